From an optimization exercise on the open Yosys and OpenROAD flow, aimed at small area and a short achievable clock period; shortcuts taken in it are not production practice.
At most, simulation tests tie the RTL to the original design; equivalence was not proved.
Order is by start time. A run may have started before the one above it ended, and the first run may already hold edits.
Some runs may be left out. An edit can pass the tests and still lose a function that they never use.
No functional check of the RTL was part of runs 2 to 8, 11 to 21, 23, 25, 26 and 34 to 36.
Power is estimated from default activity; no workload was simulated.

==> design/flow/design.v <==
module fp_abs #(
    parameter WIDTH = 24
)(
    input  wire [WIDTH - 1:0] a,
    output wire [WIDTH - 1:0] result
);
    assign result = {1'b0, a[WIDTH - 2:0]};
endmodule
module fp_neg #(
    parameter WIDTH = 24
)(
    input  wire [WIDTH - 1:0] a,
    output wire [WIDTH - 1:0] result
);
    assign result = {~a[WIDTH - 1], a[WIDTH - 2:0]};
endmodule
module fp_sign #(
    parameter WIDTH = 24
)(
    input  wire logic [WIDTH - 1:0] a,
    output logic [WIDTH - 1:0] result
);
    logic result_sign;
    assign result_sign = a[23];
    always_comb begin
        if (result_sign == 1'b0) begin
            result = 24'h3f8000; 
        end else begin
            result = 24'hbf8000;
        end
    end
endmodule
module fp_misc #(
    parameter WIDTH = 24
)(
    input logic clk,
    input logic [WIDTH - 1:0] a,
    input logic [3:0] opcode,
    output logic [WIDTH - 1:0] result
);
    wire [WIDTH - 1:0] result_neg;  
    wire [WIDTH - 1:0] result_abs;  
    wire [WIDTH - 1:0] result_sign;  
    wire [WIDTH - 1:0] intermmediate_result;
    reg [WIDTH - 1:0] intermmediate_result_reg;
    fp_neg #(.WIDTH(WIDTH)) fp_neg_inst (
        .a(a),
        .result(result_neg)
    );
    fp_abs #(.WIDTH(WIDTH)) fp_abs_inst (
        .a(a),
        .result(result_abs)
    );
    fp_sign #(.WIDTH(WIDTH)) fp_sign_inst (
        .a(a),
        .result(result_sign)
    );
    assign intermmediate_result = (opcode == 4'b0110) ? result_neg :
                    (opcode == 4'b0101) ? result_abs :
                    result_sign;
    always_ff @(posedge clk) begin
        intermmediate_result_reg <= intermmediate_result;
        result <= intermmediate_result_reg;
    end
endmodule
module fp_floor #(
    parameter WIDTH = 24
)(
    input wire [WIDTH-1:0] a,
    output logic [WIDTH-1:0] result
);
    wire sign = a[23];
    wire [7:0] exponent = a[22:15];
    wire [14:0] fraction = a[14:0];
    wire [14:0] mask;
    wire [14:0] inverted_mask;
    wire [14:0] rounded_fraction;
    wire has_fraction;
    assign mask = {
        exponent>8'd127, exponent>8'd128, exponent>8'd129,
        exponent>8'd130, exponent>8'd131, exponent>8'd132, exponent>8'd133,
        exponent>8'd134, exponent>8'd135, exponent>8'd136, exponent>8'd137,
        exponent>8'd138, exponent>8'd139, exponent>8'd140, exponent>8'd141
    };
    assign inverted_mask = ~mask;
    assign rounded_fraction = fraction & mask;
    assign has_fraction = |(fraction & inverted_mask);
    always_comb begin
        if (exponent < 8'd127) begin
            result = sign ? 24'h800000 : 24'h000000;  
        end else if (!sign) begin
            result = {a[23:15], rounded_fraction};
        end else begin
            if (has_fraction) begin
                if (rounded_fraction == 15'b0) begin
                    result = {1'b1, exponent + 8'd1, 15'b0};
                end else begin
                    result = {1'b1, exponent, rounded_fraction} + 24'd1;
                end
            end else begin
                result = a;
            end
        end
    end
endmodule
module fp_ceil #(
    parameter WIDTH = 24
)(
    input wire [WIDTH-1:0] a,
    output logic [WIDTH-1:0] result
);
    wire sign;
    wire [7:0] exponent;
    wire [14:0] fraction;
    wire is_integer;
    wire [7:0] shift_amount;
    wire [14:0] fraction_mask;
    wire has_fraction;
    wire [14:0] increment;
    logic [14:0] new_fraction;
    logic [7:0] new_exponent;
    logic new_sign;
    assign sign = a[23];
    assign exponent = a[22:15];
    assign fraction = a[14:0];
    assign is_integer = (exponent >= 8'd150) || (fraction == 15'b0);
    assign shift_amount = 8'd150 - exponent;
    assign fraction_mask = (15'h7fff >> shift_amount);
    assign has_fraction = (fraction & fraction_mask) != 15'b0;
    assign increment = 15'h4000 >> (8'd14 - shift_amount);
    always_comb begin
        if (is_integer) begin
            {new_sign, new_exponent, new_fraction} = a;
        end else if (!sign && has_fraction) begin
            {new_sign, new_exponent, new_fraction} = {1'b0, exponent, fraction} + {9'b0, increment};
        end else if (sign && has_fraction) begin
            new_sign = 1'b1;
            new_exponent = exponent;
            new_fraction = fraction & ~fraction_mask;
        end else begin
            {new_sign, new_exponent, new_fraction} = a;
        end
    end
    assign result = {new_sign, new_exponent, new_fraction};
endmodule
module fp_std_0 #(
    parameter WIDTH = 24
)(
    input  logic clk_i,
    input  wire [WIDTH - 1:0] a_i,
    input  wire [WIDTH - 1:0] b_i,
    input  wire [3:0]  op_i,
    output logic [WIDTH - 1:0] result_o,
    output logic [16:0] add_result_mantissa_o,
    output logic [15:0] sub_result_mantissa_o,
    output logic max_sign_o,
    output logic min_sign_o,
    output logic [WIDTH - 1:0] max_result_o,
    output logic [WIDTH - 1:0] min_result_o,
    output logic [7:0] max_exponent_o
);
    logic [WIDTH - 1:0] max_result;
    logic [WIDTH - 1:0] min_result;
    logic sign1;
    logic sign2;
    logic [7:0] exp1;
    logic [7:0] exp2;
    logic mantissa_top_bit_1;
    logic mantissa_top_bit_2;
    logic [15:0] mant1;
    logic [15:0] mant2;
    wire a_is_bigger;
    wire [15:0] max_mantissa;
    wire [7:0] max_exponent;
    wire [15:0] min_mantissa;
    wire [7:0] min_exponent;
    wire [7:0] exp_diff;
    wire [15:0] shift_mantissa;
    wire [16:0] add_result_mantissa;
    wire [15:0] sub_result_mantissa;
    wire max_sign;
    wire min_sign;
    assign sign1 = a_i[23];
    assign sign2 = (op_i[2] == 1) ? ~b_i[23] : b_i[23];
    assign exp1 = a_i[22:15];
    assign exp2 = b_i[22:15];
    assign mantissa_top_bit_1 = (exp1 == 0) ? 1'b0 : 1'b1;
    assign mantissa_top_bit_2 = (exp2 == 0) ? 1'b0 : 1'b1;
    assign mant1 = {mantissa_top_bit_1, a_i[14:0]};  
    assign mant2 = {mantissa_top_bit_2, b_i[14:0]}; 
    assign a_is_bigger = (exp1 > exp2) || ((exp1 == exp2) && (mant1 > mant2));
    assign max_mantissa = a_is_bigger ? mant1 : mant2;
    assign max_exponent = a_is_bigger ? exp1 : exp2;
    assign min_mantissa = a_is_bigger ? mant2 : mant1;
    assign min_exponent = a_is_bigger ? exp2 : exp1;
    assign exp_diff = max_exponent - min_exponent;
    assign shift_mantissa = min_mantissa >> exp_diff[3:0];
    assign add_result_mantissa = max_mantissa + shift_mantissa;
    assign sub_result_mantissa = max_mantissa - shift_mantissa;
    assign max_sign = a_is_bigger ? sign1 : sign2;
    assign min_sign = a_is_bigger ? sign2 : sign1;
    always_comb begin
        max_result = 24'b0;
        min_result = 24'b0;
        if (!sign1 && !sign2) begin
            max_result = a_is_bigger ? a_i : b_i;
            min_result = a_is_bigger ? b_i : a_i;
        end else if (!sign1 && sign2) begin
            max_result = a_i;
            min_result = b_i;
        end else if (sign1 && !sign2) begin
            max_result = b_i;
            min_result = a_i;
        end else if (sign1 && sign2) begin
            max_result = a_is_bigger ? b_i : a_i;
            min_result = a_is_bigger ? a_i : b_i;
        end
    end
    assign result_o = '0;
    always_ff @(posedge clk_i) begin
        max_result_o <= max_result;
        min_result_o <= min_result;
        add_result_mantissa_o <= add_result_mantissa;
        sub_result_mantissa_o <= sub_result_mantissa;
        max_sign_o <= max_sign;
        min_sign_o <= min_sign;
        max_exponent_o <= max_exponent;
    end
endmodule
module fp_std_1 #(
    parameter WIDTH = 24
)(
    input logic clk_i,
    input wire [3:0] op_i,
    input logic [WIDTH - 1:0] result_i,
    input logic [16:0] add_result_mantissa_i,
    input logic [15:0] sub_result_mantissa_i,
    input logic max_sign_i,
    input logic min_sign_i,
    input logic [WIDTH - 1:0] max_result_i,
    input logic [WIDTH - 1:0] min_result_i,
    input logic [7:0] max_exponent_i,
    output logic [WIDTH - 1:0] result_o
);
    logic [WIDTH - 1:0] add_sub_result;
    logic [7:0] new_exp_diff;
    wire [4:0] new_exp_diff_w;
    wire [7:0] add_result_exponent;
    wire [15:0] new_sub_result_mantissa;
    wire [7:0] sub_result_exponent;
    assign new_exp_diff_w = new_exp_diff[3:0] + 1;
    assign add_result_exponent = add_result_mantissa_i[16] ? max_exponent_i + 1 : max_exponent_i;
    assign new_sub_result_mantissa = sub_result_mantissa_i << new_exp_diff_w;
    assign sub_result_exponent = max_exponent_i - new_exp_diff;
    always_comb begin
        casez (sub_result_mantissa_i)
            16'b1???????????????: new_exp_diff = 0;
            16'b01??????????????: new_exp_diff = 1;
            16'b001?????????????: new_exp_diff = 2;
            16'b0001????????????: new_exp_diff = 3;
            16'b00001???????????: new_exp_diff = 4;
            16'b000001??????????: new_exp_diff = 5;
            16'b0000001?????????: new_exp_diff = 6;
            16'b00000001????????: new_exp_diff = 7;
            16'b000000001???????: new_exp_diff = 8;
            16'b0000000001??????: new_exp_diff = 9;
            16'b00000000001?????: new_exp_diff = 10;
            16'b000000000001????: new_exp_diff = 11;
            16'b0000000000001???: new_exp_diff = 12;
            16'b00000000000001??: new_exp_diff = 13;
            16'b000000000000001?: new_exp_diff = 14;
            16'b0000000000000001: new_exp_diff = 15;
            default: new_exp_diff = max_exponent_i;
        endcase
    end
    logic [WIDTH - 1:0] result_reg;
    always_ff @(posedge clk_i) begin
        case (op_i[1:0])
            2'b00: result_reg <= max_sign_i == min_sign_i ? {max_sign_i, add_result_exponent, add_result_mantissa_i[16] ? add_result_mantissa_i[15:1] : add_result_mantissa_i[14:0]} : {max_sign_i, sub_result_exponent, new_sub_result_mantissa[15:1]};
            2'b01: result_reg <= max_result_i;
            2'b10: result_reg <= min_result_i;
            default: result_reg <= 24'b0;
        endcase
    end
    assign result_o = result_reg;
endmodule
module fp_addpipe #(
    parameter WIDTH = 24
)(
    input logic clk,
    input logic [WIDTH - 1:0] a,
    input logic [WIDTH - 1:0] b,
    input logic [3:0] opcode,
    output logic [WIDTH - 1:0] result
);
    wire [WIDTH - 1:0] std_result_stage1;
    wire [WIDTH - 1:0] std_result_stage2;
    wire [WIDTH - 1:0] floor_result;
    wire [WIDTH - 1:0] ceil_result;
    reg [WIDTH - 1:0] a_reg, b_reg;
    reg [3:0] opcode_reg;
    reg [3:0] opcode_reg2;
    reg [WIDTH - 1:0] std_result_stage1_reg;
    reg [WIDTH - 1:0] floor_result_reg, ceil_result_reg;
    logic [WIDTH - 1:0] result_o;
    logic [16:0] add_result_mantissa_o;
    logic [15:0] sub_result_mantissa_o;
    logic max_sign_o;
    logic min_sign_o;
    logic [WIDTH - 1:0] max_result_o;
    logic [WIDTH - 1:0] min_result_o;
    logic [7:0] max_exponent_o;
    fp_std_0 #(.WIDTH(WIDTH)) fp_std_0_inst (
        .clk_i(clk),
        .a_i(a),
        .b_i(b),
        .op_i(opcode),
        .result_o(std_result_stage1),
        .add_result_mantissa_o(add_result_mantissa_o),
        .sub_result_mantissa_o(sub_result_mantissa_o),
        .max_sign_o(max_sign_o),
        .min_sign_o(min_sign_o),
        .max_result_o(max_result_o),
        .min_result_o(min_result_o),
        .max_exponent_o(max_exponent_o)
    );
    fp_std_1 #(.WIDTH(WIDTH)) fp_std_1_inst (
        .clk_i(clk),
        .op_i(opcode_reg),
        .result_i(std_result_stage1),
        .add_result_mantissa_i(add_result_mantissa_o),
        .sub_result_mantissa_i(sub_result_mantissa_o),
        .max_sign_i(max_sign_o),
        .min_sign_i(min_sign_o),
        .max_result_i(max_result_o),
        .min_result_i(min_result_o),
        .max_exponent_i(max_exponent_o),
        .result_o(std_result_stage2)
    );
    fp_floor #(.WIDTH(WIDTH)) fp_floor_inst (
        .a(a_reg),
        .result(floor_result)
    );
    fp_ceil #(.WIDTH(WIDTH)) fp_ceil_inst (
        .a(a_reg),
        .result(ceil_result)
    );
    always_ff @(posedge clk) begin
        a_reg <= a;
        b_reg <= b;
        opcode_reg <= opcode;
        opcode_reg2 <= opcode_reg;
        std_result_stage1_reg <= std_result_stage1;
        floor_result_reg <= floor_result;
        ceil_result_reg <= ceil_result;
        case (opcode_reg2)
            4'b0000, 4'b0100, 4'b0001, 4'b0010: result <= std_result_stage2;  
            4'b1000: result <= floor_result_reg;
            4'b1001: result <= ceil_result_reg;
            default: result <= '0;  
        endcase
    end
endmodule
module fp_mul_0 #(
    parameter WIDTH = 24
)(
    input logic clk,
    input  wire [WIDTH - 1:0] a,
    input  wire [WIDTH - 1:0] b,
    output logic [16:0] product_o,
    output logic zero_flag_o,
    output logic sign_xor_o,
    output logic [8:0] sum_exp_o
);
    logic sign1;
    logic sign2;
    logic [7:0] exp1;
    logic [7:0] exp2;
    logic mantissa_top_bit_1;
    logic mantissa_top_bit_2;
    logic [15:0] mant1;
    logic [15:0] mant2;
    logic [31:0] product;
    assign sign1 = a[23];
    assign sign2 = b[23];
    assign exp1 = a[22:15];
    assign exp2 = b[22:15];
    assign mantissa_top_bit_1 = (exp1 == 0) ? 1'b0 : 1'b1;
    assign mantissa_top_bit_2 = (exp2 == 0) ? 1'b0 : 1'b1;
    assign mant1 = {mantissa_top_bit_1, a[14:0]};  
    assign mant2 = {mantissa_top_bit_2, b[14:0]}; 
    assign product = mant1 * mant2;  
    always_ff @(posedge clk) begin
        if (mant1[15] == 0 || mant2[15] == 0) begin
            zero_flag_o <= 1;
        end
        else if (exp1 + exp2 < 128) begin
            zero_flag_o <= 1;
        end else begin
            zero_flag_o <= 0;
        end
        product_o <= product[31:15];  
        sign_xor_o <= sign1 ^ sign2;
        sum_exp_o <= exp1 + exp2;
    end
endmodule
module fp_mul_1 #(
    parameter WIDTH = 24
)(
    input  logic            clk,
    input  wire [16:0]      product_i,
    input  wire             zero_flag_i,
    input  logic            sign_xor_i,
    input  wire [8:0]       sum_exp_i,
    output logic [WIDTH - 1:0] result_o
);
    logic sign_o;
    logic [8:0] exp_o;
    logic [14:0] mant_o;
    always_ff @(posedge clk) begin
        if (!zero_flag_i) begin
            if (product_i[16] == 1) begin
                exp_o <= sum_exp_i - 126;
                mant_o <= product_i[15:1];  
            end
            else begin
                exp_o <= sum_exp_i - 127;
                mant_o <= product_i[14:0];  
            end
            sign_o <= sign_xor_i;
        end else begin
            sign_o <= 0;
            exp_o <= 0;
            mant_o <= 0;
        end
    end
    assign result_o = exp_o > 254 ? 24'h7f8000 : {sign_o, exp_o[7:0], mant_o};
endmodule
module fp_mul #(
    parameter WIDTH = 24
)(
    input logic clk, 
    input wire [WIDTH - 1:0] a,
    input wire [WIDTH - 1:0] b,
    output wire [23:0] result
);
    logic [16:0] product_o;
    logic zero_flag_o;
    logic sign_xor_o;
    logic [8:0] sum_exp_o;
    fp_mul_0 fp_mul_0_inst (
        .clk(clk),
        .a(a),
        .b(b),
        .product_o(product_o),
        .zero_flag_o(zero_flag_o),
        .sign_xor_o(sign_xor_o),
        .sum_exp_o(sum_exp_o)
    );
    fp_mul_1 fp_mul_1_inst (
        .clk(clk),
        .product_i(product_o),
        .zero_flag_i(zero_flag_o),
        .sign_xor_i(sign_xor_o),
        .sum_exp_i(sum_exp_o),
        .result_o(result)
    );
endmodule
module fpu #(
    parameter WIDTH = 24
)(
    input   logic clk,
    input   wire logic [WIDTH - 1:0] a,
    input   wire logic [WIDTH - 1:0] b,
    input   wire logic [3:0]         opcode,
    output  logic [WIDTH - 1:0] result
);
    logic [WIDTH - 1:0] result_std;
    logic [WIDTH - 1:0] result_mul;
    logic [WIDTH - 1:0] result_misc;
    fp_addpipe fp_addpipe_inst (
        .clk(clk),
        .a(a),
        .b(b),
        .opcode(opcode),
        .result(result_std)
    );
    fp_mul fp_mul_inst (
        .clk(clk),
        .a(a),
        .b(b),
        .result(result_mul)
    );
    fp_misc fp_misc_inst (
        .clk(clk),
        .a(a),
        .opcode(opcode),
        .result(result_misc)
    );
    logic [3:0] opcode_d1, opcode_d2, opcode_d3;
    logic [WIDTH - 1:0] result_mul_d;
    logic [WIDTH - 1:0] result_misc_d;
    always_ff @(posedge clk) begin
        opcode_d1 <= opcode;
        opcode_d2 <= opcode_d1;
        opcode_d3 <= opcode_d2;
        result_mul_d <= result_mul;
        result_misc_d <= result_misc;
    end
    always_comb begin
        case(opcode_d3)
            4'b0000, 4'b0100, 4'b0001, 4'b0010, 4'b1000, 4'b1001: result = result_std;
            4'b0011: result = result_mul_d;
            default: result = result_misc_d;
        endcase
    end
endmodule
==> design/flow/run.sh <==
#!/bin/bash
# synth_recipe.tcl (not shown) runs the flow's synth.tcl, then flattens the netlist and writes it again
# the make line also repeats each setting of config.mk as NAME=value (left out here)
make -C /OpenROAD-flow-scripts/flow DESIGN_CONFIG=/design/flow/config.mk WORK_HOME=/design/flow/orfs CLKGATE_MAP_FILE= SYNTH_SCRIPT=/design/flow/synth_recipe.tcl finish
==> design/flow/config.mk <==
export PLATFORM = sky130hd
export DESIGN_NAME = fpu
export DESIGN_NICKNAME = fpu
export VERILOG_FILES = /design/flow/design.v
export SDC_FILE = /design/flow/constraint.sdc
export NUM_CORES = 4
export LEC_CHECK = 0
export CAP_MARGIN = 20
export CORE_MARGIN = 2
export CORE_UTILIZATION = 40
export SLEW_MARGIN = 20
==> design/flow/constraint.sdc <==
create_clock -name core_clock -period 8.5 [get_ports {clk}]
set_input_delay 1.7000 -clock core_clock [delete_from_list [all_inputs] [get_ports {clk}]]
set_output_delay 1.7000 -clock core_clock [all_outputs]
set_load 0.01 [all_outputs]
==> results of run 1 <==
## path summary, 6_finish.rpt
path,from,endpoint,slack [ps],cells after the start
setup / recovery,b[21],register,390,33
hold / removal,fp_misc_inst.intermmediate_result_reg[16]$_DFF_P_,fp_misc_inst.result[16]$_DFF_P_,310,0
setup reg to reg,fp_addpipe_inst.a_reg[15]$_DFF_P_,fp_addpipe_inst.ceil_result_reg[14]$_DFF_P_,1500,19
hold reg to reg,fp_misc_inst.intermmediate_result_reg[16]$_DFF_P_,fp_misc_inst.result[16]$_DFF_P_,310,0
## report_power, final
group	leakage [nW]	internal (mW)	switching (mW)
clock network	0.607	0.948	0.713
logic	10.5	3.00	3.15
registers	3.10	2.17	0.281
## cell families (layout without fill, tap and decap cells)
family	Yosys count	in the layout	synth area share, %
and+or+nand+nor	877	877	16.1
AOI/OAI and AO/OA	539	539	13.6
buffers and inverters	525	738	7.66
adders and majority gates	409	409	25.1
DFF	371	371	28.2
muxes	143	143	5.97
xor gates and xnor gates	100	100	3.33
## cell usage after synthesis (13+ instances only)
cell type	number
a31oi_1	13
nand2b_1	24
o21bai_1	17
a21oi_1	121
and2_1	127
nor3_1	35
nor2b_1	31
buf_2	18
fa_1	198
a211oi_1	17
o22ai_1	30
mux2_2	40
nor2_1	197
dfxtp_1	371
a21o_1	20
or3_1	17
nand2_1	320
xor2_1	34
o21ai_0	128
inv_1	363
a22oi_1	31
mux2i_1	85
o31ai_1	14
nand4_1	18
nand3_1	29
a222oi_1	25
clkbuf_1	128
or2_2	13
ha_1	210
xnor2_1	66
## layout make-up
cell class	count	area, µm²
Clock buffer	47	1000
Clock inverter	21	250
Sequential cell	371	7430
Multi-Input combinational cell	2068	17000
Fill cell	6368	34700
Inverter	368	1380
Tap cell	864	1080
Timing Repair Buffer	302	2560
## repair_timing
| item | CTS | global route |
|---|---|---|
| gates resized for setup | 0 | 8 |
| setup buffers | 0 | 0 |
| endpoints found under the setup margin | 0 | 13 |
## per-stage QoR
stage               instances  hold WS, ps  TNS [ps]
global route             4041          311         0
floorplan                2964          310         0
global placement         3973          311     -1710
CTS                      4041          315         0
finish                   4041          312         0
detailed placement       3973          312     -3770
## cell usage in the layout (no fill, tap or decap), types with 17 or more instances in the layout
cell               n
or3_1             17
a22oi_1           31
clkdlybuf4s50_1   76
a21o_1            20
a211oi_1          17
nand2_1          320
nor3_1            34
xnor2_1           65
o21bai_1          17
buf_4            218
o21ai_0          128
clkbuf_16         38
mux2i_1           85
nor2_1           197
nand3_1           29
inv_1            363
a222oi_1          25
xor2_1            33
and2_1           127
dfxtp_1          370
fa_1             198
nand4_1           18
nor2b_1           31
ha_1             210
a21oi_1          119
mux2_2            40
nand2b_1          23
o22ai_1           30
## metal layers
metal / vias to the layer above / GRT usage, %
li1: 10200 / -
met1: 10700 / 33.7
met2: 728 / 41.1
met3: 124 / 3.30
met4: 0 / 8.25
met5: - / 0
## worst max-delay path, delay by kind of cell
| kind | cells | cell delay (ps) |
|---|---|---|
| adders and majority gates | 4 | 1020 |
| AOI/OAI and AO/OA | 13 | 2750 |
| muxes | 1 | 530 |
| and+or+nand+nor | 7 | 1220 |
| buffers and inverters | 8 | 1330 |
==> flow_metrics.py, run 1 <==
metrics = {
    "timing": {
        "relSlewSlack_pct": 24.9,
        "finalWorstSetupSlack_ps": 388,
        "period_needed_ps": 8110,
        "fin_skew_ps": 20.9,
        "clock.fmax_ghz": 0.123,
        "fin_crit_sh_pct": 95.4,
        "slew_viol_final": 0,
        "setup_viol": 0,
        "worstMarginPinSlew_ps": 1120,
        "rsz0062_at_grt": "no",
        "hold_viol": 0,
    },
    "die": {
        "ios": 77,
        "core_um2": 65400,
        "num_rows": 94,
        "die_area_um2": 67900,
        "initial_core_util_pct": 40.2,
        "die_h_um": 260,
        "die_w_um": 260,
    },
    "route": {
        "wirelength_um": 83900,
        "met1_length_um": 36800,
        "postRouteAntennaNets": 0,
        "viasPerCell": 5.39,
        "dr.pass1.iters": 6,
        "vias": 21800,
        "highest_layer": "met4",
        "wl_met3_um": 5110,
        "dr_wl_met2_um": 39500,
        "route.detailed.drc": 0,
        "wl_per_cell_um": 20.8,
        "first_iter_violations": 1642,
    },
    "clock_tree": {
        "cts_buffers": 38,
        "clockBufferDepth": 3,
        "hold_buffers": 0,
        "cts_root_buf": "clkbuf_16",
        "clock_sinks": 371,
        "clk_pin_slew_worst_paths_ps": 60,
        "h-tree-depth": 2,
        "cts_tree": "built",
        "clk_latency_ps": 560,
    },
    "cells_and_area": {
        "area_growth_pct": 16.6,
        "finish.instance_area_um2": 30700,
        "nets": 3610,
        "final_layout_size_suffix_gt1_share_pct": 12.7,
        "n_antenna_cell": 0,
        "fin_util_pct": 46.9,
    },
    "synthesis": {
        "yosys.area.top_type": "dfxtp_1",
        "synth_cells": 2964,
        "synth_seq_cells": 371,
        "avgSynthCellArea_um2": 8.88,
        "syn_area_um2": 26300,
        "seq_area_frac_synth_pct": 28.2,
        "ys_types": 99,
        "synth-main-ff-cell": "dfxtp_1",
        "synth_edf_count": 0,
        "yosysTopAreaCellShare_pct": 28.2,
        "yosysWarningCount": 10,
        "synth_area_leaders": "dfxtp_1 28%, fa_1 15%, ha_1 10%",
        "synthArstFlopShare_pct": 0,
    },
    "place": {
        "port_buffers": 76,
        "globalplace.congestion": 0.936,
        "pre_cts_ws_ps": -474,
        "dpl_cell_area_um2": 29400,
        "dp_hpwl_um": 66000,
    },
    "grt": {
        "antenna_found_initial": 0,
        "grt_max_degree": 72,
        "grt_overflow_total": 0,
        "grt_first_pass_wirelength_um": 130000,
        "grt_use_total_pct": 24.9,
        "grt_pass1_vias": 22000,
    },
    "critical_path": {
        "critical_path_class": "input pin to register",
        "cp_max_fo": 7,
        "crit_required_ps": 8950,
        "cpPeakStageDelay_ps": 530,
        "cpMostUsedCell": "buf_4",
        "worstSetupEndpointType": "register",
        "startpoint_type": "input pin",
        "critical-path-slowest-cell": "mux4_2",
        "arrival_ps": 8560,
    },
    "pwr": {
        "power_mw": 10.3,
        "vdd_drop_max_mv": 0.442,
        "power.density_nw_per_um2": 334,
        "power.leakage_nw": 14.2,
    },
    "hold_path": {
        "min_path_type": "register to register",
    },
    "flow_run": {
        "cap_violations": 0,
    },
    "outcome": {
        "outcome": "finished clean",
    },
}
==> run 2: changes to the inputs <==
==> design/flow/design.v (replaced) <==
module fp_floor #(
    parameter WIDTH = 24
)(
    input wire [WIDTH-1:0] a,
    output logic [WIDTH-1:0] result
);
    wire sign = a[23];
    wire [7:0] exponent = a[22:15];
    wire [14:0] fraction = a[14:0];
    wire [14:0] mask;
    wire [14:0] inverted_mask;
    wire [14:0] rounded_fraction;
    wire has_fraction;
    assign mask = {
        exponent>8'd127, exponent>8'd128, exponent>8'd129,
        exponent>8'd130, exponent>8'd131, exponent>8'd132, exponent>8'd133,
        exponent>8'd134, exponent>8'd135, exponent>8'd136, exponent>8'd137,
        exponent>8'd138, exponent>8'd139, exponent>8'd140, exponent>8'd141
    };
    assign inverted_mask = ~mask;
    assign rounded_fraction = fraction & mask;
    assign has_fraction = |(fraction & inverted_mask);
    always_comb begin
        if (exponent < 8'd127) begin
            result = sign ? 24'h800000 : 24'h000000;  
        end else if (!sign) begin
            result = {a[23:15], rounded_fraction};
        end else begin
            if (has_fraction) begin
                if (rounded_fraction == 15'b0) begin
                    result = {1'b1, exponent + 8'd1, 15'b0};
                end else begin
                    result = {1'b1, exponent, rounded_fraction} + 24'd1;
                end
            end else begin
                result = a;
            end
        end
    end
endmodule
module fp_ceil #(
    parameter WIDTH = 24
)(
    input wire [WIDTH-1:0] a,
    output logic [WIDTH-1:0] result
);
    wire sign;
    wire [7:0] exponent;
    wire [14:0] fraction;
    wire is_integer;
    wire [7:0] shift_amount;
    wire [14:0] fraction_mask;
    wire has_fraction;
    wire [14:0] increment;
    logic [14:0] new_fraction;
    logic [7:0] new_exponent;
    logic new_sign;
    assign sign = a[23];
    assign exponent = a[22:15];
    assign fraction = a[14:0];
    assign is_integer = (exponent >= 8'd150) || (fraction == 15'b0);
    assign shift_amount = 8'd150 - exponent;
    assign fraction_mask = (15'h7fff >> shift_amount);
    assign has_fraction = (fraction & fraction_mask) != 15'b0;
    assign increment = 15'h4000 >> (8'd14 - shift_amount);
    always_comb begin
        if (is_integer) begin
            {new_sign, new_exponent, new_fraction} = a;
        end else if (!sign && has_fraction) begin
            {new_sign, new_exponent, new_fraction} = {1'b0, exponent, fraction} + {9'b0, increment};
        end else if (sign && has_fraction) begin
            new_sign = 1'b1;
            new_exponent = exponent;
            new_fraction = fraction & ~fraction_mask;
        end else begin
            {new_sign, new_exponent, new_fraction} = a;
        end
    end
    assign result = {new_sign, new_exponent, new_fraction};
endmodule
module fp_mul_tree (
    input  wire [14:0] fa,
    input  wire [14:0] fb,
    output wire [31:0] r0,
    output wire [31:0] r1
);
    wire pp [0:14][0:14];
    genvar i, j;
    generate for (i = 0; i < 15; i = i + 1) begin : g_i
        for (j = 0; j < 15; j = j + 1) begin : g_j
            assign pp[i][j] = fa[i] & fb[j];
        end
    end endgenerate
    wire s1;
    wire c2;
    wire s3;
    wire c4;
    wire s5;
    wire c6;
    wire s7;
    wire c8;
    wire s9;
    wire c10;
    wire s11;
    wire c12;
    wire s13;
    wire c14;
    wire s15;
    wire c16;
    wire s17;
    wire c18;
    wire s19;
    wire c20;
    wire s21;
    wire c22;
    wire s23;
    wire c24;
    wire s25;
    wire c26;
    wire s27;
    wire c28;
    wire s29;
    wire c30;
    wire s31;
    wire c32;
    wire s33;
    wire c34;
    wire s35;
    wire c36;
    wire s37;
    wire c38;
    wire s39;
    wire c40;
    wire s41;
    wire c42;
    wire s43;
    wire c44;
    wire s45;
    wire c46;
    wire s47;
    wire c48;
    wire s49;
    wire c50;
    wire s51;
    wire c52;
    wire s53;
    wire c54;
    wire s55;
    wire c56;
    wire s57;
    wire c58;
    wire s59;
    wire c60;
    wire s61;
    wire c62;
    wire s63;
    wire c64;
    wire s65;
    wire c66;
    wire s67;
    wire c68;
    wire s69;
    wire c70;
    wire s71;
    wire c72;
    wire s73;
    wire c74;
    wire s75;
    wire c76;
    wire s77;
    wire c78;
    wire s79;
    wire c80;
    wire s81;
    wire c82;
    wire s83;
    wire c84;
    wire s85;
    wire c86;
    wire s87;
    wire c88;
    wire s89;
    wire c90;
    wire s91;
    wire c92;
    wire s93;
    wire c94;
    wire s95;
    wire c96;
    wire s97;
    wire c98;
    wire s99;
    wire c100;
    wire s101;
    wire c102;
    wire s103;
    wire c104;
    wire s105;
    wire c106;
    wire s107;
    wire c108;
    wire s109;
    wire c110;
    wire s111;
    wire c112;
    wire s113;
    wire c114;
    wire s115;
    wire c116;
    wire s117;
    wire c118;
    wire s119;
    wire c120;
    wire s121;
    wire c122;
    wire s123;
    wire c124;
    wire s125;
    wire c126;
    wire s127;
    wire c128;
    wire s129;
    wire c130;
    wire s131;
    wire c132;
    wire s133;
    wire c134;
    wire s135;
    wire c136;
    wire s137;
    wire c138;
    wire s139;
    wire c140;
    wire s141;
    wire c142;
    wire s143;
    wire c144;
    wire s145;
    wire c146;
    wire s147;
    wire c148;
    wire s149;
    wire c150;
    wire s151;
    wire c152;
    wire s153;
    wire c154;
    wire s155;
    wire c156;
    wire s157;
    wire c158;
    wire s159;
    wire c160;
    wire s161;
    wire c162;
    wire s163;
    wire c164;
    wire s165;
    wire c166;
    wire s167;
    wire c168;
    wire s169;
    wire c170;
    wire s171;
    wire c172;
    wire s173;
    wire c174;
    wire s175;
    wire c176;
    wire s177;
    wire c178;
    wire s179;
    wire c180;
    wire s181;
    wire c182;
    wire s183;
    wire c184;
    wire s185;
    wire c186;
    wire s187;
    wire c188;
    wire s189;
    wire c190;
    wire s191;
    wire c192;
    wire s193;
    wire c194;
    wire s195;
    wire c196;
    wire s197;
    wire c198;
    wire s199;
    wire c200;
    wire s201;
    wire c202;
    wire s203;
    wire c204;
    wire s205;
    wire c206;
    wire s207;
    wire c208;
    wire s209;
    wire c210;
    wire s211;
    wire c212;
    wire s213;
    wire c214;
    wire s215;
    wire c216;
    wire s217;
    wire c218;
    wire s219;
    wire c220;
    wire s221;
    wire c222;
    wire s223;
    wire c224;
    wire s225;
    wire c226;
    wire s227;
    wire c228;
    wire s229;
    wire c230;
    wire s231;
    wire c232;
    wire s233;
    wire c234;
    wire s235;
    wire c236;
    wire s237;
    wire c238;
    wire s239;
    wire c240;
    wire s241;
    wire c242;
    wire s243;
    wire c244;
    wire s245;
    wire c246;
    wire s247;
    wire c248;
    wire s249;
    wire c250;
    wire s251;
    wire c252;
    wire s253;
    wire c254;
    wire s255;
    wire c256;
    wire s257;
    wire c258;
    wire s259;
    wire c260;
    wire s261;
    wire c262;
    wire s263;
    wire c264;
    wire s265;
    wire c266;
    wire s267;
    wire c268;
    wire s269;
    wire c270;
    wire s271;
    wire c272;
    wire s273;
    wire c274;
    wire s275;
    wire c276;
    wire s277;
    wire c278;
    wire s279;
    wire c280;
    wire s281;
    wire c282;
    wire s283;
    wire c284;
    wire s285;
    wire c286;
    wire s287;
    wire c288;
    wire s289;
    wire c290;
    wire s291;
    wire c292;
    wire s293;
    wire c294;
    wire s295;
    wire c296;
    wire s297;
    wire c298;
    wire s299;
    wire c300;
    wire s301;
    wire c302;
    wire s303;
    wire c304;
    wire s305;
    wire c306;
    wire s307;
    wire c308;
    wire s309;
    wire c310;
    wire s311;
    wire c312;
    wire s313;
    wire c314;
    wire s315;
    wire c316;
    wire s317;
    wire c318;
    wire s319;
    wire c320;
    wire s321;
    wire c322;
    wire s323;
    wire c324;
    wire s325;
    wire c326;
    wire s327;
    wire c328;
    wire s329;
    wire c330;
    wire s331;
    wire c332;
    wire s333;
    wire c334;
    wire s335;
    wire c336;
    wire s337;
    wire c338;
    wire s339;
    wire c340;
    wire s341;
    wire c342;
    wire s343;
    wire c344;
    wire s345;
    wire c346;
    wire s347;
    wire c348;
    wire s349;
    wire c350;
    wire s351;
    wire c352;
    wire s353;
    wire c354;
    wire s355;
    wire c356;
    wire s357;
    wire c358;
    wire s359;
    wire c360;
    wire s361;
    wire c362;
    wire s363;
    wire c364;
    wire s365;
    wire c366;
    wire s367;
    wire c368;
    wire s369;
    wire c370;
    wire s371;
    wire c372;
    wire s373;
    wire c374;
    wire s375;
    wire c376;
    wire s377;
    wire c378;
    wire s379;
    wire c380;
    wire s381;
    wire c382;
    wire s383;
    wire c384;
    wire s385;
    wire c386;
    wire s387;
    wire c388;
    wire s389;
    wire c390;
    wire s391;
    wire c392;
    wire s393;
    wire c394;
    wire s395;
    wire c396;
    wire s397;
    wire c398;
    wire s399;
    wire c400;
    wire s401;
    wire c402;
    wire s403;
    wire c404;
    wire s405;
    wire c406;
    wire s407;
    wire c408;
    wire s409;
    wire c410;
    wire s411;
    wire c412;
    wire s413;
    wire c414;
    wire s415;
    wire c416;
    wire s417;
    wire c418;
    wire s419;
    wire c420;
    assign s1 = pp[0][13] ^ pp[1][12];
    assign c2 = pp[0][13] & pp[1][12];
    assign s3 = pp[0][14] ^ pp[1][13] ^ pp[2][12];
    assign c4 = (pp[0][14] & pp[1][13]) | (pp[0][14] & pp[2][12]) | (pp[1][13] & pp[2][12]);
    assign s5 = pp[3][11] ^ pp[4][10];
    assign c6 = pp[3][11] & pp[4][10];
    assign s7 = pp[1][14] ^ pp[2][13] ^ pp[3][12];
    assign c8 = (pp[1][14] & pp[2][13]) | (pp[1][14] & pp[3][12]) | (pp[2][13] & pp[3][12]);
    assign s9 = pp[4][11] ^ pp[5][10] ^ pp[6][9];
    assign c10 = (pp[4][11] & pp[5][10]) | (pp[4][11] & pp[6][9]) | (pp[5][10] & pp[6][9]);
    assign s11 = pp[7][8] ^ pp[8][7];
    assign c12 = pp[7][8] & pp[8][7];
    assign s13 = pp[2][14] ^ pp[3][13] ^ pp[4][12];
    assign c14 = (pp[2][14] & pp[3][13]) | (pp[2][14] & pp[4][12]) | (pp[3][13] & pp[4][12]);
    assign s15 = pp[5][11] ^ pp[6][10] ^ pp[7][9];
    assign c16 = (pp[5][11] & pp[6][10]) | (pp[5][11] & pp[7][9]) | (pp[6][10] & pp[7][9]);
    assign s17 = pp[8][8] ^ pp[9][7];
    assign c18 = pp[8][8] & pp[9][7];
    assign s19 = pp[3][14] ^ pp[4][13] ^ pp[5][12];
    assign c20 = (pp[3][14] & pp[4][13]) | (pp[3][14] & pp[5][12]) | (pp[4][13] & pp[5][12]);
    assign s21 = pp[6][11] ^ pp[7][10] ^ pp[8][9];
    assign c22 = (pp[6][11] & pp[7][10]) | (pp[6][11] & pp[8][9]) | (pp[7][10] & pp[8][9]);
    assign s23 = pp[4][14] ^ pp[5][13] ^ pp[6][12];
    assign c24 = (pp[4][14] & pp[5][13]) | (pp[4][14] & pp[6][12]) | (pp[5][13] & pp[6][12]);
    assign s25 = pp[0][9] ^ pp[1][8];
    assign c26 = pp[0][9] & pp[1][8];
    assign s27 = pp[0][10] ^ pp[1][9] ^ pp[2][8];
    assign c28 = (pp[0][10] & pp[1][9]) | (pp[0][10] & pp[2][8]) | (pp[1][9] & pp[2][8]);
    assign s29 = pp[3][7] ^ pp[4][6];
    assign c30 = pp[3][7] & pp[4][6];
    assign s31 = pp[0][11] ^ pp[1][10] ^ pp[2][9];
    assign c32 = (pp[0][11] & pp[1][10]) | (pp[0][11] & pp[2][9]) | (pp[1][10] & pp[2][9]);
    assign s33 = pp[3][8] ^ pp[4][7] ^ pp[5][6];
    assign c34 = (pp[3][8] & pp[4][7]) | (pp[3][8] & pp[5][6]) | (pp[4][7] & pp[5][6]);
    assign s35 = pp[6][5] ^ pp[7][4];
    assign c36 = pp[6][5] & pp[7][4];
    assign s37 = pp[0][12] ^ pp[1][11] ^ pp[2][10];
    assign c38 = (pp[0][12] & pp[1][11]) | (pp[0][12] & pp[2][10]) | (pp[1][11] & pp[2][10]);
    assign s39 = pp[3][9] ^ pp[4][8] ^ pp[5][7];
    assign c40 = (pp[3][9] & pp[4][8]) | (pp[3][9] & pp[5][7]) | (pp[4][8] & pp[5][7]);
    assign s41 = pp[6][6] ^ pp[7][5] ^ pp[8][4];
    assign c42 = (pp[6][6] & pp[7][5]) | (pp[6][6] & pp[8][4]) | (pp[7][5] & pp[8][4]);
    assign s43 = pp[9][3] ^ pp[10][2];
    assign c44 = pp[9][3] & pp[10][2];
    assign s45 = pp[2][11] ^ pp[3][10] ^ pp[4][9];
    assign c46 = (pp[2][11] & pp[3][10]) | (pp[2][11] & pp[4][9]) | (pp[3][10] & pp[4][9]);
    assign s47 = pp[5][8] ^ pp[6][7] ^ pp[7][6];
    assign c48 = (pp[5][8] & pp[6][7]) | (pp[5][8] & pp[7][6]) | (pp[6][7] & pp[7][6]);
    assign s49 = pp[8][5] ^ pp[9][4] ^ pp[10][3];
    assign c50 = (pp[8][5] & pp[9][4]) | (pp[8][5] & pp[10][3]) | (pp[9][4] & pp[10][3]);
    assign s51 = pp[11][2] ^ pp[12][1] ^ pp[13][0];
    assign c52 = (pp[11][2] & pp[12][1]) | (pp[11][2] & pp[13][0]) | (pp[12][1] & pp[13][0]);
    assign s53 = pp[5][9] ^ pp[6][8] ^ pp[7][7];
    assign c54 = (pp[5][9] & pp[6][8]) | (pp[5][9] & pp[7][7]) | (pp[6][8] & pp[7][7]);
    assign s55 = pp[8][6] ^ pp[9][5] ^ pp[10][4];
    assign c56 = (pp[8][6] & pp[9][5]) | (pp[8][6] & pp[10][4]) | (pp[9][5] & pp[10][4]);
    assign s57 = pp[11][3] ^ pp[12][2] ^ pp[13][1];
    assign c58 = (pp[11][3] & pp[12][2]) | (pp[11][3] & pp[13][1]) | (pp[12][2] & pp[13][1]);
    assign s59 = pp[14][0] ^ c2 ^ s3;
    assign c60 = (pp[14][0] & c2) | (pp[14][0] & s3) | (c2 & s3);
    assign s61 = pp[9][6] ^ pp[10][5] ^ pp[11][4];
    assign c62 = (pp[9][6] & pp[10][5]) | (pp[9][6] & pp[11][4]) | (pp[10][5] & pp[11][4]);
    assign s63 = pp[12][3] ^ pp[13][2] ^ pp[14][1];
    assign c64 = (pp[12][3] & pp[13][2]) | (pp[12][3] & pp[14][1]) | (pp[13][2] & pp[14][1]);
    assign s65 = fa[0] ^ fb[0] ^ c4;
    assign c66 = (fa[0] & fb[0]) | (fa[0] & c4) | (fb[0] & c4);
    assign s67 = c6 ^ s7 ^ s9;
    assign c68 = (c6 & s7) | (c6 & s9) | (s7 & s9);
    assign s69 = pp[10][6] ^ pp[11][5] ^ pp[12][4];
    assign c70 = (pp[10][6] & pp[11][5]) | (pp[10][6] & pp[12][4]) | (pp[11][5] & pp[12][4]);
    assign s71 = pp[13][3] ^ pp[14][2] ^ fa[1];
    assign c72 = (pp[13][3] & pp[14][2]) | (pp[13][3] & fa[1]) | (pp[14][2] & fa[1]);
    assign s73 = fb[1] ^ c8 ^ c10;
    assign c74 = (fb[1] & c8) | (fb[1] & c10) | (c8 & c10);
    assign s75 = c12 ^ s13 ^ s15;
    assign c76 = (c12 & s13) | (c12 & s15) | (s13 & s15);
    assign s77 = pp[9][8] ^ pp[10][7] ^ pp[11][6];
    assign c78 = (pp[9][8] & pp[10][7]) | (pp[9][8] & pp[11][6]) | (pp[10][7] & pp[11][6]);
    assign s79 = pp[12][5] ^ pp[13][4] ^ pp[14][3];
    assign c80 = (pp[12][5] & pp[13][4]) | (pp[12][5] & pp[14][3]) | (pp[13][4] & pp[14][3]);
    assign s81 = fa[2] ^ fb[2] ^ c14;
    assign c82 = (fa[2] & fb[2]) | (fa[2] & c14) | (fb[2] & c14);
    assign s83 = c16 ^ c18 ^ s19;
    assign c84 = (c16 & c18) | (c16 & s19) | (c18 & s19);
    assign s85 = pp[7][11] ^ pp[8][10] ^ pp[9][9];
    assign c86 = (pp[7][11] & pp[8][10]) | (pp[7][11] & pp[9][9]) | (pp[8][10] & pp[9][9]);
    assign s87 = pp[10][8] ^ pp[11][7] ^ pp[12][6];
    assign c88 = (pp[10][8] & pp[11][7]) | (pp[10][8] & pp[12][6]) | (pp[11][7] & pp[12][6]);
    assign s89 = pp[13][5] ^ pp[14][4] ^ fa[3];
    assign c90 = (pp[13][5] & pp[14][4]) | (pp[13][5] & fa[3]) | (pp[14][4] & fa[3]);
    assign s91 = fb[3] ^ c20 ^ c22;
    assign c92 = (fb[3] & c20) | (fb[3] & c22) | (c20 & c22);
    assign s93 = pp[5][14] ^ pp[6][13] ^ pp[7][12];
    assign c94 = (pp[5][14] & pp[6][13]) | (pp[5][14] & pp[7][12]) | (pp[6][13] & pp[7][12]);
    assign s95 = pp[8][11] ^ pp[9][10] ^ pp[10][9];
    assign c96 = (pp[8][11] & pp[9][10]) | (pp[8][11] & pp[10][9]) | (pp[9][10] & pp[10][9]);
    assign s97 = pp[11][8] ^ pp[12][7] ^ pp[13][6];
    assign c98 = (pp[11][8] & pp[12][7]) | (pp[11][8] & pp[13][6]) | (pp[12][7] & pp[13][6]);
    assign s99 = pp[14][5] ^ fa[4] ^ fb[4];
    assign c100 = (pp[14][5] & fa[4]) | (pp[14][5] & fb[4]) | (fa[4] & fb[4]);
    assign s101 = pp[6][14] ^ pp[7][13] ^ pp[8][12];
    assign c102 = (pp[6][14] & pp[7][13]) | (pp[6][14] & pp[8][12]) | (pp[7][13] & pp[8][12]);
    assign s103 = pp[9][11] ^ pp[10][10] ^ pp[11][9];
    assign c104 = (pp[9][11] & pp[10][10]) | (pp[9][11] & pp[11][9]) | (pp[10][10] & pp[11][9]);
    assign s105 = pp[12][8] ^ pp[13][7] ^ pp[14][6];
    assign c106 = (pp[12][8] & pp[13][7]) | (pp[12][8] & pp[14][6]) | (pp[13][7] & pp[14][6]);
    assign s107 = pp[7][14] ^ pp[8][13] ^ pp[9][12];
    assign c108 = (pp[7][14] & pp[8][13]) | (pp[7][14] & pp[9][12]) | (pp[8][13] & pp[9][12]);
    assign s109 = pp[10][11] ^ pp[11][10] ^ pp[12][9];
    assign c110 = (pp[10][11] & pp[11][10]) | (pp[10][11] & pp[12][9]) | (pp[11][10] & pp[12][9]);
    assign s111 = pp[8][14] ^ pp[9][13] ^ pp[10][12];
    assign c112 = (pp[8][14] & pp[9][13]) | (pp[8][14] & pp[10][12]) | (pp[9][13] & pp[10][12]);
    assign s113 = pp[0][6] ^ pp[1][5];
    assign c114 = pp[0][6] & pp[1][5];
    assign s115 = pp[0][7] ^ pp[1][6] ^ pp[2][5];
    assign c116 = (pp[0][7] & pp[1][6]) | (pp[0][7] & pp[2][5]) | (pp[1][6] & pp[2][5]);
    assign s117 = pp[3][4] ^ pp[4][3];
    assign c118 = pp[3][4] & pp[4][3];
    assign s119 = pp[0][8] ^ pp[1][7] ^ pp[2][6];
    assign c120 = (pp[0][8] & pp[1][7]) | (pp[0][8] & pp[2][6]) | (pp[1][7] & pp[2][6]);
    assign s121 = pp[3][5] ^ pp[4][4] ^ pp[5][3];
    assign c122 = (pp[3][5] & pp[4][4]) | (pp[3][5] & pp[5][3]) | (pp[4][4] & pp[5][3]);
    assign s123 = pp[6][2] ^ pp[7][1];
    assign c124 = pp[6][2] & pp[7][1];
    assign s125 = pp[2][7] ^ pp[3][6] ^ pp[4][5];
    assign c126 = (pp[2][7] & pp[3][6]) | (pp[2][7] & pp[4][5]) | (pp[3][6] & pp[4][5]);
    assign s127 = pp[5][4] ^ pp[6][3] ^ pp[7][2];
    assign c128 = (pp[5][4] & pp[6][3]) | (pp[5][4] & pp[7][2]) | (pp[6][3] & pp[7][2]);
    assign s129 = pp[8][1] ^ pp[9][0] ^ s25;
    assign c130 = (pp[8][1] & pp[9][0]) | (pp[8][1] & s25) | (pp[9][0] & s25);
    assign s131 = pp[5][5] ^ pp[6][4] ^ pp[7][3];
    assign c132 = (pp[5][5] & pp[6][4]) | (pp[5][5] & pp[7][3]) | (pp[6][4] & pp[7][3]);
    assign s133 = pp[8][2] ^ pp[9][1] ^ pp[10][0];
    assign c134 = (pp[8][2] & pp[9][1]) | (pp[8][2] & pp[10][0]) | (pp[9][1] & pp[10][0]);
    assign s135 = c26 ^ s27 ^ s29;
    assign c136 = (c26 & s27) | (c26 & s29) | (s27 & s29);
    assign s137 = pp[8][3] ^ pp[9][2] ^ pp[10][1];
    assign c138 = (pp[8][3] & pp[9][2]) | (pp[8][3] & pp[10][1]) | (pp[9][2] & pp[10][1]);
    assign s139 = pp[11][0] ^ c28 ^ c30;
    assign c140 = (pp[11][0] & c28) | (pp[11][0] & c30) | (c28 & c30);
    assign s141 = s31 ^ s33 ^ s35;
    assign c142 = (s31 & s33) | (s31 & s35) | (s33 & s35);
    assign s143 = pp[11][1] ^ pp[12][0] ^ c32;
    assign c144 = (pp[11][1] & pp[12][0]) | (pp[11][1] & c32) | (pp[12][0] & c32);
    assign s145 = c34 ^ c36 ^ s37;
    assign c146 = (c34 & c36) | (c34 & s37) | (c36 & s37);
    assign s147 = s39 ^ s41 ^ s43;
    assign c148 = (s39 & s41) | (s39 & s43) | (s41 & s43);
    assign s149 = s1 ^ c38 ^ c40;
    assign c150 = (s1 & c38) | (s1 & c40) | (c38 & c40);
    assign s151 = c42 ^ c44 ^ s45;
    assign c152 = (c42 & c44) | (c42 & s45) | (c44 & s45);
    assign s153 = s47 ^ s49 ^ s51;
    assign c154 = (s47 & s49) | (s47 & s51) | (s49 & s51);
    assign s155 = s5 ^ c46 ^ c48;
    assign c156 = (s5 & c46) | (s5 & c48) | (c46 & c48);
    assign s157 = c50 ^ c52 ^ s53;
    assign c158 = (c50 & c52) | (c50 & s53) | (c52 & s53);
    assign s159 = s55 ^ s57 ^ s59;
    assign c160 = (s55 & s57) | (s55 & s59) | (s57 & s59);
    assign s161 = s11 ^ c54 ^ c56;
    assign c162 = (s11 & c54) | (s11 & c56) | (c54 & c56);
    assign s163 = c58 ^ c60 ^ s61;
    assign c164 = (c58 & c60) | (c58 & s61) | (c60 & s61);
    assign s165 = s63 ^ s65 ^ s67;
    assign c166 = (s63 & s65) | (s63 & s67) | (s65 & s67);
    assign s167 = s17 ^ c62 ^ c64;
    assign c168 = (s17 & c62) | (s17 & c64) | (c62 & c64);
    assign s169 = c66 ^ c68 ^ s69;
    assign c170 = (c66 & c68) | (c66 & s69) | (c68 & s69);
    assign s171 = s71 ^ s73 ^ s75;
    assign c172 = (s71 & s73) | (s71 & s75) | (s73 & s75);
    assign s173 = s21 ^ c70 ^ c72;
    assign c174 = (s21 & c70) | (s21 & c72) | (c70 & c72);
    assign s175 = c74 ^ c76 ^ s77;
    assign c176 = (c74 & c76) | (c74 & s77) | (c76 & s77);
    assign s177 = s79 ^ s81 ^ s83;
    assign c178 = (s79 & s81) | (s79 & s83) | (s81 & s83);
    assign s179 = s23 ^ c78 ^ c80;
    assign c180 = (s23 & c78) | (s23 & c80) | (c78 & c80);
    assign s181 = c82 ^ c84 ^ s85;
    assign c182 = (c82 & c84) | (c82 & s85) | (c84 & s85);
    assign s183 = s87 ^ s89 ^ s91;
    assign c184 = (s87 & s89) | (s87 & s91) | (s89 & s91);
    assign s185 = c24 ^ c86 ^ c88;
    assign c186 = (c24 & c86) | (c24 & c88) | (c86 & c88);
    assign s187 = c90 ^ c92 ^ s93;
    assign c188 = (c90 & c92) | (c90 & s93) | (c92 & s93);
    assign s189 = s95 ^ s97 ^ s99;
    assign c190 = (s95 & s97) | (s95 & s99) | (s97 & s99);
    assign s191 = fa[5] ^ fb[5] ^ c94;
    assign c192 = (fa[5] & fb[5]) | (fa[5] & c94) | (fb[5] & c94);
    assign s193 = c96 ^ c98 ^ c100;
    assign c194 = (c96 & c98) | (c96 & c100) | (c98 & c100);
    assign s195 = s101 ^ s103 ^ s105;
    assign c196 = (s101 & s103) | (s101 & s105) | (s103 & s105);
    assign s197 = pp[13][8] ^ pp[14][7] ^ fa[6];
    assign c198 = (pp[13][8] & pp[14][7]) | (pp[13][8] & fa[6]) | (pp[14][7] & fa[6]);
    assign s199 = fb[6] ^ c102 ^ c104;
    assign c200 = (fb[6] & c102) | (fb[6] & c104) | (c102 & c104);
    assign s201 = c106 ^ s107 ^ s109;
    assign c202 = (c106 & s107) | (c106 & s109) | (s107 & s109);
    assign s203 = pp[11][11] ^ pp[12][10] ^ pp[13][9];
    assign c204 = (pp[11][11] & pp[12][10]) | (pp[11][11] & pp[13][9]) | (pp[12][10] & pp[13][9]);
    assign s205 = pp[14][8] ^ fa[7] ^ fb[7];
    assign c206 = (pp[14][8] & fa[7]) | (pp[14][8] & fb[7]) | (fa[7] & fb[7]);
    assign s207 = c108 ^ c110 ^ s111;
    assign c208 = (c108 & c110) | (c108 & s111) | (c110 & s111);
    assign s209 = pp[9][14] ^ pp[10][13] ^ pp[11][12];
    assign c210 = (pp[9][14] & pp[10][13]) | (pp[9][14] & pp[11][12]) | (pp[10][13] & pp[11][12]);
    assign s211 = pp[12][11] ^ pp[13][10] ^ pp[14][9];
    assign c212 = (pp[12][11] & pp[13][10]) | (pp[12][11] & pp[14][9]) | (pp[13][10] & pp[14][9]);
    assign s213 = fa[8] ^ fb[8] ^ c112;
    assign c214 = (fa[8] & fb[8]) | (fa[8] & c112) | (fb[8] & c112);
    assign s215 = pp[10][14] ^ pp[11][13] ^ pp[12][12];
    assign c216 = (pp[10][14] & pp[11][13]) | (pp[10][14] & pp[12][12]) | (pp[11][13] & pp[12][12]);
    assign s217 = pp[13][11] ^ pp[14][10] ^ fa[9];
    assign c218 = (pp[13][11] & pp[14][10]) | (pp[13][11] & fa[9]) | (pp[14][10] & fa[9]);
    assign s219 = pp[11][14] ^ pp[12][13] ^ pp[13][12];
    assign c220 = (pp[11][14] & pp[12][13]) | (pp[11][14] & pp[13][12]) | (pp[12][13] & pp[13][12]);
    assign s221 = pp[0][4] ^ pp[1][3];
    assign c222 = pp[0][4] & pp[1][3];
    assign s223 = pp[0][5] ^ pp[1][4] ^ pp[2][3];
    assign c224 = (pp[0][5] & pp[1][4]) | (pp[0][5] & pp[2][3]) | (pp[1][4] & pp[2][3]);
    assign s225 = pp[3][2] ^ pp[4][1];
    assign c226 = pp[3][2] & pp[4][1];
    assign s227 = pp[2][4] ^ pp[3][3] ^ pp[4][2];
    assign c228 = (pp[2][4] & pp[3][3]) | (pp[2][4] & pp[4][2]) | (pp[3][3] & pp[4][2]);
    assign s229 = pp[5][1] ^ pp[6][0] ^ s113;
    assign c230 = (pp[5][1] & pp[6][0]) | (pp[5][1] & s113) | (pp[6][0] & s113);
    assign s231 = pp[5][2] ^ pp[6][1] ^ pp[7][0];
    assign c232 = (pp[5][2] & pp[6][1]) | (pp[5][2] & pp[7][0]) | (pp[6][1] & pp[7][0]);
    assign s233 = c114 ^ s115 ^ s117;
    assign c234 = (c114 & s115) | (c114 & s117) | (s115 & s117);
    assign s235 = pp[8][0] ^ c116 ^ c118;
    assign c236 = (pp[8][0] & c116) | (pp[8][0] & c118) | (c116 & c118);
    assign s237 = s119 ^ s121 ^ s123;
    assign c238 = (s119 & s121) | (s119 & s123) | (s121 & s123);
    assign s239 = c120 ^ c122 ^ c124;
    assign c240 = (c120 & c122) | (c120 & c124) | (c122 & c124);
    assign s241 = s125 ^ s127 ^ s129;
    assign c242 = (s125 & s127) | (s125 & s129) | (s127 & s129);
    assign s243 = c126 ^ c128 ^ c130;
    assign c244 = (c126 & c128) | (c126 & c130) | (c128 & c130);
    assign s245 = s131 ^ s133 ^ s135;
    assign c246 = (s131 & s133) | (s131 & s135) | (s133 & s135);
    assign s247 = c132 ^ c134 ^ c136;
    assign c248 = (c132 & c134) | (c132 & c136) | (c134 & c136);
    assign s249 = s137 ^ s139 ^ s141;
    assign c250 = (s137 & s139) | (s137 & s141) | (s139 & s141);
    assign s251 = c138 ^ c140 ^ c142;
    assign c252 = (c138 & c140) | (c138 & c142) | (c140 & c142);
    assign s253 = s143 ^ s145 ^ s147;
    assign c254 = (s143 & s145) | (s143 & s147) | (s145 & s147);
    assign s255 = c144 ^ c146 ^ c148;
    assign c256 = (c144 & c146) | (c144 & c148) | (c146 & c148);
    assign s257 = s149 ^ s151 ^ s153;
    assign c258 = (s149 & s151) | (s149 & s153) | (s151 & s153);
    assign s259 = c150 ^ c152 ^ c154;
    assign c260 = (c150 & c152) | (c150 & c154) | (c152 & c154);
    assign s261 = s155 ^ s157 ^ s159;
    assign c262 = (s155 & s157) | (s155 & s159) | (s157 & s159);
    assign s263 = c156 ^ c158 ^ c160;
    assign c264 = (c156 & c158) | (c156 & c160) | (c158 & c160);
    assign s265 = s161 ^ s163 ^ s165;
    assign c266 = (s161 & s163) | (s161 & s165) | (s163 & s165);
    assign s267 = c162 ^ c164 ^ c166;
    assign c268 = (c162 & c164) | (c162 & c166) | (c164 & c166);
    assign s269 = s167 ^ s169 ^ s171;
    assign c270 = (s167 & s169) | (s167 & s171) | (s169 & s171);
    assign s271 = c168 ^ c170 ^ c172;
    assign c272 = (c168 & c170) | (c168 & c172) | (c170 & c172);
    assign s273 = s173 ^ s175 ^ s177;
    assign c274 = (s173 & s175) | (s173 & s177) | (s175 & s177);
    assign s275 = c174 ^ c176 ^ c178;
    assign c276 = (c174 & c176) | (c174 & c178) | (c176 & c178);
    assign s277 = s179 ^ s181 ^ s183;
    assign c278 = (s179 & s181) | (s179 & s183) | (s181 & s183);
    assign s279 = c180 ^ c182 ^ c184;
    assign c280 = (c180 & c182) | (c180 & c184) | (c182 & c184);
    assign s281 = s185 ^ s187 ^ s189;
    assign c282 = (s185 & s187) | (s185 & s189) | (s187 & s189);
    assign s283 = c186 ^ c188 ^ c190;
    assign c284 = (c186 & c188) | (c186 & c190) | (c188 & c190);
    assign s285 = s191 ^ s193 ^ s195;
    assign c286 = (s191 & s193) | (s191 & s195) | (s193 & s195);
    assign s287 = c192 ^ c194 ^ c196;
    assign c288 = (c192 & c194) | (c192 & c196) | (c194 & c196);
    assign s289 = s197 ^ s199 ^ s201;
    assign c290 = (s197 & s199) | (s197 & s201) | (s199 & s201);
    assign s291 = c198 ^ c200 ^ c202;
    assign c292 = (c198 & c200) | (c198 & c202) | (c200 & c202);
    assign s293 = s203 ^ s205 ^ s207;
    assign c294 = (s203 & s205) | (s203 & s207) | (s205 & s207);
    assign s295 = c204 ^ c206 ^ c208;
    assign c296 = (c204 & c206) | (c204 & c208) | (c206 & c208);
    assign s297 = s209 ^ s211 ^ s213;
    assign c298 = (s209 & s211) | (s209 & s213) | (s211 & s213);
    assign s299 = fb[9] ^ c210 ^ c212;
    assign c300 = (fb[9] & c210) | (fb[9] & c212) | (c210 & c212);
    assign s301 = c214 ^ s215 ^ s217;
    assign c302 = (c214 & s215) | (c214 & s217) | (s215 & s217);
    assign s303 = pp[14][11] ^ fa[10] ^ fb[10];
    assign c304 = (pp[14][11] & fa[10]) | (pp[14][11] & fb[10]) | (fa[10] & fb[10]);
    assign s305 = c216 ^ c218 ^ s219;
    assign c306 = (c216 & c218) | (c216 & s219) | (c218 & s219);
    assign s307 = pp[12][14] ^ pp[13][13] ^ pp[14][12];
    assign c308 = (pp[12][14] & pp[13][13]) | (pp[12][14] & pp[14][12]) | (pp[13][13] & pp[14][12]);
    assign s309 = fa[11] ^ fb[11] ^ c220;
    assign c310 = (fa[11] & fb[11]) | (fa[11] & c220) | (fb[11] & c220);
    assign s311 = pp[13][14] ^ pp[14][13] ^ fa[12];
    assign c312 = (pp[13][14] & pp[14][13]) | (pp[13][14] & fa[12]) | (pp[14][13] & fa[12]);
    assign s313 = pp[0][3] ^ pp[1][2];
    assign c314 = pp[0][3] & pp[1][2];
    assign s315 = pp[2][2] ^ pp[3][1] ^ pp[4][0];
    assign c316 = (pp[2][2] & pp[3][1]) | (pp[2][2] & pp[4][0]) | (pp[3][1] & pp[4][0]);
    assign s317 = pp[5][0] ^ c222 ^ s223;
    assign c318 = (pp[5][0] & c222) | (pp[5][0] & s223) | (c222 & s223);
    assign s319 = c224 ^ c226 ^ s227;
    assign c320 = (c224 & c226) | (c224 & s227) | (c226 & s227);
    assign s321 = c228 ^ c230 ^ s231;
    assign c322 = (c228 & c230) | (c228 & s231) | (c230 & s231);
    assign s323 = c232 ^ c234 ^ s235;
    assign c324 = (c232 & c234) | (c232 & s235) | (c234 & s235);
    assign s325 = c236 ^ c238 ^ s239;
    assign c326 = (c236 & c238) | (c236 & s239) | (c238 & s239);
    assign s327 = c240 ^ c242 ^ s243;
    assign c328 = (c240 & c242) | (c240 & s243) | (c242 & s243);
    assign s329 = c244 ^ c246 ^ s247;
    assign c330 = (c244 & c246) | (c244 & s247) | (c246 & s247);
    assign s331 = c248 ^ c250 ^ s251;
    assign c332 = (c248 & c250) | (c248 & s251) | (c250 & s251);
    assign s333 = c252 ^ c254 ^ s255;
    assign c334 = (c252 & c254) | (c252 & s255) | (c254 & s255);
    assign s335 = c256 ^ c258 ^ s259;
    assign c336 = (c256 & c258) | (c256 & s259) | (c258 & s259);
    assign s337 = c260 ^ c262 ^ s263;
    assign c338 = (c260 & c262) | (c260 & s263) | (c262 & s263);
    assign s339 = c264 ^ c266 ^ s267;
    assign c340 = (c264 & c266) | (c264 & s267) | (c266 & s267);
    assign s341 = c268 ^ c270 ^ s271;
    assign c342 = (c268 & c270) | (c268 & s271) | (c270 & s271);
    assign s343 = c272 ^ c274 ^ s275;
    assign c344 = (c272 & c274) | (c272 & s275) | (c274 & s275);
    assign s345 = c276 ^ c278 ^ s279;
    assign c346 = (c276 & c278) | (c276 & s279) | (c278 & s279);
    assign s347 = c280 ^ c282 ^ s283;
    assign c348 = (c280 & c282) | (c280 & s283) | (c282 & s283);
    assign s349 = c284 ^ c286 ^ s287;
    assign c350 = (c284 & c286) | (c284 & s287) | (c286 & s287);
    assign s351 = c288 ^ c290 ^ s291;
    assign c352 = (c288 & c290) | (c288 & s291) | (c290 & s291);
    assign s353 = c292 ^ c294 ^ s295;
    assign c354 = (c292 & c294) | (c292 & s295) | (c294 & s295);
    assign s355 = c296 ^ c298 ^ s299;
    assign c356 = (c296 & c298) | (c296 & s299) | (c298 & s299);
    assign s357 = c300 ^ c302 ^ s303;
    assign c358 = (c300 & c302) | (c300 & s303) | (c302 & s303);
    assign s359 = c304 ^ c306 ^ s307;
    assign c360 = (c304 & c306) | (c304 & s307) | (c306 & s307);
    assign s361 = fb[12] ^ c308 ^ c310;
    assign c362 = (fb[12] & c308) | (fb[12] & c310) | (c308 & c310);
    assign s363 = pp[14][14] ^ fa[13] ^ fb[13];
    assign c364 = (pp[14][14] & fa[13]) | (pp[14][14] & fb[13]) | (fa[13] & fb[13]);
    assign s365 = pp[0][2] ^ pp[1][1];
    assign c366 = pp[0][2] & pp[1][1];
    assign s367 = pp[2][1] ^ pp[3][0] ^ s313;
    assign c368 = (pp[2][1] & pp[3][0]) | (pp[2][1] & s313) | (pp[3][0] & s313);
    assign s369 = s221 ^ c314 ^ s315;
    assign c370 = (s221 & c314) | (s221 & s315) | (c314 & s315);
    assign s371 = s225 ^ c316 ^ s317;
    assign c372 = (s225 & c316) | (s225 & s317) | (c316 & s317);
    assign s373 = s229 ^ c318 ^ s319;
    assign c374 = (s229 & c318) | (s229 & s319) | (c318 & s319);
    assign s375 = s233 ^ c320 ^ s321;
    assign c376 = (s233 & c320) | (s233 & s321) | (c320 & s321);
    assign s377 = s237 ^ c322 ^ s323;
    assign c378 = (s237 & c322) | (s237 & s323) | (c322 & s323);
    assign s379 = s241 ^ c324 ^ s325;
    assign c380 = (s241 & c324) | (s241 & s325) | (c324 & s325);
    assign s381 = s245 ^ c326 ^ s327;
    assign c382 = (s245 & c326) | (s245 & s327) | (c326 & s327);
    assign s383 = s249 ^ c328 ^ s329;
    assign c384 = (s249 & c328) | (s249 & s329) | (c328 & s329);
    assign s385 = s253 ^ c330 ^ s331;
    assign c386 = (s253 & c330) | (s253 & s331) | (c330 & s331);
    assign s387 = s257 ^ c332 ^ s333;
    assign c388 = (s257 & c332) | (s257 & s333) | (c332 & s333);
    assign s389 = s261 ^ c334 ^ s335;
    assign c390 = (s261 & c334) | (s261 & s335) | (c334 & s335);
    assign s391 = s265 ^ c336 ^ s337;
    assign c392 = (s265 & c336) | (s265 & s337) | (c336 & s337);
    assign s393 = s269 ^ c338 ^ s339;
    assign c394 = (s269 & c338) | (s269 & s339) | (c338 & s339);
    assign s395 = s273 ^ c340 ^ s341;
    assign c396 = (s273 & c340) | (s273 & s341) | (c340 & s341);
    assign s397 = s277 ^ c342 ^ s343;
    assign c398 = (s277 & c342) | (s277 & s343) | (c342 & s343);
    assign s399 = s281 ^ c344 ^ s345;
    assign c400 = (s281 & c344) | (s281 & s345) | (c344 & s345);
    assign s401 = s285 ^ c346 ^ s347;
    assign c402 = (s285 & c346) | (s285 & s347) | (c346 & s347);
    assign s403 = s289 ^ c348 ^ s349;
    assign c404 = (s289 & c348) | (s289 & s349) | (c348 & s349);
    assign s405 = s293 ^ c350 ^ s351;
    assign c406 = (s293 & c350) | (s293 & s351) | (c350 & s351);
    assign s407 = s297 ^ c352 ^ s353;
    assign c408 = (s297 & c352) | (s297 & s353) | (c352 & s353);
    assign s409 = s301 ^ c354 ^ s355;
    assign c410 = (s301 & c354) | (s301 & s355) | (c354 & s355);
    assign s411 = s305 ^ c356 ^ s357;
    assign c412 = (s305 & c356) | (s305 & s357) | (c356 & s357);
    assign s413 = s309 ^ c358 ^ s359;
    assign c414 = (s309 & c358) | (s309 & s359) | (c358 & s359);
    assign s415 = s311 ^ c360 ^ s361;
    assign c416 = (s311 & c360) | (s311 & s361) | (c360 & s361);
    assign s417 = c312 ^ c362 ^ s363;
    assign c418 = (c312 & c362) | (c312 & s363) | (c362 & s363);
    assign s419 = fa[14] ^ fb[14] ^ c364;
    assign c420 = (fa[14] & fb[14]) | (fa[14] & c364) | (fb[14] & c364);
    assign r0[0] = pp[0][0];
    assign r1[0] = 1'b0;
    assign r0[1] = pp[0][1];
    assign r1[1] = pp[1][0];
    assign r0[2] = pp[2][0];
    assign r1[2] = s365;
    assign r0[3] = c366;
    assign r1[3] = s367;
    assign r0[4] = c368;
    assign r1[4] = s369;
    assign r0[5] = c370;
    assign r1[5] = s371;
    assign r0[6] = c372;
    assign r1[6] = s373;
    assign r0[7] = c374;
    assign r1[7] = s375;
    assign r0[8] = c376;
    assign r1[8] = s377;
    assign r0[9] = c378;
    assign r1[9] = s379;
    assign r0[10] = c380;
    assign r1[10] = s381;
    assign r0[11] = c382;
    assign r1[11] = s383;
    assign r0[12] = c384;
    assign r1[12] = s385;
    assign r0[13] = c386;
    assign r1[13] = s387;
    assign r0[14] = c388;
    assign r1[14] = s389;
    assign r0[15] = c390;
    assign r1[15] = s391;
    assign r0[16] = c392;
    assign r1[16] = s393;
    assign r0[17] = c394;
    assign r1[17] = s395;
    assign r0[18] = c396;
    assign r1[18] = s397;
    assign r0[19] = c398;
    assign r1[19] = s399;
    assign r0[20] = c400;
    assign r1[20] = s401;
    assign r0[21] = c402;
    assign r1[21] = s403;
    assign r0[22] = c404;
    assign r1[22] = s405;
    assign r0[23] = c406;
    assign r1[23] = s407;
    assign r0[24] = c408;
    assign r1[24] = s409;
    assign r0[25] = c410;
    assign r1[25] = s411;
    assign r0[26] = c412;
    assign r1[26] = s413;
    assign r0[27] = c414;
    assign r1[27] = s415;
    assign r0[28] = c416;
    assign r1[28] = s417;
    assign r0[29] = c418;
    assign r1[29] = s419;
    assign r0[30] = c420;
    assign r1[30] = 1'b1;
    assign r0[31] = 1'b0;
    assign r1[31] = 1'b0;
endmodule
module fpu #(
    parameter WIDTH = 24
)(
    input   logic clk,
    input   wire logic [WIDTH - 1:0] a,
    input   wire logic [WIDTH - 1:0] b,
    input   wire logic [3:0]         opcode,
    output  logic [WIDTH - 1:0] result
);
    logic [23:0] a1, b1;
    logic [3:0]  op1;
    always_ff @(posedge clk) begin
        a1  <= a;
        b1  <= b;
        op1 <= opcode;
    end
    wire is_as   = (op1 == 4'b0000) || (op1 == 4'b0100);
    wire is_max  = (op1 == 4'b0001);
    wire is_min  = (op1 == 4'b0010);
    wire is_fl   = (op1 == 4'b1000);
    wire is_ce   = (op1 == 4'b1001);
    wire is_mul  = (op1 == 4'b0011);
    wire is_abs  = (op1 == 4'b0101);
    wire is_neg  = (op1 == 4'b0110);
    wire [7:0]  ea = a1[22:15];
    wire [7:0]  eb = b1[22:15];
    wire [15:0] ma = {ea != 8'd0, a1[14:0]};
    wire [15:0] mb = {eb != 8'd0, b1[14:0]};
    wire        sa    = a1[23];
    wire        sb    = b1[23] ^ op1[2];
    wire        abig  = a1[22:0] > b1[22:0];
    wire [15:0] maxm  = abig ? ma : mb;
    wire [15:0] minm  = abig ? mb : ma;
    wire [7:0]  maxe  = abig ? ea : eb;
    wire [3:0]  dab   = ea[3:0] - eb[3:0];
    wire [3:0]  shamt = abig ? dab : 4'd0 - dab;
    wire [15:0] shm   = minm >> shamt;
    wire        effsub = sa ^ sb;
    wire        ssign = abig ? sa : sb;
    wire [16:0] m17   = effsub ? {1'b0, maxm - shm} : {1'b0, maxm} + {1'b0, shm};
    wire a_gt = (a1[23] == b1[23]) ? (abig ^ a1[23]) : b1[23];
    wire [23:0] mm = (a_gt ^ is_min) ? a1 : b1;
    wire [23:0] fl_r, ce_r;
    fp_floor u_floor (.a(a1), .result(fl_r));
    fp_ceil  u_ceil  (.a(a1), .result(ce_r));
    wire [23:0] pass_r =
        (is_max | is_min) ? mm :
        is_fl  ? fl_r :
        is_ce  ? ce_r :
        is_abs ? {1'b0, a1[22:0]} :
        is_neg ? {~a1[23], a1[22:0]} :
        (a1[23] ? 24'hbf8000 : 24'h3f8000);
    wire [31:0] r0, r1;
    fp_mul_tree u_tree (.fa(a1[14:0]), .fb(b1[14:0]), .r0(r0), .r1(r1));
    wire [15:0] lo   = {1'b0, r0[14:0]} + {1'b0, r1[14:0]};
    wire        pcin = lo[15];
    wire [8:0]  sum9 = {1'b0, ea} + {1'b0, eb};
    wire [8:0]  e9   = sum9 - 9'd127;
    wire        mzero = (ea == 8'd0) || (eb == 8'd0) || (sum9 < 9'd128);
    wire        movf  = sum9 >= 9'd382;
    wire        meq   = sum9 == 9'd381;
    wire        msign = a1[23] ^ b1[23];
    logic        k_mul, k_as, k_sub;
    logic [43:0] d2;
    always_ff @(posedge clk) begin
        k_mul <= is_mul;
        k_as  <= is_as;
        k_sub <= effsub;
        if (is_mul)
            d2 <= {meq, movf, mzero, msign, e9[7:0], pcin, r1[29:15], r0[30:15]};
        else if (is_as)
            d2 <= {18'd0, ssign, maxe, m17};
        else
            d2 <= {20'd0, pass_r};
    end
    wire [16:0] m  = d2[16:0];
    wire [7:0]  me = d2[24:17];
    wire        ms = d2[25];
    logic [3:0] lz;
    always_comb begin
        lz = 4'd15;
        for (int i = 0; i < 16; i++)
            if (m[i]) lz = 4'(15 - i);
    end
    wire [15:0] nsh = m[15:0] << lz;
    wire [23:0] add_r = m[16] ? {ms, me + 8'd1, m[15:1]} : {ms, me, m[14:0]};
    wire [23:0] sub_r = (m[15:0] == 16'd0) ? {ms, 23'd0} : {ms, me - {4'd0, lz}, nsh[14:0]};
    wire [16:0] p    = {1'b0, d2[15:0]} + {2'b01, d2[30:16]} + {16'd0, d2[31]};
    wire [7:0]  pe   = d2[39:32] + {7'd0, p[16]};
    wire [14:0] pm   = p[16] ? p[15:1] : p[14:0];
    wire        povf = d2[42] | (d2[43] & p[16]);
    wire [23:0] mul_r = d2[41] ? 24'd0 : povf ? 24'h7f8000 : {d2[40], pe, pm};
    always_ff @(posedge clk) begin
        if (k_mul)
            result <= mul_r;
        else if (k_as)
            result <= k_sub ? sub_r : add_r;
        else
            result <= d2[23:0];
    end
endmodule
==> run 2 against run 1 <==
  * Count of clock-buffer cells in the layout down 29
  * Still clean on timing, DRC and antenna
  * Core utilization down 2.6 points
  * Synthesized cell count down 16%
  * First-iteration DRC count rose by 26%
  * Non-clock buffer count shrank 170
  * Final area decreased by 30%
  * Critical path type is now register to register
==> flow_metrics.py, run 2 <==
metrics = {
    "outcome": {
        "outcome": "finished clean",
    },
    "cells_and_area": {
        "multi_input_area_um2": 15400,
        "largest_reg_flops": 44,
        "nets": 2887,
        "final-seq-area_um2": 2460,
        "fill_cells": 4906,
        "final_layout_size_suffix_gt1_share_pct": 5.86,
        "layout_commonest_cell": "inv_1",
        "largest_register": "d2",
        "most-common-layout-cells": "297 x inv_1, 255 x nor2_1, 206 x nand2_1",
        "area_growth_pct": 10.0,
    },
    "clock_tree": {
        "hold_buffers": 0,
        "ctsResizeCount": 0,
        "cts_tree": "built",
        "clk_latency_ps": 480,
        "cts_root_buf": "clkbuf_16",
        "clk_pin_slew_worst_paths_ps": 60,
        "cts_setup_buffers": 0,
        "clockBufferDepth": 2,
        "clock_sinks": 123,
        "cts_buffers": 17,
        "h-tree-depth": 4,
    },
    "synthesis": {
        "yosysTopAreaCellShare_pct": 20.7,
        "yosys.area.top_type": "fa_1",
        "yosysWarningCount": 4,
        "synth_top_cells_by_count": "297 x inv_1, 255 x nor2_1, 206 x nand2_1, 203 x fa_1, 151 x ha_1",
        "synth_seq_cells": 123,
        "seq_area_frac_synth_pct": 12.6,
        "synth_edf_count": 0,
        "synth_cells": 2478,
        "synth-main-ff-cell": "dfxtp_1",
        "synthArstFlopShare_pct": 0,
        "post-synth-top-count-cell": "inv_1",
        "avgSynthCellArea_um2": 7.92,
        "ys_types": 93,
        "syn_area_um2": 19600,
        "synth_area_leaders": "fa_1 21%, dfxtp_1 13%, ha_1 9.6%",
    },
    "route": {
        "vias": 19000,
        "wl_per_cell_um": 25.0,
        "route.detailed.drc": 0,
        "postRouteAntennaNets": 0,
        "wirelength_um": 77900,
        "dr.pass1.iters": 6,
        "first_iter_violations": 2073,
        "viasPerCell": 6.10,
    },
    "grt": {
        "antenna_found_initial": 2,
        "grt_use_total_pct": 31.0,
        "grt_overflow_total": 0,
        "grt_first_pass_wirelength_um": 117000,
        "grt_max_degree": 41,
        "grt_pass1_vias": 18600,
    },
    "critical_path": {
        "crit_required_ps": 8830,
        "critical_path_class": "register to register",
        "worstSetupEndpointType": "register",
        "cp_max_fo": 19,
        "startpoint_type": "register",
        "arrival_ps": 7660,
    },
    "timing": {
        "slew_viol_final": 0,
        "hold_viol": 0,
        "clock.fmax_ghz": 0.136,
        "setup_viol": 0,
        "fin_skew_ps": 17.9,
        "worstMarginPinSlew_ps": 1010,
        "period_needed_ps": 7330,
        "fin_crit_sh_pct": 86.2,
        "whs_ps": 548,
        "relSlewSlack_pct": 32.7,
        "rsz0062_at_grt": "no",
        "fin_setup_tns_ps": 0,
    },
    "pwr": {
        "power_mw": 4.66,
        "seq_power_share_pct": 17.1,
        "swShare_pct": 50.1,
        "power.leakage_nw": 9.51,
        "combPwrFrac_pct": 66.4,
        "p_clk_share_pct": 16.5,
        "power.density_nw_per_um2": 216,
        "intPower_mw": 2.32,
        "vdd_drop_max_mv": 0.146,
        "switchingPower_mw": 2.33,
    },
    "flow_run": {
        "cap_violations": 0,
    },
    "place": {
        "port_buffers": 76,
        "dp_hpwl_um": 59200,
        "globalplace.congestion": 1.00,
    },
    "die": {
        "die_h_um": 225,
        "die_area_um2": 50800,
        "initial_core_util_pct": 40.3,
        "ios": 77,
        "num_rows": 81,
        "core_um2": 48600,
        "die_w_um": 225,
    },
    "hold_path": {
        "min_path_type": "register to register",
    },
}
run 2: cell count changes after synthesis, moves of 16 or more:
cell	change
mux2i_1	-33
inv_1	-66
nor2_1	+58
clkbuf_1	-22
a21oi_1	+21
and2_1	-47
nand2_1	-114
dfxtp_1	-248
o221ai_1	+16
nand3_1	+23
a222oi_1	-19
mux2_2	-26
a22oi_1	-17
ha_1	-59
run 2: logic make-up after synthesis:
group	count (synthesis)	synth area share, %
AND/OR/NAND/NOR	783	19.0
AO/OA/AOI/OAI	593	20.1
buffers and inverters	464	9.19
adder cells (fa/ha/maj)	354	30.4
flip-flops	123	12.6
multiplexers	81	5.18
XOR/XNOR	80	3.61
run 2: final timing paths:
check                          from            endpoint  slack (ps)  cells past startpoint
setup / recovery     b1[13]$_DFF_P_      d2[13]$_DFF_P_        1170                     21
hold / removal    d2[40]$_SDFF_PN0_  result[23]$_DFF_P_         550                      2
setup reg to reg     b1[13]$_DFF_P_      d2[13]$_DFF_P_        1170                     21
hold reg to reg   d2[40]$_SDFF_PN0_  result[23]$_DFF_P_         550                      2
run 2: per-stage QoR:
step           util, %  worst slack (ps)  cells  instance area (µm²)
2_1_floorplan        -              2780   2478                19600
3_3_place_gp      43.1              1460   3082                21000
3_5_place_dp      43.1              1340   3082                21000
4_1_cts           44.3              1290   3114                21600
5_1_grt           44.3               837   3115                21600
6_report          44.4              1170   3117                21600
run 2: power groups by stage:
stage / sequential, mW / combinational (mW) / clock, mW
final: 0.798 / 3.09 / 0.768
after global routing: 0.807 / 3.37 / 0.805
after CTS: 0.794 / 3.02 / 0.781
after detailed placement: 0.807 / 2.99 / 0
after global placement: 0.807 / 2.97 / 0
after floorplan: 0.746 / 1.96 / 0
run 2: layout make-up:
type	instances	share of cell area, %
antenna	2	0.0232
sequential	123	11.4
inverter	315	5.48
multi-input combinational	1891	71.2
timing repair buffer	132	5.49
tap	622	3.61
clock buffer	18	2.04
clock inverter	14	0.742
run 2: worst max-delay path, cell delays in order (launching register included):
cell and delay [ps]:
dfxtp_1 740, clkinv_1 520, ha_1 460, nand4_1 120
nor4_1 380, o21ai_0 170, o32ai_2 310, or2_2 490
mux2i_4 720, mux2i_1 360, mux2i_1 130, mux2_2 320
ha_1 290, or2_2 310, a221oi_1 370, o41ai_1 160
o41a_1 380, a21oi_1 280, a211oi_1 120, a211oi_1 280
xnor2_1 180, a32oi_1 80
run 2: metal layers:
| layer | vias to the layer above | wire length (µm) | track usage, % |
|---|---|---|---|
| met3 | 188 | 8170 | 7.73 |
| li1 | 8481 | - | - |
| met5 | - | 0 | 0.978 |
| met4 | 0 | 3190 | 11.9 |
| met2 | 1047 | 33300 | 46.4 |
| met1 | 9285 | 33200 | 42.8 |
--- run 3: outline of the changes from run 2 ---
design/flow/design.v: 1099 -> 897 lines; modules unchanged: 3
  fp_mul_tree: edited, 918 -> 708 lines, shown in part
  fp_fa: new, 4 lines
  fp_ha: new, 4 lines
==> module fp_mul_tree as of run 3, first 116 of 708 lines <==
module fp_mul_tree (
    input  wire [14:0] fa,
    input  wire [14:0] fb,
    output wire [31:0] r0,
    output wire [31:0] r1
);
    wire pp [0:14][0:14];
    genvar i, j;
    generate for (i = 0; i < 15; i = i + 1) begin : g_i
        for (j = 0; j < 15; j = j + 1) begin : g_j
            assign pp[i][j] = fa[i] & fb[j];
        end
    end endgenerate
    wire s1;
    wire c2;
    wire s3;
    wire c4;
    wire s5;
    wire c6;
    wire s7;
    wire c8;
    wire s9;
    wire c10;
    wire s11;
    wire c12;
    wire s13;
    wire c14;
    wire s15;
    wire c16;
    wire s17;
    wire c18;
    wire s19;
    wire c20;
    wire s21;
    wire c22;
    wire s23;
    wire c24;
    wire s25;
    wire c26;
    wire s27;
    wire c28;
    wire s29;
    wire c30;
    wire s31;
    wire c32;
    wire s33;
    wire c34;
    wire s35;
    wire c36;
    wire s37;
    wire c38;
    wire s39;
    wire c40;
    wire s41;
    wire c42;
    wire s43;
    wire c44;
    wire s45;
    wire c46;
    wire s47;
    wire c48;
    wire s49;
    wire c50;
    wire s51;
    wire c52;
    wire s53;
    wire c54;
    wire s55;
    wire c56;
    wire s57;
    wire c58;
    wire s59;
    wire c60;
    wire s61;
    wire c62;
    wire s63;
    wire c64;
    wire s65;
    wire c66;
    wire s67;
    wire c68;
    wire s69;
    wire c70;
    wire s71;
    wire c72;
    wire s73;
    wire c74;
    wire s75;
    wire c76;
    wire s77;
    wire c78;
    wire s79;
    wire c80;
    wire s81;
    wire c82;
    wire s83;
    wire c84;
    wire s85;
    wire c86;
    wire s87;
    wire c88;
    wire s89;
    wire c90;
    wire s91;
    wire c92;
    wire s93;
    wire c94;
    wire s95;
    wire c96;
    wire s97;
    wire c98;
    wire s99;
    wire c100;
    wire s101;
    wire c102;
    wire s103;
==> module fp_fa as of run 3 <==
module fp_fa (input wire a, input wire b, input wire c, output wire s, output wire co);
    assign s  = a ^ b ^ c;
    assign co = (a & b) | (a & c) | (b & c);
endmodule
==> module fp_ha as of run 3 <==
module fp_ha (input wire a, input wire b, output wire s, output wire co);
    assign s  = a ^ b;
    assign co = a & b;
endmodule
--- a/design/flow/config.mk
+++ b/design/flow/config.mk
@@ -8,4 +8,5 @@
 export CAP_MARGIN = 20
 export CORE_MARGIN = 2
 export CORE_UTILIZATION = 40
+export SETUP_SLACK_MARGIN = 5
 export SLEW_MARGIN = 20
==> run 3 against run 2 <==
  * Still clean
  * Final area is 16% higher
  * Combinational power is 31% higher
  * Worst hold slack worse by 83 ps
  * Count of clock-buffer cells in the layout stayed put
  * First-iteration DRC count is 14% higher
  * Critical endpoint is now d2[14]$_DFF_P_
  * Highest routed layer is now met5
==> flow_metrics.py, run 3 <==
metrics = {
    "outcome": {
        "outcome": "finished clean",
    },
    "clock_tree": {
        "clk_latency_ps": 500,
        "cts_tree": "built",
        "clk_pin_slew_worst_paths_ps": 70,
        "hold_buffers": 0,
        "cts_root_buf": "clkbuf_16",
        "h-tree-depth": 4,
        "clock_sinks": 123,
        "clockBufferDepth": 2,
        "cts_buffers": 17,
    },
    "cells_and_area": {
        "final_layout_size_suffix_gt1_share_pct": 23.5,
        "n_antenna_cell": 0,
        "nets": 3020,
        "fill_cells": 4593,
        "most-common-layout-cells": "261 x inv_1, 246 x nor2_1, 178 x nand2_1",
        "area_growth_pct": 26.6,
        "largest_reg_flops": 44,
        "layout_commonest_cell": "inv_1",
        "largest_register": "d2",
    },
    "die": {
        "core_um2": 48800,
        "die_area_um2": 51100,
        "die_w_um": 226,
        "ios": 77,
        "num_rows": 81,
        "die_h_um": 226,
        "initial_core_util_pct": 40.4,
    },
    "grt": {
        "antenna_found_initial": 2,
        "grt_first_pass_wirelength_um": 122000,
        "grt_max_degree": 46,
        "grt_use_total_pct": 31.9,
        "grt_pass1_vias": 19700,
        "grt_overflow_total": 0,
    },
    "synthesis": {
        "seq_area_frac_synth_pct": 12.5,
        "synthArstFlopShare_pct": 0,
        "synth_edf_count": 0,
        "ys_types": 104,
        "syn_area_um2": 19700,
        "synth-main-ff-cell": "dfxtp_1",
        "synth_area_leaders": "fa_1 21%, dfxtp_1 12%, ha_1 9.6%",
        "yosys.area.top_type": "fa_1",
        "yosysWarningCount": 4,
        "synth_cells": 2463,
        "yosysTopAreaCellShare_pct": 20.6,
        "synth_top_cells_by_count": "297 x inv_1, 274 x nor2_1, 203 x fa_1, 185 x nand2_1, 151 x ha_1",
        "synth_seq_cells": 123,
        "avgSynthCellArea_um2": 8.01,
        "post-synth-top-count-cell": "inv_1",
    },
    "critical_path": {
        "cpMostUsedCell": "buf_4",
        "arrival_ps": 6210,
        "worstSetupEndpointType": "register",
        "cpPeakStageDelay_ps": 430,
        "cp_max_fo": 4,
        "startpoint_type": "register",
        "worst-path-buf-inv": 8,
        "crit_required_ps": 8910,
        "cp_top_family": "compound AO/OA/AOI/OAI gates",
        "critical-path-slowest-cell": "a221oi_4",
        "critical_path_class": "register to register",
    },
    "route": {
        "wl_met3_um": 7890,
        "route.detailed.drc": 0,
        "dr.pass1.iters": 6,
        "first_iter_violations": 2372,
        "postRouteAntennaNets": 0,
        "dr_wl_met2_um": 35100,
        "wirelength_um": 81600,
        "wl_per_cell_um": 24.8,
        "vias": 20100,
        "viasPerCell": 6.10,
        "met1_length_um": 33500,
        "highest_layer": "met5",
    },
    "timing": {
        "fin_setup_tns_ps": 0,
        "whs_ps": 466,
        "period_needed_ps": 5800,
        "relSlewSlack_pct": 21.5,
        "fin_skew_ps": 26.5,
        "clock.fmax_ghz": 0.172,
        "worstMarginPinSlew_ps": 1170,
        "fin_crit_sh_pct": 68.3,
        "hold_viol": 0,
        "slew_viol_final": 0,
        "rsz0062_at_grt": "yes",
        "setup_viol": 0,
    },
    "pwr": {
        "power.density_nw_per_um2": 224,
        "power_mw": 5.61,
        "vdd_drop_max_mv": 0.196,
        "power.leakage_nw": 10.7,
    },
    "flow_run": {
        "cap_violations": 0,
    },
    "place": {
        "dp_hpwl_um": 57700,
        "port_buffers": 76,
        "globalplace.congestion": 1.01,
    },
    "hold_path": {
        "min_path_type": "register to register",
    },
}
[run 3: cell types whose count changed after synthesis, sizes merged, moves of 8 or more]
cell and change:
a21oi -32, and2 -23, nand2 -20, nor2 +18, a31oi +15, o21ai -15, o22ai +15, a211oi +8
nand4 -8, nor2b +8
[run 3: cell type report]
cell class                      count  area (µm²)  area share [%]
Multi-Input combinational cell   1878       16800            67.4
Timing Repair Buffer              278        2820            11.3
Sequential cell                   123        2570            10.3
Inverter                          315        1310            5.26
Tap cell                          664         831            3.33
Clock buffer                       18         450            1.80
Clock inverter                     14         145           0.581
[run 3: logic make-up after synthesis]
family	share of synthesized area, %
multiplexers	5.29
AND/OR/NAND/NOR	18.4
adder cells (fa/ha/maj)	30.2
AO/OA/AOI/OAI	21.0
XOR/XNOR	3.55
flip-flops	12.5
buffers and inverters	9.12
[run 3: through the flow]
step	worst slack (ps)	cell area, µm²	utilization, %	instances
CTS	2760	24000	49.0	3238
floorplan	3330	20400	-	2463
global placement	1890	21400	43.9	3092
global route	2550	25000	51.1	3290
detailed placement	1670	21400	43.9	3092
finish	2700	25000	51.1	3290
[run 3: report_power, final]
group	internal, mW	switching, mW
registers	0.659	0.127
clock network	0.430	0.345
logic	1.75	2.30
[run 3: repair_timing]
| action | 4_1_cts | 5_1_grt |
|---|---|---|
| hold endpoints to repair | 0 | 0 |
| cloned | 6 | 1 |
| endpoints found under the setup margin | 53 | 37 |
| resized for setup | 232 | 155 |
| pin swaps | 73 | 93 |
| buffers inserted | 108 | 51 |
[run 3: worst paths after layout]
check,start,endpoint,slack [ps],cells after the start
min,d2[40]$_SDFF_PN0_,result[23]$_DFF_P_,470,2
max reg2reg,b1[16]$_DFF_P_,d2[14]$_DFF_P_,2700,29
max,b1[16]$_DFF_P_,d2[14]$_DFF_P_,2700,29
min reg2reg,d2[40]$_SDFF_PN0_,result[23]$_DFF_P_,470,2
[run 3: worst min-delay path: stages, from the launching register on]
cell     delay, ps
dfxtp_1        300
inv_1           40
o22ai_1         70
[run 3: per-layer routing]
metal | up-vias | global-route usage (%)
met5 | - | 0
met4 | 4 | 16.9
met3 | 280 | 7.92
met2 | 1087 | 47.7
met1 | 9903 | 42.6
li1 | 8807 | -
==> run 4: changes to the inputs <==
--- a/design/flow/config.mk
+++ b/design/flow/config.mk
@@ -5,6 +5,7 @@
 export SDC_FILE = /design/flow/constraint.sdc
 export NUM_CORES = 4
 export LEC_CHECK = 0
+export ABC_CLOCK_PERIOD_IN_PS = 3000
 export CAP_MARGIN = 20
 export CORE_MARGIN = 2
 export CORE_UTILIZATION = 40
==> run 4 against run 3 <==
  * Routed wire length unchanged
  * Highest routed layer unchanged
  * Clock power barely moved
  * Final area unchanged
  * Via count stayed put
  * Critical path depth did not move
  * Critical endpoint unchanged
==> flow_metrics.py, run 4 <==
metrics = {
    "cells_and_area": {
        "n_antenna_cell": 0,
        "final-seq-area_um2": 2570,
        "layout_commonest_cell": "inv_1",
        "most-common-layout-cells": "261 x inv_1, 246 x nor2_1, 178 x nand2_1",
        "final_layout_size_suffix_gt1_share_pct": 23.5,
        "fill_cells": 4593,
        "area_growth_pct": 26.6,
        "multi_input_area_um2": 16800,
        "largest_register": "d2",
        "fin_util_pct": 51.1,
        "largest_reg_flops": 44,
        "nets": 3020,
    },
    "critical_path": {
        "critical-path-slowest-cell": "a221oi_4",
        "cp_top_family": "compound AO/OA/AOI/OAI gates",
        "critical_path_class": "register to register",
        "cpPeakStageDelay_ps": 430,
        "cpMostUsedCell": "buf_4",
        "worst-path-buf-inv": 8,
        "cp_max_fo": 4,
        "worstSetupEndpointType": "register",
        "arrival_ps": 6210,
        "startpoint_type": "register",
        "crit_required_ps": 8910,
    },
    "pwr": {
        "seq_power_share_pct": 14.0,
        "vdd_drop_max_mv": 0.196,
        "power.density_nw_per_um2": 224,
        "swShare_pct": 49.4,
        "combPwrFrac_pct": 72.2,
        "switchingPower_mw": 2.77,
        "power.leakage_nw": 10.7,
        "intPower_mw": 2.84,
        "p_clk_share_pct": 13.8,
    },
    "timing": {
        "clock.fmax_ghz": 0.172,
        "setup_viol": 0,
        "fin_skew_ps": 26.5,
        "hold_viol": 0,
        "slew_viol_final": 0,
        "rsz0062_at_grt": "yes",
        "fin_setup_tns_ps": 0,
        "worstMarginPinSlew_ps": 1170,
        "period_needed_ps": 5800,
        "fin_crit_sh_pct": 68.3,
        "relSlewSlack_pct": 21.5,
    },
    "synthesis": {
        "syn_area_um2": 19700,
        "synth_seq_cells": 123,
        "yosys.area.top_type": "fa_1",
        "synthArstFlopShare_pct": 0,
        "seq_area_frac_synth_pct": 12.5,
        "synth_edf_count": 0,
        "avgSynthCellArea_um2": 8.01,
        "synth_top_cells_by_count": "297 x inv_1, 274 x nor2_1, 203 x fa_1, 185 x nand2_1, 151 x ha_1",
        "ys_types": 104,
        "synth-main-ff-cell": "dfxtp_1",
        "yosysWarningCount": 4,
        "synth_cells": 2463,
        "yosysTopAreaCellShare_pct": 20.6,
        "post-synth-top-count-cell": "inv_1",
        "synth_area_leaders": "fa_1 21%, dfxtp_1 12%, ha_1 9.6%",
    },
    "route": {
        "viasPerCell": 6.10,
        "wirelength_um": 81600,
        "route.detailed.drc": 0,
        "dr.pass1.iters": 6,
        "vias": 20100,
        "postRouteAntennaNets": 0,
        "wl_per_cell_um": 24.8,
        "first_iter_violations": 2372,
    },
    "clock_tree": {
        "clock_sinks": 123,
        "h-tree-depth": 4,
        "cts_buffers": 17,
        "cts_tree": "built",
        "clk_latency_ps": 500,
        "clk_pin_slew_worst_paths_ps": 70,
        "cts_root_buf": "clkbuf_16",
        "clockBufferDepth": 2,
    },
    "die": {
        "num_rows": 81,
        "die_w_um": 226,
        "ios": 77,
        "initial_core_util_pct": 40.4,
        "die_h_um": 226,
        "die_area_um2": 51100,
        "core_um2": 48800,
    },
    "grt": {
        "grt_use_total_pct": 31.9,
        "antenna_found_initial": 2,
        "grt_overflow_total": 0,
        "grt_first_pass_wirelength_um": 122000,
        "grt_pass1_vias": 19700,
        "grt_max_degree": 46,
    },
    "outcome": {
        "outcome": "finished clean",
    },
    "place": {
        "dp_hpwl_um": 57700,
        "globalplace.congestion": 1.01,
        "port_buffers": 76,
    },
    "hold_path": {
        "min_path_type": "register to register",
    },
    "flow_run": {
        "cap_violations": 0,
    },
}
run 4: cell counts in the layout (fill, tap and decap cells not counted):
Identical to the previous run, type by type.
run 4: area by class of cell:
class / instances / share of cell area (%)
inverter: 315 / 5.26
timing repair buffer: 278 / 11.3
tap: 664 / 3.33
multi-input combinational: 1878 / 67.4
clock buffer: 18 / 1.80
clock inverter: 14 / 0.581
sequential: 123 / 10.3
run 4: kinds of logic (layout without fill, tap and decap cells):
group                      Yosys count  count (layout)  synth area share [%]
AOI/OAI and AO/OA                  601             601                  21.0
xor gates and xnor gates            79              79                  3.55
adders and majority gates          354             354                  30.2
buffers and inverters              464             625                  9.12
DFF                                123             123                  12.5
muxes                               81              82                  5.29
and+or+nand+nor                    761             762                  18.4
run 4: layer usage:
layer,GRT usage (%),up-vias,share of wire (%)
li1,-,8807,-
met1,42.6,9903,41
met2,47.7,1087,43
met3,7.92,280,9.7
met4,16.9,4,6.2
met5,0,-,0.032
run 4: repair_timing:
action / in CTS / in global routing
pin swaps: 73 / 93
gates cloned: 6 / 1
gates resized for setup: 232 / 155
setup buffers: 108 / 51
hold buffers: 0 / 0
setup endpoints to repair: 53 / 37
endpoints found under the hold margin: 0 / 0
run 4: worst min-delay path, delay by kind of cell (launching register included):
family                 cells  cell delay [ps]
flip-flops                 1              300
AO/OA/AOI/OAI              1               70
buffers and inverters      1               40
run 4: worst paths after layout:
path,startpoint,endpoint,slack (ps),depth (start not counted)
hold / removal,d2[40]$_SDFF_PN0_,result[23]$_DFF_P_,470,2
setup reg to reg,b1[16]$_DFF_P_,d2[14]$_DFF_P_,2700,29
hold reg to reg,d2[40]$_SDFF_PN0_,result[23]$_DFF_P_,470,2
setup / recovery,b1[16]$_DFF_P_,d2[14]$_DFF_P_,2700,29
run 4: per-stage QoR:
| step | worst slack [ps] | instance area, µm² | hold slack, ps | std cells | power (mW) |
|---|---|---|---|---|---|
| global placement | 1890 | 21400 | 455 | 3092 | 3.99 |
| CTS | 2760 | 24000 | 474 | 3238 | 5.17 |
| floorplan | 3330 | 20400 | 437 | 2463 | 2.86 |
| global route | 2550 | 25000 | 499 | 3290 | 5.93 |
| finish | 2700 | 25000 | 466 | 3290 | 5.61 |
| detailed placement | 1670 | 21400 | 463 | 3092 | 4.01 |
run 4: power groups by stage:
stage / sequential [mW] / combinational (mW) / clock [mW]
after global placement: 0.812 / 3.18 / 0
after global routing: 0.794 / 4.32 / 0.815
after floorplan: 0.751 / 2.11 / 0
after CTS: 0.782 / 3.60 / 0.789
after detailed placement: 0.815 / 3.19 / 0
final: 0.786 / 4.05 / 0.775
==> run 5: changes to the inputs <==
--- a/design/flow/design.v
+++ b/design/flow/design.v
@@ -1,82 +1,92 @@
-module fp_floor #(
-    parameter WIDTH = 24
-)(
-    input wire [WIDTH-1:0] a,
-    output logic [WIDTH-1:0] result
+module fp_round (
+    input  wire [23:0] a,
+    output wire [23:0] fl,
+    output wire [23:0] ce
 );
-    wire sign = a[23];
-    wire [7:0] exponent = a[22:15];
-    wire [14:0] fraction = a[14:0];
-    wire [14:0] mask;
-    wire [14:0] inverted_mask;
-    wire [14:0] rounded_fraction;
-    wire has_fraction;
-    assign mask = {
-        exponent>8'd127, exponent>8'd128, exponent>8'd129,
-        exponent>8'd130, exponent>8'd131, exponent>8'd132, exponent>8'd133,
-        exponent>8'd134, exponent>8'd135, exponent>8'd136, exponent>8'd137,
-        exponent>8'd138, exponent>8'd139, exponent>8'd140, exponent>8'd141
-    };
-    assign inverted_mask = ~mask;
-    assign rounded_fraction = fraction & mask;
-    assign has_fraction = |(fraction & inverted_mask);
-    always_comb begin
-        if (exponent < 8'd127) begin
-            result = sign ? 24'h800000 : 24'h000000;  
-        end else if (!sign) begin
-            result = {a[23:15], rounded_fraction};
-        end else begin
-            if (has_fraction) begin
-                if (rounded_fraction == 15'b0) begin
-                    result = {1'b1, exponent + 8'd1, 15'b0};
-                end else begin
-                    result = {1'b1, exponent, rounded_fraction} + 24'd1;
-                end
-            end else begin
-                result = a;
-            end
-        end
-    end
+    wire        s = a[23];
+    wire [7:0]  e = a[22:15];
+    wire [14:0] f = a[14:0];
+    wire [22:0] th;
+    genvar k;
+    generate for (k = 0; k < 23; k = k + 1) begin : g_th
+        assign th[k] = e >= 8'(128 + k);
+    end endgenerate
+    wire [14:0] fmask;
+    generate for (k = 0; k < 15; k = k + 1) begin : g_fm
+        assign fmask[k] = th[14 - k];
+    end endgenerate
+    wire [14:0] rf   = f & fmask;
+    wire        fhf  = |(f & ~fmask);
+    wire        frz  = ~|rf;
+    wire        lt1  = ~th[0] & (e != 8'd127);
+    wire        fup  = s & fhf;
+    assign fl = {s,
+                 lt1 ? 8'd0 : (fup & frz) ? e + 8'd1 : e,
+                 rf[14:1], rf[0] | (fup & ~frz)};
+    wire [14:0] cm;    
+    wire [14:0] hm;    
+    generate for (k = 0; k < 15; k = k + 1) begin : g_cm
+        assign cm[k] = th[8 + k];
+        assign hm[k] = th[22 - k];
+    end endgenerate
+    wire        inr  = ~th[22];                
+    wire        chf  = inr & |(f & cm);
+    wire [14:0] x    = f | ~hm;
+    wire [15:0] pa;                             
+    assign pa[0] = 1'b1;
+    generate for (k = 0; k < 15; k = k + 1) begin : g_pa
+        assign pa[k + 1] = pa[k] & x[k];
+    end endgenerate
+    wire [14:0] q    = hm & pa[14:0];
+    wire [14:0] fi   = f ^ q;
+    wire [7:0]  ei   = e + {7'd0, pa[15]};
+    assign ce = ~chf ? a :
+                s    ? {1'b1, e, f & ~cm} :
+                       {1'b0, ei, fi};
 endmodule
-module fp_ceil #(
-    parameter WIDTH = 24
-)(
-    input wire [WIDTH-1:0] a,
-    output logic [WIDTH-1:0] result
+module fp_align (
+    input  wire [23:0] a,
+    input  wire [23:0] b,
+    input  wire        bneg,    
+    input  wire        abig,    
+    output wire [16:0] m,       
+    output wire [7:0]  maxe,
+    output wire        sign,
+    output wire        effsub
+);
+    wire [7:0]  ea = a[22:15];
+    wire [7:0]  eb = b[22:15];
+    wire [15:0] ma = {ea != 8'd0, a[14:0]};
+    wire [15:0] mb = {eb != 8'd0, b[14:0]};
+    wire        sa = a[23];
+    wire        sb = b[23] ^ bneg;
+    wire [15:0] maxm  = abig ? ma : mb;
+    wire [15:0] minm  = abig ? mb : ma;
+    assign      maxe  = abig ? ea : eb;
+    wire [3:0]  dab   = ea[3:0] - eb[3:0];
+    wire [3:0]  shamt = abig ? dab : 4'd0 - dab;
+    wire [15:0] shm   = minm >> shamt;
+    assign effsub = sa ^ sb;
+    assign sign   = abig ? sa : sb;
+    assign m = {1'b0, maxm} + {1'b0, effsub ? ~shm : shm} + {16'd0, effsub};
+endmodule
+module fp_norm (
+    input  wire [16:0] m,
+    input  wire [7:0]  e,
+    input  wire        s,
+    input  wire        sub,
+    output wire [23:0] r
 );
-    wire sign;
-    wire [7:0] exponent;
-    wire [14:0] fraction;
-    wire is_integer;
-    wire [7:0] shift_amount;
-    wire [14:0] fraction_mask;
-    wire has_fraction;
-    wire [14:0] increment;
-    logic [14:0] new_fraction;
-    logic [7:0] new_exponent;
-    logic new_sign;
-    assign sign = a[23];
-    assign exponent = a[22:15];
-    assign fraction = a[14:0];
-    assign is_integer = (exponent >= 8'd150) || (fraction == 15'b0);
-    assign shift_amount = 8'd150 - exponent;
-    assign fraction_mask = (15'h7fff >> shift_amount);
-    assign has_fraction = (fraction & fraction_mask) != 15'b0;
-    assign increment = 15'h4000 >> (8'd14 - shift_amount);
+    logic [3:0] lz;
     always_comb begin
-        if (is_integer) begin
-            {new_sign, new_exponent, new_fraction} = a;
-        end else if (!sign && has_fraction) begin
-            {new_sign, new_exponent, new_fraction} = {1'b0, exponent, fraction} + {9'b0, increment};
-        end else if (sign && has_fraction) begin
-            new_sign = 1'b1;
-            new_exponent = exponent;
-            new_fraction = fraction & ~fraction_mask;
-        end else begin
-            {new_sign, new_exponent, new_fraction} = a;
-        end
+        lz = 4'd15;
+        for (int i = 0; i < 16; i++)
+            if (m[i]) lz = 4'(15 - i);
     end
-    assign result = {new_sign, new_exponent, new_fraction};
+    wire [15:0] nsh   = m[15:0] << lz;
+    wire [23:0] add_r = m[16] ? {s, e + 8'd1, m[15:1]} : {s, e, m[14:0]};
+    wire [23:0] sub_r = (m[15:0] == 16'd0) ? {s, 23'd0} : {s, e - {4'd0, lz}, nsh[14:0]};
+    assign r = sub ? sub_r : add_r;
 endmodule
 module fp_mul_tree (
     input  wire [14:0] fa,
@@ -794,6 +804,22 @@
     assign s  = a ^ b;
     assign co = a & b;
 endmodule
+module fp_mul_fin (
+    input  wire [15:0] r0,      
+    input  wire [14:0] r1,      
+    input  wire        cin,     
+    input  wire [7:0]  e,       
+    input  wire        s,
+    input  wire        zero,
+    input  wire        ovf,     
+    input  wire        eq,      
+    output wire [23:0] r
+);
+    wire [16:0] p  = {1'b0, r0} + {2'b01, r1} + {16'd0, cin};
+    wire [7:0]  pe = e + {7'd0, p[16]};
+    wire [14:0] pm = p[16] ? p[15:1] : p[14:0];
+    assign r = zero ? 24'd0 : (ovf | (eq & p[16])) ? 24'h7f8000 : {s, pe, pm};
+endmodule
 module fpu #(
     parameter WIDTH = 24
 )(
@@ -805,10 +831,12 @@
 );
     logic [23:0] a1, b1;
     logic [3:0]  op1;
+    logic        abig1;
     always_ff @(posedge clk) begin
-        a1  <= a;
-        b1  <= b;
-        op1 <= opcode;
+        a1    <= a;
+        b1    <= b;
+        op1   <= opcode;
+        abig1 <= a[22:0] > b[22:0];
     end
     wire is_as   = (op1 == 4'b0000) || (op1 == 4'b0100);
     wire is_max  = (op1 == 4'b0001);
@@ -818,27 +846,17 @@
     wire is_mul  = (op1 == 4'b0011);
     wire is_abs  = (op1 == 4'b0101);
     wire is_neg  = (op1 == 4'b0110);
-    wire [7:0]  ea = a1[22:15];
-    wire [7:0]  eb = b1[22:15];
-    wire [15:0] ma = {ea != 8'd0, a1[14:0]};
-    wire [15:0] mb = {eb != 8'd0, b1[14:0]};
-    wire        sa    = a1[23];
-    wire        sb    = b1[23] ^ op1[2];
-    wire        abig  = a1[22:0] > b1[22:0];
-    wire [15:0] maxm  = abig ? ma : mb;
-    wire [15:0] minm  = abig ? mb : ma;
-    wire [7:0]  maxe  = abig ? ea : eb;
-    wire [3:0]  dab   = ea[3:0] - eb[3:0];
-    wire [3:0]  shamt = abig ? dab : 4'd0 - dab;
-    wire [15:0] shm   = minm >> shamt;
-    wire        effsub = sa ^ sb;
-    wire        ssign = abig ? sa : sb;
-    wire [16:0] m17   = effsub ? {1'b0, maxm - shm} : {1'b0, maxm} + {1'b0, shm};
-    wire a_gt = (a1[23] == b1[23]) ? (abig ^ a1[23]) : b1[23];
+    wire [7:0] ea = a1[22:15];
+    wire [7:0] eb = b1[22:15];
+    wire [16:0] m17;
+    wire [7:0]  maxe;
+    wire        ssign, effsub;
+    fp_align u_align (.a(a1), .b(b1), .bneg(op1[2]), .abig(abig1),
+                      .m(m17), .maxe(maxe), .sign(ssign), .effsub(effsub));
+    wire a_gt = (a1[23] == b1[23]) ? (abig1 ^ a1[23]) : b1[23];
     wire [23:0] mm = (a_gt ^ is_min) ? a1 : b1;
     wire [23:0] fl_r, ce_r;
-    fp_floor u_floor (.a(a1), .result(fl_r));
-    fp_ceil  u_ceil  (.a(a1), .result(ce_r));
+    fp_round u_round (.a(a1), .fl(fl_r), .ce(ce_r));
     wire [23:0] pass_r =
         (is_max | is_min) ? mm :
         is_fl  ? fl_r :
@@ -848,10 +866,9 @@
         (a1[23] ? 24'hbf8000 : 24'h3f8000);
     wire [31:0] r0, r1;
     fp_mul_tree u_tree (.fa(a1[14:0]), .fb(b1[14:0]), .r0(r0), .r1(r1));
-    wire [15:0] lo   = {1'b0, r0[14:0]} + {1'b0, r1[14:0]};
-    wire        pcin = lo[15];
-    wire [8:0]  sum9 = {1'b0, ea} + {1'b0, eb};
-    wire [8:0]  e9   = sum9 - 9'd127;
+    wire [15:0] lo    = {1'b0, r0[14:0]} + {1'b0, r1[14:0]};
+    wire [8:0]  sum9  = {1'b0, ea} + {1'b0, eb};
+    wire [8:0]  e9    = sum9 - 9'd127;
     wire        mzero = (ea == 8'd0) || (eb == 8'd0) || (sum9 < 9'd128);
     wire        movf  = sum9 >= 9'd382;
     wire        meq   = sum9 == 9'd381;
@@ -863,34 +880,21 @@
         k_as  <= is_as;
         k_sub <= effsub;
         if (is_mul)
-            d2 <= {meq, movf, mzero, msign, e9[7:0], pcin, r1[29:15], r0[30:15]};
+            d2 <= {meq, movf, mzero, msign, e9[7:0], lo[15], r1[29:15], r0[30:15]};
         else if (is_as)
             d2 <= {18'd0, ssign, maxe, m17};
         else
             d2 <= {20'd0, pass_r};
     end
-    wire [16:0] m  = d2[16:0];
-    wire [7:0]  me = d2[24:17];
-    wire        ms = d2[25];
-    logic [3:0] lz;
-    always_comb begin
-        lz = 4'd15;
-        for (int i = 0; i < 16; i++)
-            if (m[i]) lz = 4'(15 - i);
-    end
-    wire [15:0] nsh = m[15:0] << lz;
-    wire [23:0] add_r = m[16] ? {ms, me + 8'd1, m[15:1]} : {ms, me, m[14:0]};
-    wire [23:0] sub_r = (m[15:0] == 16'd0) ? {ms, 23'd0} : {ms, me - {4'd0, lz}, nsh[14:0]};
-    wire [16:0] p    = {1'b0, d2[15:0]} + {2'b01, d2[30:16]} + {16'd0, d2[31]};
-    wire [7:0]  pe   = d2[39:32] + {7'd0, p[16]};
-    wire [14:0] pm   = p[16] ? p[15:1] : p[14:0];
-    wire        povf = d2[42] | (d2[43] & p[16]);
-    wire [23:0] mul_r = d2[41] ? 24'd0 : povf ? 24'h7f8000 : {d2[40], pe, pm};
+    wire [23:0] as_r, mul_r;
+    fp_norm u_norm (.m(d2[16:0]), .e(d2[24:17]), .s(d2[25]), .sub(k_sub), .r(as_r));
+    fp_mul_fin u_mfin (.r0(d2[15:0]), .r1(d2[30:16]), .cin(d2[31]), .e(d2[39:32]),
+                       .s(d2[40]), .zero(d2[41]), .ovf(d2[42]), .eq(d2[43]), .r(mul_r));
     always_ff @(posedge clk) begin
         if (k_mul)
             result <= mul_r;
         else if (k_as)
-            result <= k_sub ? sub_r : add_r;
+            result <= as_r;
         else
             result <= d2[23:0];
     end
--- a/design/flow/config.mk
+++ b/design/flow/config.mk
@@ -5,7 +5,6 @@
 export SDC_FILE = /design/flow/constraint.sdc
 export NUM_CORES = 4
 export LEC_CHECK = 0
-export ABC_CLOCK_PERIOD_IN_PS = 3000
 export CAP_MARGIN = 20
 export CORE_MARGIN = 2
 export CORE_UTILIZATION = 40
==> run 5 against run 4 <==
  * Synthesized cell count fell by 11%
  * Maximum frequency up 20%
  * Worst setup slack better by 970 ps
  * Sequential share of layout area is 1.2 points higher
  * Clock skew decreased by 11 ps
  * Non-clock buffer count is 42 lower
  * First-iteration DRC count fell by 22%
==> flow_metrics.py, run 5 <==
metrics = {
    "cells_and_area": {
        "layout_commonest_cell": "inv_1",
        "nets": 2668,
        "final_layout_size_suffix_gt1_share_pct": 20.7,
        "most-common-layout-cells": "251 x inv_1, 163 x nand2_1, 162 x nor2_1",
        "final_cells": 2906,
        "largest_register": "d2",
        "n_antenna_cell": 0,
        "fill_cells": 4174,
        "area_growth_pct": 24.2,
        "fin_util_pct": 50.2,
        "largest_reg_flops": 44,
    },
    "clock_tree": {
        "hold_buffers": 0,
        "cts_tree": "built",
        "h-tree-depth": 4,
        "clk_pin_slew_worst_paths_ps": 60,
        "clock_sinks": 124,
        "clockBufferDepth": 2,
        "cts_root_buf": "clkbuf_16",
        "clk_latency_ps": 460,
        "cts_buffers": 17,
    },
    "die": {
        "die_w_um": 215,
        "ios": 77,
        "core_um2": 44100,
        "initial_core_util_pct": 40.4,
        "die_area_um2": 46300,
        "die_h_um": 215,
        "num_rows": 77,
    },
    "synthesis": {
        "yosys.area.top_type": "fa_1",
        "yosysWarningCount": 3,
        "seq_area_frac_synth_pct": 13.9,
        "synth-main-ff-cell": "dfxtp_1",
        "yosysTopAreaCellShare_pct": 22.6,
        "syn_area_um2": 17800,
        "synthXorXnorAreaFrac_pct": 3.67,
        "yosys.area_share.simple_pct": 19.1,
        "avgSynthCellArea_um2": 8.18,
        "synth_area_leaders": "fa_1 23%, dfxtp_1 14%, ha_1 7.9%",
        "synth_compound_area_share_pct": 17.9,
        "synth_mux_area_share_pct": 5.79,
        "synthArstFlopShare_pct": 0,
        "synth_seq_cells": 124,
        "synth-adder-area-share_pct": 30.5,
        "synth_cells": 2182,
        "synth_top_cells_by_count": "280 x inv_1, 201 x fa_1, 180 x nor2_1, 169 x nand2_1, 151 x and2_1",
        "synth_top_family_by_area": "adder cells",
        "post-synth-top-count-cell": "inv_1",
        "ys_types": 90,
        "synth_edf_count": 0,
    },
    "place": {
        "dp_hpwl_um": 47200,
        "port_buffers": 76,
        "globalplace.congestion": 0.998,
        "dp.cells": 2758,
    },
    "timing": {
        "fin_skew_ps": 15.9,
        "fin_setup_tns_ps": 0,
        "clock.fmax_ghz": 0.207,
        "period_needed_ps": 4830,
        "slew_viol_final": 0,
        "setup_viol": 0,
        "rsz0062_at_grt": "yes",
        "fin_crit_sh_pct": 56.9,
        "worstMarginPinSlew_ps": 996,
        "relSlewSlack_pct": 33.6,
        "hold_viol": 0,
    },
    "grt": {
        "grt_use_total_pct": 29.7,
        "grt_max_degree": 39,
        "grt_overflow_total": 0,
        "grt_pass1_vias": 17100,
        "grt_first_pass_wirelength_um": 104000,
        "antenna_found_initial": 1,
    },
    "critical_path": {
        "arrival_ps": 5160,
        "cp_max_fo": 5,
        "worstSetupEndpointType": "register",
        "crit_required_ps": 8830,
        "critical_path_class": "register to register",
        "startpoint_type": "register",
    },
    "route": {
        "dr.pass1.iters": 6,
        "wirelength_um": 69200,
        "first_iter_violations": 1852,
        "wl_per_cell_um": 23.8,
        "postRouteAntennaNets": 0,
        "viasPerCell": 5.91,
        "vias": 17200,
        "route.detailed.drc": 0,
    },
    "pwr": {
        "vdd_drop_max_mv": 0.144,
        "power.density_nw_per_um2": 231,
        "power.leakage_nw": 9.67,
    },
    "hold_path": {
        "min_path_type": "register to register",
    },
    "outcome": {
        "outcome": "finished clean",
    },
    "flow_run": {
        "cap_violations": 0,
    },
}
## run 5: cell types whose count changed after synthesis, sizes merged, moves of 9 or more
cell / change
and3: -9
nand3: -16
ha: -38
nand2: -17
inv: -19
o211ai: -11
a221oi: -10
and2: +94
o21ai: -20
a211oi: -17
buf: -18
nor2: -94
a31oi: -13
## run 5: metrics by stage
stage / hold slack (ps) / setup WS (ps) / area, µm² / power [mW]
final: 500 / 3670 / 22200 / 5.12
after global placement: 499 / 3110 / 19300 / 3.66
after global routing: 523 / 3460 / 22200 / 5.48
after CTS: 517 / 3810 / 21600 / 4.85
after floorplan: 437 / 3850 / 18100 / 2.72
after detailed placement: 503 / 3010 / 19300 / 3.68
## run 5: report_power, final
group          switching (mW)  internal (mW)  leakage, nW  total [mW]
Sequential              0.157          0.672         1.04       0.829
Combinational            1.94           1.59         8.34        3.53
Clock                   0.313          0.446        0.287       0.759
Total                    2.41           2.71         9.67        5.12
## run 5: worst max-delay path, stage by stage, from the launching register on
cell and delay [ps]:
dfxtp_4 350, clkinv_4 50, ha_4 110, inv_2 40, fa_2 550, inv_2 60
ha_4 250, nor2b_4 140, a21oi_4 210, mux4_2 330, mux2i_2 190, nand2_1 80
o21ai_1 80, nand2_1 100, o21ai_2 70, xnor2_1 90, ha_1 370, buf_4 130
buf_4 100, nand2_2 60, a311o_1 350, nor3_4 230, o31ai_4 150, buf_6 160
xnor2_1 140, a22oi_1 220, nand2_1 90
## run 5: path summary, 6_finish.rpt
check                                        from                  to  slack [ps]  cells after the start
worst max-delay path               a1[15]$_DFF_P_       d2[7]$_DFF_P_        3670                     26
worst min-delay path            d2[40]$_SDFF_PN0_  result[23]$_DFF_P_         500                      2
worst max register to register     a1[15]$_DFF_P_       d2[7]$_DFF_P_        3670                     26
worst min register to register  d2[40]$_SDFF_PN0_  result[23]$_DFF_P_         500                      2
## run 5: final cells by class
cell class	instances	area [µm²]	area share, %
clock buffers	19	443	2.00
clock inverters	13	156	0.706
inverters	289	1160	5.22
multi-input cells	1633	14600	66.1
flip-flops and latches	124	2560	11.6
well taps	592	741	3.34
repair buffers	236	2460	11.1
## run 5: layer usage
layer | vias up | GRT usage [%] | share of wire (%)
li1 | 7610 | - | -
met1 | 8425 | 39.5 | 41
met2 | 927 | 45.9 | 44
met3 | 200 | 5.72 | 8.9
met4 | 0 | 15.1 | 5.8
met5 | - | 0 | 0
## run 5: timing repair
item / CTS / global route
gates resized for setup: 234 / 99
buffers inserted: 85 / 25
endpoints found under the setup margin: 52 / 51
gates cloned: 5 / 1
pin swaps: 91 / 79
## run 5: kinds of logic (layout without fill, tap and decap cells)
| family | count (synthesis) | count (layout) |
|---|---|---|
| simple gates | 684 | 684 |
| fa+ha+maj | 314 | 314 |
| flops | 124 | 124 |
| mux | 87 | 87 |
| xor+xnor | 73 | 73 |
| compound gates | 475 | 475 |
| buf+inv | 425 | 557 |
==> run 6: changes to the inputs <==
--- a/design/flow/config.mk
+++ b/design/flow/config.mk
@@ -10,3 +10,5 @@
 export CORE_UTILIZATION = 40
 export SETUP_SLACK_MARGIN = 5
 export SLEW_MARGIN = 20
+export SYNTH_HIERARCHICAL = 1
+export SYNTH_MINIMUM_KEEP_SIZE = 0
==> run 6 against run 5 <==
  * Still clean
  * Worst setup slack got worse by 240 ps
  * Synthesized cell count fell by 1.8%
  * Area after synthesis rose by 6.5%
  * Final area fell by 0.55%
  * Total power rose by 7.2%
  * Combinational power rose by 8.8%
  * Clock skew fell by 0.76 ps
  * Die area rose by 6.3%
  * Highest routed layer unchanged
==> flow_metrics.py, run 6 <==
metrics = {
    "timing": {
        "relSlewSlack_pct": 24.4,
        "slew_viol_final": 0,
        "clock.fmax_ghz": 0.197,
        "worstMarginPinSlew_ps": 1130,
        "setup_viol": 0,
        "fin_crit_sh_pct": 59.7,
        "fin_setup_tns_ps": 0,
        "period_needed_ps": 5070,
        "hold_viol": 0,
        "rsz0062_at_grt": "yes",
        "fin_skew_ps": 15.1,
    },
    "pwr": {
        "p_clk_share_pct": 14.3,
        "power.leakage_nw": 9.06,
        "power_mw": 5.49,
        "seq_power_share_pct": 15.7,
        "intPower_mw": 2.92,
        "combPwrFrac_pct": 70.0,
        "switchingPower_mw": 2.57,
        "power.density_nw_per_um2": 249,
        "swShare_pct": 46.8,
        "vdd_drop_max_mv": 0.124,
    },
    "clock_tree": {
        "clk_pin_slew_worst_paths_ps": 60,
        "cts_buffers": 17,
        "clockBufferDepth": 2,
        "clk_latency_ps": 470,
        "clock_sinks": 124,
        "hold_buffers": 0,
        "cts_tree": "built",
        "h-tree-depth": 4,
        "cts_root_buf": "clkbuf_16",
    },
    "synthesis": {
        "syn_area_um2": 19000,
        "yosysWarningCount": 9,
        "avgSynthCellArea_um2": 8.87,
        "synth_cells": 2142,
    },
    "cells_and_area": {
        "most-common-layout-cells": "145 x fa_1, 143 x nand2_1, 128 x and2_2",
        "finish.instance_area_um2": 22000,
        "final_layout_size_suffix_gt1_share_pct": 26.3,
        "fin_util_pct": 47.1,
        "largest_register": "d2",
        "largest_reg_flops": 44,
        "layout_commonest_cell": "fa_1",
        "nets": 2541,
        "area_growth_pct": 16.0,
        "n_antenna_cell": 0,
    },
    "critical_path": {
        "startpoint_type": "register",
        "worstSetupEndpointType": "register",
        "crit_required_ps": 8850,
        "arrival_ps": 5420,
        "cp_max_fo": 3,
        "critical_path_class": "register to register",
    },
    "grt": {
        "antenna_found_initial": 1,
        "grt_max_degree": 49,
        "grt_pass1_vias": 16900,
        "grt_overflow_total": 0,
        "grt_first_pass_wirelength_um": 100000,
        "grt_use_total_pct": 26.6,
    },
    "route": {
        "wl_per_cell_um": 23.7,
        "dr.pass1.iters": 8,
        "viasPerCell": 6.03,
        "route.detailed.drc": 0,
        "postRouteAntennaNets": 0,
        "first_iter_violations": 1710,
        "vias": 16900,
        "wirelength_um": 66200,
    },
    "place": {
        "port_buffers": 76,
        "globalplace.congestion": 0.974,
        "dp_hpwl_um": 44100,
        "dpl_cell_area_um2": 19700,
    },
    "hold_path": {
        "min_path_type": "register to register",
    },
    "die": {
        "die_h_um": 222,
        "ios": 77,
        "core_um2": 46800,
        "die_area_um2": 49200,
        "num_rows": 79,
        "initial_core_util_pct": 40.6,
        "die_w_um": 222,
    },
    "outcome": {
        "outcome": "finished clean",
    },
    "flow_run": {
        "cap_violations": 0,
    },
}
==> run 6: area by class of cell <==
class	count	area, µm²
timing repair buffer	206	2090
fill	4395	24700
inverter	88	344
tap	607	759
sequential	124	2600
multi-input combinational	1740	15600
clock buffer	18	450
clock inverter	14	173
==> run 6: worst paths after layout <==
path | startpoint | to | slack [ps] | cells past startpoint
worst max-delay path | a1[15]$_DFF_P_ | d2[14]$_DFF_P_ | 3430 | 24
worst min-delay path | d2[40]$_SDFF_PN0_ | result[23]$_DFF_P_ | 580 | 3
worst max register to register | a1[15]$_DFF_P_ | d2[14]$_DFF_P_ | 3430 | 24
worst min register to register | d2[40]$_SDFF_PN0_ | result[23]$_DFF_P_ | 580 | 3
==> run 6: power by group through the flow <==
stage,Sequential (mW),Combinational (mW),Clock (mW)
floorplan,0.790,2.64,0
global placement,0.889,3.13,0
detailed placement,0.891,3.16,0
CTS,0.862,3.54,0.799
global route,0.875,4.12,0.826
finish,0.863,3.84,0.786
==> run 6: stage by stage <==
| stage | setup slack [ps] | hold slack [ps] | instances |
|---|---|---|---|
| CTS | 3480 | 579 | 2773 |
| global placement | 2620 | 571 | 2661 |
| floorplan | 3350 | 503 | 2142 |
| finish | 3430 | 577 | 2797 |
| detailed placement | 2570 | 566 | 2661 |
| global route | 3200 | 610 | 2797 |
==> run 6: repair_timing <==
item                                    CTS  global route
endpoints found under the setup margin   35            31
gates resized for setup                 123            86
gates cloned                              3             0
pin swaps                                56            40
buffers inserted                         77            24
==> run 6: critical path: stages, from the launching register on <==
cell and delay [ps]:
dfxtp_4 350, inv_4 50, ha_4 110, inv_2 40, fa_2 540, inv_2 60
ha_4 220, mux2_4 310, mux2i_2 180, mux2i_1 250, mux2_4 330, or2_4 230
fa_2 350, a21o_1 200, a21oi_2 150, o21bai_1 90, a21oi_2 210, o21bai_2 120
a2111oi_4 330, nor2_2 120, o21ai_1 130, a2bb2oi_1 80, a22oi_1 160, nand2_1 60
a221o_1 260
==> run 6: per-layer routing <==
layer	global-route usage, %	wire, µm	up-vias
met4	15.6	3990	0
met1	34.1	27000	8240
met2	41.2	29500	899
met5	0	0	-
met3	6.12	5770	175
li1	-	-	7548
==> run 7: changes to the inputs <==
--- a/design/flow/design.v
+++ b/design/flow/design.v
@@ -1,93 +1,3 @@
-module fp_round (
-    input  wire [23:0] a,
-    output wire [23:0] fl,
-    output wire [23:0] ce
-);
-    wire        s = a[23];
-    wire [7:0]  e = a[22:15];
-    wire [14:0] f = a[14:0];
-    wire [22:0] th;
-    genvar k;
-    generate for (k = 0; k < 23; k = k + 1) begin : g_th
-        assign th[k] = e >= 8'(128 + k);
-    end endgenerate
-    wire [14:0] fmask;
-    generate for (k = 0; k < 15; k = k + 1) begin : g_fm
-        assign fmask[k] = th[14 - k];
-    end endgenerate
-    wire [14:0] rf   = f & fmask;
-    wire        fhf  = |(f & ~fmask);
-    wire        frz  = ~|rf;
-    wire        lt1  = ~th[0] & (e != 8'd127);
-    wire        fup  = s & fhf;
-    assign fl = {s,
-                 lt1 ? 8'd0 : (fup & frz) ? e + 8'd1 : e,
-                 rf[14:1], rf[0] | (fup & ~frz)};
-    wire [14:0] cm;    
-    wire [14:0] hm;    
-    generate for (k = 0; k < 15; k = k + 1) begin : g_cm
-        assign cm[k] = th[8 + k];
-        assign hm[k] = th[22 - k];
-    end endgenerate
-    wire        inr  = ~th[22];                
-    wire        chf  = inr & |(f & cm);
-    wire [14:0] x    = f | ~hm;
-    wire [15:0] pa;                             
-    assign pa[0] = 1'b1;
-    generate for (k = 0; k < 15; k = k + 1) begin : g_pa
-        assign pa[k + 1] = pa[k] & x[k];
-    end endgenerate
-    wire [14:0] q    = hm & pa[14:0];
-    wire [14:0] fi   = f ^ q;
-    wire [7:0]  ei   = e + {7'd0, pa[15]};
-    assign ce = ~chf ? a :
-                s    ? {1'b1, e, f & ~cm} :
-                       {1'b0, ei, fi};
-endmodule
-module fp_align (
-    input  wire [23:0] a,
-    input  wire [23:0] b,
-    input  wire        bneg,    
-    input  wire        abig,    
-    output wire [16:0] m,       
-    output wire [7:0]  maxe,
-    output wire        sign,
-    output wire        effsub
-);
-    wire [7:0]  ea = a[22:15];
-    wire [7:0]  eb = b[22:15];
-    wire [15:0] ma = {ea != 8'd0, a[14:0]};
-    wire [15:0] mb = {eb != 8'd0, b[14:0]};
-    wire        sa = a[23];
-    wire        sb = b[23] ^ bneg;
-    wire [15:0] maxm  = abig ? ma : mb;
-    wire [15:0] minm  = abig ? mb : ma;
-    assign      maxe  = abig ? ea : eb;
-    wire [3:0]  dab   = ea[3:0] - eb[3:0];
-    wire [3:0]  shamt = abig ? dab : 4'd0 - dab;
-    wire [15:0] shm   = minm >> shamt;
-    assign effsub = sa ^ sb;
-    assign sign   = abig ? sa : sb;
-    assign m = {1'b0, maxm} + {1'b0, effsub ? ~shm : shm} + {16'd0, effsub};
-endmodule
-module fp_norm (
-    input  wire [16:0] m,
-    input  wire [7:0]  e,
-    input  wire        s,
-    input  wire        sub,
-    output wire [23:0] r
-);
-    logic [3:0] lz;
-    always_comb begin
-        lz = 4'd15;
-        for (int i = 0; i < 16; i++)
-            if (m[i]) lz = 4'(15 - i);
-    end
-    wire [15:0] nsh   = m[15:0] << lz;
-    wire [23:0] add_r = m[16] ? {s, e + 8'd1, m[15:1]} : {s, e, m[14:0]};
-    wire [23:0] sub_r = (m[15:0] == 16'd0) ? {s, 23'd0} : {s, e - {4'd0, lz}, nsh[14:0]};
-    assign r = sub ? sub_r : add_r;
-endmodule
 module fp_mul_tree (
     input  wire [14:0] fa,
     input  wire [14:0] fb,
@@ -602,20 +512,20 @@
     fp_fa u_s157 (.a(c50), .b(c52), .c(s53), .s(s157), .co(c158));
     fp_fa u_s159 (.a(s55), .b(s57), .c(s59), .s(s159), .co(c160));
     fp_fa u_s161 (.a(s11), .b(c54), .c(c56), .s(s161), .co(c162));
-    fp_fa u_s163 (.a(c58), .b(c60), .c(s61), .s(s163), .co(c164));
-    fp_fa u_s165 (.a(s63), .b(s65), .c(s67), .s(s165), .co(c166));
+    fp_fa u_s163 (.a(c58), .b(s61), .c(s63), .s(s163), .co(c164));
+    fp_fa u_s165 (.a(c60), .b(s65), .c(s67), .s(s165), .co(c166));
     fp_fa u_s167 (.a(s17), .b(c62), .c(c64), .s(s167), .co(c168));
-    fp_fa u_s169 (.a(c66), .b(c68), .c(s69), .s(s169), .co(c170));
-    fp_fa u_s171 (.a(s71), .b(s73), .c(s75), .s(s171), .co(c172));
+    fp_fa u_s169 (.a(s69), .b(s71), .c(c66), .s(s169), .co(c170));
+    fp_fa u_s171 (.a(c68), .b(s73), .c(s75), .s(s171), .co(c172));
     fp_fa u_s173 (.a(s21), .b(c70), .c(c72), .s(s173), .co(c174));
-    fp_fa u_s175 (.a(c74), .b(c76), .c(s77), .s(s175), .co(c176));
-    fp_fa u_s177 (.a(s79), .b(s81), .c(s83), .s(s177), .co(c178));
+    fp_fa u_s175 (.a(s77), .b(s79), .c(c74), .s(s175), .co(c176));
+    fp_fa u_s177 (.a(c76), .b(s81), .c(s83), .s(s177), .co(c178));
     fp_fa u_s179 (.a(s23), .b(c78), .c(c80), .s(s179), .co(c180));
-    fp_fa u_s181 (.a(c82), .b(c84), .c(s85), .s(s181), .co(c182));
-    fp_fa u_s183 (.a(s87), .b(s89), .c(s91), .s(s183), .co(c184));
+    fp_fa u_s181 (.a(s85), .b(s87), .c(s89), .s(s181), .co(c182));
+    fp_fa u_s183 (.a(c82), .b(c84), .c(s91), .s(s183), .co(c184));
     fp_fa u_s185 (.a(c24), .b(c86), .c(c88), .s(s185), .co(c186));
-    fp_fa u_s187 (.a(c90), .b(c92), .c(s93), .s(s187), .co(c188));
-    fp_fa u_s189 (.a(s95), .b(s97), .c(s99), .s(s189), .co(c190));
+    fp_fa u_s187 (.a(c90), .b(s93), .c(s95), .s(s187), .co(c188));
+    fp_fa u_s189 (.a(s97), .b(s99), .c(c92), .s(s189), .co(c190));
     fp_fa u_s191 (.a(fa[5]), .b(fb[5]), .c(c94), .s(s191), .co(c192));
     fp_fa u_s193 (.a(c96), .b(c98), .c(c100), .s(s193), .co(c194));
     fp_fa u_s195 (.a(s101), .b(s103), .c(s105), .s(s195), .co(c196));
@@ -642,36 +552,36 @@
     fp_fa u_s237 (.a(s119), .b(s121), .c(s123), .s(s237), .co(c238));
     fp_fa u_s239 (.a(c120), .b(c122), .c(c124), .s(s239), .co(c240));
     fp_fa u_s241 (.a(s125), .b(s127), .c(s129), .s(s241), .co(c242));
-    fp_fa u_s243 (.a(c126), .b(c128), .c(c130), .s(s243), .co(c244));
-    fp_fa u_s245 (.a(s131), .b(s133), .c(s135), .s(s245), .co(c246));
-    fp_fa u_s247 (.a(c132), .b(c134), .c(c136), .s(s247), .co(c248));
-    fp_fa u_s249 (.a(s137), .b(s139), .c(s141), .s(s249), .co(c250));
+    fp_fa u_s243 (.a(c126), .b(c128), .c(s131), .s(s243), .co(c244));
+    fp_fa u_s245 (.a(s133), .b(c130), .c(s135), .s(s245), .co(c246));
+    fp_fa u_s247 (.a(c132), .b(c134), .c(s137), .s(s247), .co(c248));
+    fp_fa u_s249 (.a(c136), .b(s139), .c(s141), .s(s249), .co(c250));
     fp_fa u_s251 (.a(c138), .b(c140), .c(c142), .s(s251), .co(c252));
     fp_fa u_s253 (.a(s143), .b(s145), .c(s147), .s(s253), .co(c254));
     fp_fa u_s255 (.a(c144), .b(c146), .c(c148), .s(s255), .co(c256));
     fp_fa u_s257 (.a(s149), .b(s151), .c(s153), .s(s257), .co(c258));
     fp_fa u_s259 (.a(c150), .b(c152), .c(c154), .s(s259), .co(c260));
     fp_fa u_s261 (.a(s155), .b(s157), .c(s159), .s(s261), .co(c262));
-    fp_fa u_s263 (.a(c156), .b(c158), .c(c160), .s(s263), .co(c264));
-    fp_fa u_s265 (.a(s161), .b(s163), .c(s165), .s(s265), .co(c266));
-    fp_fa u_s267 (.a(c162), .b(c164), .c(c166), .s(s267), .co(c268));
-    fp_fa u_s269 (.a(s167), .b(s169), .c(s171), .s(s269), .co(c270));
-    fp_fa u_s271 (.a(c168), .b(c170), .c(c172), .s(s271), .co(c272));
-    fp_fa u_s273 (.a(s173), .b(s175), .c(s177), .s(s273), .co(c274));
-    fp_fa u_s275 (.a(c174), .b(c176), .c(c178), .s(s275), .co(c276));
-    fp_fa u_s277 (.a(s179), .b(s181), .c(s183), .s(s277), .co(c278));
-    fp_fa u_s279 (.a(c180), .b(c182), .c(c184), .s(s279), .co(c280));
-    fp_fa u_s281 (.a(s185), .b(s187), .c(s189), .s(s281), .co(c282));
-    fp_fa u_s283 (.a(c186), .b(c188), .c(c190), .s(s283), .co(c284));
-    fp_fa u_s285 (.a(s191), .b(s193), .c(s195), .s(s285), .co(c286));
-    fp_fa u_s287 (.a(c192), .b(c194), .c(c196), .s(s287), .co(c288));
-    fp_fa u_s289 (.a(s197), .b(s199), .c(s201), .s(s289), .co(c290));
-    fp_fa u_s291 (.a(c198), .b(c200), .c(c202), .s(s291), .co(c292));
-    fp_fa u_s293 (.a(s203), .b(s205), .c(s207), .s(s293), .co(c294));
-    fp_fa u_s295 (.a(c204), .b(c206), .c(c208), .s(s295), .co(c296));
-    fp_fa u_s297 (.a(s209), .b(s211), .c(s213), .s(s297), .co(c298));
+    fp_fa u_s263 (.a(c156), .b(c158), .c(s161), .s(s263), .co(c264));
+    fp_fa u_s265 (.a(s163), .b(c160), .c(s165), .s(s265), .co(c266));
+    fp_fa u_s267 (.a(c162), .b(c164), .c(s167), .s(s267), .co(c268));
+    fp_fa u_s269 (.a(c166), .b(s169), .c(s171), .s(s269), .co(c270));
+    fp_fa u_s271 (.a(c168), .b(s173), .c(c170), .s(s271), .co(c272));
+    fp_fa u_s273 (.a(c172), .b(s175), .c(s177), .s(s273), .co(c274));
+    fp_fa u_s275 (.a(c174), .b(s179), .c(s181), .s(s275), .co(c276));
+    fp_fa u_s277 (.a(c176), .b(c178), .c(s183), .s(s277), .co(c278));
+    fp_fa u_s279 (.a(c180), .b(c182), .c(s185), .s(s279), .co(c280));
+    fp_fa u_s281 (.a(s187), .b(c184), .c(s189), .s(s281), .co(c282));
+    fp_fa u_s283 (.a(c186), .b(c188), .c(s191), .s(s283), .co(c284));
+    fp_fa u_s285 (.a(s193), .b(s195), .c(c190), .s(s285), .co(c286));
+    fp_fa u_s287 (.a(s197), .b(c192), .c(c194), .s(s287), .co(c288));
+    fp_fa u_s289 (.a(c196), .b(s199), .c(s201), .s(s289), .co(c290));
+    fp_fa u_s291 (.a(c198), .b(s203), .c(s205), .s(s291), .co(c292));
+    fp_fa u_s293 (.a(c200), .b(c202), .c(s207), .s(s293), .co(c294));
+    fp_fa u_s295 (.a(c204), .b(c206), .c(s209), .s(s295), .co(c296));
+    fp_fa u_s297 (.a(s211), .b(c208), .c(s213), .s(s297), .co(c298));
     fp_fa u_s299 (.a(fb[9]), .b(c210), .c(c212), .s(s299), .co(c300));
-    fp_fa u_s301 (.a(c214), .b(s215), .c(s217), .s(s301), .co(c302));
+    fp_fa u_s301 (.a(s215), .b(s217), .c(c214), .s(s301), .co(c302));
     fp_fa u_s303 (.a(pp[14][11]), .b(fa[10]), .c(fb[10]), .s(s303), .co(c304));
     fp_fa u_s305 (.a(c216), .b(c218), .c(s219), .s(s305), .co(c306));
     fp_fa u_s307 (.a(pp[12][14]), .b(pp[13][13]), .c(pp[14][12]), .s(s307), .co(c308));
@@ -681,27 +591,27 @@
     fp_fa u_s315 (.a(pp[2][2]), .b(pp[3][1]), .c(pp[4][0]), .s(s315), .co(c316));
     fp_fa u_s317 (.a(pp[5][0]), .b(c222), .c(s223), .s(s317), .co(c318));
     fp_fa u_s319 (.a(c224), .b(c226), .c(s227), .s(s319), .co(c320));
-    fp_fa u_s321 (.a(c228), .b(c230), .c(s231), .s(s321), .co(c322));
+    fp_fa u_s321 (.a(c228), .b(s231), .c(c230), .s(s321), .co(c322));
     fp_fa u_s323 (.a(c232), .b(c234), .c(s235), .s(s323), .co(c324));
     fp_fa u_s325 (.a(c236), .b(c238), .c(s239), .s(s325), .co(c326));
-    fp_fa u_s327 (.a(c240), .b(c242), .c(s243), .s(s327), .co(c328));
-    fp_fa u_s329 (.a(c244), .b(c246), .c(s247), .s(s329), .co(c330));
+    fp_fa u_s327 (.a(c240), .b(s243), .c(c242), .s(s327), .co(c328));
+    fp_fa u_s329 (.a(c244), .b(s247), .c(c246), .s(s329), .co(c330));
     fp_fa u_s331 (.a(c248), .b(c250), .c(s251), .s(s331), .co(c332));
     fp_fa u_s333 (.a(c252), .b(c254), .c(s255), .s(s333), .co(c334));
     fp_fa u_s335 (.a(c256), .b(c258), .c(s259), .s(s335), .co(c336));
-    fp_fa u_s337 (.a(c260), .b(c262), .c(s263), .s(s337), .co(c338));
-    fp_fa u_s339 (.a(c264), .b(c266), .c(s267), .s(s339), .co(c340));
+    fp_fa u_s337 (.a(c260), .b(s263), .c(c262), .s(s337), .co(c338));
+    fp_fa u_s339 (.a(c264), .b(s267), .c(c266), .s(s339), .co(c340));
     fp_fa u_s341 (.a(c268), .b(c270), .c(s271), .s(s341), .co(c342));
-    fp_fa u_s343 (.a(c272), .b(c274), .c(s275), .s(s343), .co(c344));
-    fp_fa u_s345 (.a(c276), .b(c278), .c(s279), .s(s345), .co(c346));
-    fp_fa u_s347 (.a(c280), .b(c282), .c(s283), .s(s347), .co(c348));
-    fp_fa u_s349 (.a(c284), .b(c286), .c(s287), .s(s349), .co(c350));
-    fp_fa u_s351 (.a(c288), .b(c290), .c(s291), .s(s351), .co(c352));
-    fp_fa u_s353 (.a(c292), .b(c294), .c(s295), .s(s353), .co(c354));
-    fp_fa u_s355 (.a(c296), .b(c298), .c(s299), .s(s355), .co(c356));
-    fp_fa u_s357 (.a(c300), .b(c302), .c(s303), .s(s357), .co(c358));
-    fp_fa u_s359 (.a(c304), .b(c306), .c(s307), .s(s359), .co(c360));
-    fp_fa u_s361 (.a(fb[12]), .b(c308), .c(c310), .s(s361), .co(c362));
+    fp_fa u_s343 (.a(s275), .b(c272), .c(c274), .s(s343), .co(c344));
+    fp_fa u_s345 (.a(c276), .b(s279), .c(c278), .s(s345), .co(c346));
+    fp_fa u_s347 (.a(c280), .b(s283), .c(c282), .s(s347), .co(c348));
+    fp_fa u_s349 (.a(c284), .b(s287), .c(s289), .s(s349), .co(c350));
+    fp_fa u_s351 (.a(s291), .b(c288), .c(c290), .s(s351), .co(c352));
+    fp_fa u_s353 (.a(c292), .b(s295), .c(c294), .s(s353), .co(c354));
+    fp_fa u_s355 (.a(c296), .b(s299), .c(c298), .s(s355), .co(c356));
+    fp_fa u_s357 (.a(s303), .b(c300), .c(s305), .s(s357), .co(c358));
+    fp_fa u_s359 (.a(c304), .b(s307), .c(c306), .s(s359), .co(c360));
+    fp_fa u_s361 (.a(fb[12]), .b(c308), .c(s311), .s(s361), .co(c362));
     fp_fa u_s363 (.a(pp[14][14]), .b(fa[13]), .c(fb[13]), .s(s363), .co(c364));
     fp_ha u_s365 (.a(pp[0][2]), .b(pp[1][1]), .s(s365), .co(c366));
     fp_fa u_s367 (.a(pp[2][1]), .b(pp[3][0]), .c(s313), .s(s367), .co(c368));
@@ -722,14 +632,14 @@
     fp_fa u_s397 (.a(s277), .b(c342), .c(s343), .s(s397), .co(c398));
     fp_fa u_s399 (.a(s281), .b(c344), .c(s345), .s(s399), .co(c400));
     fp_fa u_s401 (.a(s285), .b(c346), .c(s347), .s(s401), .co(c402));
-    fp_fa u_s403 (.a(s289), .b(c348), .c(s349), .s(s403), .co(c404));
+    fp_fa u_s403 (.a(c286), .b(s349), .c(c348), .s(s403), .co(c404));
     fp_fa u_s405 (.a(s293), .b(c350), .c(s351), .s(s405), .co(c406));
     fp_fa u_s407 (.a(s297), .b(c352), .c(s353), .s(s407), .co(c408));
     fp_fa u_s409 (.a(s301), .b(c354), .c(s355), .s(s409), .co(c410));
-    fp_fa u_s411 (.a(s305), .b(c356), .c(s357), .s(s411), .co(c412));
+    fp_fa u_s411 (.a(c302), .b(s357), .c(c356), .s(s411), .co(c412));
     fp_fa u_s413 (.a(s309), .b(c358), .c(s359), .s(s413), .co(c414));
-    fp_fa u_s415 (.a(s311), .b(c360), .c(s361), .s(s415), .co(c416));
-    fp_fa u_s417 (.a(c312), .b(c362), .c(s363), .s(s417), .co(c418));
+    fp_fa u_s415 (.a(c310), .b(s361), .c(c360), .s(s415), .co(c416));
+    fp_fa u_s417 (.a(c312), .b(s363), .c(c362), .s(s417), .co(c418));
     fp_fa u_s419 (.a(fa[14]), .b(fb[14]), .c(c364), .s(s419), .co(c420));
     assign r0[0] = pp[0][0];
     assign r1[0] = 1'b0;
@@ -792,7 +702,7 @@
     assign r0[29] = c418;
     assign r1[29] = s419;
     assign r0[30] = c420;
-    assign r1[30] = 1'b1;
+    assign r1[30] = 1'b0;
     assign r0[31] = 1'b0;
     assign r1[31] = 1'b0;
 endmodule
@@ -804,22 +714,6 @@
     assign s  = a ^ b;
     assign co = a & b;
 endmodule
-module fp_mul_fin (
-    input  wire [15:0] r0,      
-    input  wire [14:0] r1,      
-    input  wire        cin,     
-    input  wire [7:0]  e,       
-    input  wire        s,
-    input  wire        zero,
-    input  wire        ovf,     
-    input  wire        eq,      
-    output wire [23:0] r
-);
-    wire [16:0] p  = {1'b0, r0} + {2'b01, r1} + {16'd0, cin};
-    wire [7:0]  pe = e + {7'd0, p[16]};
-    wire [14:0] pm = p[16] ? p[15:1] : p[14:0];
-    assign r = zero ? 24'd0 : (ovf | (eq & p[16])) ? 24'h7f8000 : {s, pe, pm};
-endmodule
 module fpu #(
     parameter WIDTH = 24
 )(
@@ -829,14 +723,42 @@
     input   wire logic [3:0]         opcode,
     output  logic [WIDTH - 1:0] result
 );
+    function automatic [17:0] add17(input [16:0] x, input [16:0] y, input ci);
+        logic [17:0] g, p, gn, pn, p0;
+        g[0] = ci;
+        p[0] = 1'b0;
+        for (int i = 0; i < 17; i++) begin
+            g[i + 1] = x[i] & y[i];
+            p[i + 1] = x[i] ^ y[i];
+        end
+        p0 = p;
+        for (int l = 0; l < 5; l++) begin
+            gn = g;
+            pn = p;
+            for (int i = 0; i < 18; i++)
+                if (((i >> l) & 1) == 1) begin
+                    gn[i] = g[i] | (p[i] & g[((i >> l) << l) - 1]);
+                    pn[i] = p[i] & p[((i >> l) << l) - 1];
+                end
+            g = gn;
+            p = pn;
+        end
+        for (int i = 0; i < 17; i++)
+            add17[i] = p0[i + 1] ^ g[i];
+        add17[17] = g[17];
+    endfunction
+    wire       abig  = a[22:0] > b[22:0];
+    wire [3:0] dab   = a[18:15] - b[18:15];
     logic [23:0] a1, b1;
     logic [3:0]  op1;
     logic        abig1;
+    logic [3:0]  sh1;      
     always_ff @(posedge clk) begin
         a1    <= a;
         b1    <= b;
         op1   <= opcode;
-        abig1 <= a[22:0] > b[22:0];
+        abig1 <= abig;
+        sh1   <= abig ? dab : 4'd0 - dab;
     end
     wire is_as   = (op1 == 4'b0000) || (op1 == 4'b0100);
     wire is_max  = (op1 == 4'b0001);
@@ -846,33 +768,70 @@
     wire is_mul  = (op1 == 4'b0011);
     wire is_abs  = (op1 == 4'b0101);
     wire is_neg  = (op1 == 4'b0110);
-    wire [7:0] ea = a1[22:15];
-    wire [7:0] eb = b1[22:15];
-    wire [16:0] m17;
-    wire [7:0]  maxe;
-    wire        ssign, effsub;
-    fp_align u_align (.a(a1), .b(b1), .bneg(op1[2]), .abig(abig1),
-                      .m(m17), .maxe(maxe), .sign(ssign), .effsub(effsub));
-    wire a_gt = (a1[23] == b1[23]) ? (abig1 ^ a1[23]) : b1[23];
-    wire [23:0] mm = (a_gt ^ is_min) ? a1 : b1;
-    wire [23:0] fl_r, ce_r;
-    fp_round u_round (.a(a1), .fl(fl_r), .ce(ce_r));
+    wire        sa = a1[23];
+    wire [7:0]  ea = a1[22:15];
+    wire [14:0] fa = a1[14:0];
+    wire        sb = b1[23];
+    wire [7:0]  eb = b1[22:15];
+    wire [14:0] fb = b1[14:0];
+    wire [15:0] ma     = {ea != 8'd0, fa};
+    wire [15:0] mb     = {eb != 8'd0, fb};
+    wire        sbx    = sb ^ op1[2];
+    wire [15:0] maxm   = abig1 ? ma : mb;
+    wire [15:0] minm   = abig1 ? mb : ma;
+    wire [7:0]  maxe   = abig1 ? ea : eb;
+    wire [15:0] shm    = minm >> sh1;
+    wire        effsub = sa ^ sbx;
+    wire        ssign  = abig1 ? sa : sbx;
+    wire [17:0] sum    = add17({1'b0, maxm}, {1'b0, effsub ? ~shm : shm}, effsub);
+    wire        a_gt = (sa == sb) ? (abig1 ^ sa) : sb;
+    wire [23:0] mm   = (a_gt ^ is_min) ? a1 : b1;
+    wire [22:0] th;
+    genvar k;
+    generate for (k = 0; k < 23; k = k + 1) begin : g_th
+        assign th[k] = ea >= 8'(128 + k);
+    end endgenerate
+    wire [14:0] fmask;     
+    wire [14:0] cm;        
+    wire [14:0] hm;        
+    generate for (k = 0; k < 15; k = k + 1) begin : g_masks
+        assign fmask[k] = th[14 - k];
+        assign cm[k]    = th[8 + k];
+        assign hm[k]    = th[22 - k];
+    end endgenerate
+    wire [14:0] rf   = fa & fmask;
+    wire        fhf  = |(fa & ~fmask);
+    wire        frz  = ~|rf;
+    wire        lt1  = ~th[0] & (ea != 8'd127);
+    wire        fup  = sa & fhf;
+    wire [23:0] fl_r = {sa, lt1 ? 8'd0 : (fup & frz) ? ea + 8'd1 : ea,
+                        rf[14:1], rf[0] | (fup & ~frz)};
+    wire        chf  = ~th[22] & |(fa & cm);
+    wire [14:0] cx   = fa | ~hm;
+    wire [15:0] cpa;                       
+    assign cpa[0] = 1'b1;
+    generate for (k = 0; k < 15; k = k + 1) begin : g_cpa
+        assign cpa[k + 1] = cpa[k] & cx[k];
+    end endgenerate
+    wire [23:0] ce_r = ~chf ? a1 :
+                       sa   ? {1'b1, ea, fa & ~cm} :
+                              {1'b0, ea + {7'd0, cpa[15]}, fa ^ (hm & cpa[14:0])};
     wire [23:0] pass_r =
         (is_max | is_min) ? mm :
         is_fl  ? fl_r :
         is_ce  ? ce_r :
         is_abs ? {1'b0, a1[22:0]} :
-        is_neg ? {~a1[23], a1[22:0]} :
-        (a1[23] ? 24'hbf8000 : 24'h3f8000);
+        is_neg ? {~sa, a1[22:0]} :
+        (sa ? 24'hbf8000 : 24'h3f8000);
     wire [31:0] r0, r1;
-    fp_mul_tree u_tree (.fa(a1[14:0]), .fb(b1[14:0]), .r0(r0), .r1(r1));
-    wire [15:0] lo    = {1'b0, r0[14:0]} + {1'b0, r1[14:0]};
+    fp_mul_tree u_tree (.fa(fa), .fb(fb), .r0(r0), .r1(r1));
+    wire [17:0] lo    = add17({2'b0, r0[14:0]}, {2'b0, r1[14:0]}, 1'b0);
     wire [8:0]  sum9  = {1'b0, ea} + {1'b0, eb};
     wire [8:0]  e9    = sum9 - 9'd127;
     wire        mzero = (ea == 8'd0) || (eb == 8'd0) || (sum9 < 9'd128);
     wire        movf  = sum9 >= 9'd382;
     wire        meq   = sum9 == 9'd381;
-    wire        msign = a1[23] ^ b1[23];
+    wire        msign = sa ^ sb;
     logic        k_mul, k_as, k_sub;
     logic [43:0] d2;
     always_ff @(posedge clk) begin
@@ -882,19 +841,32 @@
         if (is_mul)
             d2 <= {meq, movf, mzero, msign, e9[7:0], lo[15], r1[29:15], r0[30:15]};
         else if (is_as)
-            d2 <= {18'd0, ssign, maxe, m17};
+            d2 <= {18'd0, ssign, maxe, sum[16:0]};
         else
             d2 <= {20'd0, pass_r};
     end
-    wire [23:0] as_r, mul_r;
-    fp_norm u_norm (.m(d2[16:0]), .e(d2[24:17]), .s(d2[25]), .sub(k_sub), .r(as_r));
-    fp_mul_fin u_mfin (.r0(d2[15:0]), .r1(d2[30:16]), .cin(d2[31]), .e(d2[39:32]),
-                       .s(d2[40]), .zero(d2[41]), .ovf(d2[42]), .eq(d2[43]), .r(mul_r));
+    wire [16:0] m  = d2[16:0];
+    wire [7:0]  me = d2[24:17];
+    wire        ms = d2[25];
+    logic [3:0] lz;
+    always_comb begin
+        lz = 4'd15;
+        for (int i = 0; i < 16; i++)
+            if (m[i]) lz = 4'(15 - i);
+    end
+    wire [15:0] nsh   = m[15:0] << lz;
+    wire [23:0] add_r = m[16] ? {ms, me + 8'd1, m[15:1]} : {ms, me, m[14:0]};
+    wire [23:0] sub_r = (m[15:0] == 16'd0) ? {ms, 23'd0} : {ms, me - {4'd0, lz}, nsh[14:0]};
+    wire [17:0] p     = add17({1'b0, d2[15:0]}, {2'b01, d2[30:16]}, d2[31]);
+    wire [7:0]  pe    = d2[39:32] + {7'd0, p[16]};
+    wire [14:0] pm    = p[16] ? p[15:1] : p[14:0];
+    wire        povf  = d2[42] | (d2[43] & p[16]);
+    wire [23:0] mul_r = d2[41] ? 24'd0 : povf ? 24'h7f8000 : {d2[40], pe, pm};
     always_ff @(posedge clk) begin
         if (k_mul)
             result <= mul_r;
         else if (k_as)
-            result <= as_r;
+            result <= k_sub ? sub_r : add_r;
         else
             result <= d2[23:0];
     end
--- a/design/flow/config.mk
+++ b/design/flow/config.mk
@@ -10,5 +10,3 @@
 export CORE_UTILIZATION = 40
 export SETUP_SLACK_MARGIN = 5
 export SLEW_MARGIN = 20
-export SYNTH_HIERARCHICAL = 1
-export SYNTH_MINIMUM_KEEP_SIZE = 0
==> run 7 against run 6 <==
  * Still clean on timing, DRC and antenna
  * Global-route usage is 3.7 points higher
  * Clock skew is 0.82 ps higher
  * Sequential power is 4.1% higher
==> flow_metrics.py, run 7 <==
metrics = {
    "outcome": {
        "outcome": "finished clean",
    },
    "cells_and_area": {
        "fin_util_pct": 52.1,
        "finish.instance_area_um2": 22900,
        "largest_register": "d2",
        "final_layout_size_suffix_gt1_share_pct": 25.7,
        "layout_commonest_cell": "inv_1",
        "area_growth_pct": 29.2,
        "most-common-layout-cells": "227 x inv_1, 161 x fa_1, 154 x nand2_1",
        "largest_reg_flops": 44,
        "nets": 2656,
        "final_cells": 2894,
    },
    "grt": {
        "grt_pass1_vias": 17700,
        "grt_overflow_total": 0,
        "antenna_found_initial": 3,
        "grt_use_total_pct": 30.3,
        "grt_first_pass_wirelength_um": 107000,
        "grt_max_degree": 54,
    },
    "flow_run": {
        "cap_violations": 0,
    },
    "die": {
        "die_area_um2": 46000,
        "num_rows": 77,
        "die_h_um": 214,
        "ios": 77,
        "initial_core_util_pct": 40.3,
        "core_um2": 43900,
        "die_w_um": 214,
    },
    "synthesis": {
        "synth_edf_count": 0,
        "synth_top_cells_by_count": "262 x inv_1, 206 x fa_1, 166 x nor2_1, 159 x nand2_1, 129 x clkbuf_1",
        "synth-adder-area-share_pct": 31.1,
        "synth_compound_area_share_pct": 17.5,
        "synthXorXnorAreaFrac_pct": 3.39,
        "seq_area_frac_synth_pct": 14.5,
        "yosysTopAreaCellShare_pct": 23.3,
        "synth_top_family_by_area": "adder cells",
        "synth_cells": 2133,
        "synthArstFlopShare_pct": 0,
        "synth-main-ff-cell": "dfxtp_1",
        "avgSynthCellArea_um2": 8.31,
        "yosysWarningCount": 2,
        "yosys.area_share.simple_pct": 17.5,
        "ys_types": 83,
        "synth_mux_area_share_pct": 7.08,
        "syn_area_um2": 17700,
        "synth_seq_cells": 128,
        "synth_area_leaders": "fa_1 23%, dfxtp_1 14%, ha_1 7.8%",
        "post-synth-top-count-cell": "inv_1",
        "yosys.area.top_type": "fa_1",
    },
    "critical_path": {
        "arrival_ps": 4820,
        "cp_max_fo": 4,
        "rr_endpoint": "d2[15]$_DFF_P_",
        "r2r_start": "a1[20]$_DFF_P_",
        "critical_path_class": "register to register",
        "worstSetupEndpointType": "register",
        "rr_worst_depth": 23,
        "startpoint_type": "register",
        "crit_required_ps": 8800,
        "rrSetupSlack_ps": 3970,
    },
    "clock_tree": {
        "clk_latency_ps": 440,
        "clock_sinks": 128,
        "clk_pin_slew_worst_paths_ps": 70,
        "cts_tree": "built",
        "cts_buffers": 17,
        "hold_buffers": 0,
        "h-tree-depth": 4,
        "cts_root_buf": "clkbuf_16",
        "clockBufferDepth": 2,
    },
    "place": {
        "dp.cells": 2694,
        "port_buffers": 76,
        "dp_hpwl_um": 46700,
        "pre_cts_ws_ps": 3380,
        "dpl_cell_area_um2": 19200,
        "globalplace.congestion": 0.995,
    },
    "route": {
        "wirelength_um": 70400,
        "route.detailed.drc": 0,
        "vias": 17300,
        "first_iter_violations": 1712,
        "wl_per_cell_um": 24.3,
        "dr.pass1.iters": 8,
        "postRouteAntennaNets": 0,
        "viasPerCell": 5.97,
    },
    "timing": {
        "setup_viol": 0,
        "rsz0062_at_grt": "yes",
        "fin_setup_tns_ps": 0,
        "fin_crit_sh_pct": 53.3,
        "worstMarginPinSlew_ps": 988,
        "relSlewSlack_pct": 34.1,
        "period_needed_ps": 4530,
        "fin_skew_ps": 15.9,
        "whs_ps": 507,
        "finalWorstSetupSlack_ps": 3970,
        "hold_viol": 0,
        "clock.fmax_ghz": 0.221,
        "slew_viol_final": 0,
    },
    "hold_path": {
        "min_path_type": "register to register",
        "whs_path_depth": 2,
        "min_to": "result[23]$_DFF_P_",
        "min_from": "d2[40]$_SDFF_PN0_",
    },
    "pwr": {
        "vdd_drop_max_mv": 0.192,
        "power_mw": 5.12,
        "power.density_nw_per_um2": 224,
        "power.leakage_nw": 9.84,
    },
}
run 7: cells by family (layout without fill, tap and decap cells):
| kind of cell | count (synthesis) | after routing |
|---|---|---|
| xor+xnor | 67 | 67 |
| fa+ha+maj | 317 | 317 |
| other cells | 0 | 2 |
| mux | 98 | 98 |
| buf+inv | 422 | 589 |
| flops | 128 | 128 |
| compound gates | 469 | 469 |
| simple gates | 632 | 632 |
run 7: metal layers:
layer  GRT usage, %  share of wire, %  vias to the layer above
met5              0                 0                        -
met2           49.2                46                      970
li1               -                 -                     7558
met1           39.0                40                     8494
met3           6.13               8.9                      247
met4           14.0               5.6                        0
run 7: timing repair:
action | CTS | global route
resized for setup | 322 | 129
hold endpoints to repair | 0 | 0
pin swaps | 99 | 87
setup endpoints to repair | 54 | 54
gates cloned | 7 | 2
buffers inserted | 125 | 32
run 7: how the worst max path moves through the flow:
stage / cells after the start / from / end
finish: 23 / a1[20]$_DFF_P_ / d2[15]$_DFF_P_
CTS: 23 / a1[18]$_DFF_P_ / d2[15]$_DFF_P_
global placement: 13 / a1[4]$_DFF_P_ / d2[2]$_DFF_P_
detailed placement: 13 / a1[4]$_DFF_P_ / d2[2]$_DFF_P_
global route: 20 / a1[20]$_DFF_P_ / d2[15]$_DFF_P_
floorplan: 21 / a1[21]$_DFF_P_ / d2[15]$_DFF_P_
run 7: cell type report:
cell class,count,area (µm²)
fill,4064,21000
multi-input combinational,1583,14700
timing repair buffer,282,3000
sequential,128,2700
inverter,275,1180
tap,592,741
clock buffer,17,425
clock inverter,15,148
antenna,2,5.00
run 7: where the power goes:
group / switching, mW / internal, mW
registers: 0.190 / 0.708
logic: 1.89 / 1.60
clock network: 0.318 / 0.411
total: 2.40 / 2.72
run 7: critical path, stage by stage, from the launching register on:
cell      delay [ps]
dfxtp_4          350
or4_4            570
o41ai_4          220
buf_4            190
nor2_2            40
mux2i_1          200
nand2_1          100
o21ai_2          100
mux2i_1          110
xnor2_1          250
ha_2             230
a21o_1           110
a21o_1           120
a21oi_2           60
o211ai_1         250
a21o_1           180
a21oi_2           70
a311oi_2         340
a21oi_2          100
nor2b_1          120
nor2_1            60
fa_1             470
o22a_1           120
nand2_1           50
==> run 8: changes to the inputs <==
--- a/design/flow/config.mk
+++ b/design/flow/config.mk
@@ -10,3 +10,5 @@
 export CORE_UTILIZATION = 40
 export SETUP_SLACK_MARGIN = 5
 export SLEW_MARGIN = 20
+export SYNTH_HIERARCHICAL = 1
+export SYNTH_MINIMUM_KEEP_SIZE = 0
==> run 8 against run 7 <==
  * Combinational power rose by 1%
  * Worst setup slack improved by 49 ps
  * Final cell count fell by 9.1%
  * Worst hold slack got worse by 13 ps
  * Global-route usage fell by 2.2 points
  * Count of clock-buffer cells in the layout did not move
  * Non-clock buffer count fell by 53
  * Clock power rose by 4.7%
  * Critical path depth fell by 2
  * Sequential share of layout area rose by 0.50 points
  * Area after synthesis rose by 1.9%
  * Critical endpoint unchanged
==> flow_metrics.py, run 8 <==
metrics = {
    "outcome": {
        "outcome": "finished clean",
    },
    "timing": {
        "finalWorstSetupSlack_ps": 4020,
        "rsz0062_at_grt": "yes",
        "relSlewSlack_pct": 37.8,
        "slew_viol_final": 0,
        "clock.fmax_ghz": 0.223,
        "worstMarginPinSlew_ps": 932,
        "hold_viol": 0,
        "whs_ps": 494,
        "fin_crit_sh_pct": 52.7,
        "fin_skew_ps": 26.3,
        "setup_viol": 0,
        "period_needed_ps": 4480,
        "fin_setup_tns_ps": 0,
    },
    "synthesis": {
        "yosysWarningCount": 8,
        "avgSynthCellArea_um2": 9.20,
        "syn_area_um2": 18000,
        "synth_cells": 1962,
    },
    "route": {
        "wirelength_um": 65900,
        "dr.pass1.iters": 7,
        "wl_per_cell_um": 25.0,
        "first_iter_violations": 1824,
        "postRouteAntennaNets": 0,
        "vias": 16000,
        "route.detailed.drc": 0,
        "viasPerCell": 6.08,
    },
    "cells_and_area": {
        "fin_util_pct": 49.3,
        "layout_commonest_cell": "fa_1",
        "nets": 2389,
        "final_layout_size_suffix_gt1_share_pct": 29.2,
        "fill_cells": 4081,
        "multi_input_area_um2": 15100,
        "largest_reg_flops": 44,
        "area_growth_pct": 21.4,
        "finish.instance_area_um2": 21900,
        "final_cells": 2630,
        "final-seq-area_um2": 2690,
        "largest_register": "d2",
        "most-common-layout-cells": "152 x fa_1, 127 x and2_2, 113 x nor2_1",
    },
    "clock_tree": {
        "clockBufferDepth": 2,
        "clock_sinks": 128,
        "hold_buffers": 0,
        "cts_buffers": 17,
        "h-tree-depth": 4,
        "cts_root_buf": "clkbuf_16",
        "cts_tree": "built",
        "clk_pin_slew_worst_paths_ps": 70,
        "clk_latency_ps": 490,
    },
    "critical_path": {
        "r2r_start": "b1[15]$_DFF_P_",
        "rr_worst_depth": 21,
        "crit_required_ps": 8910,
        "worstSetupEndpointType": "register",
        "startpoint_type": "register",
        "arrival_ps": 4890,
        "rr_endpoint": "d2[15]$_DFF_P_",
        "rrSetupSlack_ps": 4020,
        "critical_path_class": "register to register",
        "cp_max_fo": 4,
    },
    "grt": {
        "grt_first_pass_wirelength_um": 99300,
        "grt_use_total_pct": 28.1,
        "grt_max_degree": 35,
        "grt_overflow_total": 0,
        "grt_pass1_vias": 16300,
        "antenna_found_initial": 3,
    },
    "flow_run": {
        "cap_violations": 0,
    },
    "hold_path": {
        "min_from": "d2[40]$_SDFF_PN0_",
        "min_to": "result[23]$_DFF_P_",
        "whs_path_depth": 2,
        "min_path_type": "register to register",
    },
    "place": {
        "dp.cells": 2473,
        "port_buffers": 76,
        "dpl_cell_area_um2": 18900,
        "globalplace.congestion": 0.938,
        "dp_hpwl_um": 43200,
        "pre_cts_ws_ps": 3280,
    },
    "pwr": {
        "vdd_drop_max_mv": 0.164,
        "power.leakage_nw": 8.94,
        "power_mw": 5.18,
        "power.density_nw_per_um2": 236,
    },
    "die": {
        "core_um2": 44400,
        "initial_core_util_pct": 40.6,
        "die_h_um": 216,
        "num_rows": 77,
        "die_area_um2": 46800,
        "ios": 77,
        "die_w_um": 216,
    },
}
[run 8: cell count changes in the layout (fill, tap and decap cells not counted), sizes merged, moves of 9 or more]
cell    change
or3        -11
a21oi       -9
inv       -183
a21o       +15
o21ai      -20
nor2       -49
clkinv     -12
and2      +115
o211ai     -12
nand2      -59
buf        -49
nand3      +10
[run 8: report_power, final]
| group | internal [mW] | leakage, nW | switching [mW] | total, mW |
|---|---|---|---|---|
| combinational | 1.67 | 7.57 | 1.86 | 3.53 |
| sequential | 0.700 | 1.08 | 0.183 | 0.883 |
| clock | 0.416 | 0.290 | 0.346 | 0.762 |
[run 8: routing by layer]
metal	wire [µm]	track usage, %	up-vias
met5	0	0	-
met4	3510	13.4	0
met3	5080	5.18	187
met2	29400	44.1	808
met1	27900	37.5	7996
li1	-	-	7003
[run 8: cell type report]
class                   count  area share [%]
clock buffers              17            1.94
multi-input cells        1570            68.7
inverters                  78            1.42
diodes                      1          0.0114
well taps                 592            3.38
clock inverters            15           0.771
repair buffers            229            11.5
flip-flops and latches    128            12.3
[run 8: critical path: stages, from the launching register on]
cell and delay [ps]:
dfxtp_1 480, nor4_2 70, buf_4 160, nand3_2 110, nand2_2 90, or3_4 340, mux2_4 270, mux2i_1 180
xnor2_1 180, ha_1 290, a21o_1 230, a2111oi_4 370, o41ai_2 150, a21oi_1 170, o21ai_2 90, a41o_1 200
o21a_1 180, nor2_2 90, fa_1 410, nand2_1 70, o21ai_1 90, a211oi_2 170
[run 8: timing repair]
item                                    CTS  global route
pin swaps                               108            45
endpoints found under the setup margin   55            54
resized for setup                       239            74
cloned                                    5             1
hold endpoints to repair                  0             0
buffers inserted                         92            26
[run 8: worst max path at each step]
stage	start	endpoint	slack, ps	depth (start not counted)
2_1_floorplan	sh1[0]$_DFF_P_	d2[15]$_DFF_P_	4150	23
3_3_place_gp	abig1$_DFF_P_	d2[15]$_DFF_P_	3370	21
3_5_place_dp	abig1$_DFF_P_	d2[15]$_DFF_P_	3280	21
4_1_cts	a1[16]$_DFF_P_	d2[15]$_DFF_P_	3990	21
5_1_grt	b1[17]$_DFF_P_	d2[15]$_DFF_P_	3760	21
6_report	b1[15]$_DFF_P_	d2[15]$_DFF_P_	4020	21
==> run 9: changes to the inputs <==
--- a/design/flow/design.v
+++ b/design/flow/design.v
@@ -714,6 +714,292 @@
     assign s  = a ^ b;
     assign co = a & b;
 endmodule
+module fp_add17 (
+    input  wire [16:0] x,
+    input  wire [16:0] y,
+    input  wire ci,
+    output wire [16:0] s,
+    output wire co
+);
+    wire [17:0] g0, p0;
+    assign g0[0] = ci;
+    assign p0[0] = 1'b0;
+    assign g0[17:1] = x & y;
+    assign p0[17:1] = x ^ y;
+    wire g1_1;
+    fp_gc u_0_1 (.gh(g0[1]), .ph(p0[1]), .gl(g0[0]), .g(g1_1));
+    wire g1_3, p1_3;
+    fp_pgc u_0_3 (.gh(g0[3]), .ph(p0[3]), .gl(g0[2]), .pl(p0[2]), .g(g1_3), .p(p1_3));
+    wire g1_5, p1_5;
+    fp_pgc u_0_5 (.gh(g0[5]), .ph(p0[5]), .gl(g0[4]), .pl(p0[4]), .g(g1_5), .p(p1_5));
+    wire g1_7, p1_7;
+    fp_pgc u_0_7 (.gh(g0[7]), .ph(p0[7]), .gl(g0[6]), .pl(p0[6]), .g(g1_7), .p(p1_7));
+    wire g1_9, p1_9;
+    fp_pgc u_0_9 (.gh(g0[9]), .ph(p0[9]), .gl(g0[8]), .pl(p0[8]), .g(g1_9), .p(p1_9));
+    wire g1_11, p1_11;
+    fp_pgc u_0_11 (.gh(g0[11]), .ph(p0[11]), .gl(g0[10]), .pl(p0[10]), .g(g1_11), .p(p1_11));
+    wire g1_13, p1_13;
+    fp_pgc u_0_13 (.gh(g0[13]), .ph(p0[13]), .gl(g0[12]), .pl(p0[12]), .g(g1_13), .p(p1_13));
+    wire g1_15, p1_15;
+    fp_pgc u_0_15 (.gh(g0[15]), .ph(p0[15]), .gl(g0[14]), .pl(p0[14]), .g(g1_15), .p(p1_15));
+    wire g1_17, p1_17;
+    fp_pgc u_0_17 (.gh(g0[17]), .ph(p0[17]), .gl(g0[16]), .pl(p0[16]), .g(g1_17), .p(p1_17));
+    wire g2_2;
+    fp_gc u_1_2 (.gh(g0[2]), .ph(p0[2]), .gl(g1_1), .g(g2_2));
+    wire g2_3;
+    fp_gc u_1_3 (.gh(g1_3), .ph(p1_3), .gl(g1_1), .g(g2_3));
+    wire g2_6, p2_6;
+    fp_pgc u_1_6 (.gh(g0[6]), .ph(p0[6]), .gl(g1_5), .pl(p1_5), .g(g2_6), .p(p2_6));
+    wire g2_7, p2_7;
+    fp_pgc u_1_7 (.gh(g1_7), .ph(p1_7), .gl(g1_5), .pl(p1_5), .g(g2_7), .p(p2_7));
+    wire g2_10, p2_10;
+    fp_pgc u_1_10 (.gh(g0[10]), .ph(p0[10]), .gl(g1_9), .pl(p1_9), .g(g2_10), .p(p2_10));
+    wire g2_11, p2_11;
+    fp_pgc u_1_11 (.gh(g1_11), .ph(p1_11), .gl(g1_9), .pl(p1_9), .g(g2_11), .p(p2_11));
+    wire g2_14, p2_14;
+    fp_pgc u_1_14 (.gh(g0[14]), .ph(p0[14]), .gl(g1_13), .pl(p1_13), .g(g2_14), .p(p2_14));
+    wire g2_15, p2_15;
+    fp_pgc u_1_15 (.gh(g1_15), .ph(p1_15), .gl(g1_13), .pl(p1_13), .g(g2_15), .p(p2_15));
+    wire g3_4;
+    fp_gc u_2_4 (.gh(g0[4]), .ph(p0[4]), .gl(g2_3), .g(g3_4));
+    wire g3_5;
+    fp_gc u_2_5 (.gh(g1_5), .ph(p1_5), .gl(g2_3), .g(g3_5));
+    wire g3_6;
+    fp_gc u_2_6 (.gh(g2_6), .ph(p2_6), .gl(g2_3), .g(g3_6));
+    wire g3_7;
+    fp_gc u_2_7 (.gh(g2_7), .ph(p2_7), .gl(g2_3), .g(g3_7));
+    wire g3_12, p3_12;
+    fp_pgc u_2_12 (.gh(g0[12]), .ph(p0[12]), .gl(g2_11), .pl(p2_11), .g(g3_12), .p(p3_12));
+    wire g3_13, p3_13;
+    fp_pgc u_2_13 (.gh(g1_13), .ph(p1_13), .gl(g2_11), .pl(p2_11), .g(g3_13), .p(p3_13));
+    wire g3_14, p3_14;
+    fp_pgc u_2_14 (.gh(g2_14), .ph(p2_14), .gl(g2_11), .pl(p2_11), .g(g3_14), .p(p3_14));
+    wire g3_15, p3_15;
+    fp_pgc u_2_15 (.gh(g2_15), .ph(p2_15), .gl(g2_11), .pl(p2_11), .g(g3_15), .p(p3_15));
+    wire g4_8;
+    fp_gc u_3_8 (.gh(g0[8]), .ph(p0[8]), .gl(g3_7), .g(g4_8));
+    wire g4_9;
+    fp_gc u_3_9 (.gh(g1_9), .ph(p1_9), .gl(g3_7), .g(g4_9));
+    wire g4_10;
+    fp_gc u_3_10 (.gh(g2_10), .ph(p2_10), .gl(g3_7), .g(g4_10));
+    wire g4_11;
+    fp_gc u_3_11 (.gh(g2_11), .ph(p2_11), .gl(g3_7), .g(g4_11));
+    wire g4_12;
+    fp_gc u_3_12 (.gh(g3_12), .ph(p3_12), .gl(g3_7), .g(g4_12));
+    wire g4_13;
+    fp_gc u_3_13 (.gh(g3_13), .ph(p3_13), .gl(g3_7), .g(g4_13));
+    wire g4_14;
+    fp_gc u_3_14 (.gh(g3_14), .ph(p3_14), .gl(g3_7), .g(g4_14));
+    wire g4_15;
+    fp_gc u_3_15 (.gh(g3_15), .ph(p3_15), .gl(g3_7), .g(g4_15));
+    wire g5_16;
+    fp_gc u_4_16 (.gh(g0[16]), .ph(p0[16]), .gl(g4_15), .g(g5_16));
+    wire g5_17;
+    fp_gc u_4_17 (.gh(g1_17), .ph(p1_17), .gl(g4_15), .g(g5_17));
+    assign s[0] = p0[1] ^ g0[0];
+    assign s[1] = p0[2] ^ g1_1;
+    assign s[2] = p0[3] ^ g2_2;
+    assign s[3] = p0[4] ^ g2_3;
+    assign s[4] = p0[5] ^ g3_4;
+    assign s[5] = p0[6] ^ g3_5;
+    assign s[6] = p0[7] ^ g3_6;
+    assign s[7] = p0[8] ^ g3_7;
+    assign s[8] = p0[9] ^ g4_8;
+    assign s[9] = p0[10] ^ g4_9;
+    assign s[10] = p0[11] ^ g4_10;
+    assign s[11] = p0[12] ^ g4_11;
+    assign s[12] = p0[13] ^ g4_12;
+    assign s[13] = p0[14] ^ g4_13;
+    assign s[14] = p0[15] ^ g4_14;
+    assign s[15] = p0[16] ^ g4_15;
+    assign s[16] = p0[17] ^ g5_16;
+    assign co = g5_17;
+endmodule
+module fp_add22 (
+    input  wire [21:0] x,
+    input  wire [21:0] y,
+    input  wire ci,
+    output wire [21:0] s,
+    output wire co
+);
+    wire [22:0] g0, p0;
+    assign g0[0] = ci;
+    assign p0[0] = 1'b0;
+    assign g0[22:1] = x & y;
+    assign p0[22:1] = x ^ y;
+    wire g1_1;
+    fp_gc u_0_1 (.gh(g0[1]), .ph(p0[1]), .gl(g0[0]), .g(g1_1));
+    wire g1_3, p1_3;
+    fp_pgc u_0_3 (.gh(g0[3]), .ph(p0[3]), .gl(g0[2]), .pl(p0[2]), .g(g1_3), .p(p1_3));
+    wire g1_5, p1_5;
+    fp_pgc u_0_5 (.gh(g0[5]), .ph(p0[5]), .gl(g0[4]), .pl(p0[4]), .g(g1_5), .p(p1_5));
+    wire g1_7, p1_7;
+    fp_pgc u_0_7 (.gh(g0[7]), .ph(p0[7]), .gl(g0[6]), .pl(p0[6]), .g(g1_7), .p(p1_7));
+    wire g1_9, p1_9;
+    fp_pgc u_0_9 (.gh(g0[9]), .ph(p0[9]), .gl(g0[8]), .pl(p0[8]), .g(g1_9), .p(p1_9));
+    wire g1_11, p1_11;
+    fp_pgc u_0_11 (.gh(g0[11]), .ph(p0[11]), .gl(g0[10]), .pl(p0[10]), .g(g1_11), .p(p1_11));
+    wire g1_13, p1_13;
+    fp_pgc u_0_13 (.gh(g0[13]), .ph(p0[13]), .gl(g0[12]), .pl(p0[12]), .g(g1_13), .p(p1_13));
+    wire g1_15, p1_15;
+    fp_pgc u_0_15 (.gh(g0[15]), .ph(p0[15]), .gl(g0[14]), .pl(p0[14]), .g(g1_15), .p(p1_15));
+    wire g1_17, p1_17;
+    fp_pgc u_0_17 (.gh(g0[17]), .ph(p0[17]), .gl(g0[16]), .pl(p0[16]), .g(g1_17), .p(p1_17));
+    wire g1_19, p1_19;
+    fp_pgc u_0_19 (.gh(g0[19]), .ph(p0[19]), .gl(g0[18]), .pl(p0[18]), .g(g1_19), .p(p1_19));
+    wire g1_21, p1_21;
+    fp_pgc u_0_21 (.gh(g0[21]), .ph(p0[21]), .gl(g0[20]), .pl(p0[20]), .g(g1_21), .p(p1_21));
+    wire g2_2;
+    fp_gc u_1_2 (.gh(g0[2]), .ph(p0[2]), .gl(g1_1), .g(g2_2));
+    wire g2_3;
+    fp_gc u_1_3 (.gh(g1_3), .ph(p1_3), .gl(g1_1), .g(g2_3));
+    wire g2_6, p2_6;
+    fp_pgc u_1_6 (.gh(g0[6]), .ph(p0[6]), .gl(g1_5), .pl(p1_5), .g(g2_6), .p(p2_6));
+    wire g2_7, p2_7;
+    fp_pgc u_1_7 (.gh(g1_7), .ph(p1_7), .gl(g1_5), .pl(p1_5), .g(g2_7), .p(p2_7));
+    wire g2_10, p2_10;
+    fp_pgc u_1_10 (.gh(g0[10]), .ph(p0[10]), .gl(g1_9), .pl(p1_9), .g(g2_10), .p(p2_10));
+    wire g2_11, p2_11;
+    fp_pgc u_1_11 (.gh(g1_11), .ph(p1_11), .gl(g1_9), .pl(p1_9), .g(g2_11), .p(p2_11));
+    wire g2_14, p2_14;
+    fp_pgc u_1_14 (.gh(g0[14]), .ph(p0[14]), .gl(g1_13), .pl(p1_13), .g(g2_14), .p(p2_14));
+    wire g2_15, p2_15;
+    fp_pgc u_1_15 (.gh(g1_15), .ph(p1_15), .gl(g1_13), .pl(p1_13), .g(g2_15), .p(p2_15));
+    wire g2_18, p2_18;
+    fp_pgc u_1_18 (.gh(g0[18]), .ph(p0[18]), .gl(g1_17), .pl(p1_17), .g(g2_18), .p(p2_18));
+    wire g2_19, p2_19;
+    fp_pgc u_1_19 (.gh(g1_19), .ph(p1_19), .gl(g1_17), .pl(p1_17), .g(g2_19), .p(p2_19));
+    wire g2_22, p2_22;
+    fp_pgc u_1_22 (.gh(g0[22]), .ph(p0[22]), .gl(g1_21), .pl(p1_21), .g(g2_22), .p(p2_22));
+    wire g3_4;
+    fp_gc u_2_4 (.gh(g0[4]), .ph(p0[4]), .gl(g2_3), .g(g3_4));
+    wire g3_5;
+    fp_gc u_2_5 (.gh(g1_5), .ph(p1_5), .gl(g2_3), .g(g3_5));
+    wire g3_6;
+    fp_gc u_2_6 (.gh(g2_6), .ph(p2_6), .gl(g2_3), .g(g3_6));
+    wire g3_7;
+    fp_gc u_2_7 (.gh(g2_7), .ph(p2_7), .gl(g2_3), .g(g3_7));
+    wire g3_12, p3_12;
+    fp_pgc u_2_12 (.gh(g0[12]), .ph(p0[12]), .gl(g2_11), .pl(p2_11), .g(g3_12), .p(p3_12));
+    wire g3_13, p3_13;
+    fp_pgc u_2_13 (.gh(g1_13), .ph(p1_13), .gl(g2_11), .pl(p2_11), .g(g3_13), .p(p3_13));
+    wire g3_14, p3_14;
+    fp_pgc u_2_14 (.gh(g2_14), .ph(p2_14), .gl(g2_11), .pl(p2_11), .g(g3_14), .p(p3_14));
+    wire g3_15, p3_15;
+    fp_pgc u_2_15 (.gh(g2_15), .ph(p2_15), .gl(g2_11), .pl(p2_11), .g(g3_15), .p(p3_15));
+    wire g3_20, p3_20;
+    fp_pgc u_2_20 (.gh(g0[20]), .ph(p0[20]), .gl(g2_19), .pl(p2_19), .g(g3_20), .p(p3_20));
+    wire g3_21, p3_21;
+    fp_pgc u_2_21 (.gh(g1_21), .ph(p1_21), .gl(g2_19), .pl(p2_19), .g(g3_21), .p(p3_21));
+    wire g3_22, p3_22;
+    fp_pgc u_2_22 (.gh(g2_22), .ph(p2_22), .gl(g2_19), .pl(p2_19), .g(g3_22), .p(p3_22));
+    wire g4_8;
+    fp_gc u_3_8 (.gh(g0[8]), .ph(p0[8]), .gl(g3_7), .g(g4_8));
+    wire g4_9;
+    fp_gc u_3_9 (.gh(g1_9), .ph(p1_9), .gl(g3_7), .g(g4_9));
+    wire g4_10;
+    fp_gc u_3_10 (.gh(g2_10), .ph(p2_10), .gl(g3_7), .g(g4_10));
+    wire g4_11;
+    fp_gc u_3_11 (.gh(g2_11), .ph(p2_11), .gl(g3_7), .g(g4_11));
+    wire g4_12;
+    fp_gc u_3_12 (.gh(g3_12), .ph(p3_12), .gl(g3_7), .g(g4_12));
+    wire g4_13;
+    fp_gc u_3_13 (.gh(g3_13), .ph(p3_13), .gl(g3_7), .g(g4_13));
+    wire g4_14;
+    fp_gc u_3_14 (.gh(g3_14), .ph(p3_14), .gl(g3_7), .g(g4_14));
+    wire g4_15;
+    fp_gc u_3_15 (.gh(g3_15), .ph(p3_15), .gl(g3_7), .g(g4_15));
+    wire g5_16;
+    fp_gc u_4_16 (.gh(g0[16]), .ph(p0[16]), .gl(g4_15), .g(g5_16));
+    wire g5_17;
+    fp_gc u_4_17 (.gh(g1_17), .ph(p1_17), .gl(g4_15), .g(g5_17));
+    wire g5_18;
+    fp_gc u_4_18 (.gh(g2_18), .ph(p2_18), .gl(g4_15), .g(g5_18));
+    wire g5_19;
+    fp_gc u_4_19 (.gh(g2_19), .ph(p2_19), .gl(g4_15), .g(g5_19));
+    wire g5_20;
+    fp_gc u_4_20 (.gh(g3_20), .ph(p3_20), .gl(g4_15), .g(g5_20));
+    wire g5_21;
+    fp_gc u_4_21 (.gh(g3_21), .ph(p3_21), .gl(g4_15), .g(g5_21));
+    wire g5_22;
+    fp_gc u_4_22 (.gh(g3_22), .ph(p3_22), .gl(g4_15), .g(g5_22));
+    assign s[0] = p0[1] ^ g0[0];
+    assign s[1] = p0[2] ^ g1_1;
+    assign s[2] = p0[3] ^ g2_2;
+    assign s[3] = p0[4] ^ g2_3;
+    assign s[4] = p0[5] ^ g3_4;
+    assign s[5] = p0[6] ^ g3_5;
+    assign s[6] = p0[7] ^ g3_6;
+    assign s[7] = p0[8] ^ g3_7;
+    assign s[8] = p0[9] ^ g4_8;
+    assign s[9] = p0[10] ^ g4_9;
+    assign s[10] = p0[11] ^ g4_10;
+    assign s[11] = p0[12] ^ g4_11;
+    assign s[12] = p0[13] ^ g4_12;
+    assign s[13] = p0[14] ^ g4_13;
+    assign s[14] = p0[15] ^ g4_14;
+    assign s[15] = p0[16] ^ g4_15;
+    assign s[16] = p0[17] ^ g5_16;
+    assign s[17] = p0[18] ^ g5_17;
+    assign s[18] = p0[19] ^ g5_18;
+    assign s[19] = p0[20] ^ g5_19;
+    assign s[20] = p0[21] ^ g5_20;
+    assign s[21] = p0[22] ^ g5_21;
+    assign co = g5_22;
+endmodule
+module fp_cy10 (
+    input  wire [9:0] x,
+    input  wire [9:0] y,
+    output wire co
+);
+    wire [10:0] g0, p0;
+    assign g0[0] = 1'b0;
+    assign p0[0] = 1'b0;
+    assign g0[10:1] = x & y;
+    assign p0[10:1] = x ^ y;
+    wire g1_1;
+    fp_gc u_0_1 (.gh(g0[1]), .ph(p0[1]), .gl(g0[0]), .g(g1_1));
+    wire g1_3, p1_3;
+    fp_pgc u_0_3 (.gh(g0[3]), .ph(p0[3]), .gl(g0[2]), .pl(p0[2]), .g(g1_3), .p(p1_3));
+    wire g1_5, p1_5;
+    fp_pgc u_0_5 (.gh(g0[5]), .ph(p0[5]), .gl(g0[4]), .pl(p0[4]), .g(g1_5), .p(p1_5));
+    wire g1_7, p1_7;
+    fp_pgc u_0_7 (.gh(g0[7]), .ph(p0[7]), .gl(g0[6]), .pl(p0[6]), .g(g1_7), .p(p1_7));
+    wire g1_9, p1_9;
+    fp_pgc u_0_9 (.gh(g0[9]), .ph(p0[9]), .gl(g0[8]), .pl(p0[8]), .g(g1_9), .p(p1_9));
+    wire g2_2;
+    fp_gc u_1_2 (.gh(g0[2]), .ph(p0[2]), .gl(g1_1), .g(g2_2));
+    wire g2_3;
+    fp_gc u_1_3 (.gh(g1_3), .ph(p1_3), .gl(g1_1), .g(g2_3));
+    wire g2_6, p2_6;
+    fp_pgc u_1_6 (.gh(g0[6]), .ph(p0[6]), .gl(g1_5), .pl(p1_5), .g(g2_6), .p(p2_6));
+    wire g2_7, p2_7;
+    fp_pgc u_1_7 (.gh(g1_7), .ph(p1_7), .gl(g1_5), .pl(p1_5), .g(g2_7), .p(p2_7));
+    wire g2_10, p2_10;
+    fp_pgc u_1_10 (.gh(g0[10]), .ph(p0[10]), .gl(g1_9), .pl(p1_9), .g(g2_10), .p(p2_10));
+    wire g3_4;
+    fp_gc u_2_4 (.gh(g0[4]), .ph(p0[4]), .gl(g2_3), .g(g3_4));
+    wire g3_5;
+    fp_gc u_2_5 (.gh(g1_5), .ph(p1_5), .gl(g2_3), .g(g3_5));
+    wire g3_6;
+    fp_gc u_2_6 (.gh(g2_6), .ph(p2_6), .gl(g2_3), .g(g3_6));
+    wire g3_7;
+    fp_gc u_2_7 (.gh(g2_7), .ph(p2_7), .gl(g2_3), .g(g3_7));
+    wire g4_8;
+    fp_gc u_3_8 (.gh(g0[8]), .ph(p0[8]), .gl(g3_7), .g(g4_8));
+    wire g4_9;
+    fp_gc u_3_9 (.gh(g1_9), .ph(p1_9), .gl(g3_7), .g(g4_9));
+    wire g4_10;
+    fp_gc u_3_10 (.gh(g2_10), .ph(p2_10), .gl(g3_7), .g(g4_10));
+    assign co = g4_10;
+endmodule
+module fp_gc (input wire gh, input wire ph, input wire gl, output wire g);
+    assign g = gh | (ph & gl);
+endmodule
+module fp_pgc (input wire gh, input wire ph, input wire gl, input wire pl, output wire g, output wire p);
+    assign g = gh | (ph & gl);
+    assign p = ph & pl;
+endmodule
 module fpu #(
     parameter WIDTH = 24
 )(
@@ -723,42 +1009,21 @@
     input   wire logic [3:0]         opcode,
     output  logic [WIDTH - 1:0] result
 );
-    function automatic [17:0] add17(input [16:0] x, input [16:0] y, input ci);
-        logic [17:0] g, p, gn, pn, p0;
-        g[0] = ci;
-        p[0] = 1'b0;
-        for (int i = 0; i < 17; i++) begin
-            g[i + 1] = x[i] & y[i];
-            p[i + 1] = x[i] ^ y[i];
-        end
-        p0 = p;
-        for (int l = 0; l < 5; l++) begin
-            gn = g;
-            pn = p;
-            for (int i = 0; i < 18; i++)
-                if (((i >> l) & 1) == 1) begin
-                    gn[i] = g[i] | (p[i] & g[((i >> l) << l) - 1]);
-                    pn[i] = p[i] & p[((i >> l) << l) - 1];
-                end
-            g = gn;
-            p = pn;
-        end
-        for (int i = 0; i < 17; i++)
-            add17[i] = p0[i + 1] ^ g[i];
-        add17[17] = g[17];
-    endfunction
     wire       abig  = a[22:0] > b[22:0];
     wire [3:0] dab   = a[18:15] - b[18:15];
     logic [23:0] a1, b1;
     logic [3:0]  op1;
     logic        abig1;
     logic [3:0]  sh1;      
+    logic        ha1, hb1;  
     always_ff @(posedge clk) begin
         a1    <= a;
         b1    <= b;
         op1   <= opcode;
         abig1 <= abig;
         sh1   <= abig ? dab : 4'd0 - dab;
+        ha1   <= a[22:15] != 8'd0;
+        hb1   <= b[22:15] != 8'd0;
     end
     wire is_as   = (op1 == 4'b0000) || (op1 == 4'b0100);
     wire is_max  = (op1 == 4'b0001);
@@ -774,8 +1039,8 @@
     wire        sb = b1[23];
     wire [7:0]  eb = b1[22:15];
     wire [14:0] fb = b1[14:0];
-    wire [15:0] ma     = {ea != 8'd0, fa};
-    wire [15:0] mb     = {eb != 8'd0, fb};
+    wire [15:0] ma     = {ha1, fa};
+    wire [15:0] mb     = {hb1, fb};
     wire        sbx    = sb ^ op1[2];
     wire [15:0] maxm   = abig1 ? ma : mb;
     wire [15:0] minm   = abig1 ? mb : ma;
@@ -783,7 +1048,10 @@
     wire [15:0] shm    = minm >> sh1;
     wire        effsub = sa ^ sbx;
     wire        ssign  = abig1 ? sa : sbx;
-    wire [17:0] sum    = add17({1'b0, maxm}, {1'b0, effsub ? ~shm : shm}, effsub);
+    wire [16:0] sum;
+    wire        sum_co;
+    fp_add17 u_add (.x({1'b0, maxm}), .y({1'b0, effsub ? ~shm : shm}), .ci(effsub),
+                    .s(sum), .co(sum_co));
     wire        a_gt = (sa == sb) ? (abig1 ^ sa) : sb;
     wire [23:0] mm   = (a_gt ^ is_min) ? a1 : b1;
     wire [22:0] th;
@@ -825,25 +1093,26 @@
         (sa ? 24'hbf8000 : 24'h3f8000);
     wire [31:0] r0, r1;
     fp_mul_tree u_tree (.fa(fa), .fb(fb), .r0(r0), .r1(r1));
-    wire [17:0] lo    = add17({2'b0, r0[14:0]}, {2'b0, r1[14:0]}, 1'b0);
+    wire        lo_co;     
+    fp_cy10 u_lo (.x(r0[9:0]), .y(r1[9:0]), .co(lo_co));
     wire [8:0]  sum9  = {1'b0, ea} + {1'b0, eb};
     wire [8:0]  e9    = sum9 - 9'd127;
-    wire        mzero = (ea == 8'd0) || (eb == 8'd0) || (sum9 < 9'd128);
+    wire        mzero = ~ha1 || ~hb1 || (sum9 < 9'd128);
     wire        movf  = sum9 >= 9'd382;
     wire        meq   = sum9 == 9'd381;
     wire        msign = sa ^ sb;
     logic        k_mul, k_as, k_sub;
-    logic [43:0] d2;
+    logic [53:0] d2;
     always_ff @(posedge clk) begin
         k_mul <= is_mul;
         k_as  <= is_as;
         k_sub <= effsub;
         if (is_mul)
-            d2 <= {meq, movf, mzero, msign, e9[7:0], lo[15], r1[29:15], r0[30:15]};
+            d2 <= {meq, movf, mzero, msign, e9[7:0], lo_co, r1[29:10], r0[30:10]};
         else if (is_as)
-            d2 <= {18'd0, ssign, maxe, sum[16:0]};
+            d2 <= {28'd0, ssign, maxe, sum};
         else
-            d2 <= {20'd0, pass_r};
+            d2 <= {30'd0, pass_r};
     end
     wire [16:0] m  = d2[16:0];
     wire [7:0]  me = d2[24:17];
@@ -857,11 +1126,17 @@
     wire [15:0] nsh   = m[15:0] << lz;
     wire [23:0] add_r = m[16] ? {ms, me + 8'd1, m[15:1]} : {ms, me, m[14:0]};
     wire [23:0] sub_r = (m[15:0] == 16'd0) ? {ms, 23'd0} : {ms, me - {4'd0, lz}, nsh[14:0]};
-    wire [17:0] p     = add17({1'b0, d2[15:0]}, {2'b01, d2[30:16]}, d2[31]);
-    wire [7:0]  pe    = d2[39:32] + {7'd0, p[16]};
+    wire [21:0] ps;                        
+    wire        ps_co;
+    fp_add22 u_cpa (.x({1'b0, d2[20:0]}), .y({2'b01, d2[40:21]}), .ci(d2[41]),
+                    .s(ps), .co(ps_co));
+    wire [16:0] p     = ps[21:5];          
+    wire [7:0]  pe0   = d2[49:42];
+    wire [7:0]  pe1   = d2[49:42] + 8'd1;
+    wire [7:0]  pe    = p[16] ? pe1 : pe0;
     wire [14:0] pm    = p[16] ? p[15:1] : p[14:0];
-    wire        povf  = d2[42] | (d2[43] & p[16]);
-    wire [23:0] mul_r = d2[41] ? 24'd0 : povf ? 24'h7f8000 : {d2[40], pe, pm};
+    wire        povf  = d2[52] | (d2[53] & p[16]);
+    wire [23:0] mul_r = d2[51] ? 24'd0 : povf ? 24'h7f8000 : {d2[50], pe, pm};
     always_ff @(posedge clk) begin
         if (k_mul)
             result <= mul_r;
--- a/design/flow/config.mk
+++ b/design/flow/config.mk
@@ -8,7 +8,7 @@
 export CAP_MARGIN = 20
 export CORE_MARGIN = 2
 export CORE_UTILIZATION = 40
-export SETUP_SLACK_MARGIN = 5
+export SETUP_SLACK_MARGIN = 4
 export SLEW_MARGIN = 20
 export SYNTH_HIERARCHICAL = 1
 export SYNTH_MINIMUM_KEEP_SIZE = 0
==> run 9 against run 8 <==
  * Area after synthesis increased by 5.6%
  * Still clean
  * Worst setup slack better by 17 ps
  * Final cell count rose by 0.53%
  * Total power fell by 15%
  * Via count fell by 0.83%
  * Register-to-register slack gained 20 ps
  * Clock skew is 7.1 ps lower
  * Routed wire length shrank 4.6%
  * Count of clock-buffer cells in the layout unchanged
  * Maximum frequency rose by 0.39%
  * First-iteration DRC count decreased by 19%
  * Non-clock buffer count fell by 113
  * Largest cell class unchanged
==> flow_metrics.py, run 9 <==
metrics = {
    "clock_tree": {
        "clockBufferDepth": 2,
        "hold_buffers": 0,
        "h-tree-depth": 4,
        "cts_tree": "built",
        "cts_buffers": 17,
        "clock_sinks": 140,
        "clk_latency_ps": 490,
        "clk_pin_slew_worst_paths_ps": 80,
        "cts_root_buf": "clkbuf_16",
    },
    "cells_and_area": {
        "final_layout_size_suffix_gt1_share_pct": 14.5,
        "area_growth_pct": 7.41,
        "n_antenna_cell": 0,
        "fill_cells": 4595,
        "largest_reg_flops": 54,
        "nets": 2386,
        "final_cells": 2644,
        "layout_commonest_cell": "fa_1",
        "largest_register": "d2",
        "most-common-layout-cells": "196 x fa_1, 162 x and2_1, 134 x and2_2",
    },
    "critical_path": {
        "critical-path-slowest-cell": "a222oi_1",
        "arrival_ps": 4800,
        "rr_worst_depth": 10,
        "critical_path_class": "register to register",
        "cpPeakStageDelay_ps": 660,
        "startpoint_type": "register",
        "cpMostUsedCell": "fa_1",
        "crit_chain": "buf_6 -> and2_2 -> fa_1 -> fa_1 -> fa_1 -> fa_1 -> fa_1 -> fa_2 -> a222oi_1 -> o211ai_1",
        "worstSetupEndpointType": "register",
        "cp_max_fo": 28,
        "crit_required_ps": 8840,
    },
    "route": {
        "first_iter_violations": 1481,
        "wl_per_cell_um": 23.8,
        "dr.pass1.iters": 6,
        "vias": 15900,
        "postRouteAntennaNets": 0,
        "route.detailed.drc": 0,
        "wirelength_um": 62800,
        "viasPerCell": 6.00,
    },
    "grt": {
        "grt_first_pass_wirelength_um": 97900,
        "grt_max_degree": 45,
        "grt_use_total_pct": 25.8,
        "grt_pass1_vias": 16300,
        "grt_overflow_total": 0,
        "antenna_found_initial": 1,
    },
    "pwr": {
        "vdd_drop_max_mv": 0.132,
        "power_mw": 4.39,
        "power.leakage_nw": 9.02,
        "power.density_nw_per_um2": 214,
    },
    "timing": {
        "hold_viol": 0,
        "relSlewSlack_pct": 22.8,
        "fin_crit_sh_pct": 52.5,
        "slew_viol_final": 0,
        "finalWorstSetupSlack_ps": 4040,
        "fin_setup_tns_ps": 0,
        "fin_skew_ps": 19.2,
        "setup_viol": 0,
        "period_needed_ps": 4460,
        "clock.fmax_ghz": 0.224,
        "rsz0062_at_grt": "yes",
        "worstMarginPinSlew_ps": 1150,
    },
    "place": {
        "dp.cells": 2610,
        "dp_hpwl_um": 45800,
        "pre_cts_ws_ps": 3670,
        "port_buffers": 76,
        "globalplace.congestion": 0.970,
    },
    "die": {
        "core_um2": 46800,
        "die_area_um2": 49400,
        "die_h_um": 222,
        "initial_core_util_pct": 40.7,
        "ios": 77,
        "num_rows": 79,
        "die_w_um": 222,
    },
    "synthesis": {
        "avgSynthCellArea_um2": 9.13,
        "synth_cells": 2087,
        "syn_area_um2": 19000,
        "yosysWarningCount": 8,
    },
    "outcome": {
        "outcome": "finished clean",
    },
    "hold_path": {
        "min_path_type": "register to register",
        "whs_path_depth": 2,
    },
    "flow_run": {
        "cap_violations": 0,
    },
}
## run 9: metal layers
layer  up-vias  routed length [µm]  track usage, %
li1       7133                   -               -
met4         0                2110            9.20
met3       124                4520            4.77
met5         -                   0               0
met2       692               29000            41.6
met1      7912               27200            34.7
## run 9: final cells by class
cell class | instances | area [µm²] | share of cell area [%]
Clock inverter | 15 | 175 | 0.856
Multi-Input combinational cell | 1686 | 14900 | 72.8
Clock buffer | 17 | 425 | 2.08
Inverter | 63 | 236 | 1.16
Sequential cell | 140 | 2830 | 13.8
Tap cell | 607 | 759 | 3.71
Timing Repair Buffer | 116 | 1150 | 5.61
## run 9: repair_timing
item | in CTS | in global routing
endpoints found under the setup margin | 10 | 8
resized for setup | 15 | 24
cloned | 0 | 1
buffers inserted | 0 | 1
pin swaps | 1 | 3
## run 9: stage by stage
stage	hold slack (ps)	utilization (%)	instance area [µm²]
after floorplan	437	-	19100
after global placement	533	42.2	19700
after detailed placement	523	42.2	19700
after CTS	529	43.5	20400
after global routing	539	43.8	20500
final	529	43.8	20500
## run 9: final timing paths
check | endpoint | slack (ps) | start
max | d2[10]$_DFF_P_ | 4040 | a1[5]$_DFF_P_
min | result[23]$_DFF_P_ | 530 | d2[50]$_SDFF_PN0_
max reg2reg | d2[10]$_DFF_P_ | 4040 | a1[5]$_DFF_P_
min reg2reg | result[23]$_DFF_P_ | 530 | d2[50]$_SDFF_PN0_
## run 9: worst max-delay path: cells and delay by family, from the launching register on
family                     cells  cell delay, ps
DFF                            1             310
buffers and inverters          1             190
AOI/OAI and AO/OA              2             820
adders and majority gates      6            2750
and+or+nand+nor                1             240
## run 9: where the power goes
part	internal [mW]	switching (mW)	leakage, nW
Combinational	1.20	1.47	7.55
Sequential	0.753	0.186	1.17
Clock	0.419	0.357	0.294
Total	2.38	2.01	9.02
==> run 10: changes to the inputs <==
--- a/design/flow/config.mk
+++ b/design/flow/config.mk
@@ -8,7 +8,7 @@
 export CAP_MARGIN = 20
 export CORE_MARGIN = 2
 export CORE_UTILIZATION = 40
-export SETUP_SLACK_MARGIN = 4
+export SETUP_SLACK_MARGIN = 5
 export SLEW_MARGIN = 20
 export SYNTH_HIERARCHICAL = 1
 export SYNTH_MINIMUM_KEEP_SIZE = 0
==> run 10 against run 9 <==
  * Still clean
  * Via count increased by 6.3%
  * Count of clock-buffer cells in the layout increased by 1
  * Core utilization rose by 4.4 points
  * Total power grew 7.6%
  * First-iteration DRC count grew 18%
  * Clock power about the same
  * Routed wire length up 10%
  * Final cell count increased by 4.8%
  * Combinational power increased by 13%
  * Critical path depth stayed put
  * Final area grew 10%
  * Global-route usage rose by 2.3 points
  * Critical path type unchanged
  * Largest cell class unchanged
==> flow_metrics.py, run 10 <==
metrics = {
    "outcome": {
        "outcome": "finished clean",
    },
    "flow_run": {
        "cap_violations": 0,
    },
    "timing": {
        "hold_viol": 0,
        "period_needed_ps": 3950,
        "fin_setup_tns_ps": 0,
        "slew_viol_final": 0,
        "setup_viol": 0,
        "relSlewSlack_pct": 33.3,
        "fin_crit_sh_pct": 46.4,
        "clock.fmax_ghz": 0.253,
        "rsz0062_at_grt": "yes",
        "worstMarginPinSlew_ps": 1000,
        "fin_skew_ps": 21.8,
    },
    "synthesis": {
        "avgSynthCellArea_um2": 9.13,
        "synth_cells": 2087,
        "syn_area_um2": 19000,
        "yosysWarningCount": 8,
    },
    "grt": {
        "grt_first_pass_wirelength_um": 105000,
        "grt_overflow_total": 0,
        "grt_pass1_vias": 17000,
        "antenna_found_initial": 1,
        "grt_use_total_pct": 28.2,
        "grt_max_degree": 38,
    },
    "cells_and_area": {
        "most-common-layout-cells": "143 x and2_1, 132 x fa_1, 122 x and2_2",
        "final_layout_size_suffix_gt1_share_pct": 28.9,
        "nets": 2513,
        "final_cells": 2772,
        "area_growth_pct": 18.2,
        "largest_register": "d2",
        "largest_reg_flops": 54,
        "fin_util_pct": 48.2,
        "fill_cells": 4351,
        "finish.instance_area_um2": 22500,
        "layout_commonest_cell": "and2_1",
    },
    "route": {
        "postRouteAntennaNets": 0,
        "vias": 16900,
        "viasPerCell": 6.08,
        "route.detailed.drc": 0,
        "wirelength_um": 69400,
        "dr.pass1.iters": 6,
        "wl_per_cell_um": 25.0,
        "first_iter_violations": 1751,
    },
    "clock_tree": {
        "h-tree-depth": 4,
        "cts_root_buf": "clkbuf_16",
        "clk_pin_slew_worst_paths_ps": 70,
        "clockBufferDepth": 2,
        "hold_buffers": 0,
        "clock_sinks": 140,
        "clk_latency_ps": 490,
        "cts_buffers": 17,
        "cts_tree": "built",
    },
    "critical_path": {
        "startpoint_type": "register",
        "crit_required_ps": 8850,
        "arrival_ps": 4300,
        "worstSetupEndpointType": "register",
        "critical_path_class": "register to register",
        "cp_max_fo": 5,
    },
    "hold_path": {
        "min_path_type": "register to register",
    },
    "die": {
        "die_h_um": 222,
        "ios": 77,
        "core_um2": 46800,
        "initial_core_util_pct": 40.7,
        "die_w_um": 222,
        "num_rows": 79,
        "die_area_um2": 49400,
    },
    "pwr": {
        "power.density_nw_per_um2": 210,
        "power.leakage_nw": 9.85,
        "power_mw": 4.72,
        "vdd_drop_max_mv": 0.150,
    },
    "place": {
        "dp.cells": 2594,
        "dp_hpwl_um": 45300,
        "port_buffers": 76,
        "globalplace.congestion": 0.984,
        "dpl_cell_area_um2": 19800,
    },
}
run 10: where the power goes:
part	leakage [nW]	total [mW]	switching [mW]	internal [mW]
clock	0.287	0.773	0.358	0.415
sequential	1.18	0.939	0.184	0.754
combinational	8.38	3.01	1.58	1.43
total	9.85	4.72	2.12	2.60
run 10: metal layers:
| metal | wire length (µm) | up-vias | track usage, % |
|---|---|---|---|
| met1 | 28300 | 8300 | 36.1 |
| met5 | 13 | - | 0 |
| met3 | 6280 | 221 | 6.77 |
| li1 | - | 7409 | - |
| met2 | 31300 | 923 | 44.3 |
| met4 | 3560 | 2 | 14.2 |
run 10: stage by stage:
step	hold slack, ps	setup slack [ps]
floorplan	437	4650
global placement	524	4050
detailed placement	515	3970
CTS	524	4560
global route	538	4490
finish	515	4550
run 10: final timing paths:
path,slack [ps],cells past startpoint,end,start
setup reg to reg,4550,10,d2[6]$_DFF_P_,a1[0]$_DFF_P_
hold / removal,520,2,result[23]$_DFF_P_,d2[50]$_SDFF_PN0_
setup / recovery,4550,10,d2[6]$_DFF_P_,a1[0]$_DFF_P_
hold reg to reg,520,2,result[23]$_DFF_P_,d2[50]$_SDFF_PN0_
run 10: repair_timing:
item | in CTS | in global routing
buffers inserted | 123 | 18
setup endpoints to repair | 62 | 56
gates resized for setup | 213 | 98
cloned | 4 | 0
pin swaps | 93 | 72
run 10: area by class of cell:
class                           count  area [µm²]  share of cell area (%)
Sequential cell                   140        2950                    13.1
Multi-Input combinational cell   1687       15600                    69.2
Antenna cell                        1        2.50                  0.0111
Tap cell                          607         759                    3.37
Inverter                           63         246                    1.09
Timing Repair Buffer              242        2400                    10.7
Clock inverter                     14         153                   0.678
Clock buffer                       18         429                    1.91
run 10: critical path: stages (launching register included):
cell and delay [ps]:
dfxtp_4 350, buf_12 130, and2_4 130, fa_1 560
fa_1 430, fa_1 470, fa_2 350, fa_1 480
fa_2 360, a222oi_1 390, o211ai_1 160
## Run 11: large edit since run 10, in outline
design/flow/design.v: 1148 -> 944 lines; modules unchanged: 7
  fp_mul_tree: edited, 708 -> 490 lines, shown in part
  fp_booth_row: new, 7 lines
  fp_bpp: new, 3 lines
  fp_fa1: new, 4 lines
  fpu: edited, 146 -> 146 lines
==> module fp_mul_tree, changes in run 11, first 47 of 1056 lines <==
@@ -4,705 +4,487 @@
     output wire [31:0] r0,
     output wire [31:0] r1
 );
-    wire pp [0:14][0:14];
-    genvar i, j;
-    generate for (i = 0; i < 15; i = i + 1) begin : g_i
-        for (j = 0; j < 15; j = j + 1) begin : g_j
-            assign pp[i][j] = fa[i] & fb[j];
-        end
+    wire [17:0] y = {2'b01, fb, 1'b0};    
+    wire [16:0] x = {1'b1, fa, 1'b0};     
+    wire [7:0] neg, one, two;
+    wire [6:0] nneg;
+    wire [16:0] pp0, pp1, pp2, pp3, pp4, pp5, pp6, pp7;
+    genvar k;
+    generate for (k = 0; k < 8; k = k + 1) begin : g_enc
+        assign neg[k] = y[2 * k + 2];
+        assign one[k] = y[2 * k + 1] ^ y[2 * k];
+        assign two[k] = (y[2 * k + 2] & ~y[2 * k + 1] & ~y[2 * k]) | (~y[2 * k + 2] & y[2 * k + 1] & y[2 * k]);
     end endgenerate
+    generate for (k = 0; k < 7; k = k + 1) begin : g_nneg
+        assign nneg[k] = ~neg[k];
+    end endgenerate
+    fp_booth_row u_row0 (.x(x), .one(one[0]), .two(two[0]), .neg(neg[0]), .pp(pp0));
+    fp_booth_row u_row1 (.x(x), .one(one[1]), .two(two[1]), .neg(neg[1]), .pp(pp1));
+    fp_booth_row u_row2 (.x(x), .one(one[2]), .two(two[2]), .neg(neg[2]), .pp(pp2));
+    fp_booth_row u_row3 (.x(x), .one(one[3]), .two(two[3]), .neg(neg[3]), .pp(pp3));
+    fp_booth_row u_row4 (.x(x), .one(one[4]), .two(two[4]), .neg(neg[4]), .pp(pp4));
+    fp_booth_row u_row5 (.x(x), .one(one[5]), .two(two[5]), .neg(neg[5]), .pp(pp5));
+    fp_booth_row u_row6 (.x(x), .one(one[6]), .two(two[6]), .neg(neg[6]), .pp(pp6));
+    fp_booth_row u_row7 (.x(x), .one(one[7]), .two(two[7]), .neg(neg[7]), .pp(pp7));
     wire s1;
+    wire c1;
+    wire s2;
     wire c2;
     wire s3;
+    wire c3;
+    wire s4;
     wire c4;
     wire s5;
+    wire c5;
+    wire s6;
     wire c6;
     wire s7;
+    wire c7;
+    wire s8;
==> module fp_booth_row as of run 11 <==
module fp_booth_row (input wire [16:0] x, input wire one, input wire two, input wire neg, output wire [16:0] pp);
    wire [17:0] xe = {1'b0, x};
    genvar j;
    generate for (j = 0; j < 17; j = j + 1) begin : g_pp
        fp_bpp u_pp (.x1(xe[j + 1]), .x0(xe[j]), .one(one), .two(two), .neg(neg), .pp(pp[j]));
    end endgenerate
endmodule
==> module fp_bpp as of run 11 <==
module fp_bpp (input wire x1, input wire x0, input wire one, input wire two, input wire neg, output wire pp);
    assign pp = ((one & x1) | (two & x0)) ^ neg;
endmodule
==> module fp_fa1 as of run 11 <==
module fp_fa1 (input wire a, input wire b, output wire s, output wire co);
    assign s  = ~(a ^ b);
    assign co = a | b;
endmodule
==> module fpu, changes in run 11 <==
@@ -100,17 +100,17 @@
     wire        meq   = sum9 == 9'd381;
     wire        msign = sa ^ sb;
     logic        k_mul, k_as, k_sub;
-    logic [53:0] d2;
+    logic [56:0] d2;
     always_ff @(posedge clk) begin
         k_mul <= is_mul;
         k_as  <= is_as;
         k_sub <= effsub;
         if (is_mul)
-            d2 <= {meq, movf, mzero, msign, e9[7:0], lo_co, r1[29:10], r0[30:10]};
+            d2 <= {meq, movf, mzero, msign, e9[7:0], lo_co, r1[31:10], r0[31:10]};
         else if (is_as)
-            d2 <= {28'd0, ssign, maxe, sum};
+            d2 <= {31'd0, ssign, maxe, sum};
         else
-            d2 <= {30'd0, pass_r};
+            d2 <= {33'd0, pass_r};
     end
     wire [16:0] m  = d2[16:0];
     wire [7:0]  me = d2[24:17];
@@ -126,15 +126,15 @@
     wire [23:0] sub_r = (m[15:0] == 16'd0) ? {ms, 23'd0} : {ms, me - {4'd0, lz}, nsh[14:0]};
     wire [21:0] ps;                        
     wire        ps_co;
-    fp_add22 u_cpa (.x({1'b0, d2[20:0]}), .y({2'b01, d2[40:21]}), .ci(d2[41]),
+    fp_add22 u_cpa (.x(d2[21:0]), .y(d2[43:22]), .ci(d2[44]),
                     .s(ps), .co(ps_co));
     wire [16:0] p     = ps[21:5];          
-    wire [7:0]  pe0   = d2[49:42];
-    wire [7:0]  pe1   = d2[49:42] + 8'd1;
+    wire [7:0]  pe0   = d2[52:45];
+    wire [7:0]  pe1   = d2[52:45] + 8'd1;
     wire [7:0]  pe    = p[16] ? pe1 : pe0;
     wire [14:0] pm    = p[16] ? p[15:1] : p[14:0];
-    wire        povf  = d2[52] | (d2[53] & p[16]);
-    wire [23:0] mul_r = d2[51] ? 24'd0 : povf ? 24'h7f8000 : {d2[50], pe, pm};
+    wire        povf  = d2[55] | (d2[56] & p[16]);
+    wire [23:0] mul_r = d2[54] ? 24'd0 : povf ? 24'h7f8000 : {d2[53], pe, pm};
     always_ff @(posedge clk) begin
         if (k_mul)
             result <= mul_r;
==> run 11 against run 10 <==
  * Total power rose by 11%
  * Worst setup slack got worse by 6.6 ps
  * Global-route usage grew 1.2 points
  * Critical path depth is 5 higher
  * Clock power down 1%
  * Count of clock-buffer cells in the layout up 3
  * Sequential share of layout area fell by 0.35 points
  * Largest power group unchanged
==> flow_metrics.py, run 11 <==
metrics = {
    "flow_run": {
        "cap_violations": 0,
    },
    "pwr": {
        "seq_power_share_pct": 18.7,
        "combPwrFrac_pct": 66.7,
        "power_mw": 5.24,
        "swShare_pct": 45.0,
        "p_clk_share_pct": 14.6,
        "switchingPower_mw": 2.36,
        "vdd_drop_max_mv": 0.133,
        "power.leakage_nw": 9.78,
        "power.density_nw_per_um2": 223,
        "intPower_mw": 2.88,
    },
    "grt": {
        "grt_max_degree": 42,
        "grt_first_pass_wirelength_um": 107000,
        "antenna_found_initial": 0,
        "grt_pass1_vias": 17300,
        "grt_use_total_pct": 29.4,
        "grt_overflow_total": 0,
    },
    "clock_tree": {
        "h-tree-depth": 4,
        "cts_buffers": 17,
        "clk_latency_ps": 480,
        "clockBufferDepth": 2,
        "hold_buffers": 0,
        "cts_root_buf": "clkbuf_16",
        "cts_tree": "built",
        "clock_sinks": 143,
        "clk_pin_slew_worst_paths_ps": 70,
    },
    "timing": {
        "setup_viol": 0,
        "rsz0062_at_grt": "yes",
        "fin_crit_sh_pct": 46.5,
        "finalWorstSetupSlack_ps": 4550,
        "period_needed_ps": 3950,
        "relSlewSlack_pct": 30.9,
        "hold_viol": 0,
        "fin_setup_tns_ps": 0,
        "clock.fmax_ghz": 0.253,
        "worstMarginPinSlew_ps": 1030,
        "slew_viol_final": 0,
        "fin_skew_ps": 14.4,
    },
    "die": {
        "die_area_um2": 48600,
        "die_h_um": 220,
        "initial_core_util_pct": 40.4,
        "num_rows": 79,
        "core_um2": 46400,
        "ios": 77,
        "die_w_um": 220,
    },
    "critical_path": {
        "critical-path-slowest-cell": "mux4_2",
        "crit_chain": "buf_4 -> mux4_2 -> mux2i_2 -> mux2_4 -> o22ai_1 -> xnor2_1 -> ha_1 -> and2_4 -> a21o_1 -> a21o_4 -> a21o_1 -> xor2_1 -> a222oi_1 -> a21oi_1 -> or3_1",
        "worstSetupEndpointType": "register",
        "cpMostUsedCell": "a21o_1",
        "crit_required_ps": 8870,
        "rr_worst_depth": 15,
        "cpPeakStageDelay_ps": 520,
        "cp_max_fo": 5,
        "critical_path_class": "register to register",
        "arrival_ps": 4320,
        "startpoint_type": "register",
    },
    "place": {
        "dp_hpwl_um": 46400,
        "globalplace.congestion": 0.987,
        "pre_cts_ws_ps": 3880,
        "port_buffers": 76,
    },
    "synthesis": {
        "syn_area_um2": 18700,
        "yosysWarningCount": 7,
        "synth_cells": 2050,
        "avgSynthCellArea_um2": 9.13,
    },
    "outcome": {
        "outcome": "finished clean",
    },
    "cells_and_area": {
        "fin_util_pct": 50.6,
        "largest_reg_flops": 57,
        "largest_register": "d2",
        "final_layout_size_suffix_gt1_share_pct": 29.0,
        "nets": 2520,
        "layout_commonest_cell": "xnor2_1",
        "area_growth_pct": 25.2,
        "most-common-layout-cells": "148 x xnor2_1, 141 x buf_4, 137 x a22oi_2",
    },
    "hold_path": {
        "min_path_type": "register to register",
        "whs_path_depth": 2,
    },
    "route": {
        "wl_per_cell_um": 25.1,
        "wirelength_um": 71600,
        "postRouteAntennaNets": 0,
        "dr.pass1.iters": 6,
        "first_iter_violations": 1580,
        "vias": 17500,
        "route.detailed.drc": 0,
        "viasPerCell": 6.11,
    },
}
run 11: layout make-up:
cell class | count | area [µm²]
antenna | 1 | 2.50
fill | 4233 | 22900
timing repair buffer | 277 | 2920
clock inverter | 10 | 98.8
sequential | 143 | 2990
tap | 607 | 759
inverter | 91 | 354
multi-input combinational | 1706 | 15900
clock buffer | 21 | 482
run 11: per-stage QoR:
step,std cells,hold slack [ps],area [µm²]
2_1_floorplan,2095,437,19500
5_1_grt,2855,549,23500
4_1_cts,2841,511,23100
3_5_place_dp,2641,504,20200
3_3_place_gp,2641,505,20200
6_report,2856,523,23500
run 11: worst max-delay path, delay by kind of cell (launching register included):
kind	cells	cell delay (ps)
AO/OA/AOI/OAI	6	1110
XOR/XNOR	2	430
adder cells (fa/ha/maj)	1	310
buffers and inverters	1	180
flip-flops	1	360
multiplexers	3	980
AND/OR/NAND/NOR	2	490
run 11: power by group through the flow:
stage	Sequential, mW	Clock, mW	Combinational, mW
2_1_floorplan	0.901	0	2.66
6_report	0.981	0.763	3.49
3_3_place_gp	1.04	0	2.95
3_5_place_dp	1.04	0	2.99
4_1_cts	0.974	0.770	3.35
5_1_grt	0.991	0.800	3.74
run 11: routing by layer:
layer	routed length [µm]	global-route usage, %	vias to the layer above
met1	29400	37.2	8566
met2	33100	47.6	869
li1	-	-	7808
met3	5540	6.03	219
met5	0	0	-
met4	3500	14.3	0
run 11: final timing paths:
| check | start | end | slack (ps) |
|---|---|---|---|
| setup / recovery | b1[9]$_DFF_P_ | d2[12]$_DFF_P_ | 4550 |
| hold / removal | d2[53]$_SDFF_PN0_ | result[23]$_DFF_P_ | 520 |
| setup reg to reg | b1[9]$_DFF_P_ | d2[12]$_DFF_P_ | 4550 |
| hold reg to reg | d2[53]$_SDFF_PN0_ | result[23]$_DFF_P_ | 520 |
run 11: what timing repair did:
action | CTS | global route
gates cloned | 3 | 0
pin swaps | 82 | 49
buffers inserted | 166 | 14
setup endpoints to repair | 67 | 59
gates resized for setup | 144 | 59
==> run 12: changes to the inputs <==
--- a/design/flow/design.v
+++ b/design/flow/design.v
@@ -806,6 +806,7 @@
     output  logic [WIDTH - 1:0] result
 );
     wire       abig  = a[22:0] > b[22:0];
+    wire       egt   = a[22:15] > b[22:15];
     wire [3:0] dab   = a[18:15] - b[18:15];
     logic [23:0] a1, b1;
     logic [3:0]  op1;
@@ -817,7 +818,7 @@
         b1    <= b;
         op1   <= opcode;
         abig1 <= abig;
-        sh1   <= abig ? dab : 4'd0 - dab;
+        sh1   <= egt ? dab : 4'd0 - dab;    
         ha1   <= a[22:15] != 8'd0;
         hb1   <= b[22:15] != 8'd0;
     end
==> run 12 against run 11 <==
  * Still clean
  * Core utilization is 1.2 points higher
  * Clock skew up 17 ps
  * Final area rose by 2.6%
  * Clock power up 4.7%
  * Area after synthesis increased by 0.49%
  * Largest cell class unchanged
  * Highest routed layer is now met5
==> flow_metrics.py, run 12 <==
metrics = {
    "place": {
        "dp_hpwl_um": 47400,
        "dpl_cell_area_um2": 20400,
        "globalplace.congestion": 0.983,
        "dp.cells": 2662,
        "port_buffers": 76,
    },
    "route": {
        "first_iter_violations": 2183,
        "vias": 18100,
        "route.detailed.drc": 0,
        "viasPerCell": 6.24,
        "wl_per_cell_um": 25.7,
        "wirelength_um": 74400,
        "dr_wl_met2_um": 33900,
        "dr.pass1.iters": 6,
        "wl_met3_um": 6670,
        "postRouteAntennaNets": 0,
        "met1_length_um": 29700,
        "highest_layer": "met5",
    },
    "pwr": {
        "power_mw": 5.45,
        "power.leakage_nw": 9.98,
        "vdd_drop_max_mv": 0.155,
        "power.density_nw_per_um2": 227,
    },
    "synthesis": {
        "yosysWarningCount": 7,
        "synth_cells": 2089,
        "avgSynthCellArea_um2": 9.01,
        "syn_area_um2": 18800,
    },
    "cells_and_area": {
        "largest_reg_flops": 57,
        "final_cells": 2898,
        "final_layout_size_suffix_gt1_share_pct": 30.9,
        "finish.instance_area_um2": 24100,
        "fill_cells": 4221,
        "area_growth_pct": 27.8,
        "layout_commonest_cell": "buf_4",
        "nets": 2561,
        "largest_register": "d2",
        "most-common-layout-cells": "147 x buf_4, 136 x a22oi_2, 130 x xnor2_1",
    },
    "flow_run": {
        "cap_violations": 0,
    },
    "timing": {
        "rsz0062_at_grt": "yes",
        "hold_viol": 0,
        "fin_setup_tns_ps": 0,
        "setup_viol": 0,
        "relSlewSlack_pct": 35.6,
        "slew_viol_final": 0,
        "fin_skew_ps": 31.4,
        "whs_ps": 479,
        "clock.fmax_ghz": 0.249,
        "worstMarginPinSlew_ps": 965,
        "period_needed_ps": 4010,
        "fin_crit_sh_pct": 47.2,
    },
    "critical_path": {
        "crit_required_ps": 8840,
        "cp_max_fo": 17,
        "startpoint_type": "register",
        "worstSetupEndpointType": "register",
        "critical_path_class": "register to register",
        "arrival_ps": 4360,
        "cpPeakStageDelay_ps": 510,
        "critical-path-slowest-cell": "mux4_2",
        "crit_chain": "inv_2 -> nor3_1 -> a21oi_2 -> mux4_2 -> xnor2_1 -> ha_1 -> and2_1 -> a21o_1 -> a21o_4 -> buf_4 -> buf_6 -> a21o_1 -> xor2_1 -> a22oi_1 -> a31oi_1 -> a31oi_1 -> o31ai_1",
    },
    "outcome": {
        "outcome": "finished clean",
    },
    "grt": {
        "grt_first_pass_wirelength_um": 110000,
        "grt_max_degree": 39,
        "grt_overflow_total": 0,
        "grt_pass1_vias": 17800,
        "grt_use_total_pct": 29.3,
        "antenna_found_initial": 2,
    },
    "clock_tree": {
        "cts_tree": "built",
        "h-tree-depth": 4,
        "clock_sinks": 143,
        "clockBufferDepth": 2,
        "hold_buffers": 0,
        "cts_root_buf": "clkbuf_16",
        "cts_buffers": 17,
        "clk_pin_slew_worst_paths_ps": 80,
        "clk_latency_ps": 490,
    },
    "die": {
        "initial_core_util_pct": 40.5,
        "ios": 77,
        "die_area_um2": 48800,
        "die_w_um": 221,
        "core_um2": 46500,
        "die_h_um": 221,
        "num_rows": 79,
    },
    "hold_path": {
        "min_path_type": "register to register",
    },
}
run 12: final timing paths:
kind | from | end | slack [ps] | cells after the start
setup / recovery | sh1[1]$_DFF_P_ | d2[9]$_DFF_P_ | 4490 | 17
hold / removal | d2[53]$_SDFF_PN0_ | result[23]$_DFF_P_ | 480 | 2
hold reg to reg | d2[53]$_SDFF_PN0_ | result[23]$_DFF_P_ | 480 | 2
setup reg to reg | sh1[1]$_DFF_P_ | d2[9]$_DFF_P_ | 4490 | 17
run 12: routing by layer:
layer  vias to the layer above  global-route usage (%)
li1                       7925                       -
met1                      8828                    37.6
met2                      1083                    46.7
met3                       255                    5.68
met4                         2                    15.3
met5                         -                       0
run 12: power by group:
part	total [mW]	leakage (nW)	switching, mW	internal [mW]
clock	0.799	0.297	0.387	0.412
sequential	1.02	1.21	0.234	0.783
combinational	3.64	8.47	1.89	1.75
run 12: worst max-delay path: cells and delay by family, from the launching register on:
family	cells	cell delay (ps)
AOI/OAI and AO/OA	8	1280
xor gates and xnor gates	2	280
adders and majority gates	1	340
buffers and inverters	3	460
DFF	1	360
muxes	1	510
and+or+nand+nor	2	630
run 12: through the flow:
step           worst slack (ps)  util [%]
4_1_cts                    4680      49.8
3_3_place_gp               3910      43.9
6_report                   4490      51.8
3_5_place_dp               3860      43.9
2_1_floorplan              4580         -
5_1_grt                    4350      51.8
run 12: what timing repair did:
item                       4_1_cts  5_1_grt
gates cloned                     2        0
setup buffers                  158       43
resized for setup              116      117
setup endpoints to repair       63       54
pin swaps                       49       48
run 12: area by class of cell:
| class | count | area (µm²) | share of cell area (%) |
|---|---|---|---|
| multi-input combinational | 1730 | 16100 | 67.0 |
| timing repair buffer | 298 | 3190 | 13.3 |
| sequential | 143 | 3030 | 12.6 |
| tap | 607 | 759 | 3.16 |
| clock buffer | 18 | 450 | 1.87 |
| inverter | 87 | 339 | 1.41 |
| clock inverter | 14 | 159 | 0.661 |
| antenna | 1 | 2.50 | 0.0104 |
==> run 13: changes to the inputs <==
--- a/design/flow/design.v
+++ b/design/flow/design.v
@@ -898,18 +898,22 @@
     wire        movf  = sum9 >= 9'd382;
     wire        meq   = sum9 == 9'd381;
     wire        msign = sa ^ sb;
+    wire        is_pass = ~is_mul & ~is_as;
+    wire [56:0] d2_mul  = {meq, movf, mzero, msign, e9[7:0], lo_co, r1[31:10], r0[31:10]};
+    wire [56:0] d2_as   = {31'd0, ssign, maxe, sum};
+    wire [56:0] d2_pass = {33'd0, pass_r & {24{is_pass}}};
+    wire [56:0] d2_in;
+    generate for (k = 0; k < 26; k = k + 1) begin : g_d2
+        fp_sel u_sel (.sa(is_as), .a(d2_as[k]), .sb(is_mul), .b(d2_mul[k]), .c(d2_pass[k]), .y(d2_in[k]));
+    end endgenerate
+    assign d2_in[56:26] = d2_mul[56:26];
     logic        k_mul, k_as, k_sub;
     logic [56:0] d2;
     always_ff @(posedge clk) begin
         k_mul <= is_mul;
         k_as  <= is_as;
         k_sub <= effsub;
-        if (is_mul)
-            d2 <= {meq, movf, mzero, msign, e9[7:0], lo_co, r1[31:10], r0[31:10]};
-        else if (is_as)
-            d2 <= {31'd0, ssign, maxe, sum};
-        else
-            d2 <= {33'd0, pass_r};
+        d2    <= d2_in;
     end
     wire [16:0] m  = d2[16:0];
     wire [7:0]  me = d2[24:17];
@@ -934,12 +938,16 @@
     wire [14:0] pm    = p[16] ? p[15:1] : p[14:0];
     wire        povf  = d2[55] | (d2[56] & p[16]);
     wire [23:0] mul_r = d2[54] ? 24'd0 : povf ? 24'h7f8000 : {d2[53], pe, pm};
+    wire [23:0] as_r = k_sub ? sub_r : add_r;
+    wire [23:0] pass3 = d2[23:0] & {24{~k_mul & ~k_as}};
+    wire [23:0] res_in;
+    generate for (k = 0; k < 24; k = k + 1) begin : g_res
+        fp_sel u_sel (.sa(k_as), .a(as_r[k]), .sb(k_mul), .b(mul_r[k]), .c(pass3[k]), .y(res_in[k]));
+    end endgenerate
     always_ff @(posedge clk) begin
-        if (k_mul)
-            result <= mul_r;
-        else if (k_as)
-            result <= k_sub ? sub_r : add_r;
-        else
-            result <= d2[23:0];
+        result <= res_in;
     end
 endmodule
+module fp_sel (input wire sa, input wire a, input wire sb, input wire b, input wire c, output wire y);
+    assign y = (sa & a) | (sb & b) | c;
+endmodule
==> run 13 against run 12 <==
  * Still clean
  * Area after synthesis is 1.6% lower
  * Sequential share of layout area is 0.56 points higher
  * Worst hold slack improved by 130 ps
  * Register-to-register slack gained 420 ps
  * Final area down 5.1%
  * Sequential power rose by 6%
  * Routed wire length is 10% lower
==> flow_metrics.py, run 13 <==
metrics = {
    "synthesis": {
        "synth_cells": 1998,
        "avgSynthCellArea_um2": 9.27,
        "yosysWarningCount": 7,
        "syn_area_um2": 18500,
    },
    "route": {
        "viasPerCell": 6.05,
        "wirelength_um": 66700,
        "vias": 16800,
        "route.detailed.drc": 0,
        "wl_per_cell_um": 24.0,
        "dr.pass1.iters": 6,
        "postRouteAntennaNets": 0,
        "first_iter_violations": 1523,
    },
    "grt": {
        "antenna_found_initial": 0,
        "use_met1_pct": 37.4,
        "grt_first_pass_wirelength_um": 100000,
        "use_met3_pct": 5.06,
        "grt_overflow_total": 0,
        "grt_use_total_pct": 27.6,
        "grt_max_degree": 48,
        "use_met2_pct": 43.2,
        "grt_pass1_vias": 16500,
        "busiest_layer": "met2",
    },
    "cells_and_area": {
        "most-common-layout-cells": "152 x xnor2_1, 136 x a22oi_2, 124 x buf_4",
        "fin_util_pct": 50.1,
        "largest_reg_flops": 57,
        "fill_cells": 4156,
        "area_growth_pct": 23.3,
        "final_layout_size_suffix_gt1_share_pct": 27.8,
        "n_antenna_cell": 0,
        "finish.instance_area_um2": 22800,
        "nets": 2447,
        "largest_register": "d2",
        "layout_commonest_cell": "xnor2_1",
    },
    "critical_path": {
        "cpPeakStageDelay_ps": 550,
        "critical-path-slowest-cell": "mux4_2",
        "cp_max_fo": 4,
        "crit_chain": "buf_12 -> mux4_2 -> mux2i_2 -> nand2_1 -> o21ai_2 -> o21ai_1 -> xnor2_1 -> ha_1 -> a21o_1 -> a21o_1 -> a21o_4 -> a21o_1 -> a21o_1 -> xor2_1 -> a221o_1",
        "cpMostUsedCell": "a21o_1",
        "rrSetupSlack_ps": 4910,
        "rr_endpoint": "d2[16]$_DFF_P_",
        "rr_worst_depth": 15,
        "r2r_start": "sh1[0]$_DFF_P_",
        "crit_required_ps": 8850,
        "worstSetupStartpoint": "sh1[0]$_DFF_P_",
        "worstSetupEndpointType": "register",
        "worst-path-buf-inv": 1,
        "cp_top_family": "compound AO/OA/AOI/OAI gates",
        "critical_path_class": "register to register",
        "startpoint_type": "register",
        "arrival_ps": 3940,
    },
    "flow_run": {
        "cap_violations": 0,
    },
    "timing": {
        "fin_setup_tns_ps": 0,
        "hold_viol": 0,
        "setup_viol": 0,
        "worstMarginPinSlew_ps": 929,
        "rsz0062_at_grt": "yes",
        "period_needed_ps": 3590,
        "fin_skew_ps": 12.1,
        "fin_crit_sh_pct": 42.3,
        "relSlewSlack_pct": 38.0,
        "clock.fmax_ghz": 0.278,
        "slew_viol_final": 0,
    },
    "die": {
        "initial_core_util_pct": 40.6,
        "core_um2": 45600,
        "die_h_um": 219,
        "die_w_um": 219,
        "ios": 77,
        "die_area_um2": 48000,
        "num_rows": 78,
    },
    "clock_tree": {
        "clk_latency_ps": 460,
        "clock_sinks": 143,
        "clockBufferDepth": 2,
        "h-tree-depth": 4,
        "clk_pin_slew_worst_paths_ps": 70,
        "cts_root_buf": "clkbuf_16",
        "hold_buffers": 0,
        "cts_tree": "built",
        "cts_buffers": 17,
    },
    "place": {
        "globalplace.congestion": 0.979,
        "dpl_cell_area_um2": 20100,
        "port_buffers": 76,
        "dp_hpwl_um": 43100,
    },
    "outcome": {
        "outcome": "finished clean",
    },
    "hold_path": {
        "whs_path_depth": 3,
        "min_from": "d2[53]$_DFF_P_",
        "min_to": "result[23]$_DFF_P_",
        "min_path_type": "register to register",
    },
    "pwr": {
        "power.leakage_nw": 9.42,
        "vdd_drop_max_mv": 0.134,
        "power.density_nw_per_um2": 260,
    },
}
run 13: final cells by class:
| class | instances | area, µm² | area share, % |
|---|---|---|---|
| Sequential cell | 143 | 3000 | 13.2 |
| Clock inverter | 12 | 136 | 0.598 |
| Multi-Input combinational cell | 1665 | 15500 | 67.9 |
| Clock buffer | 18 | 429 | 1.88 |
| Tap cell | 600 | 751 | 3.29 |
| Timing Repair Buffer | 252 | 2670 | 11.7 |
| Inverter | 84 | 325 | 1.43 |
run 13: worst max path at each step:
stage	end	slack, ps	cells past startpoint
6_report	d2[16]$_DFF_P_	4910	15
2_1_floorplan	d2[44]$_DFF_P_	4730	11
4_1_cts	d2[16]$_DFF_P_	4960	15
3_3_place_gp	d2[16]$_DFF_P_	4100	14
5_1_grt	d2[16]$_DFF_P_	4820	15
3_5_place_dp	d2[16]$_DFF_P_	4100	14
run 13: metal layers:
metal	share of wire, %	routed length [µm]
met1	43	28400
met2	45	30200
met3	7.8	5230
met4	4.1	2750
met5	0	0
run 13: where the power goes:
group	internal [mW]	leakage (nW)	switching, mW	total (mW)
clock	0.430	0.269	0.326	0.756
sequential	0.843	1.21	0.240	1.08
combinational	1.99	7.93	2.12	4.10
total	3.26	9.42	2.68	5.94
run 13: metrics by stage:
step                      setup WS [ps]  total power, mW  instances  hold WS, ps
final                              4910             5.94       2774          613
after detailed placement           4100             4.76       2590          604
after global routing               4820             6.32       2774          631
after floorplan                    4730             4.14       2045          448
after CTS                          4960             5.79       2750          625
after global placement             4100             4.70       2590          602
run 13: tightest hold or removal path, delay by kind of cell (launching register included):
kind                   cells  cell delay [ps]
AND/OR/NAND/NOR            1               90
buffers and inverters      1               30
flip-flops                 1              310
AO/OA/AOI/OAI              1              150
run 13: what timing repair did:
item,in CTS,in global routing
pin swaps,41,35
endpoints found under the hold margin,0,0
setup endpoints to repair,64,46
gates resized for setup,83,76
buffers inserted,130,24
cloned,0,0
## Run 14: large edit since run 13, in outline
design/flow/design.v: 953 -> 1140 lines; modules unchanged: 5
  fp_mul_tree: edited, 490 -> 489 lines, not shown
  fp_booth_row: edited, 7 -> 9 lines
  fp_booth_rown: new, 9 lines
  fp_bppn: new, 3 lines
  fp_add16: new, 152 lines, not shown
  fp_add22: edited, 132 -> 220 lines, shown in part
  fp_cy10: edited, 46 -> 72 lines, not shown
  fp_aoi: new, 3 lines
  fp_oai: new, 3 lines
  fp_nand: new, 3 lines
  fp_nor: new, 3 lines
  fpu: edited, 152 -> 156 lines, not shown
  removed: fp_add17, fp_gc, fp_pgc
==> module fp_booth_row as of run 14 <==
module fp_booth_row (input wire [14:0] fa, input wire one, input wire two, input wire neg, output wire [16:0] pp);
    genvar j;
    assign pp[0] = (one & fa[0]) ^ neg;
    generate for (j = 1; j < 15; j = j + 1) begin : g_pp
        fp_bpp u_pp (.x1(fa[j]), .x0(fa[j - 1]), .one(one), .two(two), .neg(neg), .pp(pp[j]));
    end endgenerate
    assign pp[15] = (one | (two & fa[14])) ^ neg;
    assign pp[16] = two ^ neg;
endmodule
==> module fp_booth_rown as of run 14 <==
module fp_booth_rown (input wire [14:0] fa, input wire one, input wire two, output wire [16:0] pp);
    genvar j;
    assign pp[0] = ~(one & fa[0]);
    generate for (j = 1; j < 15; j = j + 1) begin : g_pp
        fp_bppn u_pp (.x1(fa[j]), .x0(fa[j - 1]), .one(one), .two(two), .pp(pp[j]));
    end endgenerate
    assign pp[15] = ~(one | (two & fa[14]));
    assign pp[16] = ~two;
endmodule
==> module fp_bppn as of run 14 <==
module fp_bppn (input wire x1, input wire x0, input wire one, input wire two, output wire pp);
    assign pp = ~((one & x1) | (two & x0));
endmodule
==> module fp_add22 as of run 14, first 108 of 220 lines <==
module fp_add22 (
    input  wire [21:0] x,
    input  wire [21:0] y,
    input  wire ci,
    output wire [21:0] s,
    output wire co
);
    wire [22:0] g0, p0;
    assign g0[0] = ci;
    assign p0[0] = 1'b0;
    assign g0[22:1] = x & y;
    assign p0[22:1] = x ^ y;
    wire g1;
    wire g2;
    wire p3;
    wire g4;
    wire p5;
    wire g6;
    wire p7;
    wire g8;
    wire p9;
    wire g10;
    wire p11;
    wire g12;
    wire p13;
    wire g14;
    wire p15;
    wire g16;
    wire p17;
    wire g18;
    wire p19;
    wire g20;
    wire p21;
    wire n22;
    wire g23;
    wire g24;
    wire n25;
    wire n26;
    wire g27;
    wire p28;
    wire g29;
    wire p30;
    wire n31;
    wire n32;
    wire g33;
    wire p34;
    wire g35;
    wire p36;
    wire n37;
    wire n38;
    wire g39;
    wire p40;
    wire g41;
    wire p42;
    wire n43;
    wire n44;
    wire g45;
    wire p46;
    wire g47;
    wire p48;
    wire n49;
    wire n50;
    wire g51;
    wire p52;
    wire g53;
    wire n54;
    wire g55;
    wire g56;
    wire g57;
    wire g58;
    wire p59;
    wire n60;
    wire n61;
    wire g62;
    wire p63;
    wire g64;
    wire p65;
    wire g66;
    wire p67;
    wire g68;
    wire p69;
    wire n70;
    wire n71;
    wire g72;
    wire p73;
    wire g74;
    wire p75;
    wire n76;
    wire g77;
    wire g78;
    wire g79;
    wire g80;
    wire g81;
    wire g82;
    wire g83;
    wire g84;
    wire g85;
    wire n86;
    wire g87;
    wire g88;
    wire g89;
    wire g90;
    wire g91;
    wire g92;
    fp_aoi u1 (.a(g0[1]), .b(p0[1]), .c(g0[0]), .y(g1));
    fp_aoi u2 (.a(g0[3]), .b(p0[3]), .c(g0[2]), .y(g2));
    fp_nand u3 (.a(p0[3]), .b(p0[2]), .y(p3));
    fp_aoi u4 (.a(g0[5]), .b(p0[5]), .c(g0[4]), .y(g4));
==> module fp_aoi as of run 14 <==
module fp_aoi (input wire a, input wire b, input wire c, output wire y);
    assign y = ~(a | (b & c));
endmodule
==> module fp_oai as of run 14 <==
module fp_oai (input wire a, input wire b, input wire c, output wire y);
    assign y = ~(a & (b | c));
endmodule
==> module fp_nand as of run 14 <==
module fp_nand (input wire a, input wire b, output wire y);
    assign y = ~(a & b);
endmodule
==> module fp_nor as of run 14 <==
module fp_nor (input wire a, input wire b, output wire y);
    assign y = ~(a | b);
endmodule
==> run 14 against run 13 <==
  * Still clean
  * Sequential power about the same
  * Critical path depth unchanged
  * Worst hold slack improved by 10 ps
  * Via count increased by 4.3%
  * Global-route usage increased by 0.98 points
  * Sequential share of layout area increased by 0.13 points
  * Final cell count increased by 0.54%
  * Non-clock buffer count decreased by 2
  * Area after synthesis decreased by 1.4%
  * Synthesized cell count increased by 3.0%
  * Clock skew increased by 22 ps
  * Register-to-register slack got worse by 210 ps
  * Critical path type unchanged
  * Critical endpoint is now d2[17]$_DFF_P_
==> flow_metrics.py, run 14 <==
metrics = {
    "cells_and_area": {
        "layout_commonest_cell": "xnor2_1",
        "largest_register": "d2",
        "final_layout_size_suffix_gt1_share_pct": 29.2,
        "most-common-layout-cells": "146 x xnor2_1, 134 x nand2_1, 121 x buf_4",
        "nets": 2458,
        "area_growth_pct": 23.9,
        "n_antenna_cell": 0,
        "final_cells": 2789,
        "largest_reg_flops": 57,
    },
    "grt": {
        "grt_pass1_vias": 17000,
        "antenna_found_initial": 1,
        "grt_use_total_pct": 28.5,
        "grt_first_pass_wirelength_um": 103000,
        "grt_max_degree": 45,
        "grt_overflow_total": 0,
    },
    "route": {
        "dr.pass1.iters": 8,
        "wirelength_um": 69200,
        "vias": 17500,
        "route.detailed.drc": 0,
        "first_iter_violations": 2083,
        "wl_per_cell_um": 24.8,
        "viasPerCell": 6.28,
        "postRouteAntennaNets": 0,
    },
    "outcome": {
        "outcome": "finished clean",
    },
    "timing": {
        "slew_viol_final": 0,
        "rsz0062_at_grt": "yes",
        "fin_crit_sh_pct": 44.7,
        "setup_viol": 0,
        "clock.fmax_ghz": 0.263,
        "relSlewSlack_pct": 43.1,
        "fin_setup_tns_ps": 0,
        "worstMarginPinSlew_ps": 854,
        "finalWorstSetupSlack_ps": 4700,
        "period_needed_ps": 3800,
        "hold_viol": 0,
        "fin_skew_ps": 34.4,
    },
    "pwr": {
        "power.density_nw_per_um2": 261,
        "swShare_pct": 47.7,
        "power.leakage_nw": 8.70,
        "combPwrFrac_pct": 68.7,
        "switchingPower_mw": 2.82,
        "p_clk_share_pct": 13.3,
        "intPower_mw": 3.09,
        "seq_power_share_pct": 18.1,
        "vdd_drop_max_mv": 0.165,
    },
    "critical_path": {
        "r2r_start": "a1[16]$_DFF_P_",
        "worstSetupEndpointType": "register",
        "critical_path_class": "register to register",
        "arrival_ps": 4170,
        "worstSetupStartpoint": "a1[16]$_DFF_P_",
        "crit_chain": "inv_6 -> ha_4 -> nor4b_4 -> a21oi_2 -> o21a_2 -> or4_4 -> or4_4 -> a21oi_4 -> ha_4 -> nand2_4 -> nor3_4 -> nand3_1 -> a32oi_1 -> o311ai_1 -> a221o_1",
        "startpoint_type": "register",
        "worst-path-buf-inv": 1,
        "cp_max_fo": 5,
        "cp_top_family": "simple AND/OR/NAND/NOR gates",
        "cpPeakStageDelay_ps": 530,
        "critical-path-slowest-cell": "or4_4",
        "crit_required_ps": 8870,
    },
    "clock_tree": {
        "clock_sinks": 144,
        "cts_buffers": 17,
        "hold_buffers": 0,
        "clk_latency_ps": 490,
        "cts_tree": "built",
        "h-tree-depth": 4,
        "clk_pin_slew_worst_paths_ps": 70,
        "clockBufferDepth": 2,
        "cts_root_buf": "clkbuf_16",
    },
    "synthesis": {
        "yosysWarningCount": 7,
        "synth_cells": 2057,
        "syn_area_um2": 18300,
        "avgSynthCellArea_um2": 8.88,
    },
    "die": {
        "die_h_um": 218,
        "core_um2": 45200,
        "num_rows": 78,
        "ios": 77,
        "die_area_um2": 47400,
        "initial_core_util_pct": 40.4,
        "die_w_um": 218,
    },
    "flow_run": {
        "cap_violations": 0,
    },
    "place": {
        "dp_hpwl_um": 46200,
        "dp.cells": 2610,
        "port_buffers": 76,
        "pre_cts_ws_ps": 4030,
        "globalplace.congestion": 0.991,
    },
    "hold_path": {
        "min_from": "b1[23]$_DFF_P_",
        "min_path_type": "register to register",
    },
}
==> run 14: worst paths after layout <==
check,end,slack (ps),depth (start not counted)
min,d2[53]$_DFF_P_,620,1
max,d2[17]$_DFF_P_,4700,15
min reg2reg,d2[53]$_DFF_P_,620,1
max reg2reg,d2[17]$_DFF_P_,4700,15
==> run 14: layout make-up <==
| class | count | area, µm² |
|---|---|---|
| inverter | 113 | 435 |
| timing repair inverter | 1 | 5.00 |
| fill | 4150 | 22600 |
| timing repair buffer | 250 | 2690 |
| sequential | 144 | 3010 |
| clock inverter | 12 | 120 |
| multi-input combinational | 1649 | 15100 |
| clock buffer | 20 | 468 |
| tap | 600 | 751 |
==> run 14: per-stage QoR <==
stage                     power, mW  hold slack (ps)  cell area (µm²)  util, %
after global routing           6.30              633            22600     50.1
after floorplan                4.04              384            18800        -
after detailed placement       4.67              599            19700     43.5
after global placement         4.61              610            19700     43.5
after CTS                      5.66              617            21900     48.4
final                          5.91              623            22600     50.1
==> run 14: worst reg2reg max path, cell delays in order, from the launching register on <==
cell,delay (ps)
dfxtp_4,420
inv_6,80
ha_4,180
nor4b_4,360
a21oi_2,110
o21a_2,250
or4_4,530
or4_4,470
a21oi_4,180
ha_4,160
nand2_4,50
nor3_4,150
nand3_1,90
a32oi_1,200
o311ai_1,150
a221o_1,290
==> run 14: routing by layer <==
layer / track usage (%) / share of wire [%] / vias up
met4: 13.7 / 5.7 / 0
met2: 46.9 / 46 / 1032
met1: 35.9 / 39 / 8530
met3: 5.55 / 8.8 / 265
met5: 0 / 0 / -
li1: - / - / 7694
==> run 14: power groups by stage <==
stage                     registers, mW  logic [mW]  clock network (mW)
after floorplan                   0.990        3.05                   0
after global placement             1.10        3.51                   0
after detailed placement           1.10        3.57                   0
after CTS                          1.06        3.78               0.811
after global routing               1.09        4.37               0.836
final                              1.07        4.06               0.786
==> run 14: what timing repair did <==
item                                    4_1_cts  5_1_grt
gates resized for setup                     106       98
setup buffers                               116       28
gates cloned                                  1        2
pin swaps                                    27       34
endpoints found under the setup margin       59       29
==> run 15: changes to the inputs <==
--- a/design/flow/design.v
+++ b/design/flow/design.v
@@ -991,6 +991,7 @@
     wire       abig  = a[22:0] > b[22:0];
     wire       egt   = a[22:15] > b[22:15];
     wire [3:0] dab   = a[18:15] - b[18:15];
+    wire [3:0] dba   = b[18:15] - a[18:15];
     logic [23:0] a1, b1;
     logic [3:0]  op1;
     logic        abig1, abig1m;    
@@ -1004,7 +1005,7 @@
         abig1 <= abig;
         abig1m <= abig;
         eff1  <= a[23] ^ b[23] ^ opcode[2];
-        sh1   <= egt ? dab : 4'd0 - dab;    
+        sh1   <= egt ? dab : dba;    
         ha1   <= a[22:15] != 8'd0;
         hb1   <= b[22:15] != 8'd0;
     end
@@ -1055,7 +1056,8 @@
     wire        frz  = ~|rf;
     wire        lt1  = ~th[0] & (ea != 8'd127);
     wire        fup  = sa & fhf;
-    wire [23:0] fl_r = {sa, lt1 ? 8'd0 : (fup & frz) ? ea + 8'd1 : ea,
+    wire [7:0]  fl_ei = ea[7] ? {ea[7:4], ea[3:0] + 4'd1} : 8'd128;
+    wire [23:0] fl_r = {sa, lt1 ? 8'd0 : (fup & frz) ? fl_ei : ea,
                         rf[14:1], rf[0] | (fup & ~frz)};
     wire        chf  = ~th[22] & |(fa & cm);
     wire [14:0] cx   = fa | ~hm;
@@ -1066,7 +1068,7 @@
     end endgenerate
     wire [23:0] ce_r = ~chf ? a1 :
                        sa   ? {1'b1, ea, fa & ~cm} :
-                              {1'b0, ea + {7'd0, cpa[15]}, fa ^ (hm & cpa[14:0])};
+                              {1'b0, ea[7:5], ea[4:0] + {4'd0, cpa[15]}, fa ^ (hm & cpa[14:0])};
     wire [23:0] pass_r =
         (is_max | is_min) ? mm :
         is_fl  ? fl_r :
==> run 15 against run 14 <==
  * Still clean on timing, DRC and antenna
  * Global-route usage decreased by 1.5 points
  * First-iteration DRC count down 14%
  * Core utilization shrank 1.2 points
  * Via count decreased by 4.4%
  * Non-clock buffer count is 26 lower
  * Register-to-register slack improved by 290 ps
  * Die area fell by 0.28%
  * Clock skew shrank 20 ps
  * Combinational power is 6.2% lower
  * Sequential power about the same
  * Critical endpoint is now d2[8]$_DFF_P_
  * Largest power group unchanged
  * Highest routed layer unchanged
==> flow_metrics.py, run 15 <==
metrics = {
    "outcome": {
        "outcome": "finished clean",
    },
    "die": {
        "die_w_um": 217,
        "core_um2": 45200,
        "num_rows": 78,
        "die_area_um2": 47200,
        "ios": 77,
        "initial_core_util_pct": 40.3,
        "die_h_um": 217,
    },
    "timing": {
        "clock.fmax_ghz": 0.285,
        "setup_viol": 0,
        "slew_viol_final": 0,
        "fin_skew_ps": 14.7,
        "relSlewSlack_pct": 20.4,
        "hold_viol": 0,
        "fin_crit_sh_pct": 41.3,
        "fin_setup_tns_ps": 0,
        "rsz0062_at_grt": "yes",
        "worstMarginPinSlew_ps": 1190,
        "period_needed_ps": 3510,
    },
    "grt": {
        "grt_first_pass_wirelength_um": 98000,
        "grt_use_total_pct": 27.0,
        "grt_pass1_vias": 16600,
        "antenna_found_initial": 3,
        "grt_max_degree": 34,
        "grt_overflow_total": 0,
    },
    "route": {
        "dr.pass1.iters": 5,
        "wirelength_um": 65100,
        "highest_layer": "met4",
        "route.detailed.drc": 0,
        "dr_wl_met2_um": 30500,
        "vias": 16800,
        "wl_met3_um": 5330,
        "postRouteAntennaNets": 0,
        "wl_per_cell_um": 23.8,
        "first_iter_violations": 1796,
        "met1_length_um": 27100,
        "viasPerCell": 6.11,
    },
    "clock_tree": {
        "clock_sinks": 144,
        "cts_buffers": 17,
        "hold_buffers": 0,
        "cts_tree": "built",
        "cts_root_buf": "clkbuf_16",
        "clk_pin_slew_worst_paths_ps": 70,
        "clockBufferDepth": 2,
        "h-tree-depth": 4,
        "clk_latency_ps": 480,
    },
    "cells_and_area": {
        "final_cells": 2740,
        "largest_register": "d2",
        "multi_input_area_um2": 14900,
        "final-seq-area_um2": 3020,
        "layout_commonest_cell": "xnor2_1",
        "nets": 2410,
        "fin_util_pct": 48.9,
        "fill_cells": 4198,
        "final_layout_size_suffix_gt1_share_pct": 28.3,
        "area_growth_pct": 21.3,
        "most-common-layout-cells": "143 x xnor2_1, 132 x nand2_1, 112 x a22oi_2",
        "largest_reg_flops": 57,
    },
    "pwr": {
        "swShare_pct": 47.0,
        "switchingPower_mw": 2.67,
        "p_clk_share_pct": 13.8,
        "vdd_drop_max_mv": 0.196,
        "combPwrFrac_pct": 67.1,
        "power.density_nw_per_um2": 257,
        "seq_power_share_pct": 19.1,
        "power.leakage_nw": 8.57,
        "intPower_mw": 3.01,
    },
    "critical_path": {
        "crit_required_ps": 8870,
        "worstSetupEndpointType": "register",
        "startpoint_type": "register",
        "worstSetupStartpoint": "b1[11]$_DFF_P_",
        "critical_path_class": "register to register",
        "cp_max_fo": 5,
        "arrival_ps": 3880,
        "r2r_start": "b1[11]$_DFF_P_",
    },
    "flow_run": {
        "cap_violations": 0,
    },
    "hold_path": {
        "min_path_type": "register to register",
        "min_from": "b1[22]$_DFF_P_",
    },
    "place": {
        "dp_hpwl_um": 43400,
        "dp.cells": 2580,
        "globalplace.congestion": 0.986,
        "port_buffers": 76,
    },
    "synthesis": {
        "synth_cells": 2029,
        "yosysWarningCount": 7,
        "syn_area_um2": 18200,
        "avgSynthCellArea_um2": 8.97,
    },
}
-- run 15: changes by cell type in the layout (fill, tap and decap cells not counted), moves of 6 or more --
| cell | before | now |
|---|---|---|
| a31oi_1 | 18 | 9 |
| a21oi_1 | 90 | 76 |
| o21ai_1 | 28 | 36 |
| dfxtp_2 | 13 | 22 |
| dfxtp_1 | 102 | 92 |
| nor2_1 | 116 | 110 |
| buf_12 | 21 | 15 |
| buf_4 | 121 | 104 |
| nor3_1 | 23 | 34 |
| o21ai_0 | 71 | 62 |
| mux2i_1 | 61 | 71 |
-- run 15: worst max-delay path: stages (launching register included) --
cell and delay [ps]:
dfxtp_4 360, buf_12 140, buf_4 140, o21ai_4 150, buf_4 170, a22oi_2 60, xnor2_1 170, fa_1 540
fa_2 410, fa_1 510, fa_1 440, a221o_1 300
-- run 15: cell type report --
class / instances / share of cell area (%)
diodes: 1 / 0.0113
clock buffers: 19 / 2.06
clock inverters: 13 / 0.657
inverters: 117 / 1.99
multi-input cells: 1622 / 67.7
flip-flops and latches: 144 / 13.7
well taps: 600 / 3.40
repair buffers: 224 / 10.5
-- run 15: repair_timing --
| item | in CTS | in global routing |
|---|---|---|
| pin swaps | 23 | 33 |
| setup buffers | 95 | 32 |
| setup endpoints to repair | 62 | 43 |
| gates resized for setup | 54 | 116 |
-- run 15: routing by layer --
metal,GRT usage [%],vias to the layer above
li1,-,7520
met1,35.5,8271
met2,44.1,808
met3,5.10,151
met4,10.2,0
met5,0,-
-- run 15: worst paths after layout --
kind                          to  slack, ps  cells past startpoint
setup / recovery   d2[8]$_DFF_P_       4990                     11
hold / removal    d2[24]$_DFF_P_        640                      2
setup reg to reg   d2[8]$_DFF_P_       4990                     11
hold reg to reg   d2[24]$_DFF_P_        640                      2
-- run 15: metrics by stage --
stage	worst slack, ps	cell area [µm²]	power, mW	hold WS (ps)
6_report	4990	22100	5.68	641
5_1_grt	4930	22100	6.05	681
4_1_cts	4990	21300	5.42	655
3_5_place_dp	4210	19500	4.50	642
3_3_place_gp	4310	19500	4.42	628
2_1_floorplan	4860	18700	3.95	384
-- run 15: power groups by stage --
| stage | combinational, mW | sequential, mW | clock, mW |
|---|---|---|---|
| 5_1_grt | 4.12 | 1.10 | 0.826 |
| 6_report | 3.81 | 1.08 | 0.783 |
| 2_1_floorplan | 2.96 | 0.984 | 0 |
| 4_1_cts | 3.54 | 1.08 | 0.799 |
| 3_3_place_gp | 3.29 | 1.12 | 0 |
| 3_5_place_dp | 3.37 | 1.12 | 0 |
==> run 16: too many edits to list; what changed since run 15 <==
design/flow/design.v: 1142 -> 1296 lines; modules unchanged: 13
  fp_add16: edited, 152 -> 155 lines, not shown
  fp_add22: edited, 220 -> 223 lines, shown in part
  fp_cy10: edited, 72 -> 75 lines, not shown
  fp_gt23: new, 104 lines, not shown
  fp_gt8: new, 36 lines
  fp_xnor: new, 3 lines
  fpu: edited, 158 -> 160 lines
==> module fp_add22, changes in run 16, first 44 of 235 lines <==
@@ -6,10 +6,13 @@
     output wire co
 );
     wire [22:0] g0, p0;
-    assign g0[0] = ci;
-    assign p0[0] = 1'b0;
-    assign g0[22:1] = x & y;
-    assign p0[22:1] = x ^ y;
+    assign g0[0] = ~ci;
+    assign p0[0] = 1'b1;
+    genvar i;
+    generate for (i = 0; i < 22; i = i + 1) begin : g_pg
+        fp_nand u_g (.a(x[i]), .b(y[i]), .y(g0[i + 1]));
+        fp_xnor u_p (.a(x[i]), .b(y[i]), .y(p0[i + 1]));
+    end endgenerate
     wire g1;
     wire g2;
     wire p3;
@@ -102,119 +105,119 @@
     wire g90;
     wire g91;
     wire g92;
-    fp_aoi u1 (.a(g0[1]), .b(p0[1]), .c(g0[0]), .y(g1));
-    fp_aoi u2 (.a(g0[3]), .b(p0[3]), .c(g0[2]), .y(g2));
-    fp_nand u3 (.a(p0[3]), .b(p0[2]), .y(p3));
-    fp_aoi u4 (.a(g0[5]), .b(p0[5]), .c(g0[4]), .y(g4));
-    fp_nand u5 (.a(p0[5]), .b(p0[4]), .y(p5));
-    fp_aoi u6 (.a(g0[7]), .b(p0[7]), .c(g0[6]), .y(g6));
-    fp_nand u7 (.a(p0[7]), .b(p0[6]), .y(p7));
-    fp_aoi u8 (.a(g0[9]), .b(p0[9]), .c(g0[8]), .y(g8));
-    fp_nand u9 (.a(p0[9]), .b(p0[8]), .y(p9));
-    fp_aoi u10 (.a(g0[11]), .b(p0[11]), .c(g0[10]), .y(g10));
-    fp_nand u11 (.a(p0[11]), .b(p0[10]), .y(p11));
-    fp_aoi u12 (.a(g0[13]), .b(p0[13]), .c(g0[12]), .y(g12));
-    fp_nand u13 (.a(p0[13]), .b(p0[12]), .y(p13));
-    fp_aoi u14 (.a(g0[15]), .b(p0[15]), .c(g0[14]), .y(g14));
-    fp_nand u15 (.a(p0[15]), .b(p0[14]), .y(p15));
-    fp_aoi u16 (.a(g0[17]), .b(p0[17]), .c(g0[16]), .y(g16));
-    fp_nand u17 (.a(p0[17]), .b(p0[16]), .y(p17));
-    fp_aoi u18 (.a(g0[19]), .b(p0[19]), .c(g0[18]), .y(g18));
-    fp_nand u19 (.a(p0[19]), .b(p0[18]), .y(p19));
-    fp_aoi u20 (.a(g0[21]), .b(p0[21]), .c(g0[20]), .y(g20));
-    fp_nand u21 (.a(p0[21]), .b(p0[20]), .y(p21));
+    fp_oai u1 (.a(g0[1]), .b(p0[1]), .c(g0[0]), .y(g1));
==> module fp_gt8 as of run 16 <==
module fp_gt8 (
    input  wire [7:0] x,
    input  wire [7:0] y,
    output wire gt
);
    wire [7:0] g0, e0;
    assign g0 = ~(x & ~y);      
    assign e0 = x ^ y;          
    wire g1;
    wire e2;
    wire g3;
    wire e4;
    wire g5;
    wire e6;
    wire g7;
    wire e8;
    wire g9;
    wire e10;
    wire g11;
    wire e12;
    wire g13;
    fp_oai u1 (.a(g0[7]), .b(e0[7]), .c(g0[6]), .y(g1));
    fp_nor u2 (.a(e0[7]), .b(e0[6]), .y(e2));
    fp_oai u3 (.a(g0[5]), .b(e0[5]), .c(g0[4]), .y(g3));
    fp_nor u4 (.a(e0[5]), .b(e0[4]), .y(e4));
    fp_oai u5 (.a(g0[3]), .b(e0[3]), .c(g0[2]), .y(g5));
    fp_nor u6 (.a(e0[3]), .b(e0[2]), .y(e6));
    fp_oai u7 (.a(g0[1]), .b(e0[1]), .c(g0[0]), .y(g7));
    fp_nor u8 (.a(e0[1]), .b(e0[0]), .y(e8));
    fp_aoi u9 (.a(g1), .b(e2), .c(g3), .y(g9));
    fp_nand u10 (.a(e2), .b(e4), .y(e10));
    fp_aoi u11 (.a(g5), .b(e6), .c(g7), .y(g11));
    fp_nand u12 (.a(e6), .b(e8), .y(e12));
    fp_oai u13 (.a(g9), .b(e10), .c(g11), .y(g13));
    assign gt = g13;
endmodule
==> module fp_xnor as of run 16 <==
module fp_xnor (input wire a, input wire b, output wire y);
    assign y = ~(a ^ b);
endmodule
==> module fpu, changes in run 16 <==
@@ -7,8 +7,10 @@
     input   wire logic [3:0]         opcode,
     output  logic [WIDTH - 1:0] result
 );
-    wire       abig  = a[22:0] > b[22:0];
-    wire       egt   = a[22:15] > b[22:15];
+    wire       abig;
+    fp_gt23 u_abig (.x(a[22:0]), .y(b[22:0]), .gt(abig));
+    wire       egt;
+    fp_gt8 u_egt (.x(a[22:15]), .y(b[22:15]), .gt(egt));
     wire [3:0] dab   = a[18:15] - b[18:15];
     wire [3:0] dba   = b[18:15] - a[18:15];
     logic [23:0] a1, b1;
==> run 16 against run 15 <==
  * Non-clock buffer count is 37 higher
  * Critical path depth increased by 3
  * Worst hold slack worse by 100 ps
==> flow_metrics.py, run 16 <==
metrics = {
    "route": {
        "wirelength_um": 65300,
        "first_iter_violations": 1701,
        "vias": 17400,
        "viasPerCell": 6.02,
        "route.detailed.drc": 0,
        "wl_per_cell_um": 22.6,
        "postRouteAntennaNets": 0,
        "dr.pass1.iters": 5,
    },
    "cells_and_area": {
        "final_layout_size_suffix_gt1_share_pct": 29.3,
        "final_cells": 2896,
        "area_growth_pct": 24.6,
        "nets": 2529,
        "largest_register": "d2",
        "largest_reg_flops": 57,
        "fill_cells": 4236,
        "n_antenna_cell": 0,
        "layout_commonest_cell": "inv_1",
        "finish.instance_area_um2": 23000,
        "most-common-layout-cells": "168 x inv_1, 165 x xnor2_1, 160 x nand2_1",
        "fin_util_pct": 50.6,
    },
    "hold_path": {
        "whs_path_depth": 1,
        "min_from": "ha1$_DFF_P_",
        "min_path_type": "register to register",
    },
    "critical_path": {
        "cp_max_fo": 4,
        "crit_required_ps": 8850,
        "rr_worst_depth": 14,
        "rrSetupSlack_ps": 4920,
        "rr_endpoint": "d2[16]$_DFF_P_",
        "startpoint_type": "register",
        "critical_path_class": "register to register",
        "arrival_ps": 3930,
        "r2r_start": "a1[16]$_DFF_P_",
        "worstSetupEndpointType": "register",
        "cp-endpoint": "d2[16]$_DFF_P_",
        "worstSetupStartpoint": "a1[16]$_DFF_P_",
    },
    "pwr": {
        "switchingPower_mw": 2.77,
        "vdd_drop_max_mv": 0.159,
        "swShare_pct": 47.4,
        "power.leakage_nw": 8.94,
        "seq_power_share_pct": 18.1,
        "intPower_mw": 3.08,
        "p_clk_share_pct": 13.4,
        "combPwrFrac_pct": 68.4,
        "power.density_nw_per_um2": 254,
    },
    "timing": {
        "clock.fmax_ghz": 0.279,
        "worstMarginPinSlew_ps": 923,
        "rsz0062_at_grt": "yes",
        "period_needed_ps": 3580,
        "fin_skew_ps": 22.5,
        "whs_ps": 539,
        "fin_crit_sh_pct": 42.2,
        "relSlewSlack_pct": 37.9,
        "fin_setup_tns_ps": 0,
        "slew_viol_final": 0,
        "hold_viol": 0,
        "setup_viol": 0,
    },
    "place": {
        "dp_hpwl_um": 43400,
        "dpl_cell_area_um2": 19800,
        "dp.cells": 2706,
        "port_buffers": 76,
        "globalplace.congestion": 0.950,
    },
    "clock_tree": {
        "cts_root_buf": "clkbuf_16",
        "cts_tree": "built",
        "clockBufferDepth": 2,
        "h-tree-depth": 4,
        "clk_pin_slew_worst_paths_ps": 70,
        "hold_buffers": 0,
        "clock_sinks": 144,
        "clk_latency_ps": 480,
        "cts_buffers": 17,
    },
    "grt": {
        "grt_max_degree": 38,
        "grt_pass1_vias": 16800,
        "busiest_layer": "met2",
        "grt_overflow_total": 0,
        "grt_use_total_pct": 26.6,
        "use_met1_pct": 34.9,
        "grt_first_pass_wirelength_um": 97900,
        "use_met3_pct": 5.46,
        "use_met2_pct": 43.1,
        "antenna_found_initial": 1,
    },
    "synthesis": {
        "syn_area_um2": 18500,
        "avgSynthCellArea_um2": 8.60,
        "synth_cells": 2147,
        "yosysWarningCount": 7,
    },
    "die": {
        "die_w_um": 219,
        "core_um2": 45500,
        "num_rows": 78,
        "die_area_um2": 47900,
        "die_h_um": 219,
        "initial_core_util_pct": 40.6,
        "ios": 77,
    },
    "outcome": {
        "outcome": "finished clean",
    },
    "flow_run": {
        "cap_violations": 0,
    },
}
## run 16: cell type report
cell class              count  area, µm²  area share, %
clock buffers              19        464           2.02
repair buffers            261       2710           11.8
flip-flops and latches    144       2990           13.0
well taps                 600        751           3.26
clock inverters            13        138          0.598
multi-input cells        1680      15300           66.4
inverters                 179        686           2.98
## run 16: how the worst min path moves through the flow
stage	to	slack, ps
after global placement	d2[54]$_DFF_P_	510
after detailed placement	d2[54]$_DFF_P_	490
after floorplan	k_sub$_DFF_P_	370
final	d2[54]$_DFF_P_	540
after global routing	d2[54]$_DFF_P_	550
after CTS	d2[54]$_DFF_P_	540
## run 16: metal layers
metal | up-vias | part of all wire [%]
met5 | - | 0
met4 | 0 | 4.2
met3 | 190 | 8.2
met2 | 859 | 46
met1 | 8554 | 41
li1 | 7825 | -
## run 16: worst max-delay path, cell delays in order (launching register included)
cell	delay (ps)
dfxtp_4	380
clkinvlp_4	130
ha_4	190
nand2b_4	150
a2111oi_4	420
o221ai_2	160
or3_4	400
and4bb_1	320
o21ai_1	90
a21oi_1	170
ha_2	240
ha_4	210
a211oi_4	250
a2111oi_4	80
a221o_1	280
## run 16: through the flow
| step | setup slack, ps | power (mW) |
|---|---|---|
| after floorplan | 4860 | 4.00 |
| after global placement | 4260 | 4.51 |
| after detailed placement | 4240 | 4.56 |
| after CTS | 4970 | 5.51 |
| after global routing | 4820 | 6.25 |
| final | 4920 | 5.85 |
## run 16: power groups by stage
stage	combinational [mW]	clock, mW	sequential [mW]
finish	4.01	0.786	1.06
global route	4.34	0.828	1.08
CTS	3.66	0.799	1.05
detailed placement	3.47	0	1.09
global placement	3.43	0	1.08
floorplan	2.99	0	1.01
## run 16: what timing repair did
action                     CTS  global route
gates resized for setup     84           146
gates cloned                 3             2
setup endpoints to repair   60            47
pin swaps                   27            58
buffers inserted            93            60
==> run 17: changes to the inputs <==
--- a/design/flow/design.v
+++ b/design/flow/design.v
@@ -1243,10 +1243,10 @@
     wire        is_pass = ~is_mul & ~is_as;
     wire [56:0] d2_mul  = {meq, movf, mzero, msign, e9[7:0], lo_co, r1[31:10], r0[31:10]};
     wire [56:0] d2_as   = {31'd0, ssign, maxe, sum};
-    wire [56:0] d2_pass = {33'd0, pass_r & {24{is_pass}}};
+    wire [23:0] d2_passn = ~(pass_r & {24{is_pass}});
     wire [56:0] d2_in;
     generate for (k = 0; k < 24; k = k + 1) begin : g_d2
-        fp_sel u_sel (.sa(is_as), .a(d2_as[k]), .sb(is_mul), .b(d2_mul[k]), .c(d2_pass[k]), .y(d2_in[k]));
+        fp_sel u_sel (.sa(is_as), .a(d2_as[k]), .sb(is_mul), .b(d2_mul[k]), .cn(d2_passn[k]), .y(d2_in[k]));
     end endgenerate
     assign d2_in[25:24] = is_mul ? d2_mul[25:24] : d2_as[25:24];
     assign d2_in[56:26] = d2_mul[56:26];
@@ -1282,15 +1282,20 @@
     wire        povf  = d2[55] | (d2[56] & p[16]);
     wire [23:0] mul_r = d2[54] ? 24'd0 : povf ? 24'h7f8000 : {d2[53], pe, pm};
     wire [23:0] as_r = k_sub ? sub_r : add_r;
-    wire [23:0] pass3 = d2[23:0] & {24{~k_mul & ~k_as}};
+    wire [23:0] pass3n = ~(d2[23:0] & {24{~k_mul & ~k_as}});
     wire [23:0] res_in;
     generate for (k = 0; k < 24; k = k + 1) begin : g_res
-        fp_sel u_sel (.sa(k_as), .a(as_r[k]), .sb(k_mul), .b(mul_r[k]), .c(pass3[k]), .y(res_in[k]));
+        fp_sel u_sel (.sa(k_as), .a(as_r[k]), .sb(k_mul), .b(mul_r[k]), .cn(pass3n[k]), .y(res_in[k]));
     end endgenerate
     always_ff @(posedge clk) begin
         result <= res_in;
     end
 endmodule
-module fp_sel (input wire sa, input wire a, input wire sb, input wire b, input wire c, output wire y);
-    assign y = (sa & a) | (sb & b) | c;
+module fp_sel (input wire sa, input wire a, input wire sb, input wire b, input wire cn, output wire y);
+    wire t;
+    fp_a22oi u_t (.a1(sa), .a2(a), .b1(sb), .b2(b), .y(t));
+    fp_nand  u_y (.a(t), .b(cn), .y(y));
+endmodule
+module fp_a22oi (input wire a1, input wire a2, input wire b1, input wire b2, output wire y);
+    assign y = ~((a1 & a2) | (b1 & b2));
 endmodule
==> run 17 against run 16 <==
  * Critical endpoint unchanged
  * Sequential cell count unchanged
  * Worst hold slack got worse by 4.5 ps
  * Highest routed layer unchanged
  * Clock skew decreased by 11 ps
  * Final cell count increased by 1.0%
  * Count of clock-buffer cells in the layout decreased by 2
==> flow_metrics.py, run 17 <==
metrics = {
    "critical_path": {
        "rrSetupSlack_ps": 4980,
        "crit_required_ps": 8850,
        "rr_worst_depth": 13,
        "startpoint_type": "register",
        "rr_endpoint": "d2[16]$_DFF_P_",
        "crit_chain": "inv_6 -> ha_4 -> nand2b_4 -> a2111o_1 -> a221oi_4 -> nand3_4 -> or3_4 -> a31oi_2 -> ha_2 -> ha_1 -> o32a_1 -> o211ai_1 -> nand2_1",
        "cp-endpoint": "d2[16]$_DFF_P_",
        "worstSetupEndpointType": "register",
        "worstSetupStartpoint": "a1[16]$_DFF_P_",
        "cpPeakStageDelay_ps": 490,
        "arrival_ps": 3870,
        "r2r_start": "a1[16]$_DFF_P_",
        "critical-path-slowest-cell": "a2111o_1",
        "cp_max_fo": 8,
        "critical_path_class": "register to register",
    },
    "die": {
        "die_h_um": 222,
        "core_um2": 46800,
        "num_rows": 79,
        "die_area_um2": 49300,
        "die_w_um": 222,
        "initial_core_util_pct": 40.7,
        "ios": 77,
    },
    "route": {
        "first_iter_violations": 1829,
        "wl_met3_um": 4540,
        "vias": 17400,
        "dr_wl_met2_um": 30700,
        "route.detailed.drc": 0,
        "wirelength_um": 66100,
        "postRouteAntennaNets": 0,
        "highest_layer": "met4",
        "wl_per_cell_um": 22.6,
        "met1_length_um": 29100,
        "viasPerCell": 5.95,
        "dr.pass1.iters": 7,
    },
    "synthesis": {
        "synth_cells": 2214,
        "syn_area_um2": 19000,
        "yosysWarningCount": 7,
        "avgSynthCellArea_um2": 8.59,
    },
    "cells_and_area": {
        "nets": 2552,
        "most-common-layout-cells": "221 x nand2_1, 181 x xnor2_1, 179 x inv_1",
        "largest_register": "d2",
        "area_growth_pct": 19.7,
        "finish.instance_area_um2": 22800,
        "n_antenna_cell": 0,
        "final_layout_size_suffix_gt1_share_pct": 28.2,
        "fill_cells": 4459,
        "largest_reg_flops": 57,
        "layout_commonest_cell": "nand2_1",
    },
    "timing": {
        "fin_crit_sh_pct": 41.4,
        "fin_skew_ps": 11.5,
        "period_needed_ps": 3520,
        "fin_setup_tns_ps": 0,
        "rsz0062_at_grt": "yes",
        "worstMarginPinSlew_ps": 1100,
        "clock.fmax_ghz": 0.284,
        "setup_viol": 0,
        "slew_viol_final": 0,
        "hold_viol": 0,
        "relSlewSlack_pct": 26.0,
    },
    "clock_tree": {
        "cts_tree": "built",
        "hold_buffers": 0,
        "clockBufferDepth": 2,
        "h-tree-depth": 4,
        "cts_buffers": 17,
        "clock_sinks": 144,
        "clk_pin_slew_worst_paths_ps": 70,
        "clk_latency_ps": 470,
        "cts_root_buf": "clkbuf_16",
    },
    "grt": {
        "grt_pass1_vias": 17000,
        "grt_max_degree": 44,
        "grt_first_pass_wirelength_um": 100000,
        "grt_overflow_total": 0,
        "grt_use_total_pct": 26.2,
        "antenna_found_initial": 0,
    },
    "outcome": {
        "outcome": "finished clean",
    },
    "place": {
        "dp_hpwl_um": 44800,
        "dpl_cell_area_um2": 20300,
        "port_buffers": 76,
        "globalplace.congestion": 0.952,
    },
    "pwr": {
        "power.density_nw_per_um2": 256,
        "power.leakage_nw": 8.87,
        "vdd_drop_max_mv": 0.173,
        "power_mw": 5.82,
    },
    "flow_run": {
        "cap_violations": 0,
    },
    "hold_path": {
        "min_path_type": "register to register",
    },
}
run 17: repair_timing:
item                                    4_1_cts  5_1_grt
pin swaps                                    19       22
endpoints found under the setup margin       58       44
resized for setup                            64       98
buffers inserted                             74       47
gates cloned                                  0        1
run 17: per-layer routing:
layer | up-vias | track usage (%)
met1 | 8619 | 35.7
met5 | - | 0
met4 | 0 | 9.00
met2 | 763 | 42.2
li1 | 7920 | -
met3 | 119 | 3.78
run 17: worst min-delay path by stage:
| stage | startpoint | end | slack, ps | cells past startpoint |
|---|---|---|---|---|
| finish | b1[23]$_DFF_P_ | d2[53]$_DFF_P_ | 530 | 1 |
| CTS | b1[23]$_DFF_P_ | d2[53]$_DFF_P_ | 540 | 1 |
| floorplan | eff1$_DFF_P_ | k_sub$_DFF_P_ | 370 | 0 |
| global placement | b1[23]$_DFF_P_ | d2[53]$_DFF_P_ | 500 | 1 |
| detailed placement | b1[23]$_DFF_P_ | d2[53]$_DFF_P_ | 520 | 1 |
| global route | b1[23]$_DFF_P_ | d2[53]$_DFF_P_ | 560 | 1 |
run 17: cell type report:
cell class | count | area (µm²) | area share, %
clock buffer | 17 | 425 | 1.87
tap | 607 | 759 | 3.33
clock inverter | 15 | 189 | 0.830
inverter | 187 | 719 | 3.16
timing repair buffer | 226 | 2340 | 10.3
multi-input combinational | 1730 | 15300 | 67.4
sequential | 144 | 2990 | 13.1
run 17: critical path: cells and delay by family, from the launching register on:
kind,cells,cell delay (ps)
buffers and inverters,1,50
flip-flops,1,400
AND/OR/NAND/NOR,4,760
adder cells (fa/ha/maj),3,580
AO/OA/AOI/OAI,5,1600
run 17: metrics by stage:
stage / cells / worst slack [ps] / hold slack, ps / util, %
2_1_floorplan: 2217 / 4900 / 374 / -
3_3_place_gp: 2772 / 4420 / 499 / 43.4
3_5_place_dp: 2772 / 4320 / 521 / 43.4
4_1_cts: 2878 / 5000 / 537 / 47.0
5_1_grt: 2926 / 4840 / 556 / 48.7
6_report: 2926 / 4980 / 535 / 48.7
run 17: where the power goes:
group	switching, mW	total, mW	leakage (nW)	internal [mW]
Combinational	2.20	3.93	7.35	1.74
Sequential	0.257	1.10	1.22	0.840
Clock	0.348	0.794	0.296	0.446
Total	2.80	5.82	8.87	3.02
==> run 18: changes to the inputs <==
--- a/design/flow/design.v
+++ b/design/flow/design.v
@@ -1218,11 +1218,12 @@
     wire [15:0] cpa;                       
     assign cpa[0] = 1'b1;
     generate for (k = 0; k < 15; k = k + 1) begin : g_cpa
-        assign cpa[k + 1] = cpa[k] & cx[k];
+        assign cpa[k + 1] = &cx[k:0];
     end endgenerate
+    wire [7:0]  ce_ei = {ea[7:5], ea[4:0] + 5'd1};
     wire [23:0] ce_r = ~chf ? a1 :
                        sa   ? {1'b1, ea, fa & ~cm} :
-                              {1'b0, ea[7:5], ea[4:0] + {4'd0, cpa[15]}, fa ^ (hm & cpa[14:0])};
+                              {1'b0, cpa[15] ? ce_ei : ea, fa ^ (hm & cpa[14:0])};
     wire [23:0] pass_r =
         (is_max | is_min) ? mm :
         is_fl  ? fl_r :
==> run 18 against run 17 <==
  * Global-route usage is 0.94 points higher
  * Count of clock-buffer cells in the layout stayed put
  * Worst setup slack better by 13 ps
  * Maximum frequency is 0.38% higher
  * Via count is 0.32% lower
  * Clock skew is 9.0 ps higher
  * Sequential power hardly changed
  * Largest power group unchanged
  * Highest routed layer unchanged
==> flow_metrics.py, run 18 <==
metrics = {
    "outcome": {
        "outcome": "finished clean",
    },
    "critical_path": {
        "rrSetupSlack_ps": 5000,
        "worst-path-buf-inv": 1,
        "r2r_start": "b1[8]$_DFF_P_",
        "worstSetupEndpointType": "register",
        "critical-path-slowest-cell": "fa_2",
        "cpMostUsedCell": "fa_2",
        "crit_chain": "nand2b_4 -> o21ai_4 -> buf_12 -> a22oi_2 -> xnor2_1 -> fa_2 -> fa_2 -> fa_1 -> fa_2 -> a22oi_2 -> nand2_1",
        "rr_endpoint": "d2[6]$_DFF_P_",
        "critical_path_class": "register to register",
        "cp_top_family": "adder cells",
        "cp_max_fo": 8,
        "rr_worst_depth": 11,
        "startpoint_type": "register",
        "cpPeakStageDelay_ps": 500,
        "arrival_ps": 3800,
        "cp_num_cells": 11,
        "crit_required_ps": 8800,
    },
    "timing": {
        "rsz0062_at_grt": "yes",
        "fin_crit_sh_pct": 41.2,
        "whs_ps": 543,
        "relSlewSlack_pct": 37.3,
        "fin_skew_ps": 20.5,
        "hold_viol": 0,
        "slew_viol_final": 0,
        "worstMarginPinSlew_ps": 937,
        "fin_setup_tns_ps": 0,
        "clock.fmax_ghz": 0.285,
        "setup_viol": 0,
        "period_needed_ps": 3500,
    },
    "route": {
        "route.detailed.drc": 0,
        "dr.pass1.iters": 6,
        "wirelength_um": 66400,
        "first_iter_violations": 1803,
        "vias": 17400,
        "postRouteAntennaNets": 0,
        "wl_per_cell_um": 22.9,
        "viasPerCell": 5.99,
    },
    "pwr": {
        "combPwrFrac_pct": 67.8,
        "swShare_pct": 49.1,
        "switchingPower_mw": 2.92,
        "power.density_nw_per_um2": 264,
        "power.leakage_nw": 8.72,
        "intPower_mw": 3.02,
        "p_clk_share_pct": 13.6,
        "power_mw": 5.94,
        "vdd_drop_max_mv": 0.149,
        "seq_power_share_pct": 18.6,
    },
    "clock_tree": {
        "clockBufferDepth": 2,
        "h-tree-depth": 4,
        "cts_buffers": 17,
        "cts_tree": "built",
        "clk_pin_slew_worst_paths_ps": 90,
        "clock_sinks": 144,
        "hold_buffers": 0,
        "cts_root_buf": "clkbuf_16",
        "clk_latency_ps": 480,
    },
    "grt": {
        "grt_max_degree": 41,
        "grt_pass1_vias": 17000,
        "grt_first_pass_wirelength_um": 100000,
        "grt_overflow_total": 0,
        "antenna_found_initial": 0,
        "grt_use_total_pct": 27.1,
    },
    "place": {
        "globalplace.congestion": 0.958,
        "dp.cells": 2752,
        "port_buffers": 76,
        "dp_hpwl_um": 43800,
    },
    "die": {
        "die_w_um": 220,
        "num_rows": 79,
        "ios": 77,
        "core_um2": 46400,
        "die_h_um": 220,
        "initial_core_util_pct": 40.4,
        "die_area_um2": 48500,
    },
    "synthesis": {
        "syn_area_um2": 18700,
        "yosysWarningCount": 7,
        "avgSynthCellArea_um2": 8.54,
        "synth_cells": 2192,
    },
    "hold_path": {
        "min_path_type": "register to register",
        "min_from": "ha1$_DFF_P_",
        "min_to": "d2[54]$_DFF_P_",
        "whs_path_depth": 1,
    },
    "cells_and_area": {
        "layout_commonest_cell": "nand2_1",
        "multi_input_area_um2": 15100,
        "most-common-layout-cells": "228 x nand2_1, 180 x inv_1, 179 x xnor2_1",
        "largest_reg_flops": 57,
        "largest_register": "d2",
        "fill_cells": 4388,
        "nets": 2524,
        "final_cells": 2900,
        "area_growth_pct": 20.3,
        "final_layout_size_suffix_gt1_share_pct": 27.1,
        "final-seq-area_um2": 3000,
    },
    "flow_run": {
        "cap_violations": 0,
    },
}
run 18: cell types whose count changed in the layout (fill, tap and decap cells not counted), moves of 6 or more:
cell	previous run	this run
nand4_1	5	14
o21ai_2	12	5
o211ai_1	13	6
nand2b_1	21	14
a31oi_1	19	10
buf_4	109	103
nand2_1	221	228
nor3_1	13	25
a21oi_1	79	66
dfxtp_2	29	21
run 18: worst max-delay path by stage:
stage	startpoint	to	slack, ps
floorplan	b1[5]$_DFF_P_	d2[25]$_DFF_P_	4900
CTS	b1[14]$_DFF_P_	d2[9]$_DFF_P_	4990
global placement	a1[16]$_DFF_P_	d2[6]$_DFF_P_	4410
finish	b1[8]$_DFF_P_	d2[6]$_DFF_P_	5000
detailed placement	b1[11]$_DFF_P_	d2[9]$_DFF_P_	4380
global route	a1[16]$_DFF_P_	d2[6]$_DFF_P_	4900
run 18: what timing repair did:
| item | CTS | global route |
|---|---|---|
| gates resized for setup | 72 | 84 |
| gates cloned | 1 | 1 |
| pin swaps | 25 | 20 |
| endpoints found under the setup margin | 60 | 40 |
| buffers inserted | 89 | 24 |
run 18: power groups by stage:
stage	clock network [mW]	logic [mW]	registers, mW
2_1_floorplan	0	3.13	0.999
3_3_place_gp	0	3.60	1.12
3_5_place_dp	0	3.64	1.13
4_1_cts	0.819	3.79	1.10
5_1_grt	0.853	4.34	1.12
6_report	0.809	4.03	1.10
run 18: final cells by class:
type	count	area share (%)
inverters	185	3.12
multi-input cells	1712	67.3
well taps	607	3.38
clock buffers	17	1.89
repair buffers	219	10.2
diodes	1	0.0111
clock inverters	15	0.840
flip-flops and latches	144	13.3
run 18: per-layer routing:
layer,wire length (µm),global-route usage (%),vias to the layer above
met1,28900,36.9,8531
li1,-,-,7831
met3,4820,3.82,173
met2,30200,43.4,830
met4,2460,10.5,0
met5,0,0,-
run 18: metrics by stage:
| stage | area [µm²] | utilization [%] | setup WS, ps |
|---|---|---|---|
| 2_1_floorplan | 19200 | - | 4900 |
| 3_3_place_gp | 20000 | 43.2 | 4410 |
| 3_5_place_dp | 20000 | 43.2 | 4380 |
| 4_1_cts | 21900 | 47.2 | 4990 |
| 5_1_grt | 22500 | 48.5 | 4900 |
| 6_report | 22500 | 48.5 | 5000 |
==> run 19: changes to the inputs <==
--- a/design/flow/design.v
+++ b/design/flow/design.v
@@ -1163,6 +1163,7 @@
         ha1   <= a[22:15] != 8'd0;
         hb1   <= b[22:15] != 8'd0;
     end
+    genvar k;
     wire is_as   = (op1 == 4'b0000) || (op1 == 4'b0100);
     wire is_max  = (op1 == 4'b0001);
     wire is_min  = (op1 == 4'b0010);
@@ -1192,44 +1193,10 @@
     fp_add16 u_add (.x(maxm), .y(shx[15:0]), .ci(effsub), .s(sum[15:0]), .co(sum[16]));
     wire        a_gt = (sa == sb) ? (abig1m ^ sa) : sb;
     wire [23:0] mm   = (a_gt ^ is_min) ? a1 : b1;
-    wire [22:0] th;
-    genvar k;
-    generate for (k = 0; k < 23; k = k + 1) begin : g_th
-        assign th[k] = ea >= 8'(128 + k);
-    end endgenerate
-    wire [14:0] fmask;     
-    wire [14:0] cm;        
-    wire [14:0] hm;        
-    generate for (k = 0; k < 15; k = k + 1) begin : g_masks
-        assign fmask[k] = th[14 - k];
-        assign cm[k]    = th[8 + k];
-        assign hm[k]    = th[22 - k];
-    end endgenerate
-    wire [14:0] rf   = fa & fmask;
-    wire        fhf  = |(fa & ~fmask);
-    wire        frz  = ~|rf;
-    wire        lt1  = ~th[0] & (ea != 8'd127);
-    wire        fup  = sa & fhf;
-    wire [7:0]  fl_ei = ea[7] ? {ea[7:4], ea[3:0] + 4'd1} : 8'd128;
-    wire [23:0] fl_r = {sa, lt1 ? 8'd0 : (fup & frz) ? fl_ei : ea,
-                        rf[14:1], rf[0] | (fup & ~frz)};
-    wire        chf  = ~th[22] & |(fa & cm);
-    wire [14:0] cx   = fa | ~hm;
-    wire [15:0] cpa;                       
-    assign cpa[0] = 1'b1;
-    generate for (k = 0; k < 15; k = k + 1) begin : g_cpa
-        assign cpa[k + 1] = &cx[k:0];
-    end endgenerate
-    wire [7:0]  ce_ei = {ea[7:5], ea[4:0] + 5'd1};
-    wire [23:0] ce_r = ~chf ? a1 :
-                       sa   ? {1'b1, ea, fa & ~cm} :
-                              {1'b0, cpa[15] ? ce_ei : ea, fa ^ (hm & cpa[14:0])};
     wire [23:0] pass_r =
         (is_max | is_min) ? mm :
-        is_fl  ? fl_r :
-        is_ce  ? ce_r :
-        is_abs ? {1'b0, a1[22:0]} :
-        is_neg ? {~sa, a1[22:0]} :
+        (is_abs | is_neg) ? {is_neg & ~sa, a1[22:0]} :
+        (is_fl | is_ce) ? a1 :
         (sa ? 24'hbf8000 : 24'h3f8000);
     wire [31:0] r0, r1;
     fp_mul_tree u_tree (.fa(fa), .fb(fb), .r0(r0), .r1(r1));
@@ -1251,12 +1218,14 @@
     end endgenerate
     assign d2_in[25:24] = is_mul ? d2_mul[25:24] : d2_as[25:24];
     assign d2_in[56:26] = d2_mul[56:26];
-    logic        k_mul, k_as, k_sub;
+    logic        k_mul, k_as, k_sub, k_fl, k_ce;
     logic [56:0] d2;
     always_ff @(posedge clk) begin
         k_mul <= is_mul;
         k_as  <= is_as;
         k_sub <= effsub;
+        k_fl  <= is_fl;
+        k_ce  <= is_ce;
         d2    <= d2_in;
     end
     wire [16:0] m  = d2[16:0];
@@ -1270,7 +1239,10 @@
     end
     wire [15:0] nsh   = m[15:0] << lz;
     wire [23:0] add_r = m[16] ? {ms, me + 8'd1, m[15:1]} : {ms, me, m[14:0]};
-    wire [23:0] sub_r = (m[15:0] == 16'd0) ? {ms, 23'd0} : {ms, me - {4'd0, lz}, nsh[14:0]};
+    wire [4:0]  se_lo = {1'b0, me[3:0]} - {1'b0, lz};
+    wire [3:0]  me_hi1 = me[7:4] - 4'd1;
+    wire [7:0]  se    = {se_lo[4] ? me_hi1 : me[7:4], se_lo[3:0]};
+    wire [23:0] sub_r = (m[15:0] == 16'd0) ? {ms, 23'd0} : {ms, se, nsh[14:0]};
     wire [21:0] ps;                        
     wire        ps_co;
     fp_add22 u_cpa (.x(d2[21:0]), .y(d2[43:22]), .ci(d2[44]),
@@ -1283,7 +1255,42 @@
     wire        povf  = d2[55] | (d2[56] & p[16]);
     wire [23:0] mul_r = d2[54] ? 24'd0 : povf ? 24'h7f8000 : {d2[53], pe, pm};
     wire [23:0] as_r = k_sub ? sub_r : add_r;
-    wire [23:0] pass3n = ~(d2[23:0] & {24{~k_mul & ~k_as}});
+    wire        xs = d2[23];
+    wire [7:0]  xe = d2[22:15];
+    wire [14:0] xf = d2[14:0];
+    wire [22:0] th;
+    generate for (k = 0; k < 23; k = k + 1) begin : g_th3
+        assign th[k] = xe >= 8'(128 + k);
+    end endgenerate
+    wire [14:0] fmask;     
+    wire [14:0] cm;        
+    wire [14:0] hm;        
+    generate for (k = 0; k < 15; k = k + 1) begin : g_masks3
+        assign fmask[k] = th[14 - k];
+        assign cm[k]    = th[8 + k];
+        assign hm[k]    = th[22 - k];
+    end endgenerate
+    wire [14:0] rf   = xf & fmask;
+    wire        fhf  = |(xf & ~fmask);
+    wire        frz  = ~|rf;
+    wire        lt1  = ~th[0] & (xe != 8'd127);
+    wire        fup  = xs & fhf;
+    wire [7:0]  fl_ei = xe[7] ? {xe[7:4], xe[3:0] + 4'd1} : 8'd128;
+    wire [23:0] fl_r = {xs, lt1 ? 8'd0 : (fup & frz) ? fl_ei : xe,
+                        rf[14:1], rf[0] | (fup & ~frz)};
+    wire        chf  = ~th[22] & |(xf & cm);
+    wire [14:0] cx   = xf | ~hm;
+    wire [15:0] cpa;                       
+    assign cpa[0] = 1'b1;
+    generate for (k = 0; k < 15; k = k + 1) begin : g_cpa3
+        assign cpa[k + 1] = &cx[k:0];
+    end endgenerate
+    wire [7:0]  ce_ei = {xe[7:5], xe[4:0] + 5'd1};
+    wire [23:0] ce_r = ~chf ? d2[23:0] :
+                       xs   ? {1'b1, xe, xf & ~cm} :
+                              {1'b0, cpa[15] ? ce_ei : xe, xf ^ (hm & cpa[14:0])};
+    wire [23:0] pass3  = k_fl ? fl_r : k_ce ? ce_r : d2[23:0];
+    wire [23:0] pass3n = ~(pass3 & {24{~k_mul & ~k_as}});
     wire [23:0] res_in;
     generate for (k = 0; k < 24; k = k + 1) begin : g_res
         fp_sel u_sel (.sa(k_as), .a(as_r[k]), .sb(k_mul), .b(mul_r[k]), .cn(pass3n[k]), .y(res_in[k]));
==> run 19 against run 18 <==
  * Still clean
  * Worst hold slack lost 26 ps
  * Global-route usage shrank 0.80 points
  * Highest routed layer unchanged
  * Critical endpoint is now d2[12]$_DFF_P_
  * Register-to-register slack gained 50 ps
  * Worst setup slack gained 53 ps
  * Critical path depth grew 3
==> flow_metrics.py, run 19 <==
metrics = {
    "critical_path": {
        "crit_required_ps": 8840,
        "cp_max_fo": 21,
        "rrSetupSlack_ps": 5050,
        "worstSetupEndpointType": "register",
        "arrival_ps": 3790,
        "startpoint_type": "register",
        "critical_path_class": "register to register",
    },
    "synthesis": {
        "syn_area_um2": 18700,
        "yosysWarningCount": 7,
        "avgSynthCellArea_um2": 8.60,
        "synth_cells": 2172,
    },
    "clock_tree": {
        "cts_tree": "built",
        "clock_sinks": 146,
        "h-tree-depth": 4,
        "cts_buffers": 17,
        "clk_latency_ps": 450,
        "cts_root_buf": "clkbuf_16",
        "clockBufferDepth": 2,
        "clk_pin_slew_worst_paths_ps": 70,
    },
    "timing": {
        "slew_viol_final": 0,
        "setup_viol": 0,
        "fin_setup_tns_ps": 0,
        "fin_crit_sh_pct": 40.6,
        "period_needed_ps": 3450,
        "hold_viol": 0,
        "fin_skew_ps": 14.0,
        "finalWorstSetupSlack_ps": 5050,
        "worstMarginPinSlew_ps": 1040,
        "relSlewSlack_pct": 30.5,
        "clock.fmax_ghz": 0.290,
        "rsz0062_at_grt": "yes",
    },
    "cells_and_area": {
        "fill_cells": 4256,
        "nets": 2541,
        "final-seq-area_um2": 3000,
        "largest_register": "d2",
        "largest_reg_flops": 57,
        "layout_commonest_cell": "nand2_1",
        "multi_input_area_um2": 15200,
        "final_layout_size_suffix_gt1_share_pct": 28.3,
        "area_growth_pct": 21.3,
        "n_antenna_cell": 0,
        "most-common-layout-cells": "210 x nand2_1, 183 x inv_1, 181 x xnor2_1",
    },
    "pwr": {
        "vdd_drop_max_mv": 0.133,
        "power.leakage_nw": 8.91,
        "p_clk_share_pct": 12.4,
        "swShare_pct": 48.9,
        "switchingPower_mw": 3.01,
        "seq_power_share_pct": 17.5,
        "intPower_mw": 3.15,
        "power.density_nw_per_um2": 272,
        "combPwrFrac_pct": 70.1,
    },
    "route": {
        "wl_per_cell_um": 22.2,
        "first_iter_violations": 1738,
        "postRouteAntennaNets": 0,
        "wirelength_um": 64600,
        "viasPerCell": 5.89,
        "vias": 17100,
        "dr.pass1.iters": 6,
        "route.detailed.drc": 0,
    },
    "die": {
        "die_h_um": 220,
        "ios": 77,
        "initial_core_util_pct": 40.3,
        "die_area_um2": 48400,
        "num_rows": 79,
        "core_um2": 46400,
        "die_w_um": 220,
    },
    "outcome": {
        "outcome": "finished clean",
    },
    "grt": {
        "grt_first_pass_wirelength_um": 97700,
        "grt_pass1_vias": 16700,
        "grt_max_degree": 35,
        "grt_use_total_pct": 26.3,
        "antenna_found_initial": 0,
        "grt_overflow_total": 0,
    },
    "flow_run": {
        "cap_violations": 0,
    },
    "place": {
        "pre_cts_ws_ps": 4170,
        "globalplace.congestion": 0.950,
        "dp_hpwl_um": 44600,
        "port_buffers": 76,
    },
    "hold_path": {
        "min_path_type": "register to register",
    },
}
-- run 19: timing repair --
action                                  4_1_cts  5_1_grt
endpoints found under the setup margin       62       40
setup buffers                                96       32
gates cloned                                  0        1
pin swaps                                    19       18
endpoints found under the hold margin         0        0
hold buffers                                  0        0
resized for setup                            64      100
-- run 19: worst paths after layout --
kind / startpoint / endpoint / depth (start not counted)
min reg2reg: ha1$_DFF_P_ / d2[54]$_DFF_P_ / 1
max: a1[8]$_DFF_P_ / d2[12]$_DFF_P_ / 14
min: ha1$_DFF_P_ / d2[54]$_DFF_P_ / 1
max reg2reg: a1[8]$_DFF_P_ / d2[12]$_DFF_P_ / 14
-- run 19: final cells by class --
cell class	instances	share of cell area (%)
Multi-Input combinational cell	1692	67.0
Inverter	190	3.20
Sequential cell	146	13.3
Clock buffer	24	2.22
Timing Repair Buffer	239	10.6
Clock inverter	8	0.392
Tap cell	607	3.35
-- run 19: layer usage --
metal | vias to the layer above | GRT usage (%) | wire, µm
met1 | 8388 | 33.1 | 26400
met3 | 171 | 3.60 | 4050
met4 | 0 | 11.6 | 2900
met5 | - | 0 | 0
met2 | 773 | 44.7 | 31200
li1 | 7798 | - | -
-- run 19: through the flow --
| stage | cells | total power [mW] | util, % | hold slack, ps | area (µm²) |
|---|---|---|---|---|---|
| after global routing | 2906 | 6.54 | 48.9 | 543 | 22700 |
| final | 2906 | 6.15 | 48.9 | 517 | 22700 |
| after CTS | 2873 | 5.90 | 47.3 | 508 | 21900 |
| after floorplan | 2175 | 4.30 | - | 374 | 19100 |
| after detailed placement | 2745 | 4.97 | 43.4 | 474 | 20100 |
| after global placement | 2745 | 4.92 | 43.4 | 484 | 20100 |
-- run 19: power by group through the flow --
stage                     Combinational, mW  Clock [mW]  Sequential (mW)
after floorplan                        3.29           0             1.02
after detailed placement               3.86           0             1.11
final                                  4.32       0.762             1.08
after global placement                 3.81           0             1.11
after CTS                              4.05       0.778             1.07
after global routing                   4.64       0.800             1.09
-- run 19: critical path, cell delays in order (launching register included) --
cell and delay [ps]:
dfxtp_1 300, buf_4 240, mux4_2 520, xnor2_1 250, mux2i_1 150, mux4_2 570
xnor2_4 200, nor2_4 130, nand2_1 90, o21ai_4 240, buf_4 180, a21oi_2 50
xor2_1 170, a22oi_2 170, nand2_1 70
==> run 20: changes to the inputs <==
==> design/flow/design.v: back to that of run 15 <==
--- a/design/flow/config.mk
+++ b/design/flow/config.mk
@@ -7,7 +7,8 @@
 export LEC_CHECK = 0
 export CAP_MARGIN = 20
 export CORE_MARGIN = 2
-export CORE_UTILIZATION = 40
+export CORE_UTILIZATION = 60
+export PLACE_DENSITY = 0.75
 export SETUP_SLACK_MARGIN = 5
 export SLEW_MARGIN = 20
 export SYNTH_HIERARCHICAL = 1
==> run 20 against run 19 <==
  * Sequential cell count is 2 lower
  * Still clean
  * Critical path depth is 1 higher
  * Sequential share of layout area is 0.58 points higher
  * Largest power group unchanged
==> flow_metrics.py, run 20 <==
metrics = {
    "critical_path": {
        "crit_chain": "buf_8 -> mux4_2 -> mux2i_1 -> xnor2_1 -> and2_1 -> a211oi_2 -> a21oi_2 -> ha_1 -> a21oi_2 -> o21ai_2 -> a21oi_4 -> inv_2 -> a21oi_2 -> xnor2_1 -> a221o_1",
        "critical-path-slowest-cell": "mux4_2",
        "cpMostUsedCell": "a21oi_2",
        "critical_path_class": "register to register",
        "cp_max_fo": 7,
        "startpoint_type": "register",
        "arrival_ps": 4080,
        "worstSetupEndpointType": "register",
        "crit_required_ps": 8840,
        "rrSetupSlack_ps": 4760,
        "cpPeakStageDelay_ps": 530,
    },
    "clock_tree": {
        "clk_latency_ps": 450,
        "cts_buffers": 17,
        "clockBufferDepth": 2,
        "cts_root_buf": "clkbuf_16",
        "cts_tree": "built",
        "clock_sinks": 144,
        "h-tree-depth": 4,
        "clk_pin_slew_worst_paths_ps": 70,
    },
    "cells_and_area": {
        "area_growth_pct": 19.9,
        "finish.instance_area_um2": 21800,
        "fin_util_pct": 73.3,
        "final_layout_size_suffix_gt1_share_pct": 28.1,
        "layout_commonest_cell": "xnor2_1",
        "largest_register": "d2",
        "nets": 2413,
        "largest_reg_flops": 57,
        "most-common-layout-cells": "140 x xnor2_1, 134 x nand2_1, 114 x ha_1",
        "fill_cells": 2087,
    },
    "grt": {
        "grt_overflow_total": 0,
        "grt_use_total_pct": 39.1,
        "antenna_found_initial": 0,
        "grt_max_degree": 34,
        "grt_pass1_vias": 16800,
        "grt_first_pass_wirelength_um": 94800,
    },
    "synthesis": {
        "synth_cells": 2029,
        "avgSynthCellArea_um2": 8.97,
        "syn_area_um2": 18200,
        "yosysWarningCount": 7,
    },
    "route": {
        "postRouteAntennaNets": 0,
        "first_iter_violations": 2513,
        "viasPerCell": 6.87,
        "wl_per_cell_um": 25.8,
        "route.detailed.drc": 0,
        "vias": 17400,
        "wirelength_um": 65300,
        "dr.pass1.iters": 7,
    },
    "timing": {
        "whs_ps": 606,
        "rsz0062_at_grt": "yes",
        "period_needed_ps": 3740,
        "fin_setup_tns_ps": 0,
        "worstMarginPinSlew_ps": 1060,
        "setup_viol": 0,
        "relSlewSlack_pct": 29.2,
        "slew_viol_final": 0,
        "fin_crit_sh_pct": 44.0,
        "hold_viol": 0,
        "fin_skew_ps": 10.7,
        "clock.fmax_ghz": 0.267,
    },
    "die": {
        "initial_core_util_pct": 61.1,
        "num_rows": 63,
        "die_w_um": 178,
        "die_area_um2": 31800,
        "die_h_um": 178,
        "core_um2": 29800,
        "ios": 77,
    },
    "place": {
        "port_buffers": 76,
        "globalplace.congestion": 1.03,
        "dpl_cell_area_um2": 19200,
        "dp_hpwl_um": 41300,
    },
    "hold_path": {
        "min_path_type": "register to register",
    },
    "outcome": {
        "outcome": "finished clean",
    },
    "pwr": {
        "vdd_drop_max_mv": 0.196,
        "power.leakage_nw": 8.63,
        "power.density_nw_per_um2": 258,
    },
    "flow_run": {
        "cap_violations": 0,
    },
}
run 20: changes by cell type in the layout (fill, tap and decap cells not counted), sizes merged, moves of 17 or more:
cell	delta
ha	+29
inv	-68
and2	+22
nand2	-78
nor3	+17
o21ai	-30
a22oi	-66
a221o	+47
nor2	-29
xnor2	-47
run 20: worst max-delay path: cells and delay by family (launching register included):
| kind | cells | cell delay (ps) |
|---|---|---|
| muxes | 2 | 830 |
| adders and majority gates | 1 | 380 |
| AOI/OAI and AO/OA | 7 | 1300 |
| DFF | 1 | 400 |
| buffers and inverters | 2 | 260 |
| and+or+nand+nor | 1 | 180 |
| xor gates and xnor gates | 2 | 270 |
run 20: timing repair:
item / in CTS / in global routing
buffers inserted: 86 / 43
hold buffers: 0 / 0
resized for setup: 56 / 109
setup endpoints to repair: 62 / 49
pin swaps: 20 / 58
cloned: 0 / 3
run 20: layout make-up:
| type | count | area (µm²) | area share [%] |
|---|---|---|---|
| sequential | 144 | 3020 | 13.8 |
| clock buffer | 18 | 439 | 2.01 |
| antenna | 1 | 2.50 | 0.0115 |
| clock inverter | 14 | 121 | 0.556 |
| inverter | 117 | 440 | 2.02 |
| timing repair buffer | 227 | 2410 | 11.0 |
| multi-input combinational | 1622 | 14900 | 68.3 |
| tap | 390 | 488 | 2.23 |
run 20: stage by stage:
step                      worst slack [ps]  total power [mW]  std cells
after floorplan                       4860              3.95       2032
after global placement                4370              4.35       2368
after detailed placement              4210              4.45       2368
after CTS                             5000              5.31       2486
after global routing                  4630              5.95       2532
final                                 4760              5.64       2533
run 20: where the power goes:
| group | internal (mW) | total [mW] | leakage, nW | switching, mW |
|---|---|---|---|---|
| Combinational | 1.72 | 3.82 | 7.12 | 2.10 |
| Clock | 0.391 | 0.729 | 0.285 | 0.338 |
| Sequential | 0.838 | 1.09 | 1.22 | 0.251 |
| Total | 2.95 | 5.64 | 8.63 | 2.68 |
run 20: path summary, 6_finish.rpt:
| check | from | cells after the start | end |
|---|---|---|---|
| setup reg to reg | sh1[0]$_DFF_P_ | 15 | d2[13]$_DFF_P_ |
| hold reg to reg | b1[22]$_DFF_P_ | 2 | d2[24]$_DFF_P_ |
| setup / recovery | sh1[0]$_DFF_P_ | 15 | d2[13]$_DFF_P_ |
| hold / removal | b1[22]$_DFF_P_ | 2 | d2[24]$_DFF_P_ |
run 20: layer usage:
metal  track usage, %  vias to the layer above  part of all wire [%]
li1                 -                     7519                     -
met1             49.5                     8373                    38
met2             62.0                     1243                    46
met3             8.93                      279                    10
met4             21.2                        0                   6.0
met5                0                        -                     0
## Run 21: large edit since run 20, in outline
design/flow/design.v: 1142 -> 1167 lines; modules unchanged: 12
  fp_add16: edited, 152 -> 155 lines, not shown
  fp_add22: edited, 220 -> 223 lines, shown in part
  fp_cy10: edited, 72 -> 75 lines, not shown
  fp_xnor: new, 3 lines
  fpu: edited, 158 -> 166 lines, not shown
  fp_sel: edited, 3 -> 5 lines
  fp_a22oi: new, 3 lines
==> module fp_add22, changes in run 21, first 44 of 235 lines <==
@@ -6,10 +6,13 @@
     output wire co
 );
     wire [22:0] g0, p0;
-    assign g0[0] = ci;
-    assign p0[0] = 1'b0;
-    assign g0[22:1] = x & y;
-    assign p0[22:1] = x ^ y;
+    assign g0[0] = ~ci;
+    assign p0[0] = 1'b1;
+    genvar i;
+    generate for (i = 0; i < 22; i = i + 1) begin : g_pg
+        fp_nand u_g (.a(x[i]), .b(y[i]), .y(g0[i + 1]));
+        fp_xnor u_p (.a(x[i]), .b(y[i]), .y(p0[i + 1]));
+    end endgenerate
     wire g1;
     wire g2;
     wire p3;
@@ -102,119 +105,119 @@
     wire g90;
     wire g91;
     wire g92;
-    fp_aoi u1 (.a(g0[1]), .b(p0[1]), .c(g0[0]), .y(g1));
-    fp_aoi u2 (.a(g0[3]), .b(p0[3]), .c(g0[2]), .y(g2));
-    fp_nand u3 (.a(p0[3]), .b(p0[2]), .y(p3));
-    fp_aoi u4 (.a(g0[5]), .b(p0[5]), .c(g0[4]), .y(g4));
-    fp_nand u5 (.a(p0[5]), .b(p0[4]), .y(p5));
-    fp_aoi u6 (.a(g0[7]), .b(p0[7]), .c(g0[6]), .y(g6));
-    fp_nand u7 (.a(p0[7]), .b(p0[6]), .y(p7));
-    fp_aoi u8 (.a(g0[9]), .b(p0[9]), .c(g0[8]), .y(g8));
-    fp_nand u9 (.a(p0[9]), .b(p0[8]), .y(p9));
-    fp_aoi u10 (.a(g0[11]), .b(p0[11]), .c(g0[10]), .y(g10));
-    fp_nand u11 (.a(p0[11]), .b(p0[10]), .y(p11));
-    fp_aoi u12 (.a(g0[13]), .b(p0[13]), .c(g0[12]), .y(g12));
-    fp_nand u13 (.a(p0[13]), .b(p0[12]), .y(p13));
-    fp_aoi u14 (.a(g0[15]), .b(p0[15]), .c(g0[14]), .y(g14));
-    fp_nand u15 (.a(p0[15]), .b(p0[14]), .y(p15));
-    fp_aoi u16 (.a(g0[17]), .b(p0[17]), .c(g0[16]), .y(g16));
-    fp_nand u17 (.a(p0[17]), .b(p0[16]), .y(p17));
-    fp_aoi u18 (.a(g0[19]), .b(p0[19]), .c(g0[18]), .y(g18));
-    fp_nand u19 (.a(p0[19]), .b(p0[18]), .y(p19));
-    fp_aoi u20 (.a(g0[21]), .b(p0[21]), .c(g0[20]), .y(g20));
-    fp_nand u21 (.a(p0[21]), .b(p0[20]), .y(p21));
+    fp_oai u1 (.a(g0[1]), .b(p0[1]), .c(g0[0]), .y(g1));
==> module fp_xnor as of run 21 <==
module fp_xnor (input wire a, input wire b, output wire y);
    assign y = ~(a ^ b);
endmodule
==> module fp_sel as of run 21 <==
module fp_sel (input wire sa, input wire a, input wire sb, input wire b, input wire cn, output wire y);
    wire t;
    fp_a22oi u_t (.a1(sa), .a2(a), .b1(sb), .b2(b), .y(t));
    fp_nand  u_y (.a(t), .b(cn), .y(y));
endmodule
==> module fp_a22oi as of run 21 <==
module fp_a22oi (input wire a1, input wire a2, input wire b1, input wire b2, output wire y);
    assign y = ~((a1 & a2) | (b1 & b2));
endmodule
--- a/design/flow/config.mk
+++ b/design/flow/config.mk
@@ -7,8 +7,7 @@
 export LEC_CHECK = 0
 export CAP_MARGIN = 20
 export CORE_MARGIN = 2
-export CORE_UTILIZATION = 60
-export PLACE_DENSITY = 0.75
+export CORE_UTILIZATION = 40
 export SETUP_SLACK_MARGIN = 5
 export SLEW_MARGIN = 20
 export SYNTH_HIERARCHICAL = 1
==> run 21 against run 20 <==
  * Die area increased by 50%
  * Via count decreased by 1.4%
  * Worst hold slack got worse by 130 ps
  * Largest cell class unchanged
  * Largest power group unchanged
==> flow_metrics.py, run 21 <==
metrics = {
    "outcome": {
        "outcome": "finished clean",
    },
    "pwr": {
        "power.density_nw_per_um2": 285,
        "vdd_drop_max_mv": 0.144,
        "power_mw": 6.52,
        "power.leakage_nw": 8.70,
    },
    "clock_tree": {
        "clockBufferDepth": 2,
        "clk_pin_slew_worst_paths_ps": 70,
        "clk_latency_ps": 450,
        "cts_buffers": 17,
        "clock_sinks": 146,
        "cts_root_buf": "clkbuf_16",
        "hold_buffers": 0,
        "h-tree-depth": 4,
        "cts_tree": "built",
    },
    "grt": {
        "grt_max_degree": 32,
        "grt_use_total_pct": 27.2,
        "grt_overflow_total": 0,
        "grt_pass1_vias": 17200,
        "grt_first_pass_wirelength_um": 99500,
        "antenna_found_initial": 0,
    },
    "place": {
        "port_buffers": 76,
        "dp.cells": 2670,
        "globalplace.congestion": 0.983,
        "dp_hpwl_um": 45100,
    },
    "cells_and_area": {
        "largest_register": "d2",
        "final_cells": 2863,
        "largest_reg_flops": 57,
        "fin_util_pct": 50.5,
        "layout_commonest_cell": "nand2_1",
        "n_antenna_cell": 0,
        "multi_input_area_um2": 15200,
        "final-seq-area_um2": 3000,
        "area_growth_pct": 24.9,
        "final_layout_size_suffix_gt1_share_pct": 30.6,
        "fill_cells": 4183,
        "nets": 2496,
        "most-common-layout-cells": "211 x nand2_1, 177 x xnor2_1, 160 x a22oi_2",
    },
    "synthesis": {
        "avgSynthCellArea_um2": 8.74,
        "yosysWarningCount": 7,
        "syn_area_um2": 18300,
        "synth_cells": 2095,
    },
    "die": {
        "core_um2": 45300,
        "die_area_um2": 47500,
        "die_w_um": 218,
        "die_h_um": 218,
        "num_rows": 78,
        "initial_core_util_pct": 40.5,
        "ios": 77,
    },
    "timing": {
        "fin_skew_ps": 14.4,
        "fin_crit_sh_pct": 41.4,
        "worstMarginPinSlew_ps": 1050,
        "fin_setup_tns_ps": 0,
        "hold_viol": 0,
        "relSlewSlack_pct": 30.0,
        "setup_viol": 0,
        "clock.fmax_ghz": 0.284,
        "rsz0062_at_grt": "yes",
        "period_needed_ps": 3520,
        "slew_viol_final": 0,
    },
    "hold_path": {
        "min_path_type": "register to register",
    },
    "critical_path": {
        "startpoint_type": "register",
        "crit_required_ps": 8830,
        "critical_path_class": "register to register",
        "arrival_ps": 3840,
        "worstSetupEndpointType": "register",
        "cp_max_fo": 8,
    },
    "route": {
        "viasPerCell": 6.00,
        "route.detailed.drc": 0,
        "first_iter_violations": 1600,
        "postRouteAntennaNets": 0,
        "vias": 17200,
        "wl_per_cell_um": 23.2,
        "dr.pass1.iters": 9,
        "wirelength_um": 66300,
    },
    "flow_run": {
        "cap_violations": 0,
    },
}
## run 21: routing by layer
layer  routed length [µm]  GRT usage (%)  up-vias
met2                31400           45.2      862
met1                26700           34.0     8335
met3                 4730           4.31      218
met5                    0              0        -
li1                     -              -     7756
met4                 3500           14.1        0
## run 21: per-stage QoR
step           hold WS, ps  area (µm²)  setup WS (ps)
2_1_floorplan          374       18800           4840
3_3_place_gp           454       19800           4100
3_5_place_dp           447       19800           4070
4_1_cts                470       21900           4990
5_1_grt                479       22900           4870
6_report               475       22900           4980
## run 21: report_power, final
group          switching, mW  internal, mW
Clock                  0.333         0.500
Sequential             0.186         0.854
Combinational           2.69          1.96
## run 21: cell type report
class / count / share of cell area (%)
multi-input cells: 1679 / 66.4
well taps: 600 / 3.28
inverters: 128 / 2.21
clock inverters: 11 / 0.700
flip-flops and latches: 146 / 13.1
clock buffers: 21 / 2.10
repair buffers: 278 / 12.2
## run 21: repair_timing
action	CTS	global route
gates cloned	3	5
endpoints found under the setup margin	61	44
setup buffers	104	49
gates resized for setup	82	109
pin swaps	26	58
## run 21: worst paths after layout
kind                                     from             end  slack, ps  cells past startpoint
worst max register to register  b1[3]$_DFF_P_  d2[44]$_DFF_P_       4980                     14
worst max-delay path            b1[3]$_DFF_P_  d2[44]$_DFF_P_       4980                     14
worst min register to register    ha1$_DFF_P_  d2[54]$_DFF_P_        480                      1
worst min-delay path              ha1$_DFF_P_  d2[54]$_DFF_P_        480                      1
## run 21: critical path: stages (launching register included)
cell,delay (ps)
dfxtp_4,380
buf_12,130
xor2_4,170
buf_12,160
a22oi_2,160
xnor2_1,160
fa_1,460
fa_1,530
fa_2,600
xnor2_2,120
o21ai_1,70
inv_1,90
o21ai_2,70
a21oi_2,200
inv_2,70
==> run 22: too many edits to list; what changed since run 21 <==
design/flow/design.v: 1167 -> 1141 lines; modules unchanged: 12
  fp_add16: edited, 155 -> 152 lines, not shown
  fp_add22: edited, 223 -> 220 lines, shown in part
  fp_cy10: edited, 75 -> 72 lines, not shown
  fpu: edited, 166 -> 157 lines, not shown
  fp_sel: edited, 5 -> 3 lines
  removed: fp_xnor, fp_a22oi
==> module fp_add22, changes in run 22, first 44 of 235 lines <==
@@ -6,13 +6,10 @@
     output wire co
 );
     wire [22:0] g0, p0;
-    assign g0[0] = ~ci;
-    assign p0[0] = 1'b1;
-    genvar i;
-    generate for (i = 0; i < 22; i = i + 1) begin : g_pg
-        fp_nand u_g (.a(x[i]), .b(y[i]), .y(g0[i + 1]));
-        fp_xnor u_p (.a(x[i]), .b(y[i]), .y(p0[i + 1]));
-    end endgenerate
+    assign g0[0] = ci;
+    assign p0[0] = 1'b0;
+    assign g0[22:1] = x & y;
+    assign p0[22:1] = x ^ y;
     wire g1;
     wire g2;
     wire p3;
@@ -105,119 +102,119 @@
     wire g90;
     wire g91;
     wire g92;
-    fp_oai u1 (.a(g0[1]), .b(p0[1]), .c(g0[0]), .y(g1));
-    fp_oai u2 (.a(g0[3]), .b(p0[3]), .c(g0[2]), .y(g2));
-    fp_nor u3 (.a(p0[3]), .b(p0[2]), .y(p3));
-    fp_oai u4 (.a(g0[5]), .b(p0[5]), .c(g0[4]), .y(g4));
-    fp_nor u5 (.a(p0[5]), .b(p0[4]), .y(p5));
-    fp_oai u6 (.a(g0[7]), .b(p0[7]), .c(g0[6]), .y(g6));
-    fp_nor u7 (.a(p0[7]), .b(p0[6]), .y(p7));
-    fp_oai u8 (.a(g0[9]), .b(p0[9]), .c(g0[8]), .y(g8));
-    fp_nor u9 (.a(p0[9]), .b(p0[8]), .y(p9));
-    fp_oai u10 (.a(g0[11]), .b(p0[11]), .c(g0[10]), .y(g10));
-    fp_nor u11 (.a(p0[11]), .b(p0[10]), .y(p11));
-    fp_oai u12 (.a(g0[13]), .b(p0[13]), .c(g0[12]), .y(g12));
-    fp_nor u13 (.a(p0[13]), .b(p0[12]), .y(p13));
-    fp_oai u14 (.a(g0[15]), .b(p0[15]), .c(g0[14]), .y(g14));
-    fp_nor u15 (.a(p0[15]), .b(p0[14]), .y(p15));
-    fp_oai u16 (.a(g0[17]), .b(p0[17]), .c(g0[16]), .y(g16));
-    fp_nor u17 (.a(p0[17]), .b(p0[16]), .y(p17));
-    fp_oai u18 (.a(g0[19]), .b(p0[19]), .c(g0[18]), .y(g18));
-    fp_nor u19 (.a(p0[19]), .b(p0[18]), .y(p19));
-    fp_oai u20 (.a(g0[21]), .b(p0[21]), .c(g0[20]), .y(g20));
-    fp_nor u21 (.a(p0[21]), .b(p0[20]), .y(p21));
+    fp_aoi u1 (.a(g0[1]), .b(p0[1]), .c(g0[0]), .y(g1));
==> module fp_sel as of run 22 <==
module fp_sel (input wire sa, input wire a, input wire sb, input wire b, input wire c, output wire y);
    assign y = (sa & a) | (sb & b) | c;
endmodule
--- a/design/flow/config.mk
+++ b/design/flow/config.mk
@@ -8,7 +8,7 @@
 export CAP_MARGIN = 20
 export CORE_MARGIN = 2
 export CORE_UTILIZATION = 40
-export SETUP_SLACK_MARGIN = 5
+export SETUP_SLACK_MARGIN = 4.7
 export SLEW_MARGIN = 20
 export SYNTH_HIERARCHICAL = 1
 export SYNTH_MINIMUM_KEEP_SIZE = 0
==> run 22 against run 21 <==
  * Largest cell class unchanged
  * Worst hold slack better by 67 ps
  * Global-route usage shrank 0.83 points
  * Worst setup slack got worse by 220 ps
  * Synthesized cell count fell by 4.7%
  * Sequential cell count down 2
  * Highest routed layer unchanged
  * Final cell count decreased by 6.3%
  * Sequential share of layout area grew 0.85 points
  * Die area shrank 1.7%
  * First-iteration DRC count is 5.9% lower
  * Core utilization shrank 3.1 points
  * Maximum frequency decreased by 5.8%
  * Clock skew rose by 1.0 ps
==> flow_metrics.py, run 22 <==
metrics = {
    "outcome": {
        "outcome": "finished clean",
    },
    "cells_and_area": {
        "fin_util_pct": 47.5,
        "fill_cells": 4238,
        "largest_register": "d2",
        "most-common-layout-cells": "156 x xnor2_1, 135 x nand2_1, 124 x nor2_1",
        "n_antenna_cell": 0,
        "largest_reg_flops": 57,
        "nets": 2361,
        "final_layout_size_suffix_gt1_share_pct": 22.6,
        "layout_commonest_cell": "xnor2_1",
        "area_growth_pct": 16.8,
    },
    "timing": {
        "clock.fmax_ghz": 0.268,
        "hold_viol": 0,
        "fin_skew_ps": 15.4,
        "slew_viol_final": 0,
        "relSlewSlack_pct": 32.4,
        "worstMarginPinSlew_ps": 1010,
        "fin_crit_sh_pct": 43.9,
        "period_needed_ps": 3730,
        "setup_viol": 0,
        "rsz0062_at_grt": "yes",
        "fin_setup_tns_ps": 0,
    },
    "critical_path": {
        "critical_path_class": "register to register",
        "worst-path-buf-inv": 1,
        "startpoint_type": "register",
        "cpMostUsedCell": "fa_1",
        "rr_worst_depth": 10,
        "critical-path-slowest-cell": "fa_1",
        "arrival_ps": 4090,
        "rrSetupSlack_ps": 4770,
        "r2r_start": "b1[2]$_DFF_P_",
        "crit_chain": "nand2b_1 -> o21ai_4 -> buf_4 -> a22oi_2 -> xnor2_1 -> fa_1 -> fa_1 -> fa_1 -> fa_1 -> a221o_1",
        "cp_max_fo": 7,
        "crit_required_ps": 8860,
        "cpPeakStageDelay_ps": 480,
        "rr_endpoint": "d2[8]$_DFF_P_",
        "worstSetupEndpointType": "register",
        "cp_top_family": "adder cells",
    },
    "synthesis": {
        "avgSynthCellArea_um2": 9.02,
        "yosysWarningCount": 7,
        "syn_area_um2": 18000,
        "synth_cells": 1996,
    },
    "hold_path": {
        "whs_path_depth": 1,
        "min_to": "d2[53]$_DFF_P_",
        "min_path_type": "register to register",
        "min_from": "b1[23]$_DFF_P_",
    },
    "route": {
        "wirelength_um": 61600,
        "wl_per_cell_um": 23.0,
        "route.detailed.drc": 0,
        "dr.pass1.iters": 7,
        "vias": 16200,
        "postRouteAntennaNets": 0,
        "first_iter_violations": 1505,
        "viasPerCell": 6.02,
    },
    "pwr": {
        "power_mw": 5.67,
        "power.density_nw_per_um2": 269,
        "power.leakage_nw": 8.22,
        "vdd_drop_max_mv": 0.136,
    },
    "place": {
        "port_buffers": 76,
        "globalplace.congestion": 0.966,
        "dp_hpwl_um": 42700,
    },
    "clock_tree": {
        "clk_latency_ps": 470,
        "hold_buffers": 0,
        "clock_sinks": 144,
        "cts_root_buf": "clkbuf_16",
        "cts_buffers": 17,
        "clk_pin_slew_worst_paths_ps": 80,
        "clockBufferDepth": 2,
        "cts_tree": "built",
        "h-tree-depth": 4,
    },
    "die": {
        "die_area_um2": 46700,
        "ios": 77,
        "initial_core_util_pct": 40.6,
        "core_um2": 44300,
        "num_rows": 77,
        "die_w_um": 216,
        "die_h_um": 216,
    },
    "grt": {
        "grt_max_degree": 44,
        "grt_pass1_vias": 16100,
        "grt_use_total_pct": 26.4,
        "grt_overflow_total": 0,
        "grt_first_pass_wirelength_um": 95400,
        "antenna_found_initial": 1,
    },
    "flow_run": {
        "cap_violations": 0,
    },
}
run 22: power by group:
group	switching (mW)	total, mW	internal, mW
registers	0.229	1.08	0.846
clock network	0.335	0.750	0.415
logic	2.16	3.84	1.68
run 22: worst reg2reg max path, delay by kind of cell, from the launching register on:
family | cells | cell delay (ps)
flip-flops | 1 | 430
AO/OA/AOI/OAI | 3 | 640
adder cells (fa/ha/maj) | 4 | 1850
buffers and inverters | 1 | 210
XOR/XNOR | 1 | 250
AND/OR/NAND/NOR | 1 | 220
run 22: through the flow:
stage | area, µm² | std cells | hold WS (ps) | setup slack [ps]
2_1_floorplan | 18200 | 1999 | 384 | 4690
3_3_place_gp | 19100 | 2548 | 528 | 4190
3_5_place_dp | 19100 | 2548 | 528 | 4050
4_1_cts | 20600 | 2644 | 540 | 4710
5_1_grt | 21000 | 2683 | 601 | 4670
6_report | 21000 | 2683 | 543 | 4770
run 22: layout make-up:
cell class                      count  area (µm²)  share of cell area [%]
Clock buffer                       19         443                    2.11
Clock inverter                     12         124                   0.589
Inverter                          111         420                    2.00
Multi-Input combinational cell   1592       14200                    67.6
Sequential cell                   144        2930                    13.9
Tap cell                          592         741                    3.52
Timing Repair Buffer              213        2160                    10.3
run 22: timing repair:
item / 4_1_cts / 5_1_grt
endpoints found under the setup margin: 56 / 40
pin swaps: 15 / 2
gates resized for setup: 19 / 44
setup buffers: 65 / 38
run 22: worst max path at each step:
stage                   startpoint                 end  slack (ps)  depth (start not counted)
floorplan           b1[13]$_DFF_P_      d2[12]$_DFF_P_        4690                         10
CTS                  d2[4]$_DFF_P_  result[23]$_DFF_P_        4710                         12
detailed placement  a1[16]$_DFF_P_      d2[15]$_DFF_P_        4050                         13
global route        sh1[0]$_DFF_P_      d2[11]$_DFF_P_        4670                         15
finish               b1[2]$_DFF_P_       d2[8]$_DFF_P_        4770                         10
global placement    a1[16]$_DFF_P_      d2[15]$_DFF_P_        4190                         13
run 22: per-layer routing:
metal	share of wire (%)	vias to the layer above	wire (µm)	global-route usage, %
li1	-	7349	-	-
met1	44	7950	26800	35.4
met2	46	727	28600	42.8
met3	7.1	132	4350	4.51
met4	3.0	0	1860	9.20
met5	0	-	0	0
==> run 23: changes to the inputs <==
==> design/flow/design.v: back to that of run 19 <==
==> design/flow/flow/run.sh (new file) <==
#!/bin/bash
# The standard layout, except that the input and output ports are
# buffered with sky130_fd_sc_hd__buf_2 cells (buffer_ports -buffer_cell)
# instead of the default delay-cell buffers. ORFS's own logs are kept
# under orfs/logs; make's output goes to standard.log.
set -euo pipefail
export BUFFER_PORTS_ARGS="-buffer_cell sky130_fd_sc_hd__buf_2"
bash standard.sh > standard.log 2>&1
==> design/flow/standard.sh (new file) <==
#!/bin/bash
# synth_recipe.tcl (not shown) runs the flow's synth.tcl, then flattens the netlist and writes it again
# the make line also repeats each setting of config.mk as NAME=value (left out here)
make -C /OpenROAD-flow-scripts/flow DESIGN_CONFIG=/design/flow/config.mk WORK_HOME=/design/flow/orfs CLKGATE_MAP_FILE= SYNTH_SCRIPT=/design/flow/synth_recipe.tcl "${@:-finish}"
--- a/design/flow/config.mk
+++ b/design/flow/config.mk
@@ -8,7 +8,7 @@
 export CAP_MARGIN = 20
 export CORE_MARGIN = 2
 export CORE_UTILIZATION = 40
-export SETUP_SLACK_MARGIN = 4.7
+export SETUP_SLACK_MARGIN = 5
 export SLEW_MARGIN = 20
 export SYNTH_HIERARCHICAL = 1
 export SYNTH_MINIMUM_KEEP_SIZE = 0
removed: design/flow/run.sh
==> run 23 against run 22 <==
  * Sequential share of layout area is 0.55 points lower
  * Register-to-register slack better by 200 ps
  * Final cell count is 7.9% higher
  * Largest cell class unchanged
  * Area after synthesis is 3.8% higher
  * Routed wire length is 4.6% higher
  * Global-route usage hardly changed
  * Synthesized cell count is 8.8% higher
  * Sequential cell count is 2 higher
==> flow_metrics.py, run 23 <==
metrics = {
    "critical_path": {
        "critical_path_class": "register to register",
        "crit_required_ps": 8810,
        "rrSetupSlack_ps": 4970,
        "r2r_start": "abig1m$_DFF_P_",
        "cp_max_fo": 7,
        "worstSetupStartpoint": "abig1m$_DFF_P_",
        "rr_endpoint": "d2[15]$_DFF_P_",
        "rr_worst_depth": 15,
        "cp-endpoint": "d2[15]$_DFF_P_",
        "startpoint_type": "register",
        "arrival_ps": 3840,
        "worstSetupEndpointType": "register",
    },
    "cells_and_area": {
        "finish.instance_area_um2": 22400,
        "most-common-layout-cells": "206 x nand2_1, 185 x inv_1, 183 x xnor2_1",
        "final_cells": 2894,
        "fin_util_pct": 48.3,
        "largest_register": "d2",
        "final_layout_size_suffix_gt1_share_pct": 31.4,
        "fill_cells": 4360,
        "area_growth_pct": 19.9,
        "largest_reg_flops": 57,
        "nets": 2528,
        "layout_commonest_cell": "nand2_1",
    },
    "flow_run": {
        "cap_violations": 0,
    },
    "grt": {
        "grt_max_degree": 35,
        "grt_use_total_pct": 26.4,
        "antenna_found_initial": 1,
        "grt_first_pass_wirelength_um": 97900,
        "busiest_layer": "met2",
        "use_met1_pct": 32.3,
        "use_met2_pct": 44.2,
        "grt_pass1_vias": 17200,
        "use_met3_pct": 4.40,
        "grt_overflow_total": 0,
    },
    "place": {
        "globalplace.congestion": 0.945,
        "port_buffers": 76,
        "dp_hpwl_um": 44800,
        "pre_cts_ws_ps": 4210,
        "dpl_cell_area_um2": 19800,
        "dp.cells": 2753,
    },
    "die": {
        "die_area_um2": 48400,
        "die_h_um": 220,
        "num_rows": 79,
        "initial_core_util_pct": 40.3,
        "core_um2": 46400,
        "die_w_um": 220,
        "ios": 77,
    },
    "clock_tree": {
        "cts_buffers": 17,
        "cts_tree": "built",
        "clk_pin_slew_worst_paths_ps": 60,
        "clock_sinks": 146,
        "clk_latency_ps": 460,
        "clockBufferDepth": 2,
        "cts_root_buf": "clkbuf_16",
        "h-tree-depth": 4,
        "hold_buffers": 0,
    },
    "timing": {
        "worstMarginPinSlew_ps": 718,
        "fin_setup_tns_ps": 0,
        "hold_viol": 0,
        "rsz0062_at_grt": "yes",
        "relSlewSlack_pct": 52.0,
        "period_needed_ps": 3530,
        "fin_crit_sh_pct": 41.5,
        "whs_ps": 507,
        "slew_viol_final": 0,
        "clock.fmax_ghz": 0.284,
        "fin_skew_ps": 26.9,
        "finalWorstSetupSlack_ps": 4970,
        "setup_viol": 0,
    },
    "route": {
        "vias": 17100,
        "first_iter_violations": 1469,
        "wirelength_um": 64400,
        "dr.pass1.iters": 8,
        "viasPerCell": 5.91,
        "postRouteAntennaNets": 0,
        "route.detailed.drc": 0,
        "wl_per_cell_um": 22.3,
    },
    "pwr": {
        "power_mw": 6.19,
        "power.density_nw_per_um2": 276,
        "vdd_drop_max_mv": 0.138,
        "power.leakage_nw": 8.90,
    },
    "outcome": {
        "outcome": "finished clean",
    },
    "synthesis": {
        "yosysWarningCount": 7,
        "avgSynthCellArea_um2": 8.60,
        "synth_cells": 2172,
        "syn_area_um2": 18700,
    },
    "hold_path": {
        "min_path_type": "register to register",
    },
}
## run 23: layer usage
layer,up-vias,routed length (µm)
li1,7777,-
met1,8325,25700
met2,792,31100
met3,198,4330
met4,2,3250
met5,-,13
## run 23: worst max-delay path: stages, from the launching register on
cell,delay (ps)
dfxtp_4,370
buf_12,130
buf_4,110
mux4_2,550
xnor2_4,160
mux4_2,510
mux2i_4,220
xnor2_2,100
o21ai_2,220
a21oi_4,110
o21ai_4,240
buf_12,140
a21oi_4,50
xor2_1,180
a22oi_2,190
nand2_2,90
## run 23: how the worst min path moves through the flow
stage,start,endpoint,cells past startpoint
6_report,ha1$_DFF_P_,d2[54]$_DFF_P_,1
5_1_grt,ha1$_DFF_P_,d2[54]$_DFF_P_,1
4_1_cts,ha1$_DFF_P_,d2[54]$_DFF_P_,1
3_5_place_dp,ha1$_DFF_P_,d2[54]$_DFF_P_,1
3_3_place_gp,ha1$_DFF_P_,d2[54]$_DFF_P_,1
2_1_floorplan,eff1$_DFF_P_,k_sub$_DFF_P_,0
## run 23: repair_timing
action | CTS | global route
gates resized for setup | 63 | 109
endpoints found under the setup margin | 60 | 40
pin swaps | 22 | 37
hold endpoints to repair | 0 | 0
gates cloned | 2 | 1
buffers inserted | 78 | 27
## run 23: area by class of cell
type                       count  area [µm²]  share of cell area, %
multi-input combinational   1692       15300                   68.1
sequential                   146        3000                   13.4
timing repair buffer         226        2020                   9.00
tap                          607         759                   3.39
inverter                     190         717                   3.20
clock buffer                  22         475                   2.12
clock inverter                10         170                  0.760
antenna                        1        2.50                 0.0112
## run 23: where the power goes
group	switching (mW)	total [mW]	internal (mW)
sequential	0.184	1.04	0.853
combinational	2.50	4.32	1.82
clock	0.305	0.825	0.519
total	2.99	6.19	3.19
==> run 24: changes to the inputs <==
==> design/flow/design.v: back to that of run 22 <==
==> design/flow/run.sh (new file) <==
#!/bin/bash
# synth_recipe.tcl (not shown) runs the flow's synth.tcl, then flattens the netlist and writes it again
# the make line also repeats each setting of config.mk as NAME=value (left out here)
make -C /OpenROAD-flow-scripts/flow DESIGN_CONFIG=/design/flow/config.mk WORK_HOME=/design/flow/orfs CLKGATE_MAP_FILE= SYNTH_SCRIPT=/design/flow/synth_recipe.tcl finish
removed: design/flow/flow/run.sh
removed: design/flow/standard.sh
==> run 24 against run 23 <==
  * Still clean on timing, DRC and antenna
  * Total power down 4.1%
  * Critical path depth down 4
  * Synthesized cell count down 8.1%
  * First-iteration DRC count up 14%
  * Final area down 3.6%
  * Core utilization up 0.38 points
  * Register-to-register slack about the same
  * Worst setup slack worse by 2.7 ps
  * Non-clock buffer count down 15
==> flow_metrics.py, run 24 <==
metrics = {
    "outcome": {
        "outcome": "finished clean",
    },
    "pwr": {
        "power.density_nw_per_um2": 275,
        "seq_power_share_pct": 18.6,
        "swShare_pct": 48.1,
        "power.leakage_nw": 8.36,
        "intPower_mw": 3.08,
        "p_clk_share_pct": 12.8,
        "combPwrFrac_pct": 68.6,
        "switchingPower_mw": 2.85,
        "vdd_drop_max_mv": 0.145,
        "power_mw": 5.93,
    },
    "timing": {
        "hold_viol": 0,
        "relSlewSlack_pct": 49.3,
        "period_needed_ps": 3530,
        "fin_skew_ps": 12.7,
        "slew_viol_final": 0,
        "fin_crit_sh_pct": 41.5,
        "setup_viol": 0,
        "rsz0062_at_grt": "yes",
        "fin_setup_tns_ps": 0,
        "whs_ps": 543,
        "clock.fmax_ghz": 0.283,
        "worstMarginPinSlew_ps": 757,
    },
    "critical_path": {
        "worstSetupEndpointType": "register",
        "crit_required_ps": 8840,
        "startpoint_type": "register",
        "critical-path-slowest-cell": "dfxtp_2",
        "critical_path_class": "register to register",
        "cpMostUsedCell": "fa_1",
        "cpPeakStageDelay_ps": 490,
        "cp_max_fo": 10,
        "cp_top_family": "adder cells",
        "crit_chain": "nand3b_1 -> o21ai_4 -> buf_12 -> buf_4 -> a22oi_2 -> xnor2_1 -> fa_1 -> fa_2 -> fa_1 -> fa_1 -> a221o_1",
        "arrival_ps": 3870,
        "worst-path-buf-inv": 2,
    },
    "clock_tree": {
        "h-tree-depth": 4,
        "clock_sinks": 144,
        "clockBufferDepth": 2,
        "hold_buffers": 0,
        "cts_tree": "built",
        "clk_latency_ps": 460,
        "clk_pin_slew_worst_paths_ps": 70,
        "cts_root_buf": "clkbuf_16",
        "cts_buffers": 17,
    },
    "die": {
        "core_um2": 44300,
        "die_h_um": 216,
        "die_area_um2": 46700,
        "initial_core_util_pct": 40.6,
        "die_w_um": 216,
        "ios": 77,
        "num_rows": 77,
    },
    "grt": {
        "grt_overflow_total": 0,
        "antenna_found_initial": 0,
        "grt_pass1_vias": 16400,
        "grt_max_degree": 33,
        "grt_first_pass_wirelength_um": 98700,
        "grt_use_total_pct": 27.4,
    },
    "cells_and_area": {
        "n_antenna_cell": 0,
        "fill_cells": 4147,
        "multi_input_area_um2": 14600,
        "layout_commonest_cell": "xnor2_1",
        "nets": 2359,
        "largest_reg_flops": 57,
        "finish.instance_area_um2": 21600,
        "largest_register": "d2",
        "final_layout_size_suffix_gt1_share_pct": 27.7,
        "most-common-layout-cells": "147 x xnor2_1, 133 x nand2_1, 119 x nor2_1",
        "area_growth_pct": 19.9,
        "final-seq-area_um2": 3010,
    },
    "route": {
        "wirelength_um": 64700,
        "route.detailed.drc": 0,
        "viasPerCell": 6.05,
        "first_iter_violations": 1676,
        "postRouteAntennaNets": 0,
        "vias": 16200,
        "wl_per_cell_um": 24.1,
        "dr.pass1.iters": 6,
    },
    "hold_path": {
        "min_path_type": "register to register",
    },
    "synthesis": {
        "avgSynthCellArea_um2": 9.02,
        "yosysWarningCount": 7,
        "synth_cells": 1996,
        "syn_area_um2": 18000,
    },
    "place": {
        "globalplace.congestion": 0.947,
        "dp_hpwl_um": 43200,
        "dpl_cell_area_um2": 19300,
        "port_buffers": 76,
    },
    "flow_run": {
        "cap_violations": 0,
    },
}
## run 24: path summary, 6_finish.rpt
path	startpoint	to	slack (ps)	cells past startpoint
setup reg to reg	b1[8]$_DFF_P_	d2[14]$_DFF_P_	4970	11
hold reg to reg	b1[23]$_DFF_P_	d2[53]$_DFF_P_	540	1
setup / recovery	b1[8]$_DFF_P_	d2[14]$_DFF_P_	4970	11
hold / removal	b1[23]$_DFF_P_	d2[53]$_DFF_P_	540	1
## run 24: worst reg2reg max path, delay by kind of cell, from the launching register on
| family | cells | cell delay [ps] |
|---|---|---|
| AO/OA/AOI/OAI | 3 | 460 |
| XOR/XNOR | 1 | 230 |
| buffers and inverters | 2 | 310 |
| AND/OR/NAND/NOR | 1 | 170 |
| flip-flops | 1 | 490 |
| adder cells (fa/ha/maj) | 4 | 1770 |
## run 24: power by group through the flow
stage	clock, mW	sequential [mW]	combinational [mW]
finish	0.760	1.10	4.07
global route	0.804	1.12	4.42
CTS	0.774	1.09	3.88
detailed placement	0	1.14	3.66
global placement	0	1.14	3.59
floorplan	0	0.998	3.11
## run 24: layout make-up
cell class	instances	area share [%]
multi-input combinational	1592	67.4
inverter	111	1.96
tap	592	3.43
clock inverter	14	0.690
sequential	144	14.0
clock buffer	18	2.03
timing repair buffer	211	10.5
## run 24: routing by layer
metal | share of wire [%] | routed length [µm] | track usage, %
met1 | 43 | 27900 | 36.2
met2 | 47 | 30100 | 44.8
met3 | 6.8 | 4370 | 4.24
met4 | 3.6 | 2360 | 10.5
met5 | 0 | 0 | 0
## run 24: timing repair
item                                   CTS  global route
pin swaps                               23            24
cloned                                   0             1
resized for setup                       77            79
setup buffers                           85            26
endpoints found under the hold margin    0             0
setup endpoints to repair               67            43
## run 24: stage by stage
step / worst slack [ps] / utilization (%) / cells
CTS: 4960 / 47.6 / 2655
global route: 4860 / 48.7 / 2682
global placement: 4180 / 43.4 / 2538
finish: 4970 / 48.7 / 2682
detailed placement: 4090 / 43.4 / 2538
floorplan: 4860 / - / 1999
## Run 25: large edit since run 24, in outline
design/flow/design.v: 1141 -> 1311 lines; modules unchanged: 12
  fp_add16: edited, 152 -> 155 lines, not shown
  fp_add22: edited, 220 -> 223 lines, shown in part
  fp_cy10: edited, 72 -> 75 lines, not shown
  fp_gt23: new, 104 lines, not shown
  fp_gt8: new, 36 lines
  fp_xnor: new, 3 lines
  fpu: edited, 157 -> 170 lines, not shown
  fp_sel: edited, 3 -> 5 lines
  fp_a22oi: new, 3 lines
==> module fp_add22, changes in run 25, first 44 of 235 lines <==
@@ -6,10 +6,13 @@
     output wire co
 );
     wire [22:0] g0, p0;
-    assign g0[0] = ci;
-    assign p0[0] = 1'b0;
-    assign g0[22:1] = x & y;
-    assign p0[22:1] = x ^ y;
+    assign g0[0] = ~ci;
+    assign p0[0] = 1'b1;
+    genvar i;
+    generate for (i = 0; i < 22; i = i + 1) begin : g_pg
+        fp_nand u_g (.a(x[i]), .b(y[i]), .y(g0[i + 1]));
+        fp_xnor u_p (.a(x[i]), .b(y[i]), .y(p0[i + 1]));
+    end endgenerate
     wire g1;
     wire g2;
     wire p3;
@@ -102,119 +105,119 @@
     wire g90;
     wire g91;
     wire g92;
-    fp_aoi u1 (.a(g0[1]), .b(p0[1]), .c(g0[0]), .y(g1));
-    fp_aoi u2 (.a(g0[3]), .b(p0[3]), .c(g0[2]), .y(g2));
-    fp_nand u3 (.a(p0[3]), .b(p0[2]), .y(p3));
-    fp_aoi u4 (.a(g0[5]), .b(p0[5]), .c(g0[4]), .y(g4));
-    fp_nand u5 (.a(p0[5]), .b(p0[4]), .y(p5));
-    fp_aoi u6 (.a(g0[7]), .b(p0[7]), .c(g0[6]), .y(g6));
-    fp_nand u7 (.a(p0[7]), .b(p0[6]), .y(p7));
-    fp_aoi u8 (.a(g0[9]), .b(p0[9]), .c(g0[8]), .y(g8));
-    fp_nand u9 (.a(p0[9]), .b(p0[8]), .y(p9));
-    fp_aoi u10 (.a(g0[11]), .b(p0[11]), .c(g0[10]), .y(g10));
-    fp_nand u11 (.a(p0[11]), .b(p0[10]), .y(p11));
-    fp_aoi u12 (.a(g0[13]), .b(p0[13]), .c(g0[12]), .y(g12));
-    fp_nand u13 (.a(p0[13]), .b(p0[12]), .y(p13));
-    fp_aoi u14 (.a(g0[15]), .b(p0[15]), .c(g0[14]), .y(g14));
-    fp_nand u15 (.a(p0[15]), .b(p0[14]), .y(p15));
-    fp_aoi u16 (.a(g0[17]), .b(p0[17]), .c(g0[16]), .y(g16));
-    fp_nand u17 (.a(p0[17]), .b(p0[16]), .y(p17));
-    fp_aoi u18 (.a(g0[19]), .b(p0[19]), .c(g0[18]), .y(g18));
-    fp_nand u19 (.a(p0[19]), .b(p0[18]), .y(p19));
-    fp_aoi u20 (.a(g0[21]), .b(p0[21]), .c(g0[20]), .y(g20));
-    fp_nand u21 (.a(p0[21]), .b(p0[20]), .y(p21));
+    fp_oai u1 (.a(g0[1]), .b(p0[1]), .c(g0[0]), .y(g1));
==> module fp_gt8 as of run 25 <==
module fp_gt8 (
    input  wire [7:0] x,
    input  wire [7:0] y,
    output wire gt
);
    wire [7:0] g0, e0;
    assign g0 = ~(x & ~y);      
    assign e0 = x ^ y;          
    wire g1;
    wire e2;
    wire g3;
    wire e4;
    wire g5;
    wire e6;
    wire g7;
    wire e8;
    wire g9;
    wire e10;
    wire g11;
    wire e12;
    wire g13;
    fp_oai u1 (.a(g0[7]), .b(e0[7]), .c(g0[6]), .y(g1));
    fp_nor u2 (.a(e0[7]), .b(e0[6]), .y(e2));
    fp_oai u3 (.a(g0[5]), .b(e0[5]), .c(g0[4]), .y(g3));
    fp_nor u4 (.a(e0[5]), .b(e0[4]), .y(e4));
    fp_oai u5 (.a(g0[3]), .b(e0[3]), .c(g0[2]), .y(g5));
    fp_nor u6 (.a(e0[3]), .b(e0[2]), .y(e6));
    fp_oai u7 (.a(g0[1]), .b(e0[1]), .c(g0[0]), .y(g7));
    fp_nor u8 (.a(e0[1]), .b(e0[0]), .y(e8));
    fp_aoi u9 (.a(g1), .b(e2), .c(g3), .y(g9));
    fp_nand u10 (.a(e2), .b(e4), .y(e10));
    fp_aoi u11 (.a(g5), .b(e6), .c(g7), .y(g11));
    fp_nand u12 (.a(e6), .b(e8), .y(e12));
    fp_oai u13 (.a(g9), .b(e10), .c(g11), .y(g13));
    assign gt = g13;
endmodule
==> module fp_xnor as of run 25 <==
module fp_xnor (input wire a, input wire b, output wire y);
    assign y = ~(a ^ b);
endmodule
==> module fp_sel as of run 25 <==
module fp_sel (input wire sa, input wire a, input wire sb, input wire b, input wire cn, output wire y);
    wire t;
    fp_a22oi u_t (.a1(sa), .a2(a), .b1(sb), .b2(b), .y(t));
    fp_nand  u_y (.a(t), .b(cn), .y(y));
endmodule
==> module fp_a22oi as of run 25 <==
module fp_a22oi (input wire a1, input wire a2, input wire b1, input wire b2, output wire y);
    assign y = ~((a1 & a2) | (b1 & b2));
endmodule
removed: design/flow/run.sh
==> design/flow/flow/run.sh (new file) <==
#!/bin/bash
# The standard layout, except that the input and output ports are
# buffered with sky130_fd_sc_hd__buf_2 cells (buffer_ports -buffer_cell)
# instead of the default delay-cell buffers. ORFS's own logs are kept
# under orfs/logs; make's output goes to standard.log.
set -euo pipefail
export BUFFER_PORTS_ARGS="-buffer_cell sky130_fd_sc_hd__buf_2"
bash standard.sh > standard.log 2>&1
==> design/flow/standard.sh (new file) <==
#!/bin/bash
# synth_recipe.tcl (not shown) runs the flow's synth.tcl, then flattens the netlist and writes it again
# the make line also repeats each setting of config.mk as NAME=value (left out here)
make -C /OpenROAD-flow-scripts/flow DESIGN_CONFIG=/design/flow/config.mk WORK_HOME=/design/flow/orfs CLKGATE_MAP_FILE= SYNTH_SCRIPT=/design/flow/synth_recipe.tcl "${@:-finish}"
==> run 25 against run 24 <==
  * Register-to-register slack improved by 80 ps
  * Non-clock buffer count rose by 11
  * Sequential cell count rose by 3
  * Synthesized cell count rose by 7.6%
  * Largest power group unchanged
  * Still clean on timing, DRC and antenna
==> flow_metrics.py, run 25 <==
metrics = {
    "outcome": {
        "outcome": "finished clean",
    },
    "clock_tree": {
        "hold_buffers": 0,
        "clock_sinks": 147,
        "cts_buffers": 17,
        "h-tree-depth": 4,
        "cts_root_buf": "clkbuf_16",
        "clockBufferDepth": 2,
        "clk_latency_ps": 450,
        "clk_pin_slew_worst_paths_ps": 70,
        "cts_tree": "built",
    },
    "critical_path": {
        "critical_path_class": "register to register",
        "startpoint_type": "register",
        "r2r_start": "b1[1]$_DFF_P_",
        "crit_required_ps": 8830,
        "rr_endpoint": "d2[25]$_DFF_P_",
        "worstSetupStartpoint": "b1[1]$_DFF_P_",
        "crit_chain": "inv_2 -> nor2_4 -> a22oi_2 -> xnor2_1 -> fa_1 -> fa_1 -> fa_1 -> fa_1 -> mux2_2",
        "worst-path-buf-inv": 1,
        "rr_worst_depth": 9,
        "cp_max_fo": 7,
        "arrival_ps": 3780,
        "cpPeakStageDelay_ps": 550,
        "worstSetupEndpointType": "register",
        "critical-path-slowest-cell": "fa_1",
        "cp_top_family": "adder cells",
        "rrSetupSlack_ps": 5050,
        "cpMostUsedCell": "fa_1",
    },
    "die": {
        "core_um2": 46300,
        "ios": 77,
        "die_h_um": 220,
        "die_w_um": 220,
        "initial_core_util_pct": 40.3,
        "num_rows": 79,
        "die_area_um2": 48300,
    },
    "hold_path": {
        "min_from": "hb1$_DFF_P_",
        "whs_path_depth": 1,
        "min_to": "d2[54]$_DFF_P_",
        "min_path_type": "register to register",
    },
    "route": {
        "route.detailed.drc": 0,
        "wl_per_cell_um": 21.8,
        "dr.pass1.iters": 6,
        "postRouteAntennaNets": 0,
        "vias": 16700,
        "wirelength_um": 62500,
        "viasPerCell": 5.83,
        "first_iter_violations": 1666,
    },
    "timing": {
        "setup_viol": 0,
        "relSlewSlack_pct": 45.4,
        "hold_viol": 0,
        "rsz0062_at_grt": "yes",
        "period_needed_ps": 3450,
        "fin_skew_ps": 15.6,
        "clock.fmax_ghz": 0.290,
        "worstMarginPinSlew_ps": 818,
        "fin_crit_sh_pct": 40.6,
        "slew_viol_final": 0,
        "fin_setup_tns_ps": 0,
    },
    "place": {
        "dp_hpwl_um": 43300,
        "port_buffers": 76,
        "globalplace.congestion": 0.963,
        "dpl_cell_area_um2": 19900,
        "dp.cells": 2724,
    },
    "pwr": {
        "vdd_drop_max_mv": 0.151,
        "power.density_nw_per_um2": 295,
        "power.leakage_nw": 8.67,
    },
    "cells_and_area": {
        "area_growth_pct": 19.2,
        "n_antenna_cell": 0,
        "nets": 2505,
        "most-common-layout-cells": "209 x nand2_1, 189 x xnor2_1, 165 x inv_1",
        "multi_input_area_um2": 15100,
        "largest_register": "d2",
        "largest_reg_flops": 57,
        "finish.instance_area_um2": 22200,
        "fill_cells": 4449,
        "final_layout_size_suffix_gt1_share_pct": 32.6,
        "final-seq-area_um2": 3030,
        "layout_commonest_cell": "nand2_1",
        "final_cells": 2870,
    },
    "synthesis": {
        "yosysWarningCount": 7,
        "synth_cells": 2147,
        "avgSynthCellArea_um2": 8.68,
        "syn_area_um2": 18600,
    },
    "grt": {
        "grt_overflow_total": 0,
        "grt_max_degree": 57,
        "grt_use_total_pct": 25.2,
        "antenna_found_initial": 1,
        "grt_first_pass_wirelength_um": 93700,
        "grt_pass1_vias": 16500,
    },
    "flow_run": {
        "cap_violations": 0,
    },
}
-- run 25: cell types whose count changed in the layout (fill, tap and decap cells not counted), moves of 22 or more --
cell             change
nand2_1             +76
and2_1              -22
clkdlybuf4s50_1     -73
buf_2               +66
o21ai_1             +27
ha_1                -40
buf_4               +27
a22oi_2             +48
xnor2_1             +42
inv_1               +61
a221o_1             -47
-- run 25: area by class of cell --
| class | count | area share (%) |
|---|---|---|
| inverters | 191 | 3.33 |
| clock inverters | 14 | 0.727 |
| well taps | 607 | 3.42 |
| flip-flops and latches | 147 | 13.7 |
| repair buffers | 222 | 8.76 |
| multi-input cells | 1671 | 68.1 |
| clock buffers | 18 | 1.98 |
-- run 25: routing by layer --
metal	vias up	share of wire (%)	track usage, %
met4	0	4.1	10.9
li1	7706	-	-
met3	165	5.5	3.60
met5	-	0	0
met2	688	49	43.6
met1	8177	41	31.1
-- run 25: how the worst max path moves through the flow --
stage	endpoint	slack [ps]	depth (start not counted)
floorplan	d2[25]$_DFF_P_	4830	10
global placement	result[21]$_DFF_P_	4180	15
detailed placement	result[21]$_DFF_P_	4080	15
CTS	result[21]$_DFF_P_	4980	15
global route	result[19]$_DFF_P_	4970	13
finish	d2[25]$_DFF_P_	5050	9
-- run 25: timing repair --
action	CTS	global route
setup buffers	72	34
endpoints found under the setup margin	102	79
gates cloned	0	8
pin swaps	15	22
gates resized for setup	54	101
-- run 25: power by group --
part | switching, mW | leakage (nW) | total (mW) | internal, mW
clock | 0.327 | 0.299 | 0.774 | 0.448
sequential | 0.233 | 1.24 | 1.12 | 0.883
combinational | 2.67 | 7.13 | 4.66 | 1.99
-- run 25: through the flow --
| stage | utilization [%] | hold WS [ps] | setup slack (ps) | total power, mW |
|---|---|---|---|---|
| floorplan | - | 374 | 4830 | 4.87 |
| global placement | 42.9 | 524 | 4180 | 5.37 |
| detailed placement | 42.9 | 531 | 4080 | 5.43 |
| CTS | 46.4 | 560 | 4980 | 6.36 |
| global route | 48.0 | 572 | 4970 | 6.99 |
| finish | 48.0 | 541 | 5050 | 6.55 |
==> run 26: changes to the inputs <==
==> design/flow/design.v: back to that of run 15 <==
==> run 26 against run 25 <==
  * First-iteration DRC count fell by 9.1%
  * Global-route usage rose by 1.6 points
  * Combinational power decreased by 21%
  * Still clean
  * Largest cell class unchanged
  * Clock power barely moved
  * Count of clock-buffer cells in the layout stayed put
  * Critical path depth up 5
  * Largest power group unchanged
  * Register-to-register slack got worse by 110 ps
  * Worst hold slack better by 49 ps
  * Final area is 3.7% lower
  * Routed wire length increased by 2.6%
  * Critical path type unchanged
  * Clock skew decreased by 0.75 ps
  * Area after synthesis shrank 2.3%
==> flow_metrics.py, run 26 <==
metrics = {
    "route": {
        "dr.pass1.iters": 5,
        "wirelength_um": 64100,
        "first_iter_violations": 1514,
        "viasPerCell": 6.11,
        "wl_per_cell_um": 23.5,
        "route.detailed.drc": 0,
        "vias": 16700,
        "postRouteAntennaNets": 0,
    },
    "timing": {
        "relSlewSlack_pct": 32.3,
        "slew_viol_final": 0,
        "setup_viol": 0,
        "fin_skew_ps": 14.9,
        "fin_crit_sh_pct": 41.9,
        "hold_viol": 0,
        "worstMarginPinSlew_ps": 1010,
        "period_needed_ps": 3560,
        "clock.fmax_ghz": 0.281,
        "rsz0062_at_grt": "yes",
        "fin_setup_tns_ps": 0,
    },
    "critical_path": {
        "worstSetupStartpoint": "sh1[0]$_DFF_P_",
        "cp_num_cells": 14,
        "critical_path_class": "register to register",
        "worstSetupEndpointType": "register",
        "crit_required_ps": 8850,
        "crit_chain": "buf_8 -> mux4_2 -> mux2i_1 -> xnor2_1 -> mux2i_1 -> a21oi_1 -> ha_1 -> a21oi_4 -> o21ai_4 -> a21oi_4 -> buf_6 -> o21ai_2 -> xor2_1 -> a221o_1",
        "cpPeakStageDelay_ps": 520,
        "arrival_ps": 3910,
        "r2r_start": "sh1[0]$_DFF_P_",
        "cp_max_fo": 7,
        "worst-path-buf-inv": 2,
        "cp_top_family": "compound AO/OA/AOI/OAI gates",
        "startpoint_type": "register",
        "critical-path-slowest-cell": "mux4_2",
        "rr_worst_depth": 14,
    },
    "synthesis": {
        "yosysWarningCount": 7,
        "synth_cells": 2029,
        "syn_area_um2": 18200,
        "avgSynthCellArea_um2": 8.97,
    },
    "clock_tree": {
        "clk_pin_slew_worst_paths_ps": 70,
        "clk_latency_ps": 470,
        "clockBufferDepth": 2,
        "cts_buffers": 17,
        "cts_tree": "built",
        "clock_sinks": 144,
        "h-tree-depth": 4,
        "cts_root_buf": "clkbuf_16",
    },
    "cells_and_area": {
        "nets": 2398,
        "largest_register": "d2",
        "final-seq-area_um2": 3030,
        "largest_reg_flops": 57,
        "layout_commonest_cell": "xnor2_1",
        "fill_cells": 4247,
        "final_layout_size_suffix_gt1_share_pct": 30.8,
        "most-common-layout-cells": "149 x xnor2_1, 135 x nand2_1, 112 x a22oi_2",
        "area_growth_pct": 17.5,
        "multi_input_area_um2": 14800,
    },
    "pwr": {
        "power_mw": 5.53,
        "vdd_drop_max_mv": 0.142,
        "power.density_nw_per_um2": 259,
        "power.leakage_nw": 8.42,
    },
    "grt": {
        "grt_use_total_pct": 26.7,
        "antenna_found_initial": 1,
        "grt_max_degree": 34,
        "grt_first_pass_wirelength_um": 97500,
        "grt_overflow_total": 0,
        "grt_pass1_vias": 16800,
    },
    "die": {
        "ios": 77,
        "die_h_um": 217,
        "die_area_um2": 47200,
        "num_rows": 78,
        "core_um2": 45200,
        "initial_core_util_pct": 40.3,
        "die_w_um": 217,
    },
    "place": {
        "globalplace.congestion": 0.984,
        "port_buffers": 76,
        "dp_hpwl_um": 43000,
    },
    "hold_path": {
        "min_path_type": "register to register",
        "whs_path_depth": 1,
        "min_from": "d2[25]$_DFF_P_",
    },
    "flow_run": {
        "cap_violations": 0,
    },
    "outcome": {
        "outcome": "finished clean",
    },
}
-- run 26: layout make-up --
cell class	count	area share (%)
Antenna cell	2	0.0234
Multi-Input combinational cell	1622	69.3
Inverter	117	2.09
Timing Repair Buffer	212	8.18
Clock buffer	18	2.05
Clock inverter	14	0.678
Tap cell	600	3.51
Sequential cell	144	14.1
-- run 26: report_power, final --
part | leakage [nW] | total (mW) | switching [mW] | internal (mW)
Clock | 0.286 | 0.772 | 0.351 | 0.421
Sequential | 1.22 | 1.09 | 0.254 | 0.838
Combinational | 6.91 | 3.67 | 2.03 | 1.64
Total | 8.42 | 5.53 | 2.63 | 2.90
-- run 26: final timing paths --
check	slack, ps	end
worst min register to register	590	result[23]$_DFF_P_
worst max register to register	4940	d2[9]$_DFF_P_
worst max-delay path	4940	d2[9]$_DFF_P_
worst min-delay path	590	result[23]$_DFF_P_
-- run 26: worst reg2reg max path, cell delays in order (launching register included) --
cell and delay [ps]:
dfxtp_4 400, buf_8 150, mux4_2 520, mux2i_1 180
xnor2_1 120, mux2i_1 320, a21oi_1 140, ha_1 380
a21oi_4 210, o21ai_4 100, a21oi_4 260, buf_6 140
o21ai_2 50, xor2_1 140, a221o_1 340
-- run 26: timing repair --
| item | CTS | global route |
|---|---|---|
| endpoints found under the setup margin | 61 | 41 |
| gates resized for setup | 71 | 72 |
| buffers inserted | 89 | 27 |
| hold buffers | 0 | 0 |
| pin swaps | 19 | 31 |
-- run 26: metrics by stage --
step                      instance area (µm²)  utilization [%]  hold WS [ps]  setup slack [ps]  cells
after floorplan                         18700                -           384              4860   2032
after global placement                  19100             42.3           572              4300   2579
after detailed placement                19100             42.3           564              4220   2579
after CTS                               20900             46.2           580              4990   2700
after global routing                    21400             47.3           605              4840   2727
final                                   21400             47.4           591              4940   2729
-- run 26: per-layer routing --
metal  part of all wire [%]  global-route usage, %
met1                     43                   35.1
met2                     46                   43.2
met3                    7.9                   5.67
met4                    3.6                   9.91
met5                      0                      0
==> run 27: changes to the inputs <==
--- a/design/flow/design.v
+++ b/design/flow/design.v
@@ -991,7 +991,6 @@
     wire       abig  = a[22:0] > b[22:0];
     wire       egt   = a[22:15] > b[22:15];
     wire [3:0] dab   = a[18:15] - b[18:15];
-    wire [3:0] dba   = b[18:15] - a[18:15];
     logic [23:0] a1, b1;
     logic [3:0]  op1;
     logic        abig1, abig1m;    
@@ -1005,7 +1004,7 @@
         abig1 <= abig;
         abig1m <= abig;
         eff1  <= a[23] ^ b[23] ^ opcode[2];
-        sh1   <= egt ? dab : dba;    
+        sh1   <= egt ? dab : 4'd0 - dab;    
         ha1   <= a[22:15] != 8'd0;
         hb1   <= b[22:15] != 8'd0;
     end
--- a/design/flow/config.mk
+++ b/design/flow/config.mk
@@ -8,6 +8,7 @@
 export CAP_MARGIN = 20
 export CORE_MARGIN = 2
 export CORE_UTILIZATION = 40
+export CTS_BUF_LIST = sky130_fd_sc_hd__clkbuf_4 sky130_fd_sc_hd__clkbuf_8
 export SETUP_SLACK_MARGIN = 5
 export SLEW_MARGIN = 20
 export SYNTH_HIERARCHICAL = 1
==> run 27 against run 26 <==
  * Core utilization rose by 0.40 points
  * Synthesized cell count fell by 1.6%
  * Final area fell by 1.1%
  * Final cell count fell by 1.3%
  * Clock power fell by 27%
  * Worst setup slack improved by 44 ps
  * Area after synthesis fell by 1.1%
  * Count of clock-buffer cells in the layout did not move
  * First-iteration DRC count fell by 3.8%
  * Sequential cell count did not move
  * Non-clock buffer count rose by 8
  * Critical endpoint is now d2[11]$_DFF_P_
  * Largest power group unchanged
==> flow_metrics.py, run 27 <==
metrics = {
    "timing": {
        "fin_setup_tns_ps": 0,
        "finalWorstSetupSlack_ps": 4980,
        "fin_skew_ps": 17.3,
        "worstMarginPinSlew_ps": 1080,
        "relSlewSlack_pct": 27.9,
        "setup_viol": 0,
        "clock.fmax_ghz": 0.284,
        "period_needed_ps": 3520,
        "hold_viol": 0,
        "rsz0062_at_grt": "yes",
        "slew_viol_final": 0,
        "fin_crit_sh_pct": 41.4,
    },
    "die": {
        "die_area_um2": 46700,
        "die_h_um": 216,
        "core_um2": 44300,
        "initial_core_util_pct": 40.6,
        "num_rows": 77,
        "die_w_um": 216,
        "ios": 77,
    },
    "place": {
        "dpl_cell_area_um2": 18900,
        "globalplace.congestion": 0.948,
        "pre_cts_ws_ps": 4080,
        "port_buffers": 76,
        "dp_hpwl_um": 43000,
        "dp.cells": 2539,
    },
    "pwr": {
        "intPower_mw": 2.85,
        "vdd_drop_max_mv": 0.132,
        "combPwrFrac_pct": 70.6,
        "seq_power_share_pct": 19.4,
        "power.density_nw_per_um2": 267,
        "power.leakage_nw": 8.34,
        "swShare_pct": 49.5,
        "p_clk_share_pct": 10.0,
        "switchingPower_mw": 2.80,
    },
    "hold_path": {
        "min_path_type": "register to register",
        "min_from": "b1[23]$_DFF_P_",
    },
    "synthesis": {
        "avgSynthCellArea_um2": 9.02,
        "yosysWarningCount": 7,
        "syn_area_um2": 18000,
        "synth_cells": 1996,
    },
    "route": {
        "first_iter_violations": 1456,
        "viasPerCell": 6.07,
        "dr.pass1.iters": 6,
        "vias": 16400,
        "wl_per_cell_um": 24.1,
        "route.detailed.drc": 0,
        "postRouteAntennaNets": 0,
        "wirelength_um": 64900,
    },
    "clock_tree": {
        "cts_tree": "built",
        "clk_pin_slew_worst_paths_ps": 90,
        "h-tree-depth": 4,
        "clk_latency_ps": 520,
        "clockBufferDepth": 2,
        "cts_root_buf": "clkbuf_8",
        "clock_sinks": 144,
        "cts_buffers": 17,
    },
    "flow_run": {
        "cap_violations": 0,
    },
    "cells_and_area": {
        "largest_reg_flops": 57,
        "finish.instance_area_um2": 21200,
        "most-common-layout-cells": "146 x xnor2_1, 134 x nand2_1, 119 x nor2_1",
        "nets": 2368,
        "layout_commonest_cell": "xnor2_1",
        "final_cells": 2694,
        "largest_register": "d2",
        "fill_cells": 4213,
        "area_growth_pct": 17.5,
        "final_layout_size_suffix_gt1_share_pct": 31.3,
    },
    "outcome": {
        "outcome": "finished clean",
    },
    "critical_path": {
        "critical_path_class": "register to register",
        "crit_required_ps": 8890,
        "arrival_ps": 3910,
        "r2r_start": "sh1[0]$_DFF_P_",
        "crit_chain": "buf_8 -> mux4_2 -> mux2i_1 -> xor2_1 -> nor2_1 -> a211oi_1 -> a21oi_1 -> ha_1 -> nand2_1 -> o21ai_4 -> a21oi_4 -> inv_4 -> a21oi_2 -> xnor2_1 -> a221o_1",
        "worstSetupEndpointType": "register",
        "cpPeakStageDelay_ps": 520,
        "worstSetupStartpoint": "sh1[0]$_DFF_P_",
        "cp_max_fo": 7,
        "critical-path-slowest-cell": "mux4_2",
        "startpoint_type": "register",
    },
    "grt": {
        "grt_first_pass_wirelength_um": 97700,
        "antenna_found_initial": 5,
        "grt_max_degree": 33,
        "grt_pass1_vias": 16300,
        "grt_overflow_total": 0,
        "grt_use_total_pct": 27.3,
    },
}
-- run 27: metal layers --
layer,up-vias,track usage (%),wire (µm)
met1,8077,35.5,27400
met3,161,6.72,5350
met2,762,43.0,29700
met5,-,0,28
met4,4,12.1,2410
li1,7356,-,-
-- run 27: path summary, 6_finish.rpt --
| path | depth (start not counted) | end | slack [ps] |
|---|---|---|---|
| worst max-delay path | 15 | d2[11]$_DFF_P_ | 4980 |
| worst min-delay path | 1 | d2[53]$_DFF_P_ | 550 |
| worst min register to register | 1 | d2[53]$_DFF_P_ | 550 |
| worst max register to register | 15 | d2[11]$_DFF_P_ | 4980 |
-- run 27: timing repair --
| item | in CTS | in global routing |
|---|---|---|
| endpoints found under the setup margin | 63 | 47 |
| setup buffers | 81 | 36 |
| cloned | 2 | 1 |
| pin swaps | 17 | 32 |
| hold buffers | 0 | 0 |
| resized for setup | 63 | 74 |
-- run 27: worst max-delay path, delay by kind of cell, from the launching register on --
| kind | cells | cell delay, ps |
|---|---|---|
| compound gates | 6 | 1200 |
| simple gates | 2 | 190 |
| flops | 1 | 410 |
| fa+ha+maj | 1 | 400 |
| mux | 2 | 710 |
| buf+inv | 2 | 240 |
| xor+xnor | 2 | 230 |
-- run 27: area by class of cell --
class                           instances  area [µm²]  share of cell area (%)
Clock buffer                           18         248                    1.17
Multi-Input combinational cell       1592       14500                    68.7
Sequential cell                       144        3020                    14.3
Antenna cell                            4        10.0                  0.0473
Tap cell                              592         741                    3.50
Timing Repair Buffer                  220        2030                    9.59
Inverter                              111         425                    2.01
Clock inverter                         13         145                   0.686
-- run 27: per-stage QoR --
| step | hold slack [ps] | util, % | power, mW |
|---|---|---|---|
| 2_1_floorplan | 384 | - | 4.11 |
| 3_3_place_gp | 524 | 42.6 | 4.66 |
| 3_5_place_dp | 522 | 42.6 | 4.72 |
| 4_1_cts | 551 | 46.2 | 5.44 |
| 5_1_grt | 562 | 47.7 | 6.06 |
| 6_report | 551 | 47.7 | 5.65 |
-- run 27: power groups by stage --
stage	clock [mW]	combinational (mW)	sequential [mW]
global placement	0	3.52	1.13
detailed placement	0	3.58	1.13
CTS	0.580	3.76	1.09
global route	0.604	4.34	1.12
floorplan	0	3.11	0.998
finish	0.565	3.99	1.10
==> run 28: changes to the inputs <==
--- a/design/flow/config.mk
+++ b/design/flow/config.mk
@@ -8,7 +8,6 @@
 export CAP_MARGIN = 20
 export CORE_MARGIN = 2
 export CORE_UTILIZATION = 40
-export CTS_BUF_LIST = sky130_fd_sc_hd__clkbuf_4 sky130_fd_sc_hd__clkbuf_8
 export SETUP_SLACK_MARGIN = 5
 export SLEW_MARGIN = 20
 export SYNTH_HIERARCHICAL = 1
==> run 28 against run 27 <==
  * Still clean
  * Worst hold slack worse by 3.4 ps
  * Worst setup slack better by 34 ps
  * Sequential cell count stayed put
  * Largest cell class unchanged
  * Largest power group unchanged
==> flow_metrics.py, run 28 <==
metrics = {
    "outcome": {
        "outcome": "finished clean",
    },
    "place": {
        "dp_hpwl_um": 43000,
        "globalplace.congestion": 0.948,
        "port_buffers": 76,
    },
    "die": {
        "die_w_um": 216,
        "die_area_um2": 46700,
        "ios": 77,
        "die_h_um": 216,
        "num_rows": 77,
        "core_um2": 44300,
        "initial_core_util_pct": 40.6,
    },
    "grt": {
        "grt_use_total_pct": 27.3,
        "grt_overflow_total": 0,
        "antenna_found_initial": 7,
        "grt_first_pass_wirelength_um": 97800,
        "grt_pass1_vias": 16400,
        "grt_max_degree": 33,
    },
    "critical_path": {
        "critical_path_class": "register to register",
        "rr_endpoint": "d2[7]$_DFF_P_",
        "rr_worst_depth": 10,
        "rrSetupSlack_ps": 5020,
        "cp_max_fo": 10,
        "worstSetupEndpointType": "register",
        "worstSetupStartpoint": "b1[9]$_DFF_P_",
        "arrival_ps": 3800,
        "startpoint_type": "register",
        "crit_required_ps": 8820,
        "r2r_start": "b1[9]$_DFF_P_",
    },
    "route": {
        "route.detailed.drc": 0,
        "postRouteAntennaNets": 0,
        "vias": 16500,
        "first_iter_violations": 1741,
        "dr.pass1.iters": 7,
        "wl_per_cell_um": 24.3,
        "wirelength_um": 65500,
        "viasPerCell": 6.11,
    },
    "cells_and_area": {
        "fill_cells": 4155,
        "largest_register": "d2",
        "area_growth_pct": 20.0,
        "largest_reg_flops": 57,
        "most-common-layout-cells": "141 x xnor2_1, 130 x nand2_1, 120 x nor2_1",
        "nets": 2374,
        "layout_commonest_cell": "xnor2_1",
        "fin_util_pct": 48.7,
        "final_layout_size_suffix_gt1_share_pct": 32.9,
    },
    "synthesis": {
        "yosysWarningCount": 7,
        "synth_cells": 1996,
        "syn_area_um2": 18000,
        "avgSynthCellArea_um2": 9.02,
    },
    "pwr": {
        "vdd_drop_max_mv": 0.183,
        "power.leakage_nw": 8.50,
        "power.density_nw_per_um2": 278,
    },
    "clock_tree": {
        "clock_sinks": 144,
        "h-tree-depth": 4,
        "cts_root_buf": "clkbuf_16",
        "hold_buffers": 0,
        "clk_pin_slew_worst_paths_ps": 70,
        "clk_latency_ps": 460,
        "clockBufferDepth": 2,
        "cts_buffers": 17,
        "cts_tree": "built",
    },
    "timing": {
        "fin_setup_tns_ps": 0,
        "fin_skew_ps": 11.3,
        "period_needed_ps": 3480,
        "rsz0062_at_grt": "yes",
        "relSlewSlack_pct": 28.5,
        "worstMarginPinSlew_ps": 1070,
        "fin_crit_sh_pct": 41.0,
        "hold_viol": 0,
        "setup_viol": 0,
        "clock.fmax_ghz": 0.287,
        "slew_viol_final": 0,
    },
    "hold_path": {
        "min_path_type": "register to register",
        "whs_path_depth": 1,
        "min_from": "b1[23]$_DFF_P_",
        "min_to": "d2[53]$_DFF_P_",
    },
    "flow_run": {
        "cap_violations": 0,
    },
}
run 28: repair_timing:
action	in CTS	in global routing
buffers inserted	81	42
setup endpoints to repair	63	48
pin swaps	18	33
resized for setup	65	118
cloned	2	1
run 28: where the power goes:
group	switching, mW	internal [mW]
sequential	0.253	0.848
combinational	2.30	1.85
clock	0.341	0.408
total	2.90	3.11
run 28: routing by layer:
| layer | share of wire [%] | GRT usage (%) | up-vias | wire length, µm |
|---|---|---|---|---|
| met4 | 4.0 | 11.9 | 10 | 2640 |
| met1 | 43 | 35.8 | 8155 | 27900 |
| met5 | 0.10 | 0 | - | 66 |
| li1 | - | - | 7377 | - |
| met2 | 45 | 42.8 | 747 | 29500 |
| met3 | 8.3 | 6.40 | 198 | 5440 |
run 28: cell type report:
type                    instances  area, µm²  share of cell area (%)
clock inverters                12        115                   0.533
well taps                     592        741                    3.43
repair buffers                226       2110                    9.76
multi-input cells            1592      14700                    68.1
clock buffers                  19        464                    2.15
diodes                          1       2.50                  0.0116
inverters                     111        434                    2.01
flip-flops and latches        144       3020                    14.0
run 28: worst max path at each step:
stage / cells past startpoint / endpoint
2_1_floorplan: 9 / d2[11]$_DFF_P_
3_3_place_gp: 13 / d2[15]$_DFF_P_
3_5_place_dp: 13 / d2[15]$_DFF_P_
4_1_cts: 12 / result[23]$_DFF_P_
5_1_grt: 17 / d2[11]$_DFF_P_
6_report: 10 / d2[7]$_DFF_P_
run 28: per-stage QoR:
stage / cell area, µm² / instances / setup slack (ps) / hold WS (ps) / power [mW]
2_1_floorplan: 18400 / 1999 / 4860 / 384 / 4.11
3_3_place_gp: 18900 / 2539 / 4140 / 524 / 4.66
3_5_place_dp: 18900 / 2539 / 4080 / 522 / 4.72
4_1_cts: 20700 / 2653 / 4990 / 545 / 5.63
5_1_grt: 21600 / 2696 / 4900 / 555 / 6.42
6_report: 21600 / 2697 / 5020 / 547 / 6.01
run 28: critical path: stages, from the launching register on:
cell     delay, ps
dfxtp_4        400
buf_12         150
xor2_4         180
buf_12         160
a22oi_2        190
xnor2_1        170
fa_2           490
fa_2           380
fa_1           480
fa_1           400
a221o_1        350
==> run 29: changes to the inputs <==
==> design/flow/flow/run.sh (replaced) <==
#!/bin/bash
# The standard layout, except that:
# - the input and output ports are buffered with sky130_fd_sc_hd__buf_2 cells
#   (buffer_ports -buffer_cell) instead of the default delay-cell buffers;
# - the buffers that synthesis (ABC) inserted are removed at floorplan
#   (REMOVE_ABC_BUFFERS), leaving buffering to the placement-aware repair.
# ORFS's own logs are kept under orfs/logs; make's output goes to standard.log.
set -euo pipefail
export BUFFER_PORTS_ARGS="-buffer_cell sky130_fd_sc_hd__buf_2"
export REMOVE_ABC_BUFFERS=1
bash standard.sh > standard.log 2>&1
--- a/design/flow/config.mk
+++ b/design/flow/config.mk
@@ -8,6 +8,7 @@
 export CAP_MARGIN = 20
 export CORE_MARGIN = 2
 export CORE_UTILIZATION = 40
+export CTS_BUF_LIST = sky130_fd_sc_hd__clkbuf_4 sky130_fd_sc_hd__clkbuf_8
 export SETUP_SLACK_MARGIN = 5
 export SLEW_MARGIN = 20
 export SYNTH_HIERARCHICAL = 1
==> run 29 against run 28 <==
  * Still clean on timing, DRC and antenna
  * Die area unchanged
  * Clock power decreased by 19%
  * Sequential power about the same
==> flow_metrics.py, run 29 <==
metrics = {
    "route": {
        "wl_per_cell_um": 23.6,
        "route.detailed.drc": 0,
        "postRouteAntennaNets": 0,
        "wirelength_um": 64000,
        "viasPerCell": 6.09,
        "dr.pass1.iters": 6,
        "vias": 16500,
        "first_iter_violations": 1800,
    },
    "timing": {
        "fin_setup_tns_ps": 0,
        "worstMarginPinSlew_ps": 1090,
        "finalWorstSetupSlack_ps": 4940,
        "setup_viol": 0,
        "period_needed_ps": 3560,
        "fin_crit_sh_pct": 41.9,
        "fin_skew_ps": 33.3,
        "hold_viol": 0,
        "slew_viol_final": 0,
        "rsz0062_at_grt": "yes",
        "relSlewSlack_pct": 26.9,
        "clock.fmax_ghz": 0.281,
    },
    "critical_path": {
        "rr_worst_depth": 13,
        "worstSetupEndpointType": "register",
        "critical_path_class": "register to register",
        "rr_endpoint": "d2[25]$_DFF_P_",
        "startpoint_type": "register",
        "arrival_ps": 3960,
        "crit_required_ps": 8900,
        "rrSetupSlack_ps": 4940,
        "r2r_start": "b1[5]$_DFF_P_",
        "cp_max_fo": 8,
    },
    "hold_path": {
        "min_to": "d2[24]$_DFF_P_",
        "min_path_type": "register to register",
        "min_from": "b1[22]$_DFF_P_",
        "whs_path_depth": 2,
    },
    "die": {
        "num_rows": 77,
        "die_area_um2": 46700,
        "die_h_um": 216,
        "ios": 77,
        "die_w_um": 216,
        "initial_core_util_pct": 40.6,
        "core_um2": 44300,
    },
    "synthesis": {
        "avgSynthCellArea_um2": 9.02,
        "yosysWarningCount": 7,
        "syn_area_um2": 18000,
        "synth_cells": 1996,
    },
    "cells_and_area": {
        "most-common-layout-cells": "129 x nand2_1, 124 x xnor2_1, 120 x nor2_1",
        "largest_register": "d2",
        "fin_util_pct": 49.2,
        "area_growth_pct": 21.1,
        "final_layout_size_suffix_gt1_share_pct": 34.0,
        "largest_reg_flops": 57,
        "layout_commonest_cell": "nand2_1",
        "nets": 2389,
    },
    "clock_tree": {
        "clk_latency_ps": 540,
        "clk_pin_slew_worst_paths_ps": 100,
        "cts_tree": "built",
        "cts_root_buf": "clkbuf_8",
        "clock_sinks": 144,
        "clockBufferDepth": 2,
        "h-tree-depth": 4,
        "cts_buffers": 17,
    },
    "place": {
        "dp_hpwl_um": 42500,
        "port_buffers": 76,
        "globalplace.congestion": 0.979,
        "pre_cts_ws_ps": 3990,
    },
    "grt": {
        "grt_max_degree": 33,
        "grt_overflow_total": 0,
        "grt_first_pass_wirelength_um": 96700,
        "antenna_found_initial": 4,
        "grt_use_total_pct": 26.8,
        "grt_pass1_vias": 16300,
    },
    "pwr": {
        "power.density_nw_per_um2": 271,
        "swShare_pct": 48.4,
        "intPower_mw": 3.05,
        "switchingPower_mw": 2.85,
        "combPwrFrac_pct": 71.6,
        "vdd_drop_max_mv": 0.141,
        "power.leakage_nw": 8.67,
        "p_clk_share_pct": 10.2,
        "seq_power_share_pct": 18.2,
    },
    "outcome": {
        "outcome": "finished clean",
    },
    "flow_run": {
        "cap_violations": 0,
    },
}
run 29: per-layer routing:
| layer | up-vias | wire length [µm] | global-route usage (%) |
|---|---|---|---|
| met2 | 832 | 29600 | 42.9 |
| met3 | 182 | 5360 | 5.95 |
| met1 | 8121 | 26700 | 35.1 |
| met4 | 6 | 2380 | 10.9 |
| met5 | - | 42 | 0 |
| li1 | 7379 | - | - |
run 29: critical path: stages (launching register included):
cell and delay, ps:
dfxtp_4 360, buf_12 140, buf_12 120, xor2_4 150
buf_12 150, buf_4 180, a22oi_2 210, xnor2_1 170
ha_1 310, fa_2 410, fa_1 550, fa_2 460
nand2_1 80, o21ai_0 100
run 29: how the worst max path moves through the flow:
stage | start | end | depth (start not counted)
global placement | b1[7]$_DFF_P_ | d2[12]$_DFF_P_ | 9
global route | sh1[0]$_DFF_P_ | d2[14]$_DFF_P_ | 14
detailed placement | b1[7]$_DFF_P_ | d2[12]$_DFF_P_ | 10
finish | b1[5]$_DFF_P_ | d2[25]$_DFF_P_ | 13
floorplan | b1[13]$_DFF_P_ | d2[12]$_DFF_P_ | 9
CTS | b1[5]$_DFF_P_ | d2[12]$_DFF_P_ | 12
run 29: power by group through the flow:
stage	Combinational [mW]	Sequential, mW	Clock, mW
6_report	4.23	1.07	0.603
5_1_grt	4.57	1.09	0.648
4_1_cts	3.82	1.06	0.614
3_5_place_dp	3.55	1.07	0
3_3_place_gp	3.52	1.07	0
2_1_floorplan	2.47	1.07	0
run 29: through the flow:
stage | instance area [µm²] | std cells | total power, mW | hold WS (ps)
finish | 21800 | 2713 | 5.90 | 642
global route | 21800 | 2711 | 6.31 | 656
CTS | 20800 | 2673 | 5.49 | 640
detailed placement | 18700 | 2563 | 4.62 | 615
global placement | 18700 | 2563 | 4.58 | 596
floorplan | 17200 | 1847 | 3.53 | 438
run 29: what timing repair did:
action,CTS,global route
setup buffers,69,36
setup endpoints to repair,63,47
cloned,10,2
hold buffers,0,0
pin swaps,46,73
gates resized for setup,172,175
run 29: final cells by class:
cell class | count | area [µm²]
Antenna cell | 2 | 5.00
Clock buffer | 17 | 234
Clock inverter | 14 | 179
Fill cell | 4093 | 22500
Inverter | 111 | 429
Multi-Input combinational cell | 1592 | 14900
Sequential cell | 144 | 2970
Tap cell | 592 | 741
Timing Repair Buffer | 241 | 2390
==> run 30: changes to the inputs <==
==> design/flow/flow/run.sh (replaced) <==
#!/bin/bash
# The standard layout, except that the input and output ports are
# buffered with sky130_fd_sc_hd__buf_2 cells (buffer_ports -buffer_cell)
# instead of the default delay-cell buffers. ORFS's own logs are kept
# under orfs/logs; make's output goes to standard.log.
set -euo pipefail
export BUFFER_PORTS_ARGS="-buffer_cell sky130_fd_sc_hd__buf_2"
bash standard.sh > standard.log 2>&1
--- a/design/flow/config.mk
+++ b/design/flow/config.mk
@@ -7,7 +7,7 @@
 export LEC_CHECK = 0
 export CAP_MARGIN = 20
 export CORE_MARGIN = 2
-export CORE_UTILIZATION = 40
+export CORE_UTILIZATION = 50
 export CTS_BUF_LIST = sky130_fd_sc_hd__clkbuf_4 sky130_fd_sc_hd__clkbuf_8
 export SETUP_SLACK_MARGIN = 5
 export SLEW_MARGIN = 20
==> run 30 against run 29 <==
  * Still clean on timing, DRC and antenna
  * Maximum frequency grew 0.52%
  * Worst setup slack gained 19 ps
  * Non-clock buffer count shrank 17
  * Largest cell class unchanged
  * Via count shrank 1.2%
  * Final cell count shrank 5.4%
  * Clock skew shrank 9.5 ps
  * Clock power shrank 8.3%
  * First-iteration DRC count shrank 31%
  * Highest routed layer is now met4
  * Global-route usage grew 6.3 points
==> flow_metrics.py, run 30 <==
metrics = {
    "outcome": {
        "outcome": "finished clean",
    },
    "timing": {
        "rsz0062_at_grt": "yes",
        "period_needed_ps": 3540,
        "worstMarginPinSlew_ps": 1020,
        "relSlewSlack_pct": 31.8,
        "fin_setup_tns_ps": 0,
        "setup_viol": 0,
        "hold_viol": 0,
        "whs_ps": 578,
        "clock.fmax_ghz": 0.282,
        "fin_skew_ps": 23.7,
        "slew_viol_final": 0,
        "finalWorstSetupSlack_ps": 4960,
        "fin_crit_sh_pct": 41.7,
    },
    "grt": {
        "antenna_found_initial": 1,
        "grt_pass1_vias": 16300,
        "grt_first_pass_wirelength_um": 96400,
        "grt_use_total_pct": 33.2,
        "grt_max_degree": 33,
        "grt_overflow_total": 0,
    },
    "pwr": {
        "power_mw": 5.67,
        "power.density_nw_per_um2": 270,
        "power.leakage_nw": 8.33,
        "p_clk_share_pct": 9.8,
        "swShare_pct": 49.6,
        "intPower_mw": 2.86,
        "combPwrFrac_pct": 70.7,
        "switchingPower_mw": 2.81,
        "vdd_drop_max_mv": 0.164,
        "seq_power_share_pct": 19.5,
    },
    "die": {
        "core_um2": 35500,
        "die_w_um": 194,
        "die_area_um2": 37500,
        "ios": 77,
        "num_rows": 69,
        "initial_core_util_pct": 50.7,
        "die_h_um": 194,
    },
    "critical_path": {
        "worstSetupEndpointType": "register",
        "critical_path_class": "register to register",
        "crit_required_ps": 8890,
        "cp_max_fo": 6,
        "cpPeakStageDelay_ps": 510,
        "rr_worst_depth": 15,
        "crit_chain": "buf_4 -> mux4_2 -> xnor2_2 -> mux2i_1 -> buf_4 -> mux2i_1 -> o21ai_1 -> ha_1 -> nand2_1 -> nor2_4 -> inv_1 -> nor2_1 -> a21oi_2 -> xnor2_1 -> a221o_1",
        "arrival_ps": 3940,
        "startpoint_type": "register",
        "critical-path-slowest-cell": "mux4_2",
    },
    "flow_run": {
        "cap_violations": 0,
    },
    "clock_tree": {
        "clk_pin_slew_worst_paths_ps": 90,
        "cts_buffers": 17,
        "clockBufferDepth": 2,
        "clk_latency_ps": 520,
        "hold_buffers": 0,
        "cts_root_buf": "clkbuf_8",
        "cts_tree": "built",
        "clock_sinks": 144,
        "h-tree-depth": 4,
    },
    "route": {
        "viasPerCell": 6.36,
        "route.detailed.drc": 0,
        "dr.pass1.iters": 6,
        "wl_per_cell_um": 24.9,
        "vias": 16300,
        "postRouteAntennaNets": 0,
        "first_iter_violations": 1238,
        "wirelength_um": 63900,
    },
    "place": {
        "dp_hpwl_um": 41900,
        "pre_cts_ws_ps": 4120,
        "port_buffers": 76,
        "globalplace.congestion": 0.944,
    },
    "synthesis": {
        "yosysWarningCount": 7,
        "avgSynthCellArea_um2": 9.02,
        "syn_area_um2": 18000,
        "synth_cells": 1996,
    },
    "cells_and_area": {
        "largest_reg_flops": 57,
        "layout_commonest_cell": "xnor2_1",
        "most-common-layout-cells": "147 x xnor2_1, 134 x nand2_1, 120 x nor2_1",
        "nets": 2372,
        "area_growth_pct": 16.6,
        "final_layout_size_suffix_gt1_share_pct": 31.8,
        "largest_register": "d2",
    },
    "hold_path": {
        "whs_path_depth": 1,
        "min_path_type": "register to register",
    },
}
run 30: cell count changes in the layout (fill, tap and decap cells not counted), moves of 11 or more:
| cell | change |
|---|---|
| buf_12 | -15 |
| buf_16 | +11 |
| dfxtp_1 | -11 |
| fa_1 | +14 |
| fa_2 | -14 |
| xnor2_1 | +23 |
| xnor2_2 | -24 |
run 30: through the flow:
stage	cells	util, %	cell area [µm²]
6_report	2566	59.2	21000
3_3_place_gp	2405	52.7	18700
4_1_cts	2528	57.4	20400
3_5_place_dp	2405	52.7	18700
5_1_grt	2564	59.1	21000
2_1_floorplan	1999	-	18400
run 30: power by group through the flow:
stage / clock [mW] / sequential, mW / combinational, mW
3_3_place_gp: 0 / 1.14 / 3.47
3_5_place_dp: 0 / 1.14 / 3.53
6_report: 0.553 / 1.11 / 4.01
4_1_cts: 0.562 / 1.10 / 3.74
5_1_grt: 0.592 / 1.12 / 4.35
2_1_floorplan: 0 / 0.998 / 3.11
run 30: final timing paths:
kind	from	to	slack, ps
worst max-delay path	b1[11]$_DFF_P_	d2[13]$_DFF_P_	4960
worst max register to register	b1[11]$_DFF_P_	d2[13]$_DFF_P_	4960
worst min register to register	b1[23]$_DFF_P_	d2[53]$_DFF_P_	580
worst min-delay path	b1[23]$_DFF_P_	d2[53]$_DFF_P_	580
run 30: area by class of cell:
class | instances | area (µm²)
multi-input cells | 1592 | 14600
fillers | 3151 | 14500
flip-flops and latches | 144 | 3010
repair buffers | 224 | 2000
well taps | 461 | 577
inverters | 111 | 420
clock buffers | 18 | 248
clock inverters | 14 | 141
diodes | 2 | 5.00
run 30: what timing repair did:
item                       in CTS  in global routing
pin swaps                      17                 26
buffers inserted               91                 35
gates resized for setup        68                 69
setup endpoints to repair      63                 43
gates cloned                    0                  1
run 30: critical path, delay by kind of cell (launching register included):
kind	cells	cell delay [ps]
multiplexers	3	780
XOR/XNOR	2	280
adder cells (fa/ha/maj)	1	290
buffers and inverters	3	430
AND/OR/NAND/NOR	3	500
flip-flops	1	410
AO/OA/AOI/OAI	3	750
run 30: per-layer routing:
metal / vias up / routed length, µm / track usage [%]
met5: - / 0 / 0
met4: 0 / 2900 / 14.2
met3: 199 / 4990 / 6.75
met2: 809 / 29600 / 54.2
met1: 7934 / 26300 / 42.7
li1: 7384 / - / -
==> run 31: changes to the inputs <==
==> design/flow/config.mk (replaced) <==
export PLATFORM = sky130hd
export DESIGN_NAME = fpu
export DESIGN_NICKNAME = fpu
export VERILOG_FILES = /design/flow/design.v
export SDC_FILE = /design/flow/constraint.sdc
export NUM_CORES = 4
export LEC_CHECK = 0
export CAP_MARGIN = 5
export CORE_MARGIN = 2
export CORE_UTILIZATION = 40
export CTS_BUF_LIST = sky130_fd_sc_hd__clkbuf_4 sky130_fd_sc_hd__clkbuf_8
export SETUP_SLACK_MARGIN = 5
export SLEW_MARGIN = 5
export SYNTH_HIERARCHICAL = 1
export SYNTH_MINIMUM_KEEP_SIZE = 0
==> run 31 against run 30 <==
  * Count of clock-buffer cells in the layout unchanged
  * Sequential cell count unchanged
  * Area after synthesis unchanged
  * Core utilization down 11 points
  * Final cell count up 5.0%
  * Global-route usage down 5.9 points
  * Via count up 0.21%
  * Worst setup slack better by 24 ps
  * Worst hold slack worse by 27 ps
  * Highest routed layer is now met5
  * Combinational power about the same
  * Die area up 24%
  * Still clean
  * Critical path type unchanged
  * Register-to-register slack better by 20 ps
==> flow_metrics.py, run 31 <==
metrics = {
    "place": {
        "dp_hpwl_um": 43000,
        "globalplace.congestion": 0.948,
        "port_buffers": 76,
    },
    "critical_path": {
        "startpoint_type": "register",
        "crit_required_ps": 8890,
        "cpPeakStageDelay_ps": 520,
        "rr_worst_depth": 15,
        "rrSetupSlack_ps": 4980,
        "r2r_start": "sh1[0]$_DFF_P_",
        "critical-path-slowest-cell": "mux4_2",
        "cp_max_fo": 7,
        "crit_chain": "buf_8 -> mux4_2 -> mux2i_1 -> xor2_1 -> nor2_1 -> a211oi_1 -> a21oi_1 -> ha_1 -> nand2_1 -> o21ai_4 -> a21oi_4 -> inv_4 -> a21oi_2 -> xnor2_1 -> a221o_1",
        "worstSetupStartpoint": "sh1[0]$_DFF_P_",
        "worstSetupEndpointType": "register",
        "rr_endpoint": "d2[11]$_DFF_P_",
        "arrival_ps": 3910,
        "critical_path_class": "register to register",
    },
    "timing": {
        "rsz0062_at_grt": "yes",
        "period_needed_ps": 3520,
        "setup_viol": 0,
        "worstMarginPinSlew_ps": 1080,
        "hold_viol": 0,
        "clock.fmax_ghz": 0.284,
        "slew_viol_final": 0,
        "relSlewSlack_pct": 27.9,
        "fin_crit_sh_pct": 41.4,
        "fin_skew_ps": 17.3,
        "fin_setup_tns_ps": 0,
    },
    "route": {
        "wirelength_um": 64900,
        "viasPerCell": 6.07,
        "wl_per_cell_um": 24.1,
        "route.detailed.drc": 0,
        "dr.pass1.iters": 6,
        "first_iter_violations": 1456,
        "vias": 16400,
        "postRouteAntennaNets": 0,
    },
    "cells_and_area": {
        "largest_register": "d2",
        "area_growth_pct": 17.5,
        "nets": 2368,
        "fill_cells": 4213,
        "final_layout_size_suffix_gt1_share_pct": 31.3,
        "most-common-layout-cells": "146 x xnor2_1, 134 x nand2_1, 119 x nor2_1",
        "fin_util_pct": 47.7,
        "largest_reg_flops": 57,
        "layout_commonest_cell": "xnor2_1",
    },
    "grt": {
        "grt_pass1_vias": 16300,
        "grt_first_pass_wirelength_um": 97700,
        "grt_use_total_pct": 27.3,
        "grt_max_degree": 33,
        "grt_overflow_total": 0,
        "antenna_found_initial": 5,
    },
    "pwr": {
        "power_mw": 5.65,
        "power.leakage_nw": 8.34,
        "vdd_drop_max_mv": 0.132,
        "power.density_nw_per_um2": 267,
    },
    "die": {
        "die_area_um2": 46700,
        "initial_core_util_pct": 40.6,
        "die_w_um": 216,
        "die_h_um": 216,
        "core_um2": 44300,
        "ios": 77,
        "num_rows": 77,
    },
    "hold_path": {
        "whs_path_depth": 1,
        "min_path_type": "register to register",
        "min_from": "b1[23]$_DFF_P_",
        "min_to": "d2[53]$_DFF_P_",
    },
    "synthesis": {
        "avgSynthCellArea_um2": 9.02,
        "yosysWarningCount": 7,
        "syn_area_um2": 18000,
        "synth_cells": 1996,
    },
    "clock_tree": {
        "clock_sinks": 144,
        "clockBufferDepth": 2,
        "h-tree-depth": 4,
        "cts_root_buf": "clkbuf_8",
        "cts_buffers": 17,
        "cts_tree": "built",
        "clk_latency_ps": 520,
        "clk_pin_slew_worst_paths_ps": 90,
    },
    "outcome": {
        "outcome": "finished clean",
    },
    "flow_run": {
        "cap_violations": 0,
    },
}
run 31: routing by layer:
layer / wire [µm] / GRT usage [%] / vias up
li1: - / - / 7356
met1: 27400 / 35.5 / 8077
met2: 29700 / 43.0 / 762
met3: 5350 / 6.72 / 161
met4: 2410 / 12.1 / 4
met5: 28 / 0 / -
run 31: metrics by stage:
step | cell area [µm²] | hold WS [ps] | instances | setup slack, ps
2_1_floorplan | 18400 | 384 | 1999 | 4860
3_3_place_gp | 18900 | 524 | 2539 | 4140
3_5_place_dp | 18900 | 522 | 2539 | 4080
4_1_cts | 20500 | 551 | 2653 | 5000
5_1_grt | 21200 | 562 | 2690 | 4860
6_report | 21200 | 551 | 2694 | 4980
run 31: timing repair:
action,CTS,global route
gates resized for setup,63,74
buffers inserted,81,36
gates cloned,2,1
hold buffers,0,0
setup endpoints to repair,63,47
pin swaps,17,32
run 31: report_power, final:
part | internal [mW] | total [mW] | switching, mW
clock | 0.249 | 0.565 | 0.316
combinational | 1.75 | 3.99 | 2.23
sequential | 0.847 | 1.10 | 0.248
total | 2.85 | 5.65 | 2.80
run 31: cell type report:
class / count / area [µm²] / area share (%)
Antenna cell: 4 / 10.0 / 0.0473
Clock buffer: 18 / 248 / 1.17
Clock inverter: 13 / 145 / 0.686
Inverter: 111 / 425 / 2.01
Multi-Input combinational cell: 1592 / 14500 / 68.7
Sequential cell: 144 / 3020 / 14.3
Tap cell: 592 / 741 / 3.50
Timing Repair Buffer: 220 / 2030 / 9.59
run 31: worst max-delay path, delay by kind of cell (launching register included):
kind	cells	cell delay, ps
AO/OA/AOI/OAI	6	1200
XOR/XNOR	2	230
adder cells (fa/ha/maj)	1	400
buffers and inverters	2	240
flip-flops	1	410
multiplexers	2	710
AND/OR/NAND/NOR	2	190
run 31: worst max path at each step:
stage                      to  slack (ps)  cells after the start
2_1_floorplan  d2[11]$_DFF_P_        4860                      9
3_3_place_gp   d2[15]$_DFF_P_        4140                     13
3_5_place_dp   d2[15]$_DFF_P_        4080                     13
4_1_cts        d2[11]$_DFF_P_        5000                     16
5_1_grt        d2[11]$_DFF_P_        4860                     15
6_report       d2[11]$_DFF_P_        4980                     15
==> run 32: changes to the inputs <==
==> design/flow/config.mk (replaced) <==
export PLATFORM = sky130hd
export DESIGN_NAME = fpu
export DESIGN_NICKNAME = fpu
export VERILOG_FILES = /design/flow/design.v
export SDC_FILE = /design/flow/constraint.sdc
export NUM_CORES = 4
export LEC_CHECK = 0
export CAP_MARGIN = 20
export CORE_MARGIN = 2
export CORE_UTILIZATION = 40
export CTS_BUF_LIST = sky130_fd_sc_hd__clkbuf_4 sky130_fd_sc_hd__clkbuf_8
export GPL_ROUTABILITY_DRIVEN = 0
export SETUP_SLACK_MARGIN = 5
export SLEW_MARGIN = 20
export SYNTH_HIERARCHICAL = 1
export SYNTH_MINIMUM_KEEP_SIZE = 0
==> run 32 against run 31 <==
  * Still clean on timing, DRC and antenna
  * Worst hold slack worse by 4.5 ps
  * Critical path depth is the same
  * Clock power grew 2%
  * Maximum frequency down 0.28%
  * Via count rose by 0.67%
  * Synthesized cell count unchanged
  * Critical path type unchanged
  * Highest routed layer is now met4
==> flow_metrics.py, run 32 <==
metrics = {
    "outcome": {
        "outcome": "finished clean",
    },
    "cells_and_area": {
        "multi_input_area_um2": 14500,
        "final-seq-area_um2": 3020,
        "final_layout_size_suffix_gt1_share_pct": 30.9,
        "largest_register": "d2",
        "n_antenna_cell": 0,
        "fill_cells": 4180,
        "area_growth_pct": 16.5,
        "nets": 2357,
        "layout_commonest_cell": "xnor2_1",
        "most-common-layout-cells": "148 x xnor2_1, 134 x nand2_1, 121 x nor2_1",
        "final_cells": 2679,
        "largest_reg_flops": 57,
    },
    "place": {
        "dp_hpwl_um": 41000,
        "dp.cells": 2536,
        "pre_cts_ws_ps": 4060,
        "port_buffers": 76,
    },
    "route": {
        "dr.pass1.iters": 8,
        "wirelength_um": 62700,
        "postRouteAntennaNets": 0,
        "route.detailed.drc": 0,
        "viasPerCell": 6.15,
        "vias": 16500,
        "first_iter_violations": 1844,
        "wl_per_cell_um": 23.4,
    },
    "critical_path": {
        "arrival_ps": 3920,
        "worstSetupEndpointType": "register",
        "cp_max_fo": 8,
        "startpoint_type": "register",
        "crit_required_ps": 8890,
        "critical_path_class": "register to register",
        "rr_worst_depth": 15,
    },
    "clock_tree": {
        "cts_tree": "built",
        "cts_buffers": 17,
        "h-tree-depth": 4,
        "clk_latency_ps": 510,
        "hold_buffers": 0,
        "clk_pin_slew_worst_paths_ps": 90,
        "cts_root_buf": "clkbuf_8",
        "clockBufferDepth": 2,
        "clock_sinks": 144,
    },
    "pwr": {
        "vdd_drop_max_mv": 0.153,
        "p_clk_share_pct": 10.2,
        "switchingPower_mw": 2.79,
        "power.leakage_nw": 8.25,
        "seq_power_share_pct": 19.6,
        "swShare_pct": 49.3,
        "combPwrFrac_pct": 70.3,
        "intPower_mw": 2.87,
        "power.density_nw_per_um2": 270,
    },
    "hold_path": {
        "whs_path_depth": 1,
        "min_path_type": "register to register",
    },
    "die": {
        "initial_core_util_pct": 40.6,
        "die_w_um": 216,
        "ios": 77,
        "num_rows": 77,
        "core_um2": 44300,
        "die_area_um2": 46700,
        "die_h_um": 216,
    },
    "timing": {
        "period_needed_ps": 3530,
        "finalWorstSetupSlack_ps": 4970,
        "fin_setup_tns_ps": 0,
        "relSlewSlack_pct": 25.4,
        "setup_viol": 0,
        "whs_ps": 546,
        "hold_viol": 0,
        "slew_viol_final": 0,
        "worstMarginPinSlew_ps": 1110,
        "fin_skew_ps": 20.8,
        "fin_crit_sh_pct": 41.5,
        "clock.fmax_ghz": 0.283,
        "rsz0062_at_grt": "yes",
    },
    "flow_run": {
        "cap_violations": 0,
    },
    "grt": {
        "grt_pass1_vias": 16500,
        "grt_use_total_pct": 26.1,
        "grt_max_degree": 44,
        "antenna_found_initial": 0,
        "grt_overflow_total": 0,
        "grt_first_pass_wirelength_um": 95000,
    },
    "synthesis": {
        "yosysWarningCount": 7,
        "syn_area_um2": 18000,
        "synth_cells": 1996,
        "avgSynthCellArea_um2": 9.02,
    },
}
[run 32: final timing paths]
| check | start | end | slack [ps] |
|---|---|---|---|
| max | sh1[0]$_DFF_P_ | d2[11]$_DFF_P_ | 4970 |
| min | b1[23]$_DFF_P_ | d2[53]$_DFF_P_ | 550 |
| max reg2reg | sh1[0]$_DFF_P_ | d2[11]$_DFF_P_ | 4970 |
| min reg2reg | b1[23]$_DFF_P_ | d2[53]$_DFF_P_ | 550 |
[run 32: cell type report]
type / count / share of cell area, %
clock buffer: 18 / 1.15
clock inverter: 13 / 0.722
inverter: 111 / 2.00
multi-input combinational: 1592 / 69.2
sequential: 144 / 14.4
tap: 592 / 3.53
timing repair buffer: 209 / 8.99
[run 32: worst max-delay path, stage by stage, from the launching register on]
cell     delay [ps]
dfxtp_4         370
buf_12          130
mux4_2          500
xor2_1          170
nor2_1          180
a21oi_2          60
mux2i_1         240
a21oi_1         130
ha_1            370
a21oi_4         200
o21ai_4         100
a21oi_4         270
inv_2           120
a21oi_2         160
xnor2_1          80
a221o_1         300
[run 32: what timing repair did]
| action | in CTS | in global routing |
|---|---|---|
| gates cloned | 0 | 3 |
| resized for setup | 59 | 71 |
| endpoints found under the setup margin | 63 | 42 |
| setup buffers | 79 | 30 |
| pin swaps | 18 | 26 |
[run 32: through the flow]
step	utilization [%]	power, mW	area (µm²)
2_1_floorplan	-	4.11	18400
3_3_place_gp	42.5	4.63	18900
3_5_place_dp	42.5	4.71	18900
4_1_cts	45.9	5.41	20400
5_1_grt	47.3	6.02	21000
6_report	47.3	5.66	21000
[run 32: per-layer routing]
metal	global-route usage [%]	share of wire, %	up-vias
met3	4.63	9.0	210
met5	0	0	-
met2	41.8	45	871
met4	9.93	3.9	0
met1	35.0	42	8055
li1	-	-	7334
[run 32: power groups by stage]
stage	Combinational [mW]	Sequential [mW]	Clock, mW
2_1_floorplan	3.11	0.998	0
3_3_place_gp	3.50	1.14	0
3_5_place_dp	3.58	1.14	0
4_1_cts	3.73	1.10	0.583
5_1_grt	4.28	1.13	0.610
6_report	3.97	1.11	0.576
==> run 33: changes to the inputs <==
--- a/design/flow/config.mk
+++ b/design/flow/config.mk
@@ -9,8 +9,8 @@
 export CORE_MARGIN = 2
 export CORE_UTILIZATION = 40
 export CTS_BUF_LIST = sky130_fd_sc_hd__clkbuf_4 sky130_fd_sc_hd__clkbuf_8
-export GPL_ROUTABILITY_DRIVEN = 0
 export SETUP_SLACK_MARGIN = 5
 export SLEW_MARGIN = 20
 export SYNTH_HIERARCHICAL = 1
 export SYNTH_MINIMUM_KEEP_SIZE = 0
+export TNS_END_PERCENT = 10
==> run 33 against run 32 <==
  * Total power up 0.27%
  * Largest cell class unchanged
  * Worst hold slack better by 14 ps
  * Largest power group unchanged
  * Die area unchanged
  * Synthesized cell count unchanged
  * Critical endpoint is now d2[12]$_DFF_P_
  * Critical path type unchanged
  * Core utilization up 0.53 points
  * Global-route usage up 0.31 points
  * Still clean on timing, DRC and antenna
==> flow_metrics.py, run 33 <==
metrics = {
    "timing": {
        "setup_viol": 0,
        "relSlewSlack_pct": 32.4,
        "hold_viol": 0,
        "fin_skew_ps": 27.9,
        "slew_viol_final": 0,
        "fin_setup_tns_ps": 0,
        "whs_ps": 561,
        "clock.fmax_ghz": 0.285,
        "finalWorstSetupSlack_ps": 4990,
        "period_needed_ps": 3510,
        "rsz0062_at_grt": "yes",
        "fin_crit_sh_pct": 41.3,
        "worstMarginPinSlew_ps": 1010,
    },
    "route": {
        "route.detailed.drc": 0,
        "dr_wl_met2_um": 29200,
        "wl_per_cell_um": 23.5,
        "dr.pass1.iters": 7,
        "postRouteAntennaNets": 0,
        "wirelength_um": 63400,
        "viasPerCell": 6.04,
        "met1_length_um": 27400,
        "vias": 16300,
        "first_iter_violations": 1732,
        "wl_met3_um": 4700,
        "highest_layer": "met4",
    },
    "clock_tree": {
        "cts_buffers": 17,
        "clockBufferDepth": 2,
        "cts_root_buf": "clkbuf_8",
        "clk_pin_slew_worst_paths_ps": 90,
        "clk_latency_ps": 530,
        "hold_buffers": 0,
        "h-tree-depth": 4,
        "cts_tree": "built",
        "clock_sinks": 144,
    },
    "die": {
        "die_h_um": 216,
        "ios": 77,
        "num_rows": 77,
        "die_w_um": 216,
        "core_um2": 44300,
        "initial_core_util_pct": 40.6,
        "die_area_um2": 46700,
    },
    "cells_and_area": {
        "final_layout_size_suffix_gt1_share_pct": 31.2,
        "area_growth_pct": 17.8,
        "most-common-layout-cells": "142 x xnor2_1, 133 x nand2_1, 121 x nor2_1",
        "finish.instance_area_um2": 21200,
        "layout_commonest_cell": "xnor2_1",
        "largest_reg_flops": 57,
        "fin_util_pct": 47.9,
        "final_cells": 2693,
        "nets": 2369,
        "fill_cells": 4208,
        "largest_register": "d2",
    },
    "grt": {
        "antenna_found_initial": 1,
        "grt_use_total_pct": 26.4,
        "grt_max_degree": 44,
        "grt_first_pass_wirelength_um": 96000,
        "grt_overflow_total": 0,
        "grt_pass1_vias": 16200,
    },
    "pwr": {
        "power.density_nw_per_um2": 267,
        "swShare_pct": 49.5,
        "power_mw": 5.67,
        "seq_power_share_pct": 19.3,
        "power.leakage_nw": 8.40,
        "vdd_drop_max_mv": 0.139,
        "p_clk_share_pct": 10.1,
        "switchingPower_mw": 2.81,
        "intPower_mw": 2.87,
        "combPwrFrac_pct": 70.7,
    },
    "critical_path": {
        "crit_chain": "buf_12 -> nand3b_1 -> o21ai_4 -> buf_12 -> a22oi_2 -> xnor2_1 -> fa_2 -> fa_2 -> fa_1 -> fa_1 -> a221o_1",
        "cpPeakStageDelay_ps": 510,
        "critical-path-slowest-cell": "fa_2",
        "startpoint_type": "register",
        "critical_path_class": "register to register",
        "worstSetupStartpoint": "b1[5]$_DFF_P_",
        "cp-endpoint": "d2[12]$_DFF_P_",
        "arrival_ps": 3900,
        "crit_required_ps": 8890,
        "worstSetupEndpointType": "register",
        "rr_endpoint": "d2[12]$_DFF_P_",
        "r2r_start": "b1[5]$_DFF_P_",
        "rrSetupSlack_ps": 4990,
        "cp_max_fo": 11,
        "rr_worst_depth": 11,
    },
    "hold_path": {
        "min_path_type": "register to register",
        "whs_path_depth": 1,
    },
    "synthesis": {
        "yosysWarningCount": 7,
        "avgSynthCellArea_um2": 9.02,
        "synth_cells": 1996,
        "syn_area_um2": 18000,
    },
    "place": {
        "pre_cts_ws_ps": 4230,
        "dp.cells": 2541,
        "dpl_cell_area_um2": 18900,
        "dp_hpwl_um": 42100,
        "globalplace.congestion": 0.949,
        "port_buffers": 76,
    },
    "flow_run": {
        "cap_violations": 0,
    },
    "outcome": {
        "outcome": "finished clean",
    },
}
## run 33: metal layers
layer	GRT usage, %	vias up
li1	-	7355
met1	35.4	8011
met2	42.6	746
met3	4.84	151
met4	9.25	0
met5	0	-
## run 33: worst min path at each step
stage / end / from / slack (ps)
after floorplan: k_sub$_DFF_P_ / eff1$_DFF_P_ / 380
after global placement: d2[53]$_DFF_P_ / b1[23]$_DFF_P_ / 530
after detailed placement: d2[53]$_DFF_P_ / b1[23]$_DFF_P_ / 530
after CTS: d2[53]$_DFF_P_ / b1[23]$_DFF_P_ / 560
after global routing: d2[53]$_DFF_P_ / b1[23]$_DFF_P_ / 610
final: d2[53]$_DFF_P_ / b1[23]$_DFF_P_ / 560
## run 33: area by class of cell
| cell class | count | area, µm² | area share, % |
|---|---|---|---|
| Multi-Input combinational cell | 1592 | 14600 | 68.8 |
| Sequential cell | 144 | 3010 | 14.2 |
| Timing Repair Buffer | 221 | 2040 | 9.64 |
| Tap cell | 592 | 741 | 3.49 |
| Inverter | 111 | 419 | 1.98 |
| Clock buffer | 17 | 234 | 1.10 |
| Clock inverter | 15 | 169 | 0.796 |
| Antenna cell | 1 | 2.50 | 0.0118 |
## run 33: worst max-delay path: cells and delay by family, from the launching register on
kind                     cells  cell delay [ps]
adder cells (fa/ha/maj)      4             1790
AO/OA/AOI/OAI                3              520
flip-flops                   1              400
buffers and inverters        2              290
XOR/XNOR                     1              230
AND/OR/NAND/NOR              1              160
## run 33: power groups by stage
| stage | combinational, mW | sequential, mW | clock (mW) |
|---|---|---|---|
| global placement | 3.51 | 1.12 | 0 |
| finish | 4.01 | 1.09 | 0.571 |
| detailed placement | 3.56 | 1.12 | 0 |
| CTS | 3.70 | 1.08 | 0.587 |
| floorplan | 3.09 | 0.997 | 0 |
| global route | 4.37 | 1.11 | 0.616 |
## run 33: what timing repair did
action                                  4_1_cts  5_1_grt
resized for setup                            52       97
setup buffers                                74       42
pin swaps                                    16       30
cloned                                        0        3
endpoints found under the setup margin       63       47
==> run 34: changes to the inputs <==
--- a/design/flow/design.v
+++ b/design/flow/design.v
@@ -1037,43 +1037,11 @@
     fp_add16 u_add (.x(maxm), .y(shx[15:0]), .ci(effsub), .s(sum[15:0]), .co(sum[16]));
     wire        a_gt = (sa == sb) ? (abig1m ^ sa) : sb;
     wire [23:0] mm   = (a_gt ^ is_min) ? a1 : b1;
-    wire [22:0] th;
     genvar k;
-    generate for (k = 0; k < 23; k = k + 1) begin : g_th
-        assign th[k] = ea >= 8'(128 + k);
-    end endgenerate
-    wire [14:0] fmask;     
-    wire [14:0] cm;        
-    wire [14:0] hm;        
-    generate for (k = 0; k < 15; k = k + 1) begin : g_masks
-        assign fmask[k] = th[14 - k];
-        assign cm[k]    = th[8 + k];
-        assign hm[k]    = th[22 - k];
-    end endgenerate
-    wire [14:0] rf   = fa & fmask;
-    wire        fhf  = |(fa & ~fmask);
-    wire        frz  = ~|rf;
-    wire        lt1  = ~th[0] & (ea != 8'd127);
-    wire        fup  = sa & fhf;
-    wire [7:0]  fl_ei = ea[7] ? {ea[7:4], ea[3:0] + 4'd1} : 8'd128;
-    wire [23:0] fl_r = {sa, lt1 ? 8'd0 : (fup & frz) ? fl_ei : ea,
-                        rf[14:1], rf[0] | (fup & ~frz)};
-    wire        chf  = ~th[22] & |(fa & cm);
-    wire [14:0] cx   = fa | ~hm;
-    wire [15:0] cpa;                       
-    assign cpa[0] = 1'b1;
-    generate for (k = 0; k < 15; k = k + 1) begin : g_cpa
-        assign cpa[k + 1] = cpa[k] & cx[k];
-    end endgenerate
-    wire [23:0] ce_r = ~chf ? a1 :
-                       sa   ? {1'b1, ea, fa & ~cm} :
-                              {1'b0, ea[7:5], ea[4:0] + {4'd0, cpa[15]}, fa ^ (hm & cpa[14:0])};
     wire [23:0] pass_r =
         (is_max | is_min) ? mm :
-        is_fl  ? fl_r :
-        is_ce  ? ce_r :
-        is_abs ? {1'b0, a1[22:0]} :
-        is_neg ? {~sa, a1[22:0]} :
+        (is_abs | is_neg) ? {is_neg & ~sa, a1[22:0]} :
+        (is_fl | is_ce) ? a1 :
         (sa ? 24'hbf8000 : 24'h3f8000);
     wire [31:0] r0, r1;
     fp_mul_tree u_tree (.fa(fa), .fb(fb), .r0(r0), .r1(r1));
@@ -1095,12 +1063,14 @@
     end endgenerate
     assign d2_in[25:24] = is_mul ? d2_mul[25:24] : d2_as[25:24];
     assign d2_in[56:26] = d2_mul[56:26];
-    logic        k_mul, k_as, k_sub;
+    logic        k_mul, k_as, k_sub, k_fl, k_ce;
     logic [56:0] d2;
     always_ff @(posedge clk) begin
         k_mul <= is_mul;
         k_as  <= is_as;
         k_sub <= effsub;
+        k_fl  <= is_fl;
+        k_ce  <= is_ce;
         d2    <= d2_in;
     end
     wire [16:0] m  = d2[16:0];
@@ -1127,7 +1097,40 @@
     wire        povf  = d2[55] | (d2[56] & p[16]);
     wire [23:0] mul_r = d2[54] ? 24'd0 : povf ? 24'h7f8000 : {d2[53], pe, pm};
     wire [23:0] as_r = k_sub ? sub_r : add_r;
-    wire [23:0] pass3 = d2[23:0] & {24{~k_mul & ~k_as}};
+    wire        xs = d2[23];
+    wire [7:0]  xe = d2[22:15];
+    wire [14:0] xf = d2[14:0];
+    wire [22:0] th;
+        generate for (k = 0; k < 23; k = k + 1) begin : g_th3
+        assign th[k] = xe >= 8'(128 + k);
+    end endgenerate
+    wire [14:0] fmask;     
+    wire [14:0] cm;        
+    wire [14:0] hm;        
+    generate for (k = 0; k < 15; k = k + 1) begin : g_masks3
+        assign fmask[k] = th[14 - k];
+        assign cm[k]    = th[8 + k];
+        assign hm[k]    = th[22 - k];
+    end endgenerate
+    wire [14:0] rf   = xf & fmask;
+    wire        fhf  = |(xf & ~fmask);
+    wire        frz  = ~|rf;
+    wire        lt1  = ~th[0] & (xe != 8'd127);
+    wire        fup  = xs & fhf;
+    wire [7:0]  fl_ei = xe[7] ? {xe[7:4], xe[3:0] + 4'd1} : 8'd128;
+    wire [23:0] fl_r = {xs, lt1 ? 8'd0 : (fup & frz) ? fl_ei : xe,
+                        rf[14:1], rf[0] | (fup & ~frz)};
+    wire        chf  = ~th[22] & |(xf & cm);
+    wire [14:0] cx   = xf | ~hm;
+    wire [15:0] cpa;                       
+    assign cpa[0] = 1'b1;
+    generate for (k = 0; k < 15; k = k + 1) begin : g_cpa3
+        assign cpa[k + 1] = cpa[k] & cx[k];
+    end endgenerate
+    wire [23:0] ce_r = ~chf ? d2[23:0] :
+                       xs   ? {1'b1, xe, xf & ~cm} :
+                              {1'b0, xe[7:5], xe[4:0] + {4'd0, cpa[15]}, xf ^ (hm & cpa[14:0])};
+    wire [23:0] pass3 = (k_fl ? fl_r : k_ce ? ce_r : d2[23:0]) & {24{~k_mul & ~k_as}};
     wire [23:0] res_in;
     generate for (k = 0; k < 24; k = k + 1) begin : g_res
         fp_sel u_sel (.sa(k_as), .a(as_r[k]), .sb(k_mul), .b(mul_r[k]), .c(pass3[k]), .y(res_in[k]));
==> run 34 against run 33 <==
  * Still clean
  * Worst setup slack got worse by 180 ps
  * Routed wire length down 4.2%
  * Combinational power increased by 4%
  * Sequential cell count grew 2
  * Sequential power is 5% lower
  * Critical path type unchanged
==> flow_metrics.py, run 34 <==
metrics = {
    "critical_path": {
        "worst-path-buf-inv": 3,
        "critical_path_class": "register to register",
        "cpPeakStageDelay_ps": 400,
        "critical-path-slowest-cell": "dfxtp_4",
        "crit_chain": "clkinvlp_4 -> ha_4 -> buf_4 -> buf_4 -> a211o_1 -> a311oi_4 -> nand4_4 -> a2111oi_4 -> o21ai_2 -> a31oi_1 -> ha_2 -> ha_4 -> and4_1 -> a31oi_1 -> and3_1 -> a221o_1",
        "cp_top_family": "compound AO/OA/AOI/OAI gates",
        "arrival_ps": 4090,
        "worstSetupEndpointType": "register",
        "startpoint_type": "register",
        "crit_required_ps": 8900,
        "cp_max_fo": 4,
    },
    "timing": {
        "worstMarginPinSlew_ps": 702,
        "slew_viol_final": 0,
        "hold_viol": 0,
        "fin_crit_sh_pct": 43.4,
        "period_needed_ps": 3690,
        "setup_viol": 0,
        "clock.fmax_ghz": 0.271,
        "fin_setup_tns_ps": 0,
        "relSlewSlack_pct": 53.0,
        "rsz0062_at_grt": "yes",
        "fin_skew_ps": 34.9,
        "whs_ps": 530,
    },
    "route": {
        "first_iter_violations": 1499,
        "wirelength_um": 60700,
        "wl_per_cell_um": 23.1,
        "postRouteAntennaNets": 0,
        "vias": 15800,
        "viasPerCell": 6.02,
        "dr.pass1.iters": 5,
        "route.detailed.drc": 0,
    },
    "clock_tree": {
        "cts_buffers": 17,
        "clockBufferDepth": 2,
        "h-tree-depth": 4,
        "cts_root_buf": "clkbuf_8",
        "cts_tree": "built",
        "clock_sinks": 146,
        "clk_pin_slew_worst_paths_ps": 90,
        "clk_latency_ps": 510,
    },
    "synthesis": {
        "synth_cells": 1931,
        "syn_area_um2": 17700,
        "avgSynthCellArea_um2": 9.19,
        "yosysWarningCount": 7,
    },
    "die": {
        "initial_core_util_pct": 40.3,
        "core_um2": 44000,
        "die_area_um2": 46100,
        "die_h_um": 215,
        "num_rows": 77,
        "ios": 77,
        "die_w_um": 215,
    },
    "pwr": {
        "power.density_nw_per_um2": 284,
        "power.leakage_nw": 8.09,
        "vdd_drop_max_mv": 0.126,
    },
    "place": {
        "dp.cells": 2497,
        "dp_hpwl_um": 41800,
        "port_buffers": 76,
        "globalplace.congestion": 0.945,
    },
    "outcome": {
        "outcome": "finished clean",
    },
    "cells_and_area": {
        "layout_commonest_cell": "xnor2_1",
        "n_antenna_cell": 0,
        "most-common-layout-cells": "158 x xnor2_1, 132 x nand2_1, 119 x dfxtp_1, 119 x buf_4, 118 x nor2_1",
        "nets": 2315,
        "fin_util_pct": 46.8,
        "largest_reg_flops": 57,
        "final_layout_size_suffix_gt1_share_pct": 30.2,
        "largest_register": "d2",
        "final_cells": 2631,
        "area_growth_pct": 16.0,
    },
    "grt": {
        "grt_max_degree": 39,
        "grt_overflow_total": 0,
        "grt_first_pass_wirelength_um": 94000,
        "grt_pass1_vias": 15900,
        "antenna_found_initial": 0,
        "grt_use_total_pct": 26.2,
    },
    "hold_path": {
        "min_path_type": "register to register",
    },
    "flow_run": {
        "cap_violations": 0,
    },
}
run 34: worst paths after layout:
check | from | slack, ps | cells past startpoint | endpoint
max | d2[18]$_DFF_P_ | 4810 | 16 | result[17]$_DFF_P_
min | ha1$_DFF_P_ | 530 | 1 | d2[54]$_DFF_P_
max reg2reg | d2[18]$_DFF_P_ | 4810 | 16 | result[17]$_DFF_P_
min reg2reg | ha1$_DFF_P_ | 530 | 1 | d2[54]$_DFF_P_
run 34: layer usage:
layer,up-vias,part of all wire (%),track usage (%)
met2,767,47,43.1
met4,0,3.6,10.5
met3,148,7.1,3.94
met1,7749,42,34.5
li1,7174,-,-
met5,-,0,0
run 34: power by group:
group	leakage, nW	total (mW)	internal [mW]	switching [mW]
sequential	1.23	1.04	0.856	0.183
combinational	6.64	4.17	1.75	2.41
clock	0.227	0.649	0.338	0.311
total	8.09	5.86	2.95	2.91
run 34: through the flow:
step / cell area, µm² / power, mW / setup slack, ps
2_1_floorplan: 18100 / 4.23 / 4840
3_3_place_gp: 18800 / 4.89 / 4150
3_5_place_dp: 18800 / 4.93 / 4070
4_1_cts: 20300 / 5.76 / 4870
5_1_grt: 20600 / 6.27 / 4630
6_report: 20600 / 5.86 / 4810
run 34: worst register-to-register path, stage by stage, from the launching register on:
cell	delay [ps]
dfxtp_4	400
clkinvlp_4	160
ha_4	210
buf_4	130
buf_4	140
a211o_1	320
a311oi_4	340
nand4_4	200
a2111oi_4	370
o21ai_2	130
a31oi_1	170
ha_2	240
ha_4	140
and4_1	160
a31oi_1	40
and3_1	210
a221o_1	250
run 34: repair_timing:
action / in CTS / in global routing
buffers inserted: 88 / 15
setup endpoints to repair: 60 / 42
pin swaps: 20 / 10
gates resized for setup: 45 / 31
hold buffers: 0 / 0
run 34: cell type report:
cell class | count | area, µm²
clock inverters | 12 | 194
well taps | 592 | 741
fillers | 4202 | 23400
repair buffers | 220 | 1770
flip-flops and latches | 146 | 2990
multi-input cells | 1534 | 14200
clock buffers | 19 | 255
inverters | 108 | 419
==> run 35: changes to the inputs <==
--- a/design/flow/design.v
+++ b/design/flow/design.v
@@ -1125,11 +1125,12 @@
     wire [15:0] cpa;                       
     assign cpa[0] = 1'b1;
     generate for (k = 0; k < 15; k = k + 1) begin : g_cpa3
-        assign cpa[k + 1] = cpa[k] & cx[k];
+        assign cpa[k + 1] = &cx[k:0];
     end endgenerate
+    wire [7:0]  ce_ei = {xe[7:5], xe[4:0] + 5'd1};
     wire [23:0] ce_r = ~chf ? d2[23:0] :
                        xs   ? {1'b1, xe, xf & ~cm} :
-                              {1'b0, xe[7:5], xe[4:0] + {4'd0, cpa[15]}, xf ^ (hm & cpa[14:0])};
+                              {1'b0, cpa[15] ? ce_ei : xe, xf ^ (hm & cpa[14:0])};
     wire [23:0] pass3 = (k_fl ? fl_r : k_ce ? ce_r : d2[23:0]) & {24{~k_mul & ~k_as}};
     wire [23:0] res_in;
     generate for (k = 0; k < 24; k = k + 1) begin : g_res
==> run 35 against run 34 <==
  * Total power increased by 2.2%
  * Largest power group unchanged
  * Clock power decreased by 12%
  * Combinational power increased by 3%
  * Still clean
  * Global-route usage decreased by 0.21 points
  * Non-clock buffer count increased by 1
  * Largest cell class unchanged
  * Register-to-register slack improved by 110 ps
  * Worst hold slack improved by 49 ps
  * Final area increased by 1.4%
  * Via count decreased by 0.50%
  * Final cell count decreased by 0.19%
==> flow_metrics.py, run 35 <==
metrics = {
    "outcome": {
        "outcome": "finished clean",
    },
    "cells_and_area": {
        "final-seq-area_um2": 3000,
        "fill_cells": 4222,
        "most-common-layout-cells": "153 x xnor2_1, 120 x nand2_1, 115 x ha_1",
        "final_cells": 2626,
        "fin_util_pct": 47.3,
        "largest_reg_flops": 57,
        "finish.instance_area_um2": 20900,
        "largest_register": "d2",
        "multi_input_area_um2": 14400,
        "nets": 2309,
        "layout_commonest_cell": "xnor2_1",
        "area_growth_pct": 17.3,
        "final_layout_size_suffix_gt1_share_pct": 31.8,
        "n_antenna_cell": 0,
    },
    "flow_run": {
        "cap_violations": 0,
    },
    "grt": {
        "grt_use_total_pct": 26.0,
        "grt_pass1_vias": 16100,
        "grt_first_pass_wirelength_um": 93700,
        "grt_overflow_total": 0,
        "grt_max_degree": 34,
        "antenna_found_initial": 0,
    },
    "critical_path": {
        "worstSetupEndpointType": "register",
        "rrSetupSlack_ps": 4910,
        "startpoint_type": "register",
        "arrival_ps": 3980,
        "cp_max_fo": 5,
        "rr_worst_depth": 14,
        "cp_num_cells": 14,
        "critical-path-slowest-cell": "mux4_2",
        "r2r_start": "abig1m$_DFF_P_",
        "worstSetupStartpoint": "abig1m$_DFF_P_",
        "cpPeakStageDelay_ps": 530,
        "worst-path-buf-inv": 2,
        "rr_endpoint": "d2[10]$_DFF_P_",
        "crit_required_ps": 8890,
        "critical_path_class": "register to register",
        "crit_chain": "clkbuf_16 -> mux4_2 -> xnor2_1 -> o21ai_0 -> a21boi_1 -> a21oi_2 -> ha_1 -> a21oi_2 -> o21ai_2 -> a21oi_4 -> buf_6 -> o21ai_2 -> xor2_1 -> a221o_1",
        "cp_top_family": "compound AO/OA/AOI/OAI gates",
    },
    "hold_path": {
        "min_path_type": "register to register",
        "whs_path_depth": 1,
        "min_to": "d2[54]$_DFF_P_",
        "min_from": "hb1$_DFF_P_",
    },
    "timing": {
        "period_needed_ps": 3590,
        "clock.fmax_ghz": 0.279,
        "relSlewSlack_pct": 36.3,
        "hold_viol": 0,
        "fin_setup_tns_ps": 0,
        "slew_viol_final": 0,
        "worstMarginPinSlew_ps": 952,
        "fin_skew_ps": 35.7,
        "fin_crit_sh_pct": 42.2,
        "rsz0062_at_grt": "yes",
        "setup_viol": 0,
    },
    "synthesis": {
        "avgSynthCellArea_um2": 9.29,
        "syn_area_um2": 17800,
        "synth_cells": 1917,
        "yosysWarningCount": 7,
    },
    "die": {
        "core_um2": 44100,
        "num_rows": 77,
        "die_w_um": 215,
        "ios": 77,
        "die_h_um": 215,
        "die_area_um2": 46200,
        "initial_core_util_pct": 40.4,
    },
    "place": {
        "dp.cells": 2481,
        "port_buffers": 76,
        "globalplace.congestion": 0.968,
        "dpl_cell_area_um2": 18800,
        "dp_hpwl_um": 42400,
    },
    "clock_tree": {
        "cts_buffers": 17,
        "cts_tree": "built",
        "clk_latency_ps": 520,
        "h-tree-depth": 4,
        "clockBufferDepth": 2,
        "clock_sinks": 146,
        "clk_pin_slew_worst_paths_ps": 90,
        "hold_buffers": 0,
        "cts_root_buf": "clkbuf_8",
    },
    "pwr": {
        "power.density_nw_per_um2": 286,
        "power_mw": 5.98,
        "power.leakage_nw": 8.23,
        "vdd_drop_max_mv": 0.154,
    },
    "route": {
        "vias": 15800,
        "postRouteAntennaNets": 0,
        "wirelength_um": 60900,
        "dr.pass1.iters": 6,
        "first_iter_violations": 1372,
        "wl_per_cell_um": 23.2,
        "route.detailed.drc": 0,
        "viasPerCell": 6.00,
    },
}
==> run 35: worst max path at each step <==
stage | end | slack [ps]
after floorplan | d2[25]$_DFF_P_ | 4840
after global placement | result[22]$_DFF_P_ | 4010
after CTS | result[16]$_DFF_P_ | 4900
after detailed placement | result[22]$_DFF_P_ | 4090
final | d2[10]$_DFF_P_ | 4910
after global routing | d2[14]$_DFF_P_ | 4770
==> run 35: area by class of cell <==
cell class | instances | share of cell area (%)
multi-input cells | 1519 | 68.8
flip-flops and latches | 146 | 14.4
repair buffers | 221 | 9.23
well taps | 592 | 3.55
inverters | 116 | 2.13
clock buffers | 22 | 1.33
clock inverters | 10 | 0.581
==> run 35: metrics by stage <==
stage | hold slack [ps] | worst slack [ps]
floorplan | 384 | 4840
global placement | 540 | 4010
detailed placement | 545 | 4090
CTS | 562 | 4900
global route | 573 | 4770
finish | 579 | 4910
==> run 35: routing by layer <==
layer | global-route usage, % | wire length [µm] | vias to the layer above
met2 | 43.7 | 29000 | 650
met4 | 11.7 | 2570 | 0
met5 | 0 | 0 | -
met1 | 32.8 | 25800 | 7780
met3 | 4.01 | 3470 | 161
li1 | - | - | 7168
==> run 35: what timing repair did <==
item                                    in CTS  in global routing
cloned                                       2                  1
pin swaps                                   24                 22
buffers inserted                            85                 25
endpoints found under the setup margin      61                 41
resized for setup                           71                 67
==> run 35: power by group <==
group          switching, mW  total (mW)  internal (mW)
combinational           2.46        4.29           1.83
clock                  0.284       0.568          0.284
sequential             0.265        1.12          0.858
total                   3.01        5.98           2.98
==> run 36: changes to the inputs <==
--- a/design/flow/config.mk
+++ b/design/flow/config.mk
@@ -9,6 +9,7 @@
 export CORE_MARGIN = 2
 export CORE_UTILIZATION = 40
 export CTS_BUF_LIST = sky130_fd_sc_hd__clkbuf_4 sky130_fd_sc_hd__clkbuf_8
+export GPL_ROUTABILITY_DRIVEN = 0
 export SETUP_SLACK_MARGIN = 5
 export SLEW_MARGIN = 20
 export SYNTH_HIERARCHICAL = 1
==> run 36 against run 35 <==
  * Clock skew is 10 ps lower
  * Clock power hardly changed
  * Sequential cell count stayed put
  * Highest routed layer unchanged
  * Sequential power hardly changed
  * Final cell count is 0.95% higher
  * Still clean on timing, DRC and antenna
  * Routed wire length is 3.3% lower
  * Largest cell class unchanged
  * Non-clock buffer count is 25 higher
  * Largest power group unchanged
==> flow_metrics.py, run 36 <==
metrics = {
    "hold_path": {
        "min_from": "hb1$_DFF_P_",
        "min_path_type": "register to register",
    },
    "synthesis": {
        "syn_area_um2": 17800,
        "avgSynthCellArea_um2": 9.29,
        "synth_cells": 1917,
        "yosysWarningCount": 7,
    },
    "place": {
        "dpl_cell_area_um2": 18800,
        "dp_hpwl_um": 39900,
        "pre_cts_ws_ps": 3920,
        "port_buffers": 76,
    },
    "flow_run": {
        "cap_violations": 0,
    },
    "timing": {
        "fin_setup_tns_ps": 0,
        "slew_viol_final": 0,
        "clock.fmax_ghz": 0.282,
        "period_needed_ps": 3540,
        "fin_skew_ps": 25.3,
        "worstMarginPinSlew_ps": 1070,
        "relSlewSlack_pct": 28.5,
        "fin_crit_sh_pct": 41.7,
        "whs_ps": 585,
        "setup_viol": 0,
        "finalWorstSetupSlack_ps": 4960,
        "hold_viol": 0,
        "rsz0062_at_grt": "yes",
    },
    "clock_tree": {
        "clockBufferDepth": 2,
        "cts_buffers": 17,
        "hold_buffers": 0,
        "cts_root_buf": "clkbuf_8",
        "h-tree-depth": 4,
        "clk_latency_ps": 500,
        "clock_sinks": 146,
        "clk_pin_slew_worst_paths_ps": 90,
        "cts_tree": "built",
    },
    "grt": {
        "grt_pass1_vias": 15900,
        "grt_overflow_total": 0,
        "grt_first_pass_wirelength_um": 90300,
        "grt_use_total_pct": 24.7,
        "antenna_found_initial": 0,
        "grt_max_degree": 34,
    },
    "die": {
        "ios": 77,
        "die_w_um": 215,
        "initial_core_util_pct": 40.4,
        "die_area_um2": 46200,
        "num_rows": 77,
        "die_h_um": 215,
        "core_um2": 44100,
    },
    "critical_path": {
        "arrival_ps": 3910,
        "r2r_start": "abig1m$_DFF_P_",
        "cp_max_fo": 5,
        "worstSetupEndpointType": "register",
        "startpoint_type": "register",
        "crit_required_ps": 8870,
        "worstSetupStartpoint": "abig1m$_DFF_P_",
        "critical_path_class": "register to register",
    },
    "cells_and_area": {
        "largest_register": "d2",
        "nets": 2334,
        "most-common-layout-cells": "148 x xnor2_1, 121 x nand2_1, 119 x buf_4",
        "finish.instance_area_um2": 21100,
        "final_layout_size_suffix_gt1_share_pct": 32.8,
        "n_antenna_cell": 0,
        "area_growth_pct": 18.5,
        "fill_cells": 4125,
        "layout_commonest_cell": "xnor2_1",
        "largest_reg_flops": 57,
    },
    "route": {
        "wl_per_cell_um": 22.2,
        "highest_layer": "met4",
        "dr.pass1.iters": 8,
        "wl_met3_um": 4420,
        "route.detailed.drc": 0,
        "vias": 16000,
        "met1_length_um": 24900,
        "postRouteAntennaNets": 0,
        "dr_wl_met2_um": 27000,
        "wirelength_um": 58900,
        "viasPerCell": 6.05,
        "first_iter_violations": 1965,
    },
    "pwr": {
        "power.density_nw_per_um2": 280,
        "vdd_drop_max_mv": 0.143,
        "power.leakage_nw": 8.37,
    },
    "outcome": {
        "outcome": "finished clean",
    },
}
## run 36: worst paths after layout
kind,endpoint,slack [ps],cells past startpoint
min,d2[54]$_DFF_P_,580,1
max,d2[12]$_DFF_P_,4960,14
min reg2reg,d2[54]$_DFF_P_,580,1
max reg2reg,d2[12]$_DFF_P_,4960,14
## run 36: per-layer routing
metal  vias to the layer above  track usage [%]
li1                       7212                -
met1                      7804             32.7
met2                       846             39.9
met3                       187             3.82
met4                         0             10.6
met5                         -                0
## run 36: timing repair
item	in CTS	in global routing
resized for setup	45	112
endpoints found under the setup margin	61	40
setup buffers	78	61
pin swaps	16	35
## run 36: cell type report
cell class | count | area, µm² | area share, %
clock buffers | 19 | 262 | 1.24
clock inverters | 13 | 138 | 0.652
inverters | 116 | 443 | 2.10
multi-input cells | 1519 | 14400 | 68.3
flip-flops and latches | 146 | 3020 | 14.3
well taps | 592 | 741 | 3.51
repair buffers | 246 | 2100 | 9.95
## run 36: per-stage QoR
stage / utilization, % / std cells / power [mW]
3_5_place_dp: 42.5 / 2480 / 4.83
6_report: 47.8 / 2651 / 5.90
2_1_floorplan: - / 1920 / 4.22
5_1_grt: 47.8 / 2651 / 6.32
3_3_place_gp: 42.5 / 2480 / 4.77
4_1_cts: 45.7 / 2590 / 5.53
## run 36: critical path: stages (launching register included)
cell and delay (ps):
dfxtp_4 410, buf_12 130, mux4_2 520, xnor2_1 150, o21ai_0 260, mux2i_1 170, a21oi_1 300, ha_1 340
a21oi_2 270, o21ai_4 90, buf_4 150, a21oi_2 100, o21ai_1 80, xor2_1 150, a221o_1 320
## run 36: where the power goes
part,internal (mW),leakage (nW),switching (mW)
clock network,0.258,0.204,0.307
registers,0.858,1.23,0.241
logic,1.85,6.93,2.39
total,2.96,8.37,2.94

==> afterwards: timing with drivers on the ports <==
In the flow no input, the clock included, has a driving cell. The finished layouts below were timed again as built, in two steps. Step 1 (the two cells are an assumption about what drives the block):
set clk [get_ports {clk}]
set_driving_cell -lib_cell sky130_fd_sc_hd__clkbuf_16 $clk
set_driving_cell -lib_cell sky130_fd_sc_hd__buf_2 [delete_from_list [all_inputs] $clk]
Step 2 moves the port delays by t, midway between the first and last clock arrival at a register: inputs arrive t later, outputs are due t later. That takes back most of the time a late clock gives input paths. a / b / c = ideal / step 1 / step 2; a / b = the first two.
run	t (ns)	slack for setup (ns)	slew at the worst register clock pin (ns)	pins driven straight from the clock port
run 1	0.610	0.388 / 0.413 / -0.197	0.06 / 0.06	1
run 2	0.532	1.171 / 1.171 / 1.171	0.08 / 0.08	1
run 3	0.544	2.698 / 2.698 / 2.698	0.09 / 0.09	1
run 4	0.544	2.698 / 2.698 / 2.698	0.09 / 0.09	1
run 5	0.506	3.667 / 3.667 / 3.667	0.07 / 0.07	1
run 6	0.521	3.428 / 3.428 / 3.428	0.07 / 0.07	1
run 7	0.481	3.973 / 3.973 / 3.973	0.07 / 0.07	1
run 8	0.544	4.022 / 4.022 / 4.022	0.07 / 0.07	1
run 9	0.537	4.040 / 4.040 / 3.984	0.08 / 0.08	1
run 10	0.542	4.552 / 4.552 / 4.552	0.08 / 0.08	1
run 11	0.530	4.545 / 4.545 / 4.531	0.07 / 0.07	1
run 12	0.528	4.486 / 4.486 / 4.486	0.09 / 0.09	1
run 13	0.503	4.908 / 4.908 / 4.578	0.07 / 0.07	1
run 14	0.534	4.702 / 4.702 / 4.655	0.08 / 0.08	1
run 15	0.524	4.989 / 4.989 / 4.627	0.07 / 0.07	1
run 16	0.522	4.916 / 4.916 / 4.688	0.08 / 0.08	1
run 17	0.524	4.983 / 4.983 / 4.634	0.07 / 0.07	1
run 18	0.532	4.997 / 4.997 / 4.700	0.09 / 0.09	1
run 19	0.500	5.049 / 5.049 / 4.700	0.07 / 0.07	1
run 20	0.502	4.756 / 4.756 / 4.604	0.07 / 0.07	1
run 21	0.505	4.985 / 4.985 / 4.649	0.07 / 0.07	1
run 22	0.522	4.769 / 4.769 / 4.548	0.08 / 0.08	1
run 23	0.502	4.973 / 4.973 / 4.850	0.07 / 0.07	1
run 24	0.514	4.971 / 4.971 / 4.554	0.07 / 0.07	1
run 25	0.499	5.053 / 5.053 / 4.601	0.07 / 0.07	1
run 26	0.510	4.938 / 4.938 / 4.690	0.08 / 0.08	1
run 27	0.560	4.982 / 4.982 / 4.845	0.10 / 0.10	1
run 28	0.510	5.015 / 5.015 / 4.847	0.07 / 0.07	1
run 29	0.575	4.939 / 4.939 / 4.939	0.11 / 0.11	1
run 30	0.563	4.957 / 4.957 / 4.792	0.11 / 0.11	1
run 31	0.560	4.982 / 4.982 / 4.845	0.10 / 0.10	1
run 32	0.556	4.972 / 4.972 / 4.695	0.10 / 0.10	1
run 33	0.565	4.991 / 4.991 / 4.663	0.11 / 0.11	1
run 34	0.542	4.808 / 4.808 / 4.808	0.11 / 0.11	1
run 35	0.553	4.914 / 4.914 / 4.914	0.11 / 0.11	1
run 36	0.530	4.959 / 4.959 / 4.892	0.11 / 0.11	1
With both steps, setup timing fails in run 1, where it was met with ideal ports. The setup slack of run 1, which loses most, moves by +0.025 ns with the drivers and by -0.585 ns with both steps.
